Background: an optimization exercise with open tools, aiming at small area, a short achievable clock period and few clock cycles per item. Do not read the settings as production practice.
At most, simulation tests tie the RTL to the original design; equivalence was not proved.
The runs stand in the order in which they began. Some may have run side by side, so a run need not build on the results above it, and the first need not be the original design.
Not every run is shown, and edits may drop behaviour that the tests do not exercise.
No functional check of the RTL was part of runs 2 to 7, 10, 11, 14 to 20, 24, 26, 34, 40 to 45, 49 to 56 and 58.
Power and IR drop assume default switching activity.

[flow/run.sh]
#!/bin/bash
# synth_recipe.tcl (not shown) runs the flow's synth.tcl, then flattens the netlist and writes it again
# the make line also repeats each setting of config.mk as NAME=value (left out here)
make -C /OpenROAD-flow-scripts/flow DESIGN_CONFIG=/design/flow/config.mk WORK_HOME=/design/flow/orfs CLKGATE_MAP_FILE= SYNTH_SCRIPT=/design/flow/synth_recipe.tcl finish
[flow/config.mk]
export PLATFORM = sky130hd
export DESIGN_NAME = booth_multiplier
export DESIGN_NICKNAME = booth_multiplier
export VERILOG_FILES = /design/flow/design.v
export SDC_FILE = /design/flow/constraint.sdc
export NUM_CORES = 4
export LEC_CHECK = 0
export CAP_MARGIN = 20
export CORE_MARGIN = 2
export CORE_UTILIZATION = 40
export PLACE_DENSITY = 0.6
export SLEW_MARGIN = 20
[flow/constraint.sdc]
create_clock -name core_clock -period 5.0 [get_ports {clk}]
set_input_delay 1.0000 -clock core_clock [delete_from_list [all_inputs] [get_ports {clk}]]
set_output_delay 1.0000 -clock core_clock [all_outputs]
set_load 0.01 [all_outputs]
[flow/design.v]
module booth_multiplier(
    input        clk,
    input        reset_n,
    input        op_start,
    input        op_clear,
    input  [31:0] multiplier,
    input  [31:0] multiplicand,
    output reg    op_done,
    output reg [63:0] result
);
    localparam IDLE  = 2'b00;	 
    localparam CALC  = 2'b01;  
    localparam SHIFT = 2'b10;  
    localparam DONE  = 2'b11;	 
    reg [1:0] state;
    reg [64:0] p_reg;  
    reg [31:0] m_reg;  
    reg        q_0;    
    reg [5:0]  count;  
    wire [64:0] add_val;
    wire [64:0] sub_val;
    assign add_val = {m_reg[31], m_reg, 32'b0};
    assign sub_val = {(~{m_reg[31], m_reg} + 33'd1), 32'b0};  
    always @(posedge clk or negedge reset_n) begin
        if (!reset_n) begin
            state   <= IDLE;
            p_reg   <= 0;
            m_reg   <= 0;
            q_0     <= 0;
            count   <= 0;
            op_done <= 0;
            result  <= 0;
        end
        else if (op_clear) begin
            state   <= IDLE;
            p_reg   <= 0;
            m_reg   <= 0;
            q_0     <= 0;
            count   <= 0;
            op_done <= 0;
            result  <= 0;
        end
        else begin
            case (state)
                IDLE: begin
                    op_done <= 0;
                    if (op_start) begin
                        m_reg <= multiplicand;
                        p_reg <= {33'b0, multiplier};  
                        q_0   <= 0;
                        count <= 0;
                        state <= CALC;  
                    end
                end
                CALC: begin
                    case ({p_reg[0], q_0})
                        2'b01: p_reg <= p_reg + add_val;  
                        2'b10: p_reg <= p_reg + sub_val;  
                        default: p_reg <= p_reg;          
                    endcase
                    state <= SHIFT;  
                end
                SHIFT: begin
                    {p_reg, q_0} <= {p_reg[64], p_reg[64:1], p_reg[0]};
                    if (count == 31) begin
                        state <= DONE;
                    end else begin
                        count <= count + 1;
                        state <= CALC;  
                    end
                end
                DONE: begin
                    result  <= p_reg[63:0];
                    op_done <= 1;
                end
            endcase
        end
    end
endmodule
==> impl_results.md, run 1 <==
* Outcome: no timing/DRC/antenna violations
* Ys flop type: dfrtp_1
* DR pass1 iterations at 5
* Sequential area share after synthesis at 43.14%
* Crit-path max cell delay at 0.59 ns
* Max frequency at 0.2307 GHz
* Vias at 8,208
* Crit path arrival time at 4.68 ns
* Period utilization at 86.69%
* # port buffers at 132
* WL final at 25,900 um
* Worst-margin pin slew at 1.002 ns
* Clock latency (worst-skew pair) at 0.45 ns
* LEAKAGE at 5.261 nW
* Worst vdd ir at 0.2370 mV
* Post-CTS Setup Bufs at 0
* H-tree levels at 4
* RePlAce Congestion at 0.8714
* Max Cap Violations at 0
* Worst hold margin at 0.4532 ns
* WP buf/inv at 0
* Unrepaired setup endpoints after global routing: false
* Syn-to-layout area delta at 23.10%
* Max reg flops at 65
* Setup TNS at 0 ns
* Async set or reset register ratio after synthesis at 100.0%
* Crit-path slowest cell: or4_4
* Crit path launch type: register
* Vias per cell at 5.396
* Non-filler cells, final at 1,521
* CTS resizes at 0
* Clock Sinks at 171
* Clock-pin slew on the worst setup and hold paths at 0.08 ns
* Core Footprint at 24,320 um^2
* Area contributors post-synth: dfrtp_1 (43%), mux2i_1 (6.7%), o21ai_0 (6.1%)
* Share of cells above drive strength 1 at 5.263%
* Final instance area at 12,210 um^2
* Most area-hungry cell type in the Yosys netlist: dfrtp_1
* Nets@finish at 1,297
* Die Area at 26,070 um^2
* Top-count cell post-synth: dfrtp_1
* Wl on met1 at 11,960 um
* Post-DP Area at 11,540 um^2
* TritonCTS Buffers at 17
* First-pass GRT wire length at 43,120 um
* Std cell rows at 57
* Total grt overflow at 0
* Min-delay worst type: in -> async
* Avg Synthesized Cell Area at 9.168 um^2
* WP data required at 5.35 ns
* Cells after DPL at 1,488
* Vias in the first global route at 8,312
* Starting Density at 40.79%
* Pins Over Slew Limit at 0
* YS warnings at 1
* Top Layer Used: met5
* Total power draw at 0.004700 W
* WL met3 at 1480 um
* Final Hold Fails at 0
* Relative slew slack at 33.22%
* DR iter-0 viols at 520
* DRC at 0
* PD cells at 384.9 nW/um^2
* Final setup vio count at 0
* DR WL met2 at 12,010 um
* GRT Total Usage at 20.64%
* Synth Instances at 1,082
* Clock buffer depth at 2
* Yosys reg bits at 171
* Commonest cells post-synth: dfrtp_1 (171), nand2_1 (122), o21ai_0 (120), nor2_1 (93), mux2i_1 (66)
* Yosys top cell area share at 43.14%
* Die Width at 161.5 um
* Initial antenna violation count at 1
* Worst-path cell chain: or4_4, nor4_4, or3b_1, nor2_2, a21o_4, o21a_4, o21ai_0, xor2_1, ha_1, a21o_1, a211oi_1, nor3_1, a211oi_1, a21boi_0, o21a_1, o41ai_2
* Clock skew at 0.01412 ns
* Pin count of the biggest net entering global routing at 106
* Post-synth EDFFs at 0
* Kind of critical path: reg -> reg
* Largest fanout on the critical path at 6
* CP Capture Type: register
* CTS tree: yes
* Final worst path period need at 4.334 ns
* Antenna cell count at 0
* Post-CTS Hold Buffers at 0
* Count of cell types in the netlist at 58
* Fill cells at 2,313
* Final ANT Viol Nets at 0
* CP delay by family, top: compound AO/OA/AOI/OAI gates
* DR WL/cell at 17.03 um
* Detail Placement HPWL at 17,910 um
* # IOs at 133
* Root Buffer: clkbuf_16
* Post-Syn Area at 9920 um^2
* Die H at 161.5 um
* CP dominant cell by count: a211oi_1
path summary, 6_finish.rpt:
| kind | start | end | slack, ns | depth (start not counted) |
|---|---|---|---|---|
| min in group core_clock | result[46] | result[46] | 0.52 | 2 |
| max | m_reg[3] | p_reg[64] | 0.67 | 16 |
| max reg2reg | m_reg[3] | p_reg[64] | 0.67 | 16 |
| max in group asynchronous | reset_n | result[0] | 3.86 | 2 |
| min | reset_n | result[38] | 0.45 | 1 |
| min reg2reg | result[46] | result[46] | 0.52 | 2 |
final cells by class:
class                      instances  area [um^2]  area share, %
clock buffer                      17        425.4          3.484
multi-input combinational        831         5375          44.02
clock inverter                    15        211.5          1.732
inverter                          19        71.32         0.5841
sequential                       171         4279          35.04
timing repair buffer             144         1443          11.81
tap                              324        405.4          3.320
logic make-up after synthesis:
kind of cell | count (synthesis) | synth area share (%)
AOI/OAI and AO/OA | 301 | 18.72
muxes | 66 | 6.660
and+or+nand+nor | 362 | 17.66
adders and majority gates | 45 | 5.752
buffers and inverters | 80 | 3.040
xor gates and xnor gates | 57 | 5.033
DFF | 171 | 43.14
report_power, final:
group	internal, W	switching (W)	total, W
sequential	0.00153	0.000164	0.00169
clock	0.000697	0.000718	0.00142
combinational	0.000600	0.000994	0.00159
total	0.00282	0.00188	0.00470
per-stage QoR:
step	setup slack (ns)	utilization [%]
floorplan	1.098	-
global placement	0.8343	47.47
detailed placement	0.6806	47.47
CTS	0.6564	50.09
global route	0.2835	50.21
finish	0.6656	50.21
cell usage in the layout, fill, tap and decap left out, drive strengths merged, types with 10 or more instances in the layout:
cell type / instances
a21o: 14
a21oi: 47
a22oi: 29
a31oi: 36
buf: 14
clkbuf: 17
clkdlybuf4s50: 130
dfrtp: 171
ha: 44
inv: 26
mux2i: 66
nand2: 122
nand2b: 43
nand3: 10
nor2: 94
nor2b: 36
nor3: 12
o21ai: 121
o31ai: 11
xnor2: 25
xor2: 32
metal layers:
| metal | vias up | global-route usage (%) |
|---|---|---|
| li1 | 4015 | - |
| met3 | 36 | 5.187 |
| met1 | 3954 | 27.06 |
| met5 | - | 0 |
| met4 | 2 | 5.438 |
| met2 | 201 | 34.13 |
Testbench counts, summed over its fixed seeds: cycles 107,192, items 1,600.
==> run 2: too many edits to list; what changed since run 1 <==
flow/design.v: 79 -> 465 lines; modules unchanged: 0
  booth_multiplier: edited, 79 -> 465 lines, shown in part
==> module booth_multiplier, changes in run 2, first 42 of 539 lines <==
@@ -1,79 +1,465 @@
 module booth_multiplier(
-    input        clk,
-    input        reset_n,
-    input        op_start,
-    input        op_clear,
+    input         clk,
+    input         reset_n,
+    input         op_start,
+    input         op_clear,
     input  [31:0] multiplier,
     input  [31:0] multiplicand,
-    output reg    op_done,
-    output reg [63:0] result
+    output        op_done,
+    output [63:0] result
 );
-    localparam IDLE  = 2'b00;	 
-    localparam CALC  = 2'b01;  
-    localparam SHIFT = 2'b10;  
-    localparam DONE  = 2'b11;	 
-    reg [1:0] state;
-    reg [64:0] p_reg;  
-    reg [31:0] m_reg;  
-    reg        q_0;    
-    reg [5:0]  count;  
-    wire [64:0] add_val;
-    wire [64:0] sub_val;
-    assign add_val = {m_reg[31], m_reg, 32'b0};
-    assign sub_val = {(~{m_reg[31], m_reg} + 33'd1), 32'b0};  
-    always @(posedge clk or negedge reset_n) begin
-        if (!reset_n) begin
-            state   <= IDLE;
-            p_reg   <= 0;
-            m_reg   <= 0;
-            q_0     <= 0;
-            count   <= 0;
-            op_done <= 0;
-            result  <= 0;
-        end
-        else if (op_clear) begin
-            state   <= IDLE;
==> run 2 against run 1 <==
The layout now fails its checks (negative setup slack). Final area grew 1.2%. Clock power shrank 49%. Die area shrank 3.3%. Synthesized area shrank 3.4%. Setup slack lost 9.1 ns. Routed wire length grew 9.7%. Sequential share of layout area shrank 13 points.
==> impl_results.md, run 2 <==
* Outcome: finished with violations (was no timing/DRC/antenna violations)
* Violated checks: negative setup slack
* H-tree levels at 3 (was 4)
* Die Width at 158.8 um (was 161.5 um)
* Clock buffer depth at 2 (unchanged)
* Most frequent cells in the layout: buf_4 (148), clkdlybuf4s50_1 (132), a21oi_1 (114), nor2_1 (88), nand2_1 (77) (was dfrtp_1 (171), clkdlybuf4s50_1 (130), nand2_1 (122), o21ai_0 (120), nor2_1 (92))
* DR WL/cell at 17.86 um (was 17.03 um)
* Top cell category: multi-input gates (unchanged)
* Die Area at 25,200 um^2 (was 26,070 um^2)
* Yosys reg bits at 104 (was 171)
* Worst R2R Path Depth at 43 (was 16)
* Place WS at -8.371 ns (was 0.6806 ns)
* Crit-path slowest cell: edfxtp_1 (was or4_4)
* Final Hold Fails at 0 (unchanged)
* PD cells at 463.0 nW/um^2 (was 384.9 nW/um^2)
* WP data required at 5.25 ns (was 5.35 ns)
* Avg Synthesized Cell Area at 8.732 um^2 (was 9.168 um^2)
* CP dominant cell by count: fa_2 (was a211oi_1)
* YS warnings at 1 (unchanged)
* Relative slew slack at 31.05% (was 33.22%)
* Initial antenna violation count at 0 (was 1)
* # IOs at 133 (unchanged)
* Unrepaired setup endpoints after global routing: true (was false)
* CP Capture Type: register (unchanged)
* Sequential area share after synthesis at 28.53% (was 43.14%)
* Vias per cell at 5.554 (was 5.396)
* Buffering overhead at 19.96% (was 11.81%)
* Antenna cell count at 0 (unchanged)
* Die H at 158.8 um (was 161.5 um)
* Starting Density at 40.81% (was 40.79%)
* FF-to-FF End: s_q[29] (was p_reg[64])
* Hold endpoint: cnt[0]
* Final ANT Viol Nets at 0 (unchanged)
* Max frequency at 0.07468 GHz (was 0.2307 GHz)
* RePlAce Congestion at 0.8842 (was 0.8714)
* Crit path arrival time at 13.64 ns (was 4.68 ns)
* GRT Total Usage at 22.32% (was 20.64%)
* DR iter-0 viols at 761 (was 520)
* Nets@finish at 1,433 (was 1,297)
* Async set or reset register ratio after synthesis at 1.923% (was 100.0%)
* Post-CTS Hold Buffers at 0 (unchanged)
* Final setup vio count at 26 (was 0)
* Bufs w/o clock at 283 (was 144)
* Most area-hungry cell type in the Yosys netlist: edfxtp_1 (was dfrtp_1)
* TritonCTS Buffers at 9 (was 17)
* Fraction of area in multi-input gates at 49.95% (was 44.02%)
* Vias in the first global route at 8,125 (was 8,312)
* # port buffers at 132 (unchanged)
* Sequential share of cell area at 22.12% (was 35.04%)
* Clock Sinks at 104 (was 171)
* Pins Over Slew Limit at 0 (unchanged)
* LEAKAGE at 4.890 nW (was 5.261 nW)
* Storage cell area at 2734 um^2 (was 4279 um^2)
* Flop-to-flop setup slack at -8.39 ns (was 0.67 ns)
* Final worst setup slack at -8.391 ns (was 0.6656 ns)
* DRC at 0 (unchanged)
* Multi-input gates at 790 (was 831)
* Post-synth EDFFs at 64 (was 0)
* Root Buffer: clkbuf_16 (unchanged)
* Clock-pin slew on the worst setup and hold paths at 0.08 ns (about the same)
* Worst-margin pin slew at 1.032 ns (was 1.002 ns)
* Final worst path period need at 13.39 ns (was 4.334 ns)
* Commonest cells post-synth: a21oi_1 (114), clkbuf_1 (97), nor2_1 (91), nand2_1 (82), inv_1 (77) (was dfrtp_1 (171), nand2_1 (122), o21ai_0 (120), nor2_1 (93), mux2i_1 (66))
* Cells after DPL at 1,572 (was 1,488)
* Largest fanout on the critical path at 7 (was 6)
* Synth Instances at 1,097 (was 1,082)
* Area contributors post-synth: edfxtp_1 (20%), fa_1 (13%), dfxtp_1 (7.9%) (was dfrtp_1 (43%), mux2i_1 (6.7%), o21ai_0 (6.1%))
* Reg2Reg Launch Point: lo_q[0] (was m_reg[3])
* Share of cells above drive strength 1 at 20.99% (was 5.263%)
* Std cell rows at 56 (was 57)
* Yosys top cell area share at 20.06% (was 43.14%)
run 2: changes by cell type in the layout (fill, tap and decap cells not counted), sizes merged, moves of 40 or more:
cell	previous run	this run
dfrtp	171	2
buf	14	151
o21ai	121	49
a21oi	47	114
edfxtp	0	64
fa	1	64
mux2i	66	3
o22ai	0	62
inv	26	84
nand2	122	82
run 2: critical path: cells and delay by family, from the launching register on:
kind	cells	cell delay, ns
AOI/OAI and AO/OA	4	0.65
adders and majority gates	34	11.87
buffers and inverters	5	0.25
DFF	1	0.54
run 2: what timing repair did:
action	4_1_cts	5_1_grt
pin swaps	3	10
resized for setup	4	12
buffers inserted	2	1
setup endpoints to repair	26	26
run 2: cells by family (layout without fill, tap and decap cells):
logic type                 Yosys count  in the layout  share of synthesized area (%)
buffers and inverters              203            378                          8.242
DFF                                104            104                          28.53
and+or+nand+nor                    263            263                          12.96
adders and majority gates          129            129                          21.06
AOI/OAI and AO/OA                  357            357                          24.65
xor gates and xnor gates             8              8                         0.7315
muxes                               33             33                          3.840
run 2: worst max path at each step:
stage,to,cells after the start,startpoint
after floorplan,s_q[29],45,lo_q[0]
final,s_q[29],43,lo_q[0]
after detailed placement,s_q[29],45,lo_q[0]
after global placement,s_q[29],43,lo_q[0]
after CTS,s_q[29],43,lo_q[0]
after global routing,s_q[29],43,lo_q[0]
run 2: report_power, final:
group / internal (W) / switching (W)
Clock: 0.000353 / 0.000373
Sequential: 0.00108 / 0.000137
Combinational: 0.00178 / 0.00199
run 2: per-layer routing:
layer	part of all wire [%]	vias up	GRT usage [%]
met5	0	-	0
met4	0.86	0	4.337
met3	6.2	15	3.239
met2	43	276	31.56
met1	50	4285	35.71
li1	-	4260	-
run 2: through the flow:
step	total power (W)	instance area, um^2	hold WS [ns]	setup TNS, ns
floorplan	0.003655	9704	0.4368	-110.25
global placement	0.004871	12000	0.4549	-111.19
detailed placement	0.004908	12000	0.4645	-112.64
CTS	0.005688	12320	0.4876	-112.04
global route	0.006265	12360	0.4972	-118.97
finish	0.005721	12360	0.4794	-113.39
--- run 3: outline of the changes from run 2 ---
flow/design.v: 465 -> 727 lines; modules unchanged: 0
  booth_multiplier: edited, 465 -> 727 lines, not shown
==> run 3 against run 2 <==
Still fails the layout checks on negative setup slack. Register-to-register slack better by 0.25 ns. Cell count rose by 49%. Via count rose by 51%. Total power grew 110%. Largest cell class unchanged. Largest power group unchanged. Highest routed layer unchanged.
==> impl_results.md, run 3 <==
* Final Util at 50.61% (was 52.64%)
* Std cell rows at 67 (was 56)
* TritonCTS Buffers at 9 (unchanged)
* LEAKAGE at 7.057 nW (was 4.890 nW)
* Most area-hungry cell type in the Yosys netlist: fa_1 (was edfxtp_1)
* Final worst setup slack at -8.141 ns (was -8.391 ns)
* Ys flop type: edfxtp_1 (unchanged)
* Crit-path slowest cell: fa_1 (was edfxtp_1)
* Cells after DPL at 2,345 (was 1,572)
* Final Hold Fails at 0 (unchanged)
* Largest fanout on the critical path at 5 (was 7)
* Area contributors post-synth: fa_1 (19%), edfxtp_1 (14%), a21oi_1 (6.8%) (was edfxtp_1 (20%), fa_1 (13%), dfxtp_1 (7.9%))
* Post-synth EDFFs at 64 (unchanged)
* Non-filler cells, final at 2,365 (was 1,591)
* Post-CTS Setup Bufs at 3 (was 2)
* Share of cells above drive strength 1 at 17.11% (was 20.99%)
* Max Cap Violations at 0 (unchanged)
* Unrepaired setup endpoints after global routing: true (unchanged)
* Commonest non-fill, non-tap cell in the layout: buf_4 (unchanged)
* WP buf/inv at 7 (was 5)
* DR WL/cell at 18.50 um (was 17.86 um)
* # port buffers at 132 (unchanged)
* Most frequent cells in the layout: buf_4 (201), a21oi_1 (178), nand2_1 (170), inv_1 (166), nor2_1 (147) (was buf_4 (148), clkdlybuf4s50_1 (132), a21oi_1 (114), nor2_1 (88), nand2_1 (77))
* Clock latency (worst-skew pair) at 0.39 ns (was 0.37 ns)
* Pin count of the biggest net entering global routing at 62 (was 126)
* Top Layer Used: met4 (unchanged)
* Outcome: finished with violations (unchanged)
* Starting Density at 40.67% (was 40.81%)
* WP data required at 5.26 ns (was 5.25 ns)
* CTS resizes at 42 (was 4)
* Commonest cells post-synth: a21oi_1 (185), nand2_1 (178), inv_1 (175), clkbuf_1 (154), nor2_1 (151) (was a21oi_1 (114), clkbuf_1 (97), nor2_1 (91), nand2_1 (82), inv_1 (77))
* Vias at 13,310 (was 8,836)
* CP delay by family, top: adder cells (unchanged)
* Logic gate share of total power at 82.7% (was 66.1%)
* Internal power at 0.006157 W (was 0.003216 W)
* Post-Syn Area at 13,670 um^2 (was 9579 um^2)
* Pins Over Slew Limit at 0 (unchanged)
* Core Footprint at 33,620 um^2 (was 23,470 um^2)
* Final worst path period need at 13.14 ns (was 13.39 ns)
* Vias in the first global route at 12,360 (was 8,125)
* Crit-path max cell delay at 0.55 ns (was 0.54 ns)
* Clk network pwr share at 6.5% (was 12.7%)
* Total power draw at 0.01192 W (was 0.005721 W)
* CP Capture Type: register (unchanged)
* Count of cell types in the netlist at 62 (was 71)
* Nets@finish at 2,171 (was 1,433)
* WL final at 43,740 um (was 28,420 um)
* Vias per cell at 5.629 (was 5.554)
* Yosys top cell area share at 18.89% (was 20.06%)
* Clock-pin slew on the worst setup and hold paths at 0.09 ns (was 0.08 ns)
* Final setup vio count at 25 (was 26)
* Net Sw Frac at 48.34% (was 43.78%)
* Root Buffer: clkbuf_16 (unchanged)
* Top-count cell post-synth: a21oi_1 (unchanged)
* Initial antenna violation count at 0 (unchanged)
* H-tree levels at 3 (unchanged)
* PD cells at 700.6 nW/um^2 (was 463.0 nW/um^2)
* Sequential area share after synthesis at 20.13% (was 28.53%)
* Critical Path Start: lo_q[1] (was lo_q[0])
* Final ANT Viol Nets at 0 (unchanged)
* Crit path launch type: register (unchanged)
* # IOs at 133 (unchanged)
* Antenna cell count at 0 (unchanged)
* YS warnings at 1 (unchanged)
* Worst vdd ir at 0.5337 mV (was 0.1648 mV)
* HP Start: cnt[0] (unchanged)
* Async set or reset register ratio after synthesis at 1.905% (was 1.923%)
* Min-delay worst type: reg -> reg (unchanged)
* Violated checks: negative setup slack (unchanged)
* GRT Total Usage at 24.59% (was 22.32%)
* Setup TNS at -107.69 ns (was -113.39 ns)
-- run 3: cell count changes after synthesis, sizes merged, moves of 28 or more --
cell    before  now
a21oi      114  185
a22oi        5   72
clkbuf      98  154
fa          64  129
ha          34   62
inv         78  175
nand2       82  178
nor2        91  152
o21ai       49  102
o22ai       62  117
-- run 3: path summary, 6_finish.rpt --
path / end / slack (ns) / cells after the start
worst max-delay path: s_q[26] / -8.14 / 45
worst min-delay path: cnt[0] / 0.47 / 1
worst max register to register: s_q[26] / -8.14 / 45
worst min register to register: cnt[0] / 0.47 / 1
max in group asynchronous: done / 4.12 / 1
min in group asynchronous: busy / 0.76 / 1
-- run 3: stage by stage --
| step | hold slack, ns | setup slack [ns] |
|---|---|---|
| 2_1_floorplan | 0.4202 | -8.044 |
| 3_3_place_gp | 0.4353 | -8.252 |
| 3_5_place_dp | 0.4461 | -8.408 |
| 4_1_cts | 0.4637 | -8.160 |
| 5_1_grt | 0.4996 | -8.482 |
| 6_report | 0.4657 | -8.141 |
-- run 3: power by group through the flow --
stage / Clock [W] / Combinational, W / Sequential, W
floorplan: 0 / 0.00602 / 0.00134
global placement: 0 / 0.00917 / 0.00130
detailed placement: 0 / 0.00931 / 0.00130
CTS: 0.000795 / 0.00962 / 0.00128
global route: 0.000823 / 0.0110 / 0.00130
finish: 0.000777 / 0.00986 / 0.00128
-- run 3: kinds of logic after synthesis --
family	count (synthesis)	share of synthesized area [%]
compound gates	604	27.46
simple gates	428	13.57
buf+inv	371	10.25
fa+ha+maj	222	26.83
flops	105	20.13
xor+xnor	20	1.281
mux	6	0.4667
-- run 3: metal layers --
metal	track usage, %	vias up
met1	37.86	6395
met3	3.336	34
met4	5.589	0
li1	-	6418
met5	0	-
met2	36.37	465
-- run 3: area by class of cell --
class | instances | area [um^2] | area share, %
multi-input combinational | 1280 | 9812 | 57.67
sequential | 105 | 2754 | 16.19
timing repair buffer | 340 | 2909 | 17.10
tap | 448 | 560.5 | 3.295
clock inverter | 6 | 62.56 | 0.3677
clock buffer | 10 | 250.2 | 1.471
inverter | 176 | 664.4 | 3.905
## Run 4: large edit since run 3, in outline
flow/design.v: 727 -> 727 lines; modules unchanged: 0
  booth_multiplier: edited, 727 -> 727 lines, shown in part
==> module booth_multiplier, changes in run 4, first 85 of 619 lines <==
@@ -50,22 +50,22 @@
   wire fs1;
   wire fc2;
-  wire fs3;
-  wire fc4;
+  wire hs3;
+  wire hc4;
   wire fs5;
   wire fc6;
-  wire fs7;
-  wire fc8;
+  wire hs7;
+  wire hc8;
   wire fs9;
   wire fc10;
   wire fs11;
   wire fc12;
-  wire fs13;
-  wire fc14;
+  wire hs13;
+  wire hc14;
   wire fs15;
   wire fc16;
   wire fs17;
   wire fc18;
-  wire fs19;
-  wire fc20;
+  wire hs19;
+  wire hc20;
   wire fs21;
   wire fc22;
@@ -74,6 +74,6 @@
   wire fs25;
   wire fc26;
-  wire fs27;
-  wire fc28;
+  wire hs27;
+  wire hc28;
   wire fs29;
   wire fc30;
@@ -82,6 +82,6 @@
   wire fs33;
   wire fc34;
-  wire fs35;
-  wire fc36;
+  wire hs35;
+  wire hc36;
   wire fs37;
   wire fc38;
@@ -92,6 +92,6 @@
   wire fs43;
   wire fc44;
-  wire fs45;
-  wire fc46;
+  wire hs45;
+  wire hc46;
   wire fs47;
   wire fc48;
@@ -102,6 +102,6 @@
   wire fs53;
   wire fc54;
-  wire fs55;
-  wire fc56;
+  wire hs55;
+  wire hc56;
   wire fs57;
   wire fc58;
@@ -112,6 +112,6 @@
   wire fs63;
   wire fc64;
-  wire fs65;
-  wire fc66;
+  wire hs65;
+  wire hc66;
   wire fs67;
   wire fc68;
@@ -122,6 +122,6 @@
   wire fs73;
   wire fc74;
-  wire fs75;
-  wire fc76;
+  wire hs75;
+  wire hc76;
   wire fs77;
   wire fc78;
==> run 4 against run 3 <==
The run now finishes clean. Total power down 6.3%. Sequential power is 39% higher. Clock power increased by 71%. Flip-flop and latch count is 28 higher. Non-clock buffer count is 169 lower. Setup slack better by 8.7 ns.
==> impl_results.md, run 4 <==
* Fraction of area in multi-input gates at 59.98% (was 57.67%)
* LEAKAGE at 7.210 nW (was 7.057 nW)
* Multi-input gates at 1,389 (was 1,280)
* Count of cell types in the netlist at 63 (was 62)
* Top cell category: multi-input gates (unchanged)
* Buffering overhead at 9.502% (was 17.10%)
* Clock buffer depth at 2 (unchanged)
* Final Hold Fails at 0 (unchanged)
* DR pass1 iterations at 6 (was 5)
* Async set or reset register ratio after synthesis at 1.504% (was 1.905%)
* CP Capture Type: register (unchanged)
* Starting Density at 40.66% (was 40.67%)
* CTS resizes at 0 (was 42)
* Clock latency (worst-skew pair) at 0.46 ns (was 0.39 ns)
* CTS tree: yes (unchanged)
* Core Footprint at 37,760 um^2 (was 33,620 um^2)
* Seq_cells at 133 (was 105)
* Relative slew slack at 37.08% (was 36.87%)
* Largest fanout on the critical path at 87 (was 5)
* Clock buffers at 23 (was 10)
* Area of the multi-input gates at 10,500 um^2 (was 9812 um^2)
* Antenna cell count at 0 (unchanged)
* Area contributors post-synth: fa_1 (16%), edfxtp_1 (13%), ha_1 (8.8%) (was fa_1 (19%), edfxtp_1 (14%), a21oi_1 (6.8%))
* Synth Instances at 1,936 (was 1,756)
* Grt met3 use at 4.301% (was 3.336%)
* Unrepaired setup endpoints after global routing: false (was true)
* Total grt overflow at 0 (unchanged)
* Post-CTS Hold Buffers at 0 (unchanged)
* Max frequency at 0.2268 GHz (was 0.07610 GHz)
* Max Cap Violations at 0 (unchanged)
* Non-CTS inverters at 209 (was 176)
* Pins Over Slew Limit at 0 (unchanged)
* H-tree levels at 4 (was 3)
* Commonest non-fill, non-tap cell in the layout: inv_1 (was buf_4)
* Clock skew at 0.008258 ns (was 0.02177 ns)
* PD cells at 637.8 nW/um^2 (was 700.6 nW/um^2)
* YS warnings at 1 (unchanged)
* Root Buffer: clkbuf_16 (unchanged)
* Syn-to-layout area delta at 14.09% (was 24.44%)
* Clk cell area share at 3.458% (was 1.839%)
* Setup TNS at 0 ns (was -107.69 ns)
* Post-synth EDFFs at 64 (unchanged)
* Min-delay worst type: reg -> reg (unchanged)
* Crit path launch type: register (unchanged)
* Vias at 13,970 (was 13,310)
* Final ANT Viol Nets at 0 (unchanged)
* Vias in the first global route at 13,670 (was 12,360)
* Clock Sinks at 133 (was 105)
* Clock-pin slew on the worst setup and hold paths at 0.06 ns (was 0.09 ns)
* Vias per cell at 5.712 (was 5.629)
* Worst-margin pin slew at 0.9437 ns (was 0.9435 ns)
* TritonCTS Buffers at 17 (was 9)
* Pin count of the biggest net entering global routing at 88 (was 62)
* Global route hottest layer: met2 (was met1)
* Total power draw at 0.01117 W (was 0.01192 W)
* Die Area at 39,960 um^2 (was 35,670 um^2)
* Most area-hungry cell type in the Yosys netlist: fa_1 (unchanged)
* WP data required at 5.18 ns (was 5.26 ns)
* DR iter-0 viols at 1,222 (was 1,455)
* Top-count cell post-synth: inv_1 (was a21oi_1)
* First-pass GRT wire length at 79,380 um (was 69,480 um)
* Detail Placement HPWL at 36,980 um (was 33,500 um)
* Cells after DPL at 2,413 (was 2,345)
* Ys flop type: dfxtp_1 (was edfxtp_1)
* Avg Synthesized Cell Area at 7.929 um^2 (was 7.786 um^2)
* DRC at 0 (unchanged)
* DR WL/cell at 20.37 um (was 18.50 um)
* Kind of critical path: reg -> reg (unchanged)
* Yosys reg bits at 133 (was 105)
* Final worst path period need at 4.410 ns (was 13.14 ns)
* Outcome: no timing/DRC/antenna violations (was finished with violations)
-- run 4: changes by cell type after synthesis, sizes merged, moves of 27 or more --
cell   change
ha        +46
o21ai     +39
inv       +34
a22oi     +28
dfxtp     +28
nand2     +27
-- run 4: critical path: stages (launching register included) --
cell and delay (ns):
edfxtp_1 0.61, buf_12 0.35, nor2b_1 0.46, nand2_1 0.09
o21ai_0 0.09, nand2_1 0.07, o221ai_1 0.11, fa_1 0.50
fa_1 0.53, inv_1 0.05, ha_1 0.19, ha_1 0.29
ha_1 0.34, a21oi_1 0.18, xor2_1 0.18, o21ai_1 0.07
-- run 4: through the flow --
step / util [%] / worst slack [ns] / instance area, um^2 / hold slack [ns]
floorplan: - / 0.8202 / 15350 / 0.4202
global placement: 44.75 / 0.5080 / 16900 / 0.4318
detailed placement: 44.75 / 0.4100 / 16900 / 0.4463
CTS: 46.36 / 0.4327 / 17500 / 0.4604
global route: 46.39 / 0.2210 / 17510 / 0.4779
finish: 46.39 / 0.5901 / 17510 / 0.4561
-- run 4: worst paths after layout --
check	slack, ns	start	end	cells past startpoint
setup reg to reg	0.59	lo_q[1]	lo_q[31]	15
setup / recovery	0.59	lo_q[1]	lo_q[31]	15
max in group asynchronous	4.19	reset_n	busy	1
min in group asynchronous	0.70	reset_n	done	1
hold / removal	0.46	cnt[0]	cnt[0]	1
hold reg to reg	0.46	cnt[0]	cnt[0]	1
-- run 4: cells by family after synthesis --
| family | count (synthesis) | synth area share [%] |
|---|---|---|
| compound gates | 660 | 27.11 |
| xor+xnor | 42 | 2.397 |
| fa+ha+maj | 262 | 26.93 |
| buf+inv | 414 | 10.13 |
| flops | 133 | 21.58 |
| mux | 2 | 0.1467 |
| simple gates | 423 | 11.70 |
-- run 4: metal layers --
| layer | wire (um) | up-vias |
|---|---|---|
| met5 | 0 | - |
| met4 | 1574 | 0 |
| met3 | 2406 | 68 |
| met2 | 24570 | 433 |
| met1 | 21250 | 6743 |
| li1 | - | 6721 |
-- run 4: power breakdown --
group	internal (W)	leakage, nW	total, W	switching, W
combinational	0.00339	5.68	0.00806	0.00467
sequential	0.00144	1.23	0.00178	0.000342
clock	0.000798	0.300	0.00133	0.000532
==> run 5, diff against run 4 <==
==> flow/design.v (replaced) <==
module booth_multiplier(
    input         clk,
    input         reset_n,
    input         op_start,
    input         op_clear,
    input  [31:0] multiplier,
    input  [31:0] multiplicand,
    output        op_done,
    output [63:0] result
);
  reg busy, done;
  reg [3:0] cnt;
  wire last = (cnt == 8);
  reg  [31:0] m_q;             
  reg  [31:0] lo_q;            
  reg  [31:0] s_q, c_q;       
  reg         bq;              
  reg         cy_q;            
  assign op_done = done;
  assign result  = {s_q[31:0], lo_q};
  wire [1:0] ng;
  wire [32:0] e0;
  wire one0 = lo_q[0] ^ bq;
  wire two0 = (lo_q[1] & ~lo_q[0] & ~bq) | (~lo_q[1] & lo_q[0] & bq);
  assign ng[0] = lo_q[1];
  wire [32:0] mg0 = ({33{one0}} & {m_q[31], m_q}) | ({33{two0}} & {m_q, 1'b0});
  wire [32:0] pp0 = mg0 ^ {33{ng[0]}};
  assign e0 = {~pp0[32], pp0[31:0]};
  wire [32:0] e1;
  wire one1 = lo_q[2] ^ lo_q[1];
  wire two1 = (lo_q[3] & ~lo_q[2] & ~lo_q[1]) | (~lo_q[3] & lo_q[2] & lo_q[1]);
  assign ng[1] = lo_q[3];
  wire [32:0] mg1 = ({33{one1}} & {m_q[31], m_q}) | ({33{two1}} & {m_q, 1'b0});
  wire [32:0] pp1 = mg1 ^ {33{ng[1]}};
  assign e1 = {~pp1[32], pp1[31:0]};
  wire fs1;
  wire fc2;
  wire hs3;
  wire hc4;
  wire fs5;
  wire fc6;
  wire hs7;
  wire hc8;
  wire fs9;
  wire fc10;
  wire fs11;
  wire fc12;
  wire hs13;
  wire hc14;
  wire fs15;
  wire fc16;
  wire fs17;
  wire fc18;
  wire hs19;
  wire hc20;
  wire fs21;
  wire fc22;
  wire fs23;
  wire fc24;
  wire hs25;
  wire hc26;
  wire fs27;
  wire fc28;
  wire fs29;
  wire fc30;
  wire hs31;
  wire hc32;
  wire fs33;
  wire fc34;
  wire fs35;
  wire fc36;
  wire hs37;
  wire hc38;
  wire fs39;
  wire fc40;
  wire fs41;
  wire fc42;
  wire hs43;
  wire hc44;
  wire fs45;
  wire fc46;
  wire fs47;
  wire fc48;
  wire hs49;
  wire hc50;
  wire fs51;
  wire fc52;
  wire fs53;
  wire fc54;
  wire hs55;
  wire hc56;
  wire fs57;
  wire fc58;
  wire fs59;
  wire fc60;
  wire hs61;
  wire hc62;
  wire fs63;
  wire fc64;
  wire fs65;
  wire fc66;
  wire hs67;
  wire hc68;
  wire fs69;
  wire fc70;
  wire fs71;
  wire fc72;
  wire hs73;
  wire hc74;
  wire fs75;
  wire fc76;
  wire fs77;
  wire fc78;
  wire hs79;
  wire hc80;
  wire fs81;
  wire fc82;
  wire fs83;
  wire fc84;
  wire hs85;
  wire hc86;
  wire fs87;
  wire fc88;
  wire fs89;
  wire fc90;
  wire hs91;
  wire hc92;
  wire fs93;
  wire fc94;
  wire fs95;
  wire fc96;
  wire hs97;
  wire hc98;
  wire fs99;
  wire fc100;
  wire fs101;
  wire fc102;
  wire hs103;
  wire hc104;
  wire fs105;
  wire fc106;
  wire fs107;
  wire fc108;
  wire hs109;
  wire hc110;
  wire fs111;
  wire fc112;
  wire fs113;
  wire fc114;
  wire hs115;
  wire hc116;
  wire fs117;
  wire fc118;
  wire fs119;
  wire fc120;
  wire hs121;
  wire hc122;
  wire fs123;
  wire fc124;
  wire fs125;
  wire fc126;
  wire hs127;
  wire hc128;
  wire fs129;
  wire fc130;
  wire fs131;
  wire fc132;
  wire hs133;
  wire hc134;
  wire fs135;
  wire fc136;
  wire fs137;
  wire fc138;
  wire hs139;
  wire hc140;
  wire fs141;
  wire fc142;
  wire fs143;
  wire fc144;
  wire hs145;
  wire hc146;
  wire fs147;
  wire fc148;
  wire fs149;
  wire fc150;
  wire hs151;
  wire hc152;
  wire fs153;
  wire fc154;
  wire fs155;
  wire fc156;
  wire hs157;
  wire hc158;
  wire fs159;
  wire fc160;
  wire fs161;
  wire fc162;
  wire hs163;
  wire hc164;
  wire fs165;
  wire fc166;
  wire fs167;
  wire fc168;
  wire hs169;
  wire hc170;
  wire fs171;
  wire fc172;
  wire fs173;
  wire fc174;
  wire hs175;
  wire hc176;
  wire fs177;
  wire fc178;
  wire fs179;
  wire fc180;
  wire hs181;
  wire hc182;
  wire fs183;
  wire fc184;
  wire fs185;
  wire fc186;
  wire hs187;
  wire hc188;
  wire fs189;
  wire fc190;
  wire hs191;
  wire hc192;
  wire hs193;
  wire hc194;
  assign fs1 = c_q[0] ^ cy_q ^ s_q[0];
  assign fc2 = (c_q[0] & cy_q) | (s_q[0] & (c_q[0] ^ cy_q));
  assign hs3 = ng[0] ^ fs1;
  assign hc4 = ng[0] & fs1;
  assign fs5 = c_q[1] ^ s_q[1] ^ fc2;
  assign fc6 = (c_q[1] & s_q[1]) | (fc2 & (c_q[1] ^ s_q[1]));
  assign hs7 = e0[1] ^ hc4;
  assign hc8 = e0[1] & hc4;
  assign fs9 = c_q[2] ^ s_q[2] ^ ng[1];
  assign fc10 = (c_q[2] & s_q[2]) | (ng[1] & (c_q[2] ^ s_q[2]));
  assign fs11 = e0[2] ^ e1[0] ^ fs9;
  assign fc12 = (e0[2] & e1[0]) | (fs9 & (e0[2] ^ e1[0]));
  assign hs13 = fc6 ^ hc8;
  assign hc14 = fc6 & hc8;
  assign fs15 = c_q[3] ^ s_q[3] ^ e0[3];
  assign fc16 = (c_q[3] & s_q[3]) | (e0[3] & (c_q[3] ^ s_q[3]));
  assign fs17 = e1[1] ^ fc10 ^ fs15;
  assign fc18 = (e1[1] & fc10) | (fs15 & (e1[1] ^ fc10));
  assign hs19 = fc12 ^ hc14;
  assign hc20 = fc12 & hc14;
  assign fs21 = c_q[4] ^ s_q[4] ^ e0[4];
  assign fc22 = (c_q[4] & s_q[4]) | (e0[4] & (c_q[4] ^ s_q[4]));
  assign fs23 = e1[2] ^ fc16 ^ fs21;
  assign fc24 = (e1[2] & fc16) | (fs21 & (e1[2] ^ fc16));
  assign hs25 = fc18 ^ hc20;
  assign hc26 = fc18 & hc20;
  assign fs27 = c_q[5] ^ s_q[5] ^ e0[5];
  assign fc28 = (c_q[5] & s_q[5]) | (e0[5] & (c_q[5] ^ s_q[5]));
  assign fs29 = e1[3] ^ fc22 ^ fs27;
  assign fc30 = (e1[3] & fc22) | (fs27 & (e1[3] ^ fc22));
  assign hs31 = fc24 ^ fs29;
  assign hc32 = fc24 & fs29;
  assign fs33 = c_q[6] ^ s_q[6] ^ e0[6];
  assign fc34 = (c_q[6] & s_q[6]) | (e0[6] & (c_q[6] ^ s_q[6]));
  assign fs35 = e1[4] ^ fc28 ^ fs33;
  assign fc36 = (e1[4] & fc28) | (fs33 & (e1[4] ^ fc28));
  assign hs37 = fc30 ^ fs35;
  assign hc38 = fc30 & fs35;
  assign fs39 = c_q[7] ^ s_q[7] ^ e0[7];
  assign fc40 = (c_q[7] & s_q[7]) | (e0[7] & (c_q[7] ^ s_q[7]));
  assign fs41 = e1[5] ^ fc34 ^ fs39;
  assign fc42 = (e1[5] & fc34) | (fs39 & (e1[5] ^ fc34));
  assign hs43 = fc36 ^ fs41;
  assign hc44 = fc36 & fs41;
  assign fs45 = c_q[8] ^ s_q[8] ^ e0[8];
  assign fc46 = (c_q[8] & s_q[8]) | (e0[8] & (c_q[8] ^ s_q[8]));
  assign fs47 = e1[6] ^ fc40 ^ fs45;
  assign fc48 = (e1[6] & fc40) | (fs45 & (e1[6] ^ fc40));
  assign hs49 = fc42 ^ fs47;
  assign hc50 = fc42 & fs47;
  assign fs51 = c_q[9] ^ s_q[9] ^ e0[9];
  assign fc52 = (c_q[9] & s_q[9]) | (e0[9] & (c_q[9] ^ s_q[9]));
  assign fs53 = e1[7] ^ fc46 ^ fs51;
  assign fc54 = (e1[7] & fc46) | (fs51 & (e1[7] ^ fc46));
  assign hs55 = fc48 ^ fs53;
  assign hc56 = fc48 & fs53;
  assign fs57 = c_q[10] ^ s_q[10] ^ e0[10];
  assign fc58 = (c_q[10] & s_q[10]) | (e0[10] & (c_q[10] ^ s_q[10]));
  assign fs59 = e1[8] ^ fc52 ^ fs57;
  assign fc60 = (e1[8] & fc52) | (fs57 & (e1[8] ^ fc52));
  assign hs61 = fc54 ^ fs59;
  assign hc62 = fc54 & fs59;
  assign fs63 = c_q[11] ^ s_q[11] ^ e0[11];
  assign fc64 = (c_q[11] & s_q[11]) | (e0[11] & (c_q[11] ^ s_q[11]));
  assign fs65 = e1[9] ^ fc58 ^ fs63;
  assign fc66 = (e1[9] & fc58) | (fs63 & (e1[9] ^ fc58));
  assign hs67 = fc60 ^ fs65;
  assign hc68 = fc60 & fs65;
  assign fs69 = c_q[12] ^ s_q[12] ^ e0[12];
  assign fc70 = (c_q[12] & s_q[12]) | (e0[12] & (c_q[12] ^ s_q[12]));
  assign fs71 = e1[10] ^ fc64 ^ fs69;
  assign fc72 = (e1[10] & fc64) | (fs69 & (e1[10] ^ fc64));
  assign hs73 = fc66 ^ fs71;
  assign hc74 = fc66 & fs71;
  assign fs75 = c_q[13] ^ s_q[13] ^ e0[13];
  assign fc76 = (c_q[13] & s_q[13]) | (e0[13] & (c_q[13] ^ s_q[13]));
  assign fs77 = e1[11] ^ fc70 ^ fs75;
  assign fc78 = (e1[11] & fc70) | (fs75 & (e1[11] ^ fc70));
  assign hs79 = fc72 ^ fs77;
  assign hc80 = fc72 & fs77;
  assign fs81 = c_q[14] ^ s_q[14] ^ e0[14];
  assign fc82 = (c_q[14] & s_q[14]) | (e0[14] & (c_q[14] ^ s_q[14]));
  assign fs83 = e1[12] ^ fc76 ^ fs81;
  assign fc84 = (e1[12] & fc76) | (fs81 & (e1[12] ^ fc76));
  assign hs85 = fc78 ^ fs83;
  assign hc86 = fc78 & fs83;
  assign fs87 = c_q[15] ^ s_q[15] ^ e0[15];
  assign fc88 = (c_q[15] & s_q[15]) | (e0[15] & (c_q[15] ^ s_q[15]));
  assign fs89 = e1[13] ^ fc82 ^ fs87;
  assign fc90 = (e1[13] & fc82) | (fs87 & (e1[13] ^ fc82));
  assign hs91 = fc84 ^ fs89;
  assign hc92 = fc84 & fs89;
  assign fs93 = c_q[16] ^ s_q[16] ^ e0[16];
  assign fc94 = (c_q[16] & s_q[16]) | (e0[16] & (c_q[16] ^ s_q[16]));
  assign fs95 = e1[14] ^ fc88 ^ fs93;
  assign fc96 = (e1[14] & fc88) | (fs93 & (e1[14] ^ fc88));
  assign hs97 = fc90 ^ fs95;
  assign hc98 = fc90 & fs95;
  assign fs99 = c_q[17] ^ s_q[17] ^ e0[17];
  assign fc100 = (c_q[17] & s_q[17]) | (e0[17] & (c_q[17] ^ s_q[17]));
  assign fs101 = e1[15] ^ fc94 ^ fs99;
  assign fc102 = (e1[15] & fc94) | (fs99 & (e1[15] ^ fc94));
  assign hs103 = fc96 ^ fs101;
  assign hc104 = fc96 & fs101;
  assign fs105 = c_q[18] ^ s_q[18] ^ e0[18];
  assign fc106 = (c_q[18] & s_q[18]) | (e0[18] & (c_q[18] ^ s_q[18]));
  assign fs107 = e1[16] ^ fc100 ^ fs105;
  assign fc108 = (e1[16] & fc100) | (fs105 & (e1[16] ^ fc100));
  assign hs109 = fc102 ^ fs107;
  assign hc110 = fc102 & fs107;
  assign fs111 = c_q[19] ^ s_q[19] ^ e0[19];
  assign fc112 = (c_q[19] & s_q[19]) | (e0[19] & (c_q[19] ^ s_q[19]));
  assign fs113 = e1[17] ^ fc106 ^ fs111;
  assign fc114 = (e1[17] & fc106) | (fs111 & (e1[17] ^ fc106));
  assign hs115 = fc108 ^ fs113;
  assign hc116 = fc108 & fs113;
  assign fs117 = c_q[20] ^ s_q[20] ^ e0[20];
  assign fc118 = (c_q[20] & s_q[20]) | (e0[20] & (c_q[20] ^ s_q[20]));
  assign fs119 = e1[18] ^ fc112 ^ fs117;
  assign fc120 = (e1[18] & fc112) | (fs117 & (e1[18] ^ fc112));
  assign hs121 = fc114 ^ fs119;
  assign hc122 = fc114 & fs119;
  assign fs123 = c_q[21] ^ s_q[21] ^ e0[21];
  assign fc124 = (c_q[21] & s_q[21]) | (e0[21] & (c_q[21] ^ s_q[21]));
  assign fs125 = e1[19] ^ fc118 ^ fs123;
  assign fc126 = (e1[19] & fc118) | (fs123 & (e1[19] ^ fc118));
  assign hs127 = fc120 ^ fs125;
  assign hc128 = fc120 & fs125;
  assign fs129 = c_q[22] ^ s_q[22] ^ e0[22];
  assign fc130 = (c_q[22] & s_q[22]) | (e0[22] & (c_q[22] ^ s_q[22]));
  assign fs131 = e1[20] ^ fc124 ^ fs129;
  assign fc132 = (e1[20] & fc124) | (fs129 & (e1[20] ^ fc124));
  assign hs133 = fc126 ^ fs131;
  assign hc134 = fc126 & fs131;
  assign fs135 = c_q[23] ^ s_q[23] ^ e0[23];
  assign fc136 = (c_q[23] & s_q[23]) | (e0[23] & (c_q[23] ^ s_q[23]));
  assign fs137 = e1[21] ^ fc130 ^ fs135;
  assign fc138 = (e1[21] & fc130) | (fs135 & (e1[21] ^ fc130));
  assign hs139 = fc132 ^ fs137;
  assign hc140 = fc132 & fs137;
  assign fs141 = c_q[24] ^ s_q[24] ^ e0[24];
  assign fc142 = (c_q[24] & s_q[24]) | (e0[24] & (c_q[24] ^ s_q[24]));
  assign fs143 = e1[22] ^ fc136 ^ fs141;
  assign fc144 = (e1[22] & fc136) | (fs141 & (e1[22] ^ fc136));
  assign hs145 = fc138 ^ fs143;
  assign hc146 = fc138 & fs143;
  assign fs147 = c_q[25] ^ s_q[25] ^ e0[25];
  assign fc148 = (c_q[25] & s_q[25]) | (e0[25] & (c_q[25] ^ s_q[25]));
  assign fs149 = e1[23] ^ fc142 ^ fs147;
  assign fc150 = (e1[23] & fc142) | (fs147 & (e1[23] ^ fc142));
  assign hs151 = fc144 ^ fs149;
  assign hc152 = fc144 & fs149;
  assign fs153 = c_q[26] ^ s_q[26] ^ e0[26];
  assign fc154 = (c_q[26] & s_q[26]) | (e0[26] & (c_q[26] ^ s_q[26]));
  assign fs155 = e1[24] ^ fc148 ^ fs153;
  assign fc156 = (e1[24] & fc148) | (fs153 & (e1[24] ^ fc148));
  assign hs157 = fc150 ^ fs155;
  assign hc158 = fc150 & fs155;
  assign fs159 = c_q[27] ^ s_q[27] ^ e0[27];
  assign fc160 = (c_q[27] & s_q[27]) | (e0[27] & (c_q[27] ^ s_q[27]));
  assign fs161 = e1[25] ^ fc154 ^ fs159;
  assign fc162 = (e1[25] & fc154) | (fs159 & (e1[25] ^ fc154));
  assign hs163 = fc156 ^ fs161;
  assign hc164 = fc156 & fs161;
  assign fs165 = c_q[28] ^ s_q[28] ^ e0[28];
  assign fc166 = (c_q[28] & s_q[28]) | (e0[28] & (c_q[28] ^ s_q[28]));
  assign fs167 = e1[26] ^ fc160 ^ fs165;
  assign fc168 = (e1[26] & fc160) | (fs165 & (e1[26] ^ fc160));
  assign hs169 = fc162 ^ fs167;
  assign hc170 = fc162 & fs167;
  assign fs171 = c_q[29] ^ s_q[29] ^ e0[29];
  assign fc172 = (c_q[29] & s_q[29]) | (e0[29] & (c_q[29] ^ s_q[29]));
  assign fs173 = e1[27] ^ fc166 ^ fs171;
  assign fc174 = (e1[27] & fc166) | (fs171 & (e1[27] ^ fc166));
  assign hs175 = fc168 ^ fs173;
  assign hc176 = fc168 & fs173;
  assign fs177 = c_q[30] ^ s_q[30] ^ e0[30];
  assign fc178 = (c_q[30] & s_q[30]) | (e0[30] & (c_q[30] ^ s_q[30]));
  assign fs179 = e1[28] ^ fc172 ^ fs177;
  assign fc180 = (e1[28] & fc172) | (fs177 & (e1[28] ^ fc172));
  assign hs181 = fc174 ^ fs179;
  assign hc182 = fc174 & fs179;
  assign fs183 = c_q[31] ^ s_q[31] ^ e0[31];
  assign fc184 = (c_q[31] & s_q[31]) | (e0[31] & (c_q[31] ^ s_q[31]));
  assign fs185 = e1[29] ^ fc178 ^ fs183;
  assign fc186 = (e1[29] & fc178) | (fs183 & (e1[29] ^ fc178));
  assign hs187 = fc180 ^ fs185;
  assign hc188 = fc180 & fs185;
  assign fs189 = e0[32] ^ e1[30] ^ fc184;
  assign fc190 = (e0[32] & e1[30]) | (fc184 & (e0[32] ^ e1[30]));
  assign hs191 = fs189 ^ fc186;
  assign hc192 = fs189 & fc186;
  assign hs193 = e1[31] ^ fc190;
  assign hc194 = e1[31] & fc190;
  wire [35:0] sn = {1'b0, e1[32], hc192, hc188, hc182, hc176, hc170, hc164, hc158, hc152, hc146, hc140, hc134, hc128, hc122, hc116, hc110, hc104, hc98, hc92, hc86, hc80, hc74, hc68, hc62, hc56, hc50, hc44, hc38, hc32, hc26, fs23, fs17, fs11, fs5, e0[0]};
  wire [35:0] cn = {1'b0, hc194, hs193, hs191, hs187, hs181, hs175, hs169, hs163, hs157, hs151, hs145, hs139, hs133, hs127, hs121, hs115, hs109, hs103, hs97, hs91, hs85, hs79, hs73, hs67, hs61, hs55, hs49, hs43, hs37, hs31, hs25, hs19, hs13, hs7, hs3};
  wire [4:0] lowsum = sn[3:0] + cn[3:0];
  wire [31:0] hi = s_q[31:0] + c_q[31:0] + 32'hAAAAAAAB + {31'b0, cy_q};
  always @(posedge clk or negedge reset_n) begin
    if (!reset_n) begin
      busy <= 1'b0;
      done <= 1'b0;
    end else if (op_clear) begin
      busy <= 1'b0;
      done <= 1'b0;
    end else if (!busy && !done) begin
      busy <= op_start;
    end else if (busy && last) begin
      busy <= 1'b0;
      done <= 1'b1;
    end
  end
  always @(posedge clk) begin
    if (!busy) begin
      cnt <= 0;
    end else begin
      cnt <= cnt + 1'b1;
    end
    if (!busy && !done) begin
      m_q  <= multiplicand;
      lo_q <= multiplier;
      s_q  <= 0;
      c_q  <= 0;
      bq   <= 1'b0;
      cy_q <= 1'b0;
    end else if (busy && !last) begin
      lo_q <= {lowsum[3:0], lo_q[31:4]};
      bq   <= lo_q[3];
      cy_q <= lowsum[4];
      s_q  <= sn[35:4];
      c_q  <= cn[35:4];
    end else if (busy) begin
      s_q  <= hi;
    end
  end
endmodule
==> run 5 against run 4 <==
Setup slack gained 0.69 ns. Cell count shrank 20%. Utilization grew 1.6 points. Routed wire length shrank 30%. Critical path type unchanged. Largest cell class unchanged.
==> impl_results.md, run 5 <==
* Outcome: no timing/DRC/antenna violations (unchanged)
* LEAKAGE at 6.207 nW (was 7.210 nW)
* Post-CTS Hold Buffers at 0 (unchanged)
* XOR/XNOR share of the synthesized area at 2.585% (was 2.396%)
* Critical Path Start: lo_q[1] (unchanged)
* GRT Total Usage at 22.67% (was 26.02%)
* Min-delay worst type: reg -> reg (unchanged)
* DRC at 0 (unchanged)
* Core Footprint at 29,800 um^2 (was 37,760 um^2)
* Starting Density at 40.94% (was 40.66%)
* Post-synth EDFFs at 64 (unchanged)
* Commonest cells post-synth: nand2_1 (223), inv_1 (202), a21oi_1 (126), clkbuf_1 (108), ha_1 (100) (was inv_1 (208), nand2_1 (205), clkbuf_1 (176), a21oi_1 (167), nor2_1 (125))
* Setup TNS at 0 ns (unchanged)
* RePlAce Congestion at 0.8567 (was 0.8858)
* Max frequency at 0.2690 GHz (was 0.2268 GHz)
* Yosys reg bits at 135 (was 133)
* Detail Placement HPWL at 26,010 um (was 36,980 um)
* Share of cells above drive strength 1 at 4.528% (was 4.705%)
* DR pass1 iterations at 5 (was 6)
* Vias at 10,720 (was 13,970)
* Initial antenna violation count at 1 (was 0)
* Largest family of logic cells by synthesized area: adder cells (was compound AO/OA/AOI/OAI gates)
* Internal power at 0.003732 W (was 0.005626 W)
* Sequential area share after synthesis at 27.49% (was 21.58%)
* Final Hold Fails at 0 (unchanged)
* Clock Sinks at 135 (was 133)
* Commonest non-fill, non-tap cell in the layout: nand2_1 (was inv_1)
* FF-to-FF End: s_q[26] (was lo_q[31])
* H-tree levels at 4 (unchanged)
* Adder-Cell Fraction of Synth Area at 23.55% (was 26.93%)
* CP Capture Type: register (unchanged)
* Yosys top cell area share at 15.76% (was 16.17%)
* Async set or reset register ratio after synthesis at 1.481% (was 1.504%)
* Pin count of the biggest net entering global routing at 150 (was 88)
* TritonCTS Buffers at 17 (unchanged)
* Final worst path period need at 3.717 ns (was 4.410 ns)
* Period utilization at 74.35% (was 88.20%)
* WP data required at 5.29 ns (was 5.18 ns)
* Clk network pwr share at 19.3% (was 11.9%)
* Worst R2R Path Depth at 12 (was 15)
* Final ANT Viol Nets at 0 (unchanged)
* Vias in the first global route at 10,650 (was 13,670)
* Post-synthesis simple-gate area fraction at 13.48% (was 11.70%)
* WL final at 34,860 um (was 49,810 um)
* Pins Over Slew Limit at 0 (unchanged)
* Sw power at 0.003024 W (was 0.005543 W)
* DR iter-0 viols at 810 (was 1,222)
* # port buffers at 132 (unchanged)
* Die Width at 178.6 um (was 199.9 um)
* Total power draw at 0.006756 W (was 0.01117 W)
* # IOs at 133 (unchanged)
* Most frequent cells in the layout: nand2_1 (223), inv_1 (202), clkdlybuf4s50_1 (132), a21oi_1 (126), ha_1 (100) (was inv_1 (208), nand2_1 (205), a21oi_1 (167), clkdlybuf4s50_1 (132), fa_1 (124))
* Sequential power share at 24.4% (was 15.9%)
* Clock-pin slew on the worst setup and hold paths at 0.06 ns (about the same)
* Root Buffer: clkbuf_16 (unchanged)
* Clock buffer depth at 2 (unchanged)
* Post-Syn Area at 12,200 um^2 (was 15,350 um^2)
* Area contributors post-synth: edfxtp_1 (16%), dfxtp_1 (11%), fa_1 (11%) (was fa_1 (16%), edfxtp_1 (13%), ha_1 (8.8%))
* Syn-to-layout area delta at 17.29% (was 14.09%)
* Post-synthesis compound-gate area fraction at 22.47% (was 27.11%)
* Mux share of post-synthesis cell area at 0.3282% (was 0.1467%)
* Unrepaired setup endpoints after global routing: false (unchanged)
* Worst-margin pin slew at 1.078 ns (was 0.9437 ns)
* Post-DP Area at 13,710 um^2 (was 16,900 um^2)
* Logic gate share of total power at 56.3% (was 72.2%)
* Antenna cell count at 0 (unchanged)
* Top-count cell post-synth: nand2_1 (was inv_1)
* Kind of critical path: reg -> reg (unchanged)
* YS warnings at 1 (unchanged)
* Flop-to-flop setup slack at 1.28 ns (was 0.59 ns)
* PD cells at 472.2 nW/um^2 (was 637.8 nW/um^2)
[run 5: how the worst min path moves through the flow]
stage,end,slack [ns],depth (start not counted)
after detailed placement,cnt[0],0.46,1
final,cnt[0],0.47,1
after global placement,cnt[0],0.45,1
after global routing,cnt[0],0.50,1
after CTS,cnt[0],0.48,1
after floorplan,cnt[0],0.44,1
[run 5: worst max-delay path: stages, from the launching register on]
cell and delay [ns]:
edfxtp_1 0.68, and2_0 0.54, buf_4 0.39, a21oi_1 0.11, o22ai_1 0.14, a21oi_1 0.09
fa_1 0.52, inv_1 0.06, fa_1 0.47, inv_1 0.05, ha_1 0.17, a22oi_1 0.20
o21ai_0 0.13
[run 5: stage by stage]
stage | setup WS (ns) | std cells
global placement | 1.370 | 1926
floorplan | 1.707 | 1510
CTS | 1.323 | 1958
global route | 1.027 | 1958
detailed placement | 1.342 | 1926
finish | 1.283 | 1958
[run 5: cells by family after synthesis]
group / Yosys count
XOR/XNOR: 36
AND/OR/NAND/NOR: 377
adder cells (fa/ha/maj): 198
multiplexers: 4
AO/OA/AOI/OAI: 432
flip-flops: 135
buffers and inverters: 328
[run 5: cell type report]
type	count	area [um^2]	share of cell area, %
Inverter	203	763.2	5.334
Tap cell	390	488.0	3.411
Timing Repair Buffer	151	1489	10.41
Clock inverter	15	168.9	1.181
Clock buffer	17	425.4	2.973
Multi-Input combinational cell	1047	7619	53.25
Sequential cell	135	3354	23.45
[run 5: per-layer routing]
layer | global-route usage (%) | part of all wire, % | wire (um) | up-vias
met2 | 40.65 | 51 | 17740 | 261
met3 | 4.177 | 4.4 | 1517 | 52
li1 | - | - | - | 5261
met5 | 0 | 0 | 0 | -
met4 | 7.825 | 2.7 | 936 | 0
met1 | 27.06 | 42 | 14670 | 5145
[run 5: power groups by stage]
stage | Clock (W) | Combinational [W] | Sequential [W]
final | 0.00130 | 0.00381 | 0.00165
after global routing | 0.00137 | 0.00440 | 0.00168
after CTS | 0.00133 | 0.00384 | 0.00165
after detailed placement | 0 | 0.00380 | 0.00167
after global placement | 0 | 0.00375 | 0.00167
after floorplan | 0 | 0.00273 | 0.00158
==> run 6, diff against run 5 <==
==> flow/design.v: back to that of run 4 <==
--- a/flow/config.mk
+++ b/flow/config.mk
@@ -10,3 +10,4 @@
 export CORE_UTILIZATION = 40
 export PLACE_DENSITY = 0.6
+export SETUP_SLACK_MARGIN = 1.5
 export SLEW_MARGIN = 20
==> run 6 against run 5 <==
Fmax down 2.5%. Die area up 25%. Via count up 41%. Highest routed layer unchanged.
==> impl_results.md, run 6 <==
* Avg Synthesized Cell Area at 7.929 um^2 (was 8.078 um^2)
* # IOs at 133 (unchanged)
* Top-count cell post-synth: inv_1 (was nand2_1)
* Area contributors post-synth: fa_1 (16%), edfxtp_1 (13%), ha_1 (8.8%) (was edfxtp_1 (16%), dfxtp_1 (11%), fa_1 (11%))
* H-tree levels at 4 (unchanged)
* Yosys top cell area share at 16.17% (was 15.76%)
* Starting Density at 40.66% (was 40.94%)
* Count of cell types in the netlist at 63 (was 62)
* Crit path launch type: register (unchanged)
* WP data required at 5.32 ns (was 5.29 ns)
* Detail Placement HPWL at 36,710 um (was 26,010 um)
* YS warnings at 1 (unchanged)
* Worst hold margin at 0.4513 ns (was 0.4731 ns)
* GRT Total Usage at 27.82% (was 22.67%)
* Post-Syn Area at 15,350 um^2 (was 12,200 um^2)
* HP Start: cnt[0] (unchanged)
* Initial antenna violation count at 0 (was 1)
* Vias per cell at 5.896 (was 5.474)
* Pin count of the biggest net entering global routing at 74 (was 150)
* Ys flop type: dfxtp_1 (unchanged)
* Pins Over Slew Limit at 0 (unchanged)
* Unrepaired setup endpoints after global routing: true (was false)
* Vias in the first global route at 14,250 (was 10,650)
* Crit path arrival time at 4.13 ns (was 4.01 ns)
* Yosys reg bits at 133 (was 135)
* Clock-pin slew on the worst setup and hold paths at 0.06 ns (about the same)
* Post-synth EDFFs at 64 (unchanged)
* Worst-path cell chain: buf_6, buf_12, buf_16, nor2b_4, nand2_1, o31ai_2, a21oi_2, fa_1, inv_2, fa_1, fa_1, inv_2, ha_4, ha_4, buf_4, buf_6, a21oi_2, a21oi_1 (was and2_0, buf_4, a21oi_1, o22ai_1, a21oi_1, fa_1, inv_1, fa_1, inv_1, ha_1, a22oi_1, o21ai_0)
* Outcome: no timing/DRC/antenna violations (unchanged)
* Commonest cells post-synth: inv_1 (208), nand2_1 (205), clkbuf_1 (176), a21oi_1 (167), nor2_1 (125) (was nand2_1 (223), inv_1 (202), a21oi_1 (126), clkbuf_1 (108), ha_1 (100))
* Most frequent cells in the layout: nand2_1 (195), inv_1 (193), a21oi_1 (150), clkdlybuf4s50_1 (132), nor2_1 (122) (was nand2_1 (223), inv_1 (202), clkdlybuf4s50_1 (132), a21oi_1 (126), ha_1 (100))
* CTS tree: yes (unchanged)
* Non-filler cells, final at 2,563 (was 1,958)
* Flop-to-flop setup slack at 1.19 ns (was 1.28 ns)
* Clock skew at 0.009350 ns (was 0.007915 ns)
* Die Width at 199.9 um (was 178.6 um)
* Total power draw at 0.01329 W (was 0.006756 W)
* Vias at 15,110 (was 10,720)
* Max frequency at 0.2624 GHz (was 0.2690 GHz)
* # port buffers at 132 (unchanged)
* Crit-path slowest cell: fa_1 (was edfxtp_1)
* Cells after DPL at 2,412 (was 1,926)
* Syn-to-layout area delta at 32.23% (was 17.29%)
* Std cell rows at 71 (was 63)
* Post-CTS Hold Buffers at 0 (unchanged)
* Crit-path max cell delay at 0.54 ns (was 0.68 ns)
* Clock buffer depth at 2 (unchanged)
* Clock Sinks at 133 (was 135)
* DR WL/cell at 22.10 um (was 17.80 um)
* Die Area at 39,960 um^2 (was 31,910 um^2)
* Final ANT Viol Nets at 0 (unchanged)
* Sequential area share after synthesis at 21.58% (was 27.49%)
* Critical Path Start: lo_q[0] (was lo_q[1])
* Kind of critical path: reg -> reg (unchanged)
* Commonest non-fill, non-tap cell in the layout: nand2_1 (unchanged)
* RePlAce Congestion at 0.8942 (was 0.8567)
* WL final at 56,630 um (was 34,860 um)
* Final Hold Fails at 0 (unchanged)
* LEAKAGE at 8.284 nW (was 6.207 nW)
* PD cells at 654.9 nW/um^2 (was 472.2 nW/um^2)
* DR pass1 iterations at 6 (was 5)
* Total grt overflow at 0 (unchanged)
* TritonCTS Buffers at 17 (unchanged)
* Relative slew slack at 30.38% (was 28.16%)
* First-pass GRT wire length at 84,040 um (was 56,100 um)
* Core Footprint at 37,760 um^2 (was 29,800 um^2)
* Antenna cell count at 0 (unchanged)
* CP dominant cell by count: fa_1
* Min-delay worst type: reg -> reg (unchanged)
* Largest fanout on the critical path at 6 (was 23)
* Most area-hungry cell type in the Yosys netlist: fa_1 (was edfxtp_1)
run 6: cell types whose count changed after synthesis, sizes merged, moves of 10 or more:
cell    before  now
nor2        56  126
o22ai       62  114
a21oi      126  167
o31ai       50   35
a211oi       6   16
nand2      223  205
clkbuf     108  176
a22oi       43  100
a221oi       4   19
o21ai       83  141
o311a        1   13
buf         17   29
fa          64  124
run 6: repair_timing:
action,4_1_cts,5_1_grt
endpoints found under the setup margin,61,59
pin swaps,59,89
gates cloned,13,7
resized for setup,192,194
setup buffers,28,71
run 6: logic make-up after synthesis:
| family | share of synthesized area (%) |
|---|---|
| buffers and inverters | 10.13 |
| muxes | 0.1467 |
| xor gates and xnor gates | 2.397 |
| AOI/OAI and AO/OA | 27.11 |
| DFF | 21.58 |
| and+or+nand+nor | 11.70 |
| adders and majority gates | 26.93 |
run 6: layout make-up:
type / count / area (um^2)
fillers: 3443 / 17460
well taps: 511 / 639.4
clock buffers: 18 / 429.2
multi-input cells: 1389 / 11660
clock inverters: 14 / 127.6
inverters: 209 / 785.8
flip-flops and latches: 133 / 3317
repair buffers: 289 / 3334
run 6: final timing paths:
check                          to  cells past startpoint
hold reg to reg            cnt[0]                      1
setup reg to reg             cy_q                     18
max in group asynchronous    busy                      1
setup / recovery             cy_q                     18
min in group asynchronous    done                      1
hold / removal             cnt[0]                      1
run 6: routing by layer:
metal  vias to the layer above  GRT usage [%]  routed length, um
met1                      7254          35.46              22670
met4                         0          14.02               3327
met3                       166          4.536               4170
met5                         -              0                  0
li1                       6981              -                  -
met2                       711          45.78              26460
run 6: through the flow:
step	setup WS [ns]	utilization (%)	instance area [um^2]
after floorplan	1.255	-	15530
after global placement	0.8885	44.92	16960
after detailed placement	0.7918	44.94	16970
after CTS	1.178	49.92	18850
after global routing	1.014	53.76	20300
final	1.189	53.76	20300
run 6: power by group:
part,internal (W),switching (W),total [W]
registers,0.00144,0.000305,0.00174
logic,0.00480,0.00551,0.0103
clock network,0.000687,0.000557,0.00124
==> run 7, diff against run 6 <==
--- a/flow/config.mk
+++ b/flow/config.mk
@@ -10,4 +10,4 @@
 export CORE_UTILIZATION = 40
 export PLACE_DENSITY = 0.6
-export SETUP_SLACK_MARGIN = 1.5
+export SETUP_SLACK_MARGIN = 2.5
 export SLEW_MARGIN = 20
==> run 7 against run 6 <==
Critical path depth fell by 5. Routed wire length rose by 2.5%. Register-to-register slack got worse by 0.07 ns. Count of clock-buffer cells in the layout fell by 1. Clock power rose by 5%. Setup slack got worse by 0.067 ns. Combinational power rose by 17%. Critical endpoint is now lo_q[31]. Largest cell class unchanged. Largest power group unchanged.
==> impl_results.md, run 7 <==
* Nets@finish at 2,349 (was 2,339)
* # port buffers at 132 (unchanged)
* Worst-path cell chain: buf_6, xor2_2, and2_4, a221oi_2, fa_2, inv_1, fa_1, fa_1, inv_2, ha_4, ha_4, xor2_2, o21ai_1 (was buf_6, buf_12, buf_16, nor2b_4, nand2_1, o31ai_2, a21oi_2, fa_1, inv_2, fa_1, fa_1, inv_2, ha_4, ha_4, buf_4, buf_6, a21oi_2, a21oi_1)
* Vias at 15,380 (was 15,110)
* Vias per cell at 5.977 (was 5.896)
* Max frequency at 0.2579 GHz (was 0.2624 GHz)
* Vias in the first global route at 14,780 (was 14,250)
* WP buf/inv at 3 (was 7)
* Critical Path Start: lo_q[3] (was lo_q[0])
* Worst vdd ir at 0.7296 mV (was 0.5507 mV)
* Final instance area at 21,270 um^2 (was 20,300 um^2)
* Worst R2R Path Depth at 13 (was 18)
* CP delay by family, top: adder cells (unchanged)
* Clock buffer depth at 2 (unchanged)
* Crit path launch type: register (unchanged)
* CTS tree: yes (unchanged)
* Final worst setup slack at 1.122 ns (was 1.189 ns)
* Clock Sinks at 133 (unchanged)
* PD cells at 711.1 nW/um^2 (was 654.9 nW/um^2)
* Clock-pin slew on the worst setup and hold paths at 0.06 ns (about the same)
* RePlAce Congestion at 0.9436 (was 0.8942)
* Std cell rows at 71 (unchanged)
* Most area-hungry cell type in the Yosys netlist: fa_1 (unchanged)
* Area of the multi-input gates at 12,530 um^2 (was 11,660 um^2)
* H-tree levels at 4 (unchanged)
* Crit path arrival time at 4.04 ns (was 4.13 ns)
* Non-filler cells, final at 2,573 (was 2,563)
* Die H at 199.9 um (unchanged)
* Outcome: no timing/DRC/antenna violations (unchanged)
* Post-synth EDFFs at 64 (unchanged)
* Yosys reg bits at 133 (unchanged)
* Synth Instances at 1,936 (unchanged)
* Sequential area share after synthesis at 21.58% (unchanged)
* DR pass1 iterations at 7 (was 6)
* Kind of critical path: reg -> reg (unchanged)
* Clock skew at 0.01383 ns (was 0.009350 ns)
* Levels on crit path at 13 (was 18)
* Initial antenna violation count at 0 (unchanged)
* Max Cap Violations at 0 (unchanged)
* Period utilization at 77.55% (was 76.22%)
* Storage cell area at 3378 um^2 (was 3317 um^2)
* Post-Syn Area at 15,350 um^2 (unchanged)
* Share of cells above drive strength 1 at 30.60% (was 21.78%)
* Clock latency (worst-skew pair) at 0.46 ns (was 0.45 ns)
* Place WS at 0.6994 ns (was 0.7918 ns)
* Core Footprint at 37,760 um^2 (unchanged)
* Fill cells at 3,222 (was 3,443)
* Pin count of the biggest net entering global routing at 73 (was 74)
* Die Area at 39,960 um^2 (unchanged)
* Ys flop type: dfxtp_1 (unchanged)
* Avg Synthesized Cell Area at 7.929 um^2 (unchanged)
* FF-to-FF End: lo_q[31] (was cy_q)
* Cells after DPL at 2,420 (was 2,412)
* WL final at 58,030 um (was 56,630 um)
* Relative slew slack at 23.99% (was 30.38%)
* Crit-path max cell delay at 0.55 ns (was 0.54 ns)
* Worst Setup EP: lo_q[31] (was cy_q)
* Starting Density at 40.66% (unchanged)
* CP Capture Type: register (unchanged)
* Commonest non-fill, non-tap cell in the layout: nand2_1 (unchanged)
* TritonCTS Buffers at 17 (unchanged)
* Antenna cell count at 0 (unchanged)
* Syn-to-layout area delta at 38.56% (was 32.23%)
* Count of cell types in the netlist at 63 (unchanged)
* Async set or reset register ratio after synthesis at 1.504% (unchanged)
* Post-DP Area at 17,340 um^2 (was 16,970 um^2)
* LEAKAGE at 8.408 nW (was 8.284 nW)
* Unrepaired setup endpoints after global routing: true (unchanged)
* Final Hold Fails at 0 (unchanged)
* DR iter-0 viols at 1,753 (was 1,571)
* Pins Over Slew Limit at 0 (unchanged)
-- run 7: cell types whose count changed in the layout (fill, tap and decap cells not counted), sizes merged, moves of 2 or more --
| cell | delta |
|---|---|
| clkinv | -2 |
| clkdlybuf4s50 | -12 |
| dlygate4sd2 | +5 |
| buf | +15 |
| bufbuf | -4 |
| dlymetal6s2s | +3 |
| clkinvlp | +3 |
-- run 7: power by group --
| part | leakage (nW) | internal [W] | switching, W | total (W) |
|---|---|---|---|---|
| registers | 1.25 | 0.00146 | 0.000316 | 0.00178 |
| logic | 6.89 | 0.00584 | 0.00621 | 0.0120 |
| clock network | 0.266 | 0.000734 | 0.000568 | 0.00130 |
| total | 8.41 | 0.00803 | 0.00709 | 0.0151 |
-- run 7: logic make-up (layout without fill, tap and decap cells) --
logic type / after synthesis / in the layout / share of synthesized area (%)
compound gates: 660 / 660 / 27.11
simple gates: 423 / 424 / 11.70
buf+inv: 414 / 539 / 10.13
fa+ha+maj: 262 / 262 / 26.93
flops: 133 / 133 / 21.58
xor+xnor: 42 / 42 / 2.397
mux: 2 / 2 / 0.1467
-- run 7: worst min-delay path by stage --
stage,start,endpoint,slack [ns]
2_1_floorplan,cnt[0],cnt[0],0.42
3_3_place_gp,cnt[0],cnt[0],0.43
3_5_place_dp,cnt[0],cnt[0],0.45
4_1_cts,cnt[0],cnt[0],0.46
5_1_grt,cnt[0],cnt[0],0.50
6_report,cnt[0],cnt[0],0.46
-- run 7: layout make-up --
cell class                      instances  area share, %
Timing Repair Buffer                  298          15.73
Inverter                              209          3.736
Sequential cell                       133          15.88
Clock buffer                           17          2.000
Tap cell                              511          3.006
Multi-Input combinational cell       1390          58.93
Clock inverter                         15         0.7177
-- run 7: per-layer routing --
metal | vias up | track usage, % | share of wire [%]
met1 | 7424 | 36.69 | 41
met4 | 0 | 12.81 | 5.0
li1 | 6986 | - | -
met3 | 173 | 4.704 | 8.0
met5 | - | 0 | 0
met2 | 796 | 46.01 | 46
-- run 7: repair_timing --
item / CTS / global route
pin swaps: 92 / 127
resized for setup: 301 / 204
buffers inserted: 49 / 48
setup endpoints to repair: 89 / 110
gates cloned: 17 / 7
--- run 8: outline of the changes from run 7 ---
flow/design.v: 727 -> 718 lines; modules unchanged: 0
  booth_multiplier: edited, 727 -> 476 lines, shown in part
  mul_fa: new, 4 lines
  mul_ha: new, 4 lines
  mul_add8: new, 37 lines, not shown
  mul_add32: new, 197 lines, not shown
==> module booth_multiplier, changes in run 8, first 24 of 895 lines <==
@@ -9,63 +9,63 @@
     output [63:0] result
 );
-  reg busy, done;
+  reg       busy, done;
   reg [2:0] cnt;
-  wire last = (cnt == 4);
-  reg  [31:0] m_q;             
-  reg  [31:0] lo_q;            
-  reg  [31:0] s_q, c_q;       
-  reg         bq;              
-  reg         cy_q;            
+  wire      idle = !busy && !done;
+  wire      last = cnt[2];           
+  reg  [31:0] m_q;           
+  reg  [31:0] lo_q;          
+  reg  [31:0] s_q, c_q;      
+  reg  [7:0]  rs_q, rc_q;    
+  reg         cy_q;          
+  reg  [3:0]  one_q, two_q, ng_q;   
   assign op_done = done;
   assign result  = {s_q[31:0], lo_q};
-  wire [3:0] ng;
-  wire [32:0] e0;
==> module mul_fa as of run 8 <==
module mul_fa(input a, input b, input ci, output s, output co);
  assign s  = a ^ b ^ ci;
  assign co = (a & b) | (ci & (a ^ b));
endmodule
==> module mul_ha as of run 8 <==
module mul_ha(input a, input b, output s, output c);
  assign s = a ^ b;
  assign c = a & b;
endmodule
--- a/flow/config.mk
+++ b/flow/config.mk
@@ -10,4 +10,3 @@
 export CORE_UTILIZATION = 40
 export PLACE_DENSITY = 0.6
-export SETUP_SLACK_MARGIN = 2.5
 export SLEW_MARGIN = 20
==> run 8 against run 7 <==
Still clean on timing, DRC and antenna. Global-route usage shrank 5.7 points. Sequential power up 9%. Synthesized area fell by 9.6%. Setup slack worse by 0.017 ns. Non-clock buffer count down 142. Clock skew up 0.0038 ns. Hold slack got worse by 0.037 ns. Die area fell by 9.4%. First-iteration DRC count shrank 51%. Routed wire length down 32%. Clock power up 6%. Largest power group unchanged.
==> impl_results.md, run 8 <==
* Vias in the first global route at 10,750 (was 14,780)
* Core Footprint at 34,370 um^2 (was 37,760 um^2)
* Final setup vio count at 0 (unchanged)
* Period utilization at 77.89% (was 77.55%)
* Ys flop type: dfxtp_1 (unchanged)
* Clock buffer depth at 2 (unchanged)
* Commonest cells post-synth: inv_1 (234), xnor2_1 (147), a22oi_1 (130), fa_1 (122), nand2_1 (91) (was inv_1 (208), nand2_1 (205), clkbuf_1 (176), a21oi_1 (167), nor2_1 (125))
* First-pass GRT wire length at 61,760 um (was 86,150 um)
* Largest fanout on the critical path at 4 (unchanged)
* Die Width at 190.2 um (was 199.9 um)
* Async set or reset register ratio after synthesis at 1.250% (was 1.504%)
* Initial antenna violation count at 1 (was 0)
* GRT Total Usage at 22.52% (was 28.19%)
* Post-CTS Setup Bufs at 0 (was 49)
* Nets@finish at 1,762 (was 2,349)
* # IOs at 133 (unchanged)
* Final worst setup slack at 1.105 ns (was 1.122 ns)
* DR WL/cell at 19.96 um (was 22.55 um)
* Root Buffer: clkbuf_16 (unchanged)
* Std cell rows at 68 (was 71)
* Final instance area at 15,930 um^2 (was 21,270 um^2)
* Crit path launch type: register (unchanged)
* Clock Sinks at 160 (was 133)
* Worst-margin pin slew at 1.057 ns (was 1.140 ns)
* Logic gate share of total power at 62.3% (was 79.6%)
* Sw power at 0.003964 W (was 0.007092 W)
* TritonCTS Buffers at 17 (unchanged)
* Final ANT Viol Nets at 0 (unchanged)
* Max Cap Violations at 0 (unchanged)
* GR Layer Usage met1 at 30.68% (was 36.69%)
* Post-synth EDFFs at 76 (was 64)
* WP data required at 5.32 ns (was 5.17 ns)
* LEAKAGE at 6.482 nW (was 8.408 nW)
* Clock skew at 0.01761 ns (was 0.01383 ns)
* GR Util met2 at 36.22% (was 46.01%)
* Outcome: no timing/DRC/antenna violations (unchanged)
* Yosys reg bits at 160 (was 133)
* Count of cell types in the netlist at 63 (unchanged)
* Setup TNS at 0 ns (unchanged)
* Kind of critical path: reg -> reg (unchanged)
* Total grt overflow at 0 (unchanged)
* Die H at 190.2 um (was 199.9 um)
* CTS resizes at 0 (was 301)
* Final Hold Fails at 0 (unchanged)
* Internal power at 0.004835 W (was 0.008031 W)
* Global route hottest layer: met2 (unchanged)
* Non-filler cells, final at 1,973 (was 2,573)
* Detail Placement HPWL at 29,150 um (was 35,910 um)
* Worst hold margin at 0.4205 ns (was 0.4577 ns)
* Share of cells above drive strength 1 at 6.126% (was 30.60%)
* Clock latency (worst-skew pair) at 0.46 ns (about the same)
* CP Capture Type: register (unchanged)
* Avg Synthesized Cell Area at 9.444 um^2 (was 7.929 um^2)
* Grt met3 use at 5.024% (was 4.704%)
* Cells after DPL at 1,941 (was 2,420)
* Sequential area share after synthesis at 28.64% (was 21.58%)
* YS warnings at 1 (unchanged)
* DRC at 0 (unchanged)
* Commonest non-fill, non-tap cell in the layout: inv_1 (was nand2_1)
* Min-delay worst type: reg -> reg (unchanged)
* Starting Density at 40.36% (was 40.66%)
* Crit path arrival time at 4.22 ns (was 4.04 ns)
* # port buffers at 132 (unchanged)
* Top-count cell post-synth: inv_1 (unchanged)
* Most frequent cells in the layout: inv_1 (233), xnor2_1 (147), clkdlybuf4s50_1 (132), a22oi_1 (130), fa_1 (122) (was nand2_1 (183), inv_1 (160), a21oi_1 (138), clkdlybuf4s50_1 (120), nor2_1 (119))
* WL final at 39,370 um (was 58,030 um)
* Sequential power share at 22.1% (was 11.8%)
* DR pass1 iterations at 6 (was 7)
* Net Sw Frac at 45.05% (was 46.89%)
* RePlAce Congestion at 0.8786 (was 0.9436)
* Crit-path max cell delay at 0.66 ns (was 0.55 ns)
[run 8: area by class of cell]
class                           instances  area (um^2)
Fill cell                            3260        18440
Multi-Input combinational cell        933         8361
Sequential cell                       160         3974
Timing Repair Buffer                  156         1541
Inverter                              237        889.6
Tap cell                              455        569.3
Clock buffer                           21        440.4
Clock inverter                         11        155.1
[run 8: stage by stage]
stage	utilization (%)	power (W)
finish	46.35	0.008799
global route	46.35	0.009645
CTS	46.35	0.008879
detailed placement	44.61	0.007436
global placement	44.49	0.007370
floorplan	-	0.005639
[run 8: final timing paths]
path / depth (start not counted) / end / from / slack [ns]
min reg2reg: 1 / cnt[0] / cnt[0] / 0.42
min in group asynchronous: 1 / done / reset_n / 0.70
max reg2reg: 13 / s_q[30] / s_q[1] / 1.11
min: 1 / cnt[0] / cnt[0] / 0.42
max: 13 / s_q[30] / s_q[1] / 1.11
max in group asynchronous: 1 / busy / reset_n / 4.18
[run 8: worst max-delay path, delay by kind of cell (launching register included)]
family                     cells  cell delay [ns]
adders and majority gates      2             0.57
AOI/OAI and AO/OA              7             2.31
and+or+nand+nor                2             0.41
DFF                            1             0.35
buffers and inverters          2             0.12
[run 8: logic make-up after synthesis]
logic type      Yosys count  synth area share, %
xor+xnor                175                11.05
simple gates            225                7.269
mux                      28                2.237
fa+ha+maj               193                23.95
buf+inv                 376                11.27
compound gates          312                15.58
flops                   160                28.64
[run 8: power by group through the flow]
| stage | clock (W) | combinational [W] | sequential (W) |
|---|---|---|---|
| 6_report | 0.00138 | 0.00548 | 0.00194 |
| 5_1_grt | 0.00145 | 0.00621 | 0.00198 |
| 4_1_cts | 0.00141 | 0.00553 | 0.00194 |
| 3_5_place_dp | 0 | 0.00547 | 0.00197 |
| 3_3_place_gp | 0 | 0.00540 | 0.00197 |
| 2_1_floorplan | 0 | 0.00384 | 0.00180 |
[run 8: layer usage]
layer | vias up | routed length [um]
met5 | - | 0
met4 | 0 | 591
met3 | 39 | 2463
met2 | 342 | 18320
met1 | 5118 | 18000
li1 | 4889 | -
Testbench counts for the RTL of run 8, summed over its fixed seeds: cycles 11,192, items 1,600.
==> run 9, diff against run 8 <==
--- a/flow/config.mk
+++ b/flow/config.mk
@@ -11,2 +11,4 @@
 export PLACE_DENSITY = 0.6
 export SLEW_MARGIN = 20
+export SYNTH_HIERARCHICAL = 1
+export SYNTH_MINIMUM_KEEP_SIZE = 0
==> run 9 against run 8 <==
Still clean. Flip-flop and latch count unchanged. Critical path depth increased by 1. Utilization increased by 0.49 points. Register-to-register slack improved by 0.28 ns. Routed wire length decreased by 6.9%. Hold slack improved by 0.0040 ns. Global-route usage decreased by 1.1 points. Clock power about the same. Final area decreased by 1.9%. Synthesized cell count decreased by 11%. Largest power group unchanged. Highest routed layer unchanged.
==> impl_results.md, run 9 <==
* Unrepaired setup endpoints after global routing: false (unchanged)
* Largest fanout on the critical path at 4 (unchanged)
* Clock Sinks at 160 (unchanged)
* Max Cap Violations at 0 (unchanged)
* Final Hold Fails at 0 (unchanged)
* Most frequent cells in the layout: xnor2_1 (151), clkdlybuf4s50_1 (132), a22oi_1 (125), fa_1 (125), nand2_1 (112) (was inv_1 (233), xnor2_1 (147), clkdlybuf4s50_1 (132), a22oi_1 (130), fa_1 (122))
* CTS tree: yes (unchanged)
* Final ANT Viol Nets at 0 (unchanged)
* Die H at 187.5 um (was 190.2 um)
* Worst-margin pin slew at 1.217 ns (was 1.057 ns)
* Std cell rows at 67 (was 68)
* Post-CTS Hold Buffers at 0 (unchanged)
* CP Capture Type: register (unchanged)
* PD cells at 572.9 nW/um^2 (was 552.3 nW/um^2)
* Clock buffer depth at 2 (unchanged)
* Die Width at 187.5 um (was 190.2 um)
* Cells after DPL at 1,800 (was 1,941)
* DR iter-0 viols at 917 (was 855)
* YS warnings at 7 (was 1)
* Total grt overflow at 0 (unchanged)
* Core Footprint at 33,360 um^2 (was 34,370 um^2)
* Logic gate share of total power at 62.2% (was 62.3%)
* Min-delay worst type: reg -> reg (unchanged)
* RePlAce Congestion at 0.8597 (was 0.8786)
* Syn-to-layout area delta at 16.04% (was 14.83%)
* Sequential power share at 22.7% (was 22.1%)
* Pins Over Slew Limit at 0 (unchanged)
* Period utilization at 72.29% (was 77.89%)
* Root Buffer: clkbuf_16 (unchanged)
* Avg Synthesized Cell Area at 10.33 um^2 (was 9.444 um^2)
* Clock-pin slew on the worst setup and hold paths at 0.07 ns (about the same)
* Kind of critical path: reg -> reg (unchanged)
* First-pass GRT wire length at 57,890 um (was 61,760 um)
* Vias in the first global route at 10,180 (was 10,750)
* Post-Syn Area at 13,470 um^2 (was 13,870 um^2)
* Net Sw Frac at 43.98% (was 45.05%)
* Nets@finish at 1,641 (was 1,762)
* Starting Density at 40.36% (about the same)
* DR WL/cell at 19.96 um (about the same)
* Outcome: no timing/DRC/antenna violations (unchanged)
* DRC at 0 (unchanged)
* WL final at 36,650 um (was 39,370 um)
* Internal power at 0.005015 W (was 0.004835 W)
* Post-CTS Setup Bufs at 0 (unchanged)
* Final setup vio count at 0 (unchanged)
* Clk network pwr share at 15.1% (was 15.7%)
* Vias per cell at 5.394 (was 5.265)
* Setup TNS at 0 ns (unchanged)
* Commonest non-fill, non-tap cell in the layout: xnor2_1 (was inv_1)
* Initial antenna violation count at 0 (was 1)
* Pin count of the biggest net entering global routing at 50 (was 86)
* # port buffers at 132 (unchanged)
* Share of cells above drive strength 1 at 7.709% (was 6.126%)
* H-tree levels at 4 (unchanged)
* GRT Total Usage at 21.38% (was 22.52%)
* CTS resizes at 0 (unchanged)
* Vias at 9,903 (was 10,390)
* # IOs at 133 (unchanged)
* Fill cells at 3,185 (was 3,260)
* Relative slew slack at 18.83% (was 29.55%)
* Crit path launch type: register (unchanged)
* Die Area at 35,150 um^2 (was 36,190 um^2)
* Clock skew at 0.02094 ns (was 0.01761 ns)
* Detail Placement HPWL at 26,830 um (was 29,150 um)
* Worst Hold Path Cells at 1 (unchanged)
* WP data required at 5.38 ns (was 5.32 ns)
* Non-filler cells, final at 1,836 (was 1,973)
* Synth Instances at 1,304 (was 1,469)
* Final worst setup slack at 1.385 ns (was 1.105 ns)
* Worst vdd ir at 0.2790 mV (was 0.2927 mV)
* Crit path arrival time at 3.99 ns (was 4.22 ns)
* Sw power at 0.003937 W (was 0.003964 W)
* Worst R2R Path Depth at 14 (was 13)
* Clock latency (worst-skew pair) at 0.46 ns (about the same)
* Final worst path period need at 3.615 ns (was 3.895 ns)
* DR pass1 iterations at 5 (was 6)
* Max frequency at 0.2766 GHz (was 0.2568 GHz)
* Worst hold margin at 0.4245 ns (was 0.4205 ns)
* Place WS at 1.429 ns (was 1.205 ns)
* Antenna cell count at 0 (unchanged)
* LEAKAGE at 5.938 nW (was 6.482 nW)
* TritonCTS Buffers at 17 (unchanged)
run 9: layout make-up:
type / instances / area (um^2) / share of cell area (%)
Clock buffer: 21 / 480.5 / 3.075
Clock inverter: 11 / 117.6 / 0.7527
Inverter: 84 / 315.3 / 2.018
Multi-Input combinational cell: 952 / 8608 / 55.09
Sequential cell: 160 / 3975 / 25.44
Tap cell: 448 / 560.5 / 3.587
Timing Repair Buffer: 160 / 1569 / 10.04
run 9: metrics by stage:
stage / power, W / cell area, um^2 / utilization [%]
finish: 0.008952 / 15630 / 46.83
global route: 0.009790 / 15630 / 46.83
CTS: 0.008993 / 15570 / 46.65
detailed placement: 0.007597 / 14970 / 44.86
global placement: 0.007513 / 14950 / 44.82
floorplan: 0.005797 / 13480 / -
run 9: critical path: stages (launching register included):
cell and delay [ns]:
dfxtp_1 0.33, ha_1 0.31, a21oi_2 0.19, o2111ai_2 0.19
a221o_1 0.39, a21o_1 0.22, a21oi_1 0.17, nand4b_4 0.21
a2111oi_4 0.10, o31ai_1 0.49, or3b_4 0.48, a21oi_2 0.16
xnor2_1 0.12, nand3_1 0.07, o21ai_0 0.09
run 9: path summary, 6_finish.rpt:
check                           slack (ns)       to     from
worst max-delay path                  1.39  s_q[31]  rs_q[0]
worst min-delay path                  0.42   cnt[0]   cnt[0]
worst max register to register        1.39  s_q[31]  rs_q[0]
worst min register to register        0.42   cnt[0]   cnt[0]
max in group asynchronous             4.16     done  reset_n
min in group asynchronous             0.71     busy  reset_n
run 9: power by group through the flow:
stage	sequential (W)	combinational (W)	clock, W
after floorplan	0.00194	0.00386	0
after global placement	0.00209	0.00542	0
after detailed placement	0.00209	0.00551	0
after CTS	0.00206	0.00554	0.00139
after global routing	0.00208	0.00627	0.00144
final	0.00203	0.00556	0.00135
run 9: per-layer routing:
| metal | routed length [um] | share of wire [%] | global-route usage, % | vias to the layer above |
|---|---|---|---|---|
| met2 | 17140 | 47 | 34.27 | 338 |
| met1 | 16650 | 45 | 29.40 | 4901 |
| met5 | 0 | 0 | 0 | - |
| li1 | - | - | - | 4623 |
| met3 | 2170 | 5.9 | 4.165 | 41 |
| met4 | 693 | 1.9 | 6.269 | 0 |
## Run 10: large edit since run 9, in outline
flow/design.v: 718 -> 719 lines; modules unchanged: 2
  booth_multiplier: edited, 476 -> 556 lines, shown in part
  mul_add8: edited, 37 -> 35 lines, not shown
  mul_pg32: new, 120 lines, not shown
  removed: mul_add32
==> module booth_multiplier, changes in run 10, first 63 of 461 lines <==
@@ -10,7 +10,7 @@
 );
   reg       busy, done;
-  reg [2:0] cnt;
+  reg [1:0] cnt;
   wire      idle = !busy && !done;
-  wire      last = cnt[2];           
+  wire      last = (cnt == 2'd3);
   reg  [31:0] m_q;           
   reg  [31:0] lo_q;          
@@ -19,6 +19,4 @@
   reg         cy_q;          
   reg  [3:0]  one_q, two_q, ng_q;   
-  assign op_done = done;
-  assign result  = {s_q[31:0], lo_q};
   function [11:0] enc;
     input [7:0] b;
@@ -96,6 +94,6 @@
   wire fs47;
   wire fc48;
-  wire fs49;
-  wire fc50;
+  wire hs49;
+  wire hc50;
   wire fs51;
   wire fc52;
@@ -116,6 +114,6 @@
   wire fs67;
   wire fc68;
-  wire fs69;
-  wire fc70;
+  wire hs69;
+  wire hc70;
   wire fs71;
   wire fc72;
@@ -136,6 +134,6 @@
   wire fs87;
   wire fc88;
-  wire fs89;
-  wire fc90;
+  wire hs89;
+  wire hc90;
   wire fs91;
   wire fc92;
@@ -156,6 +154,6 @@
   wire fs107;
   wire fc108;
-  wire fs109;
-  wire fc110;
+  wire hs109;
+  wire hc110;
   wire fs111;
   wire fc112;
@@ -176,6 +174,6 @@
   wire fs127;
   wire fc128;
-  wire fs129;
-  wire fc130;
+  wire hs129;
+  wire hc130;
   wire fs131;
   wire fc132;
@@ -196,6 +194,6 @@
==> run 10 against run 9 <==
Critical path type is now reg -> out. First-iteration DRC count shrank 23%. Register-to-register slack is essentially flat. Flip-flop and latch count shrank 8. Setup slack lost 1.2 ns. Non-clock buffer count shrank 5. Hold slack lost 0.00085 ns. Largest cell class unchanged. Sequential share of layout area shrank 0.77 points. Cell count shrank 4.1%. Count of clock-buffer cells in the layout shrank 1. Clock skew shrank 0.0090 ns. Still clean on timing, DRC and antenna. Largest power group unchanged.
==> impl_results.md, run 10 <==
* Worst-margin pin slew at 1.103 ns (was 1.217 ns)
* Global route hottest layer: met2 (unchanged)
* Crit path arrival time at 3.81 ns (was 3.99 ns)
* Post-DP Area at 14,490 um^2 (was 14,970 um^2)
* Final worst path period need at 4.808 ns (was 3.615 ns)
* Largest fanout on the critical path at 5 (was 4)
* Crit path launch type: register (unchanged)
* Root Buffer: clkbuf_16 (unchanged)
* CTS tree: yes (unchanged)
* Final ANT Viol Nets at 0 (unchanged)
* Syn-to-layout area delta at 11.76% (was 16.04%)
* Unrepaired setup endpoints after global routing: false (unchanged)
* Commonest non-fill, non-tap cell in the layout: xnor2_1 (unchanged)
* Detail Placement HPWL at 24,580 um (was 26,830 um)
* Min-delay worst type: reg -> reg (unchanged)
* DR pass1 iterations at 6 (was 5)
* Reg2Reg Launch Point: ng_q[1] (was rs_q[0])
* Post-Syn Area at 13,560 um^2 (was 13,470 um^2)
* GRT Total Usage at 19.78% (was 21.38%)
* Avg Synthesized Cell Area at 10.29 um^2 (was 10.33 um^2)
* Total grt overflow at 0 (unchanged)
* Setup TNS at 0 ns (unchanged)
* Die Width at 188.1 um (was 187.5 um)
* HP Start: cnt[0] (unchanged)
* Die H at 188.1 um (was 187.5 um)
* Pin count of the biggest net entering global routing at 86 (was 50)
* Die Area at 35,390 um^2 (was 35,150 um^2)
* Relative slew slack at 26.49% (was 18.83%)
* Std cell rows at 67 (unchanged)
* Period utilization at 96.17% (was 72.29%)
* Nets@finish at 1,562 (was 1,641)
* LEAKAGE at 5.835 nW (was 5.938 nW)
* Grt met3 use at 4.005% (was 4.165%)
* First-pass GRT wire length at 54,400 um (was 57,890 um)
* Kind of critical path: reg -> out (was reg -> reg)
* Worst Hold Path Cells at 1 (unchanged)
* Clock-pin slew on the worst setup and hold paths at 0.06 ns (was 0.07 ns)
* Clock skew at 0.01190 ns (was 0.02094 ns)
* DR iter-0 viols at 707 (was 917)
* DR WL/cell at 19.35 um (was 19.96 um)
* Total power draw at 0.008714 W (was 0.008952 W)
* Final instance area at 15,160 um^2 (was 15,630 um^2)
* PD cells at 574.9 nW/um^2 (was 572.9 nW/um^2)
* Worst R2R Path Depth at 8 (was 14)
* FF-to-FF End: c_q[17] (was s_q[31])
* Core Footprint at 33,450 um^2 (was 33,360 um^2)
* Max Cap Violations at 0 (unchanged)
* TritonCTS Buffers at 17 (unchanged)
* WL final at 34,050 um (was 36,650 um)
* CP Capture Type: output port (was register)
* YS warnings at 7 (unchanged)
* Vias at 9,424 (was 9,903)
* WP data required at 4.00 ns (was 5.38 ns)
* Vias per cell at 5.355 (was 5.394)
* Clock buffer depth at 2 (unchanged)
* Vias in the first global route at 9,669 (was 10,180)
* GR Util met2 at 31.59% (was 34.27%)
* Share of cells above drive strength 1 at 7.393% (was 7.709%)
* Pins Over Slew Limit at 0 (unchanged)
* Final setup vio count at 0 (unchanged)
* Outcome: no timing/DRC/antenna violations (unchanged)
* Fill cells at 3,136 (was 3,185)
* H-tree levels at 4 (unchanged)
* GR Layer Usage met1 at 27.09% (was 29.40%)
* Most frequent cells in the layout: xnor2_1 (167), nand2_1 (160), fa_1 (139), clkdlybuf4s50_1 (132), a22oi_1 (124) (was xnor2_1 (151), clkdlybuf4s50_1 (132), a22oi_1 (125), fa_1 (125), nand2_1 (112))
* Final Hold Fails at 0 (unchanged)
* Hold endpoint: cnt[0] (unchanged)
* Clock latency (worst-skew pair) at 0.45 ns (was 0.46 ns)
* Antenna cell count at 0 (unchanged)
* Flop-to-flop setup slack at 1.40 ns (was 1.39 ns)
* DRC at 0 (unchanged)
## run 10: layer usage
metal,routed length [um],share of wire [%],up-vias
met4,556,1.6,2
met5,11,0.032,-
met1,15630,46,4735
met2,16170,47,247
li1,-,-,4408
met3,1681,4.9,32
## run 10: critical path: stages, from the launching register on
cell	delay, ns
dfxtp_1	0.34
ha_1	0.38
and4_1	0.25
a2bb2oi_4	0.20
a32oi_4	0.18
a2111o_1	0.53
buf_4	0.21
a31oi_1	0.20
inv_1	0.07
a21o_1	0.17
a21oi_1	0.14
xnor2_1	0.14
clkdlybuf4s50_1	0.55
## run 10: per-stage QoR
step	hold WS, ns	instances	util (%)
after CTS	0.4242	1760	45.21
after global placement	0.4005	1727	43.31
final	0.4236	1760	45.31
after global routing	0.4460	1760	45.31
after floorplan	0.3896	1319	-
after detailed placement	0.4139	1727	43.31
## run 10: how the worst max path moves through the flow
| stage | startpoint | end | slack (ns) | cells past startpoint |
|---|---|---|---|---|
| after floorplan | s_q[5] | result[54] | 1.46 | 11 |
| after global placement | s_q[5] | result[63] | 0.48 | 10 |
| after detailed placement | s_q[5] | result[63] | 0.46 | 10 |
| after CTS | s_q[5] | result[54] | 0.05 | 12 |
| after global routing | s_q[3] | result[54] | 0.005 | 12 |
| final | s_q[3] | result[54] | 0.19 | 12 |
## run 10: timing repair
action | in CTS | in global routing
endpoints found under the setup margin | 1 | 4
pin swaps | 1 | 2
gates resized for setup | 1 | 4
hold buffers | 0 | 0
setup buffers | 1 | 0
## run 10: power by group
group	internal [W]	switching [W]	leakage [nW]	total, W
Sequential	0.00159	0.000332	1.41	0.00192
Clock	0.000845	0.000568	0.298	0.00141
Combinational	0.00262	0.00276	4.13	0.00538
Total	0.00505	0.00366	5.83	0.00871
## run 10: cell type report
| cell class | instances | area (um^2) | share of cell area (%) |
|---|---|---|---|
| clock buffer | 20 | 436.7 | 2.881 |
| multi-input combinational | 958 | 8642 | 57.02 |
| clock inverter | 12 | 190.2 | 1.255 |
| inverter | 15 | 56.30 | 0.3715 |
| sequential | 152 | 3739 | 24.67 |
| timing repair buffer | 155 | 1531 | 10.10 |
| tap | 448 | 560.5 | 3.699 |
## Run 11: large edit since run 10, in outline
flow/design.v: 719 -> 718 lines; modules unchanged: 4
  booth_multiplier: edited, 556 -> 555 lines, shown in part
==> module booth_multiplier, changes in run 11, first 14 of 269 lines <==
@@ -12,5 +12,6 @@
   reg [1:0] cnt;
   wire      idle = !busy && !done;
-  wire      last = (cnt == 2'd3);
+  wire      fin  = (cnt == 2'd0);             
+  wire      last = busy && (cnt == 2'd3);   
   reg  [31:0] m_q;           
   reg  [31:0] lo_q;          
@@ -33,16 +34,23 @@
     end
   endfunction
-  wire [11:0] enc_next = idle ? enc(multiplier[7:0], 1'b0) : enc(lo_q[15:8], lo_q[7]);
-  wire [32:0] mg0 = ({33{one_q[0]}} & {m_q[31], m_q}) | ({33{two_q[0]}} & {m_q, 1'b0});
-  wire [32:0] pp0 = mg0 ^ {33{ng_q[0]}};
removed: flow/run.sh
==> flow/flow/run.sh (new file) <==
#!/bin/bash
# Standard layout, except: plain buf_1 cells as the port buffers, and a
# clock tree of clkbuf_4 cells without dummy loads.
export BUFFER_PORTS_ARGS="-buffer_cell sky130_fd_sc_hd__buf_1"
export CTS_ARGS="-sink_clustering_enable -repair_clock_nets -dont_use_dummy_load -root_buf sky130_fd_sc_hd__clkbuf_16 -buf_list \"sky130_fd_sc_hd__clkbuf_4 sky130_fd_sc_hd__clkbuf_8\""
bash standard.sh > standard.log 2>&1
==> flow/standard.sh (new file) <==
#!/bin/bash
# synth_recipe.tcl (not shown) runs the flow's synth.tcl, then flattens the netlist and writes it again
# the make line also repeats each setting of config.mk as NAME=value (left out here)
make -C /OpenROAD-flow-scripts/flow DESIGN_CONFIG=/design/flow/config.mk WORK_HOME=/design/flow/orfs CLKGATE_MAP_FILE= SYNTH_SCRIPT=/design/flow/synth_recipe.tcl "${@:-finish}"
==> run 11 against run 10 <==
Still clean on timing, DRC and antenna. Utilization down 2.5 points. Flip-flop and latch count up 8. Synthesized area up 3.2%. Hold slack worse by 0.052 ns. First-iteration DRC count up 0.99%. Clock power down 46%. Critical path type is now reg -> reg. Largest cell class unchanged.
==> impl_results.md, run 11 <==
* Outcome: no timing/DRC/antenna violations (unchanged)
* Clock Sinks at 160 (was 152)
* Sw power at 0.004792 W (was 0.003659 W)
* Max Cap Violations at 0 (unchanged)
* Crit path launch type: register (unchanged)
* Final Util at 42.81% (was 45.31%)
* Vias per cell at 5.302 (was 5.355)
* Final ANT Viol Nets at 0 (unchanged)
* Vias at 9,745 (was 9,424)
* Worst-path cell chain: or2_4, buf_4, mux2i_2, o22ai_1, xnor2_1, fa_1, fa_1, fa_1, fa_1, nand2_1, o21ai_0 (was ha_1, and4_1, a2bb2oi_4, a32oi_4, a2111o_1, buf_4, a31oi_1, inv_1, a21o_1, a21oi_1, xnor2_1, clkdlybuf4s50_1)
* Core Footprint at 34,460 um^2 (was 33,450 um^2)
* Worst vdd ir at 0.2466 mV (was 0.2814 mV)
* Final setup vio count at 0 (unchanged)
* Min-delay worst type: in -> async (was reg -> reg)
* GRT Total Usage at 20.15% (was 19.78%)
* Setup TNS at 0 ns (unchanged)
* Root Buffer: clkbuf_16 (unchanged)
* # port buffers at 132 (unchanged)
* Die Width at 191.1 um (was 188.1 um)
* CP dominant cell by count: fa_1
* Total grt overflow at 0 (unchanged)
* LEAKAGE at 5.856 nW (was 5.835 nW)
* TritonCTS Buffers at 17 (unchanged)
* First-pass GRT wire length at 56,340 um (was 54,400 um)
* Worst hold margin at 0.3711 ns (was 0.4236 ns)
* Final Hold Fails at 0 (unchanged)
* Avg Synthesized Cell Area at 10.51 um^2 (was 10.29 um^2)
* DRC at 0 (unchanged)
* WL final at 35,840 um (was 34,050 um)
* Synth Instances at 1,332 (was 1,318)
* Final worst setup slack at 0.5712 ns (was 0.1916 ns)
* WP buf/inv at 1 (was 3)
* CTS tree: yes (unchanged)
* Clock skew at 0.03169 ns (was 0.01190 ns)
* Clock buffer depth at 2 (unchanged)
* Pin count of the biggest net entering global routing at 78 (was 86)
* Die H at 191.1 um (was 188.1 um)
* # IOs at 133 (unchanged)
* Detail Placement HPWL at 26,860 um (was 24,580 um)
* Starting Density at 40.62% (was 40.54%)
* Sequential power share at 23.7% (was 22.0%)
* Die Area at 36,500 um^2 (was 35,390 um^2)
* YS warnings at 7 (unchanged)
* Crit-path slowest cell: or2_4 (was clkdlybuf4s50_1)
* Clk network pwr share at 7.3% (was 16.2%)
* Internal power at 0.005530 W (was 0.005055 W)
* Post-CTS Setup Bufs at 0 (was 1)
* Clock-pin slew on the worst setup and hold paths at 0.08 ns (was 0.06 ns)
* Std cell rows at 68 (was 67)
* Place WS at 0.4783 ns (was 0.4638 ns)
* Most frequent cells in the layout: xnor2_1 (144), fa_1 (139), buf_1 (132), nand2_1 (131), o22ai_1 (125) (was xnor2_1 (167), nand2_1 (160), fa_1 (139), clkdlybuf4s50_1 (132), a22oi_1 (124))
* Period utilization at 88.58% (was 96.17%)
* Nets@finish at 1,649 (was 1,562)
* Antenna cell count at 0 (unchanged)
* Clock latency (worst-skew pair) at 0.40 ns (was 0.45 ns)
* Commonest non-fill, non-tap cell in the layout: xnor2_1 (unchanged)
* Total power draw at 0.01032 W (was 0.008714 W)
* Initial antenna violation count at 0 (was 1)
* Post-CTS Hold Buffers at 0 (unchanged)
* Relative slew slack at 51.00% (was 26.49%)
* Pins Over Slew Limit at 0 (unchanged)
* Logic gate share of total power at 68.9% (was 61.8%)
* Net Sw Frac at 46.43% (was 41.99%)
* DR WL/cell at 19.50 um (was 19.35 um)
* PD cells at 699.6 nW/um^2 (was 574.9 nW/um^2)
* Unrepaired setup endpoints after global routing: false (unchanged)
* CP delay by family, top: adder cells (was compound AO/OA/AOI/OAI gates)
* Crit path arrival time at 4.52 ns (was 3.81 ns)
* DR iter-0 viols at 714 (was 707)
* Vias in the first global route at 10,050 (was 9,669)
* H-tree levels at 4 (unchanged)
* CP Capture Type: register (was output port)
* Syn-to-layout area delta at 5.409% (was 11.76%)
* Post-Syn Area at 14,000 um^2 (was 13,560 um^2)
* RePlAce Congestion at 0.8237 (was 0.8488)
* Kind of critical path: reg -> reg (was reg -> out)
* CTS resizes at 0 (was 1)
* WP data required at 5.09 ns (was 4.00 ns)
* Crit-path max cell delay at 0.56 ns (was 0.55 ns)
* Max frequency at 0.2258 GHz (was 0.2080 GHz)
* DR pass1 iterations at 6 (unchanged)
* Share of cells above drive strength 1 at 8.171% (was 7.393%)
* Worst-margin pin slew at 0.7350 ns (was 1.103 ns)
* Largest fanout on the critical path at 25 (was 5)
* Final worst path period need at 4.429 ns (was 4.808 ns)
-- run 11: routing by layer --
metal,part of all wire (%),global-route usage [%],routed length [um]
met5,0,0,0
met4,1.3,5.296,461
met3,5.0,3.286,1778
met2,48,33.24,17290
met1,45,27.53,16310
-- run 11: cell type report --
cell class	instances	area [um^2]
inverter	52	195.2
multi-input combinational	989	9095
timing repair buffer	165	793.3
tap	455	569.3
fill	3321	19710
sequential	160	3855
clock buffer	17	245.2
-- run 11: worst paths after layout --
check	from	end	slack, ns	cells after the start
worst max-delay path	busy	s_q[4]	0.57	11
worst min register to register	cnt[0]	cnt[0]	0.41	1
min in group core_clock	cnt[0]	cnt[0]	0.41	1
worst max register to register	busy	s_q[4]	0.57	11
worst min-delay path	reset_n	busy	0.37	1
max in group asynchronous	reset_n	busy	4.49	1
-- run 11: power groups by stage --
stage	Clock, W	Sequential [W]	Combinational [W]
after floorplan	0	0.00242	0.00538
after global placement	0	0.00247	0.00699
after detailed placement	0	0.00248	0.00709
after CTS	0.000787	0.00245	0.00718
after global routing	0.000829	0.00250	0.00803
final	0.000757	0.00245	0.00712
-- run 11: stage by stage --
step / cells / cell area [um^2]
after floorplan: 1333 / 14000
after global placement: 1821 / 14500
after detailed placement: 1821 / 14500
after CTS: 1838 / 14750
after global routing: 1838 / 14750
final: 1838 / 14750
==> run 12, diff against run 11 <==
==> flow/design.v: back to that of run 8 <==
==> run 12 against run 11 <==
Still clean on timing, DRC and antenna. Register-to-register slack better by 0.67 ns. Flip-flop and latch count unchanged. Clock power up 2.8%. Sequential share of layout area up 1.4 points. First-iteration DRC count up 22%. Setup slack better by 0.67 ns. Count of clock-buffer cells in the layout unchanged. Cell count down 1.1%. Final area down 2.2%. Global-route usage up 1.0 points. Critical path type unchanged. Highest routed layer unchanged.
==> impl_results.md, run 12 <==
* Commonest non-fill, non-tap cell in the layout: xnor2_1 (unchanged)
* Clock buffer depth at 2 (unchanged)
* Setup TNS at 0 ns (unchanged)
* Vias in the first global route at 10,180 (was 10,050)
* CTS resizes at 0 (unchanged)
* Syn-to-layout area delta at 7.117% (was 5.409%)
* Die Width at 187.5 um (was 191.1 um)
* Non-filler cells, final at 1,817 (was 1,838)
* Clock latency (worst-skew pair) at 0.41 ns (was 0.40 ns)
* Pin count of the biggest net entering global routing at 49 (was 78)
* Max Cap Violations at 0 (unchanged)
* Crit path arrival time at 4.07 ns (was 4.52 ns)
* Share of cells above drive strength 1 at 6.501% (was 8.171%)
* Core Footprint at 33,360 um^2 (was 34,460 um^2)
* DR pass1 iterations at 5 (was 6)
* Clock Sinks at 160 (unchanged)
* WP data required at 5.31 ns (was 5.09 ns)
* Cells after DPL at 1,798 (was 1,821)
* Post-CTS Hold Buffers at 0 (unchanged)
* Final ANT Viol Nets at 0 (unchanged)
* Worst vdd ir at 0.2643 mV (was 0.2466 mV)
* CP Capture Type: register (unchanged)
* PD cells at 566.0 nW/um^2 (was 699.6 nW/um^2)
* H-tree levels at 4 (unchanged)
* YS warnings at 7 (unchanged)
* Final worst path period need at 3.762 ns (was 4.429 ns)
* Clock-pin slew on the worst setup and hold paths at 0.08 ns (about the same)
* CP dominant cell by count: a21oi_1 (was fa_1)
* Largest fanout on the critical path at 4 (was 25)
* Avg Synthesized Cell Area at 10.33 um^2 (was 10.51 um^2)
* Starting Density at 40.36% (was 40.62%)
* # IOs at 133 (unchanged)
* Unrepaired setup endpoints after global routing: false (unchanged)
* Vias at 9,959 (was 9,745)
* Die H at 187.5 um (was 191.1 um)
* Outcome: no timing/DRC/antenna violations (unchanged)
* Reg2Reg Launch Point: rs_q[0] (was busy)
* Post-Syn Area at 13,470 um^2 (was 14,000 um^2)
* Die Area at 35,150 um^2 (was 36,500 um^2)
* Flop-to-flop setup slack at 1.24 ns (was 0.57 ns)
* DR WL/cell at 20.01 um (was 19.50 um)
* Post-CTS Setup Bufs at 0 (unchanged)
* Root Buffer: clkbuf_16 (unchanged)
* First-pass GRT wire length at 57,140 um (was 56,340 um)
* WL final at 36,360 um (was 35,840 um)
* Relative slew slack at 25.15% (was 51.00%)
* Final Util at 43.23% (was 42.81%)
* Worst R2R Path Depth at 14 (was 11)
* Crit-path max cell delay at 0.68 ns (was 0.56 ns)
* GRT Total Usage at 21.16% (was 20.15%)
* Initial antenna violation count at 0 (unchanged)
* Kind of critical path: reg -> reg (unchanged)
* Crit-path slowest cell: nor3_1 (was or2_4)
* RePlAce Congestion at 0.8417 (was 0.8237)
* Std cell rows at 67 (was 68)
* TritonCTS Buffers at 17 (unchanged)
* DR iter-0 viols at 870 (was 714)
* Synth Instances at 1,304 (was 1,332)
* Vias per cell at 5.481 (was 5.302)
* Nets@finish at 1,637 (was 1,649)
* Worst-path cell chain: ha_1, a21oi_2, o2111ai_2, a221o_1, a21o_1, a21oi_1, nand4b_4, a2111oi_4, nor3_1, o31ai_1, a21oi_1, xnor2_1, mux2i_1, o21ai_0 (was or2_4, buf_4, mux2i_2, o22ai_1, xnor2_1, fa_1, fa_1, fa_1, fa_1, nand2_1, o21ai_0)
* CTS tree: yes (unchanged)
* Min-delay worst type: in -> async (unchanged)
* Max frequency at 0.2658 GHz (was 0.2258 GHz)
* # port buffers at 132 (unchanged)
* FF-to-FF End: s_q[25] (was s_q[4])
* Period utilization at 75.24% (was 88.58%)
* Total grt overflow at 0 (unchanged)
* Final Hold Fails at 0 (unchanged)
* Crit path launch type: register (unchanged)
* Most frequent cells in the layout: xnor2_1 (151), buf_1 (132), a22oi_1 (125), fa_1 (125), nand2_1 (112) (was xnor2_1 (144), fa_1 (139), buf_1 (132), nand2_1 (131), o22ai_1 (125))
* LEAKAGE at 5.414 nW (was 5.856 nW)
* Pins Over Slew Limit at 0 (unchanged)
* DRC at 0 (unchanged)
* Detail Placement HPWL at 26,960 um (was 26,860 um)
* Worst-margin pin slew at 1.123 ns (was 0.7350 ns)
* Final setup vio count at 0 (unchanged)
* Antenna cell count at 0 (unchanged)
* Clock skew at 0.04366 ns (was 0.03169 ns)
-- run 12: final cells by class --
cell class | instances | area [um^2]
fillers | 3291 | 18940
well taps | 448 | 560.5
flip-flops and latches | 160 | 3975
clock buffers | 17 | 245.2
multi-input cells | 952 | 8616
repair buffers | 156 | 713.2
inverters | 84 | 315.3
-- run 12: how the worst max path moves through the flow --
| stage | from | endpoint | slack, ns |
|---|---|---|---|
| finish | rs_q[0] | s_q[25] | 1.24 |
| global placement | rs_q[0] | s_q[25] | 1.48 |
| global route | rs_q[0] | s_q[25] | 1.0 |
| floorplan | rs_q[0] | s_q[29] | 1.80 |
| CTS | rs_q[0] | s_q[25] | 1.30 |
| detailed placement | rs_q[0] | s_q[25] | 1.37 |
-- run 12: critical path: cells and delay by family (launching register included) --
| kind | cells | cell delay (ns) |
|---|---|---|
| xor+xnor | 1 | 0.14 |
| simple gates | 2 | 0.89 |
| compound gates | 9 | 1.90 |
| flops | 1 | 0.33 |
| mux | 1 | 0.08 |
| fa+ha+maj | 1 | 0.31 |
-- run 12: where the power goes --
| part | total, W | switching [W] | internal, W |
|---|---|---|---|
| logic | 0.00532 | 0.00289 | 0.00242 |
| clock network | 0.000778 | 0.000457 | 0.000322 |
| registers | 0.00207 | 0.000423 | 0.00165 |
-- run 12: metrics by stage --
stage	setup slack (ns)	hold WS, ns	instance area (um^2)	total power (W)
after floorplan	1.804	0.3896	13480	0.005797
after global placement	1.483	0.4000	14100	0.007339
after detailed placement	1.367	0.4214	14140	0.007405
after CTS	1.301	0.3558	14390	0.008217
after global routing	0.9980	0.3521	14430	0.008965
final	1.238	0.3746	14430	0.008164
-- run 12: layer usage --
| layer | GRT usage [%] | vias to the layer above | wire [um] |
|---|---|---|---|
| li1 | - | 4600 | - |
| met2 | 34.29 | 341 | 17170 |
| met5 | 0 | - | 0 |
| met3 | 3.977 | 40 | 2228 |
| met4 | 6.723 | 0 | 759 |
| met1 | 28.70 | 4978 | 16200 |
Testbench counts for the RTL of run 12, summed over its fixed seeds: cycles 11,192, items 1,600.
--- run 13: outline of the changes from run 12 ---
flow/design.v: 718 -> 749 lines; modules unchanged: 2
  booth_multiplier: edited, 476 -> 586 lines, shown in part
  mul_add8: edited, 37 -> 35 lines, not shown
  mul_pg32: new, 120 lines, not shown
  removed: mul_add32
==> module booth_multiplier, changes in run 13, first 31 of 636 lines <==
@@ -10,7 +10,9 @@
 );
   reg       busy, done;
-  reg [2:0] cnt;
-  wire      idle = !busy && !done;
-  wire      last = cnt[2];           
+  reg       act;                         
+  reg [1:0] cnt;
+  wire      idle = !act;
+  wire      fin  = (cnt == 2'd0);             
+  wire      last = busy && (cnt == 2'd3);   
   reg  [31:0] m_q;           
   reg  [31:0] lo_q;          
@@ -19,6 +21,4 @@
   reg         cy_q;          
   reg  [3:0]  one_q, two_q, ng_q;   
-  assign op_done = done;
-  assign result  = {s_q[31:0], lo_q};
   function [11:0] enc;
     input [7:0] b;
@@ -35,31 +35,38 @@
     end
   endfunction
-  wire [11:0] enc_next = idle ? enc(multiplier[7:0], 1'b0) : enc(lo_q[15:8], lo_q[7]);
-  wire [32:0] mg0 = ({33{one_q[0]}} & {m_q[31], m_q}) | ({33{two_q[0]}} & {m_q, 1'b0});
-  wire [32:0] pp0 = mg0 ^ {33{ng_q[0]}};
+  wire [11:0] enc_next = busy ? enc(lo_q[15:8], lo_q[7]) : enc(multiplier[15:8], multiplier[7]);
+  wire [11:0] enc_in   = enc(multiplier[7:0], 1'b0);
+  wire [3:0]  one_c = busy ? one_q : enc_in[3:0];
+  wire [3:0]  two_c = busy ? two_q : enc_in[7:4];
+  wire [3:0]  ng_c  = busy ? ng_q  : enc_in[11:8];
==> run 13 against run 12 <==
Register-to-register slack worse by 0.30 ns. Fmax is 7.4% lower. Clock skew hardly changed. Critical path type unchanged.
==> impl_results.md, run 13 <==
* TritonCTS Buffers at 17 (unchanged)
* Vias in the first global route at 9,763 (was 10,180)
* Relative slew slack at 40.07% (was 25.15%)
* Synth Instances at 1,311 (was 1,304)
* WP data required at 5.12 ns (was 5.31 ns)
* Internal power at 0.004618 W (was 0.004392 W)
* Unrepaired setup endpoints after global routing: false (unchanged)
* Final worst path period need at 4.062 ns (was 3.762 ns)
* CTS resizes at 0 (unchanged)
* Share of cells above drive strength 1 at 10.22% (was 6.501%)
* Starting Density at 40.60% (was 40.36%)
* Fill cells at 3,377 (was 3,291)
* Final ANT Viol Nets at 0 (unchanged)
* WL final at 34,950 um (was 36,360 um)
* Post-CTS Hold Buffers at 0 (unchanged)
* Clock skew at 0.04346 ns (was 0.04366 ns)
* Min-delay worst type: in -> async (unchanged)
* Worst Setup EP: s_q[17] (was s_q[25])
* DR WL/cell at 19.25 um (was 20.01 um)
* CP Capture Type: register (unchanged)
* Die Width at 191.3 um (was 187.5 um)
* Pins Over Slew Limit at 0 (unchanged)
* First-pass GRT wire length at 54,390 um (was 57,140 um)
* Std cell rows at 68 (was 67)
* DR pass1 iterations at 4 (was 5)
* Largest fanout on the critical path at 17 (was 4)
* Crit path launch type: register (unchanged)
* Total grt overflow at 0 (unchanged)
* Clock buffer depth at 2 (unchanged)
* Sequential power share at 27.4% (was 25.3%)
* Logic gate share of total power at 63.5% (was 65.1%)
* Most frequent cells in the layout: xnor2_1 (145), fa_1 (139), buf_1 (132), o22ai_1 (125), dfxtp_1 (94) (was xnor2_1 (151), buf_1 (132), a22oi_1 (125), fa_1 (125), nand2_1 (112))
* YS warnings at 7 (unchanged)
* Worst vdd ir at 0.2568 mV (was 0.2643 mV)
* Clock latency (worst-skew pair) at 0.40 ns (was 0.41 ns)
* Die Area at 36,580 um^2 (was 35,150 um^2)
* Max Cap Violations at 0 (unchanged)
* Clock-pin slew on the worst setup and hold paths at 0.09 ns (was 0.08 ns)
* Post-Syn Area at 14,030 um^2 (was 13,470 um^2)
* Storage cell area at 3886 um^2 (was 3975 um^2)
* Post-CTS Setup Bufs at 0 (unchanged)
* Vias at 9,628 (was 9,959)
* Avg Synthesized Cell Area at 10.70 um^2 (was 10.33 um^2)
* Pin count of the biggest net entering global routing at 63 (was 49)
* DR iter-0 viols at 553 (was 870)
* Root Buffer: clkbuf_16 (unchanged)
* Sw power at 0.003808 W (was 0.003773 W)
* Total power draw at 0.008426 W (was 0.008164 W)
* Antenna cell count at 0 (unchanged)
* Setup TNS at 0 ns (unchanged)
* Syn-to-layout area delta at 5.228% (was 7.117%)
* DRC at 0 (unchanged)
* Reg2Reg Launch Point: act (was rs_q[0])
* PD cells at 570.9 nW/um^2 (was 566.0 nW/um^2)
* LEAKAGE at 5.860 nW (was 5.414 nW)
* Clk network pwr share at 9.1% (was 9.5%)
* Initial antenna violation count at 1 (was 0)
* H-tree levels at 4 (unchanged)
* Max frequency at 0.2462 GHz (was 0.2658 GHz)
* Commonest non-fill, non-tap cell in the layout: xnor2_1 (unchanged)
* Worst R2R Path Depth at 9 (was 14)
* GRT Total Usage at 19.47% (was 21.16%)
* Worst hold margin at 0.3906 ns (was 0.3746 ns)
* Nets@finish at 1,635 (was 1,637)
* Final Hold Fails at 0 (unchanged)
* Kind of critical path: reg -> reg (unchanged)
* Flop-to-flop setup slack at 0.94 ns (was 1.24 ns)
* Final setup vio count at 0 (unchanged)
* Detail Placement HPWL at 26,770 um (was 26,960 um)
* RePlAce Congestion at 0.8205 (was 0.8417)
* Worst-margin pin slew at 0.8801 ns (was 1.123 ns)
* Core Footprint at 34,540 um^2 (was 33,360 um^2)
* FF-to-FF End: s_q[17] (was s_q[25])
* Period utilization at 81.23% (was 75.24%)
* Crit path arrival time at 4.19 ns (was 4.07 ns)
* # IOs at 133 (unchanged)
* Net Sw Frac at 45.20% (was 46.21%)
* Area of the multi-input gates at 9107 um^2 (was 8616 um^2)
* Die H at 191.3 um (was 187.5 um)
* Vias per cell at 5.305 (was 5.481)
* Outcome: no timing/DRC/antenna violations (unchanged)
* Critical Path Start: act (was rs_q[0])
* CTS tree: yes (unchanged)
* # port buffers at 132 (unchanged)
* Clock Sinks at 161 (was 160)
==> run 13: cell type report <==
cell class                      count  area share (%)
Tap cell                          455           3.857
Inverter                           52           1.322
Timing Repair Buffer              165           5.120
Sequential cell                   161           26.33
Clock buffer                       17           1.662
Multi-Input combinational cell    965           61.71
==> run 13: per-layer routing <==
layer	routed length (um)	vias up	GRT usage, %
li1	-	4545	-
met1	15700	4771	26.27
met2	16880	286	32.06
met3	1848	26	3.855
met4	520	0	4.822
met5	0	-	0
==> run 13: critical path, cell delays in order (launching register included) <==
cell     delay [ns]
dfrtp_4        0.74
buf_4          0.35
mux2i_2        0.60
o22ai_1        0.21
xnor2_1        0.34
fa_1           0.50
fa_1           0.49
fa_1           0.39
nand2_1        0.06
o21ai_0        0.08
==> run 13: metrics by stage <==
stage	instances	util [%]	cell area, um^2	setup slack [ns]
2_1_floorplan	1312	-	14030	1.060
6_report	1815	42.73	14760	0.9385
3_3_place_gp	1798	42.02	14510	0.6358
3_5_place_dp	1798	42.02	14510	0.6005
5_1_grt	1815	42.73	14760	0.7499
4_1_cts	1815	42.73	14760	0.8840
==> run 13: how the worst min path moves through the flow <==
stage	start	to	cells after the start	slack (ns)
finish	reset_n	done	1	0.39
global route	reset_n	done	1	0.38
CTS	reset_n	done	1	0.38
detailed placement	cnt[0]	cnt[0]	1	0.40
global placement	cnt[0]	cnt[0]	1	0.39
floorplan	cnt[0]	cnt[0]	1	0.38
==> run 13: power groups by stage <==
stage | registers (W) | logic [W] | clock network (W)
3_3_place_gp | 0.00234 | 0.00530 | 0
6_report | 0.00231 | 0.00535 | 0.000763
2_1_floorplan | 0.00229 | 0.00426 | 0
4_1_cts | 0.00232 | 0.00541 | 0.000795
5_1_grt | 0.00237 | 0.00607 | 0.000835
3_5_place_dp | 0.00235 | 0.00536 | 0
Testbench counts for the RTL of run 13, summed over its fixed seeds: cycles 9,592, items 1,600.
==> run 14, diff against run 13 <==
--- a/flow/design.v
+++ b/flow/design.v
@@ -11,4 +11,5 @@
   reg       busy, done;
   reg       act;                         
+  reg       esel, msel_a, msel_b, gsel;
   reg [1:0] cnt;
   wire      idle = !act;
@@ -37,10 +38,10 @@
   wire [11:0] enc_next = busy ? enc(lo_q[15:8], lo_q[7]) : enc(multiplier[15:8], multiplier[7]);
   wire [11:0] enc_in   = enc(multiplier[7:0], 1'b0);
-  wire [3:0]  one_c = busy ? one_q : enc_in[3:0];
-  wire [3:0]  two_c = busy ? two_q : enc_in[7:4];
-  wire [3:0]  ng_c  = busy ? ng_q  : enc_in[11:8];
-  wire [31:0]     m_c   = act  ? m_q   : multiplicand;
-  wire [31:0] s_g = s_q & {32{busy}};
-  wire [31:0] c_g = c_q & {32{busy}};
+  wire [3:0]  one_c = esel ? one_q : enc_in[3:0];
+  wire [3:0]  two_c = esel ? two_q : enc_in[7:4];
+  wire [3:0]  ng_c  = esel ? ng_q  : enc_in[11:8];
+  wire [31:0]     m_c   = {msel_b ? m_q[31:16] : multiplicand[31:16], msel_a ? m_q[15:0] : multiplicand[15:0]};
+  wire [31:0] s_g = s_q & {32{gsel}};
+  wire [31:0] c_g = c_q & {32{gsel}};
   wire [32:0] mg0 = ({33{one_c[0]}} & {m_c[31], m_c}) | ({33{two_c[0]}} & {m_c, 1'b0});
   wire [32:0] pp0 = mg0 ^ {33{ng_c[0]}};
@@ -553,4 +554,17 @@
   always @(posedge clk or negedge reset_n) begin
     if (!reset_n) begin
+      esel   <= 1'b0;
+      msel_a <= 1'b0;
+      msel_b <= 1'b0;
+      gsel   <= 1'b0;
+    end else begin
+      esel   <= !op_clear && (busy || (!act && op_start));
+      msel_a <= !op_clear && (msel_a || done || op_start);
+      msel_b <= !op_clear && (busy ? !fin : (!done && op_start));
+      gsel   <= !op_clear && (busy || done || (!act && op_start));
+    end
+  end
+  always @(posedge clk or negedge reset_n) begin
+    if (!reset_n) begin
       busy <= 1'b0;
       done <= 1'b0;
@@ -570,6 +584,5 @@
   always @(posedge clk) begin
     cnt <= busy ? cnt + 2'd1 : 2'd1;
-    if (idle)
-      m_q <= multiplicand;
+    m_q <= m_c;                            
     if (idle)
       lo_q <= {lw_sum[7:0], multiplier[31:8]};
==> run 14 against run 13 <==
Combinational power is 4.9% higher. Fmax is 0.33% lower. Largest cell class unchanged. Non-clock buffer count is 1 lower. Total power is 3.8% higher. Utilization is 0.20 points lower. Die area is 1.6% higher. Synthesized cell count is 0.84% higher. Routed wire length is 1.4% higher. Global-route usage is 0.27 points higher. Still clean on timing, DRC and antenna. Synthesized area is 1.7% higher. Clock power is 2% higher. Setup slack worse by 0.013 ns.
==> impl_results.md, run 14 <==
* Outcome: no timing/DRC/antenna violations (unchanged)
* Initial antenna violation count at 0 (was 1)
* Setup TNS at 0 ns (unchanged)
* Final worst path period need at 4.075 ns (was 4.062 ns)
* DR iter-0 viols at 557 (was 553)
* Pin count of the biggest net entering global routing at 63 (unchanged)
* GR Layer Usage met1 at 26.76% (was 26.27%)
* Worst R2R Path Depth at 9 (unchanged)
* Core Footprint at 35,310 um^2 (was 34,540 um^2)
* Die Area at 37,170 um^2 (was 36,580 um^2)
* Worst-path cell chain: buf_1, and3b_1, o31ai_4, buf_4, o22ai_1, xnor2_1, fa_1, fa_1, fa_1, nand2_1, o21ai_0 (was buf_4, mux2i_2, o22ai_1, xnor2_1, fa_1, fa_1, fa_1, nand2_1, o21ai_0)
* CTS resizes at 0 (unchanged)
* Root Buffer: clkbuf_16 (unchanged)
* Final ANT Viol Nets at 0 (unchanged)
* DRC at 0 (unchanged)
* YS warnings at 7 (unchanged)
* H-tree levels at 4 (unchanged)
* Global route hottest layer: met2 (unchanged)
* Net Sw Frac at 45.31% (was 45.20%)
* Die Width at 192.8 um (was 191.3 um)
* Flop-to-flop setup slack at 1.09 ns (was 0.94 ns)
* Total grt overflow at 0 (unchanged)
* WP data required at 5.10 ns (was 5.12 ns)
* Fill cells at 3,363 (was 3,377)
* Sequential power share at 26.9% (was 27.4%)
* PD cells at 582.3 nW/um^2 (was 570.9 nW/um^2)
* Place WS at 0.5199 ns (was 0.6005 ns)
* CP Capture Type: register (unchanged)
* Syn-to-layout area delta at 5.318% (was 5.228%)
* Antenna cell count at 0 (unchanged)
* Vias per cell at 5.366 (was 5.305)
* Final Hold Fails at 0 (unchanged)
* Clock buffer depth at 2 (unchanged)
* Grt met3 use at 3.673% (was 3.855%)
* CP dominant cell by count: fa_1 (unchanged)
* Pins Over Slew Limit at 0 (unchanged)
* Post-CTS Hold Buffers at 0 (unchanged)
* Relative slew slack at 29.56% (was 40.07%)
* Clock-pin slew on the worst setup and hold paths at 0.07 ns (was 0.09 ns)
* Worst vdd ir at 0.2999 mV (was 0.2568 mV)
* GR Util met2 at 31.98% (was 32.06%)
* Final worst setup slack at 0.9250 ns (was 0.9385 ns)
* Vias at 9,836 (was 9,628)
* # port buffers at 132 (unchanged)
* Std cell rows at 69 (was 68)
* Detail Placement HPWL at 26,960 um (was 26,770 um)
* Clock skew at 0.04048 ns (was 0.04346 ns)
* Die H at 192.8 um (was 191.3 um)
* Post-Syn Area at 14,260 um^2 (was 14,030 um^2)
* CP delay by family, top: adder cells (unchanged)
* Commonest non-fill, non-tap cell in the layout: xnor2_1 (unchanged)
* Clock Sinks at 165 (was 161)
* Min-delay worst type: reg -> reg (was in -> async)
* First-pass GRT wire length at 55,650 um (was 54,390 um)
* Starting Density at 40.38% (was 40.60%)
* WP buf/inv at 2 (was 1)
* Most frequent cells in the layout: xnor2_1 (145), fa_1 (139), buf_1 (132), o22ai_1 (116), dfxtp_1 (94) (was xnor2_1 (145), fa_1 (139), buf_1 (132), o22ai_1 (125), dfxtp_1 (94))
* TritonCTS Buffers at 17 (unchanged)
* Logic gate share of total power at 64.2% (was 63.5%)
* HP Start: cnt[0]
* Final setup vio count at 0 (unchanged)
* Crit path arrival time at 4.17 ns (was 4.19 ns)
* GRT Total Usage at 19.74% (was 19.47%)
* Sw power at 0.003962 W (was 0.003808 W)
* DR WL/cell at 19.33 um (was 19.25 um)
* Worst-margin pin slew at 1.027 ns (was 0.8801 ns)
* Period utilization at 81.50% (was 81.23%)
* LEAKAGE at 5.967 nW (was 5.860 nW)
* DR pass1 iterations at 5 (was 4)
* RePlAce Congestion at 0.8881 (was 0.8205)
* Avg Synthesized Cell Area at 10.78 um^2 (was 10.70 um^2)
run 14: power by group through the flow:
stage,Sequential [W],Combinational [W],Clock [W]
floorplan,0.00234,0.00442,0
detailed placement,0.00239,0.00558,0
global route,0.00241,0.00635,0.000851
global placement,0.00239,0.00551,0
CTS,0.00236,0.00564,0.000811
finish,0.00235,0.00561,0.000782
run 14: stage by stage:
step | cell area (um^2) | hold slack [ns] | power, W | util (%) | instances
finish | 15020 | 0.4085 | 0.008744 | 42.53 | 1833
global route | 15020 | 0.4414 | 0.009605 | 42.53 | 1833
CTS | 15010 | 0.4143 | 0.008816 | 42.51 | 1833
detailed placement | 14760 | 0.3972 | 0.007971 | 41.81 | 1816
global placement | 14760 | 0.3856 | 0.007901 | 41.81 | 1816
floorplan | 14260 | 0.3753 | 0.006753 | - | 1323
run 14: how the worst max path moves through the flow:
| stage | startpoint | cells past startpoint | slack (ns) | to |
|---|---|---|---|---|
| final | multiplier[3] | 11 | 0.93 | s_q[13] |
| after global routing | multiplier[3] | 11 | 0.78 | s_q[13] |
| after CTS | multiplier[3] | 11 | 0.92 | s_q[13] |
| after detailed placement | multiplier[3] | 11 | 0.52 | s_q[13] |
| after global placement | multiplier[3] | 11 | 0.59 | s_q[13] |
| after floorplan | multiplier[7] | 10 | 1.19 | s_q[0] |
run 14: layout make-up:
| cell class | instances | area (um^2) | area share [%] |
|---|---|---|---|
| Multi-Input combinational cell | 972 | 9261 | 61.68 |
| Sequential cell | 165 | 3981 | 26.51 |
| Timing Repair Buffer | 164 | 748.2 | 4.983 |
| Tap cell | 461 | 576.8 | 3.841 |
| Clock buffer | 17 | 245.2 | 1.633 |
| Inverter | 54 | 202.7 | 1.350 |
run 14: metal layers:
layer / routed length [um] / vias up
met1: 15880 / 4891
met3: 1923 / 42
li1: - / 4591
met5: 0 / -
met2: 16910 / 312
met4: 714 / 0
==> run 15, diff against run 14 <==
--- a/flow/design.v
+++ b/flow/design.v
@@ -544,10 +544,7 @@
   wire [39:0] sn = {last, e3[32], hc322, fc318, hc314, fc308, fc302, fc294, fc284, fc274, fc264, fc254, fc244, fc234, fc224, fc214, fc204, fc194, fc184, fc174, fc164, fc154, fc144, fc134, fc124, fc114, fc104, fc94, fc84, fc74, fc64, fc54, hc44, fc34, fc26, fc18, fs15, fs9, e0[1], e0[0]};
   wire [39:0] cn = {1'b0, fc324, fs323, hs321, fs317, hs313, fs307, fs301, fs293, fs283, fs273, fs263, fs253, fs243, fs233, fs223, fs213, fs203, fs193, fs183, fs173, fs163, fs153, fs143, fs133, fs123, fs113, fs103, fs93, fs83, fs73, fs63, fs53, hs43, fs33, fs25, fs17, hs11, hs5, fs1};
-  wire [8:0] lw_sum;
-  mul_add8 u_lw (.a(rs_q), .b(rc_q), .ci(cy_q), .s(lw_sum));
-  wire [31:0] hp, hg, hpp;
-  mul_pg32 u_hf (.a(s_q[31:0]), .b(c_q[31:0]), .p(hp), .g(hg), .pp(hpp));
-  wire [31:0] hc = hg | (hpp & {32{lw_sum[8]}});
-  wire [31:0] hi = hp ^ {hc[30:0], lw_sum[8]};
+  wire [39:0] ad_sum;
+  wire        ad_cy;                     
+  mul_add40 u_ad (.a({s_q, rs_q}), .b({c_q, rc_q}), .ci(cy_q), .s(ad_sum), .ct(ad_cy));
   assign op_done = done;
   assign result  = {s_q[31:0], lo_q};
@@ -586,13 +583,13 @@
     m_q <= m_c;                            
     if (idle)
-      lo_q <= {lw_sum[7:0], multiplier[31:8]};
+      lo_q <= {ad_sum[7:0], multiplier[31:8]};
     else if (busy)
-      lo_q <= {lw_sum[7:0], lo_q[31:8]};
+      lo_q <= {ad_sum[7:0], lo_q[31:8]};
     if (!done)
-      s_q <= (busy && fin) ? hi : sn[39:8];
+      s_q <= (busy && fin) ? ad_sum[39:8] : sn[39:8];
     c_q  <= cn[39:8];
     rs_q <= sn[7:0];
     rc_q <= cn[7:0];
-    cy_q <= busy & lw_sum[8];
+    cy_q <= busy & ad_cy;
     {ng_q, two_q, one_q} <= enc_next;
   end
@@ -606,7 +603,8 @@
   assign c = a & b;
 endmodule
-module mul_add8(input [7:0] a, input [7:0] b, input ci, output [8:0] s);
-  wire [7:0] p = a ^ b;
-  wire [7:0] g = a & b;
+module mul_add40(input [39:0] a, input [39:0] b, input ci, output [39:0] s, output ct);
+  wire [39:0] p = a ^ b;
+  wire [39:0] g0 = a & b;
+  wire [39:0] g = {g0[39:1], g0[0] | (p[0] & ci)};
   wire gg1 = g[1] | (p[1] & g[0]);
   wire pq2 = p[1] & p[0];
@@ -617,146 +615,141 @@
   wire gg7 = g[7] | (p[7] & g[6]);
   wire pq8 = p[7] & p[6];
-  wire gg9 = gg3 | (pq4 & gg1);
-  wire pq10 = pq4 & pq2;
-  wire gg11 = gg7 | (pq8 & gg5);
-  wire pq12 = pq8 & pq6;
-  wire gg13 = gg11 | (pq12 & gg9);
-  wire pq14 = pq12 & pq10;
-  wire gg15 = gg5 | (pq6 & gg9);
-  wire pq16 = pq6 & pq10;
-  wire gg17 = g[2] | (p[2] & gg1);
-  wire pq18 = p[2] & pq2;
-  wire gg19 = g[4] | (p[4] & gg9);
-  wire pq20 = p[4] & pq10;
-  wire gg21 = g[6] | (p[6] & gg15);
-  wire pq22 = p[6] & pq16;
-  wire c0 = g[0] | (p[0] & ci);
-  wire c1 = gg1 | (pq2 & ci);
-  wire c2 = gg17 | (pq18 & ci);
-  wire c3 = gg9 | (pq10 & ci);
-  wire c4 = gg19 | (pq20 & ci);
-  wire c5 = gg15 | (pq16 & ci);
-  wire c6 = gg21 | (pq22 & ci);
-  wire c7 = gg13 | (pq14 & ci);
-  assign s = {c7, p ^ {c6, c5, c4, c3, c2, c1, c0, ci}};
-endmodule
-module mul_pg32(input [31:0] a, input [31:0] b, output [31:0] p, output [31:0] g, output [31:0] pp);
-  wire [31:0] gb = a & b;
-  assign p = a ^ b;
-  wire gg1 = gb[1] | (p[1] & gb[0]);
-  wire pq2 = p[1] & p[0];
-  wire gg3 = gb[3] | (p[3] & gb[2]);
-  wire pq4 = p[3] & p[2];
-  wire gg5 = gb[5] | (p[5] & gb[4]);
-  wire pq6 = p[5] & p[4];
-  wire gg7 = gb[7] | (p[7] & gb[6]);
-  wire pq8 = p[7] & p[6];
-  wire gg9 = gb[9] | (p[9] & gb[8]);
+  wire gg9 = g[9] | (p[9] & g[8]);
   wire pq10 = p[9] & p[8];
-  wire gg11 = gb[11] | (p[11] & gb[10]);
+  wire gg11 = g[11] | (p[11] & g[10]);
   wire pq12 = p[11] & p[10];
-  wire gg13 = gb[13] | (p[13] & gb[12]);
+  wire gg13 = g[13] | (p[13] & g[12]);
   wire pq14 = p[13] & p[12];
-  wire gg15 = gb[15] | (p[15] & gb[14]);
+  wire gg15 = g[15] | (p[15] & g[14]);
   wire pq16 = p[15] & p[14];
-  wire gg17 = gb[17] | (p[17] & gb[16]);
+  wire gg17 = g[17] | (p[17] & g[16]);
   wire pq18 = p[17] & p[16];
-  wire gg19 = gb[19] | (p[19] & gb[18]);
+  wire gg19 = g[19] | (p[19] & g[18]);
   wire pq20 = p[19] & p[18];
-  wire gg21 = gb[21] | (p[21] & gb[20]);
+  wire gg21 = g[21] | (p[21] & g[20]);
   wire pq22 = p[21] & p[20];
-  wire gg23 = gb[23] | (p[23] & gb[22]);
+  wire gg23 = g[23] | (p[23] & g[22]);
   wire pq24 = p[23] & p[22];
-  wire gg25 = gb[25] | (p[25] & gb[24]);
+  wire gg25 = g[25] | (p[25] & g[24]);
   wire pq26 = p[25] & p[24];
-  wire gg27 = gb[27] | (p[27] & gb[26]);
+  wire gg27 = g[27] | (p[27] & g[26]);
   wire pq28 = p[27] & p[26];
-  wire gg29 = gb[29] | (p[29] & gb[28]);
+  wire gg29 = g[29] | (p[29] & g[28]);
   wire pq30 = p[29] & p[28];
-  wire gg31 = gb[31] | (p[31] & gb[30]);
+  wire gg31 = g[31] | (p[31] & g[30]);
   wire pq32 = p[31] & p[30];
-  wire gg33 = gg3 | (pq4 & gg1);
-  wire pq34 = pq4 & pq2;
-  wire gg35 = gg7 | (pq8 & gg5);
-  wire pq36 = pq8 & pq6;
-  wire gg37 = gg11 | (pq12 & gg9);
-  wire pq38 = pq12 & pq10;
-  wire gg39 = gg15 | (pq16 & gg13);
-  wire pq40 = pq16 & pq14;
-  wire gg41 = gg19 | (pq20 & gg17);
-  wire pq42 = pq20 & pq18;
-  wire gg43 = gg23 | (pq24 & gg21);
-  wire pq44 = pq24 & pq22;
-  wire gg45 = gg27 | (pq28 & gg25);
-  wire pq46 = pq28 & pq26;
-  wire gg47 = gg31 | (pq32 & gg29);
-  wire pq48 = pq32 & pq30;
-  wire gg49 = gg35 | (pq36 & gg33);
-  wire pq50 = pq36 & pq34;
-  wire gg51 = gg39 | (pq40 & gg37);
-  wire pq52 = pq40 & pq38;
-  wire gg53 = gg43 | (pq44 & gg41);
-  wire pq54 = pq44 & pq42;
-  wire gg55 = gg47 | (pq48 & gg45);
-  wire pq56 = pq48 & pq46;
-  wire gg57 = gg51 | (pq52 & gg49);
-  wire pq58 = pq52 & pq50;
-  wire gg59 = gg55 | (pq56 & gg53);
-  wire pq60 = pq56 & pq54;
-  wire gg61 = gg59 | (pq60 & gg57);
-  wire pq62 = pq60 & pq58;
-  wire gg63 = gg53 | (pq54 & gg57);
-  wire pq64 = pq54 & pq58;
-  wire gg65 = gg37 | (pq38 & gg49);
-  wire pq66 = pq38 & pq50;
-  wire gg67 = gg41 | (pq42 & gg57);
-  wire pq68 = pq42 & pq58;
-  wire gg69 = gg45 | (pq46 & gg63);
-  wire pq70 = pq46 & pq64;
-  wire gg71 = gg5 | (pq6 & gg33);
-  wire pq72 = pq6 & pq34;
-  wire gg73 = gg9 | (pq10 & gg49);
-  wire pq74 = pq10 & pq50;
-  wire gg75 = gg13 | (pq14 & gg65);
-  wire pq76 = pq14 & pq66;
-  wire gg77 = gg17 | (pq18 & gg57);
-  wire pq78 = pq18 & pq58;
-  wire gg79 = gg21 | (pq22 & gg67);
-  wire pq80 = pq22 & pq68;
-  wire gg81 = gg25 | (pq26 & gg63);
-  wire pq82 = pq26 & pq64;
-  wire gg83 = gg29 | (pq30 & gg69);
-  wire pq84 = pq30 & pq70;
-  wire gg85 = gb[2] | (p[2] & gg1);
-  wire pq86 = p[2] & pq2;
-  wire gg87 = gb[4] | (p[4] & gg33);
-  wire pq88 = p[4] & pq34;
-  wire gg89 = gb[6] | (p[6] & gg71);
-  wire pq90 = p[6] & pq72;
-  wire gg91 = gb[8] | (p[8] & gg49);
-  wire pq92 = p[8] & pq50;
-  wire gg93 = gb[10] | (p[10] & gg73);
-  wire pq94 = p[10] & pq74;
-  wire gg95 = gb[12] | (p[12] & gg65);
-  wire pq96 = p[12] & pq66;
-  wire gg97 = gb[14] | (p[14] & gg75);
-  wire pq98 = p[14] & pq76;
-  wire gg99 = gb[16] | (p[16] & gg57);
-  wire pq100 = p[16] & pq58;
-  wire gg101 = gb[18] | (p[18] & gg77);
-  wire pq102 = p[18] & pq78;
-  wire gg103 = gb[20] | (p[20] & gg67);
-  wire pq104 = p[20] & pq68;
-  wire gg105 = gb[22] | (p[22] & gg79);
-  wire pq106 = p[22] & pq80;
-  wire gg107 = gb[24] | (p[24] & gg63);
-  wire pq108 = p[24] & pq64;
-  wire gg109 = gb[26] | (p[26] & gg81);
-  wire pq110 = p[26] & pq82;
-  wire gg111 = gb[28] | (p[28] & gg69);
-  wire pq112 = p[28] & pq70;
-  wire gg113 = gb[30] | (p[30] & gg83);
-  wire pq114 = p[30] & pq84;
-  assign g = {gg61, gg113, gg83, gg111, gg69, gg109, gg81, gg107, gg63, gg105, gg79, gg103, gg67, gg101, gg77, gg99, gg57, gg97, gg75, gg95, gg65, gg93, gg73, gg91, gg49, gg89, gg71, gg87, gg33, gg85, gg1, gb[0]};
-  assign pp = {pq62, pq114, pq84, pq112, pq70, pq110, pq82, pq108, pq64, pq106, pq80, pq104, pq68, pq102, pq78, pq100, pq58, pq98, pq76, pq96, pq66, pq94, pq74, pq92, pq50, pq90, pq72, pq88, pq34, pq86, pq2, p[0]};
+  wire gg33 = g[33] | (p[33] & g[32]);
+  wire pq34 = p[33] & p[32];
+  wire gg35 = g[35] | (p[35] & g[34]);
+  wire pq36 = p[35] & p[34];
+  wire gg37 = g[37] | (p[37] & g[36]);
+  wire pq38 = p[37] & p[36];
+  wire gg39 = g[39] | (p[39] & g[38]);
+  wire pq40 = p[39] & p[38];
+  wire gg41 = gg3 | (pq4 & gg1);
+  wire pq42 = pq4 & pq2;
+  wire gg43 = gg7 | (pq8 & gg5);
+  wire pq44 = pq8 & pq6;
+  wire gg45 = gg11 | (pq12 & gg9);
+  wire pq46 = pq12 & pq10;
+  wire gg47 = gg15 | (pq16 & gg13);
+  wire pq48 = pq16 & pq14;
+  wire gg49 = gg19 | (pq20 & gg17);
+  wire pq50 = pq20 & pq18;
+  wire gg51 = gg23 | (pq24 & gg21);
+  wire pq52 = pq24 & pq22;
+  wire gg53 = gg27 | (pq28 & gg25);
+  wire pq54 = pq28 & pq26;
+  wire gg55 = gg31 | (pq32 & gg29);
+  wire pq56 = pq32 & pq30;
+  wire gg57 = gg35 | (pq36 & gg33);
+  wire pq58 = pq36 & pq34;
+  wire gg59 = gg39 | (pq40 & gg37);
+  wire pq60 = pq40 & pq38;
+  wire gg61 = gg43 | (pq44 & gg41);
+  wire pq62 = pq44 & pq42;
+  wire gg63 = gg47 | (pq48 & gg45);
+  wire pq64 = pq48 & pq46;
+  wire gg65 = gg51 | (pq52 & gg49);
+  wire pq66 = pq52 & pq50;
+  wire gg67 = gg55 | (pq56 & gg53);
+  wire pq68 = pq56 & pq54;
+  wire gg69 = gg59 | (pq60 & gg57);
+  wire pq70 = pq60 & pq58;
+  wire gg71 = gg63 | (pq64 & gg61);
+  wire pq72 = pq64 & pq62;
+  wire gg73 = gg67 | (pq68 & gg65);
+  wire pq74 = pq68 & pq66;
+  wire gg75 = gg73 | (pq74 & gg71);
+  wire pq76 = pq74 & pq72;
+  wire gg77 = gg65 | (pq66 & gg71);
+  wire pq78 = pq66 & pq72;
+  wire gg79 = gg69 | (pq70 & gg75);
+  wire pq80 = pq70 & pq76;
+  wire gg81 = gg45 | (pq46 & gg61);
+  wire pq82 = pq46 & pq62;
+  wire gg83 = gg49 | (pq50 & gg71);
+  wire pq84 = pq50 & pq72;
+  wire gg85 = gg53 | (pq54 & gg77);
+  wire pq86 = pq54 & pq78;
+  wire gg87 = gg57 | (pq58 & gg75);
+  wire pq88 = pq58 & pq76;
+  wire gg89 = gg5 | (pq6 & gg41);
+  wire pq90 = pq6 & pq42;
+  wire gg91 = gg9 | (pq10 & gg61);
+  wire pq92 = pq10 & pq62;
+  wire gg93 = gg13 | (pq14 & gg81);
+  wire pq94 = pq14 & pq82;
+  wire gg95 = gg17 | (pq18 & gg71);
+  wire pq96 = pq18 & pq72;
+  wire gg97 = gg21 | (pq22 & gg83);
+  wire pq98 = pq22 & pq84;
+  wire gg99 = gg25 | (pq26 & gg77);
+  wire pq100 = pq26 & pq78;
+  wire gg101 = gg29 | (pq30 & gg85);
+  wire pq102 = pq30 & pq86;
+  wire gg103 = gg33 | (pq34 & gg75);
+  wire pq104 = pq34 & pq76;
+  wire gg105 = gg37 | (pq38 & gg87);
+  wire pq106 = pq38 & pq88;
+  wire gg107 = g[2] | (p[2] & gg1);
+  wire pq108 = p[2] & pq2;
+  wire gg109 = g[4] | (p[4] & gg41);
+  wire pq110 = p[4] & pq42;
+  wire gg111 = g[6] | (p[6] & gg89);
+  wire pq112 = p[6] & pq90;
+  wire gg113 = g[8] | (p[8] & gg61);
+  wire pq114 = p[8] & pq62;
+  wire gg115 = g[10] | (p[10] & gg91);
+  wire pq116 = p[10] & pq92;
+  wire gg117 = g[12] | (p[12] & gg81);
+  wire pq118 = p[12] & pq82;
+  wire gg119 = g[14] | (p[14] & gg93);
+  wire pq120 = p[14] & pq94;
+  wire gg121 = g[16] | (p[16] & gg71);
+  wire pq122 = p[16] & pq72;
+  wire gg123 = g[18] | (p[18] & gg95);
+  wire pq124 = p[18] & pq96;
+  wire gg125 = g[20] | (p[20] & gg83);
+  wire pq126 = p[20] & pq84;
+  wire gg127 = g[22] | (p[22] & gg97);
+  wire pq128 = p[22] & pq98;
+  wire gg129 = g[24] | (p[24] & gg77);
+  wire pq130 = p[24] & pq78;
+  wire gg131 = g[26] | (p[26] & gg99);
+  wire pq132 = p[26] & pq100;
+  wire gg133 = g[28] | (p[28] & gg85);
+  wire pq134 = p[28] & pq86;
+  wire gg135 = g[30] | (p[30] & gg101);
+  wire pq136 = p[30] & pq102;
+  wire gg137 = g[32] | (p[32] & gg75);
+  wire pq138 = p[32] & pq76;
+  wire gg139 = g[34] | (p[34] & gg103);
+  wire pq140 = p[34] & pq104;
+  wire gg141 = g[36] | (p[36] & gg87);
+  wire pq142 = p[36] & pq88;
+  wire gg143 = g[38] | (p[38] & gg105);
+  wire pq144 = p[38] & pq106;
+  assign s = p ^ {gg143, gg105, gg141, gg87, gg139, gg103, gg137, gg75, gg135, gg101, gg133, gg85, gg131, gg99, gg129, gg77, gg127, gg97, gg125, gg83, gg123, gg95, gg121, gg71, gg119, gg93, gg117, gg81, gg115, gg91, gg113, gg61, gg111, gg89, gg109, gg41, gg107, gg1, g[0], ci};
+  assign ct = gg61;
 endmodule
==> run 15 against run 14 <==
Still clean. Combinational power decreased by 7.8%. Global-route usage up 0.47 points. First-iteration DRC count up 5.0%. Via count down 6.4%. Non-clock buffer count grew 3. Register-to-register slack worse by 0.33 ns. Routed wire length down 1.1%. Synthesized area fell by 3.7%. Cell count fell by 5.1%.
==> impl_results.md, run 15 <==
* Crit path arrival time at 4.38 ns (was 4.17 ns)
* Worst hold margin at 0.4024 ns (was 0.4085 ns)
* Yosys reg bits at 165
* LEAKAGE at 5.941 nW (was 5.967 nW)
* Avg Synthesized Cell Area at 11.73 um^2 (was 10.78 um^2)
* Commonest non-fill, non-tap cell in the layout: fa_1 (was xnor2_1)
* Crit-path max cell delay at 1.05 ns (was 0.49 ns)
* Clock Sinks at 165 (unchanged)
* CP Capture Type: register (unchanged)
* DR pass1 iterations at 5 (unchanged)
* Unrepaired setup endpoints after global routing: false (unchanged)
* Total power draw at 0.008377 W (was 0.008744 W)
* Relative slew slack at 28.94% (was 29.56%)
* Net Sw Frac at 43.37% (was 45.31%)
* Cells after DPL at 1,723 (was 1,816)
* Initial antenna violation count at 0 (unchanged)
* Sequential area share after synthesis at 28.99%
* Setup TNS at 0 ns (unchanged)
* Final instance area at 14,950 um^2 (was 15,020 um^2)
* Die Width at 189.2 um (was 192.8 um)
* Crit path launch type: register (was input pin)
* Die Area at 35,810 um^2 (was 37,170 um^2)
* Outcome: no timing/DRC/antenna violations (unchanged)
* Final Hold Fails at 0 (unchanged)
* PD cells at 560.2 nW/um^2 (was 582.3 nW/um^2)
* First-pass GRT wire length at 55,060 um (was 55,650 um)
* WL met3 at 2250 um (was 1923 um)
* Kind of critical path: reg -> reg (was in -> reg)
* Storage cell area at 3980 um^2 (was 3981 um^2)
* Final ANT Viol Nets at 0 (unchanged)
* Largest fanout on the critical path at 32 (was 31)
* Max Cap Violations at 0 (unchanged)
* Ys flop type: dfxtp_1
* Top-count cell post-synth: fa_1
* # IOs at 133 (unchanged)
* Clock buffer depth at 2 (unchanged)
* CTS tree: yes (unchanged)
* WP data required at 5.14 ns (was 5.10 ns)
* Max frequency at 0.2359 GHz (was 0.2454 GHz)
* GRT Total Usage at 20.21% (was 19.74%)
* DR iter-0 viols at 585 (was 557)
* Pins Over Slew Limit at 0 (unchanged)
* Std cell rows at 67 (was 69)
* Starting Density at 40.73% (was 40.38%)
* DR WL/cell at 20.14 um (was 19.33 um)
* Post-DP Area at 14,710 um^2 (was 14,760 um^2)
* Clock skew at 0.03236 ns (was 0.04048 ns)
* Most area-hungry cell type in the Yosys netlist: fa_1
* Area of the multi-input gates at 9100 um^2 (was 9261 um^2)
* Die H at 189.2 um (was 192.8 um)
* CTS resizes at 0 (unchanged)
* Internal power at 0.004743 W (was 0.004782 W)
* # port buffers at 132 (unchanged)
* Clock-pin slew on the worst setup and hold paths at 0.07 ns (about the same)
* Synth Instances at 1,170 (was 1,322)
* CP dominant cell by count: fa_1 (unchanged)
* Share of cells above drive strength 1 at 12.93% (was 10.13%)
* Count of cell types in the netlist at 61
* DR WL met2 at 16,670 um (was 16,910 um)
* TritonCTS Buffers at 17 (unchanged)
* Final Util at 44.37% (was 42.53%)
* Clk network pwr share at 9.4% (was 8.9%)
* DRC at 0 (unchanged)
* Top Layer Used: met4 (unchanged)
* Post-synth EDFFs at 64
* Area contributors post-synth: fa_1 (23%), edfxtp_1 (14%), dfxtp_1 (14%)
* Non-filler cells, final at 1,740 (was 1,833)
* Worst-margin pin slew at 1.066 ns (was 1.027 ns)
* Vias per cell at 5.289 (was 5.366)
* Worst vdd ir at 0.2464 mV (was 0.2999 mV)
* Root Buffer: clkbuf_16 (unchanged)
-- run 15: kinds of logic after synthesis --
kind of cell / share of synthesized area [%]
AOI/OAI and AO/OA: 10.92
and+or+nand+nor: 6.865
adders and majority gates: 28.84
muxes: 8.861
other: 0.02732
xor gates and xnor gates: 10.40
DFF: 28.99
buffers and inverters: 5.087
-- run 15: per-module statistics from Yosys (local to each module, per instance) --
module,cell area (um^2),times used,flip-flops and latches,cells
mul_ha,12.51,24,0,1
mul_fa,20.02,138,0,1
mul_add40,1782,1,0,205
booth_multiplier,8880,1,165,803
-- run 15: layer usage --
| metal | vias to the layer above | global-route usage [%] |
|---|---|---|
| met1 | 4588 | 27.06 |
| met2 | 321 | 32.60 |
| met5 | - | 0 |
| met4 | 0 | 6.440 |
| met3 | 41 | 4.560 |
| li1 | 4253 | - |
-- run 15: layout make-up --
class,instances,area share (%)
multi-input cells,861,60.86
flip-flops and latches,165,26.62
repair buffers,167,5.071
well taps,448,3.749
inverters,82,2.059
clock buffers,17,1.640
-- run 15: final timing paths --
check,from,endpoint,slack (ns),cells after the start
max,esel,s_q[24],0.76,9
min,cnt[0],cnt[0],0.40,1
max reg2reg,esel,s_q[24],0.76,9
min reg2reg,cnt[0],cnt[0],0.40,1
max in group asynchronous,reset_n,msel_b,4.23,1
min in group asynchronous,reset_n,done,0.48,1
-- run 15: power groups by stage --
stage / Sequential (W) / Combinational (W) / Clock (W)
after floorplan: 0.00239 / 0.00372 / 0
after global placement: 0.00245 / 0.00510 / 0
after detailed placement: 0.00245 / 0.00521 / 0
after CTS: 0.00243 / 0.00526 / 0.000814
after global routing: 0.00248 / 0.00593 / 0.000862
final: 0.00242 / 0.00517 / 0.000788
-- run 15: worst max-delay path, delay by kind of cell (launching register included) --
family / cells / cell delay, ns
adders and majority gates: 3 / 1.38
muxes: 1 / 0.28
AOI/OAI and AO/OA: 2 / 0.28
buffers and inverters: 1 / 0.39
xor gates and xnor gates: 1 / 0.34
and+or+nand+nor: 1 / 0.25
DFF: 1 / 1.05
==> run 16, diff against run 15 <==
--- a/flow/config.mk
+++ b/flow/config.mk
@@ -10,4 +10,5 @@
 export CORE_UTILIZATION = 40
 export PLACE_DENSITY = 0.6
+export SETUP_SLACK_MARGIN = 1.0
 export SLEW_MARGIN = 20
 export SYNTH_HIERARCHICAL = 1
==> run 16 against run 15 <==
Synthesized area unchanged. Still clean. Register-to-register slack improved by 0.40 ns. Count of clock-buffer cells in the layout unchanged. Highest routed layer unchanged. Routed wire length increased by 0.29%. First-iteration DRC count decreased by 11%. Critical path type is now in -> reg. Final area increased by 0.27%.
==> impl_results.md, run 16 <==
* Detail Placement HPWL at 26,480 um (unchanged)
* Vias in the first global route at 9,663 (unchanged)
* Core Footprint at 33,700 um^2 (unchanged)
* Synth Instances at 1,170 (unchanged)
* Flop-to-flop setup slack at 1.16 ns (was 0.76 ns)
* Grt met3 use at 4.560% (unchanged)
* DRC at 0 (unchanged)
* DR pass1 iterations at 4 (was 5)
* WL final at 35,150 um (was 35,050 um)
* Post-synthesis compound-gate area fraction at 10.92% (unchanged)
* Post-Syn Area at 13,720 um^2 (unchanged)
* Initial antenna violation count at 0 (unchanged)
* Kind of critical path: in -> reg (was reg -> reg)
* Final setup vio count at 0 (unchanged)
* Syn-to-layout area delta at 9.235% (was 8.943%)
* Relative slew slack at 36.07% (was 28.94%)
* CTS tree: yes (unchanged)
* HP Start: cnt[0] (unchanged)
* GR Layer Usage met1 at 27.06% (unchanged)
* Levels on crit path at 10 (was 9)
* CP dominant cell by count: fa_1 (unchanged)
* Clock-pin slew on the worst setup and hold paths at 0.07 ns (about the same)
* Crit path arrival time at 4.03 ns (was 4.38 ns)
* LEAKAGE at 5.952 nW (was 5.941 nW)
* Share of cells above drive strength 1 at 13.31% (was 12.93%)
* Max frequency at 0.2574 GHz (was 0.2359 GHz)
* Root Buffer: clkbuf_16 (unchanged)
* Most frequent cells in the layout: fa_1 (159), xnor2_1 (147), buf_1 (130), o22ai_1 (115), dfxtp_1 (94) (was fa_1 (159), xnor2_1 (147), buf_1 (132), o22ai_1 (115), dfxtp_1 (94))
* Total grt overflow at 0 (unchanged)
* Worst vdd ir at 0.2452 mV (was 0.2464 mV)
* PD cells at 561.3 nW/um^2 (was 560.2 nW/um^2)
* Commonest non-fill, non-tap cell in the layout: fa_1 (unchanged)
* Setup TNS at 0 ns (unchanged)
* Max Cap Violations at 0 (unchanged)
* Crit-path max cell delay at 0.49 ns (was 1.05 ns)
* Unrepaired setup endpoints after global routing: false (unchanged)
* Die H at 189.2 um (unchanged)
* Pin count of the biggest net entering global routing at 64 (unchanged)
* RePlAce Congestion at 0.8278 (unchanged)
* GRT Total Usage at 20.21% (unchanged)
* Crit path launch type: input pin (was register)
* Avg Synthesized Cell Area at 11.73 um^2 (unchanged)
* Largest family of logic cells by synthesized area: adder cells (unchanged)
* Largest fanout on the critical path at 31 (was 32)
* Die Area at 35,810 um^2 (unchanged)
* Clock latency (worst-skew pair) at 0.41 ns (about the same)
* Std cell rows at 67 (unchanged)
* Min-delay worst type: reg -> reg (unchanged)
* Die Width at 189.2 um (unchanged)
* TritonCTS Buffers at 17 (unchanged)
* Final Hold Fails at 0 (unchanged)
* Reg2Reg Launch Point: msel_b (was esel)
* # IOs at 133 (unchanged)
* Vias per cell at 5.321 (was 5.289)
* Sequential area share after synthesis at 28.99% (unchanged)
* Outcome: no timing/DRC/antenna violations (unchanged)
* Final Util at 44.49% (was 44.37%)
* Period utilization at 77.71% (was 84.77%)
* Post-CTS Setup Bufs at 0 (unchanged)
* XOR/XNOR share of the synthesized area at 10.40% (unchanged)
* CP Capture Type: register (unchanged)
* Final worst setup slack at 1.114 ns (was 0.7613 ns)
* Most area-hungry cell type in the Yosys netlist: fa_1 (unchanged)
* # port buffers at 132 (unchanged)
* Final worst path period need at 3.886 ns (was 4.239 ns)
* First-pass GRT wire length at 55,060 um (unchanged)
* WP buf/inv at 2 (was 1)
* Vias at 9,259 (was 9,203)
* DR WL/cell at 20.20 um (was 20.14 um)
* DR iter-0 viols at 523 (was 585)
* H-tree levels at 4 (unchanged)
-- run 16: cell counts after synthesis --
Identical to the previous run, type by type.
-- run 16: kinds of logic after synthesis --
family / after synthesis
fa+ha+maj: 221
compound gates: 210
simple gates: 169
flops: 165
xor+xnor: 163
buf+inv: 145
mux: 96
other cells: 1
-- run 16: power by group --
group          total [W]  switching [W]  internal (W)
Sequential       0.00242       0.000387       0.00203
Combinational    0.00521        0.00280       0.00241
Clock           0.000789       0.000468      0.000322
Total            0.00842        0.00366       0.00476
-- run 16: routing by layer --
metal,vias up,part of all wire [%]
li1,4256,-
met2,331,48
met5,-,0
met1,4628,44
met3,44,6.2
met4,0,2.3
-- run 16: cell type report --
type,count,area (um^2)
clock buffers,17,245.2
fillers,3173,18710
inverters,82,307.8
multi-input cells,861,9126
flip-flops and latches,165,3984
well taps,448,560.5
repair buffers,167,768.2
-- run 16: repair_timing --
action	in CTS	in global routing
endpoints found under the setup margin	26	26
gates resized for setup	2	9
hold buffers	0	0
endpoints found under the hold margin	0	0
pin swaps	0	2
-- run 16: Yosys stat by module (local to each module, per instance) --
| module | area, um^2 | flops+latches | copies in the design | cells |
|---|---|---|---|---|
| mul_fa | 20.02 | 0 | 138 | 1 |
| mul_add40 | 1782 | 0 | 1 | 205 |
| mul_ha | 12.51 | 0 | 24 | 1 |
| booth_multiplier | 8880 | 165 | 1 | 803 |
-- run 16: worst max-delay path by stage --
stage | from | end | slack, ns
2_1_floorplan | multiplier[7] | s_q[0] | 1.06
3_3_place_gp | multiplier[3] | s_q[17] | 0.53
3_5_place_dp | multiplier[3] | s_q[3] | 0.48
4_1_cts | multiplier[5] | s_q[16] | 1.02
5_1_grt | rs_q[0] | s_q[19] | 0.98
6_report | multiplier[3] | s_q[22] | 1.11
-- run 16: per-stage QoR --
stage,cell area (um^2),std cells
2_1_floorplan,13730,1171
3_3_place_gp,14710,1723
3_5_place_dp,14710,1723
4_1_cts,14950,1740
5_1_grt,14990,1740
6_report,14990,1740
==> run 17, diff against run 16 <==
--- a/flow/config.mk
+++ b/flow/config.mk
@@ -10,5 +10,5 @@
 export CORE_UTILIZATION = 40
 export PLACE_DENSITY = 0.6
-export SETUP_SLACK_MARGIN = 1.0
+export SETUP_SLACK_MARGIN = 1.5
 export SLEW_MARGIN = 20
 export SYNTH_HIERARCHICAL = 1
==> run 17 against run 16 <==
Total power grew 9.5%. Setup slack gained 0.17 ns. Critical path depth grew 2. Utilization grew 5.7 points. Die area is the same. Critical path type unchanged. Largest cell class unchanged. Highest routed layer unchanged.
==> impl_results.md, run 17 <==
* Clock buffer depth at 2 (unchanged)
* Net Sw Frac at 43.11% (was 43.47%)
* Reg2Reg Launch Point: cnt[0] (was msel_b)
* Die Area at 35,810 um^2 (unchanged)
* Detail Placement HPWL at 26,760 um (was 26,480 um)
* Crit-path slowest cell: fa_2 (was fa_1)
* DR pass1 iterations at 6 (was 4)
* Crit path arrival time at 3.84 ns (was 4.03 ns)
* CP Capture Type: register (unchanged)
* Post-CTS Hold Buffers at 0 (unchanged)
* Storage cell area at 3990 um^2 (was 3984 um^2)
* Post-synthesis simple-gate area fraction at 6.865% (unchanged)
* Adder-Cell Fraction of Synth Area at 28.84% (unchanged)
* Root Buffer: clkbuf_16 (unchanged)
* Post-synthesis compound-gate area fraction at 10.92% (unchanged)
* Largest fanout on the critical path at 6 (was 31)
* Crit path launch type: input pin (unchanged)
* RePlAce Congestion at 0.8182 (was 0.8278)
* Yosys reg bits at 165 (unchanged)
* Syn-to-layout area delta at 23.15% (was 9.235%)
* Final worst path period need at 3.712 ns (was 3.886 ns)
* Clk network pwr share at 8.6% (was 9.4%)
* Min-delay worst type: reg -> reg (unchanged)
* Final Hold Fails at 0 (unchanged)
* Worst-path cell chain: buf_8, and3b_2, o31ai_4, buf_6, buf_12, buf_16, o22ai_4, xnor2_2, fa_2, fa_2, fa_2, mux2_4 (was buf_2, and3b_1, o31ai_4, buf_6, o22ai_1, xnor2_1, fa_1, fa_1, fa_1, mux2_2)
* Clock-pin slew on the worst setup and hold paths at 0.09 ns (was 0.07 ns)
* CTS resizes at 81 (was 2)
* XOR/XNOR share of the synthesized area at 10.40% (unchanged)
* CP dominant cell by count: fa_2 (was fa_1)
* Largest family of logic cells by synthesized area: adder cells (unchanged)
* Share of cells above drive strength 1 at 27.81% (was 13.31%)
* Std cell rows at 67 (unchanged)
* Pin count of the biggest net entering global routing at 35 (was 64)
* Worst Setup EP: s_q[18] (was s_q[22])
* GRT Total Usage at 21.35% (was 20.21%)
* Antenna cell count at 0 (unchanged)
* Final setup vio count at 0 (unchanged)
* Pins Over Slew Limit at 0 (unchanged)
* YS warnings at 7 (unchanged)
* WL final at 39,380 um (was 35,150 um)
* Starting Density at 40.73% (unchanged)
* Clock skew at 0.03283 ns (was 0.03323 ns)
* Max Cap Violations at 0 (unchanged)
* Outcome: no timing/DRC/antenna violations (unchanged)
* Worst R2R Path Depth at 7 (unchanged)
* Critical Path Start: multiplier[4] (was multiplier[3])
* Kind of critical path: in -> reg (unchanged)
* DRC at 0 (unchanged)
* Sw power at 0.003971 W (was 0.003658 W)
* Worst-margin pin slew at 0.8681 ns (was 0.9324 ns)
* TritonCTS Buffers at 17 (unchanged)
* WP data required at 5.13 ns (was 5.14 ns)
* Area contributors post-synth: fa_1 (23%), edfxtp_1 (14%), dfxtp_1 (14%) (unchanged)
* FF-to-FF End: s_q[3] (was s_q[12])
* DR iter-0 viols at 744 (was 523)
* Setup TNS at 0 ns (unchanged)
* Relative slew slack at 42.12% (was 36.07%)
* Initial antenna violation count at 1 (was 0)
* # port buffers at 132 (unchanged)
* Total grt overflow at 0 (unchanged)
* # IOs at 133 (unchanged)
* Vias in the first global route at 9,716 (was 9,663)
* Die H at 189.2 um (unchanged)
* CTS tree: yes (unchanged)
* Ys flop type: dfxtp_1 (unchanged)
* Clock latency (worst-skew pair) at 0.40 ns (was 0.41 ns)
* Clock Sinks at 165 (unchanged)
* Post-synth EDFFs at 64 (unchanged)
* Area of the multi-input gates at 9945 um^2 (was 9126 um^2)
* Internal power at 0.005241 W (was 0.004757 W)
* LEAKAGE at 6.713 nW (was 5.952 nW)
[run 17: cell type report]
| cell class | count | area share, % |
|---|---|---|
| timing repair buffer | 244 | 10.96 |
| tap | 448 | 3.317 |
| multi-input combinational | 862 | 58.84 |
| clock buffer | 17 | 1.451 |
| inverter | 82 | 1.821 |
| sequential | 165 | 23.61 |
[run 17: worst reg2reg max path, cell delays in order (launching register included)]
cell and delay, ns:
dfxtp_1 0.37, ha_1 0.18, and2_1 0.70, fa_1 0.57, fa_1 0.41, fa_1 0.49
fa_2 0.36, mux2_2 0.27
[run 17: how the worst min path moves through the flow]
stage                start      to  slack [ns]  depth (start not counted)
finish              cnt[0]  cnt[0]        0.42                          1
detailed placement  cnt[0]  cnt[0]        0.40                          1
global placement    cnt[0]  cnt[0]        0.38                          1
CTS                 cnt[0]  cnt[0]        0.42                          1
floorplan           cnt[0]  cnt[0]        0.38                          1
global route        cnt[0]  cnt[0]        0.43                          1
[run 17: per-stage QoR]
step / utilization, % / total power, W / std cells / setup WS, ns
6_report: 50.15 / 0.009212 / 1818 / 1.288
3_5_place_dp: 44.40 / 0.007840 / 1725 / 0.6582
2_1_floorplan: - / 0.006200 / 1171 / 1.190
4_1_cts: 46.85 / 0.008910 / 1764 / 1.311
5_1_grt: 50.15 / 0.01006 / 1818 / 1.225
3_3_place_gp: 44.40 / 0.007794 / 1725 / 0.6970
[run 17: Yosys stat by module, one instance, submodules excluded]
module,copies in the design,cell area [um^2],cells,flip-flops and latches
mul_add40,1,1782,205,0
booth_multiplier,1,8880,803,165
mul_fa,138,20.02,1,0
mul_ha,24,12.51,1,0
[run 17: power groups by stage]
stage,sequential [W],clock (W),combinational [W]
4_1_cts,0.00242,0.000823,0.00567
2_1_floorplan,0.00239,0,0.00381
3_3_place_gp,0.00244,0,0.00535
3_5_place_dp,0.00245,0,0.00539
5_1_grt,0.00248,0.000862,0.00671
6_report,0.00243,0.000794,0.00599
[run 17: routing by layer]
metal | vias to the layer above | track usage [%] | routed length [um]
li1 | 4441 | - | -
met1 | 4879 | 29.24 | 17210
met2 | 362 | 34.67 | 19150
met3 | 44 | 3.763 | 2454
met4 | 0 | 6.380 | 565
met5 | - | 0 | 0
==> run 18, diff against run 17 <==
--- a/flow/config.mk
+++ b/flow/config.mk
@@ -10,5 +10,5 @@
 export CORE_UTILIZATION = 40
 export PLACE_DENSITY = 0.6
-export SETUP_SLACK_MARGIN = 1.5
+export SETUP_SLACK_MARGIN = 2.0
 export SLEW_MARGIN = 20
 export SYNTH_HIERARCHICAL = 1
==> run 18 against run 17 <==
Still clean on timing, DRC and antenna. Fmax is 1.7% higher. Cell count up 1.7%. Global-route usage up 0.60 points. Synthesized cell count did not move. Sequential share of layout area decreased by 0.91 points. Critical path depth is the same. Final area grew 4.0%. Register-to-register slack better by 0.05 ns. Via count is 1.1% higher. Largest power group unchanged.
==> impl_results.md, run 18 <==
* TritonCTS Buffers at 17 (unchanged)
* Final ANT Viol Nets at 0 (unchanged)
* Async set or reset register ratio after synthesis at 4.242% (unchanged)
* Setup TNS at 0 ns (unchanged)
* Unrepaired setup endpoints after global routing: true (unchanged)
* Clock skew at 0.05522 ns (was 0.03283 ns)
* First-pass GRT wire length at 59,270 um (was 57,580 um)
* Vias per cell at 5.321 (was 5.350)
* Place WS at 0.5899 ns (was 0.6582 ns)
* Max frequency at 0.2740 GHz (was 0.2694 GHz)
* Initial antenna violation count at 0 (was 1)
* Outcome: no timing/DRC/antenna violations (unchanged)
* Worst-path cell chain: buf_6, and3b_1, o31ai_4, buf_6, buf_16, buf_4, o22ai_4, xnor2_2, fa_2, fa_2, fa_2, mux2_4 (was buf_8, and3b_2, o31ai_4, buf_6, buf_12, buf_16, o22ai_4, xnor2_2, fa_2, fa_2, fa_2, mux2_4)
* Total grt overflow at 0 (unchanged)
* Die H at 189.2 um (unchanged)
* Area contributors post-synth: fa_1 (23%), edfxtp_1 (14%), dfxtp_1 (14%) (unchanged)
* Relative slew slack at 41.15% (was 42.12%)
* PD cells at 537.9 nW/um^2 (was 545.1 nW/um^2)
* Storage cell area at 3991 um^2 (was 3990 um^2)
* Syn-to-layout area delta at 28.10% (was 23.15%)
* Commonest cells post-synth: fa_1 (159), xnor2_1 (147), o22ai_1 (115), dfxtp_1 (94), inv_1 (82) (unchanged)
* Pin count of the biggest net entering global routing at 35 (unchanged)
* Clock latency (worst-skew pair) at 0.43 ns (was 0.40 ns)
* Pins Over Slew Limit at 0 (unchanged)
* # port buffers at 132 (unchanged)
* CP delay by family, top: adder cells (unchanged)
* Worst hold margin at 0.4115 ns (was 0.4182 ns)
* Starting Density at 40.73% (unchanged)
* Vias at 9,834 (was 9,726)
* Final worst path period need at 3.649 ns (was 3.712 ns)
* Clock buffer depth at 2 (unchanged)
* Top-count cell post-synth: fa_1 (unchanged)
* Final worst setup slack at 1.351 ns (was 1.288 ns)
* Synth Instances at 1,170 (unchanged)
* Fill cells at 2,962 (was 3,006)
* Max Cap Violations at 0 (unchanged)
* Sequential area share after synthesis at 28.99% (unchanged)
* Die Width at 189.2 um (unchanged)
* Largest fanout on the critical path at 8 (was 6)
* Die Area at 35,810 um^2 (unchanged)
* Min-delay worst type: reg -> reg (unchanged)
* Worst vdd ir at 0.2519 mV (was 0.2367 mV)
* Yosys top cell area share at 23.19% (unchanged)
* DR iter-0 viols at 730 (was 744)
* Count of cell types in the netlist at 61 (unchanged)
* DRC at 0 (unchanged)
* GRT Total Usage at 21.95% (was 21.35%)
* Clock-pin slew on the worst setup and hold paths at 0.10 ns (was 0.09 ns)
* Nets@finish at 1,691 (was 1,661)
* Share of cells above drive strength 1 at 31.93% (was 27.81%)
* RePlAce Congestion at 0.8073 (was 0.8182)
* DR pass1 iterations at 5 (was 6)
* Post-CTS Hold Buffers at 0 (unchanged)
* Post-Syn Area at 13,720 um^2 (unchanged)
* Area of the multi-input gates at 10,280 um^2 (was 9945 um^2)
* # IOs at 133 (unchanged)
* Detail Placement HPWL at 26,660 um (was 26,760 um)
* WP buf/inv at 4 (unchanged)
* Final Hold Fails at 0 (unchanged)
* Clock Sinks at 165 (unchanged)
* DR WL/cell at 21.12 um (was 21.66 um)
* Post-synth EDFFs at 64 (unchanged)
* Std cell rows at 67 (unchanged)
* Total power draw at 0.009456 W (was 0.009212 W)
* Root Buffer: clkbuf_16 (unchanged)
* Period utilization at 72.98% (was 74.24%)
* Yosys reg bits at 165 (unchanged)
* YS warnings at 7 (unchanged)
* Avg Synthesized Cell Area at 11.73 um^2 (unchanged)
* Vias in the first global route at 10,000 (was 9,716)
* LEAKAGE at 6.963 nW (was 6.713 nW)
-- run 18: cells by family (layout without fill, tap and decap cells) --
logic type	Yosys count	after routing	synth area share, %
AOI/OAI and AO/OA	210	210	10.92
xor gates and xnor gates	163	163	10.40
adders and majority gates	221	221	28.84
buffers and inverters	145	374	5.087
DFF	165	165	28.99
muxes	96	96	8.861
other	1	2	0.02732
and+or+nand+nor	169	169	6.865
-- run 18: power breakdown --
group	internal, W	switching (W)
registers	0.00203	0.000384
logic	0.00303	0.00321
clock network	0.000322	0.000481
-- run 18: Yosys stat by module (local to each module, per instance) --
module            flip-flops and latches  cells
mul_add40                              0    205
mul_ha                                 0      1
booth_multiplier                     165    803
mul_fa                                 0      1
-- run 18: repair_timing --
action / in CTS / in global routing
endpoints found under the setup margin: 69 / 65
resized for setup: 176 / 83
pin swaps: 84 / 79
gates cloned: 8 / 3
buffers inserted: 42 / 52
-- run 18: metal layers --
layer,track usage (%),part of all wire (%),wire length (um),vias up
met1,30.10,44,17170,5019
met2,35.98,49,19180,275
met3,3.818,5.1,1986,45
li1,-,-,-,4495
met5,0,0,0,-
met4,5.844,1.8,698,0
-- run 18: area by class of cell --
cell class              count  area share (%)
clock buffers              17           1.395
flip-flops and latches    165           22.70
repair buffers            275           12.48
well taps                 448           3.188
inverters                  82           1.751
multi-input cells         861           58.49
-- run 18: path summary, 6_finish.rpt --
check,startpoint,end,slack [ns],cells past startpoint
hold / removal,cnt[0],cnt[0],0.41,1
setup / recovery,multiplier[1],s_q[2],1.35,12
hold reg to reg,cnt[0],cnt[0],0.41,1
max in group asynchronous,reset_n,msel_b,4.24,1
setup reg to reg,esel,s_q[2],1.44,12
min in group asynchronous,reset_n,done,0.45,1
-- run 18: metrics by stage --
stage	util (%)	area (um^2)	instances
4_1_cts	49.21	16580	1793
6_report	52.17	17580	1848
3_3_place_gp	44.40	14960	1726
5_1_grt	52.17	17580	1848
2_1_floorplan	-	13970	1171
3_5_place_dp	44.40	14960	1726
==> run 19: too many edits to list; what changed since run 18 <==
flow/design.v: 755 -> 737 lines; modules unchanged: 3
  booth_multiplier: edited, 596 -> 578 lines, shown in part
==> module booth_multiplier, changes in run 19, first 26 of 287 lines <==
@@ -10,10 +10,8 @@
 );
   reg       busy, done;
-  reg       act;                         
-  reg       esel, msel_a, msel_b, gsel;
-  reg [1:0] cnt;
-  wire      idle = !act;
-  wire      fin  = (cnt == 2'd0);             
-  wire      last = busy && (cnt == 2'd3);   
+  reg [2:0] cnt;
+  wire      idle = !busy && !done;
+  wire      fin  = cnt[2];                        
+  wire      last = (cnt == 3'd3);         
   reg  [31:0] m_q;           
   reg  [31:0] lo_q;          
@@ -36,23 +34,16 @@
     end
   endfunction
-  wire [11:0] enc_next = busy ? enc(lo_q[15:8], lo_q[7]) : enc(multiplier[15:8], multiplier[7]);
-  wire [11:0] enc_in   = enc(multiplier[7:0], 1'b0);
-  wire [3:0]  one_c = esel ? one_q : enc_in[3:0];
-  wire [3:0]  two_c = esel ? two_q : enc_in[7:4];
-  wire [3:0]  ng_c  = esel ? ng_q  : enc_in[11:8];
-  wire [31:0]     m_c   = {msel_b ? m_q[31:16] : multiplicand[31:16], msel_a ? m_q[15:0] : multiplicand[15:0]};
-  wire [31:0] s_g = s_q & {32{gsel}};
-  wire [31:0] c_g = c_q & {32{gsel}};
--- a/flow/config.mk
+++ b/flow/config.mk
@@ -10,5 +10,4 @@
 export CORE_UTILIZATION = 40
 export PLACE_DENSITY = 0.6
-export SETUP_SLACK_MARGIN = 2.0
 export SLEW_MARGIN = 20
 export SYNTH_HIERARCHICAL = 1
==> run 19 against run 18 <==
Critical endpoint is now s_q[31]. Synthesized area down 2.3%. Still clean on timing, DRC and antenna. Sequential power shrank 9.5%. Utilization is 9.2 points lower. Routed wire length fell by 8.5%.
==> impl_results.md, run 19 <==
* Vias in the first global route at 9,939 (was 10,000)
* Cells after DPL at 1,704 (was 1,726)
* Root Buffer: clkbuf_16 (unchanged)
* DR WL/cell at 20.76 um (was 21.12 um)
* DR iter-0 viols at 789 (was 730)
* Post-synth EDFFs at 64 (unchanged)
* Storage cell area at 3890 um^2 (was 3991 um^2)
* Period utilization at 69.10% (was 72.98%)
* H-tree levels at 4 (unchanged)
* Syn-to-layout area delta at 6.605% (was 28.10%)
* Clock buffer depth at 2 (unchanged)
* Flop-to-flop setup slack at 1.55 ns (was 1.44 ns)
* Final ANT Viol Nets at 0 (unchanged)
* Count of cell types in the netlist at 57 (was 61)
* Outcome: no timing/DRC/antenna violations (unchanged)
* TritonCTS Buffers at 17 (unchanged)
* Worst hold margin at 0.3678 ns (was 0.4115 ns)
* Vias per cell at 5.494 (was 5.321)
* Nets@finish at 1,564 (was 1,691)
* First-pass GRT wire length at 57,470 um (was 59,270 um)
* Final setup vio count at 0 (unchanged)
* Relative slew slack at 21.90% (was 41.15%)
* RePlAce Congestion at 0.8793 (was 0.8073)
* FF-to-FF End: s_q[31] (was s_q[2])
* DRC at 0 (unchanged)
* Final worst setup slack at 1.545 ns (was 1.351 ns)
* Clock Sinks at 161 (was 165)
* Synth Instances at 1,217 (was 1,170)
* Crit path arrival time at 3.76 ns (was 3.82 ns)
* Commonest cells post-synth: fa_1 (159), xnor2_1 (142), a22oi_1 (124), nand2_1 (108), dfxtp_1 (95) (was fa_1 (159), xnor2_1 (147), o22ai_1 (115), dfxtp_1 (94), inv_1 (82))
* Ys flop type: dfxtp_1 (unchanged)
* Clock latency (worst-skew pair) at 0.41 ns (was 0.43 ns)
* Final Hold Fails at 0 (unchanged)
* PD cells at 534.9 nW/um^2 (was 537.9 nW/um^2)
* Min-delay worst type: in -> async (was reg -> reg)
* Post-Syn Area at 13,410 um^2 (was 13,720 um^2)
* Clk network pwr share at 10.2% (was 8.5%)
* Detail Placement HPWL at 25,650 um (was 26,660 um)
* Kind of critical path: reg -> reg (was in -> reg)
* Max frequency at 0.2894 GHz (was 0.2740 GHz)
* Largest fanout on the critical path at 3 (was 8)
* Crit path launch type: register (was input pin)
* Clock-pin slew on the worst setup and hold paths at 0.08 ns (was 0.10 ns)
* Yosys reg bits at 161 (was 165)
* Critical Path Start: rs_q[0] (was multiplier[1])
* Reg2Reg Launch Point: rs_q[0] (was esel)
* Initial antenna violation count at 0 (unchanged)
* GRT Total Usage at 21.06% (was 21.95%)
* Die Area at 35,010 um^2 (was 35,810 um^2)
* Die H at 187.1 um (was 189.2 um)
* Core Footprint at 33,280 um^2 (was 33,700 um^2)
* Antenna cell count at 0 (unchanged)
* WP data required at 5.31 ns (was 5.18 ns)
* Non-filler cells, final at 1,721 (was 1,848)
* Area contributors post-synth: fa_1 (24%), edfxtp_1 (14%), dfxtp_1 (14%) (was fa_1 (23%), edfxtp_1 (14%), dfxtp_1 (14%))
* Worst R2R Path Depth at 15 (was 12)
* DR pass1 iterations at 6 (was 5)
* # port buffers at 132 (unchanged)
* Avg Synthesized Cell Area at 11.02 um^2 (was 11.73 um^2)
* Unrepaired setup endpoints after global routing: false (was true)
* Total grt overflow at 0 (unchanged)
* Most frequent cells in the layout: fa_1 (159), xnor2_1 (142), buf_1 (132), a22oi_1 (124), nand2_1 (108) (was buf_1 (124), xnor2_1 (113), dfxtp_1 (94), buf_4 (89), fa_1 (88))
* LEAKAGE at 5.571 nW (was 6.963 nW)
* CTS resizes at 0 (was 176)
* Final worst path period need at 3.455 ns (was 3.649 ns)
* Internal power at 0.004208 W (was 0.005380 W)
* Fill cells at 3,228 (was 2,962)
* Post-CTS Hold Buffers at 0 (unchanged)
* CP Capture Type: register (unchanged)
* Vias at 9,455 (was 9,834)
* Area of the multi-input gates at 8838 um^2 (was 10,280 um^2)
==> run 19: how the worst min path moves through the flow <==
stage	endpoint	slack, ns	cells past startpoint
2_1_floorplan	cnt[0]	0.39	1
3_3_place_gp	cnt[0]	0.40	1
3_5_place_dp	cnt[0]	0.41	1
4_1_cts	busy	0.35	1
5_1_grt	busy	0.35	1
6_report	busy	0.37	1
==> run 19: cells by family after synthesis <==
logic type	Yosys count	synth area share, %
simple gates	191	6.596
flops	161	28.88
mux	66	6.064
compound gates	268	13.28
other cells	1	0.02796
buf+inv	150	5.243
fa+ha+maj	221	29.52
xor+xnor	159	10.38
==> run 19: final cells by class <==
cell class | instances | area share, %
clock buffers | 17 | 1.715
inverters | 41 | 1.085
multi-input cells | 907 | 61.82
flip-flops and latches | 161 | 27.21
well taps | 448 | 3.921
repair buffers | 147 | 4.253
==> run 19: power by group through the flow <==
stage	logic, W	clock network, W	registers (W)
3_5_place_dp	0.00466	0	0.00221
3_3_place_gp	0.00457	0	0.00221
6_report	0.00468	0.000782	0.00219
5_1_grt	0.00533	0.000855	0.00224
2_1_floorplan	0.00343	0	0.00199
4_1_cts	0.00469	0.000806	0.00219
==> run 19: per-layer routing <==
metal,vias up,track usage [%],part of all wire [%],wire length [um]
met5,-,0,0,0
met1,4723,28.81,45,15920
li1,4315,-,-,-
met4,0,5.495,1.8,638
met3,42,4.221,6.9,2467
met2,375,34.22,47,16700
==> run 19: modules after synthesis, one instance, submodules excluded <==
module	cells	flip-flops and latches	cell area (um^2)
booth_multiplier	854	161	8616
mul_add40	201	0	1733
mul_fa	1	0	20.02
mul_ha	1	0	12.51
==> run 19: worst max-delay path, stage by stage (launching register included) <==
cell	delay (ns)
dfxtp_1	0.32
inv_1	0.08
fa_1	0.16
inv_1	0.05
fa_1	0.40
a211oi_1	0.28
o211ai_1	0.22
nand4_1	0.13
o221a_2	0.22
o211a_1	0.26
a21oi_1	0.12
a211o_1	0.29
fa_1	0.38
xnor2_1	0.17
mux2i_1	0.09
o21ai_0	0.18
==> run 19: stage by stage <==
step                utilization [%]  area, um^2
global placement              42.22       14050
finish                        42.96       14300
floorplan                         -       13420
global route                  42.96       14300
detailed placement            42.22       14050
CTS                           42.96       14300
==> run 20, diff against run 19 <==
--- a/flow/config.mk
+++ b/flow/config.mk
@@ -10,4 +10,5 @@
 export CORE_UTILIZATION = 40
 export PLACE_DENSITY = 0.6
+export SETUP_SLACK_MARGIN = 1.5
 export SLEW_MARGIN = 20
 export SYNTH_HIERARCHICAL = 1
==> run 20 against run 19 <==
Combinational power about the same. Via count increased by 0.12%. Total power about the same. Clock power about the same. Setup slack improved by 0.16 ns. Count of clock-buffer cells in the layout unchanged. Final area increased by 0.32%. Utilization increased by 0.14 points.
==> impl_results.md, run 20 <==
* WP data required at 5.31 ns (about the same)
* Clock skew at 0.03821 ns (was 0.03777 ns)
* Die Width at 187.1 um (unchanged)
* Initial antenna violation count at 0 (unchanged)
* Synth Instances at 1,217 (unchanged)
* Crit path launch type: register (unchanged)
* LEAKAGE at 5.578 nW (was 5.571 nW)
* Final ANT Viol Nets at 0 (unchanged)
* DR iter-0 viols at 804 (was 789)
* Core Footprint at 33,280 um^2 (unchanged)
* Crit-path slowest cell: fa_1 (unchanged)
* Top-count cell post-synth: fa_1 (unchanged)
* # port buffers at 132 (unchanged)
* Total grt overflow at 0 (unchanged)
* Area contributors post-synth: fa_1 (24%), edfxtp_1 (14%), dfxtp_1 (14%) (unchanged)
* Share of cells above drive strength 1 at 7.300% (was 6.834%)
* Post-CTS Hold Buffers at 0 (unchanged)
* Max frequency at 0.3035 GHz (was 0.2894 GHz)
* Vias per cell at 5.497 (was 5.494)
* Reg2Reg Launch Point: rs_q[0] (unchanged)
* DRC at 0 (unchanged)
* Die H at 187.1 um (unchanged)
* Worst-path cell chain: inv_1, fa_1, inv_1, fa_2, a211oi_2, o211ai_1, nand4_1, o221a_4, o211a_4, a21oi_4, a211o_1, fa_1, xnor2_1, mux2i_1, o21ai_0 (was inv_1, fa_1, inv_1, fa_1, a211oi_1, o211ai_1, nand4_1, o221a_2, o211a_1, a21oi_1, a211o_1, fa_1, xnor2_1, mux2i_1, o21ai_0)
* RePlAce Congestion at 0.8793 (unchanged)
* H-tree levels at 4 (unchanged)
* Clk network pwr share at 10.2% (about the same)
* Critical Path Start: rs_q[0] (unchanged)
* Avg Synthesized Cell Area at 11.02 um^2 (unchanged)
* Final setup vio count at 0 (unchanged)
* DR pass1 iterations at 5 (was 6)
* Final instance area at 14,340 um^2 (was 14,300 um^2)
* Logic gate share of total power at 61.2% (about the same)
* Max Cap Violations at 0 (unchanged)
* Commonest cells post-synth: fa_1 (159), xnor2_1 (142), a22oi_1 (124), nand2_1 (108), dfxtp_1 (95) (unchanged)
* Final Util at 43.10% (was 42.96%)
* PD cells at 533.5 nW/um^2 (was 534.9 nW/um^2)
* CTS tree: yes (unchanged)
* Yosys reg bits at 161 (unchanged)
* Unrepaired setup endpoints after global routing: false (unchanged)
* Cells after DPL at 1,704 (unchanged)
* Ys flop type: dfxtp_1 (unchanged)
* GRT Total Usage at 21.06% (unchanged)
* Outcome: no timing/DRC/antenna violations (unchanged)
* First-pass GRT wire length at 57,470 um (unchanged)
* Place WS at 1.640 ns (unchanged)
* Async set or reset register ratio after synthesis at 1.242% (unchanged)
* Detail Placement HPWL at 25,650 um (unchanged)
* Std cell rows at 67 (unchanged)
* Worst vdd ir at 0.2518 mV (was 0.2528 mV)
* Final worst setup slack at 1.705 ns (was 1.545 ns)
* Crit-path max cell delay at 0.38 ns (was 0.40 ns)
* Sequential power share at 28.6% (about the same)
* Post-DP Area at 14,050 um^2 (unchanged)
* Relative slew slack at 22.56% (was 21.90%)
* DR WL/cell at 20.80 um (was 20.76 um)
* Net Sw Frac at 44.98% (was 44.97%)
* Root Buffer: clkbuf_16 (unchanged)
* Most area-hungry cell type in the Yosys netlist: fa_1 (unchanged)
* WL final at 35,820 um (was 35,720 um)
* Pin count of the biggest net entering global routing at 70 (unchanged)
* Vias at 9,466 (was 9,455)
* Die Area at 35,010 um^2 (unchanged)
* CP delay by family, top: compound AO/OA/AOI/OAI gates (unchanged)
* Sequential area share after synthesis at 28.88% (unchanged)
* WP buf/inv at 2 (unchanged)
* Count of cell types in the netlist at 57 (unchanged)
* Pins Over Slew Limit at 0 (unchanged)
* Internal power at 0.004210 W (was 0.004208 W)
* Setup TNS at 0 ns (unchanged)
* Period utilization at 65.89% (was 69.10%)
* Post-Syn Area at 13,410 um^2 (unchanged)
==> run 20: repair_timing <==
item / in CTS / in global routing
setup buffers: 0 / 1
resized for setup: 0 / 7
endpoints found under the setup margin: 0 / 11
==> run 20: cells by family after synthesis <==
family	Yosys count	share of synthesized area [%]
XOR/XNOR	159	10.38
AND/OR/NAND/NOR	191	6.596
AO/OA/AOI/OAI	268	13.28
multiplexers	66	6.064
flip-flops	161	28.88
other	1	0.02796
adder cells (fa/ha/maj)	221	29.52
buffers and inverters	150	5.243
==> run 20: metrics by stage <==
stage / hold WS (ns) / total power (W)
2_1_floorplan: 0.3896 / 0.005425
3_3_place_gp: 0.4007 / 0.006779
3_5_place_dp: 0.4097 / 0.006875
4_1_cts: 0.3521 / 0.007679
5_1_grt: 0.3521 / 0.008433
6_report: 0.3665 / 0.007652
==> run 20: worst paths after layout <==
path,to,slack (ns),cells past startpoint
max,s_q[31],1.71,15
min,busy,0.37,1
max reg2reg,s_q[31],1.71,15
min reg2reg,cnt[0],0.42,1
max in group asynchronous,busy,4.49,1
min in group core_clock,cnt[0],0.42,1
==> run 20: routing by layer <==
| metal | vias up | track usage, % | wire (um) |
|---|---|---|---|
| li1 | 4315 | - | - |
| met5 | - | 0 | 0 |
| met2 | 337 | 34.22 | 16850 |
| met3 | 42 | 4.221 | 2241 |
| met4 | 0 | 5.495 | 615 |
| met1 | 4772 | 28.81 | 16110 |
==> run 20: power groups by stage <==
stage	Combinational [W]	Clock, W	Sequential (W)
final	0.00468	0.000781	0.00219
after global routing	0.00533	0.000855	0.00224
after CTS	0.00469	0.000806	0.00219
after detailed placement	0.00466	0	0.00221
after global placement	0.00457	0	0.00221
after floorplan	0.00343	0	0.00199
==> run 20: per-module statistics from Yosys (local to each module, per instance) <==
module	cells	area, um^2	copies in the design	flip-flops and latches
mul_ha	1	12.51	24	0
mul_add40	201	1733	1	0
mul_fa	1	20.02	138	0
booth_multiplier	854	8616	1	161
==> run 20: layout make-up <==
class | instances | area, um^2
Fill cell | 3221 | 18940
Multi-Input combinational cell | 907 | 8877
Sequential cell | 161 | 3890
Timing Repair Buffer | 148 | 615.6
Tap cell | 448 | 560.5
Clock buffer | 17 | 245.2
Inverter | 41 | 155.1
==> run 21, diff against run 20 <==
--- a/flow/design.v
+++ b/flow/design.v
@@ -562,15 +562,11 @@
     else if (busy)
       lo_q <= {ad_sum[7:0], lo_q[31:8]};
-    if (idle) begin
+    if (idle)
       s_q  <= 0;
-      c_q  <= 0;
-      rs_q <= 0;
-      rc_q <= 0;
-    end else if (busy) begin
+    else if (busy)
       s_q  <= fin ? ad_sum[39:8] : sn[39:8];
-      c_q  <= cn[39:8];
-      rs_q <= sn[7:0];
-      rc_q <= cn[7:0];
-    end
+    c_q  <= busy ? cn[39:8] : 32'd0;
+    rs_q <= busy ? sn[7:0] : 8'd0;
+    rc_q <= busy ? cn[7:0] : 8'd0;
     cy_q <= busy & ad_cy;
     {ng_q, two_q, one_q} <= enc_next;
==> run 21 against run 20 <==
Total power is 1.7% lower. Final area is 1.8% lower. Via count is 6.1% lower. Register-to-register slack worse by 0.03 ns. First-iteration DRC count is 0.50% lower. Setup slack worse by 0.027 ns. Combinational power is 2% lower. Critical path depth is 9 lower. Largest cell class unchanged. Largest power group unchanged.
==> impl_results.md, run 21 <==
* Outcome: no timing/DRC/antenna violations (unchanged)
* Vias at 8,888 (was 9,466)
* Crit path arrival time at 3.59 ns (was 3.60 ns)
* CTS tree: yes (unchanged)
* # IOs at 133 (unchanged)
* Seq group at 0.00218 W (was 0.00219 W)
* Starting Density at 40.80% (was 40.30%)
* Top-count cell post-synth: fa_1 (unchanged)
* Initial antenna violation count at 0 (unchanged)
* Most frequent cells in the layout: fa_1 (158), xnor2_1 (142), buf_1 (132), a22oi_1 (111), dfxtp_1 (84) (was fa_1 (158), xnor2_1 (142), buf_1 (132), a22oi_1 (124), nand2_1 (108))
* Flop-to-flop setup slack at 1.68 ns (was 1.71 ns)
* Final instance area at 14,090 um^2 (was 14,340 um^2)
* # port buffers at 132 (unchanged)
* Pin count of the biggest net entering global routing at 71 (was 70)
* PD cells at 533.8 nW/um^2 (was 533.5 nW/um^2)
* Yosys top cell area share at 23.92% (was 23.73%)
* Yosys reg bits at 161 (unchanged)
* Final Util at 43.19% (was 43.10%)
* Ys flop type: dfxtp_1 (unchanged)
* Die Width at 186.4 um (was 187.1 um)
* RePlAce Congestion at 0.8324 (was 0.8793)
* CTS resizes at 0 (unchanged)
* Period utilization at 66.44% (was 65.89%)
* Logic gate share of total power at 61.0% (was 61.2%)
* Worst-path cell chain: a22oi_1, xnor2_1, fa_1, fa_1, fa_1, and2_1 (was inv_1, fa_1, inv_1, fa_2, a211oi_2, o211ai_1, nand4_1, o221a_4, o211a_4, a21oi_4, a211o_1, fa_1, xnor2_1, mux2i_1, o21ai_0)
* Pins Over Slew Limit at 0 (unchanged)
* Final setup vio count at 0 (unchanged)
* Count of cell types in the netlist at 61 (was 57)
* Largest fanout on the critical path at 33 (was 3)
* Crit path launch type: register (unchanged)
* Max frequency at 0.3010 GHz (was 0.3035 GHz)
* Post-DP Area at 13,830 um^2 (was 14,050 um^2)
* Post-Syn Area at 13,310 um^2 (was 13,410 um^2)
* Clock-pin slew on the worst setup and hold paths at 0.11 ns (was 0.08 ns)
* Area contributors post-synth: fa_1 (24%), edfxtp_1 (14%), dfxtp_1 (14%) (unchanged)
* Std cell rows at 66 (was 67)
* WP buf/inv at 0 (was 2)
* Clock Sinks at 161 (unchanged)
* First-pass GRT wire length at 54,180 um (was 57,470 um)
* H-tree levels at 4 (unchanged)
* Clock latency (worst-skew pair) at 0.40 ns (was 0.41 ns)
* Post-CTS Hold Buffers at 0 (unchanged)
* Nets@finish at 1,480 (was 1,565)
* Most area-hungry cell type in the Yosys netlist: fa_1 (unchanged)
* CP dominant cell by count: fa_1
* Post-CTS Setup Bufs at 0 (unchanged)
* Min-delay worst type: in -> async (unchanged)
* Vias per cell at 5.449 (was 5.497)
* FF-to-FF End: c_q[22] (was s_q[31])
* Clock-net power at 0.000761 W (was 0.000781 W)
* Final worst path period need at 3.322 ns (was 3.295 ns)
* Crit-path max cell delay at 0.93 ns (was 0.38 ns)
* DR iter-0 viols at 800 (was 804)
* Top pwr grp: combinational logic (unchanged)
* GRT Total Usage at 20.13% (was 21.06%)
* YS warnings at 7 (unchanged)
* Final Hold Fails at 0 (unchanged)
* WP data required at 5.26 ns (was 5.31 ns)
* Worst vdd ir at 0.2089 mV (was 0.2518 mV)
* Setup TNS at 0 ns (unchanged)
* Internal power at 0.004207 W (was 0.004210 W)
* CP delay by family, top: adder cells (was compound AO/OA/AOI/OAI gates)
* Clock skew at 0.04169 ns (was 0.03821 ns)
* Share of cells above drive strength 1 at 8.663% (was 7.300%)
* Sw power at 0.003313 W (was 0.003442 W)
* Relative slew slack at 23.50% (was 22.56%)
* Commonest cells post-synth: fa_1 (159), xnor2_1 (142), a22oi_1 (111), dfxtp_1 (95), edfxtp_1 (64) (was fa_1 (159), xnor2_1 (142), a22oi_1 (124), nand2_1 (108), dfxtp_1 (95))
* Async set or reset register ratio after synthesis at 1.242% (unchanged)
* Unrepaired setup endpoints after global routing: false (unchanged)
* Total grt overflow at 0 (unchanged)
* Worst-margin pin slew at 1.147 ns (was 1.162 ns)
==> run 21: cell count changes after synthesis, sizes merged <==
cell | previous run | this run
a22o | 4 | 0
and2 | 4 | 49
buf | 50 | 90
clkbuf | 59 | 11
clkinv | 1 | 0
inv | 40 | 41
nand2 | 108 | 27
nand3 | 37 | 34
nor2 | 12 | 14
o21ai | 86 | 43
==> run 21: routing by layer <==
layer	track usage [%]	routed length, um	share of wire, %
met1	26.72	14570	43
met5	0	0	0
met3	4.608	2335	6.8
met4	5.262	601	1.8
met2	33.21	16680	49
==> run 21: stage by stage <==
| stage | cells | hold WS (ns) | setup slack [ns] | total power, W |
|---|---|---|---|---|
| final | 1631 | 0.4067 | 1.678 | 0.007520 |
| after global routing | 1631 | 0.3873 | 1.523 | 0.008312 |
| after CTS | 1631 | 0.3911 | 1.551 | 0.007582 |
| after floorplan | 1126 | 0.3896 | 1.558 | 0.005295 |
| after global placement | 1614 | 0.4015 | 1.578 | 0.006738 |
| after detailed placement | 1614 | 0.4127 | 1.563 | 0.006800 |
==> run 21: how the worst max path moves through the flow <==
stage | startpoint | to | slack [ns] | cells after the start
CTS | one_q[0] | s_q[2] | 1.55 | 8
finish | one_q[2] | c_q[22] | 1.68 | 6
floorplan | cnt[2] | c_q[2] | 1.56 | 8
detailed placement | two_q[0] | s_q[2] | 1.56 | 8
global placement | one_q[0] | s_q[3] | 1.58 | 8
global route | cnt[0] | s_q[3] | 1.52 | 9
==> run 21: cell type report <==
type	count	area (um^2)
inverters	41	155.1
multi-input cells	823	8637
clock buffers	17	245.2
fillers	3131	18530
well taps	442	553.0
flip-flops and latches	161	3889
repair buffers	147	608.1
==> run 21: modules after synthesis, one instance, submodules excluded <==
module            copies in the design  cells inside
booth_multiplier                     1           762
mul_add40                            1           201
mul_fa                             138             1
mul_ha                              24             1
==> run 21: logic make-up after synthesis <==
logic type / after synthesis / share of synthesized area [%]
xor gates and xnor gates: 159 / 10.46
DFF: 161 / 29.11
and+or+nand+nor: 154 / 6.440
AOI/OAI and AO/OA: 221 / 12.00
adders and majority gates: 221 / 29.75
other: 1 / 0.02818
muxes: 66 / 6.111
buffers and inverters: 142 / 6.102
Testbench counts for the RTL of run 21, summed over its fixed seeds: cycles 11,192, items 1,600.
==> run 22, diff against run 21 <==
--- a/flow/config.mk
+++ b/flow/config.mk
@@ -10,5 +10,5 @@
 export CORE_UTILIZATION = 40
 export PLACE_DENSITY = 0.6
-export SETUP_SLACK_MARGIN = 1.5
+export SETUP_SLACK_MARGIN = 1.8
 export SLEW_MARGIN = 20
 export SYNTH_HIERARCHICAL = 1
==> run 22 against run 21 <==
Sequential share of layout area decreased by 0.22 points. Clock skew decreased by 0.00085 ns. Largest cell class unchanged. Global-route usage increased by 0.29 points. Final area increased by 1.3%. Fmax increased by 2.9%. Cell count increased by 0.43%. Critical path depth increased by 8. Synthesized cell count unchanged. Clock power increased by 2%. Largest power group unchanged. Highest routed layer unchanged. Sequential power about the same.
==> impl_results.md, run 22 <==
* Count of cell types in the netlist at 61 (unchanged)
* Post-CTS Hold Buffers at 0 (unchanged)
* Adder-Cell Fraction of Synth Area at 29.75% (unchanged)
* Post-synthesis simple-gate area fraction at 6.440% (unchanged)
* CTS tree: yes (unchanged)
* Clock buffer depth at 2 (unchanged)
* DR WL/cell at 21.24 um (was 20.97 um)
* Avg Synthesized Cell Area at 11.83 um^2 (unchanged)
* Max frequency at 0.3099 GHz (was 0.3010 GHz)
* Final instance area at 14,270 um^2 (was 14,090 um^2)
* Die H at 186.4 um (unchanged)
* Place WS at 1.569 ns (was 1.563 ns)
* RePlAce Congestion at 0.8332 (was 0.8324)
* Commonest non-fill, non-tap cell in the layout: fa_1 (unchanged)
* Pin count of the biggest net entering global routing at 100 (was 71)
* Worst-margin pin slew at 0.7756 ns (was 1.147 ns)
* Std cell rows at 66 (unchanged)
* Kind of critical path: reg -> reg (unchanged)
* TritonCTS Buffers at 17 (unchanged)
* Detail Placement HPWL at 24,360 um (was 24,600 um)
* H-tree levels at 4 (unchanged)
* Share of cells above drive strength 1 at 11.20% (was 8.663%)
* Final setup vio count at 0 (unchanged)
* Largest family of logic cells by synthesized area: adder cells (unchanged)
* Total grt overflow at 0 (unchanged)
* Area contributors post-synth: fa_1 (24%), edfxtp_1 (14%), dfxtp_1 (14%) (unchanged)
* Min-delay worst type: in -> async (unchanged)
* Syn-to-layout area delta at 7.240% (was 5.858%)
* Post-synth EDFFs at 64 (unchanged)
* PD cells at 524.9 nW/um^2 (was 533.8 nW/um^2)
* Final worst path period need at 3.227 ns (was 3.322 ns)
* DR pass1 iterations at 5 (was 8)
* Yosys reg bits at 161 (unchanged)
* Core Footprint at 32,620 um^2 (unchanged)
* Post-Syn Area at 13,310 um^2 (unchanged)
* Most frequent cells in the layout: fa_1 (148), xnor2_1 (141), buf_1 (132), a22oi_1 (111), dfxtp_1 (83) (was fa_1 (158), xnor2_1 (142), buf_1 (132), a22oi_1 (111), dfxtp_1 (84))
* XOR/XNOR share of the synthesized area at 10.46% (unchanged)
* Clock skew at 0.04084 ns (was 0.04169 ns)
* CP Capture Type: register (unchanged)
* Setup TNS at 0 ns (unchanged)
* Nets@finish at 1,487 (was 1,480)
* Unrepaired setup endpoints after global routing: true (was false)
* Die Area at 34,750 um^2 (unchanged)
* Ys flop type: dfxtp_1 (unchanged)
* Worst vdd ir at 0.2146 mV (was 0.2089 mV)
* Antenna cell count at 0 (unchanged)
* Sequential area share after synthesis at 29.11% (unchanged)
* Final ANT Viol Nets at 0 (unchanged)
* Crit path launch type: register (unchanged)
* First-pass GRT wire length at 54,550 um (was 54,180 um)
* Largest fanout on the critical path at 3 (was 33)
* YS warnings at 7 (unchanged)
* Commonest cells post-synth: fa_1 (159), xnor2_1 (142), a22oi_1 (111), dfxtp_1 (95), edfxtp_1 (64) (unchanged)
* Period utilization at 64.54% (was 66.44%)
* # port buffers at 132 (unchanged)
* WL final at 34,790 um (was 34,200 um)
* Crit path arrival time at 3.50 ns (was 3.59 ns)
* Top-count cell post-synth: fa_1 (unchanged)
* Outcome: no timing/DRC/antenna violations (unchanged)
* Yosys top cell area share at 23.92% (unchanged)
* Starting Density at 40.80% (unchanged)
* Pins Over Slew Limit at 0 (unchanged)
* Async set or reset register ratio after synthesis at 1.242% (unchanged)
* Max Cap Violations at 0 (unchanged)
* Reg2Reg Launch Point: rs_q[0] (was one_q[2])
* Fill cells at 3,050 (was 3,131)
* Clock Sinks at 161 (unchanged)
* Synth Instances at 1,125 (unchanged)
* GRT Total Usage at 20.42% (was 20.13%)
* Vias in the first global route at 9,260 (was 9,481)
* LEAKAGE at 5.618 nW (was 5.560 nW)
[run 22: metal layers]
metal	up-vias	global-route usage, %	wire [um]
met5	-	0	0
met4	0	5.631	505
met3	39	3.461	2034
met2	325	33.65	16810
met1	4532	27.80	15450
li1	4015	-	-
[run 22: layout make-up]
type	count	area (um^2)	area share, %
Clock buffer	17	245.2	1.718
Inverter	41	155.1	1.087
Multi-Input combinational cell	823	8726	61.14
Sequential cell	161	3908	27.38
Tap cell	442	553.0	3.875
Timing Repair Buffer	154	684.4	4.796
[run 22: cell families (layout without fill, tap and decap cells)]
family,count (synthesis),count (layout)
AO/OA/AOI/OAI,221,221
XOR/XNOR,159,159
buffers and inverters,142,212
other,1,2
adder cells (fa/ha/maj),221,221
AND/OR/NAND/NOR,154,154
flip-flops,161,161
multiplexers,66,66
[run 22: power breakdown]
part	switching, W	total (W)	leakage, nW	internal (W)
clock network	0.000452	0.000774	0.127	0.000322
logic	0.00235	0.00455	4.01	0.00219
registers	0.000494	0.00217	1.48	0.00168
[run 22: path summary, 6_finish.rpt]
kind,endpoint,slack [ns],depth (start not counted)
worst min register to register,cnt[0],0.42,1
min in group core_clock,cnt[0],0.42,1
worst max-delay path,s_q[30],1.77,14
worst max register to register,s_q[30],1.77,14
max in group asynchronous,busy,4.45,1
worst min-delay path,done,0.40,1
[run 22: what timing repair did]
item | in CTS | in global routing
endpoints found under the setup margin | 47 | 26
pin swaps | 15 | 24
gates resized for setup | 22 | 27
setup buffers | 1 | 6
[run 22: stage by stage]
stage	cells	utilization (%)	total power, W	hold WS, ns
after floorplan	1126	-	0.005295	0.3896
after global placement	1613	42.38	0.006636	0.3988
after CTS	1631	43.30	0.007516	0.3832
final	1638	43.75	0.007491	0.3991
after global routing	1638	43.75	0.008301	0.3796
after detailed placement	1613	42.38	0.006707	0.4106
[run 22: critical path: stages (launching register included)]
cell	delay [ns]
dfxtp_2	0.33
inv_2	0.04
fa_2	0.37
inv_2	0.06
fa_2	0.25
a211oi_4	0.08
o211ai_1	0.36
nand4_1	0.18
o221a_4	0.18
o211a_4	0.25
a21oi_4	0.17
a211o_1	0.18
fa_2	0.43
a32oi_1	0.18
o21ai_1	0.08
==> run 23, diff against run 22 <==
--- a/flow/config.mk
+++ b/flow/config.mk
@@ -10,5 +10,5 @@
 export CORE_UTILIZATION = 40
 export PLACE_DENSITY = 0.6
-export SETUP_SLACK_MARGIN = 1.8
+export SETUP_SLACK_MARGIN = 2.1
 export SLEW_MARGIN = 20
 export SYNTH_HIERARCHICAL = 1
==> run 23 against run 22 <==
Combinational power rose by 5.1%. Sequential power is 4% lower. Synthesized cell count unchanged. First-iteration DRC count fell by 5.9%. Utilization is 1.2 points higher. Register-to-register slack got worse by 0.10 ns. Still clean. Non-clock buffer count is 28 higher.
==> impl_results.md, run 23 <==
* DR iter-0 viols at 739 (was 785)
* Avg Synthesized Cell Area at 11.83 um^2 (unchanged)
* Commonest non-fill, non-tap cell in the layout: xnor2_1 (was fa_1)
* Final worst path period need at 3.329 ns (was 3.227 ns)
* Clock-pin slew on the worst setup and hold paths at 0.07 ns (about the same)
* Die Area at 34,750 um^2 (unchanged)
* RePlAce Congestion at 0.8595 (was 0.8332)
* Die H at 186.4 um (unchanged)
* Antenna cell count at 0 (unchanged)
* Nets@finish at 1,515 (was 1,487)
* Max Cap Violations at 0 (unchanged)
* Final Util at 44.94% (was 43.75%)
* CTS tree: yes (unchanged)
* Sw power at 0.003342 W (was 0.003300 W)
* WL final at 35,650 um (was 34,790 um)
* Kind of critical path: reg -> reg (unchanged)
* Max frequency at 0.3004 GHz (was 0.3099 GHz)
* Core Footprint at 32,620 um^2 (unchanged)
* Initial antenna violation count at 0 (unchanged)
* Most area-hungry cell type in the Yosys netlist: fa_1 (unchanged)
* DRC at 0 (unchanged)
* Place WS at 1.610 ns (was 1.569 ns)
* Clock latency (worst-skew pair) at 0.41 ns (was 0.40 ns)
* Outcome: no timing/DRC/antenna violations (unchanged)
* Period utilization at 66.57% (was 64.54%)
* PD cells at 521.2 nW/um^2 (was 524.9 nW/um^2)
* Min-delay worst type: in -> async (unchanged)
* Vias in the first global route at 9,427 (was 9,260)
* Async set or reset register ratio after synthesis at 1.242% (unchanged)
* Final ANT Viol Nets at 0 (unchanged)
* DR WL/cell at 21.40 um (was 21.24 um)
* Total power draw at 0.007640 W (was 0.007491 W)
* Relative slew slack at 47.95% (was 48.29%)
* Final worst setup slack at 1.671 ns (was 1.773 ns)
* Worst R2R Path Depth at 11 (was 14)
* Crit path arrival time at 3.59 ns (was 3.50 ns)
* Commonest cells post-synth: fa_1 (159), xnor2_1 (142), a22oi_1 (111), dfxtp_1 (95), edfxtp_1 (64) (unchanged)
* Starting Density at 40.80% (unchanged)
* First-pass GRT wire length at 54,990 um (was 54,550 um)
* Worst-margin pin slew at 0.7808 ns (was 0.7756 ns)
* YS warnings at 7 (unchanged)
* Logic gate share of total power at 62.6% (was 60.7%)
* Clock buffer depth at 2 (unchanged)
* Clock skew at 0.04369 ns (was 0.04084 ns)
* Unrepaired setup endpoints after global routing: true (unchanged)
* Final setup vio count at 0 (unchanged)
* Internal power at 0.004298 W (was 0.004191 W)
* Clock Sinks at 161 (unchanged)
* Syn-to-layout area delta at 10.14% (was 7.240%)
* Most frequent cells in the layout: xnor2_1 (142), fa_1 (141), buf_1 (132), a22oi_1 (110), dfxtp_1 (82) (was fa_1 (148), xnor2_1 (141), buf_1 (132), a22oi_1 (111), dfxtp_1 (83))
* Ys flop type: dfxtp_1 (unchanged)
* Post-Syn Area at 13,310 um^2 (unchanged)
* Area contributors post-synth: fa_1 (24%), edfxtp_1 (14%), dfxtp_1 (14%) (unchanged)
* Post-synth EDFFs at 64 (unchanged)
* Setup TNS at 0 ns (unchanged)
* Post-CTS Hold Buffers at 0 (unchanged)
* Clock-net power at 0.000765 W (was 0.000774 W)
* Top-count cell post-synth: fa_1 (unchanged)
* CP Capture Type: register (unchanged)
* # port buffers at 132 (unchanged)
* CTS resizes at 50 (was 22)
* Pins Over Slew Limit at 0 (unchanged)
* Vias at 9,012 (was 8,911)
* Post-CTS Setup Bufs at 12 (was 1)
* Net Sw Frac at 43.74% (was 44.05%)
* Die Width at 186.4 um (unchanged)
* Post-DP Area at 13,820 um^2 (unchanged)
* Share of cells above drive strength 1 at 13.89% (was 11.20%)
* WP data required at 5.26 ns (was 5.27 ns)
* Seq group at 0.00209 W (was 0.00217 W)
* Std cell rows at 66 (unchanged)
-- run 23: logic make-up (layout without fill, tap and decap cells) --
| kind of cell | Yosys count | count (layout) | synth area share [%] |
|---|---|---|---|
| xor+xnor | 159 | 159 | 10.46 |
| flops | 161 | 161 | 29.11 |
| mux | 66 | 66 | 6.111 |
| simple gates | 154 | 154 | 6.440 |
| other cells | 1 | 2 | 0.02818 |
| buf+inv | 142 | 240 | 6.102 |
| compound gates | 221 | 221 | 12.00 |
| fa+ha+maj | 221 | 221 | 29.75 |
-- run 23: per-stage QoR --
| step | hold slack, ns | std cells |
|---|---|---|
| final | 0.4005 | 1666 |
| after CTS | 0.3811 | 1640 |
| after floorplan | 0.3896 | 1126 |
| after global placement | 0.4015 | 1611 |
| after detailed placement | 0.4042 | 1611 |
| after global routing | 0.3929 | 1666 |
-- run 23: Yosys stat by module, one instance, submodules excluded --
module	area (um^2)	flip-flops and latches	cells inside
mul_fa	20.02	0	1
mul_add40	1733	0	201
mul_ha	12.51	0	1
booth_multiplier	8512	161	762
-- run 23: metal layers --
metal,track usage [%],part of all wire [%],vias to the layer above
met3,3.329,5.3,24
li1,-,-,4074
met4,5.385,0.91,0
met2,34.89,50,312
met1,27.29,44,4602
met5,0,0,-
-- run 23: final timing paths --
path,start,end,slack [ns]
worst min-delay path,reset_n,done,0.40
max in group asynchronous,reset_n,busy,4.45
worst min register to register,cnt[0],cnt[0],0.42
worst max register to register,s_q[9],s_q[30],1.67
min in group core_clock,cnt[0],cnt[0],0.42
worst max-delay path,s_q[9],s_q[30],1.67
-- run 23: critical path, stage by stage (launching register included) --
cell and delay, ns:
dfxtp_1 0.36, ha_1 0.37, a21oi_1 0.08, o21ai_0 0.50
nand2_1 0.21, o221a_2 0.35, o211a_1 0.26, a21oi_2 0.21
a211o_1 0.19, fa_2 0.44, a32oi_1 0.18, o21ai_1 0.08
-- run 23: final cells by class --
| type | count | area (um^2) |
|---|---|---|
| Timing Repair Buffer | 182 | 1044 |
| Tap cell | 442 | 553.0 |
| Multi-Input combinational cell | 823 | 8741 |
| Sequential cell | 161 | 3920 |
| Inverter | 41 | 155.1 |
| Fill cell | 3047 | 17960 |
| Clock buffer | 17 | 245.2 |
--- run 24: outline of the changes from run 23 ---
flow/design.v: 733 -> 797 lines; modules unchanged: 2
  booth_multiplier: edited, 574 -> 582 lines, not shown
  mul_add40: edited, 151 -> 207 lines, not shown
--- a/flow/config.mk
+++ b/flow/config.mk
@@ -10,5 +10,5 @@
 export CORE_UTILIZATION = 40
 export PLACE_DENSITY = 0.6
-export SETUP_SLACK_MARGIN = 2.1
+export SETUP_SLACK_MARGIN = 1.8
 export SLEW_MARGIN = 20
 export SYNTH_HIERARCHICAL = 1
==> run 24 against run 23 <==
Critical endpoint is now s_q[2]. Highest routed layer unchanged. Fmax up 6.1%. Non-clock buffer count is 26 lower. Critical path depth down 2. Die area down 1.4%. Critical path type unchanged. Largest power group unchanged.
==> impl_results.md, run 24 <==
* Die H at 185.1 um (was 186.4 um)
* Std cell rows at 66 (unchanged)
* Async set or reset register ratio after synthesis at 1.852% (was 1.242%)
* Top Layer Used: met4 (unchanged)
* # port buffers at 132 (unchanged)
* Ys flop type: dfxtp_1 (unchanged)
* Period utilization at 62.72% (was 66.57%)
* Detail Placement HPWL at 24,160 um (was 24,780 um)
* Outcome: no timing/DRC/antenna violations (unchanged)
* Logic gate share of total power at 64.5% (was 62.6%)
* Core Footprint at 32,450 um^2 (was 32,620 um^2)
* CTS tree: yes (unchanged)
* Syn-to-layout area delta at 8.680% (was 10.14%)
* Worst vdd ir at 0.2070 mV (was 0.2203 mV)
* Worst-margin pin slew at 0.9157 ns (was 0.7808 ns)
* CP Capture Type: register (unchanged)
* Root Buffer: clkbuf_16 (unchanged)
* WP data required at 5.26 ns (about the same)
* WL met3 at 1702 um (was 1879 um)
* Pins Over Slew Limit at 0 (unchanged)
* Max Cap Violations at 0 (unchanged)
* Avg Synthesized Cell Area at 11.26 um^2 (was 11.83 um^2)
* Synth Instances at 1,165 (was 1,125)
* Area contributors post-synth: fa_1 (22%), edfxtp_1 (15%), dfxtp_1 (14%) (was fa_1 (24%), edfxtp_1 (14%), dfxtp_1 (14%))
* Yosys top cell area share at 22.13% (was 23.92%)
* TritonCTS Buffers at 17 (unchanged)
* Final setup vio count at 0 (unchanged)
* Kind of critical path: reg -> reg (unchanged)
* First-pass GRT wire length at 53,030 um (was 54,990 um)
* Flop-to-flop setup slack at 1.86 ns (was 1.67 ns)
* Final worst path period need at 3.136 ns (was 3.329 ns)
* Antenna cell count at 0 (unchanged)
* Clock-pin slew on the worst setup and hold paths at 0.11 ns (was 0.07 ns)
* Total grt overflow at 0 (unchanged)
* Sequential power share at 26.2% (was 27.4%)
* Most area-hungry cell type in the Yosys netlist: fa_1 (unchanged)
* Final ANT Viol Nets at 0 (unchanged)
* Share of cells above drive strength 1 at 10.53% (was 13.89%)
* Commonest non-fill, non-tap cell in the layout: xnor2_1 (unchanged)
* Internal power at 0.004717 W (was 0.004298 W)
* FF-to-FF End: s_q[2] (was s_q[30])
* Starting Density at 40.42% (was 40.80%)
* Pin count of the biggest net entering global routing at 63 (was 100)
* Nets@finish at 1,513 (was 1,515)
* LEAKAGE at 5.421 nW (was 5.783 nW)
* Initial antenna violation count at 0 (unchanged)
* Sequential area share after synthesis at 29.72% (was 29.11%)
* DR WL/cell at 19.93 um (was 21.40 um)
* RePlAce Congestion at 0.8429 (was 0.8595)
* DR iter-0 viols at 615 (was 739)
* DRC at 0 (unchanged)
* Die Area at 34,260 um^2 (was 34,750 um^2)
* Clock buffer depth at 2 (unchanged)
* Post-synth EDFFs at 64 (unchanged)
* Relative slew slack at 38.81% (was 47.95%)
* # IOs at 133 (unchanged)
* Seq group at 0.00221 W (was 0.00209 W)
* Vias at 8,995 (was 9,012)
* Sw power at 0.003694 W (was 0.003342 W)
* Post-Syn Area at 13,120 um^2 (was 13,310 um^2)
* Clock-net power at 0.000782 W (was 0.000765 W)
* GRT Total Usage at 20.35% (was 20.54%)
* DR pass1 iterations at 5 (was 6)
* Fill cells at 3,038 (was 3,047)
* Clock Sinks at 162 (was 161)
* Final Util at 43.93% (was 44.94%)
* Net Sw Frac at 43.92% (was 43.74%)
* Worst R2R Path Depth at 9 (was 11)
* Clock latency (worst-skew pair) at 0.41 ns (about the same)
* Min-delay worst type: in -> async (unchanged)
* Setup TNS at 0 ns (unchanged)
run 24: cell types whose count changed in the layout (fill, tap and decap cells not counted), sizes merged, moves of 13 or more:
cell   previous run  this run
and2             49        19
buf             182       156
nor2b             3        65
fa              159       145
a21oi            16        29
inv              40        20
run 24: cell type report:
type                       instances  area [um^2]  area share [%]
sequential                       162         3921           27.51
multi-input combinational        879         8740           61.30
timing repair buffer             156        716.9           5.029
tap                              442        553.0           3.879
inverter                          21        80.08          0.5617
clock buffer                      17        245.2           1.720
run 24: worst min-delay path by stage:
stage                       start  endpoint  slack [ns]  cells after the start
after floorplan            cnt[0]    cnt[0]        0.39                      1
after global placement     cnt[0]    cnt[0]        0.40                      1
after detailed placement   cnt[0]    cnt[0]        0.41                      1
after CTS                 reset_n     first        0.36                      1
after global routing      reset_n     first        0.36                      1
final                     reset_n     first        0.37                      1
run 24: stage by stage:
step | hold slack (ns) | setup WS, ns
4_1_cts | 0.3575 | 1.802
6_report | 0.3731 | 1.864
2_1_floorplan | 0.3896 | 1.948
3_3_place_gp | 0.3998 | 1.404
5_1_grt | 0.3632 | 1.756
3_5_place_dp | 0.4096 | 1.359
run 24: modules after synthesis, one instance, submodules excluded:
| module | copies in the design | area, um^2 | cells inside |
|---|---|---|---|
| mul_fa | 138 | 20.02 | 1 |
| mul_add40 | 1 | 1628 | 203 |
| mul_ha | 24 | 12.51 | 1 |
| booth_multiplier | 1 | 8427 | 800 |
run 24: what timing repair did:
item | in CTS | in global routing
pin swaps | 1 | 7
setup buffers | 6 | 1
endpoints found under the setup margin | 61 | 30
gates resized for setup | 5 | 37
run 24: layer usage:
metal,GRT usage (%),vias to the layer above
met5,0,-
met4,6.032,0
met3,3.382,37
met2,33.02,284
met1,28.00,4503
li1,-,4171
run 24: critical path: stages (launching register included):
cell     delay, ns
dfrtp_4       0.54
buf_12        0.17
nor2b_1       0.12
ha_1          0.17
fa_2          0.48
fa_2          0.36
fa_1          0.48
fa_1          0.41
mux2i_1       0.14
o21ai_0       0.08
run 24: kinds of logic after synthesis:
kind of cell	share of synthesized area, %
mux	5.370
simple gates	7.907
other cells	0.02859
flops	29.72
fa+ha+maj	28.14
compound gates	12.82
xor+xnor	11.42
buf+inv	4.597
==> run 25: too many edits to list; what changed since run 24 <==
flow/design.v: 797 -> 789 lines; modules unchanged: 3
  booth_multiplier: edited, 582 -> 574 lines, not shown
==> run 25 against run 24 <==
Critical path type unchanged. Synthesized cell count fell by 3.3%. Via count down 1.7%. Still clean on timing, DRC and antenna. Cell count fell by 2.1%.
==> impl_results.md, run 25 <==
* PD cells at 523.7 nW/um^2 (was 590.0 nW/um^2)
* Vias per cell at 5.386 (was 5.364)
* Worst R2R Path Depth at 7 (was 9)
* DRC at 0 (unchanged)
* Die Area at 34,480 um^2 (was 34,260 um^2)
* Syn-to-layout area delta at 6.520% (was 8.680%)
* CP delay by family, top: adder cells (unchanged)
* Count of cell types in the netlist at 64 (was 59)
* # IOs at 133 (unchanged)
* Crit path launch type: register (unchanged)
* Clock buffer depth at 2 (unchanged)
* Kind of critical path: reg -> reg (unchanged)
* Die H at 185.7 um (was 185.1 um)
* Die Width at 185.7 um (was 185.1 um)
* TritonCTS Buffers at 17 (unchanged)
* Commonest cells post-synth: xnor2_1 (147), fa_1 (145), a22oi_1 (111), dfxtp_1 (95), edfxtp_1 (64) (was xnor2_1 (147), fa_1 (145), a22oi_1 (124), dfxtp_1 (95), nor2b_1 (65))
* Period utilization at 60.50% (was 62.72%)
* CP dominant cell by count: fa_1
* Avg Synthesized Cell Area at 11.71 um^2 (was 11.26 um^2)
* LEAKAGE at 5.576 nW (was 5.421 nW)
* Vias in the first global route at 9,167 (was 9,445)
* Area of the multi-input gates at 8620 um^2 (was 8740 um^2)
* Area contributors post-synth: fa_1 (22%), edfxtp_1 (15%), dfxtp_1 (14%) (unchanged)
* Initial antenna violation count at 0 (unchanged)
* Final ANT Viol Nets at 0 (unchanged)
* Clock Sinks at 161 (was 162)
* Clock skew at 0.04015 ns (was 0.04689 ns)
* Sequential area share after synthesis at 29.34% (was 29.72%)
* Max Cap Violations at 0 (unchanged)
* Final worst setup slack at 1.975 ns (was 1.864 ns)
* Max frequency at 0.3306 GHz (was 0.3189 GHz)
* Final setup vio count at 0 (unchanged)
* GRT Total Usage at 19.83% (was 20.35%)
* CTS tree: yes (unchanged)
* Yosys reg bits at 161 (was 162)
* DR WL/cell at 19.87 um (was 19.93 um)
* Worst-path cell chain: a22oi_1, xnor2_1, fa_1, fa_1, fa_1, mux2i_1, o21ai_0 (was buf_12, nor2b_1, ha_1, fa_2, fa_2, fa_1, fa_1, mux2i_1, o21ai_0)
* Place WS at 1.490 ns (was 1.359 ns)
* Flop-to-flop setup slack at 1.97 ns (was 1.86 ns)
* Pin count of the biggest net entering global routing at 71 (was 63)
* Crit path arrival time at 3.26 ns (was 3.39 ns)
* Worst-margin pin slew at 0.7590 ns (was 0.9157 ns)
* Pins Over Slew Limit at 0 (unchanged)
* Relative slew slack at 49.40% (was 38.81%)
* Async set or reset register ratio after synthesis at 1.242% (was 1.852%)
* Root Buffer: clkbuf_16 (unchanged)
* Core Footprint at 32,540 um^2 (was 32,450 um^2)
* Storage cell area at 3894 um^2 (was 3921 um^2)
* Post-synth EDFFs at 64 (unchanged)
* Fill cells at 3,149 (was 3,038)
* Min-delay worst type: in -> async (unchanged)
* Synth Instances at 1,127 (was 1,165)
* Yosys top cell area share at 21.99% (was 22.13%)
* WP data required at 5.23 ns (was 5.26 ns)
* CP Capture Type: register (unchanged)
* Post-Syn Area at 13,200 um^2 (was 13,120 um^2)
* Largest fanout on the critical path at 30 (was 12)
* Std cell rows at 66 (unchanged)
* Final worst path period need at 3.025 ns (was 3.136 ns)
* Starting Density at 40.58% (was 40.42%)
* Ys flop type: dfxtp_1 (unchanged)
* Most area-hungry cell type in the Yosys netlist: fa_1 (unchanged)
* YS warnings at 7 (unchanged)
* Post-CTS Hold Buffers at 0 (unchanged)
* Detail Placement HPWL at 23,950 um (was 24,160 um)
* # port buffers at 132 (unchanged)
* Outcome: no timing/DRC/antenna violations (unchanged)
* WL final at 32,610 um (was 33,430 um)
* Worst vdd ir at 0.2392 mV (was 0.2070 mV)
* Crit-path slowest cell: dfxtp_2 (was dfrtp_4)
* Clock latency (worst-skew pair) at 0.40 ns (was 0.41 ns)
## run 25: area by class of cell
cell class                      instances  share of cell area [%]
Tap cell                              442                   3.932
Sequential cell                       161                   27.69
Multi-Input combinational cell        844                   61.29
Clock buffer                           17                   1.744
Inverter                               22                  0.5961
Timing Repair Buffer                  155                   4.751
## run 25: layer usage
metal / vias to the layer above / track usage (%) / share of wire, %
met2: 254 / 32.66 / 49
met3: 38 / 3.307 / 4.6
li1: 4063 / - / -
met4: 0 / 5.795 / 1.7
met5: - / 0 / 0
met1: 4484 / 26.92 / 45
## run 25: final timing paths
kind / end / from
worst min-delay path: done / reset_n
max in group asynchronous: busy / reset_n
worst max register to register: s_q[22] / one_q[1]
worst min register to register: cnt[0] / cnt[0]
min in group core_clock: cnt[0] / cnt[0]
worst max-delay path: s_q[22] / one_q[1]
## run 25: cells by family after synthesis
family,synth area share (%)
other cells,0.02840
fa+ha+maj,27.96
compound gates,13.21
xor+xnor,11.34
flops,29.34
buf+inv,5.610
mux,6.160
simple gates,6.350
## run 25: power breakdown
group          switching (W)  leakage [nW]  internal [W]
sequential          0.000401          1.48       0.00167
clock               0.000439         0.127      0.000322
combinational        0.00235          3.97       0.00218
## run 25: repair_timing
action / 4_1_cts / 5_1_grt
gates resized for setup: 4 / 5
setup endpoints to repair: 59 / 21
pin swaps: 1 / 0
buffers inserted: 3 / 0
## run 25: worst reg2reg max path, delay by kind of cell, from the launching register on
family                   cells  cell delay, ns
XOR/XNOR                     1            0.29
multiplexers                 1            0.14
adder cells (fa/ha/maj)      3            1.36
AO/OA/AOI/OAI                2            0.32
flip-flops                   1            0.76
## run 25: through the flow
step	hold slack, ns	instances	area, um^2	util (%)	total power (W)
6_report	0.4055	1641	14060	43.22	0.007366
5_1_grt	0.4001	1641	14060	43.22	0.008185
4_1_cts	0.3934	1641	14040	43.14	0.007473
3_5_place_dp	0.4133	1621	13760	42.29	0.006690
3_3_place_gp	0.4013	1621	13760	42.29	0.006631
2_1_floorplan	0.3896	1128	13210	-	0.005340
Testbench counts for the RTL of run 25, summed over its fixed seeds: cycles 11,192, items 1,600.
--- run 26: outline of the changes from run 25 ---
flow/design.v: 789 -> 803 lines; modules unchanged: 3
  booth_multiplier: edited, 574 -> 588 lines, shown in part
==> module booth_multiplier, changes in run 26, first 27 of 260 lines <==
@@ -10,4 +10,5 @@
 );
   reg       busy, done;
+  reg       first;                        
   reg [2:0] cnt;
   wire      idle = !busy && !done;
@@ -20,4 +21,5 @@
   reg         cy_q;          
   reg  [3:0]  one_q, two_q, ng_q;   
+  reg  [3:0]  one_n, two_n, ng_n;   
   function [11:0] enc;
     input [7:0] b;
@@ -34,16 +36,22 @@
     end
   endfunction
+  wire [31:0] s_g = s_q & {32{~first}};
+  wire [31:0] c_g = c_q & {32{~first}};
   wire [11:0] enc_next = busy ? enc(lo_q[15:8], lo_q[7]) : enc(multiplier[7:0], 1'b0);
-  wire [32:0] mg0 = ({33{one_q[0]}} & {m_q[31], m_q}) | ({33{two_q[0]}} & {m_q, 1'b0});
-  wire [32:0] pp0 = mg0 ^ {33{ng_q[0]}};
+  wire [32:0] mg0 = {({17{~one_n[0]}} & {m_q[31], m_q[31:16]}) | ({17{~two_n[0]}} & m_q[31:15]),
+                      ({16{one_q[0]}} & m_q[15:0]) | ({16{two_q[0]}} & {m_q[14:0], 1'b0})};
+  wire [32:0] pp0 = mg0 ^ {{17{~ng_n[0]}}, {16{ng_q[0]}}};
   wire [32:0] e0 = {~pp0[32], pp0[31:0]};
-  wire [32:0] mg1 = ({33{one_q[1]}} & {m_q[31], m_q}) | ({33{two_q[1]}} & {m_q, 1'b0});
-  wire [32:0] pp1 = mg1 ^ {33{ng_q[1]}};
+  wire [32:0] mg1 = {({17{~one_n[1]}} & {m_q[31], m_q[31:16]}) | ({17{~two_n[1]}} & m_q[31:15]),
==> run 26 against run 25 <==
Still clean on timing, DRC and antenna. Critical path depth increased by 8. Clock power is 2.6% higher. Final area grew 3.7%. Highest routed layer unchanged.
==> impl_results.md, run 26 <==
* Final instance area at 14,580 um^2 (was 14,060 um^2)
* Largest fanout on the critical path at 7 (was 30)
* CP Capture Type: register (unchanged)
* Final Hold Fails at 0 (unchanged)
* Top-count cell post-synth: xnor2_1 (unchanged)
* Die Width at 188.0 um (was 185.7 um)
* Root Buffer: clkbuf_16 (unchanged)
* Flop-to-flop setup slack at 1.93 ns (was 1.97 ns)
* Async set or reset register ratio after synthesis at 1.724% (was 1.242%)
* Ys flop type: dfxtp_1 (unchanged)
* Post-synth EDFFs at 64 (unchanged)
* Unrepaired setup endpoints after global routing: true (unchanged)
* Area contributors post-synth: fa_1 (21%), dfxtp_1 (16%), edfxtp_1 (14%) (was fa_1 (22%), edfxtp_1 (15%), dfxtp_1 (14%))
* Avg Synthesized Cell Area at 11.36 um^2 (was 11.71 um^2)
* Max Cap Violations at 0 (unchanged)
* Outcome: no timing/DRC/antenna violations (unchanged)
* WP data required at 5.24 ns (was 5.23 ns)
* Logic gate share of total power at 63.3% (was 61.5%)
* Nets@finish at 1,546 (was 1,477)
* Pin count of the biggest net entering global routing at 60 (was 71)
* Sequential power share at 27.5% (was 28.2%)
* Worst-margin pin slew at 1.074 ns (was 0.7590 ns)
* Die H at 188.0 um (was 185.7 um)
* Vias in the first global route at 9,391 (was 9,167)
* Worst Setup EP: s_q[22] (unchanged)
* Critical Path Start: rs_q[0] (was one_q[1])
* Initial antenna violation count at 0 (unchanged)
* Commonest cells post-synth: xnor2_1 (150), fa_1 (145), dfxtp_1 (107) (was xnor2_1 (147), fa_1 (145), a22oi_1 (111), dfxtp_1 (95), edfxtp_1 (64))
* Setup TNS at 0 ns (unchanged)
* FF-to-FF End: s_q[22] (unchanged)
* Most area-hungry cell type in the Yosys netlist: fa_1 (unchanged)
* Place WS at 1.413 ns (was 1.490 ns)
* Total grt overflow at 0 (unchanged)
* Syn-to-layout area delta at 7.678% (was 6.520%)
* Worst R2R Path Depth at 15 (was 7)
* WP buf/inv at 3 (was 0)
* Share of cells above drive strength 1 at 8.123% (was 9.842%)
* Clk network pwr share at 9.3% (was 10.3%)
* Reg2Reg Launch Point: rs_q[0] (was one_q[1])
* Clock Sinks at 174 (was 161)
* Min-delay worst type: in -> async (unchanged)
* Final worst setup slack at 1.929 ns (was 1.975 ns)
* Clock-pin slew on the worst setup and hold paths at 0.08 ns (about the same)
* Synth Instances at 1,192 (was 1,127)
* Sequential area share after synthesis at 30.56% (was 29.34%)
* Vias at 9,057 (was 8,839)
* Yosys reg bits at 174 (was 161)
* Detail Placement HPWL at 24,980 um (was 23,950 um)
* LEAKAGE at 5.697 nW (was 5.576 nW)
* Worst-path cell chain: inv_1, fa_1, inv_1, fa_2, a21o_1, o21ai_2, a32o_2, o41ai_4, buf_12, a21oi_4, o21bai_4, o21a_1, o311ai_2, mux2i_1, o21ai_0 (was a22oi_1, xnor2_1, fa_1, fa_1, fa_1, mux2i_1, o21ai_0)
* Crit path arrival time at 3.31 ns (was 3.26 ns)
* Clock buffer depth at 2 (unchanged)
* Net Sw Frac at 43.28% (was 43.33%)
* H-tree levels at 4 (unchanged)
* Crit-path max cell delay at 0.42 ns (was 0.76 ns)
* DRC at 0 (unchanged)
* Final setup vio count at 0 (unchanged)
* Post-DP Area at 14,170 um^2 (was 13,760 um^2)
* Final Util at 43.59% (was 43.22%)
* Fill cells at 3,163 (was 3,149)
* YS warnings at 7 (unchanged)
* Count of cell types in the netlist at 61 (was 64)
* Crit-path slowest cell: fa_1 (was dfxtp_2)
* Final ANT Viol Nets at 0 (unchanged)
* Clock skew at 0.01919 ns (was 0.04015 ns)
* Std cell rows at 67 (was 66)
* # port buffers at 132 (unchanged)
* Pins Over Slew Limit at 0 (unchanged)
* Worst vdd ir at 0.2422 mV (was 0.2392 mV)
* WL final at 33,050 um (was 32,610 um)
* Die Area at 35,340 um^2 (was 34,480 um^2)
## run 26: modules after synthesis, one instance, submodules excluded
module,cells,flip-flops and latches,times used,area (um^2)
booth_multiplier,827,174,1,8851
mul_ha,1,0,24,12.51
mul_add40,203,0,1,1628
mul_fa,1,0,138,20.02
## run 26: area by class of cell
type | count | area, um^2 | area share [%]
Multi-Input combinational cell | 888 | 8815 | 60.45
Clock buffer | 17 | 245.2 | 1.682
Timing Repair Buffer | 147 | 653.1 | 4.479
Inverter | 42 | 158.9 | 1.090
Tap cell | 448 | 560.5 | 3.844
Sequential cell | 174 | 4149 | 28.45
## run 26: worst min path at each step
stage	from	end	slack [ns]	cells after the start
final	reset_n	done	0.41	1
after global routing	reset_n	done	0.39	1
after CTS	reset_n	done	0.38	1
after detailed placement	cnt[0]	cnt[0]	0.41	1
after global placement	cnt[0]	cnt[0]	0.40	1
after floorplan	cnt[0]	cnt[0]	0.39	1
## run 26: per-layer routing
metal  GRT usage [%]  up-vias  part of all wire, %
li1                -     4286                    -
met1           26.15     4517                   45
met2           31.88      218                   49
met3           4.323       36                  4.8
met4           4.694        0                  1.5
met5               0        -                    0
## run 26: repair_timing
item | 4_1_cts | 5_1_grt
setup endpoints to repair | 60 | 24
pin swaps | 1 | 4
buffers inserted | 4 | 2
resized for setup | 1 | 22
## run 26: worst reg2reg max path, delay by kind of cell, from the launching register on
kind	cells	cell delay (ns)
compound gates	9	1.54
buf+inv	3	0.32
fa+ha+maj	2	0.62
flops	1	0.31
mux	1	0.15
## run 26: logic make-up after synthesis
logic type / Yosys count / synth area share, %
AO/OA/AOI/OAI: 248 / 12.33
multiplexers: 66 / 5.996
other: 1 / 0.02769
flip-flops: 174 / 30.56
XOR/XNOR: 171 / 11.06
AND/OR/NAND/NOR: 193 / 7.872
buffers and inverters: 131 / 4.897
adder cells (fa/ha/maj): 208 / 27.26
## run 26: power groups by stage
stage	sequential (W)	combinational [W]	clock (W)
after floorplan	0.00214	0.00393	0
after global placement	0.00236	0.00524	0
after detailed placement	0.00235	0.00530	0
after CTS	0.00232	0.00535	0.000814
after global routing	0.00237	0.00608	0.000870
final	0.00232	0.00533	0.000781
==> run 27, diff against run 26 <==
==> flow/design.v: back to that of run 25 <==
--- a/flow/config.mk
+++ b/flow/config.mk
@@ -8,6 +8,6 @@
 export CAP_MARGIN = 20
 export CORE_MARGIN = 2
-export CORE_UTILIZATION = 40
-export PLACE_DENSITY = 0.6
+export CORE_UTILIZATION = 50
+export PLACE_DENSITY = 0.7
 export SETUP_SLACK_MARGIN = 1.8
 export SLEW_MARGIN = 20
==> run 27 against run 26 <==
Clock power decreased by 3.2%. Global-route usage grew 4.0 points. Die area is 22% lower. Largest cell class unchanged. Combinational power fell by 14%. Critical path depth shrank 5. Flip-flop and latch count shrank 13. Largest power group unchanged. Final area down 3.9%.
==> impl_results.md, run 27 <==
* Outcome: no timing/DRC/antenna violations (unchanged)
* Setup TNS at 0 ns (unchanged)
* Most frequent cells in the layout: xnor2_1 (147), fa_1 (145), buf_1 (132), a22oi_1 (111), dfxtp_1 (84) (was xnor2_1 (150), fa_1 (136), buf_1 (132), dfxtp_1 (102))
* Clock Sinks at 161 (was 174)
* Yosys reg bits at 161 (was 174)
* Kind of critical path: reg -> reg (unchanged)
* Post-DP Area at 13,600 um^2 (was 14,170 um^2)
* Async set or reset register ratio after synthesis at 1.242% (was 1.724%)
* GR Util met2 at 37.80% (was 31.88%)
* Clock latency (worst-skew pair) at 0.40 ns (about the same)
* Largest fanout on the critical path at 4 (was 7)
* Commonest cells post-synth: xnor2_1 (147), fa_1 (145), a22oi_1 (111), dfxtp_1 (95), edfxtp_1 (64) (was xnor2_1 (150), fa_1 (145), dfxtp_1 (107))
* Critical Path Start: s_q[9] (was rs_q[0])
* Logic gate share of total power at 61.8% (was 63.3%)
* # IOs at 133 (unchanged)
* Total grt overflow at 0 (unchanged)
* LEAKAGE at 5.614 nW (was 5.697 nW)
* Sequential power share at 28.1% (was 27.5%)
* Final setup vio count at 0 (unchanged)
* Relative slew slack at 49.58% (was 28.28%)
* Internal power at 0.004204 W (was 0.004782 W)
* Clock buffer depth at 2 (unchanged)
* Final Hold Fails at 0 (unchanged)
* Vias in the first global route at 9,250 (was 9,391)
* Max frequency at 0.3245 GHz (was 0.3256 GHz)
* YS warnings at 7 (unchanged)
* Reg2Reg Launch Point: s_q[9] (was rs_q[0])
* Sequential area share after synthesis at 29.34% (was 30.56%)
* Worst-margin pin slew at 0.7563 ns (was 1.074 ns)
* CP Capture Type: register (unchanged)
* Total power draw at 0.007438 W (was 0.008431 W)
* Top Layer Used: met4 (unchanged)
* Area contributors post-synth: fa_1 (22%), edfxtp_1 (15%), dfxtp_1 (14%) (was fa_1 (21%), dfxtp_1 (16%), edfxtp_1 (14%))
* Count of cell types in the netlist at 64 (was 61)
* Worst vdd ir at 0.2297 mV (was 0.2422 mV)
* Initial antenna violation count at 0 (unchanged)
* PD cells at 530.9 nW/um^2 (was 578.2 nW/um^2)
* Die H at 166.5 um (was 188.0 um)
* Worst hold margin at 0.3942 ns (was 0.4081 ns)
* Post-synth EDFFs at 64 (unchanged)
* Cells after DPL at 1,511 (was 1,693)
* Period utilization at 61.63% (was 61.42%)
* Clock skew at 0.04890 ns (was 0.01919 ns)
* Starting Density at 50.81% (was 40.49%)
* Sw power at 0.003234 W (was 0.003649 W)
* CTS tree: yes (unchanged)
* Most area-hungry cell type in the Yosys netlist: fa_1 (unchanged)
* Clk network pwr share at 10.2% (was 9.3%)
* Synth Instances at 1,127 (was 1,192)
* Core Footprint at 25,980 um^2 (was 33,450 um^2)
* Share of cells above drive strength 1 at 10.47% (was 8.123%)
* First-pass GRT wire length at 51,180 um (was 53,100 um)
* DR pass1 iterations at 7 (was 5)
* Detail Placement HPWL at 23,440 um (was 24,980 um)
* Pins Over Slew Limit at 0 (unchanged)
* Wl on met1 at 13,690 um (was 14,760 um)
* # port buffers at 132 (unchanged)
* Avg Synthesized Cell Area at 11.71 um^2 (was 11.36 um^2)
* GR Layer Usage met1 at 32.46% (was 26.15%)
* Die Area at 27,720 um^2 (was 35,340 um^2)
* Fill cells at 2,290 (was 3,163)
* Nets@finish at 1,482 (was 1,546)
* Yosys top cell area share at 21.99% (was 21.44%)
* DR WL/cell at 20.75 um (was 19.26 um)
* Root Buffer: clkbuf_16 (unchanged)
* RePlAce Congestion at 0.8542 (was 0.8680)
* Net Sw Frac at 43.48% (was 43.28%)
* Clock-pin slew on the worst setup and hold paths at 0.09 ns (was 0.08 ns)
* Max Cap Violations at 0 (unchanged)
* Final Util at 53.91% (was 43.59%)
* GRT Total Usage at 23.43% (was 19.43%)
==> run 27: changes by cell type after synthesis, sizes merged, moves of 12 or more <==
cell	before	now
a22oi	60	124
and2	20	50
buf	55	90
clkbuf	34	11
dfxtp	107	95
inv	41	22
nor2b	64	3
o22ai	64	1
==> run 27: kinds of logic (layout without fill, tap and decap cells) <==
family / count (synthesis) / count (layout) / share of synthesized area, %
XOR/XNOR: 171 / 171 / 11.34
other: 1 / 2 / 0.02840
multiplexers: 66 / 66 / 6.160
AND/OR/NAND/NOR: 156 / 156 / 6.350
buffers and inverters: 123 / 199 / 5.610
flip-flops: 161 / 161 / 29.34
AO/OA/AOI/OAI: 241 / 241 / 13.21
adder cells (fa/ha/maj): 208 / 208 / 27.96
==> run 27: final timing paths <==
kind	to	cells past startpoint
hold / removal	busy	1
max in group asynchronous	busy	1
setup / recovery	s_q[25]	10
setup reg to reg	s_q[25]	10
hold reg to reg	cnt[0]	1
min in group core_clock	cnt[0]	1
==> run 27: critical path: stages, from the launching register on <==
cell and delay (ns):
dfxtp_1 0.47, ha_1 0.32, a21oi_1 0.13, o21ai_0 0.16, a21oi_1 0.44, o21ai_0 0.36, a21o_2 0.32, fa_1 0.37
xor2_1 0.17, mux2i_1 0.13, o21ai_0 0.09
==> run 27: power by group through the flow <==
stage          clock (W)  sequential [W]  combinational [W]
5_1_grt         0.000817         0.00214            0.00523
2_1_floorplan          0         0.00195            0.00339
4_1_cts         0.000769         0.00208            0.00461
3_5_place_dp           0         0.00211            0.00459
3_3_place_gp           0         0.00210            0.00446
6_report        0.000756         0.00209            0.00459
==> run 27: cell type report <==
class	count	area, um^2	share of cell area [%]
Timing Repair Buffer	160	718.2	5.126
Inverter	22	83.83	0.5984
Tap cell	335	419.2	2.992
Sequential cell	161	3901	27.85
Multi-Input combinational cell	844	8642	61.69
Clock buffer	17	245.2	1.750
==> run 27: repair_timing <==
| item | in CTS | in global routing |
|---|---|---|
| setup endpoints to repair | 59 | 20 |
| pin swaps | 1 | 5 |
| hold buffers | 0 | 0 |
| resized for setup | 6 | 11 |
| setup buffers | 2 | 9 |
Testbench counts for the RTL of run 27, summed over its fixed seeds: cycles 11,192, items 1,600.
==> run 28, diff against run 27 <==
--- a/flow/config.mk
+++ b/flow/config.mk
@@ -8,7 +8,7 @@
 export CAP_MARGIN = 20
 export CORE_MARGIN = 2
-export CORE_UTILIZATION = 50
-export PLACE_DENSITY = 0.7
-export SETUP_SLACK_MARGIN = 1.8
+export CORE_UTILIZATION = 40
+export PLACE_DENSITY = 0.6
+export SETUP_SLACK_MARGIN = 2.0
 export SLEW_MARGIN = 20
 export SYNTH_HIERARCHICAL = 1
==> run 28 against run 27 <==
Still clean on timing, DRC and antenna. Global-route usage decreased by 3.1 points. Cell count increased by 6.9%. Die area increased by 24%. Register-to-register slack improved by 0.09 ns. Largest power group unchanged. First-iteration DRC count increased by 7.1%. Setup slack improved by 0.089 ns. Critical endpoint is now s_q[7]. Highest routed layer unchanged. Sequential share of layout area decreased by 0.33 points. Synthesized area unchanged.
==> impl_results.md, run 28 <==
* Final ANT Viol Nets at 0 (unchanged)
* Area contributors post-synth: fa_1 (22%), edfxtp_1 (15%), dfxtp_1 (14%) (unchanged)
* Worst-path cell chain: inv_1, fa_2, inv_2, fa_2, a21o_1, o21ai_2, a32o_2, o21bai_1, a21o_1, a211o_1, o41ai_2, xnor2_1, mux2i_1, o21ai_1 (was ha_1, a21oi_1, o21ai_0, a21oi_1, o21ai_0, a21o_2, fa_1, xor2_1, mux2i_1, o21ai_0)
* Final worst setup slack at 2.007 ns (was 1.919 ns)
* Most frequent cells in the layout: xnor2_1 (147), fa_1 (142), buf_1 (132), a22oi_1 (111), dfxtp_1 (83) (was xnor2_1 (147), fa_1 (145), buf_1 (132), a22oi_1 (111), dfxtp_1 (84))
* Initial antenna violation count at 0 (unchanged)
* Syn-to-layout area delta at 7.543% (was 6.113%)
* DR WL/cell at 20.42 um (was 20.75 um)
* Vias in the first global route at 9,182 (was 9,250)
* Antenna cell count at 0 (unchanged)
* Relative slew slack at 32.14% (was 49.58%)
* Crit path launch type: register (unchanged)
* Worst vdd ir at 0.2265 mV (was 0.2297 mV)
* Detail Placement HPWL at 23,940 um (was 23,440 um)
* RePlAce Congestion at 0.8577 (was 0.8542)
* Clock-pin slew on the worst setup and hold paths at 0.10 ns (was 0.09 ns)
* Crit path arrival time at 3.25 ns (was 3.33 ns)
* Final Hold Fails at 0 (unchanged)
* Min-delay worst type: in -> async (unchanged)
* Kind of critical path: reg -> reg (unchanged)
* Global route hottest layer: met2 (unchanged)
* Clock latency (worst-skew pair) at 0.40 ns (about the same)
* LEAKAGE at 5.614 nW (about the same)
* WL met3 at 1842 um (was 1895 um)
* Period utilization at 59.85% (was 61.63%)
* Starting Density at 40.58% (was 50.81%)
* Avg Synthesized Cell Area at 11.71 um^2 (unchanged)
* Core Footprint at 32,540 um^2 (was 25,980 um^2)
* WP data required at 5.26 ns (was 5.25 ns)
* Top Layer Used: met4 (unchanged)
* PD cells at 525.2 nW/um^2 (was 530.9 nW/um^2)
* Die H at 185.7 um (was 166.5 um)
* Commonest cells post-synth: xnor2_1 (147), fa_1 (145), a22oi_1 (111), dfxtp_1 (95), edfxtp_1 (64) (unchanged)
* Max Cap Violations at 0 (unchanged)
* Top pwr grp: combinational logic (unchanged)
* Final worst path period need at 2.993 ns (was 3.081 ns)
* Final Util at 43.64% (was 53.91%)
* Post-CTS Hold Buffers at 0 (unchanged)
* Most area-hungry cell type in the Yosys netlist: fa_1 (unchanged)
* Net Sw Frac at 43.59% (was 43.48%)
* Total grt overflow at 0 (unchanged)
* Share of cells above drive strength 1 at 11.22% (was 10.47%)
* Setup TNS at 0 ns (unchanged)
* Outcome: no timing/DRC/antenna violations (unchanged)
* Wl on met1 at 15,010 um (was 13,690 um)
* Sequential power share at 28.2% (was 28.1%)
* Nets@finish at 1,481 (was 1,482)
* Top-count cell post-synth: xnor2_1 (unchanged)
* H-tree levels at 4 (unchanged)
* Internal power at 0.004206 W (was 0.004204 W)
* Place WS at 1.467 ns (was 1.462 ns)
* Crit-path max cell delay at 0.34 ns (was 0.47 ns)
* Crit-path slowest cell: o41ai_2 (was dfxtp_1)
* Post-CTS Setup Bufs at 7 (was 2)
* Commonest non-fill, non-tap cell in the layout: xnor2_1 (unchanged)
* First-pass GRT wire length at 53,010 um (was 51,180 um)
* Die Area at 34,480 um^2 (was 27,720 um^2)
* Count of cell types in the netlist at 64 (unchanged)
* DR pass1 iterations at 5 (was 7)
* Non-filler cells, final at 1,645 (was 1,539)
* Sequential area share after synthesis at 29.34% (unchanged)
* Clock buffer depth at 2 (unchanged)
* Root Buffer: clkbuf_16 (unchanged)
* GR Layer Usage met1 at 28.34% (was 32.46%)
* Synth Instances at 1,127 (unchanged)
* Grt met3 use at 3.111% (was 4.206%)
* Clk network pwr share at 10.5% (was 10.2%)
* Cells after DPL at 1,616 (was 1,511)
* DR iter-0 viols at 803 (was 750)
* Logic gate share of total power at 61.3% (was 61.8%)
* Final setup vio count at 0 (unchanged)
-- run 28: cell counts after synthesis --
Identical to the previous run, type by type.
-- run 28: modules after synthesis, one instance, submodules excluded --
module | flops+latches | cell area [um^2] | copies in the design | cells inside
mul_ha | 0 | 12.51 | 24 | 1
mul_fa | 0 | 20.02 | 138 | 1
mul_add40 | 0 | 1628 | 1 | 203
booth_multiplier | 161 | 8512 | 1 | 762
-- run 28: worst paths after layout --
kind / endpoint / cells past startpoint / from
min in group core_clock: cnt[0] / 1 / cnt[0]
setup / recovery: s_q[7] / 14 / cy_q
hold reg to reg: cnt[0] / 1 / cnt[0]
setup reg to reg: s_q[7] / 14 / cy_q
hold / removal: done / 1 / reset_n
max in group asynchronous: busy / 1 / reset_n
-- run 28: logic make-up (layout without fill, tap and decap cells) --
logic type	Yosys count	in the layout	share of synthesized area, %
AO/OA/AOI/OAI	241	241	13.21
XOR/XNOR	171	171	11.34
adder cells (fa/ha/maj)	208	208	27.96
buffers and inverters	123	198	5.610
flip-flops	161	161	29.34
multiplexers	66	66	6.160
other	1	2	0.02840
AND/OR/NAND/NOR	156	156	6.350
-- run 28: through the flow --
| step | area [um^2] | hold WS (ns) |
|---|---|---|
| 6_report | 14200 | 0.4112 |
| 5_1_grt | 14200 | 0.3941 |
| 4_1_cts | 14070 | 0.3922 |
| 3_5_place_dp | 13740 | 0.4062 |
| 3_3_place_gp | 13730 | 0.4008 |
| 2_1_floorplan | 13220 | 0.3896 |
-- run 28: final cells by class --
| class | count | area, um^2 |
|---|---|---|
| Timing Repair Buffer | 159 | 738.2 |
| Inverter | 22 | 83.83 |
| Multi-Input combinational cell | 844 | 8671 |
| Sequential cell | 161 | 3908 |
| Fill cell | 3126 | 18340 |
| Clock buffer | 17 | 245.2 |
| Tap cell | 442 | 553.0 |
-- run 28: critical path: cells and delay by family, from the launching register on --
| family | cells | cell delay [ns] |
|---|---|---|
| AOI/OAI and AO/OA | 8 | 1.62 |
| xor gates and xnor gates | 1 | 0.14 |
| adders and majority gates | 2 | 0.52 |
| buffers and inverters | 2 | 0.10 |
| DFF | 1 | 0.31 |
| muxes | 1 | 0.16 |
==> run 29, diff against run 28 <==
--- a/flow/config.mk
+++ b/flow/config.mk
@@ -14,2 +14,3 @@
 export SYNTH_HIERARCHICAL = 1
 export SYNTH_MINIMUM_KEEP_SIZE = 0
+export TNS_END_PERCENT = 20
==> run 29 against run 28 <==
Sequential power about the same. Setup slack improved by 0.0024 ns. Final area down 0.19%. Clock skew grew 0.0012 ns.
==> impl_results.md, run 29 <==
* WP data required at 5.25 ns (was 5.26 ns)
* Count of cell types in the netlist at 64 (unchanged)
* Pins Over Slew Limit at 0 (unchanged)
* Final ANT Viol Nets at 0 (unchanged)
* Area of the multi-input gates at 8671 um^2 (unchanged)
* Die Width at 185.7 um (unchanged)
* PD cells at 525.2 nW/um^2 (about the same)
* # IOs at 133 (unchanged)
* CP Capture Type: register (unchanged)
* Clock buffer depth at 2 (unchanged)
* Place WS at 1.467 ns (unchanged)
* Final setup vio count at 0 (unchanged)
* # port buffers at 132 (unchanged)
* DRC at 0 (unchanged)
* Core Footprint at 32,540 um^2 (unchanged)
* CTS tree: yes (unchanged)
* Post-Syn Area at 13,200 um^2 (unchanged)
* RePlAce Congestion at 0.8577 (unchanged)
* Commonest cells post-synth: xnor2_1 (147), fa_1 (145), a22oi_1 (111), dfxtp_1 (95), edfxtp_1 (64) (unchanged)
* Pin count of the biggest net entering global routing at 100 (unchanged)
* Synth Instances at 1,127 (unchanged)
* Async set or reset register ratio after synthesis at 1.242% (unchanged)
* YS warnings at 7 (unchanged)
* DR iter-0 viols at 823 (was 803)
* Relative slew slack at 31.06% (was 32.14%)
* Outcome: no timing/DRC/antenna violations (unchanged)
* Nets@finish at 1,480 (was 1,481)
* Worst vdd ir at 0.2271 mV (was 0.2265 mV)
* GRT Total Usage at 20.37% (about the same)
* Most frequent cells in the layout: xnor2_1 (147), fa_1 (143), buf_1 (132), a22oi_1 (111), dfxtp_1 (85) (was xnor2_1 (147), fa_1 (142), buf_1 (132), a22oi_1 (111), dfxtp_1 (83))
* Clock Sinks at 161 (unchanged)
* GR Layer Usage met1 at 28.35% (was 28.34%)
* Non-filler cells, final at 1,644 (was 1,645)
* Vias per cell at 5.428 (was 5.391)
* Die H at 185.7 um (unchanged)
* Largest fanout on the critical path at 4 (was 3)
* Avg Synthesized Cell Area at 11.71 um^2 (unchanged)
* Clock-pin slew on the worst setup and hold paths at 0.10 ns (about the same)
* Vias in the first global route at 9,187 (was 9,182)
* Total grt overflow at 0 (unchanged)
* Total power draw at 0.007443 W (was 0.007457 W)
* Final Hold Fails at 0 (unchanged)
* Clock latency (worst-skew pair) at 0.40 ns (about the same)
* Worst R2R Path Depth at 14 (unchanged)
* Max Cap Violations at 0 (unchanged)
* Unrepaired setup endpoints after global routing: true (unchanged)
* Final Util at 43.55% (was 43.64%)
* Worst hold margin at 0.4133 ns (was 0.4112 ns)
* Final worst path period need at 2.990 ns (was 2.993 ns)
* Area contributors post-synth: fa_1 (22%), edfxtp_1 (15%), dfxtp_1 (14%) (unchanged)
* H-tree levels at 4 (unchanged)
* Root Buffer: clkbuf_16 (unchanged)
* WL final at 33,490 um (was 33,590 um)
* Min-delay worst type: in -> async (unchanged)
* Fill cells at 3,129 (was 3,126)
* Crit path arrival time at 3.24 ns (was 3.25 ns)
* Antenna cell count at 0 (unchanged)
* Starting Density at 40.58% (unchanged)
* Crit path launch type: register (unchanged)
* Commonest non-fill, non-tap cell in the layout: xnor2_1 (unchanged)
* Period utilization at 59.80% (was 59.85%)
* LEAKAGE at 5.605 nW (was 5.614 nW)
* Max frequency at 0.3344 GHz (was 0.3342 GHz)
* Setup TNS at 0 ns (unchanged)
* Yosys reg bits at 161 (unchanged)
* Clock skew at 0.03614 ns (was 0.03497 ns)
* Yosys top cell area share at 21.99% (unchanged)
* Detail Placement HPWL at 23,940 um (unchanged)
* Die Area at 34,480 um^2 (unchanged)
* Storage cell area at 3905 um^2 (was 3908 um^2)
* Post-synth EDFFs at 64 (unchanged)
[run 29: cell counts after synthesis]
Identical to the previous run, type by type.
[run 29: Yosys stat by module (local to each module, per instance)]
module / times used / cells
booth_multiplier: 1 / 762
mul_ha: 24 / 1
mul_add40: 1 / 203
mul_fa: 138 / 1
[run 29: cells by family (layout without fill, tap and decap cells)]
kind of cell | after synthesis | in the layout | synth area share, %
AOI/OAI and AO/OA | 241 | 241 | 13.21
xor gates and xnor gates | 171 | 171 | 11.34
adders and majority gates | 208 | 208 | 27.96
buffers and inverters | 123 | 197 | 5.610
DFF | 161 | 161 | 29.34
muxes | 66 | 66 | 6.160
other | 1 | 2 | 0.02840
and+or+nand+nor | 156 | 156 | 6.350
[run 29: timing repair]
item,CTS,global route
resized for setup,12,24
endpoints found under the setup margin,59,46
hold buffers,0,0
pin swaps,6,8
buffers inserted,7,4
cloned,0,0
[run 29: path summary, 6_finish.rpt]
check / slack, ns / from / to
worst min-delay path: 0.41 / reset_n / done
max in group asynchronous: 4.44 / reset_n / busy
worst max-delay path: 2.01 / cy_q / s_q[25]
min in group core_clock: 0.41 / cnt[0] / cnt[0]
worst min register to register: 0.41 / cnt[0] / cnt[0]
worst max register to register: 2.01 / cy_q / s_q[25]
[run 29: where the power goes]
part	switching, W	internal [W]
Clock	0.000454	0.000322
Combinational	0.00236	0.00220
Sequential	0.000433	0.00168
[run 29: critical path, stage by stage, from the launching register on]
cell,delay (ns)
dfxtp_1,0.31
inv_1,0.06
fa_2,0.19
inv_2,0.04
fa_2,0.33
a21o_1,0.21
o21ai_2,0.15
a32o_2,0.25
o41ai_4,0.08
buf_6,0.17
a21o_2,0.22
fa_1,0.37
xor2_1,0.17
mux2i_1,0.21
o21ai_1,0.08
[run 29: layout make-up]
type / instances / share of cell area, %
flip-flops and latches: 161 / 27.56
multi-input cells: 844 / 61.19
repair buffers: 158 / 5.033
inverters: 22 / 0.5916
well taps: 442 / 3.903
clock buffers: 17 / 1.731
[run 29: metal layers]
metal  routed length (um)  share of wire [%]  vias up
met1                15270                 46     4554
met4                  393                1.2        0
met3                 1652                4.9       34
met2                16180                 48      268
li1                     -                  -     4067
met5                    0                  0        -
==> run 30, diff against run 29 <==
--- a/flow/config.mk
+++ b/flow/config.mk
@@ -10,7 +10,6 @@
 export CORE_UTILIZATION = 40
 export PLACE_DENSITY = 0.6
-export SETUP_SLACK_MARGIN = 2.0
+export SETUP_SLACK_MARGIN = 2.3
 export SLEW_MARGIN = 20
 export SYNTH_HIERARCHICAL = 1
 export SYNTH_MINIMUM_KEEP_SIZE = 0
-export TNS_END_PERCENT = 20
==> run 30 against run 29 <==
Flip-flop and latch count is the same. Sequential power decreased by 5%. Register-to-register slack improved by 0.06 ns. Via count rose by 3.9%. Die area unchanged. Utilization grew 4.4 points. Combinational power rose by 13%.
==> impl_results.md, run 30 <==
* Outcome: no timing/DRC/antenna violations (unchanged)
* Antenna cell count at 1 (was 0)
* DR pass1 iterations at 6 (was 7)
* Top pwr grp: combinational logic (unchanged)
* CTS tree: yes (unchanged)
* Internal power at 0.004497 W (was 0.004200 W)
* Clk network pwr share at 9.7% (was 10.4%)
* Clock buffers at 17 (unchanged)
* Commonest non-fill, non-tap cell in the layout: buf_1 (was xnor2_1)
* Non-CTS inverters at 22 (unchanged)
* Sw power at 0.003438 W (was 0.003243 W)
* Pins Over Slew Limit at 0 (unchanged)
* Max frequency at 0.3415 GHz (was 0.3344 GHz)
* Count of cell types in the netlist at 64 (unchanged)
* FF-to-FF End: s_q[7] (was s_q[25])
* Initial antenna violation count at 1 (was 0)
* Total power draw at 0.007934 W (was 0.007443 W)
* Vias at 9,275 (was 8,923)
* Die Width at 185.7 um (unchanged)
* Worst-margin pin slew at 1.122 ns (was 1.033 ns)
* Logic gate share of total power at 64.9% (was 61.3%)
* Adder-Cell Fraction of Synth Area at 27.96% (unchanged)
* Worst vdd ir at 0.2202 mV (was 0.2271 mV)
* Post-synth EDFFs at 64 (unchanged)
* Post-CTS Hold Buffers at 0 (unchanged)
* Min-delay worst type: in -> async (unchanged)
* Commonest cells post-synth: xnor2_1 (147), fa_1 (145), a22oi_1 (111), dfxtp_1 (95), edfxtp_1 (64) (unchanged)
* Detail Placement HPWL at 23,700 um (was 23,940 um)
* Nets@finish at 1,550 (was 1,480)
* Mux share of post-synthesis cell area at 6.160% (unchanged)
* Core Footprint at 32,540 um^2 (unchanged)
* Sequential area share after synthesis at 29.34% (unchanged)
* WP data required at 5.31 ns (was 5.25 ns)
* Avg Synthesized Cell Area at 11.71 um^2 (unchanged)
* TritonCTS Buffers at 17 (unchanged)
* Clock buffer depth at 2 (unchanged)
* Final Util at 47.97% (was 43.55%)
* Multi-input gates at 844 (unchanged)
* Storage cell area at 3934 um^2 (was 3905 um^2)
* Vias per cell at 5.408 (was 5.428)
* Crit path launch type: register (unchanged)
* Vias in the first global route at 9,582 (was 9,187)
* DR iter-0 viols at 683 (was 823)
* Root Buffer: clkbuf_16 (unchanged)
* RePlAce Congestion at 0.8323 (was 0.8577)
* Clk cell area share at 1.571% (was 1.731%)
* Pin count of the biggest net entering global routing at 100 (unchanged)
* Most frequent cells in the layout: buf_1 (132), xnor2_1 (127), fa_1 (111), dfxtp_1 (68), edfxtp_1 (64) (was xnor2_1 (147), fa_1 (143), buf_1 (132), a22oi_1 (111), dfxtp_1 (85))
* # IOs at 133 (unchanged)
* Worst R2R Path Depth at 14 (unchanged)
* Final Hold Fails at 0 (unchanged)
* Sequential power share at 25.4% (was 28.3%)
* Bufs w/o clock at 228 (was 158)
* Most area-hungry cell type in the Yosys netlist: fa_1 (unchanged)
* Logic power comb at 0.00515 W (was 0.00456 W)
* Top cell category: multi-input gates (unchanged)
* Yosys top cell area share at 21.99% (unchanged)
* Clock skew at 0.03496 ns (was 0.03614 ns)
* CP Capture Type: register (unchanged)
* Kind of critical path: reg -> reg (unchanged)
* Syn-to-layout area delta at 18.20% (was 7.335%)
* Area of the multi-input gates at 9240 um^2 (was 8671 um^2)
* # port buffers at 132 (unchanged)
* Die H at 185.7 um (unchanged)
* XOR/XNOR share of the synthesized area at 11.34% (unchanged)
* Largest family of logic cells by synthesized area: adder cells (unchanged)
* Starting Density at 40.58% (unchanged)
* Place WS at 1.578 ns (was 1.467 ns)
* Max Cap Violations at 0 (unchanged)
* Period utilization at 58.56% (was 59.80%)
* Clock-net power at 0.000772 W (was 0.000776 W)
run 30: cell counts after synthesis:
Identical to the previous run, type by type.
run 30: kinds of logic after synthesis:
logic type                 count (synthesis)
xor gates and xnor gates                 171
adders and majority gates                208
muxes                                     66
buffers and inverters                    123
and+or+nand+nor                          156
other                                      1
DFF                                      161
AOI/OAI and AO/OA                        241
run 30: modules after synthesis (local to each module, per instance):
module / cells / times used / flops+latches
mul_add40: 203 / 1 / 0
mul_ha: 1 / 24 / 0
mul_fa: 1 / 138 / 0
booth_multiplier: 762 / 1 / 161
run 30: routing by layer:
layer	wire length, um	track usage [%]	vias to the layer above
met1	16180	29.14	4740
met5	0	0	-
met3	2008	3.639	41
li1	-	-	4211
met2	17550	34.63	283
met4	733	6.236	0
run 30: critical path, cell delays in order, from the launching register on:
cell,delay [ns]
dfxtp_2,0.33
inv_2,0.05
fa_2,0.18
inv_2,0.03
fa_2,0.34
a21o_1,0.20
o21ai_2,0.14
a32o_2,0.26
o21bai_1,0.10
a21o_1,0.24
a211o_1,0.32
o41ai_4,0.27
xnor2_1,0.17
mux2i_1,0.10
o21ai_1,0.14
run 30: what timing repair did:
action                                  in CTS  in global routing
resized for setup                           79                130
pin swaps                                   28                 70
setup buffers                               41                 36
cloned                                       0                  3
hold endpoints to repair                     0                  0
endpoints found under the setup margin      69                 58
run 30: worst max path at each step:
stage / from / end / slack [ns]
after floorplan: cnt[2] / c_q[2] / 2.19
after global placement: one_q[1] / s_q[22] / 1.52
after CTS: rs_q[0] / s_q[24] / 2.05
final: rc_q[0] / s_q[7] / 2.07
after global routing: rc_q[0] / s_q[7] / 1.91
after detailed placement: rs_q[0] / s_q[15] / 1.58
run 30: through the flow:
step / hold WS (ns) / area (um^2) / std cells
4_1_cts: 0.3881 / 14710 / 1674
5_1_grt: 0.3954 / 15610 / 1715
6_report: 0.4048 / 15610 / 1715
3_5_place_dp: 0.4114 / 13760 / 1616
3_3_place_gp: 0.4071 / 13760 / 1616
2_1_floorplan: 0.4007 / 13250 / 1128
==> run 31, diff against run 30 <==
==> flow/flow/run.sh (replaced) <==
#!/bin/bash
# Standard layout, except: plain buf_1 cells as the port buffers, and a
# clock tree of clkbuf_4/8 cells under a clkbuf_16 root, without dummy loads.
export BUFFER_PORTS_ARGS="-buffer_cell sky130_fd_sc_hd__buf_1"
export CTS_ARGS="-sink_clustering_enable -repair_clock_nets -dont_use_dummy_load -root_buf sky130_fd_sc_hd__clkbuf_16 -buf_list \"sky130_fd_sc_hd__clkbuf_4 sky130_fd_sc_hd__clkbuf_8\""
export SKIP_GATE_CLONING=1
bash standard.sh > standard.log 2>&1
--- a/flow/config.mk
+++ b/flow/config.mk
@@ -10,5 +10,5 @@
 export CORE_UTILIZATION = 40
 export PLACE_DENSITY = 0.6
-export SETUP_SLACK_MARGIN = 2.3
+export SETUP_SLACK_MARGIN = 2.0
 export SLEW_MARGIN = 20
 export SYNTH_HIERARCHICAL = 1
==> run 31 against run 30 <==
Global-route usage shrank 0.90 points. Setup slack worse by 0.064 ns. Register-to-register slack worse by 0.06 ns. Total power is 6.0% lower. First-iteration DRC count grew 18%. Die area stayed put. Synthesized area is the same. Hold slack better by 0.0064 ns. Fmax fell by 2.2%. Flip-flop and latch count stayed put. Sequential share of layout area grew 2.3 points. Count of clock-buffer cells in the layout stayed put. Largest cell class unchanged.
==> impl_results.md, run 31 <==
* Core Footprint at 32,540 um^2 (unchanged)
* LEAKAGE at 5.614 nW (was 6.163 nW)
* Min-delay worst type: in -> async (unchanged)
* CP delay by family, top: compound AO/OA/AOI/OAI gates (unchanged)
* Starting Density at 40.58% (unchanged)
* Max frequency at 0.3342 GHz (was 0.3415 GHz)
* Worst vdd ir at 0.2265 mV (was 0.2202 mV)
* CTS tree: yes (unchanged)
* Crit-path slowest cell: o41ai_2 (was fa_2)
* TritonCTS Buffers at 17 (unchanged)
* Fill cells at 3,126 (was 2,960)
* Sw power at 0.003251 W (was 0.003438 W)
* Async set or reset register ratio after synthesis at 1.242% (unchanged)
* Ys flop type: dfxtp_1 (unchanged)
* First-pass GRT wire length at 53,010 um (was 55,060 um)
* Kind of critical path: reg -> reg (unchanged)
* PD cells at 525.2 nW/um^2 (was 508.4 nW/um^2)
* # IOs at 133 (unchanged)
* Top-count cell post-synth: xnor2_1 (unchanged)
* WP data required at 5.26 ns (was 5.31 ns)
* Pin count of the biggest net entering global routing at 100 (unchanged)
* Adder-Cell Fraction of Synth Area at 27.96% (unchanged)
* Vias per cell at 5.391 (was 5.408)
* Max Cap Violations at 0 (unchanged)
* Vias at 8,868 (was 9,275)
* Yosys top cell area share at 21.99% (unchanged)
* Final setup vio count at 0 (unchanged)
* Post-synthesis simple-gate area fraction at 6.350% (unchanged)
* Setup TNS at 0 ns (unchanged)
* Internal power at 0.004206 W (was 0.004497 W)
* Clock Sinks at 161 (unchanged)
* Pins Over Slew Limit at 0 (unchanged)
* Sequential area share after synthesis at 29.34% (unchanged)
* Most area-hungry cell type in the Yosys netlist: fa_1 (unchanged)
* Yosys reg bits at 161 (unchanged)
* Die H at 185.7 um (unchanged)
* Worst-path cell chain: inv_1, fa_2, inv_2, fa_2, a21o_1, o21ai_2, a32o_2, o21bai_1, a21o_1, a211o_1, o41ai_2, xnor2_1, mux2i_1, o21ai_1 (was inv_2, fa_2, inv_2, fa_2, a21o_1, o21ai_2, a32o_2, o21bai_1, a21o_1, a211o_1, o41ai_4, xnor2_1, mux2i_1, o21ai_1)
* # port buffers at 132 (unchanged)
* Commonest non-fill, non-tap cell in the layout: xnor2_1 (was buf_1)
* Share of cells above drive strength 1 at 11.22% (was 26.10%)
* Vias in the first global route at 9,182 (was 9,582)
* DR WL/cell at 20.42 um (was 21.27 um)
* Largest family of logic cells by synthesized area: adder cells (unchanged)
* YS warnings at 7 (unchanged)
* Root Buffer: clkbuf_16 (unchanged)
* H-tree levels at 4 (unchanged)
* Post-Syn Area at 13,200 um^2 (unchanged)
* Place WS at 1.467 ns (was 1.578 ns)
* Die Width at 185.7 um (unchanged)
* Initial antenna violation count at 0 (was 1)
* Clock skew at 0.03497 ns (was 0.03496 ns)
* Crit-path max cell delay at 0.34 ns (about the same)
* Area contributors post-synth: fa_1 (22%), edfxtp_1 (15%), dfxtp_1 (14%) (unchanged)
* Most frequent cells in the layout: xnor2_1 (147), fa_1 (142), buf_1 (132), a22oi_1 (111), dfxtp_1 (83) (was buf_1 (132), xnor2_1 (127), fa_1 (111), dfxtp_1 (68), edfxtp_1 (64))
* XOR/XNOR share of the synthesized area at 11.34% (unchanged)
* Relative slew slack at 32.14% (was 25.20%)
* Std cell rows at 66 (unchanged)
* Crit path arrival time at 3.25 ns (was 3.24 ns)
* Clock buffer depth at 2 (unchanged)
* DRC at 0 (unchanged)
* Net Sw Frac at 43.59% (was 43.33%)
* Post-CTS Hold Buffers at 0 (unchanged)
* Largest fanout on the critical path at 3 (was 4)
* Final Hold Fails at 0 (unchanged)
* Count of cell types in the netlist at 64 (unchanged)
* Total grt overflow at 0 (unchanged)
* DR iter-0 viols at 803 (was 683)
* Outcome: no timing/DRC/antenna violations (unchanged)
* Sequential power share at 28.2% (was 25.4%)
* Die Area at 34,480 um^2 (unchanged)
* Final worst path period need at 2.993 ns (was 2.928 ns)
## run 31: path summary, 6_finish.rpt
check                         from     end  slack, ns  cells after the start
max                           cy_q  s_q[7]       2.01                     14
min                        reset_n    done       0.41                      1
max reg2reg                   cy_q  s_q[7]       2.01                     14
min reg2reg                 cnt[0]  cnt[0]       0.41                      1
max in group asynchronous  reset_n    busy       4.44                      1
min in group core_clock     cnt[0]  cnt[0]       0.41                      1
## run 31: area by class of cell
| type | count | area share [%] |
|---|---|---|
| multi-input cells | 844 | 61.07 |
| repair buffers | 159 | 5.199 |
| flip-flops and latches | 161 | 27.52 |
| inverters | 22 | 0.5904 |
| clock buffers | 17 | 1.727 |
| well taps | 442 | 3.895 |
## run 31: timing repair
item	in CTS	in global routing
gates resized for setup	13	28
pin swaps	6	9
setup endpoints to repair	59	46
setup buffers	7	5
## run 31: cells by family after synthesis
kind of cell	count (synthesis)
compound gates	241
xor+xnor	171
fa+ha+maj	208
buf+inv	123
flops	161
mux	66
other cells	1
simple gates	156
## run 31: Yosys stat by module, one instance, submodules excluded
module | cells | copies in the design | area, um^2 | flops+latches
booth_multiplier | 762 | 1 | 8512 | 161
mul_add40 | 203 | 1 | 1628 | 0
mul_ha | 1 | 24 | 12.51 | 0
mul_fa | 1 | 138 | 20.02 | 0
## run 31: power groups by stage
stage               Sequential, W  Combinational, W  Clock, W
finish                    0.00211           0.00457  0.000780
global route              0.00215           0.00525  0.000846
CTS                       0.00211           0.00459  0.000805
detailed placement        0.00214           0.00455         0
global placement          0.00213           0.00449         0
floorplan                 0.00195           0.00339         0
## run 31: per-stage QoR
step | instances | instance area [um^2] | utilization [%] | total power (W)
floorplan | 1128 | 13220 | - | 0.005340
global placement | 1616 | 13730 | 42.21 | 0.006621
detailed placement | 1616 | 13740 | 42.22 | 0.006689
CTS | 1640 | 14070 | 43.25 | 0.007503
global route | 1645 | 14200 | 43.64 | 0.008244
finish | 1645 | 14200 | 43.64 | 0.007457
## run 31: routing by layer
layer	vias to the layer above	GRT usage, %	part of all wire [%]
met5	-	0	0
met1	4489	28.34	45
met4	0	5.638	1.4
met2	275	33.07	48
met3	34	3.111	5.5
li1	4070	-	-
==> run 32, diff against run 31 <==
--- a/flow/flow/run.sh
+++ b/flow/flow/run.sh
@@ -4,4 +4,4 @@
 export BUFFER_PORTS_ARGS="-buffer_cell sky130_fd_sc_hd__buf_1"
 export CTS_ARGS="-sink_clustering_enable -repair_clock_nets -dont_use_dummy_load -root_buf sky130_fd_sc_hd__clkbuf_16 -buf_list \"sky130_fd_sc_hd__clkbuf_4 sky130_fd_sc_hd__clkbuf_8\""
-export SKIP_GATE_CLONING=1
+export SETUP_REPAIR_SEQUENCE="unbuffer,sizedown,sizeup,swap"
 bash standard.sh > standard.log 2>&1
==> run 32 against run 31 <==
Cell count did not move. Sequential power barely moved. Synthesized cell count stayed put. Critical endpoint unchanged. Register-to-register slack hardly changed.
==> impl_results.md, run 32 <==
* Yosys top cell area share at 21.99% (unchanged)
* LEAKAGE at 5.614 nW (unchanged)
* Root Buffer: clkbuf_16 (unchanged)
* Mux share of post-synthesis cell area at 6.160% (unchanged)
* Net Sw Frac at 43.59% (unchanged)
* Final ANT Viol Nets at 0 (unchanged)
* Clock-pin slew on the worst setup and hold paths at 0.10 ns (about the same)
* Worst vdd ir at 0.2265 mV (unchanged)
* Final Util at 43.64% (unchanged)
* Share of cells above drive strength 1 at 11.22% (unchanged)
* Std cell rows at 66 (unchanged)
* Detail Placement HPWL at 23,940 um (unchanged)
* Clock Sinks at 161 (unchanged)
* Crit path arrival time at 3.25 ns (about the same)
* Crit-path max cell delay at 0.34 ns (about the same)
* Sequential power share at 28.2% (about the same)
* Period utilization at 59.85% (unchanged)
* Starting Density at 40.58% (unchanged)
* DR pass1 iterations at 5 (unchanged)
* Initial antenna violation count at 0 (unchanged)
* Sequential area share after synthesis at 29.34% (unchanged)
* Logic gate share of total power at 61.3% (about the same)
* Most frequent cells in the layout: xnor2_1 (147), fa_1 (142), buf_1 (132), a22oi_1 (111), dfxtp_1 (83) (unchanged)
* Relative slew slack at 32.14% (unchanged)
* WP data required at 5.26 ns (about the same)
* Final worst setup slack at 2.007 ns (unchanged)
* Vias in the first global route at 9,182 (unchanged)
* Clk network pwr share at 10.5% (about the same)
* Vias at 8,868 (unchanged)
* CTS tree: yes (unchanged)
* # port buffers at 132 (unchanged)
* Crit-path slowest cell: o41ai_2 (unchanged)
* Syn-to-layout area delta at 7.543% (unchanged)
* Outcome: no timing/DRC/antenna violations (unchanged)
* Clock skew at 0.03497 ns (unchanged)
* Commonest cells post-synth: xnor2_1 (147), fa_1 (145), a22oi_1 (111), dfxtp_1 (95), edfxtp_1 (64) (unchanged)
* Area contributors post-synth: fa_1 (22%), edfxtp_1 (15%), dfxtp_1 (14%) (unchanged)
* YS warnings at 7 (unchanged)
* Most area-hungry cell type in the Yosys netlist: fa_1 (unchanged)
* Internal power at 0.004206 W (unchanged)
* Setup TNS at 0 ns (unchanged)
* Sw power at 0.003251 W (unchanged)
* Count of cell types in the netlist at 64 (unchanged)
* DRC at 0 (unchanged)
* Post-CTS Hold Buffers at 0 (unchanged)
* CP Capture Type: register (unchanged)
* Yosys reg bits at 161 (unchanged)
* Core Footprint at 32,540 um^2 (unchanged)
* Adder-Cell Fraction of Synth Area at 27.96% (unchanged)
* Cells after DPL at 1,616 (unchanged)
* Commonest non-fill, non-tap cell in the layout: xnor2_1 (unchanged)
* XOR/XNOR share of the synthesized area at 11.34% (unchanged)
* Worst-path cell chain: inv_1, fa_2, inv_2, fa_2, a21o_1, o21ai_2, a32o_2, o21bai_1, a21o_1, a211o_1, o41ai_2, xnor2_1, mux2i_1, o21ai_1 (unchanged)
* Total grt overflow at 0 (unchanged)
* Final Hold Fails at 0 (unchanged)
* First-pass GRT wire length at 53,010 um (unchanged)
* DR iter-0 viols at 803 (unchanged)
* Antenna cell count at 0 (unchanged)
* PD cells at 525.2 nW/um^2 (unchanged)
* Async set or reset register ratio after synthesis at 1.242% (unchanged)
* GRT Total Usage at 20.37% (unchanged)
* Die Width at 185.7 um (unchanged)
* Max frequency at 0.3342 GHz (unchanged)
* WL final at 33,590 um (unchanged)
* Ys flop type: dfxtp_1 (unchanged)
* Flop-to-flop setup slack at 2.01 ns (about the same)
* # IOs at 133 (unchanged)
* Crit path launch type: register (unchanged)
* Post-Syn Area at 13,200 um^2 (unchanged)
* Kind of critical path: reg -> reg (unchanged)
* TritonCTS Buffers at 17 (unchanged)
## run 32: area by class of cell
cell class | instances | area [um^2]
multi-input cells | 844 | 8671
clock buffers | 17 | 245.2
well taps | 442 | 553.0
repair buffers | 159 | 738.2
flip-flops and latches | 161 | 3908
fillers | 3126 | 18340
inverters | 22 | 83.83
## run 32: layer usage
metal / up-vias / part of all wire, % / track usage [%]
li1: 4070 / - / -
met1: 4489 / 45 / 28.34
met2: 275 / 48 / 33.07
met3: 34 / 5.5 / 3.111
met4: 0 / 1.4 / 5.638
met5: - / 0 / 0
## run 32: what timing repair did
action,4_1_cts,5_1_grt
setup buffers,7,5
pin swaps,6,9
endpoints found under the setup margin,59,46
gates resized for setup,13,28
gates cloned,0,0
## run 32: stage by stage
stage,hold slack (ns),total power (W),cell area (um^2)
4_1_cts,0.3922,0.007503,14070
5_1_grt,0.3941,0.008244,14200
3_3_place_gp,0.4008,0.006621,13730
2_1_floorplan,0.3896,0.005340,13220
6_report,0.4112,0.007457,14200
3_5_place_dp,0.4062,0.006689,13740
## run 32: power groups by stage
stage | clock [W] | sequential, W | combinational (W)
after global routing | 0.000846 | 0.00215 | 0.00525
final | 0.000780 | 0.00211 | 0.00457
after detailed placement | 0 | 0.00214 | 0.00455
after CTS | 0.000805 | 0.00211 | 0.00459
after global placement | 0 | 0.00213 | 0.00449
after floorplan | 0 | 0.00195 | 0.00339
## run 32: Yosys stat by module (local to each module, per instance)
module	area, um^2	cells	flops+latches
mul_fa	20.02	1	0
mul_ha	12.51	1	0
mul_add40	1628	203	0
booth_multiplier	8512	762	161
## run 32: final timing paths
| kind | from | to | cells past startpoint |
|---|---|---|---|
| worst min-delay path | reset_n | done | 1 |
| worst max-delay path | cy_q | s_q[7] | 14 |
| max in group asynchronous | reset_n | busy | 1 |
| worst min register to register | cnt[0] | cnt[0] | 1 |
| worst max register to register | cy_q | s_q[7] | 14 |
| min in group core_clock | cnt[0] | cnt[0] | 1 |
## run 32: critical path, delay by kind of cell (launching register included)
family / cells / cell delay [ns]
xor gates and xnor gates: 1 / 0.14
AOI/OAI and AO/OA: 8 / 1.62
DFF: 1 / 0.31
buffers and inverters: 2 / 0.10
muxes: 1 / 0.16
adders and majority gates: 2 / 0.52
==> run 33, diff against run 32 <==
==> flow/flow/run.sh (replaced) <==
#!/bin/bash
# Standard layout, except: plain buf_1 cells as the port buffers, and a
# clock tree of clkbuf_4 cells without dummy loads.
export BUFFER_PORTS_ARGS="-buffer_cell sky130_fd_sc_hd__buf_1"
export CTS_ARGS="-sink_clustering_enable -repair_clock_nets -dont_use_dummy_load -root_buf sky130_fd_sc_hd__clkbuf_16 -buf_list \"sky130_fd_sc_hd__clkbuf_4 sky130_fd_sc_hd__clkbuf_8\""
bash standard.sh > standard.log 2>&1
--- a/flow/config.mk
+++ b/flow/config.mk
@@ -6,4 +6,5 @@
 export NUM_CORES = 4
 export LEC_CHECK = 0
+export ABC_AREA = 1
 export CAP_MARGIN = 20
 export CORE_MARGIN = 2
==> run 33 against run 32 <==
Hold slack worse by 0.043 ns. Synthesized cell count is 34% higher. Flip-flop and latch count is the same. Sequential share of layout area fell by 1.1 points. Final area rose by 4.2%. Sequential power decreased by 2%. Critical path type unchanged. Critical endpoint is now s_q[20]. Largest cell class unchanged.
==> impl_results.md, run 33 <==
* Final Hold Fails at 0 (unchanged)
* PD cells at 478.4 nW/um^2 (was 525.2 nW/um^2)
* Sequential area share after synthesis at 28.48% (was 29.34%)
* Top pwr grp: combinational logic (unchanged)
* DR iter-0 viols at 699 (was 803)
* Std cell rows at 67 (was 66)
* DR WL/cell at 16.99 um (was 20.42 um)
* Commonest non-fill, non-tap cell in the layout: nand2_1 (was xnor2_1)
* Yosys top cell area share at 21.35% (was 21.99%)
* Final instance area at 14,800 um^2 (was 14,200 um^2)
* Reg2Reg Launch Point: one_q[1] (was cy_q)
* Pins Over Slew Limit at 0 (unchanged)
* Initial antenna violation count at 1 (was 0)
* Flop-to-flop setup slack at 2.09 ns (was 2.01 ns)
* Vias per cell at 4.953 (was 5.391)
* Most frequent cells in the layout: nand2_1 (350), o21ai_0 (168), inv_1 (153), fa_1 (145), xor2_1 (144) (was xnor2_1 (147), fa_1 (142), buf_1 (132), a22oi_1 (111), dfxtp_1 (83))
* Clock-net power at 0.000751 W (was 0.000780 W)
* Logic power comb at 0.00427 W (was 0.00457 W)
* LEAKAGE at 7.159 nW (was 5.614 nW)
* First-pass GRT wire length at 56,700 um (was 53,010 um)
* Clock buffer depth at 2 (unchanged)
* GRT Total Usage at 20.68% (was 20.37%)
* Final setup vio count at 0 (unchanged)
* # IOs at 133 (unchanged)
* Nets@finish at 1,892 (was 1,481)
* Clock latency (worst-skew pair) at 0.41 ns (was 0.40 ns)
* Clock-pin slew on the worst setup and hold paths at 0.10 ns (about the same)
* Largest fanout on the critical path at 15 (was 3)
* H-tree levels at 4 (unchanged)
* Clock skew at 0.04056 ns (was 0.03497 ns)
* Vias in the first global route at 10,390 (was 9,182)
* Share of cells above drive strength 1 at 8.984% (was 11.22%)
* Post-DP Area at 14,370 um^2 (was 13,740 um^2)
* Starting Density at 40.56% (was 40.58%)
* Synth Instances at 1,505 (was 1,127)
* Commonest cells post-synth: nand2_1 (350), o21ai_0 (179), inv_1 (157), fa_1 (145), xor2_1 (144) (was xnor2_1 (147), fa_1 (145), a22oi_1 (111), dfxtp_1 (95), edfxtp_1 (64))
* Die Area at 35,490 um^2 (was 34,480 um^2)
* Fill cells at 3,352 (was 3,126)
* Antenna cell count at 0 (unchanged)
* Ys flop type: dfxtp_1 (unchanged)
* Worst-margin pin slew at 0.9779 ns (was 1.017 ns)
* Die H at 188.4 um (was 185.7 um)
* Die Width at 188.4 um (was 185.7 um)
* Final ANT Viol Nets at 0 (unchanged)
* Post-CTS Hold Buffers at 0 (unchanged)
* Outcome: no timing/DRC/antenna violations (unchanged)
* WL final at 35,030 um (was 33,590 um)
* Max Cap Violations at 0 (unchanged)
* Setup TNS at 0 ns (unchanged)
* Area of the multi-input gates at 8743 um^2 (was 8671 um^2)
* Post-Syn Area at 13,600 um^2 (was 13,200 um^2)
* XOR/XNOR share of the synthesized area at 9.854% (was 11.34%)
* Worst vdd ir at 0.2330 mV (was 0.2265 mV)
* Max frequency at 0.3439 GHz (was 0.3342 GHz)
* Kind of critical path: reg -> reg (unchanged)
* Count of cell types in the netlist at 44 (was 64)
* Area contributors post-synth: fa_1 (21%), edfxtp_1 (14%), dfxtp_1 (14%) (was fa_1 (22%), edfxtp_1 (15%), dfxtp_1 (14%))
* Clock Sinks at 161 (unchanged)
* Post-synthesis compound-gate area fraction at 10.42% (was 13.21%)
* Unrepaired setup endpoints after global routing: true (unchanged)
* TritonCTS Buffers at 17 (unchanged)
* # port buffers at 132 (unchanged)
* Net Sw Frac at 45.04% (was 43.59%)
* Async set or reset register ratio after synthesis at 1.242% (unchanged)
* DRC at 0 (unchanged)
* Pin count of the biggest net entering global routing at 56 (was 100)
* Internal power at 0.003890 W (was 0.004206 W)
* Detail Placement HPWL at 26,040 um (was 23,940 um)
* FF-to-FF End: s_q[20] (was s_q[7])
* YS warnings at 7 (unchanged)
* Largest family of logic cells by synthesized area: adder cells (unchanged)
[run 33: cell types whose count changed in the layout (fill, tap and decap cells not counted), moves of 14 or more]
cell	delta
xnor2_1	-138
a22oi_1	-111
a21oi_1	+17
xor2_1	+120
nand2_1	+322
inv_1	+135
nor2_1	+43
and2_1	-50
o21ai_2	+14
mux2i_1	-31
o21ai_0	+134
[run 33: layout make-up]
class | instances | share of cell area, %
multi-input combinational | 1114 | 59.09
sequential | 161 | 26.46
timing repair buffer | 155 | 4.600
inverter | 164 | 4.261
tap | 448 | 3.788
clock buffer | 17 | 1.657
timing repair inverter | 3 | 0.1522
[run 33: worst max path at each step]
stage | startpoint | to | slack [ns] | cells after the start
6_report | one_q[1] | s_q[20] | 2.09 | 9
3_3_place_gp | two_q[0] | s_q[22] | 1.61 | 8
5_1_grt | one_q[1] | s_q[11] | 1.95 | 9
4_1_cts | one_q[1] | s_q[22] | 2.00 | 9
2_1_floorplan | cnt[2] | s_q[3] | 2.02 | 9
3_5_place_dp | two_q[0] | s_q[22] | 1.60 | 8
[run 33: repair_timing]
item	CTS	global route
setup endpoints to repair	60	50
cloned	3	0
gates resized for setup	19	17
pin swaps	1	3
setup buffers	11	2
[run 33: routing by layer]
layer,GRT usage [%],vias up,part of all wire [%]
li1,-,4962,-
met1,27.98,4856,45
met2,32.63,338,46
met3,4.954,56,6.6
met4,6.941,2,2.6
met5,0,-,0.037
[run 33: per-stage QoR]
stage	power [W]	utilization [%]	std cells	hold slack (ns)
3_5_place_dp	0.006351	42.85	2029	0.4260
4_1_cts	0.007171	44.04	2060	0.3501
6_report	0.007079	44.13	2062	0.3685
2_1_floorplan	0.005114	-	1506	0.3992
5_1_grt	0.007895	44.13	2062	0.3416
3_3_place_gp	0.006288	42.85	2029	0.4066
[run 33: modules after synthesis, one instance, submodules excluded]
module,copies in the design,cells
mul_ha,24,1
mul_fa,138,1
mul_add40,1,337
booth_multiplier,1,1006
[run 33: worst max-delay path, stage by stage, from the launching register on]
cell and delay, ns:
dfxtp_4 0.42, clkinvlp_4 0.09, buf_4 0.19, o21ai_0 0.20
xor2_1 0.12, fa_1 0.65, fa_1 0.46, fa_1 0.38
o21ai_0 0.18, o21ai_1 0.08
==> run 34, diff against run 33 <==
==> flow/design.v: back to that of run 24 <==
--- a/flow/config.mk
+++ b/flow/config.mk
@@ -6,5 +6,4 @@
 export NUM_CORES = 4
 export LEC_CHECK = 0
-export ABC_AREA = 1
 export CAP_MARGIN = 20
 export CORE_MARGIN = 2
==> run 34 against run 33 <==
Non-clock buffer count up 13. Cell count down 18%. Synthesized cell count down 23%.
==> impl_results.md, run 34 <==
* Outcome: no timing/DRC/antenna violations (unchanged)
* Final worst setup slack at 1.893 ns (was 2.092 ns)
* Logic gate share of total power at 65.6% (was 60.3%)
* Worst vdd ir at 0.2418 mV (was 0.2330 mV)
* Period utilization at 62.15% (was 58.16%)
* # IOs at 133 (unchanged)
* Clk network pwr share at 8.8% (was 10.6%)
* CTS tree: yes (unchanged)
* Largest fanout on the critical path at 8 (was 15)
* Crit path launch type: register (unchanged)
* Storage cell area at 3935 um^2 (was 3915 um^2)
* WL final at 34,450 um (was 35,030 um)
* Ys flop type: dfxtp_1 (unchanged)
* Sequential power share at 25.6% (was 29.1%)
* Post-Syn Area at 13,120 um^2 (was 13,600 um^2)
* Max frequency at 0.3218 GHz (was 0.3439 GHz)
* Min-delay worst type: in -> async (unchanged)
* Post-DP Area at 13,790 um^2 (was 14,370 um^2)
* DR WL/cell at 20.39 um (was 16.99 um)
* Sequential area share after synthesis at 29.72% (was 28.48%)
* Most frequent cells in the layout: xnor2_1 (147), buf_1 (132), a22oi_1 (124), dfxtp_1 (83), fa_1 (78) (was nand2_1 (350), o21ai_0 (168), inv_1 (153), fa_1 (145), xor2_1 (144))
* Syn-to-layout area delta at 12.69% (was 8.814%)
* Final Util at 45.55% (was 44.13%)
* Initial antenna violation count at 0 (was 1)
* DR pass1 iterations at 5 (unchanged)
* YS warnings at 7 (unchanged)
* Std cell rows at 66 (was 67)
* Avg Synthesized Cell Area at 11.26 um^2 (was 9.036 um^2)
* RePlAce Congestion at 0.8460 (was 0.8578)
* Clock skew at 0.03524 ns (was 0.04056 ns)
* Final Hold Fails at 0 (unchanged)
* Vias at 9,118 (was 10,210)
* Internal power at 0.004957 W (was 0.003890 W)
* Vias in the first global route at 9,386 (was 10,390)
* Yosys reg bits at 162 (was 161)
* Async set or reset register ratio after synthesis at 1.852% (was 1.242%)
* Detail Placement HPWL at 23,940 um (was 26,040 um)
* Starting Density at 40.42% (was 40.56%)
* Die Area at 34,260 um^2 (was 35,490 um^2)
* GR Util met2 at 33.56% (was 32.63%)
* WP data required at 5.24 ns (was 5.27 ns)
* Fill cells at 3,024 (was 3,352)
* Area contributors post-synth: fa_1 (22%), edfxtp_1 (15%), dfxtp_1 (14%) (was fa_1 (21%), edfxtp_1 (14%), dfxtp_1 (14%))
* Final instance area at 14,780 um^2 (was 14,800 um^2)
* Die H at 185.1 um (was 188.4 um)
* Crit path arrival time at 3.35 ns (was 3.18 ns)
* Setup TNS at 0 ns (unchanged)
* Total grt overflow at 0 (unchanged)
* Unrepaired setup endpoints after global routing: true (unchanged)
* Pins Over Slew Limit at 0 (unchanged)
* GR Layer Usage met1 at 28.38% (was 27.98%)
* Commonest non-fill, non-tap cell in the layout: xnor2_1 (was nand2_1)
* Mux share of post-synthesis cell area at 5.370% (was 2.622%)
* Relative slew slack at 38.96% (was 34.73%)
* Area of the multi-input gates at 9101 um^2 (was 8743 um^2)
* DR iter-0 viols at 754 (was 699)
* WL met3 at 1571 um (was 2309 um)
* Core Footprint at 32,450 um^2 (was 33,530 um^2)
* Global route hottest layer: met2 (unchanged)
* Wl on met1 at 15,610 um (was 15,690 um)
* Clock Sinks at 162 (was 161)
* TritonCTS Buffers at 17 (unchanged)
* Most area-hungry cell type in the Yosys netlist: fa_1 (unchanged)
* Max Cap Violations at 0 (unchanged)
* Net Sw Frac at 43.40% (was 45.04%)
* CP Capture Type: register (unchanged)
* Post-synth EDFFs at 64 (unchanged)
* Grt met3 use at 3.048% (was 4.954%)
* Clock-pin slew on the worst setup and hold paths at 0.07 ns (was 0.10 ns)
* Post-synthesis compound-gate area fraction at 12.82% (was 10.42%)
* Die Width at 185.1 um (was 188.4 um)
## run 34: cell count changes in the layout (fill, tap and decap cells not counted), sizes merged, moves of 11 or more
cell | previous run | this run
inv | 160 | 20
nor2b | 0 | 65
and2 | 0 | 19
xor2 | 144 | 24
o21ai | 199 | 50
xnor2 | 9 | 147
a21oi | 46 | 29
mux2 | 24 | 35
nor2 | 67 | 21
nand2 | 370 | 29
nand3 | 24 | 35
mux2i | 0 | 31
buf | 155 | 167
a22oi | 0 | 124
## run 34: metrics by stage
stage / hold WS (ns) / std cells
final: 0.4157 / 1689
after global routing: 0.4045 / 1689
after CTS: 0.4015 / 1681
after detailed placement: 0.4124 / 1652
after global placement: 0.4038 / 1652
after floorplan: 0.3896 / 1166
## run 34: power by group through the flow
stage          combinational, W  clock, W  sequential, W
2_1_floorplan           0.00388         0        0.00202
3_3_place_gp            0.00520         0        0.00226
3_5_place_dp            0.00526         0        0.00226
4_1_cts                 0.00554  0.000797        0.00222
5_1_grt                 0.00649  0.000842        0.00228
6_report                0.00575  0.000773        0.00224
## run 34: path summary, 6_finish.rpt
path	start	endpoint	slack [ns]	cells after the start
worst max-delay path	first	s_q[23]	1.89	9
worst min-delay path	reset_n	done	0.42	1
worst max register to register	first	s_q[23]	1.89	9
worst min register to register	cnt[0]	cnt[0]	0.42	1
max in group asynchronous	reset_n	first	4.41	1
min in group core_clock	cnt[0]	cnt[0]	0.42	1
## run 34: area by class of cell
class                           count  share of cell area [%]
Tap cell                          442                   3.741
Clock buffer                       17                   1.659
Multi-Input combinational cell    879                   61.57
Timing Repair Buffer              168                   5.866
Sequential cell                   162                   26.62
Inverter                           21                  0.5417
## run 34: timing repair
item | in CTS | in global routing
pin swaps | 10 | 46
endpoints found under the setup margin | 65 | 45
resized for setup | 68 | 103
cloned | 1 | 2
setup buffers | 11 | 6
## run 34: critical path, cell delays in order (launching register included)
cell and delay (ns):
dfrtp_4 0.60, buf_6 0.17, clkbuf_16 0.18, nor2b_1 0.13
ha_2 0.29, fa_1 0.56, fa_2 0.47, fa_2 0.36
mux2i_1 0.12, o21ai_0 0.08
==> run 35, diff against run 34 <==
==> flow/design.v: back to that of run 25 <==
--- a/flow/config.mk
+++ b/flow/config.mk
@@ -9,5 +9,5 @@
 export CORE_MARGIN = 2
 export CORE_UTILIZATION = 40
-export PLACE_DENSITY = 0.6
+export PLACE_DENSITY = 0.5
 export SETUP_SLACK_MARGIN = 2.0
 export SLEW_MARGIN = 20
==> run 35 against run 34 <==
Fmax is 1.3% higher. Critical endpoint is now s_q[11]. Critical path type unchanged. First-iteration DRC count is 35% lower. Synthesized cell count is 3.3% lower. Highest routed layer unchanged. Largest cell class unchanged. Final area decreased by 3.5%. Sequential power fell by 8%.
==> impl_results.md, run 35 <==
* Cells after DPL at 1,619 (was 1,652)
* Crit-path max cell delay at 0.36 ns (was 0.60 ns)
* Std cell rows at 66 (unchanged)
* Post-DP Area at 13,770 um^2 (was 13,790 um^2)
* Final worst setup slack at 1.931 ns (was 1.893 ns)
* Area of the multi-input gates at 8692 um^2 (was 9101 um^2)
* Async set or reset register ratio after synthesis at 1.242% (was 1.852%)
* Clock latency (worst-skew pair) at 0.41 ns (was 0.40 ns)
* Die Width at 185.7 um (was 185.1 um)
* Yosys top cell area share at 21.99% (was 22.13%)
* Yosys reg bits at 161 (was 162)
* Storage cell area at 3904 um^2 (was 3935 um^2)
* Min-delay worst type: in -> async (unchanged)
* Relative slew slack at 48.83% (was 38.96%)
* Setup TNS at 0 ns (unchanged)
* Most area-hungry cell type in the Yosys netlist: fa_1 (unchanged)
* Clock skew at 0.04331 ns (was 0.03524 ns)
* Share of cells above drive strength 1 at 11.45% (was 18.85%)
* Internal power at 0.004206 W (was 0.004957 W)
* Place WS at 1.685 ns (was 1.323 ns)
* Count of cell types in the netlist at 64 (was 59)
* Sw power at 0.003250 W (was 0.003800 W)
* Antenna cell count at 0 (unchanged)
* Worst vdd ir at 0.2090 mV (was 0.2418 mV)
* WP buf/inv at 4 (was 2)
* DR WL met2 at 16,000 um (was 16,630 um)
* Outcome: no timing/DRC/antenna violations (unchanged)
* Net Sw Frac at 43.59% (was 43.40%)
* Die Area at 34,480 um^2 (was 34,260 um^2)
* Worst-margin pin slew at 0.7676 ns (was 0.9134 ns)
* Post-CTS Hold Buffers at 0 (unchanged)
* Detail Placement HPWL at 25,260 um (was 23,940 um)
* GRT Total Usage at 20.96% (was 20.47%)
* Vias per cell at 5.289 (was 5.398)
* # IOs at 133 (unchanged)
* Crit path launch type: register (unchanged)
* Wl on met1 at 16,340 um (was 15,610 um)
* Reg2Reg Launch Point: rs_q[0] (was first)
* YS warnings at 7 (unchanged)
* Unrepaired setup endpoints after global routing: true (unchanged)
* Levels on crit path at 16 (was 9)
* Pin count of the biggest net entering global routing at 100 (was 59)
* Most frequent cells in the layout: xnor2_1 (147), fa_1 (141), buf_1 (132), a22oi_1 (111), dfxtp_1 (85) (was xnor2_1 (147), buf_1 (132), a22oi_1 (124), dfxtp_1 (83), fa_1 (78))
* DR iter-0 viols at 489 (was 754)
* Crit path arrival time at 3.36 ns (was 3.35 ns)
* Starting Density at 40.58% (was 40.42%)
* Worst R2R Path Depth at 16 (was 9)
* Worst-path cell chain: inv_2, fa_2, inv_2, fa_2, a21o_1, o21ai_2, a32o_2, o41ai_4, buf_6, buf_6, a21o_2, a21o_1, a21oi_2, xnor2_1, mux2i_1, o21ai_1 (was buf_6, clkbuf_16, nor2b_1, ha_2, fa_1, fa_2, fa_2, mux2i_1, o21ai_0)
* Clock Sinks at 161 (was 162)
* PD cells at 522.6 nW/um^2 (was 592.4 nW/um^2)
* Clock buffer depth at 2 (unchanged)
* First-pass GRT wire length at 54,300 um (was 53,220 um)
* Synth Instances at 1,127 (was 1,165)
* WL met3 at 1619 um (was 1571 um)
* Die H at 185.7 um (was 185.1 um)
* Non-filler cells, final at 1,647 (was 1,689)
* TritonCTS Buffers at 17 (unchanged)
* Seq group at 0.00207 W (was 0.00224 W)
* DR pass1 iterations at 5 (unchanged)
* Critical Path Start: rs_q[0] (was first)
* Final instance area at 14,270 um^2 (was 14,780 um^2)
* RePlAce Congestion at 0.7894 (was 0.8460)
* Max Cap Violations at 0 (unchanged)
* Clock-net power at 0.000768 W (was 0.000773 W)
* Clk network pwr share at 10.3% (was 8.8%)
* Area contributors post-synth: fa_1 (22%), edfxtp_1 (15%), dfxtp_1 (14%) (unchanged)
* DR WL/cell at 20.92 um (was 20.39 um)
* H-tree levels at 4 (unchanged)
* DRC at 0 (unchanged)
* Final Util at 43.85% (was 45.55%)
* Top Layer Used: met4 (unchanged)
## run 35: what timing repair did
| action | CTS | global route |
|---|---|---|
| resized for setup | 27 | 18 |
| setup buffers | 7 | 4 |
| endpoints found under the setup margin | 60 | 47 |
| pin swaps | 15 | 9 |
| cloned | 0 | 0 |
## run 35: routing by layer
layer / track usage [%] / vias up
li1: - / 4077
met1: 29.62 / 4404
met2: 32.70 / 199
met3: 4.461 / 31
met4: 5.417 / 0
met5: 0 / -
## run 35: worst paths after layout
| check | slack [ns] | to |
|---|---|---|
| worst min-delay path | 0.39 | busy |
| min in group core_clock | 0.42 | cnt[0] |
| worst min register to register | 0.42 | cnt[0] |
| worst max register to register | 1.93 | s_q[11] |
| max in group asynchronous | 4.48 | done |
| worst max-delay path | 1.93 | s_q[11] |
## run 35: cells by family (layout without fill, tap and decap cells)
| family | count (synthesis) | count (layout) | synth area share, % |
|---|---|---|---|
| buffers and inverters | 123 | 200 | 5.610 |
| adder cells (fa/ha/maj) | 208 | 208 | 27.96 |
| other | 1 | 2 | 0.02840 |
| multiplexers | 66 | 66 | 6.160 |
| XOR/XNOR | 171 | 171 | 11.34 |
| flip-flops | 161 | 161 | 29.34 |
| AND/OR/NAND/NOR | 156 | 156 | 6.350 |
| AO/OA/AOI/OAI | 241 | 241 | 13.21 |
## run 35: area by class of cell
class                      instances  area share [%]
multi-input combinational        844           60.93
sequential                       161           27.36
inverter                          22          0.5876
tap                              442           3.877
timing repair buffer             161           5.525
clock buffer                      17           1.719
## run 35: Yosys stat by module (local to each module, per instance)
module,copies in the design,flops+latches
mul_add40,1,0
booth_multiplier,1,161
mul_ha,24,0
mul_fa,138,0
## run 35: worst register-to-register path, cell delays in order, from the launching register on
cell     delay [ns]
dfxtp_2        0.33
inv_2          0.05
fa_2           0.19
inv_2          0.04
fa_2           0.36
a21o_1         0.21
o21ai_2        0.16
a32o_2         0.29
o41ai_4        0.08
buf_6          0.21
buf_6          0.14
a21o_2         0.17
a21o_1         0.18
a21oi_2        0.14
xnor2_1        0.15
mux2i_1        0.10
o21ai_1        0.14
Testbench counts for the RTL of run 35, summed over its fixed seeds: cycles 11,192, items 1,600.
==> run 36, diff against run 35 <==
--- a/flow/config.mk
+++ b/flow/config.mk
@@ -9,5 +9,5 @@
 export CORE_MARGIN = 2
 export CORE_UTILIZATION = 40
-export PLACE_DENSITY = 0.5
+export PLACE_DENSITY = 0.95
 export SETUP_SLACK_MARGIN = 2.0
 export SLEW_MARGIN = 20
==> run 36 against run 35 <==
Still clean. Die area is the same. Clock skew is 0.0012 ns higher. Combinational power increased by 7.8%. Critical path depth fell by 1. Sequential power grew 4%. First-iteration DRC count increased to 2.7 times the previous value. Critical path type unchanged. Critical endpoint is now s_q[7].
==> impl_results.md, run 36 <==
* Final setup vio count at 0 (unchanged)
* CTS resizes at 24 (was 27)
* PD cells at 552.8 nW/um^2 (was 522.6 nW/um^2)
* Final Hold Fails at 0 (unchanged)
* Non-filler cells, final at 1,651 (was 1,647)
* Setup TNS at 0 ns (unchanged)
* DR WL met2 at 18,280 um (was 16,000 um)
* TritonCTS Buffers at 17 (unchanged)
* Post-DP Area at 13,740 um^2 (was 13,770 um^2)
* Cells after DPL at 1,615 (was 1,619)
* Top-count cell post-synth: xnor2_1 (unchanged)
* Max frequency at 0.3105 GHz (was 0.3259 GHz)
* Share of cells above drive strength 1 at 12.90% (was 11.45%)
* Initial antenna violation count at 0 (unchanged)
* Async set or reset register ratio after synthesis at 1.242% (unchanged)
* Detail Placement HPWL at 25,800 um (was 25,260 um)
* GR Layer Usage met1 at 25.61% (was 29.62%)
* Grt met3 use at 4.774% (was 4.461%)
* Starting Density at 40.58% (unchanged)
* Most area-hungry cell type in the Yosys netlist: fa_1 (unchanged)
* Crit path arrival time at 3.51 ns (was 3.36 ns)
* Final Util at 43.99% (was 43.85%)
* RePlAce Congestion at 0.9227 (was 0.7894)
* Final ANT Viol Nets at 0 (unchanged)
* Crit path launch type: register (unchanged)
* Worst-path cell chain: inv_2, fa_2, inv_2, fa_2, a21o_1, o21ai_2, a32o_2, buf_6, o21bai_1, a21o_1, a211o_1, o41ai_2, xnor2_1, mux2i_1, o21ai_1 (was inv_2, fa_2, inv_2, fa_2, a21o_1, o21ai_2, a32o_2, o41ai_4, buf_6, buf_6, a21o_2, a21o_1, a21oi_2, xnor2_1, mux2i_1, o21ai_1)
* Synth Instances at 1,127 (unchanged)
* Final worst path period need at 3.221 ns (was 3.069 ns)
* Vias at 9,917 (was 8,711)
* Unrepaired setup endpoints after global routing: true (unchanged)
* Syn-to-layout area delta at 8.406% (was 8.055%)
* Crit-path max cell delay at 0.35 ns (was 0.36 ns)
* DR WL/cell at 22.66 um (was 20.92 um)
* Die H at 185.7 um (unchanged)
* YS warnings at 7 (unchanged)
* CP delay by family, top: compound AO/OA/AOI/OAI gates (unchanged)
* DRC at 0 (unchanged)
* WL final at 37,410 um (was 34,450 um)
* GRT Total Usage at 21.32% (was 20.96%)
* Clock Sinks at 161 (unchanged)
* Top Layer Used: met4 (unchanged)
* LEAKAGE at 5.656 nW (was 5.635 nW)
* Kind of critical path: reg -> reg (unchanged)
* Worst-margin pin slew at 0.8639 ns (was 0.7676 ns)
* Post-synth EDFFs at 64 (unchanged)
* WP buf/inv at 3 (was 4)
* # IOs at 133 (unchanged)
* # port buffers at 132 (unchanged)
* First-pass GRT wire length at 55,990 um (was 54,300 um)
* Clock buffer depth at 2 (unchanged)
* Outcome: no timing/DRC/antenna violations (unchanged)
* Vias per cell at 6.007 (was 5.289)
* Clock-pin slew on the worst setup and hold paths at 0.10 ns (about the same)
* Antenna cell count at 0 (unchanged)
* Count of cell types in the netlist at 64 (unchanged)
* Relative slew slack at 42.41% (was 48.83%)
* Pin count of the biggest net entering global routing at 71 (was 100)
* Vias in the first global route at 10,230 (was 9,170)
* Die Area at 34,480 um^2 (unchanged)
* Total power draw at 0.007912 W (was 0.007456 W)
* Crit-path slowest cell: fa_2 (unchanged)
* Post-CTS Setup Bufs at 7 (unchanged)
* Yosys top cell area share at 21.99% (unchanged)
* Die Width at 185.7 um (unchanged)
* GR Util met2 at 35.54% (was 32.70%)
* Flop-to-flop setup slack at 1.78 ns (was 1.93 ns)
* WP data required at 5.29 ns (was 5.30 ns)
* DR pass1 iterations at 6 (was 5)
* DR iter-0 viols at 1,343 (was 489)
* Commonest cells post-synth: xnor2_1 (147), fa_1 (145), a22oi_1 (111), dfxtp_1 (95), edfxtp_1 (64) (unchanged)
* Final worst setup slack at 1.779 ns (was 1.931 ns)
==> run 36: changes by cell type in the layout (fill, tap and decap cells not counted), moves of 3 or more <==
cell     change
o21ai_0     -10
o21ai_1     +10
buf_4        +8
dfxtp_1      -7
dfxtp_4      +5
buf_6        -3
==> run 36: kinds of logic (layout without fill, tap and decap cells) <==
group / count (synthesis) / after routing / synth area share, %
other: 1 / 2 / 0.02840
adders and majority gates: 208 / 208 / 27.96
xor gates and xnor gates: 171 / 171 / 11.34
AOI/OAI and AO/OA: 241 / 241 / 13.21
buffers and inverters: 123 / 204 / 5.610
DFF: 161 / 161 / 29.34
muxes: 66 / 66 / 6.160
and+or+nand+nor: 156 / 156 / 6.350
==> run 36: final timing paths <==
kind | start | to | cells past startpoint
min | reset_n | done | 1
max in group asynchronous | reset_n | busy | 1
min reg2reg | cnt[0] | cnt[0] | 1
max reg2reg | rc_q[0] | s_q[7] | 15
max | rc_q[0] | s_q[7] | 15
min in group core_clock | cnt[0] | cnt[0] | 1
==> run 36: cell type report <==
type | instances | area, um^2
Fill cell | 2827 | 18220
Multi-Input combinational cell | 844 | 8712
Sequential cell | 161 | 3924
Timing Repair Buffer | 165 | 794.5
Tap cell | 442 | 553.0
Clock buffer | 17 | 245.2
Inverter | 22 | 83.83
==> run 36: power by group <==
| part | switching, W | leakage, nW | internal (W) |
|---|---|---|---|
| combinational | 0.00265 | 4.05 | 0.00233 |
| clock | 0.000450 | 0.127 | 0.000322 |
| sequential | 0.000482 | 1.48 | 0.00168 |
==> run 36: worst register-to-register path: stages, from the launching register on <==
cell	delay [ns]
dfxtp_2	0.34
inv_2	0.06
fa_2	0.20
inv_2	0.04
fa_2	0.35
a21o_1	0.19
o21ai_2	0.15
a32o_2	0.29
buf_6	0.12
o21bai_1	0.06
a21o_1	0.23
a211o_1	0.31
o41ai_2	0.33
xnor2_1	0.19
mux2i_1	0.10
o21ai_1	0.14
==> run 36: modules after synthesis (local to each module, per instance) <==
| module | flops+latches | cells inside | times used |
|---|---|---|---|
| booth_multiplier | 161 | 762 | 1 |
| mul_add40 | 0 | 203 | 1 |
| mul_fa | 0 | 1 | 138 |
| mul_ha | 0 | 1 | 24 |
==> run 37, diff against run 36 <==
--- a/flow/config.mk
+++ b/flow/config.mk
@@ -9,5 +9,5 @@
 export CORE_MARGIN = 2
 export CORE_UTILIZATION = 40
-export PLACE_DENSITY = 0.95
+export PLACE_DENSITY = 0.75
 export SETUP_SLACK_MARGIN = 2.0
 export SLEW_MARGIN = 20
==> run 37 against run 36 <==
Count of clock-buffer cells in the layout is the same. Cell count fell by 0.30%. Critical endpoint is now s_q[24]. Total power decreased by 4.8%. Highest routed layer unchanged. Utilization fell by 0.30 points. Final area is 0.68% lower. Clock power is 2% lower. Global-route usage shrank 1.4 points. Still clean on timing, DRC and antenna. Clock skew is 0.0088 ns lower. Non-clock buffer count decreased by 5. Critical path depth fell by 6. Sequential share of layout area grew 0.11 points.
==> impl_results.md, run 37 <==
* Clock-net power at 0.000753 W (was 0.000772 W)
* Setup TNS at 0 ns (unchanged)
* Nets@finish at 1,482 (was 1,487)
* Seq group at 0.00209 W (was 0.00216 W)
* Clock skew at 0.03570 ns (was 0.04449 ns)
* Sequential area share after synthesis at 29.34% (unchanged)
* Post-synthesis compound-gate area fraction at 13.21% (unchanged)
* YS warnings at 7 (unchanged)
* WL final at 33,300 um (was 37,410 um)
* Flop-to-flop setup slack at 2.06 ns (was 1.78 ns)
* Std cell rows at 66 (unchanged)
* Final Hold Fails at 0 (unchanged)
* Commonest cells post-synth: xnor2_1 (147), fa_1 (145), a22oi_1 (111), dfxtp_1 (95), edfxtp_1 (64) (unchanged)
* Async set or reset register ratio after synthesis at 1.242% (unchanged)
* CP dominant cell by count: o21ai_0
* Vias in the first global route at 9,599 (was 10,230)
* Largest family of logic cells by synthesized area: adder cells (unchanged)
* Max frequency at 0.3404 GHz (was 0.3105 GHz)
* Share of cells above drive strength 1 at 11.54% (was 12.90%)
* Die Width at 185.7 um (unchanged)
* Most frequent cells in the layout: xnor2_1 (147), fa_1 (142), buf_1 (132), a22oi_1 (111), dfxtp_1 (81) (was xnor2_1 (147), fa_1 (141), buf_1 (132), a22oi_1 (111), dfxtp_1 (78))
* Crit-path slowest cell: o21ai_0 (was fa_2)
* PD cells at 529.9 nW/um^2 (was 552.8 nW/um^2)
* WP buf/inv at 0 (was 3)
* Top-count cell post-synth: xnor2_1 (unchanged)
* Initial antenna violation count at 0 (unchanged)
* Outcome: no timing/DRC/antenna violations (unchanged)
* Unrepaired setup endpoints after global routing: true (unchanged)
* Internal power at 0.004242 W (was 0.004334 W)
* CP Capture Type: register (unchanged)
* CTS tree: yes (unchanged)
* Detail Placement HPWL at 24,160 um (was 25,800 um)
* Core Footprint at 32,540 um^2 (unchanged)
* FF-to-FF End: s_q[24] (was s_q[7])
* Vias per cell at 5.509 (was 6.007)
* Most area-hungry cell type in the Yosys netlist: fa_1 (unchanged)
* Crit-path max cell delay at 0.58 ns (was 0.35 ns)
* DRC at 0 (unchanged)
* Clk network pwr share at 10.0% (was 9.8%)
* First-pass GRT wire length at 52,050 um (was 55,990 um)
* TritonCTS Buffers at 17 (unchanged)
* DR WL/cell at 20.23 um (was 22.66 um)
* RePlAce Congestion at 0.9009 (was 0.9227)
* Worst R2R Path Depth at 9 (was 15)
* Sequential power share at 27.7% (was 27.3%)
* CP delay by family, top: compound AO/OA/AOI/OAI gates (unchanged)
* Clock latency (worst-skew pair) at 0.40 ns (was 0.41 ns)
* LEAKAGE at 5.620 nW (was 5.656 nW)
* Clock Sinks at 161 (unchanged)
* Storage cell area at 3913 um^2 (was 3924 um^2)
* Reg2Reg Launch Point: s_q[9] (was rc_q[0])
* Kind of critical path: reg -> reg (unchanged)
* Avg Synthesized Cell Area at 11.71 um^2 (unchanged)
* Area contributors post-synth: fa_1 (22%), edfxtp_1 (15%), dfxtp_1 (14%) (unchanged)
* Total grt overflow at 0 (unchanged)
* Logic gate share of total power at 62.3% (was 62.9%)
* Mux share of post-synthesis cell area at 6.160% (unchanged)
* Largest fanout on the critical path at 4 (unchanged)
* Ys flop type: dfxtp_1 (unchanged)
* GRT Total Usage at 19.90% (was 21.32%)
* DR pass1 iterations at 5 (was 6)
* Fill cells at 3,092 (was 2,827)
* Pin count of the biggest net entering global routing at 71 (unchanged)
* Post-synthesis simple-gate area fraction at 6.350% (unchanged)
* Worst vdd ir at 0.2278 mV (was 0.2502 mV)
* Min-delay worst type: in -> async (unchanged)
* Clock-pin slew on the worst setup and hold paths at 0.07 ns (was 0.10 ns)
* Final setup vio count at 0 (unchanged)
* DR iter-0 viols at 787 (was 1,343)
* XOR/XNOR share of the synthesized area at 11.34% (unchanged)
* Root Buffer: clkbuf_16 (unchanged)
[run 37: cell counts after synthesis]
No cell type changed its count.
[run 37: area by class of cell]
| cell class | instances | area share, % |
|---|---|---|
| tap | 442 | 3.890 |
| clock buffer | 17 | 1.725 |
| multi-input combinational | 844 | 61.03 |
| timing repair buffer | 160 | 5.237 |
| inverter | 22 | 0.5897 |
| sequential | 161 | 27.52 |
[run 37: worst reg2reg max path, delay by kind of cell (launching register included)]
kind | cells | cell delay, ns
multiplexers | 1 | 0.14
AO/OA/AOI/OAI | 6 | 1.49
adder cells (fa/ha/maj) | 2 | 0.80
flip-flops | 1 | 0.37
[run 37: through the flow]
| stage | cells | total power (W) | util [%] |
|---|---|---|---|
| 4_1_cts | 1638 | 0.007533 | 43.21 |
| 6_report | 1646 | 0.007533 | 43.69 |
| 2_1_floorplan | 1128 | 0.005340 | - |
| 3_5_place_dp | 1616 | 0.006729 | 42.24 |
| 5_1_grt | 1646 | 0.008280 | 43.69 |
| 3_3_place_gp | 1615 | 0.006536 | 42.18 |
[run 37: worst max-delay path by stage]
| stage | from | to | depth (start not counted) |
|---|---|---|---|
| 5_1_grt | rs_q[0] | s_q[21] | 15 |
| 3_3_place_gp | one_q[1] | s_q[13] | 7 |
| 3_5_place_dp | one_q[0] | s_q[22] | 8 |
| 2_1_floorplan | cnt[2] | c_q[2] | 8 |
| 4_1_cts | one_q[0] | s_q[22] | 8 |
| 6_report | s_q[9] | s_q[24] | 9 |
[run 37: timing repair]
item / 4_1_cts / 5_1_grt
pin swaps: 2 / 8
resized for setup: 13 / 33
hold buffers: 0 / 0
setup buffers: 5 / 8
endpoints found under the setup margin: 62 / 39
[run 37: metal layers]
layer	track usage, %	part of all wire [%]
met1	25.70	42
met2	32.36	48
met3	4.383	6.3
met4	8.283	3.3
met5	0	0
[run 37: logic make-up (layout without fill, tap and decap cells)]
group | Yosys count | count (layout)
flops | 161 | 161
compound gates | 241 | 241
other cells | 1 | 2
xor+xnor | 171 | 171
simple gates | 156 | 156
fa+ha+maj | 208 | 208
buf+inv | 123 | 199
mux | 66 | 66
==> run 38, diff against run 37 <==
--- a/flow/config.mk
+++ b/flow/config.mk
@@ -9,5 +9,5 @@
 export CORE_MARGIN = 2
 export CORE_UTILIZATION = 40
-export PLACE_DENSITY = 0.75
+export PLACE_DENSITY = 0.7
 export SETUP_SLACK_MARGIN = 2.0
 export SLEW_MARGIN = 20
==> run 38 against run 37 <==
Flip-flop and latch count unchanged. Largest cell class unchanged. Clock power rose by 0.8%. First-iteration DRC count increased by 2.5%. Sequential share of layout area down 0.17 points. Still clean. Largest power group unchanged. Total power fell by 0.13%. Synthesized area unchanged. Count of clock-buffer cells in the layout stayed put. Routed wire length shrank 0.59%. Die area unchanged.
==> impl_results.md, run 38 <==
* Vias at 8,987 (was 9,068)
* Yosys top cell area share at 21.99% (unchanged)
* Most frequent cells in the layout: xnor2_1 (147), fa_1 (141), buf_1 (132), a22oi_1 (111), dfxtp_1 (84) (was xnor2_1 (147), fa_1 (142), buf_1 (132), a22oi_1 (111), dfxtp_1 (81))
* Most area-hungry cell type in the Yosys netlist: fa_1 (unchanged)
* FF-to-FF End: s_q[7] (was s_q[24])
* Post-DP Area at 13,780 um^2 (was 13,740 um^2)
* Sequential area share after synthesis at 29.34% (unchanged)
* Max frequency at 0.3264 GHz (was 0.3404 GHz)
* First-pass GRT wire length at 52,250 um (was 52,050 um)
* # port buffers at 132 (unchanged)
* Relative slew slack at 50.06% (was 50.31%)
* Cells after DPL at 1,620 (was 1,616)
* Avg Synthesized Cell Area at 11.71 um^2 (unchanged)
* Commonest cells post-synth: xnor2_1 (147), fa_1 (145), a22oi_1 (111), dfxtp_1 (95), edfxtp_1 (64) (unchanged)
* Worst hold margin at 0.3978 ns (was 0.3933 ns)
* Fill cells at 3,078 (was 3,092)
* Share of cells above drive strength 1 at 11.83% (was 11.54%)
* Max Cap Violations at 0 (unchanged)
* CTS tree: yes (unchanged)
* Largest family of logic cells by synthesized area: adder cells (unchanged)
* Synth Instances at 1,127 (unchanged)
* # IOs at 133 (unchanged)
* DRC at 0 (unchanged)
* Final ANT Viol Nets at 0 (unchanged)
* Async set or reset register ratio after synthesis at 1.242% (unchanged)
* GRT Total Usage at 20.02% (was 19.90%)
* Largest fanout on the critical path at 4 (unchanged)
* Flop-to-flop setup slack at 1.94 ns (was 2.06 ns)
* YS warnings at 7 (unchanged)
* Outcome: no timing/DRC/antenna violations (unchanged)
* Count of cell types in the netlist at 64 (unchanged)
* Net Sw Frac at 43.59% (was 43.69%)
* Post-synthesis compound-gate area fraction at 13.21% (unchanged)
* Final setup vio count at 0 (unchanged)
* Reg2Reg Launch Point: rc_q[0] (was s_q[9])
* Non-filler cells, final at 1,651 (was 1,646)
* Yosys reg bits at 161 (unchanged)
* Area contributors post-synth: fa_1 (22%), edfxtp_1 (15%), dfxtp_1 (14%) (unchanged)
* Post-CTS Hold Buffers at 0 (unchanged)
* RePlAce Congestion at 0.8748 (was 0.9009)
* Storage cell area at 3906 um^2 (was 3913 um^2)
* CP Capture Type: register (unchanged)
* Worst vdd ir at 0.2269 mV (was 0.2278 mV)
* Ys flop type: dfxtp_1 (unchanged)
* Initial antenna violation count at 0 (unchanged)
* Place WS at 1.518 ns (was 1.533 ns)
* Internal power at 0.004243 W (was 0.004242 W)
* PD cells at 526.9 nW/um^2 (was 529.9 nW/um^2)
* Antenna cell count at 0 (unchanged)
* Post-synthesis simple-gate area fraction at 6.350% (unchanged)
* Top-count cell post-synth: xnor2_1 (unchanged)
* DR pass1 iterations at 5 (unchanged)
* Pins Over Slew Limit at 0 (unchanged)
* Clock buffer depth at 2 (unchanged)
* Starting Density at 40.58% (unchanged)
* Clock skew at 0.03810 ns (was 0.03570 ns)
* Clock latency (worst-skew pair) at 0.40 ns (about the same)
* XOR/XNOR share of the synthesized area at 11.34% (unchanged)
* Std cell rows at 66 (unchanged)
* Worst-margin pin slew at 0.7490 ns (was 0.7454 ns)
* Crit path arrival time at 3.40 ns (was 3.19 ns)
* Final instance area at 14,280 um^2 (was 14,210 um^2)
* Clk network pwr share at 10.1% (was 10.0%)
* Min-delay worst type: in -> async (unchanged)
* H-tree levels at 4 (unchanged)
* Crit-path max cell delay at 0.36 ns (was 0.58 ns)
* Die Area at 34,480 um^2 (unchanged)
* Kind of critical path: reg -> reg (unchanged)
* Clock-pin slew on the worst setup and hold paths at 0.09 ns (was 0.07 ns)
* WP data required at 5.33 ns (was 5.25 ns)
* Nets@finish at 1,487 (was 1,482)
==> run 38: cell types whose count changed in the layout (fill, tap and decap cells not counted), sizes merged <==
cell  previous run  this run
buf            160       165
==> run 38: layout make-up <==
type | instances | share of cell area [%]
clock buffers | 17 | 1.717
inverters | 22 | 0.5871
multi-input cells | 844 | 60.85
flip-flops and latches | 161 | 27.36
well taps | 442 | 3.873
repair buffers | 165 | 5.617
==> run 38: routing by layer <==
| metal | GRT usage [%] | vias up | routed length (um) | part of all wire, % |
|---|---|---|---|---|
| met5 | 0 | - | 0 | 0 |
| met4 | 7.339 | 0 | 803 | 2.4 |
| met3 | 3.815 | 65 | 2086 | 6.3 |
| met2 | 33.19 | 334 | 16150 | 49 |
| met1 | 26.09 | 4503 | 14060 | 42 |
| li1 | - | 4085 | - | - |
==> run 38: worst max-delay path: cells and delay by family (launching register included) <==
family          cells  cell delay, ns
mux                 1            0.12
buf+inv             2            0.10
compound gates      8            1.73
fa+ha+maj           2            0.55
xor+xnor            1            0.21
flops               1            0.31
==> run 38: worst max-delay path by stage <==
stage              from      end  depth (start not counted)
4_1_cts         rs_q[0]  s_q[31]                         15
5_1_grt         rc_q[0]   s_q[7]                         14
2_1_floorplan    cnt[2]   c_q[2]                          8
6_report        rc_q[0]   s_q[7]                         14
3_3_place_gp   one_q[1]  s_q[13]                          7
3_5_place_dp    rs_q[0]  s_q[31]                         14
==> run 38: Yosys stat by module (local to each module, per instance) <==
module            cells inside  copies in the design  flops+latches  cell area [um^2]
mul_fa                       1                   138              0             20.02
booth_multiplier           762                     1            161              8512
mul_ha                       1                    24              0             12.51
mul_add40                  203                     1              0              1628
==> run 38: timing repair <==
action / CTS / global route
buffers inserted: 5 / 9
resized for setup: 7 / 41
hold endpoints to repair: 0 / 0
pin swaps: 5 / 22
setup endpoints to repair: 60 / 56
==> run 38: power by group through the flow <==
stage                     combinational (W)  sequential, W  clock, W
after global placement              0.00451        0.00210         0
after CTS                           0.00466        0.00208  0.000782
after global routing                0.00530        0.00213  0.000834
after detailed placement            0.00462        0.00211         0
after floorplan                     0.00339        0.00195         0
final                               0.00468        0.00209  0.000759
==> run 39, diff against run 38 <==
--- a/flow/config.mk
+++ b/flow/config.mk
@@ -9,5 +9,5 @@
 export CORE_MARGIN = 2
 export CORE_UTILIZATION = 40
-export PLACE_DENSITY = 0.7
+export PLACE_DENSITY = 0.8
 export SETUP_SLACK_MARGIN = 2.0
 export SLEW_MARGIN = 20
==> run 39 against run 38 <==
Die area stayed put. Critical path depth fell by 5. Clock skew increased by 0.0084 ns. Setup slack better by 0.054 ns. Final area decreased by 0.44%. Largest cell class unchanged. Via count increased by 2.8%. Still clean. Flip-flop and latch count stayed put. Hold slack improved by 0.0099 ns.
==> impl_results.md, run 39 <==
* Outcome: no timing/DRC/antenna violations (unchanged)
* Largest fanout on the critical path at 4 (unchanged)
* RePlAce Congestion at 0.9158 (was 0.8748)
* Clock-pin slew on the worst setup and hold paths at 0.07 ns (was 0.09 ns)
* Yosys reg bits at 161 (unchanged)
* Sequential power share at 28.5% (was 27.7%)
* TritonCTS Buffers at 17 (unchanged)
* Sw power at 0.003287 W (was 0.003280 W)
* CTS tree: yes (unchanged)
* YS warnings at 7 (unchanged)
* Crit-path max cell delay at 0.57 ns (was 0.36 ns)
* Die H at 185.7 um (unchanged)
* Crit path arrival time at 3.23 ns (was 3.40 ns)
* Max frequency at 0.3323 GHz (was 0.3264 GHz)
* Period utilization at 60.19% (was 61.28%)
* Post-CTS Hold Buffers at 0 (unchanged)
* Crit-path slowest cell: o21ai_0 (was o41ai_2)
* Clock latency (worst-skew pair) at 0.40 ns (about the same)
* Commonest non-fill, non-tap cell in the layout: xnor2_1 (unchanged)
* FF-to-FF End: s_q[24] (was s_q[7])
* Flop-to-flop setup slack at 1.99 ns (was 1.94 ns)
* Post-Syn Area at 13,200 um^2 (unchanged)
* Top pwr grp: combinational logic (unchanged)
* H-tree levels at 4 (unchanged)
* Initial antenna violation count at 1 (was 0)
* Pins Over Slew Limit at 0 (unchanged)
* CP delay by family, top: compound AO/OA/AOI/OAI gates (unchanged)
* Yosys top cell area share at 21.99% (unchanged)
* Post-synth EDFFs at 64 (unchanged)
* Top-count cell post-synth: xnor2_1 (unchanged)
* Logic gate share of total power at 61.2% (was 62.2%)
* Levels on crit path at 9 (was 14)
* DR iter-0 viols at 917 (was 807)
* Async set or reset register ratio after synthesis at 1.242% (unchanged)
* Sequential area share after synthesis at 29.34% (unchanged)
* Share of cells above drive strength 1 at 11.82% (was 11.83%)
* Vias in the first global route at 9,630 (was 9,491)
* Commonest cells post-synth: xnor2_1 (147), fa_1 (145), a22oi_1 (111), dfxtp_1 (95), edfxtp_1 (64) (unchanged)
* Final worst setup slack at 1.991 ns (was 1.936 ns)
* Total power draw at 0.007510 W (was 0.007523 W)
* Clock Sinks at 161 (unchanged)
* Reg2Reg Launch Point: s_q[9] (was rc_q[0])
* Min-delay worst type: in -> async (unchanged)
* Synth Instances at 1,127 (unchanged)
* Internal power at 0.004222 W (was 0.004243 W)
* GRT Total Usage at 19.79% (was 20.02%)
* Area contributors post-synth: fa_1 (22%), edfxtp_1 (15%), dfxtp_1 (14%) (unchanged)
* Unrepaired setup endpoints after global routing: true (unchanged)
* Place WS at 1.496 ns (was 1.518 ns)
* Clock-net power at 0.000769 W (was 0.000759 W)
* Clock skew at 0.04651 ns (was 0.03810 ns)
* Root Buffer: clkbuf_16 (unchanged)
* Final ANT Viol Nets at 0 (unchanged)
* Net Sw Frac at 43.77% (was 43.59%)
* Final worst path period need at 3.009 ns (was 3.064 ns)
* Die Area at 34,480 um^2 (unchanged)
* Core Footprint at 32,540 um^2 (unchanged)
* Kind of critical path: reg -> reg (unchanged)
* DRC at 0 (unchanged)
* Worst vdd ir at 0.2637 mV (was 0.2269 mV)
* Relative slew slack at 50.28% (was 50.06%)
* CP Capture Type: register (unchanged)
* Pin count of the biggest net entering global routing at 71 (unchanged)
* Clock buffer depth at 2 (unchanged)
* Logic power comb at 0.00460 W (was 0.00468 W)
* WP buf/inv at 0 (was 2)
* Setup TNS at 0 ns (unchanged)
* Worst-path cell chain: ha_1, a21oi_1, o21ai_0, a21oi_2, o21ai_0, a21o_4, fa_2, mux2i_1, o21ai_0 (was inv_2, fa_2, inv_2, fa_2, a21o_1, o21ai_2, a32o_2, o21bai_1, a21o_1, a211o_1, o41ai_2, xnor2_1, mux2i_1, o21ai_1)
* Most area-hungry cell type in the Yosys netlist: fa_1 (unchanged)
* Max Cap Violations at 0 (unchanged)
* # IOs at 133 (unchanged)
[run 39: cell type report]
class                      count  area, um^2  share of cell area (%)
timing repair buffer         166       762.0                   5.360
multi-input combinational    844        8648                   60.83
clock buffer                  17       245.2                   1.725
tap                          442       553.0                   3.890
sequential                   161        3921                   27.58
antenna                        1       2.502                 0.01760
inverter                      22       83.83                  0.5897
[run 39: Yosys stat by module (local to each module, per instance)]
module	cells inside	cell area [um^2]	copies in the design
mul_add40	203	1628	1
mul_ha	1	12.51	24
booth_multiplier	762	8512	1
mul_fa	1	20.02	138
[run 39: through the flow]
| stage | instance area [um^2] | util, % | instances | hold slack (ns) |
|---|---|---|---|---|
| 2_1_floorplan | 13220 | - | 1128 | 0.3896 |
| 3_3_place_gp | 13760 | 42.29 | 1620 | 0.3995 |
| 3_5_place_dp | 13770 | 42.32 | 1620 | 0.4084 |
| 4_1_cts | 14120 | 43.39 | 1646 | 0.4008 |
| 5_1_grt | 14220 | 43.69 | 1653 | 0.4047 |
| 6_report | 14220 | 43.69 | 1653 | 0.4077 |
[run 39: how the worst min path moves through the flow]
stage / startpoint / endpoint / cells past startpoint
2_1_floorplan: cnt[0] / cnt[0] / 1
3_5_place_dp: cnt[0] / cnt[0] / 1
6_report: reset_n / done / 1
5_1_grt: reset_n / done / 1
4_1_cts: reset_n / done / 1
3_3_place_gp: cnt[0] / cnt[0] / 1
[run 39: repair_timing]
action	CTS	global route
setup buffers	9	6
setup endpoints to repair	61	52
resized for setup	16	19
pin swaps	9	13
[run 39: kinds of logic (layout without fill, tap and decap cells)]
kind of cell | Yosys count | count (layout) | share of synthesized area [%]
xor gates and xnor gates | 171 | 171 | 11.34
muxes | 66 | 66 | 6.160
and+or+nand+nor | 156 | 156 | 6.350
AOI/OAI and AO/OA | 241 | 241 | 13.21
other | 1 | 3 | 0.02840
DFF | 161 | 161 | 29.34
adders and majority gates | 208 | 208 | 27.96
buffers and inverters | 123 | 205 | 5.610
[run 39: per-layer routing]
metal / GRT usage [%] / routed length, um / up-vias
met2: 32.54 / 16250 / 455
met5: 0 / 0 / -
met4: 7.780 / 970 / 0
met1: 25.10 / 13510 / 4610
li1: - / - / 4098
met3: 4.852 / 2632 / 79
==> run 40: too many edits to list; what changed since run 39 <==
flow/design.v: 789 -> 803 lines; modules unchanged: 3
  booth_multiplier: edited, 574 -> 588 lines, shown in part
==> module booth_multiplier, changes in run 40, first 17 of 253 lines <==
@@ -10,8 +10,10 @@
 );
   reg       busy, done;
+  reg       first;                        
+  reg       step;                         
+  reg       last;                         
   reg [2:0] cnt;
   wire      idle = !busy && !done;
   wire      fin  = cnt[2];                        
-  wire      last = (cnt == 3'd3);         
   reg  [31:0] m_q;           
   reg  [31:0] lo_q;          
@@ -34,4 +36,5 @@
     end
   endfunction
+  wire [31:0] s_g = s_q & {32{~first}};
   wire [11:0] enc_next = busy ? enc(lo_q[15:8], lo_q[7]) : enc(multiplier[7:0], 1'b0);
==> flow/flow/run.sh (replaced) <==
#!/bin/bash
# Standard layout, except: plain buf_1 cells as the port buffers, and a clock
# tree of clkbuf_4/clkbuf_8 cells under a clkbuf_16 root, without dummy loads.
export BUFFER_PORTS_ARGS="-buffer_cell sky130_fd_sc_hd__buf_1"
export CTS_ARGS="-sink_clustering_enable -repair_clock_nets -dont_use_dummy_load -root_buf sky130_fd_sc_hd__clkbuf_16 -buf_list \"sky130_fd_sc_hd__clkbuf_4 sky130_fd_sc_hd__clkbuf_8\""
bash standard.sh > standard.log 2>&1
--- a/flow/config.mk
+++ b/flow/config.mk
@@ -9,5 +9,5 @@
 export CORE_MARGIN = 2
 export CORE_UTILIZATION = 40
-export PLACE_DENSITY = 0.8
+export PLACE_DENSITY = 0.75
 export SETUP_SLACK_MARGIN = 2.0
 export SLEW_MARGIN = 20
==> run 40 against run 39 <==
Routed wire length fell by 5.4%. Count of clock-buffer cells in the layout did not move. Setup slack got worse by 0.028 ns. Synthesized area fell by 1.9%. Sequential share of layout area rose by 0.38 points. Die area fell by 1.8%. Clock power fell by 1%. Still clean. Critical endpoint is now c_q[14]. Final area rose by 0.55%. Register-to-register slack got worse by 0.03 ns. Synthesized cell count fell by 2.5%.
==> impl_results.md, run 40 <==
* Min-delay worst type: in -> async (unchanged)
* Detail Placement HPWL at 23,180 um (was 23,840 um)
* Post-CTS Hold Buffers at 0 (unchanged)
* WP buf/inv at 1 (was 0)
* Clock latency (worst-skew pair) at 0.40 ns (about the same)
* Die H at 184.0 um (was 185.7 um)
* Pin count of the biggest net entering global routing at 45 (was 71)
* Root Buffer: clkbuf_16 (unchanged)
* WP data required at 5.28 ns (was 5.22 ns)
* Largest family of logic cells by synthesized area: adder cells (unchanged)
* Final Hold Fails at 0 (unchanged)
* CP Capture Type: register (unchanged)
* Post-Syn Area at 12,960 um^2 (was 13,200 um^2)
* Clk network pwr share at 9.2% (was 10.2%)
* CP dominant cell by count: fa_2 (was o21ai_0)
* Clock Sinks at 164 (was 161)
* Area contributors post-synth: fa_1 (22%), edfxtp_1 (15%), dfxtp_1 (15%) (was fa_1 (22%), edfxtp_1 (15%), dfxtp_1 (14%))
* Sw power at 0.003564 W (was 0.003287 W)
* Kind of critical path: reg -> reg (unchanged)
* Clock-pin slew on the worst setup and hold paths at 0.09 ns (was 0.07 ns)
* Total power draw at 0.008294 W (was 0.007510 W)
* Net Sw Frac at 42.97% (was 43.77%)
* Share of cells above drive strength 1 at 16.91% (was 11.82%)
* Flop-to-flop setup slack at 1.96 ns (was 1.99 ns)
* CTS tree: yes (unchanged)
* Final ANT Viol Nets at 0 (unchanged)
* Total grt overflow at 0 (unchanged)
* Syn-to-layout area delta at 10.31% (was 7.676%)
* RePlAce Congestion at 0.8501 (was 0.9158)
* Relative slew slack at 47.98% (was 50.28%)
* DR iter-0 viols at 701 (was 917)
* Die Width at 184.0 um (was 185.7 um)
* Final Util at 45.07% (was 43.69%)
* Top-count cell post-synth: xnor2_1 (unchanged)
* Initial antenna violation count at 0 (was 1)
* Worst-margin pin slew at 0.7803 ns (was 0.7458 ns)
* Final setup vio count at 0 (unchanged)
* # IOs at 133 (unchanged)
* Worst R2R Path Depth at 8 (was 9)
* Commonest cells post-synth: xnor2_1 (149), fa_1 (145), a22oi_1 (124), dfxtp_1 (95), edfxtp_1 (64) (was xnor2_1 (147), fa_1 (145), a22oi_1 (111), dfxtp_1 (95), edfxtp_1 (64))
* Nets@finish at 1,461 (was 1,488)
* Period utilization at 60.75% (was 60.19%)
* Post-synthesis compound-gate area fraction at 11.89% (was 13.21%)
* Sequential area share after synthesis at 30.48% (was 29.34%)
* DRC at 0 (unchanged)
* Post-synthesis simple-gate area fraction at 6.750% (was 6.350%)
* Crit-path max cell delay at 0.56 ns (was 0.57 ns)
* Avg Synthesized Cell Area at 11.79 um^2 (was 11.71 um^2)
* LEAKAGE at 5.588 nW (was 5.635 nW)
* Vias per cell at 5.466 (was 5.591)
* Logic gate share of total power at 63.9% (was 61.2%)
* Crit-path slowest cell: fa_2 (was o21ai_0)
* PD cells at 580.3 nW/um^2 (was 528.3 nW/um^2)
* Die Area at 33,850 um^2 (was 34,480 um^2)
* DR WL/cell at 19.92 um (was 20.18 um)
* Mux share of post-synthesis cell area at 6.692% (was 6.160%)
* CP delay by family, top: adder cells (was compound AO/OA/AOI/OAI gates)
* Crit path launch type: register (unchanged)
* Adder-Cell Fraction of Synth Area at 28.49% (was 27.96%)
* Max Cap Violations at 0 (unchanged)
* Starting Density at 40.85% (was 40.58%)
* Vias at 8,664 (was 9,242)
* YS warnings at 7 (unchanged)
* Yosys top cell area share at 22.40% (was 21.99%)
* Outcome: no timing/DRC/antenna violations (unchanged)
* Final worst path period need at 3.037 ns (was 3.009 ns)
* Async set or reset register ratio after synthesis at 3.049% (was 1.242%)
* Worst-path cell chain: buf_12, nor2b_2, ha_2, fa_2, fa_2, fa_2, fa_2, and2_1 (was ha_1, a21oi_1, o21ai_0, a21oi_2, o21ai_0, a21o_4, fa_2, mux2i_1, o21ai_0)
* Ys flop type: dfxtp_1 (unchanged)
* Post-synth EDFFs at 64 (unchanged)
* Pins Over Slew Limit at 0 (unchanged)
run 40: what timing repair did:
action	4_1_cts	5_1_grt
cloned	0	0
endpoints found under the setup margin	67	48
gates resized for setup	36	57
pin swaps	8	17
setup buffers	7	6
run 40: layer usage:
metal | track usage [%] | up-vias | part of all wire, %
li1 | - | 3946 | -
met1 | 25.30 | 4403 | 43
met2 | 31.80 | 265 | 49
met3 | 3.031 | 50 | 5.3
met4 | 7.104 | 0 | 2.3
met5 | 0 | - | 0
run 40: cell families after synthesis:
family | Yosys count
other | 1
buffers and inverters | 115
XOR/XNOR | 172
AO/OA/AOI/OAI | 213
AND/OR/NAND/NOR | 158
flip-flops | 164
multiplexers | 68
adder cells (fa/ha/maj) | 208
run 40: through the flow:
stage / setup slack, ns / hold WS [ns] / std cells / cell area, um^2
2_1_floorplan: 2.093 / 0.4173 / 1100 / 12960
3_3_place_gp: 1.444 / 0.4280 / 1555 / 13630
3_5_place_dp: 1.401 / 0.4649 / 1555 / 13630
4_1_cts: 1.996 / 0.4185 / 1579 / 14060
5_1_grt: 1.880 / 0.4342 / 1585 / 14290
6_report: 1.963 / 0.4352 / 1585 / 14290
run 40: layout make-up:
| type | count | area (um^2) |
|---|---|---|
| fill | 2888 | 17420 |
| inverter | 21 | 78.83 |
| timing repair buffer | 160 | 749.5 |
| clock buffer | 17 | 245.2 |
| tap | 402 | 503.0 |
| multi-input combinational | 821 | 8720 |
| sequential | 164 | 3998 |
run 40: power by group through the flow:
| stage | combinational (W) | clock, W | sequential, W |
|---|---|---|---|
| 2_1_floorplan | 0.00379 | 0 | 0.00202 |
| 3_3_place_gp | 0.00490 | 0 | 0.00225 |
| 3_5_place_dp | 0.00505 | 0 | 0.00225 |
| 4_1_cts | 0.00518 | 0.000789 | 0.00222 |
| 5_1_grt | 0.00603 | 0.000833 | 0.00228 |
| 6_report | 0.00530 | 0.000760 | 0.00224 |
run 40: how the worst max path moves through the flow:
stage | cells past startpoint | end | startpoint
after floorplan | 8 | s_q[11] | first
after global placement | 7 | s_q[23] | first
after detailed placement | 7 | s_q[15] | first
after CTS | 8 | s_q[23] | first
after global routing | 14 | s_q[22] | rs_q[0]
final | 8 | c_q[14] | first
==> run 41, diff against run 40 <==
--- a/flow/config.mk
+++ b/flow/config.mk
@@ -9,5 +9,5 @@
 export CORE_MARGIN = 2
 export CORE_UTILIZATION = 40
-export PLACE_DENSITY = 0.75
+export PLACE_DENSITY = 0.6
 export SETUP_SLACK_MARGIN = 2.0
 export SLEW_MARGIN = 20
==> run 41 against run 40 <==
Still clean on timing, DRC and antenna. Count of clock-buffer cells in the layout unchanged. Sequential share of layout area fell by 0.081 points. Utilization is 0.075 points higher. Global-route usage up 0.86 points. Total power up 1.8%. Fmax decreased by 0.31%. Clock power increased by 3.0%. Cell count rose by 0.13%. Synthesized area unchanged. Combinational power increased by 3%. Critical path depth unchanged. Sequential power shrank 3%. Critical path type unchanged. Largest cell class unchanged.
==> impl_results.md, run 41 <==
* Crit-path slowest cell: dfrtp_2 (was fa_2)
* Period utilization at 60.93% (was 60.75%)
* Final Hold Fails at 0 (unchanged)
* Nets@finish at 1,462 (was 1,461)
* Wl on met1 at 14,300 um (was 13,580 um)
* Most frequent cells in the layout: xnor2_1 (149), buf_1 (132), a22oi_1 (124), fa_1 (105), dfxtp_1 (83) (was xnor2_1 (147), buf_1 (132), a22oi_1 (124), fa_1 (116), dfxtp_1 (83))
* FF-to-FF End: s_q[23] (was c_q[14])
* Max Cap Violations at 0 (unchanged)
* Final instance area at 14,320 um^2 (was 14,290 um^2)
* CP delay by family, top: adder cells (unchanged)
* Post-CTS Hold Buffers at 0 (unchanged)
* Die H at 184.0 um (unchanged)
* Largest fanout on the critical path at 16 (was 9)
* Vias in the first global route at 9,050 (was 9,035)
* # IOs at 133 (unchanged)
* Crit path arrival time at 3.30 ns (was 3.32 ns)
* Top-count cell post-synth: xnor2_1 (unchanged)
* Relative slew slack at 43.03% (was 47.98%)
* Initial antenna violation count at 1 (was 0)
* Std cell rows at 65 (unchanged)
* Clock latency (worst-skew pair) at 0.42 ns (was 0.40 ns)
* Final setup vio count at 0 (unchanged)
* RePlAce Congestion at 0.8523 (was 0.8501)
* Setup TNS at 0 ns (unchanged)
* DR WL met2 at 15,790 um (was 15,580 um)
* DR iter-0 viols at 725 (was 701)
* Levels on crit path at 8 (unchanged)
* Commonest non-fill, non-tap cell in the layout: xnor2_1 (unchanged)
* Final ANT Viol Nets at 0 (unchanged)
* Die Width at 184.0 um (unchanged)
* GRT Total Usage at 20.02% (was 19.16%)
* # port buffers at 132 (unchanged)
* Core Footprint at 31,720 um^2 (unchanged)
* CTS resizes at 55 (was 36)
* TritonCTS Buffers at 17 (unchanged)
* Fill cells at 3,028 (was 2,888)
* Post-DP Area at 13,640 um^2 (was 13,630 um^2)
* WP data required at 5.26 ns (was 5.28 ns)
* Total grt overflow at 0 (unchanged)
* Starting Density at 40.85% (unchanged)
* Vias per cell at 5.382 (was 5.466)
* LEAKAGE at 5.594 nW (was 5.588 nW)
* Post-Syn Area at 12,960 um^2 (unchanged)
* DRC at 0 (unchanged)
* DR pass1 iterations at 6 (unchanged)
* Pins Over Slew Limit at 0 (unchanged)
* Crit path launch type: register (unchanged)
* PD cells at 589.7 nW/um^2 (was 580.3 nW/um^2)
* Min-delay worst type: in -> async (unchanged)
* Max frequency at 0.3282 GHz (was 0.3292 GHz)
* Kind of critical path: reg -> reg (unchanged)
* Avg Synthesized Cell Area at 11.79 um^2 (unchanged)
* Reg2Reg Launch Point: first (unchanged)
* Sequential area share after synthesis at 30.48% (unchanged)
* Pin count of the biggest net entering global routing at 44 (was 45)
* Worst vdd ir at 0.3641 mV (was 0.3101 mV)
* Post-CTS Setup Bufs at 4 (was 7)
* Outcome: no timing/DRC/antenna violations (unchanged)
* Yosys top cell area share at 22.40% (unchanged)
* Worst-margin pin slew at 0.8546 ns (was 0.7803 ns)
* Root Buffer: clkbuf_16 (unchanged)
* Post-synth EDFFs at 64 (unchanged)
* Async set or reset register ratio after synthesis at 3.049% (unchanged)
* Crit-path max cell delay at 0.46 ns (was 0.56 ns)
* Die Area at 33,850 um^2 (unchanged)
* WP buf/inv at 1 (unchanged)
* Synth Instances at 1,099 (unchanged)
* DR WL/cell at 20.30 um (was 19.92 um)
* Detail Placement HPWL at 23,260 um (was 23,180 um)
* CP Capture Type: register (unchanged)
* Area contributors post-synth: fa_1 (22%), edfxtp_1 (15%), dfxtp_1 (15%) (unchanged)
==> run 41: worst max path at each step <==
stage | startpoint | end | slack (ns)
after global placement | rs_q[0] | s_q[31] | 1.46
after global routing | first | c_q[1] | 1.87
final | first | s_q[23] | 1.95
after CTS | first | c_q[6] | 1.96
after floorplan | first | s_q[11] | 2.09
after detailed placement | rs_q[0] | s_q[31] | 1.39
==> run 41: metal layers <==
metal  GRT usage (%)  vias up
met3           3.487       34
li1                -     3957
met2           33.22      240
met5               0        -
met1           26.51     4311
met4           6.720        0
==> run 41: cells by family after synthesis <==
family | count (synthesis) | synth area share, %
buffers and inverters | 115 | 4.056
xor gates and xnor gates | 172 | 11.63
AOI/OAI and AO/OA | 213 | 11.89
other | 1 | 0.02894
muxes | 68 | 6.692
adders and majority gates | 208 | 28.49
and+or+nand+nor | 158 | 6.750
DFF | 164 | 30.48
==> run 41: modules after synthesis (local to each module, per instance) <==
module / area [um^2] / flip-flops and latches / cells inside
booth_multiplier: 8267 / 164 / 734
mul_add40: 1628 / 0 / 203
mul_fa: 20.02 / 0 / 1
mul_ha: 12.51 / 0 / 1
==> run 41: layout make-up <==
class	instances	area, um^2	share of cell area [%]
antenna	1	2.502	0.01748
clock buffer	17	245.2	1.713
inverter	21	78.83	0.5506
multi-input combinational	821	8718	60.89
sequential	164	3993	27.89
tap	402	503.0	3.513
timing repair buffer	161	777.0	5.427
==> run 41: where the power goes <==
part | internal (W) | total [W] | switching (W)
clock network | 0.000322 | 0.000783 | 0.000461
registers | 0.00174 | 0.00218 | 0.000436
logic | 0.00275 | 0.00548 | 0.00273
total | 0.00482 | 0.00844 | 0.00363
==> run 41: per-stage QoR <==
step           std cells  setup WS (ns)  util (%)  hold WS, ns  total power [W]
2_1_floorplan       1100          2.093         -       0.4173         0.005810
3_3_place_gp        1555          1.457     42.98       0.4296         0.007399
3_5_place_dp        1555          1.394     42.99       0.4431         0.007431
4_1_cts             1577          1.963     44.46       0.4099         0.008403
5_1_grt             1587          1.868     45.14       0.4082         0.009377
6_report            1587          1.953     45.14       0.4139         0.008443
==> run 42, diff against run 41 <==
--- a/flow/config.mk
+++ b/flow/config.mk
@@ -9,6 +9,6 @@
 export CORE_MARGIN = 2
 export CORE_UTILIZATION = 40
-export PLACE_DENSITY = 0.6
-export SETUP_SLACK_MARGIN = 2.0
+export PLACE_DENSITY = 0.75
+export SETUP_SLACK_MARGIN = 0
 export SLEW_MARGIN = 20
 export SYNTH_HIERARCHICAL = 1
==> run 42 against run 41 <==
Still clean. Register-to-register slack worse by 0.50 ns. Flip-flop and latch count unchanged. Critical path depth up 5. Utilization down 1.4 points.
==> impl_results.md, run 42 <==
* Period utilization at 71.03% (was 60.93%)
* DRC at 0 (unchanged)
* Sequential area share after synthesis at 30.48% (unchanged)
* GRT Total Usage at 19.03% (was 20.02%)
* Worst vdd ir at 0.2889 mV (was 0.3641 mV)
* Adder-Cell Fraction of Synth Area at 28.49% (unchanged)
* Final Hold Fails at 0 (unchanged)
* Top-count cell post-synth: xnor2_1 (unchanged)
* Share of cells above drive strength 1 at 10.51% (was 17.74%)
* Final ANT Viol Nets at 0 (unchanged)
* Avg Synthesized Cell Area at 11.79 um^2 (unchanged)
* WP data required at 5.26 ns (about the same)
* Post-synthesis compound-gate area fraction at 11.89% (unchanged)
* Net Sw Frac at 43.30% (was 42.97%)
* Clock skew at 0.03576 ns (was 0.05537 ns)
* CTS tree: yes (unchanged)
* Final setup vio count at 0 (unchanged)
* Sequential power share at 27.1% (was 25.8%)
* Root Buffer: clkbuf_16 (unchanged)
* Area of the multi-input gates at 8487 um^2 (was 8718 um^2)
* Detail Placement HPWL at 23,230 um (was 23,260 um)
* CTS resizes at 0 (was 55)
* Final worst setup slack at 1.449 ns (was 1.953 ns)
* Die H at 184.0 um (unchanged)
* PD cells at 582.9 nW/um^2 (was 589.7 nW/um^2)
* TritonCTS Buffers at 17 (unchanged)
* Die Width at 184.0 um (unchanged)
* Std cell rows at 65 (unchanged)
* Commonest cells post-synth: xnor2_1 (149), fa_1 (145), a22oi_1 (124), dfxtp_1 (95), edfxtp_1 (64) (unchanged)
* Pins Over Slew Limit at 0 (unchanged)
* RePlAce Congestion at 0.8408 (was 0.8523)
* Max frequency at 0.2816 GHz (was 0.3282 GHz)
* Pin count of the biggest net entering global routing at 83 (was 44)
* Post-Syn Area at 12,960 um^2 (unchanged)
* Largest fanout on the critical path at 7 (was 16)
* # port buffers at 132 (unchanged)
* Logic gate share of total power at 63.4% (was 64.9%)
* Clock Sinks at 164 (unchanged)
* Post-CTS Setup Bufs at 0 (was 4)
* Core Footprint at 31,720 um^2 (unchanged)
* Total power draw at 0.008093 W (was 0.008443 W)
* Critical Path Start: rs_q[0] (was first)
* Worst hold margin at 0.4388 ns (was 0.4139 ns)
* Synth Instances at 1,099 (unchanged)
* Post-DP Area at 13,630 um^2 (was 13,640 um^2)
* CP Capture Type: register (unchanged)
* Mux share of post-synthesis cell area at 6.692% (unchanged)
* Crit path launch type: register (unchanged)
* Fill cells at 2,916 (was 3,028)
* LEAKAGE at 5.507 nW (was 5.594 nW)
* Non-filler cells, final at 1,572 (was 1,587)
* Vias in the first global route at 8,985 (was 9,050)
* Total grt overflow at 0 (unchanged)
* Vias per cell at 5.464 (was 5.382)
* XOR/XNOR share of the synthesized area at 11.63% (unchanged)
* Commonest non-fill, non-tap cell in the layout: xnor2_1 (unchanged)
* Yosys reg bits at 164 (unchanged)
* # IOs at 133 (unchanged)
* Outcome: no timing/DRC/antenna violations (unchanged)
* Reg2Reg Launch Point: rs_q[0] (was first)
* Ys flop type: dfxtp_1 (unchanged)
* Clk network pwr share at 9.5% (was 9.3%)
* Cells after DPL at 1,555 (unchanged)
* Area contributors post-synth: fa_1 (22%), edfxtp_1 (15%), dfxtp_1 (15%) (unchanged)
* Syn-to-layout area delta at 7.146% (was 10.50%)
* YS warnings at 7 (unchanged)
* Async set or reset register ratio after synthesis at 3.049% (unchanged)
* Post-synth EDFFs at 64 (unchanged)
* Clock-pin slew on the worst setup and hold paths at 0.10 ns (was 0.12 ns)
* Final instance area at 13,880 um^2 (was 14,320 um^2)
* Antenna cell count at 0 (was 1)
-- run 42: cell counts after synthesis --
Identical to the previous run, type by type.
-- run 42: cells by family (layout without fill, tap and decap cells) --
kind of cell | count (synthesis) | after routing
flip-flops | 164 | 164
buffers and inverters | 115 | 185
multiplexers | 68 | 68
AO/OA/AOI/OAI | 213 | 213
XOR/XNOR | 172 | 172
adder cells (fa/ha/maj) | 208 | 208
AND/OR/NAND/NOR | 158 | 158
other | 1 | 2
-- run 42: per-module statistics from Yosys (local to each module, per instance) --
module / cell area (um^2) / flops+latches
mul_fa: 20.02 / 0
mul_add40: 1628 / 0
booth_multiplier: 8267 / 164
mul_ha: 12.51 / 0
-- run 42: power by group through the flow --
stage                     clock network, W  logic, W  registers, W
after floorplan                          0   0.00379       0.00202
after CTS                         0.000788   0.00517       0.00219
after detailed placement                 0   0.00512       0.00222
after global placement                   0   0.00500       0.00222
final                             0.000771   0.00513       0.00219
after global routing              0.000846   0.00585       0.00224
-- run 42: metal layers --
| metal | global-route usage [%] | wire (um) |
|---|---|---|
| met1 | 25.43 | 13350 |
| met2 | 32.66 | 15330 |
| met3 | 2.833 | 1346 |
| met4 | 4.288 | 518 |
| met5 | 0 | 0 |
-- run 42: final timing paths --
| check | to | slack, ns | cells after the start |
|---|---|---|---|
| min in group core_clock | cnt[0] | 0.46 | 1 |
| max in group asynchronous | step | 4.33 | 1 |
| max | s_q[29] | 1.45 | 13 |
| max reg2reg | s_q[29] | 1.45 | 13 |
| min reg2reg | cnt[0] | 0.46 | 1 |
| min | busy | 0.44 | 1 |
-- run 42: cell type report --
cell class              instances  area share [%]
clock buffers                  17           1.766
inverters                      21          0.5678
multi-input cells             821           61.13
flip-flops and latches        164           28.53
well taps                     402           3.623
repair buffers                147           4.380
-- run 42: worst max-delay path: stages, from the launching register on --
cell	delay, ns
dfxtp_1	0.32
inv_1	0.05
fa_1	0.40
inv_1	0.07
fa_1	0.19
a21o_1	0.16
o21ai_2	0.07
a32o_2	0.29
o41ai_4	0.81
a211oi_1	0.23
o21bai_1	0.29
a21oi_1	0.13
xnor2_1	0.13
mux2_2	0.26
==> run 43, diff against run 42 <==
--- a/flow/config.mk
+++ b/flow/config.mk
@@ -10,5 +10,5 @@
 export CORE_UTILIZATION = 40
 export PLACE_DENSITY = 0.75
-export SETUP_SLACK_MARGIN = 0
+export SETUP_SLACK_MARGIN = 1.6
 export SLEW_MARGIN = 20
 export SYNTH_HIERARCHICAL = 1
==> run 43 against run 42 <==
First-iteration DRC count down 3.7%. Largest cell class unchanged. Global-route usage up 0.056 points. Flip-flop and latch count unchanged. Still clean on timing, DRC and antenna. Largest power group unchanged. Cell count up 0.13%. Highest routed layer unchanged. Die area unchanged.
==> impl_results.md, run 43 <==
* Clk network pwr share at 9.5% (about the same)
* CP Capture Type: register (unchanged)
* Fraction of area in multi-input gates at 60.99% (was 61.13%)
* FF-to-FF End: s_q[0] (was s_q[29])
* Relative slew slack at 23.45% (was 23.38%)
* Syn-to-layout area delta at 7.396% (was 7.146%)
* Crit-path slowest cell: dfrtp_4 (was o41ai_4)
* Sequential area share after synthesis at 30.48% (unchanged)
* Bufs w/o clock at 149 (was 147)
* Logic gate share of total power at 63.4% (about the same)
* DR WL/cell at 19.45 um (was 19.44 um)
* Clock Sinks at 164 (unchanged)
* Final Hold Fails at 0 (unchanged)
* Total grt overflow at 0 (unchanged)
* Kind of critical path: reg -> reg (unchanged)
* Buffering overhead at 4.568% (was 4.380%)
* Non-CTS inverters at 21 (unchanged)
* Sw power at 0.003499 W (was 0.003504 W)
* Clk cell area share at 1.762% (was 1.766%)
* Synth Instances at 1,099 (unchanged)
* Die Width at 184.0 um (unchanged)
* Pin count of the biggest net entering global routing at 83 (unchanged)
* Yosys reg bits at 164 (unchanged)
* Root Buffer: clkbuf_16 (unchanged)
* Sequential power share at 27.1% (about the same)
* Period utilization at 66.17% (was 71.03%)
* Core Footprint at 31,720 um^2 (unchanged)
* Critical Path Start: first (was rs_q[0])
* Top Layer Used: met4 (unchanged)
* Flop-to-flop setup slack at 1.69 ns (was 1.45 ns)
* DR pass1 iterations at 5 (unchanged)
* Place WS at 1.436 ns (unchanged)
* Final setup vio count at 0 (unchanged)
* Detail Placement HPWL at 23,230 um (unchanged)
* Pins Over Slew Limit at 0 (unchanged)
* GR Util met2 at 32.54% (was 32.66%)
* Reg2Reg Launch Point: first (was rs_q[0])
* Sequential share of cell area at 28.50% (was 28.53%)
* Final worst path period need at 3.308 ns (was 3.551 ns)
* Wl on met1 at 13,290 um (was 13,350 um)
* WL final at 30,610 um (was 30,550 um)
* Ys flop type: dfxtp_1 (unchanged)
* Clock buffers at 17 (unchanged)
* Max Cap Violations at 0 (unchanged)
* Most frequent cells in the layout: xnor2_1 (149), fa_1 (145), buf_1 (132), a22oi_1 (124), dfxtp_1 (85) (was xnor2_1 (149), fa_1 (145), buf_1 (132), a22oi_1 (124), dfxtp_1 (86))
* Crit-path max cell delay at 0.59 ns (was 0.81 ns)
* PD cells at 581.8 nW/um^2 (was 582.9 nW/um^2)
* GRT Total Usage at 19.08% (was 19.03%)
* CTS tree: yes (unchanged)
* DRC at 0 (unchanged)
* CP dominant cell by count: fa_1
* First-pass GRT wire length at 50,050 um (was 49,930 um)
* TritonCTS Buffers at 17 (unchanged)
* Clock-pin slew on the worst setup and hold paths at 0.10 ns (about the same)
* LEAKAGE at 5.516 nW (was 5.507 nW)
* Final worst setup slack at 1.692 ns (was 1.449 ns)
* Multi-input gates at 821 (unchanged)
* Antenna cell count at 0 (unchanged)
* Clock latency (worst-skew pair) at 0.40 ns (was 0.39 ns)
* Post-CTS Hold Buffers at 0 (unchanged)
* Setup TNS at 0 ns (unchanged)
* WL met3 at 1494 um (was 1346 um)
* Outcome: no timing/DRC/antenna violations (unchanged)
* Grt met3 use at 3.051% (was 2.833%)
* Vias per cell at 5.466 (was 5.464)
* Avg Synthesized Cell Area at 11.79 um^2 (unchanged)
* Share of cells above drive strength 1 at 10.84% (was 10.51%)
* Num tapcells at 402 (unchanged)
* Initial antenna violation count at 0 (unchanged)
* Largest fanout on the critical path at 17 (was 7)
* Internal power at 0.004598 W (was 0.004588 W)
run 43: cell counts after synthesis:
No cell type changed its count.
run 43: worst min-delay path by stage:
stage,cells after the start,end,slack (ns)
detailed placement,1,cnt[0],0.46
finish,1,first,0.43
floorplan,1,cnt[0],0.42
CTS,1,busy,0.43
global placement,1,cnt[0],0.43
global route,1,busy,0.43
run 43: worst max-delay path: cells and delay by family (launching register included):
kind                     cells  cell delay, ns
adder cells (fa/ha/maj)      4            1.84
AND/OR/NAND/NOR              1            0.22
flip-flops                   1            0.59
multiplexers                 1            0.27
buffers and inverters        1            0.25
run 43: what timing repair did:
| item | CTS | global route |
|---|---|---|
| pin swaps | 1 | 0 |
| resized for setup | 3 | 2 |
| buffers inserted | 2 | 0 |
| setup endpoints to repair | 37 | 17 |
run 43: cell families (layout without fill, tap and decap cells):
family	after synthesis	count (layout)	synth area share (%)
AOI/OAI and AO/OA	213	213	11.89
DFF	164	164	30.48
muxes	68	68	6.692
buffers and inverters	115	187	4.056
and+or+nand+nor	158	158	6.750
xor gates and xnor gates	172	172	11.63
other	1	2	0.02894
adders and majority gates	208	208	28.49
run 43: power groups by stage:
stage               Sequential, W  Clock [W]  Combinational, W
floorplan                 0.00202          0           0.00379
global placement          0.00222          0           0.00500
detailed placement        0.00222          0           0.00512
CTS                       0.00219   0.000788           0.00519
global route              0.00224   0.000846           0.00587
finish                    0.00219   0.000772           0.00513
run 43: metrics by stage:
| stage | cell area, um^2 | std cells | hold slack (ns) | util (%) |
|---|---|---|---|---|
| floorplan | 12960 | 1100 | 0.4173 | - |
| global placement | 13630 | 1555 | 0.4291 | 42.98 |
| detailed placement | 13630 | 1555 | 0.4557 | 42.98 |
| CTS | 13910 | 1574 | 0.4272 | 43.85 |
| global route | 13920 | 1574 | 0.4300 | 43.87 |
| finish | 13920 | 1574 | 0.4344 | 43.87 |
run 43: Yosys stat by module (local to each module, per instance):
module,flops+latches,cells inside,times used
mul_fa,0,1,138
booth_multiplier,164,734,1
mul_ha,0,1,24
mul_add40,0,203,1
## Run 44: large edit since run 43, in outline
flow/design.v: 803 -> 842 lines; modules unchanged: 3
  booth_multiplier: edited, 588 -> 627 lines, not shown
--- a/flow/config.mk
+++ b/flow/config.mk
@@ -10,5 +10,5 @@
 export CORE_UTILIZATION = 40
 export PLACE_DENSITY = 0.75
-export SETUP_SLACK_MARGIN = 1.6
+export SETUP_SLACK_MARGIN = 1.8
 export SLEW_MARGIN = 20
 export SYNTH_HIERARCHICAL = 1
==> run 44 against run 43 <==
Still clean. Critical path depth up 1. Routed wire length rose by 4.3%. Sequential share of layout area down 0.98 points. Setup slack better by 0.14 ns. Utilization rose by 0.85 points. Final area rose by 4.3%. Register-to-register slack gained 0.14 ns. Critical endpoint is now s_q[7]. Highest routed layer unchanged.
==> impl_results.md, run 44 <==
* Die Area at 34,280 um^2 (was 33,850 um^2)
* Crit-path slowest cell: edfxtp_1 (was dfrtp_4)
* Final ANT Viol Nets at 0 (unchanged)
* Ys flop type: dfxtp_1 (unchanged)
* Worst-path cell chain: buf_4, a22oi_2, xnor2_1, fa_1, fa_1, fa_1, fa_1, mux2_2 (was buf_4, nor2b_1, fa_1, fa_1, fa_1, fa_1, mux2_2)
* Final Util at 44.72% (was 43.87%)
* Share of cells above drive strength 1 at 13.70% (was 10.84%)
* Initial antenna violation count at 0 (unchanged)
* Syn-to-layout area delta at 10.57% (was 7.396%)
* Worst vdd ir at 0.3397 mV (was 0.2880 mV)
* Worst R2R Path Depth at 8 (was 7)
* Vias in the first global route at 9,183 (was 9,016)
* Total power draw at 0.008606 W (was 0.008097 W)
* CP delay by family, top: adder cells (unchanged)
* CP dominant cell by count: fa_1 (unchanged)
* Max Cap Violations at 0 (unchanged)
* Area contributors post-synth: fa_1 (22%), dfxtp_1 (15%), edfxtp_1 (15%) (was fa_1 (22%), edfxtp_1 (15%), dfxtp_1 (15%))
* # port buffers at 132 (unchanged)
* LEAKAGE at 5.828 nW (was 5.516 nW)
* Most area-hungry cell type in the Yosys netlist: fa_1 (unchanged)
* Clock buffer depth at 2 (unchanged)
* WP buf/inv at 1 (unchanged)
* Worst Setup EP: s_q[7] (was s_q[0])
* Std cell rows at 66 (was 65)
* Count of cell types in the netlist at 54 (was 55)
* Crit-path max cell delay at 0.55 ns (was 0.59 ns)
* Max frequency at 0.3152 GHz (was 0.3023 GHz)
* Final worst path period need at 3.172 ns (was 3.308 ns)
* GRT Total Usage at 19.13% (was 19.08%)
* Synth Instances at 1,113 (was 1,099)
* Outcome: no timing/DRC/antenna violations (unchanged)
* Crit path arrival time at 3.46 ns (was 3.58 ns)
* Reg2Reg Launch Point: m_q[6] (was first)
* Post-Syn Area at 13,130 um^2 (was 12,960 um^2)
* CP Capture Type: register (unchanged)
* Kind of critical path: reg -> reg (unchanged)
* Pin count of the biggest net entering global routing at 83 (unchanged)
* Vias at 8,914 (was 8,603)
* Top-count cell post-synth: xnor2_1 (unchanged)
* Largest fanout on the critical path at 8 (was 17)
* Period utilization at 63.45% (was 66.17%)
* First-pass GRT wire length at 50,000 um (was 50,050 um)
* Vias per cell at 5.367 (was 5.466)
* DRC at 0 (unchanged)
* Critical Path Start: m_q[6] (was first)
* Setup TNS at 0 ns (unchanged)
* Relative slew slack at 25.47% (was 23.45%)
* H-tree levels at 4 (unchanged)
* TritonCTS Buffers at 17 (unchanged)
* Avg Synthesized Cell Area at 11.79 um^2 (about the same)
* YS warnings at 7 (unchanged)
* Worst-margin pin slew at 1.118 ns (was 1.148 ns)
* PD cells at 592.9 nW/um^2 (was 581.8 nW/um^2)
* Die Width at 185.2 um (was 184.0 um)
* Yosys top cell area share at 22.11% (was 22.40%)
* Levels on crit path at 8 (was 7)
* Crit path launch type: register (unchanged)
* DR WL/cell at 19.22 um (was 19.45 um)
* # IOs at 133 (unchanged)
* Detail Placement HPWL at 23,750 um (was 23,230 um)
* Die H at 185.2 um (was 184.0 um)
* Final setup vio count at 0 (unchanged)
* Commonest cells post-synth: xnor2_1 (149), fa_1 (145), a22oi_1 (124), dfxtp_1 (96), ha_1 (77) (was xnor2_1 (149), fa_1 (145), a22oi_1 (124), dfxtp_1 (95), edfxtp_1 (64))
* Most frequent cells in the layout: xnor2_1 (149), fa_1 (145), buf_1 (132), a22oi_1 (122), dfxtp_1 (83) (was xnor2_1 (149), fa_1 (145), buf_1 (132), a22oi_1 (124), dfxtp_1 (85))
* Nets@finish at 1,511 (was 1,450)
* Clock-pin slew on the worst setup and hold paths at 0.10 ns (about the same)
* Async set or reset register ratio after synthesis at 2.439% (was 3.049%)
* DR pass1 iterations at 5 (unchanged)
* Clock skew at 0.03961 ns (was 0.03685 ns)
* Root Buffer: clkbuf_16 (unchanged)
* Starting Density at 40.45% (was 40.85%)
-- run 44: cell count changes after synthesis --
cell,delta
ha_1,+14
buf_2,-1
dfxtp_1,+1
dfrtp_1,-1
buf_1,-1
clkbuf_1,+2
-- run 44: area by class of cell --
class / instances / area (um^2)
fill: 2940 / 17940
multi-input combinational: 835 / 8688
sequential: 164 / 3995
timing repair buffer: 182 / 953.4
tap: 442 / 553.0
clock buffer: 17 / 245.2
inverter: 21 / 78.83
-- run 44: timing repair --
action	CTS	global route
gates cloned	0	0
resized for setup	21	14
hold endpoints to repair	0	0
hold buffers	0	0
setup buffers	3	30
pin swaps	1	3
endpoints found under the setup margin	54	22
-- run 44: power by group --
group          internal [W]  total (W)  switching, W
registers           0.00174    0.00214      0.000397
clock network      0.000321   0.000762      0.000440
logic               0.00279    0.00571       0.00291
-- run 44: cells by family after synthesis --
kind of cell | after synthesis | share of synthesized area (%)
AO/OA/AOI/OAI | 213 | 11.73
buffers and inverters | 115 | 3.994
multiplexers | 68 | 6.606
flip-flops | 164 | 30.04
other | 1 | 0.02857
AND/OR/NAND/NOR | 158 | 6.663
XOR/XNOR | 172 | 11.48
adder cells (fa/ha/maj) | 222 | 29.45
-- run 44: Yosys stat by module (local to each module, per instance) --
module | area [um^2] | cells inside
booth_multiplier | 8260 | 734
mul_fa | 20.02 | 1
mul_ha | 12.51 | 1
mul_add40 | 1628 | 203
-- run 44: metrics by stage --
step                      area (um^2)  cells  setup slack, ns  hold WS [ns]
after floorplan                 13130   1114            1.804        0.4173
after global placement          13870   1611            1.474        0.4286
final                           14510   1661            1.828        0.3974
after global routing            14510   1661            1.732        0.3747
after CTS                       14200   1631            1.767        0.3814
after detailed placement        13870   1611            1.454        0.4590
-- run 44: metal layers --
| metal | vias to the layer above | GRT usage (%) | routed length [um] |
|---|---|---|---|
| li1 | 4065 | - | - |
| met1 | 4447 | 25.49 | 14010 |
| met2 | 354 | 31.16 | 15350 |
| met3 | 48 | 3.854 | 1833 |
| met4 | 0 | 6.413 | 723 |
| met5 | - | 0 | 0 |
==> run 45, diff against run 44 <==
--- a/flow/config.mk
+++ b/flow/config.mk
@@ -10,5 +10,5 @@
 export CORE_UTILIZATION = 40
 export PLACE_DENSITY = 0.75
-export SETUP_SLACK_MARGIN = 1.8
+export SETUP_SLACK_MARGIN = 2.0
 export SLEW_MARGIN = 20
 export SYNTH_HIERARCHICAL = 1
==> run 45 against run 44 <==
Sequential share of layout area shrank 2.0 points. Routed wire length up 9.7%. Still clean on timing, DRC and antenna. Hold slack improved by 0.0092 ns. Clock power rose by 2%. Via count increased by 6.6%. Count of clock-buffer cells in the layout unchanged.
==> impl_results.md, run 45 <==
* TritonCTS Buffers at 17 (unchanged)
* Ys flop type: dfxtp_1 (unchanged)
* Reg2Reg Launch Point: one_q[0] (was m_q[6])
* PD cells at 594.3 nW/um^2 (was 592.9 nW/um^2)
* First-pass GRT wire length at 52,120 um (was 50,000 um)
* Fill cells at 2,753 (was 2,940)
* WP data required at 5.28 ns (was 5.29 ns)
* Most frequent cells in the layout: buf_1 (132), xnor2_1 (130), fa_1 (96), a22oi_1 (85), buf_4 (83) (was xnor2_1 (149), fa_1 (145), buf_1 (132), a22oi_1 (122), dfxtp_1 (83))
* Avg Synthesized Cell Area at 11.79 um^2 (unchanged)
* Pins Over Slew Limit at 0 (unchanged)
* LEAKAGE at 6.245 nW (was 5.828 nW)
* Min-delay worst type: in -> async (unchanged)
* Unrepaired setup endpoints after global routing: true (unchanged)
* Commonest non-fill, non-tap cell in the layout: buf_1 (was xnor2_1)
* CTS resizes at 53 (was 21)
* Clock latency (worst-skew pair) at 0.42 ns (was 0.41 ns)
* Most area-hungry cell type in the Yosys netlist: fa_1 (unchanged)
* RePlAce Congestion at 0.8709 (was 0.8780)
* Post-Syn Area at 13,130 um^2 (unchanged)
* Die Width at 185.2 um (unchanged)
* Pin count of the biggest net entering global routing at 51 (was 83)
* YS warnings at 7 (unchanged)
* Final setup vio count at 0 (unchanged)
* Clock buffer depth at 2 (unchanged)
* Post-CTS Setup Bufs at 41 (was 3)
* FF-to-FF End: s_q[3] (was s_q[7])
* Crit path arrival time at 3.44 ns (was 3.46 ns)
* DRC at 0 (unchanged)
* Root Buffer: clkbuf_16 (unchanged)
* Worst Setup EP: s_q[3] (was s_q[7])
* Final worst path period need at 3.160 ns (was 3.172 ns)
* DR iter-0 viols at 962 (was 777)
* Setup TNS at 0 ns (unchanged)
* Total grt overflow at 0 (unchanged)
* Nets@finish at 1,566 (was 1,511)
* Post-CTS Hold Buffers at 0 (unchanged)
* Period utilization at 63.19% (was 63.45%)
* Worst-margin pin slew at 0.6949 ns (was 1.118 ns)
* DR WL/cell at 20.40 um (was 19.22 um)
* Final ANT Viol Nets at 0 (unchanged)
* CP Capture Type: register (unchanged)
* H-tree levels at 4 (unchanged)
* Async set or reset register ratio after synthesis at 2.439% (unchanged)
* Yosys top cell area share at 22.11% (unchanged)
* Clock-pin slew on the worst setup and hold paths at 0.11 ns (was 0.10 ns)
* Yosys reg bits at 164 (unchanged)
* Crit path launch type: register (unchanged)
* Crit-path max cell delay at 0.52 ns (was 0.55 ns)
* Top-count cell post-synth: xnor2_1 (unchanged)
* Max Cap Violations at 0 (unchanged)
* WL final at 35,010 um (was 31,920 um)
* Die H at 185.2 um (unchanged)
* CP dominant cell by count: fa_1 (unchanged)
* Detail Placement HPWL at 23,700 um (was 23,750 um)
* Synth Instances at 1,113 (unchanged)
* Post-synth EDFFs at 64 (unchanged)
* Crit-path slowest cell: fa_1 (was edfxtp_1)
* Worst R2R Path Depth at 8 (unchanged)
* Area contributors post-synth: fa_1 (22%), dfxtp_1 (15%), edfxtp_1 (15%) (unchanged)
* Vias in the first global route at 9,429 (was 9,183)
* Kind of critical path: reg -> reg (unchanged)
* DR pass1 iterations at 6 (was 5)
* Outcome: no timing/DRC/antenna violations (unchanged)
* Relative slew slack at 53.67% (was 25.47%)
* Max frequency at 0.3165 GHz (was 0.3152 GHz)
* Largest fanout on the critical path at 8 (unchanged)
* Initial antenna violation count at 0 (unchanged)
* Antenna cell count at 0 (unchanged)
* Worst-path cell chain: buf_12, a22oi_2, xnor2_1, fa_1, fa_1, fa_1, fa_1, mux2_2 (was buf_4, a22oi_2, xnor2_1, fa_1, fa_1, fa_1, fa_1, mux2_2)
* Core Footprint at 32,450 um^2 (unchanged)
* # port buffers at 132 (unchanged)
==> run 45: where the power goes <==
group | total [W] | switching, W | internal, W
registers | 0.00211 | 0.000371 | 0.00174
clock network | 0.000776 | 0.000454 | 0.000322
logic | 0.00643 | 0.00321 | 0.00321
==> run 45: logic make-up (layout without fill, tap and decap cells) <==
kind of cell | Yosys count | after routing | share of synthesized area (%)
adders and majority gates | 222 | 222 | 29.45
AOI/OAI and AO/OA | 213 | 213 | 11.73
xor gates and xnor gates | 172 | 172 | 11.48
DFF | 164 | 164 | 30.04
and+or+nand+nor | 158 | 158 | 6.663
buffers and inverters | 115 | 275 | 3.994
muxes | 68 | 68 | 6.606
other | 1 | 2 | 0.02857
==> run 45: modules after synthesis, one instance, submodules excluded <==
module | flip-flops and latches | cells
mul_ha | 0 | 1
booth_multiplier | 164 | 734
mul_add40 | 0 | 203
mul_fa | 0 | 1
==> run 45: worst max-delay path, delay by kind of cell (launching register included) <==
| family | cells | cell delay, ns |
|---|---|---|
| compound gates | 1 | 0.20 |
| xor+xnor | 1 | 0.19 |
| fa+ha+maj | 4 | 1.84 |
| buf+inv | 1 | 0.14 |
| flops | 1 | 0.39 |
| mux | 1 | 0.26 |
==> run 45: area by class of cell <==
class / instances / area (um^2) / share of cell area [%]
Timing Repair Buffer: 237 / 1505 / 9.609
Clock buffer: 17 / 245.2 / 1.565
Sequential cell: 164 / 3994 / 25.50
Multi-Input combinational cell: 835 / 9289 / 59.30
Inverter: 21 / 78.83 / 0.5032
Tap cell: 442 / 553.0 / 3.530
==> run 45: metal layers <==
| metal | up-vias | track usage, % | part of all wire (%) |
|---|---|---|---|
| li1 | 4178 | - | - |
| met1 | 4795 | 26.34 | 41 |
| met2 | 443 | 32.90 | 49 |
| met3 | 85 | 3.775 | 7.3 |
| met4 | 0 | 7.524 | 3.2 |
| met5 | - | 0 | 0 |
==> run 45: stage by stage <==
stage	std cells	instance area (um^2)	power [W]	util [%]	setup slack, ns
floorplan	1114	13170	0.006103	-	1.966
detailed placement	1609	13860	0.007795	42.70	1.451
global placement	1609	13860	0.007591	42.70	1.479
global route	1716	15670	0.01027	48.27	1.771
finish	1716	15670	0.009310	48.27	1.840
CTS	1668	14690	0.008772	45.27	1.902
==> run 46, diff against run 45 <==
==> flow/design.v: back to that of run 25 <==
==> flow/flow/run.sh (replaced) <==
#!/bin/bash
# Standard layout, except: plain buf_1 cells as the port buffers, and a clock
# tree of clkbuf_8 clusters of up to 24 flip-flops under a clkbuf_16 root,
# without dummy loads.
export BUFFER_PORTS_ARGS="-buffer_cell sky130_fd_sc_hd__buf_1"
export CTS_ARGS="-sink_clustering_enable -sink_clustering_size 24 -repair_clock_nets -dont_use_dummy_load -root_buf sky130_fd_sc_hd__clkbuf_16 -buf_list \"sky130_fd_sc_hd__clkbuf_8\""
bash standard.sh > standard.log 2>&1
==> run 46 against run 45 <==
Still clean. Synthesized area grew 0.58%. Combinational power shrank 27%. Count of clock-buffer cells in the layout is the same. Global-route usage shrank 0.14 points. Setup slack gained 0.22 ns. Register-to-register slack gained 0.22 ns. Die area grew 0.57%. Via count shrank 4.6%. Cell count shrank 4.1%. Largest cell class unchanged. Largest power group unchanged. Highest routed layer unchanged.
==> impl_results.md, run 46 <==
* Total grt overflow at 0 (unchanged)
* CP Capture Type: register (unchanged)
* Pin count of the biggest net entering global routing at 71 (was 51)
* Largest fanout on the critical path at 4 (was 8)
* Post-Syn Area at 13,200 um^2 (was 13,130 um^2)
* Place WS at 1.533 ns (was 1.451 ns)
* Die Width at 185.7 um (was 185.2 um)
* Async set or reset register ratio after synthesis at 1.242% (was 2.439%)
* Initial antenna violation count at 0 (unchanged)
* Internal power at 0.004242 W (was 0.005271 W)
* CTS tree: yes (unchanged)
* Sequential area share after synthesis at 29.34% (was 30.04%)
* Clock buffer depth at 2 (unchanged)
* Sequential power share at 27.7% (was 22.7%)
* Final instance area at 14,210 um^2 (was 15,670 um^2)
* Std cell rows at 66 (unchanged)
* Setup TNS at 0 ns (unchanged)
* Clock-pin slew on the worst setup and hold paths at 0.07 ns (was 0.11 ns)
* Share of cells above drive strength 1 at 11.54% (was 27.32%)
* LEAKAGE at 5.620 nW (was 6.245 nW)
* Outcome: no timing/DRC/antenna violations (unchanged)
* DR pass1 iterations at 5 (was 6)
* Clk network pwr share at 10.0% (was 8.3%)
* WL final at 33,300 um (was 35,010 um)
* Yosys reg bits at 161 (was 164)
* DRC at 0 (unchanged)
* Fill cells at 3,092 (was 2,753)
* Unrepaired setup endpoints after global routing: true (unchanged)
* DR iter-0 viols at 787 (was 962)
* Commonest non-fill, non-tap cell in the layout: xnor2_1 (was buf_1)
* Detail Placement HPWL at 24,160 um (was 23,700 um)
* Ys flop type: dfxtp_1 (unchanged)
* Total power draw at 0.007533 W (was 0.009310 W)
* Root Buffer: clkbuf_16 (unchanged)
* GRT Total Usage at 19.90% (was 20.04%)
* Yosys top cell area share at 21.99% (was 22.11%)
* Crit path launch type: register (unchanged)
* Kind of critical path: reg -> reg (unchanged)
* WP data required at 5.25 ns (was 5.28 ns)
* # port buffers at 132 (unchanged)
* YS warnings at 7 (unchanged)
* TritonCTS Buffers at 17 (unchanged)
* Most area-hungry cell type in the Yosys netlist: fa_1 (unchanged)
* Crit path arrival time at 3.19 ns (was 3.44 ns)
* Top-count cell post-synth: xnor2_1 (unchanged)
* Logic power comb at 0.00469 W (was 0.00643 W)
* Post-DP Area at 13,740 um^2 (was 13,860 um^2)
* Commonest cells post-synth: xnor2_1 (147), fa_1 (145), a22oi_1 (111), dfxtp_1 (95), edfxtp_1 (64) (was xnor2_1 (149), fa_1 (145), a22oi_1 (124), dfxtp_1 (96), ha_1 (77))
* Critical Path Start: s_q[9] (was one_q[0])
* Worst-margin pin slew at 0.7454 ns (was 0.6949 ns)
* Die H at 185.7 um (was 185.2 um)
* Final Hold Fails at 0 (unchanged)
* Vias at 9,068 (was 9,501)
* Relative slew slack at 50.31% (was 53.67%)
* # IOs at 133 (unchanged)
* Clock skew at 0.03570 ns (was 0.04350 ns)
* Clock Sinks at 161 (was 164)
* Final worst setup slack at 2.062 ns (was 1.840 ns)
* Logic gate share of total power at 62.3% (was 69.0%)
* Max frequency at 0.3404 GHz (was 0.3165 GHz)
* H-tree levels at 4 (unchanged)
* Syn-to-layout area delta at 7.667% (was 19.34%)
* Vias in the first global route at 9,599 (was 9,429)
* PD cells at 529.9 nW/um^2 (was 594.3 nW/um^2)
* Final setup vio count at 0 (unchanged)
* Reg2Reg Launch Point: s_q[9] (was one_q[0])
* Top pwr grp: combinational logic (unchanged)
* Vias per cell at 5.509 (was 5.537)
* Count of cell types in the netlist at 64 (was 54)
* Synth Instances at 1,127 (was 1,113)
* Non-filler cells, final at 1,646 (was 1,716)
run 46: cell count changes after synthesis, moves of 23 or more:
| cell | before | now |
|---|---|---|
| buf_2 | 15 | 63 |
| clkbuf_1 | 45 | 9 |
| mux2_2 | 41 | 6 |
| nor2b_1 | 36 | 3 |
| mux2i_1 | 0 | 31 |
| nand3_1 | 3 | 33 |
| clkbuf_2 | 29 | 1 |
| o21ai_0 | 17 | 40 |
run 46: final timing paths:
path	cells after the start	slack, ns	to
min in group core_clock	1	0.42	cnt[0]
max	9	2.06	s_q[24]
min	1	0.39	busy
max in group asynchronous	1	4.47	busy
min reg2reg	1	0.42	cnt[0]
max reg2reg	9	2.06	s_q[24]
run 46: cell families after synthesis:
logic type	share of synthesized area (%)
AO/OA/AOI/OAI	13.21
multiplexers	6.160
buffers and inverters	5.610
AND/OR/NAND/NOR	6.350
adder cells (fa/ha/maj)	27.96
XOR/XNOR	11.34
flip-flops	29.34
other	0.02840
run 46: what timing repair did:
action	4_1_cts	5_1_grt
endpoints found under the setup margin	62	39
gates resized for setup	13	33
pin swaps	2	8
buffers inserted	5	8
run 46: per-layer routing:
layer / up-vias / GRT usage [%] / part of all wire [%]
met4: 0 / 8.283 / 3.3
met3: 75 / 4.383 / 6.3
met1: 4563 / 25.70 / 42
met2: 354 / 32.36 / 48
li1: 4076 / - / -
met5: - / 0 / 0
run 46: per-module statistics from Yosys (local to each module, per instance):
module	flip-flops and latches	copies in the design	cells inside	area, um^2
mul_ha	0	24	1	12.51
booth_multiplier	161	1	762	8512
mul_add40	0	1	203	1628
mul_fa	0	138	1	20.02
run 46: area by class of cell:
type	count	area (um^2)	area share, %
Inverter	22	83.83	0.5897
Multi-Input combinational cell	844	8676	61.03
Tap cell	442	553.0	3.890
Timing Repair Buffer	160	744.5	5.237
Clock buffer	17	245.2	1.725
Sequential cell	161	3913	27.52
run 46: critical path: stages, from the launching register on:
cell     delay, ns
dfxtp_1       0.37
ha_1          0.37
a21oi_1       0.08
o21ai_0       0.36
a21oi_2       0.18
o21ai_0       0.58
a21o_2        0.21
fa_2          0.43
mux2i_1       0.14
o21ai_0       0.08
Testbench counts for the RTL of run 46, summed over its fixed seeds: cycles 11,192, items 1,600.
==> run 47, diff against run 46 <==
==> flow/flow/run.sh (replaced) <==
#!/bin/bash
# Standard layout, except: plain buf_1 cells as the port buffers, and a
# clock tree of clkbuf_4 cells without dummy loads.
export BUFFER_PORTS_ARGS="-buffer_cell sky130_fd_sc_hd__buf_1"
export CTS_ARGS="-sink_clustering_enable -repair_clock_nets -dont_use_dummy_load -root_buf sky130_fd_sc_hd__clkbuf_16 -buf_list \"sky130_fd_sc_hd__clkbuf_4 sky130_fd_sc_hd__clkbuf_8\""
bash standard.sh > standard.log 2>&1
--- a/flow/config.mk
+++ b/flow/config.mk
@@ -9,4 +9,5 @@
 export CORE_MARGIN = 2
 export CORE_UTILIZATION = 40
+export GPL_TIMING_DRIVEN = 0
 export PLACE_DENSITY = 0.75
 export SETUP_SLACK_MARGIN = 2.0
==> run 47 against run 46 <==
Utilization grew 1.6 points. First-iteration DRC count shrank 3.8%. Combinational power rose by 5.1%. Synthesized area unchanged. Setup slack worse by 0.019 ns. Routed wire length is 2.1% higher. Cell count up 5.0%. Critical path depth is 6 higher. Critical path type unchanged. Critical endpoint is now s_q[15]. Highest routed layer unchanged.
==> impl_results.md, run 47 <==
* Detail Placement HPWL at 26,480 um (was 24,160 um)
* Yosys top cell area share at 21.99% (unchanged)
* Clock latency (worst-skew pair) at 0.39 ns (was 0.40 ns)
* DR WL met2 at 16,150 um (was 16,060 um)
* Avg Synthesized Cell Area at 11.71 um^2 (unchanged)
* RePlAce Congestion at 0.9345 (was 0.9009)
* Post-synthesis compound-gate area fraction at 13.21% (unchanged)
* Min-delay worst type: in -> async (unchanged)
* Sequential area share after synthesis at 29.34% (unchanged)
* Final Hold Fails at 0 (unchanged)
* Die Width at 185.7 um (unchanged)
* H-tree levels at 4 (unchanged)
* Outcome: no timing/DRC/antenna violations (unchanged)
* Post-Syn Area at 13,200 um^2 (unchanged)
* # IOs at 133 (unchanged)
* Nets@finish at 1,565 (was 1,482)
* Post-synth EDFFs at 64 (unchanged)
* Clock skew at 0.02962 ns (was 0.03570 ns)
* Clock buffer depth at 2 (unchanged)
* Setup TNS at 0 ns (unchanged)
* Final Util at 45.25% (was 43.69%)
* Area contributors post-synth: fa_1 (22%), edfxtp_1 (15%), dfxtp_1 (14%) (unchanged)
* WL met3 at 2546 um (was 2111 um)
* Sw power at 0.003315 W (was 0.003292 W)
* Synth Instances at 1,127 (unchanged)
* WP data required at 5.30 ns (was 5.25 ns)
* Ys flop type: dfxtp_1 (unchanged)
* Total power draw at 0.007623 W (was 0.007533 W)
* Period utilization at 59.14% (was 58.76%)
* CP Capture Type: register (unchanged)
* Crit path launch type: register (unchanged)
* Die H at 185.7 um (unchanged)
* Mux share of post-synthesis cell area at 6.160% (unchanged)
* Count of cell types in the netlist at 64 (unchanged)
* Largest fanout on the critical path at 7 (was 4)
* Top-count cell post-synth: xnor2_1 (unchanged)
* Std cell rows at 66 (unchanged)
* Core Footprint at 32,540 um^2 (unchanged)
* Worst hold margin at 0.3959 ns (was 0.3933 ns)
* Pin count of the biggest net entering global routing at 42 (was 71)
* Commonest cells post-synth: xnor2_1 (147), fa_1 (145), a22oi_1 (111), dfxtp_1 (95), edfxtp_1 (64) (unchanged)
* Largest family of logic cells by synthesized area: adder cells (unchanged)
* Die Area at 34,480 um^2 (unchanged)
* DRC at 0 (unchanged)
* Final worst path period need at 2.957 ns (was 2.938 ns)
* Internal power at 0.004308 W (was 0.004242 W)
* Wl on met1 at 14,370 um (was 14,030 um)
* Clk network pwr share at 9.9% (was 10.0%)
* Max Cap Violations at 0 (unchanged)
* Relative slew slack at 30.23% (was 50.31%)
* Crit-path slowest cell: fa_2 (was o21ai_0)
* Worst-margin pin slew at 1.047 ns (was 0.7454 ns)
* Adder-Cell Fraction of Synth Area at 27.96% (unchanged)
* DR iter-0 viols at 757 (was 787)
* Syn-to-layout area delta at 11.50% (was 7.667%)
* Clock Sinks at 161 (unchanged)
* Clock-pin slew on the worst setup and hold paths at 0.08 ns (was 0.07 ns)
* XOR/XNOR share of the synthesized area at 11.34% (unchanged)
* First-pass GRT wire length at 53,320 um (was 52,050 um)
* WL final at 33,980 um (was 33,300 um)
* Worst-path cell chain: inv_2, fa_2, inv_2, fa_2, a21o_1, o21ai_2, a32o_2, o41ai_4, buf_12, a31oi_2, o21ai_2, a21o_1, xor2_1, mux2i_1, o21ai_0 (was ha_1, a21oi_1, o21ai_0, a21oi_2, o21ai_0, a21o_2, fa_2, mux2i_1, o21ai_0)
* Final setup vio count at 0 (unchanged)
* Top Layer Used: met4 (unchanged)
* Sequential power share at 25.5% (was 27.7%)
* Unrepaired setup endpoints after global routing: true (unchanged)
* Crit path arrival time at 3.26 ns (was 3.19 ns)
* WP buf/inv at 3 (was 0)
* Most area-hungry cell type in the Yosys netlist: fa_1 (unchanged)
* Vias per cell at 5.439 (was 5.509)
* Total grt overflow at 0 (unchanged)
* Starting Density at 40.58% (unchanged)
[run 47: cell counts after synthesis]
No cell type changed its count.
[run 47: metrics by stage]
stage / instances / area, um^2 / setup WS, ns
2_1_floorplan: 1128 / 13220 / 2.089
3_3_place_gp: 1702 / 14270 / 1.538
3_5_place_dp: 1702 / 14270 / 1.464
4_1_cts: 1722 / 14570 / 1.988
5_1_grt: 1729 / 14720 / 1.886
6_report: 1729 / 14720 / 2.043
[run 47: repair_timing]
action / 4_1_cts / 5_1_grt
gates resized for setup: 4 / 37
gates cloned: 0 / 0
hold buffers: 0 / 0
endpoints found under the setup margin: 30 / 27
pin swaps: 1 / 9
setup buffers: 3 / 7
[run 47: final cells by class]
cell class	count	area (um^2)
Buffer	101	686.9
Inverter	22	82.58
Timing Repair Buffer	142	586.8
Multi-Input combinational cell	844	8690
Fill cell	2998	17810
Clock buffer	17	245.2
Tap cell	442	553.0
Sequential cell	161	3877
[run 47: path summary, 6_finish.rpt]
path,start,to,slack (ns),cells after the start
min reg2reg,cnt[0],cnt[0],0.42,1
max reg2reg,rs_q[0],s_q[15],2.04,15
min,reset_n,busy,0.40,1
min in group core_clock,cnt[0],cnt[0],0.42,1
max in group asynchronous,reset_n,done,4.48,1
max,rs_q[0],s_q[15],2.04,15
[run 47: metal layers]
| layer | vias to the layer above | track usage [%] |
|---|---|---|
| li1 | 4252 | - |
| met1 | 4715 | 27.31 |
| met2 | 378 | 32.70 |
| met3 | 59 | 4.089 |
| met4 | 0 | 7.780 |
| met5 | - | 0 |
[run 47: power groups by stage]
stage	registers (W)	clock network, W	logic (W)
after floorplan	0.00195	0	0.00339
after global placement	0.00196	0	0.00472
after detailed placement	0.00197	0	0.00481
after CTS	0.00194	0.000780	0.00488
after global routing	0.00198	0.000818	0.00555
final	0.00194	0.000751	0.00493
[run 47: logic make-up (layout without fill, tap and decap cells)]
group,count (synthesis),in the layout
AO/OA/AOI/OAI,241,241
adder cells (fa/ha/maj),208,208
XOR/XNOR,171,171
flip-flops,161,161
AND/OR/NAND/NOR,156,156
buffers and inverters,123,282
multiplexers,66,66
other,1,2
==> run 48, diff against run 47 <==
--- a/flow/config.mk
+++ b/flow/config.mk
@@ -9,5 +9,5 @@
 export CORE_MARGIN = 2
 export CORE_UTILIZATION = 40
-export GPL_TIMING_DRIVEN = 0
+export GPL_ROUTABILITY_DRIVEN = 0
 export PLACE_DENSITY = 0.75
 export SETUP_SLACK_MARGIN = 2.0
==> run 48 against run 47 <==
Still clean. Utilization fell by 1.6 points. Non-clock buffer count shrank 83. Global-route usage shrank 0.51 points. Largest power group unchanged. Highest routed layer unchanged.
==> impl_results.md, run 48 <==
* Outcome: no timing/DRC/antenna violations (unchanged)
* Antenna cell count at 0 (unchanged)
* Final worst path period need at 2.938 ns (was 2.957 ns)
* Count of cell types in the netlist at 64 (unchanged)
* Levels on crit path at 9 (was 15)
* Vias at 9,068 (was 9,404)
* # port buffers at 132 (unchanged)
* Worst-path cell chain: ha_1, a21oi_1, o21ai_0, a21oi_2, o21ai_0, a21o_2, fa_2, mux2i_1, o21ai_0 (was inv_2, fa_2, inv_2, fa_2, a21o_1, o21ai_2, a32o_2, o41ai_4, buf_12, a31oi_2, o21ai_2, a21o_1, xor2_1, mux2i_1, o21ai_0)
* Pin count of the biggest net entering global routing at 71 (was 42)
* Post-synth EDFFs at 64 (unchanged)
* Clock buffer depth at 2 (unchanged)
* Clock skew at 0.03570 ns (was 0.02962 ns)
* Die Area at 34,480 um^2 (unchanged)
* Pins Over Slew Limit at 0 (unchanged)
* Share of cells above drive strength 1 at 11.54% (was 15.46%)
* CP dominant cell by count: o21ai_0
* WP data required at 5.25 ns (was 5.30 ns)
* Final ANT Viol Nets at 0 (unchanged)
* Setup TNS at 0 ns (unchanged)
* # IOs at 133 (unchanged)
* Nets@finish at 1,482 (was 1,565)
* Most area-hungry cell type in the Yosys netlist: fa_1 (unchanged)
* Clock latency (worst-skew pair) at 0.40 ns (was 0.39 ns)
* Cells after DPL at 1,616 (was 1,702)
* Final Hold Fails at 0 (unchanged)
* FF-to-FF End: s_q[24] (was s_q[15])
* DR pass1 iterations at 5 (was 6)
* Commonest cells post-synth: xnor2_1 (147), fa_1 (145), a22oi_1 (111), dfxtp_1 (95), edfxtp_1 (64) (unchanged)
* Top-count cell post-synth: xnor2_1 (unchanged)
* Most frequent cells in the layout: xnor2_1 (147), fa_1 (142), buf_1 (132), a22oi_1 (111), dfxtp_1 (81) (was xnor2_1 (147), fa_1 (142), buf_1 (134), a22oi_1 (111), dfxtp_1 (92))
* Flop-to-flop setup slack at 2.06 ns (was 2.04 ns)
* Non-filler cells, final at 1,646 (was 1,729)
* Unrepaired setup endpoints after global routing: true (unchanged)
* Final setup vio count at 0 (unchanged)
* Critical Path Start: s_q[9] (was rs_q[0])
* Async set or reset register ratio after synthesis at 1.242% (unchanged)
* Clock-pin slew on the worst setup and hold paths at 0.07 ns (was 0.08 ns)
* Final Util at 43.69% (was 45.25%)
* Place WS at 1.533 ns (was 1.464 ns)
* Commonest non-fill, non-tap cell in the layout: xnor2_1 (unchanged)
* Max Cap Violations at 0 (unchanged)
* Root Buffer: clkbuf_16 (unchanged)
* Sequential area share after synthesis at 29.34% (unchanged)
* Crit-path slowest cell: o21ai_0 (was fa_2)
* Vias per cell at 5.509 (was 5.439)
* Fill cells at 3,092 (was 2,998)
* Max frequency at 0.3404 GHz (was 0.3382 GHz)
* LEAKAGE at 5.620 nW (was 5.974 nW)
* Std cell rows at 66 (unchanged)
* Ys flop type: dfxtp_1 (unchanged)
* Core Footprint at 32,540 um^2 (unchanged)
* Crit path arrival time at 3.19 ns (was 3.26 ns)
* Final worst setup slack at 2.062 ns (was 2.043 ns)
* GRT Total Usage at 19.90% (was 20.41%)
* First-pass GRT wire length at 52,050 um (was 53,320 um)
* WP buf/inv at 0 (was 3)
* PD cells at 529.9 nW/um^2 (was 517.8 nW/um^2)
* DR WL/cell at 20.23 um (was 19.66 um)
* Worst Setup EP: s_q[24] (was s_q[15])
* Die Width at 185.7 um (unchanged)
* Worst hold margin at 0.3933 ns (was 0.3959 ns)
* Die H at 185.7 um (unchanged)
* CP delay by family, top: compound AO/OA/AOI/OAI gates (unchanged)
* Crit-path max cell delay at 0.58 ns (was 0.37 ns)
* WL final at 33,300 um (was 33,980 um)
* Total power draw at 0.007533 W (was 0.007623 W)
* Avg Synthesized Cell Area at 11.71 um^2 (unchanged)
* Initial antenna violation count at 0 (unchanged)
* Area contributors post-synth: fa_1 (22%), edfxtp_1 (15%), dfxtp_1 (14%) (unchanged)
* DR iter-0 viols at 787 (was 757)
* Reg2Reg Launch Point: s_q[9] (was rs_q[0])
[run 48: cell types whose count changed in the layout (fill, tap and decap cells not counted), moves of 7 or more]
cell      previous run  this run
buf_2               53         0
buf_6               19         5
dfxtp_1             92        81
clkbuf_1             9         0
clkbuf_4             9         0
dfxtp_4              0         8
buf_4               14        21
[run 48: kinds of logic (layout without fill, tap and decap cells)]
kind of cell | count (synthesis) | count (layout) | synth area share [%]
AO/OA/AOI/OAI | 241 | 241 | 13.21
XOR/XNOR | 171 | 171 | 11.34
adder cells (fa/ha/maj) | 208 | 208 | 27.96
other | 1 | 2 | 0.02840
multiplexers | 66 | 66 | 6.160
AND/OR/NAND/NOR | 156 | 156 | 6.350
flip-flops | 161 | 161 | 29.34
buffers and inverters | 123 | 199 | 5.610
[run 48: layer usage]
| metal | vias up | share of wire, % | GRT usage, % |
|---|---|---|---|
| met2 | 354 | 48 | 32.36 |
| met5 | - | 0 | 0 |
| met1 | 4563 | 42 | 25.70 |
| li1 | 4076 | - | - |
| met3 | 75 | 6.3 | 4.383 |
| met4 | 0 | 3.3 | 8.283 |
[run 48: area by class of cell]
class | instances | area, um^2 | area share, %
multi-input combinational | 844 | 8676 | 61.03
sequential | 161 | 3913 | 27.52
timing repair buffer | 160 | 744.5 | 5.237
tap | 442 | 553.0 | 3.890
clock buffer | 17 | 245.2 | 1.725
inverter | 22 | 83.83 | 0.5897
[run 48: modules after synthesis (local to each module, per instance)]
| module | flip-flops and latches | area [um^2] |
|---|---|---|
| mul_ha | 0 | 12.51 |
| mul_add40 | 0 | 1628 |
| booth_multiplier | 161 | 8512 |
| mul_fa | 0 | 20.02 |
[run 48: report_power, final]
group          switching [W]  internal [W]
clock network       0.000432      0.000321
registers           0.000409       0.00168
logic                0.00245       0.00224
total                0.00329       0.00424
[run 48: what timing repair did]
action,in CTS,in global routing
setup endpoints to repair,62,39
setup buffers,5,8
gates resized for setup,13,33
hold endpoints to repair,0,0
pin swaps,2,8
## Run 49: large edit since run 48, in outline
flow/design.v: 789 -> 777 lines; modules unchanged: 3
  booth_multiplier: edited, 574 -> 562 lines, shown in part
==> module booth_multiplier, changes in run 49, first 72 of 608 lines <==
@@ -49,26 +49,26 @@
   wire fs1;
   wire fc2;
-  wire hs3;
-  wire hc4;
-  wire hs5;
-  wire hc6;
+  wire fs3;
+  wire fc4;
+  wire fs5;
+  wire fc6;
   wire fs7;
   wire fc8;
   wire fs9;
   wire fc10;
-  wire hs11;
-  wire hc12;
-  wire hs13;
-  wire hc14;
+  wire fs11;
+  wire fc12;
+  wire fs13;
+  wire fc14;
   wire fs15;
   wire fc16;
-  wire fs17;
-  wire fc18;
-  wire fs19;
-  wire fc20;
+  wire hs17;
+  wire hc18;
+  wire hs19;
+  wire hc20;
   wire fs21;
   wire fc22;
-  wire hs23;
-  wire hc24;
+  wire fs23;
+  wire fc24;
   wire fs25;
   wire fc26;
@@ -83,6 +83,6 @@
   wire fs35;
   wire fc36;
-  wire fs37;
-  wire fc38;
+  wire hs37;
+  wire hc38;
   wire fs39;
   wire fc40;
@@ -91,6 +91,6 @@
   wire hs43;
   wire hc44;
-  wire hs45;
-  wire hc46;
+  wire fs45;
+  wire fc46;
   wire fs47;
   wire fc48;
@@ -115,12 +115,12 @@
   wire fs67;
   wire fc68;
-  wire fs69;
-  wire fc70;
+  wire hs69;
+  wire hc70;
   wire fs71;
   wire fc72;
   wire fs73;
   wire fc74;
-  wire hs75;
-  wire hc76;
--- a/flow/config.mk
+++ b/flow/config.mk
@@ -9,5 +9,4 @@
 export CORE_MARGIN = 2
 export CORE_UTILIZATION = 40
-export GPL_ROUTABILITY_DRIVEN = 0
 export PLACE_DENSITY = 0.75
 export SETUP_SLACK_MARGIN = 2.0
==> run 49 against run 48 <==
Setup slack worse by 0.064 ns. Routed wire length is 4.5% lower. First-iteration DRC count is 27% lower. Critical path depth is 1 lower. Still clean on timing, DRC and antenna. Hold slack worse by 0.015 ns. Count of clock-buffer cells in the layout stayed put. Total power is 2.1% lower.
==> impl_results.md, run 49 <==
* Outcome: no timing/DRC/antenna violations (unchanged)
* Logic gate share of total power at 61.7% (was 62.3%)
* Clock Sinks at 161 (unchanged)
* Crit path arrival time at 3.25 ns (was 3.19 ns)
* Final Hold Fails at 0 (unchanged)
* Die H at 185.2 um (was 185.7 um)
* Net Sw Frac at 43.24% (was 43.69%)
* Final worst path period need at 3.002 ns (was 2.938 ns)
* Yosys top cell area share at 22.11% (was 21.99%)
* Worst hold margin at 0.3779 ns (was 0.3933 ns)
* Grt met3 use at 4.090% (was 4.383%)
* Final instance area at 14,120 um^2 (was 14,210 um^2)
* Vias in the first global route at 9,166 (was 9,599)
* Most area-hungry cell type in the Yosys netlist: fa_1 (unchanged)
* RePlAce Congestion at 0.8552
* Cells after DPL at 1,611 (was 1,616)
* Kind of critical path: reg -> reg (unchanged)
* Internal power at 0.004185 W (was 0.004242 W)
* Final setup vio count at 0 (unchanged)
* Total power draw at 0.007374 W (was 0.007533 W)
* Period utilization at 60.03% (was 58.76%)
* Die Area at 34,290 um^2 (was 34,480 um^2)
* Clock buffer depth at 2 (unchanged)
* Worst-margin pin slew at 0.8185 ns (was 0.7454 ns)
* Post-Syn Area at 13,130 um^2 (was 13,200 um^2)
* Pin count of the biggest net entering global routing at 70 (was 71)
* Setup TNS at 0 ns (unchanged)
* Detail Placement HPWL at 23,340 um (was 24,160 um)
* Top-count cell post-synth: xnor2_1 (unchanged)
* Crit-path slowest cell: fa_1 (was o21ai_0)
* Commonest non-fill, non-tap cell in the layout: xnor2_1 (unchanged)
* Total grt overflow at 0 (unchanged)
* Yosys reg bits at 161 (unchanged)
* Min-delay worst type: in -> async (unchanged)
* CTS tree: yes (unchanged)
* Async set or reset register ratio after synthesis at 1.242% (unchanged)
* GR Util met2 at 31.52% (was 32.36%)
* Final worst setup slack at 1.998 ns (was 2.062 ns)
* Post-CTS Setup Bufs at 8 (was 5)
* Sequential area share after synthesis at 29.51% (was 29.34%)
* GR Layer Usage met1 at 25.21% (was 25.70%)
* Avg Synthesized Cell Area at 11.69 um^2 (was 11.71 um^2)
* Final ANT Viol Nets at 0 (unchanged)
* Syn-to-layout area delta at 7.567% (was 7.667%)
* PD cells at 522.2 nW/um^2 (was 529.9 nW/um^2)
* Area contributors post-synth: fa_1 (22%), edfxtp_1 (15%), dfxtp_1 (14%) (unchanged)
* DR iter-0 viols at 575 (was 787)
* Sequential power share at 28.0% (was 27.7%)
* GRT Total Usage at 19.19% (was 19.90%)
* YS warnings at 7 (unchanged)
* CP dominant cell by count: fa_1 (was o21ai_0)
* DR pass1 iterations at 5 (unchanged)
* Pins Over Slew Limit at 0 (unchanged)
* WP data required at 5.25 ns (about the same)
* WL final at 31,790 um (was 33,300 um)
* Vias at 8,892 (was 9,068)
* TritonCTS Buffers at 17 (unchanged)
* Clock skew at 0.03597 ns (was 0.03570 ns)
* Share of cells above drive strength 1 at 12.70% (was 11.54%)
* # port buffers at 132 (unchanged)
* Final Util at 43.52% (was 43.69%)
* Die Width at 185.2 um (was 185.7 um)
* Largest fanout on the critical path at 3 (was 4)
* LEAKAGE at 5.492 nW (was 5.620 nW)
* Non-filler cells, final at 1,639 (was 1,646)
* DRC at 0 (unchanged)
* First-pass GRT wire length at 50,310 um (was 52,050 um)
* Most frequent cells in the layout: xnor2_1 (146), buf_1 (132), fa_1 (129), a22oi_1 (109), dfxtp_1 (83) (was xnor2_1 (147), fa_1 (142), buf_1 (132), a22oi_1 (111), dfxtp_1 (81))
* # IOs at 133 (unchanged)
* CP Capture Type: register (unchanged)
* Crit path launch type: register (unchanged)
[run 49: cell types whose count changed after synthesis, sizes merged]
cell,before,now
ha,63,59
clkbuf,11,12
xnor2,147,146
nor2,21,22
and2,50,49
xor2,24,25
buf,90,89
[run 49: routing by layer]
layer	vias up	wire, um
li1	4060	-
met1	4502	13460
met2	294	15770
met3	36	1988
met4	0	573
met5	-	0
[run 49: path summary, 6_finish.rpt]
path                       startpoint     end  slack [ns]  depth (start not counted)
max                            cnt[0]  s_q[1]        2.00                          8
min                           reset_n    busy        0.38                          1
max reg2reg                    cnt[0]  s_q[1]        2.00                          8
min reg2reg                    cnt[0]  cnt[0]        0.47                          1
max in group asynchronous     reset_n    done        4.48                          1
min in group core_clock        cnt[0]  cnt[0]        0.47                          1
[run 49: cell type report]
class | instances | area (um^2)
inverters | 22 | 83.83
repair buffers | 157 | 694.4
clock buffers | 17 | 245.2
well taps | 442 | 553.0
fillers | 2979 | 18330
multi-input cells | 840 | 8643
flip-flops and latches | 161 | 3902
[run 49: logic make-up after synthesis]
kind of cell / count (synthesis) / synth area share (%)
AO/OA/AOI/OAI: 241 / 13.36
adder cells (fa/ha/maj): 204 / 27.73
XOR/XNOR: 171 / 11.41
flip-flops: 161 / 29.51
AND/OR/NAND/NOR: 156 / 6.347
buffers and inverters: 123 / 5.680
multiplexers: 66 / 5.937
other: 1 / 0.02856
[run 49: per-module statistics from Yosys (local to each module, per instance)]
module            times used  flops+latches
booth_multiplier           1            161
mul_add40                  1              0
mul_fa                   138              0
mul_ha                    20              0
[run 49: critical path, delay by kind of cell (launching register included)]
kind / cells / cell delay, ns
adder cells (fa/ha/maj): 6 / 2.30
flip-flops: 1 / 0.35
multiplexers: 1 / 0.13
AO/OA/AOI/OAI: 1 / 0.08
[run 49: power groups by stage]
| stage | Sequential [W] | Combinational (W) | Clock (W) |
|---|---|---|---|
| 3_5_place_dp | 0.00209 | 0.00446 | 0 |
| 5_1_grt | 0.00211 | 0.00520 | 0.000821 |
| 2_1_floorplan | 0.00194 | 0.00328 | 0 |
| 6_report | 0.00207 | 0.00455 | 0.000757 |
| 4_1_cts | 0.00206 | 0.00448 | 0.000773 |
| 3_3_place_gp | 0.00208 | 0.00431 | 0 |
--- run 50: outline of the changes from run 49 ---
flow/design.v: 777 -> 885 lines; modules unchanged: 3
  booth_multiplier: edited, 562 -> 670 lines, shown in part
==> module booth_multiplier, changes in run 50, first 87 of 770 lines <==
@@ -49,26 +49,26 @@
   wire fs1;
   wire fc2;
-  wire fs3;
-  wire fc4;
-  wire fs5;
-  wire fc6;
+  wire hs3;
+  wire hc4;
+  wire hs5;
+  wire hc6;
   wire fs7;
   wire fc8;
   wire fs9;
   wire fc10;
-  wire fs11;
-  wire fc12;
-  wire fs13;
-  wire fc14;
+  wire hs11;
+  wire hc12;
+  wire hs13;
+  wire hc14;
   wire fs15;
   wire fc16;
-  wire hs17;
-  wire hc18;
-  wire hs19;
-  wire hc20;
+  wire fs17;
+  wire fc18;
+  wire fs19;
+  wire fc20;
   wire fs21;
   wire fc22;
-  wire fs23;
-  wire fc24;
+  wire hs23;
+  wire hc24;
   wire fs25;
   wire fc26;
@@ -77,22 +77,22 @@
   wire fs29;
   wire fc30;
-  wire fs31;
-  wire fc32;
+  wire hs31;
+  wire hc32;
   wire fs33;
   wire fc34;
-  wire fs35;
-  wire fc36;
-  wire hs37;
-  wire hc38;
+  wire hs35;
+  wire hc36;
+  wire fs37;
+  wire fc38;
   wire fs39;
   wire fc40;
   wire fs41;
   wire fc42;
-  wire hs43;
-  wire hc44;
+  wire fs43;
+  wire fc44;
   wire fs45;
   wire fc46;
-  wire fs47;
-  wire fc48;
+  wire hs47;
+  wire hc48;
   wire fs49;
   wire fc50;
@@ -103,12 +103,12 @@
   wire fs55;
   wire fc56;
-  wire fs57;
-  wire fc58;
+  wire hs57;
+  wire hc58;
   wire fs59;
   wire fc60;
   wire fs61;
   wire fc62;
-  wire fs63;
-  wire fc64;
==> run 50 against run 49 <==
Register-to-register slack about the same. Count of clock-buffer cells in the layout unchanged. Setup slack worse by 0.0093 ns. Routed wire length up 7.0%. Final area up 4.9%. Sequential power about the same. Critical path type unchanged. Total power up 4.1%. Non-clock buffer count up 4. Fmax down 0.31%. Clock power up 0.7%. Die area up 4.2%.
==> impl_results.md, run 50 <==
* Logic power comb at 0.00483 W (was 0.00455 W)
* Outcome: no timing/DRC/antenna violations (unchanged)
* Worst-path cell chain: inv_2, fa_2, inv_2, fa_2, a21o_1, o21ai_2, a32o_2, o41ai_4, buf_12, a21oi_2, o21bai_4, buf_4, o2111ai_1, o311ai_1, mux2i_1, o21ai_0 (was ha_4, ha_4, fa_1, fa_1, fa_1, fa_2, mux2i_1, o21ai_0)
* Most frequent cells in the layout: xnor2_1 (146), buf_1 (132), fa_1 (120), a22oi_1 (98), ha_1 (95) (was xnor2_1 (146), buf_1 (132), fa_1 (129), a22oi_1 (109), dfxtp_1 (83))
* Crit-path slowest cell: fa_2 (was fa_1)
* Worst vdd ir at 0.2041 mV (was 0.1797 mV)
* Clock Sinks at 162 (was 161)
* Setup TNS at 0 ns (unchanged)
* Top-count cell post-synth: xnor2_1 (unchanged)
* Worst-margin pin slew at 0.7297 ns (was 0.8185 ns)
* Synth Instances at 1,157 (was 1,123)
* Detail Placement HPWL at 24,940 um (was 23,340 um)
* Yosys reg bits at 162 (was 161)
* Async set or reset register ratio after synthesis at 1.235% (was 1.242%)
* Clock-pin slew on the worst setup and hold paths at 0.08 ns (was 0.09 ns)
* Cells after DPL at 1,652 (was 1,611)
* Internal power at 0.004330 W (was 0.004185 W)
* Starting Density at 40.72% (was 40.45%)
* Pins Over Slew Limit at 0 (unchanged)
* Min-delay worst type: in -> async (unchanged)
* CP delay by family, top: compound AO/OA/AOI/OAI gates (was adder cells)
* Clock latency (worst-skew pair) at 0.40 ns (about the same)
* Kind of critical path: reg -> reg (unchanged)
* Crit path arrival time at 3.31 ns (was 3.25 ns)
* Seq group at 0.00209 W (was 0.00207 W)
* Max frequency at 0.3321 GHz (was 0.3332 GHz)
* Die Width at 189.0 um (was 185.2 um)
* Nets@finish at 1,544 (was 1,471)
* FF-to-FF End: s_q[22] (was s_q[1])
* Post-synth EDFFs at 64 (unchanged)
* Area contributors post-synth: fa_1 (21%), dfxtp_1 (14%), edfxtp_1 (14%) (was fa_1 (22%), edfxtp_1 (15%), dfxtp_1 (14%))
* DR WL/cell at 20.22 um (was 19.39 um)
* Commonest cells post-synth: xnor2_1 (146), fa_1 (143), a22oi_1 (98), ha_1 (97), dfxtp_1 (96) (was xnor2_1 (146), fa_1 (145), a22oi_1 (109), dfxtp_1 (95), buf_2 (65))
* Die Area at 35,720 um^2 (was 34,290 um^2)
* Relative slew slack at 51.35% (was 45.44%)
* PD cells at 518.3 nW/um^2 (was 522.2 nW/um^2)
* WP data required at 5.30 ns (was 5.25 ns)
* Syn-to-layout area delta at 8.200% (was 7.567%)
* # IOs at 133 (unchanged)
* Final instance area at 14,810 um^2 (was 14,120 um^2)
* Root Buffer: clkbuf_16 (unchanged)
* WL final at 34,010 um (was 31,790 um)
* Count of cell types in the netlist at 61 (was 62)
* Vias in the first global route at 9,867 (was 9,166)
* Vias per cell at 5.524 (was 5.425)
* Sw power at 0.003346 W (was 0.003189 W)
* Clock buffer depth at 2 (unchanged)
* Non-filler cells, final at 1,682 (was 1,639)
* YS warnings at 7 (unchanged)
* Reg2Reg Launch Point: cy_q (was cnt[0])
* Share of cells above drive strength 1 at 14.26% (was 12.70%)
* CP Capture Type: register (unchanged)
* Clk network pwr share at 9.9% (was 10.3%)
* Avg Synthesized Cell Area at 11.83 um^2 (was 11.69 um^2)
* Core Footprint at 33,620 um^2 (was 32,450 um^2)
* DRC at 0 (unchanged)
* RePlAce Congestion at 0.8729 (was 0.8552)
* LEAKAGE at 5.955 nW (was 5.492 nW)
* Final setup vio count at 0 (unchanged)
* Total grt overflow at 0 (unchanged)
* Net Sw Frac at 43.59% (was 43.24%)
* GRT Total Usage at 19.32% (was 19.19%)
* Sequential power share at 27.2% (was 28.0%)
* CTS tree: yes (unchanged)
* Yosys top cell area share at 20.91% (was 22.11%)
* Pin count of the biggest net entering global routing at 72 (was 70)
* Final Hold Fails at 0 (unchanged)
* Std cell rows at 67 (was 66)
* Flop-to-flop setup slack at 1.99 ns (was 2.00 ns)
* Max Cap Violations at 0 (unchanged)
* Commonest non-fill, non-tap cell in the layout: xnor2_1 (unchanged)
run 50: cell families (layout without fill, tap and decap cells):
| group | Yosys count | after routing | synth area share, % |
|---|---|---|---|
| AO/OA/AOI/OAI | 240 | 240 | 13.25 |
| XOR/XNOR | 171 | 171 | 10.94 |
| adder cells (fa/ha/maj) | 240 | 240 | 29.78 |
| buffers and inverters | 123 | 200 | 5.420 |
| flip-flops | 162 | 162 | 28.45 |
| multiplexers | 67 | 67 | 6.015 |
| AND/OR/NAND/NOR | 154 | 154 | 6.143 |
run 50: through the flow:
step / total power [W] / setup WS (ns) / utilization, % / hold slack, ns
2_1_floorplan: 0.005372 / 2.016 / - / 0.3896
3_3_place_gp: 0.006627 / 1.486 / 42.33 / 0.3996
3_5_place_dp: 0.006811 / 1.516 / 42.39 / 0.4069
4_1_cts: 0.007624 / 1.971 / 43.49 / 0.4034
5_1_grt: 0.008403 / 1.847 / 44.06 / 0.4094
6_report: 0.007676 / 1.989 / 44.06 / 0.4107
run 50: routing by layer:
| layer | vias up | GRT usage [%] | routed length (um) |
|---|---|---|---|
| li1 | 4208 | - | - |
| met1 | 4677 | 24.42 | 14010 |
| met2 | 338 | 32.67 | 16900 |
| met3 | 69 | 3.874 | 2082 |
| met4 | 0 | 7.242 | 1015 |
| met5 | - | 0 | 0 |
run 50: repair_timing:
action                     in CTS  in global routing
hold buffers                    0                  0
setup endpoints to repair      63                 47
setup buffers                   5                  8
hold endpoints to repair        0                  0
resized for setup              19                 59
pin swaps                       7                 26
run 50: worst max path at each step:
stage,startpoint,to,depth (start not counted)
after floorplan,cnt[2],c_q[10],9
after global placement,two_q[1],c_q[22],6
after detailed placement,rs_q[0],s_q[21],14
after CTS,rs_q[0],s_q[21],15
after global routing,cy_q,s_q[13],16
final,cy_q,s_q[22],16
run 50: layout make-up:
class / instances / area (um^2) / area share [%]
multi-input combinational: 872 / 9191 / 62.06
timing repair buffer: 161 / 793.3 / 5.356
tap: 448 / 560.5 / 3.785
inverter: 22 / 83.83 / 0.5660
sequential: 162 / 3936 / 26.58
clock buffer: 17 / 245.2 / 1.656
--- run 51: outline of the changes from run 50 ---
flow/design.v: 885 -> 802 lines; modules unchanged: 3
  booth_multiplier: edited, 670 -> 587 lines, shown in part
==> module booth_multiplier, changes in run 51, first 40 of 776 lines <==
@@ -10,11 +10,11 @@
 );
   reg       busy, done;
+  reg       first;                        
   reg [2:0] cnt;
   wire      idle = !busy && !done;
   wire      fin  = cnt[2];                        
-  wire      last = (cnt == 3'd3);         
   reg  [31:0] m_q;           
   reg  [31:0] lo_q;          
-  reg  [31:0] s_q, c_q;      
+  reg  [32:0] s_q, c_q;      
   reg  [7:0]  rs_q, rc_q;    
   reg         cy_q;          
@@ -77,10 +77,10 @@
   wire fs29;
   wire fc30;
-  wire hs31;
-  wire hc32;
+  wire fs31;
+  wire fc32;
   wire fs33;
   wire fc34;
-  wire hs35;
-  wire hc36;
+  wire fs35;
+  wire fc36;
   wire fs37;
   wire fc38;
@@ -89,10 +89,10 @@
   wire fs41;
   wire fc42;
-  wire fs43;
-  wire fc44;
-  wire fs45;
-  wire fc46;
-  wire hs47;
-  wire hc48;
+  wire hs43;
+  wire hc44;
==> flow/flow/run.sh (replaced) <==
#!/bin/bash
# Standard layout, except: plain buf_1 cells as the port buffers, and a clock
# tree of clkbuf_4/clkbuf_8 cells under a clkbuf_16 root, without dummy loads.
export BUFFER_PORTS_ARGS="-buffer_cell sky130_fd_sc_hd__buf_1"
export CTS_ARGS="-sink_clustering_enable -repair_clock_nets -dont_use_dummy_load -root_buf sky130_fd_sc_hd__clkbuf_16 -buf_list \"sky130_fd_sc_hd__clkbuf_4 sky130_fd_sc_hd__clkbuf_8\""
bash standard.sh > standard.log 2>&1
==> run 51 against run 50 <==
Highest routed layer unchanged. Largest power group unchanged. Non-clock buffer count is 1 lower. Still clean on timing, DRC and antenna. Sequential power down 2%. Utilization is 0.091 points lower.
==> impl_results.md, run 51 <==
* Outcome: no timing/DRC/antenna violations (unchanged)
* Async set or reset register ratio after synthesis at 1.227% (was 1.235%)
* Unrepaired setup endpoints after global routing: true (unchanged)
* Clock-pin slew on the worst setup and hold paths at 0.09 ns (was 0.08 ns)
* RePlAce Congestion at 0.8693 (was 0.8729)
* Share of cells above drive strength 1 at 11.41% (was 14.26%)
* Most area-hungry cell type in the Yosys netlist: fa_1 (unchanged)
* Pins Over Slew Limit at 0 (unchanged)
* Pin count of the biggest net entering global routing at 73 (was 72)
* Worst-path cell chain: inv_2, fa_2, inv_2, fa_2, a21o_1, o21ai_2, a32o_2, o41ai_4, buf_6, a21oi_4, o21bai_4, o21a_1, o311ai_1, mux2i_1, o21ai_0 (was inv_2, fa_2, inv_2, fa_2, a21o_1, o21ai_2, a32o_2, o41ai_4, buf_12, a21oi_2, o21bai_4, buf_4, o2111ai_1, o311ai_1, mux2i_1, o21ai_0)
* Vias in the first global route at 9,345 (was 9,867)
* H-tree levels at 4 (unchanged)
* Antenna cell count at 0 (unchanged)
* Final worst setup slack at 2.000 ns (was 1.989 ns)
* Count of cell types in the netlist at 64 (was 61)
* Die Area at 34,580 um^2 (was 35,720 um^2)
* Die Width at 186.0 um (was 189.0 um)
* Area contributors post-synth: fa_1 (20%), dfxtp_1 (15%), edfxtp_1 (15%) (was fa_1 (21%), dfxtp_1 (14%), edfxtp_1 (14%))
* Crit-path max cell delay at 0.38 ns (was 0.37 ns)
* Final setup vio count at 0 (unchanged)
* Post-synth EDFFs at 64 (unchanged)
* Final ANT Viol Nets at 0 (unchanged)
* PD cells at 518.9 nW/um^2 (was 518.3 nW/um^2)
* # IOs at 133 (unchanged)
* Total grt overflow at 0 (unchanged)
* Detail Placement HPWL at 23,350 um (was 24,940 um)
* Period utilization at 60.00% (was 60.22%)
* Final instance area at 14,310 um^2 (was 14,810 um^2)
* WL final at 33,490 um (was 34,010 um)
* Die H at 186.0 um (was 189.0 um)
* Worst hold margin at 0.4003 ns (was 0.4107 ns)
* Total power draw at 0.007423 W (was 0.007676 W)
* Final worst path period need at 3.000 ns (was 3.011 ns)
* Clock skew at 0.03616 ns (was 0.04611 ns)
* CTS tree: yes (unchanged)
* Std cell rows at 66 (was 67)
* Yosys reg bits at 163 (was 162)
* Yosys top cell area share at 20.25% (was 20.91%)
* Commonest cells post-synth: xnor2_1 (144), fa_1 (134), a22oi_1 (103), dfxtp_1 (97), ha_1 (76) (was xnor2_1 (146), fa_1 (143), a22oi_1 (98), ha_1 (97), dfxtp_1 (96))
* Worst-margin pin slew at 0.7891 ns (was 0.7297 ns)
* Worst R2R Path Depth at 15 (was 16)
* Nets@finish at 1,489 (was 1,544)
* Post-Syn Area at 13,250 um^2 (was 13,690 um^2)
* # port buffers at 132 (unchanged)
* Max Cap Violations at 0 (unchanged)
* Cells after DPL at 1,620 (was 1,652)
* Crit path launch type: register (unchanged)
* LEAKAGE at 5.691 nW (was 5.955 nW)
* Clock buffer depth at 2 (unchanged)
* Syn-to-layout area delta at 8.001% (was 8.200%)
* Worst vdd ir at 0.2176 mV (was 0.2041 mV)
* DR WL/cell at 20.28 um (was 20.22 um)
* Relative slew slack at 47.39% (was 51.35%)
* DRC at 0 (unchanged)
* Ys flop type: dfxtp_1 (unchanged)
* Initial antenna violation count at 0 (unchanged)
* Clock Sinks at 163 (was 162)
* Starting Density at 40.71% (was 40.72%)
* GRT Total Usage at 19.09% (was 19.32%)
* Place WS at 1.558 ns (was 1.516 ns)
* Sequential area share after synthesis at 29.55% (was 28.45%)
* Top-count cell post-synth: xnor2_1 (unchanged)
* Final Util at 43.97% (was 44.06%)
* First-pass GRT wire length at 50,570 um (was 53,840 um)
* Commonest non-fill, non-tap cell in the layout: xnor2_1 (unchanged)
* CP Capture Type: register (unchanged)
* YS warnings at 7 (unchanged)
* DR iter-0 viols at 842 (was 756)
* WP data required at 5.22 ns (was 5.30 ns)
* Kind of critical path: reg -> reg (unchanged)
* Clock latency (worst-skew pair) at 0.40 ns (about the same)
## run 51: layer usage
metal	global-route usage (%)	vias up	part of all wire [%]
met2	32.45	333	50
li1	-	4115	-
met4	6.142	0	2.6
met3	2.896	59	6.6
met5	0	-	0
met1	24.97	4564	41
## run 51: critical path: cells and delay by family, from the launching register on
kind	cells	cell delay, ns
compound gates	9	1.47
fa+ha+maj	2	0.56
buf+inv	3	0.31
flops	1	0.33
mux	1	0.14
## run 51: how the worst max path moves through the flow
stage	endpoint	startpoint	depth (start not counted)	slack [ns]
4_1_cts	s_q[15]	rs_q[0]	15	2.00
2_1_floorplan	s_q[24]	rs_q[0]	12	2.18
3_5_place_dp	s_q[14]	two_q[0]	8	1.56
3_3_place_gp	s_q[6]	two_q[0]	8	1.57
6_report	s_q[22]	rs_q[0]	15	2.00
5_1_grt	s_q[15]	rs_q[0]	15	1.84
## run 51: logic make-up (layout without fill, tap and decap cells)
group,Yosys count,after routing,synth area share (%)
compound gates,241,241,13.53
fa+ha+maj,210,210,27.43
xor+xnor,172,172,11.37
flops,163,163,29.55
simple gates,154,154,6.376
buf+inv,125,201,5.573
mux,66,66,6.140
other cells,1,2,0.02831
## run 51: repair_timing
item	4_1_cts	5_1_grt
hold buffers	0	0
buffers inserted	3	11
endpoints found under the setup margin	62	30
pin swaps	3	15
gates resized for setup	11	34
## run 51: area by class of cell
cell class / count / area (um^2) / area share, %
clock buffers: 17 / 245.2 / 1.714
inverters: 24 / 91.34 / 0.6385
multi-input cells: 845 / 8665 / 60.57
flip-flops and latches: 163 / 3941 / 27.55
well taps: 442 / 553.0 / 3.866
repair buffers: 160 / 809.5 / 5.659
## run 51: Yosys stat by module (local to each module, per instance)
module / flops+latches / times used / area [um^2] / cells inside
mul_fa: 0 / 127 / 20.02 / 1
mul_add40: 0 / 1 / 1628 / 203
booth_multiplier: 163 / 1 / 8599 / 764
mul_ha: 0 / 38 / 12.51 / 1
## run 51: power breakdown
group          internal (W)  switching, W  total (W)
Clock              0.000322      0.000442   0.000764
Sequential          0.00168      0.000361    0.00204
Combinational       0.00221       0.00242    0.00462
Total               0.00420       0.00322    0.00742
==> run 52, diff against run 51 <==
--- a/flow/config.mk
+++ b/flow/config.mk
@@ -10,5 +10,5 @@
 export CORE_UTILIZATION = 40
 export PLACE_DENSITY = 0.75
-export SETUP_SLACK_MARGIN = 2.0
+export SETUP_SLACK_MARGIN = 2.3
 export SLEW_MARGIN = 20
 export SYNTH_HIERARCHICAL = 1
==> run 52 against run 51 <==
Synthesized area stayed put. Sequential power is 2% lower. Critical path depth is 6 lower. Combinational power is 15% higher. Die area stayed put. Count of clock-buffer cells in the layout stayed put. Register-to-register slack better by 0.05 ns. Synthesized cell count stayed put. Non-clock buffer count is 95 higher. Critical endpoint is now c_q[1]. Largest power group unchanged. Highest routed layer unchanged.
==> impl_results.md, run 52 <==
* Outcome: no timing/DRC/antenna violations (unchanged)
* Final setup vio count at 0 (unchanged)
* Pin count of the biggest net entering global routing at 53 (was 73)
* Detail Placement HPWL at 23,560 um (was 23,350 um)
* DR WL/cell at 21.85 um (was 20.28 um)
* Pins Over Slew Limit at 0 (unchanged)
* Reg2Reg Launch Point: one_q[1] (was rs_q[0])
* Vias in the first global route at 9,737 (was 9,345)
* Synth Instances at 1,132 (unchanged)
* Flop-to-flop setup slack at 2.05 ns (was 2.00 ns)
* Sequential area share after synthesis at 29.55% (unchanged)
* WL final at 38,150 um (was 33,490 um)
* First-pass GRT wire length at 53,760 um (was 50,570 um)
* Storage cell area at 3961 um^2 (was 3941 um^2)
* Setup TNS at 0 ns (unchanged)
* Fill cells at 2,746 (was 3,011)
* Post-CTS Hold Buffers at 0 (unchanged)
* DRC at 0 (unchanged)
* WP data required at 5.33 ns (was 5.22 ns)
* GRT Total Usage at 20.32% (was 19.09%)
* CTS resizes at 62 (was 11)
* RePlAce Congestion at 0.8958 (was 0.8693)
* Vias per cell at 5.729 (was 5.494)
* Relative slew slack at 50.81% (was 47.39%)
* Die Area at 34,580 um^2 (unchanged)
* DR iter-0 viols at 1,073 (was 842)
* Area contributors post-synth: fa_1 (20%), dfxtp_1 (15%), edfxtp_1 (15%) (unchanged)
* Share of cells above drive strength 1 at 27.22% (was 11.41%)
* Nets@finish at 1,584 (was 1,489)
* Worst-path cell chain: buf_6, clkbuf_16, buf_6, a22oi_2, xnor2_2, fa_2, fa_2, fa_2, and2_1 (was inv_2, fa_2, inv_2, fa_2, a21o_1, o21ai_2, a32o_2, o41ai_4, buf_6, a21oi_4, o21bai_4, o21a_1, o311ai_1, mux2i_1, o21ai_0)
* Max Cap Violations at 0 (unchanged)
* Vias at 10,000 (was 9,071)
* Std cell rows at 66 (unchanged)
* Commonest non-fill, non-tap cell in the layout: buf_1 (was xnor2_1)
* Async set or reset register ratio after synthesis at 1.227% (unchanged)
* Worst-margin pin slew at 0.7379 ns (was 0.7891 ns)
* Crit-path slowest cell: fa_2 (unchanged)
* Count of cell types in the netlist at 64 (unchanged)
* Crit path arrival time at 3.27 ns (was 3.22 ns)
* Core Footprint at 32,540 um^2 (unchanged)
* Max frequency at 0.3392 GHz (was 0.3333 GHz)
* Kind of critical path: reg -> reg (unchanged)
* Ys flop type: dfxtp_1 (unchanged)
* Final ANT Viol Nets at 0 (unchanged)
* Most area-hungry cell type in the Yosys netlist: fa_1 (unchanged)
* Commonest cells post-synth: xnor2_1 (144), fa_1 (134), a22oi_1 (103), dfxtp_1 (97), ha_1 (76) (unchanged)
* CP dominant cell by count: fa_2
* YS warnings at 7 (unchanged)
* Die Width at 186.0 um (unchanged)
* Syn-to-layout area delta at 19.52% (was 8.001%)
* Crit path launch type: register (unchanged)
* Worst vdd ir at 0.2582 mV (was 0.2176 mV)
* LEAKAGE at 6.371 nW (was 5.691 nW)
* CTS tree: yes (unchanged)
* Min-delay worst type: in -> async (unchanged)
* Initial antenna violation count at 0 (unchanged)
* PD cells at 511.5 nW/um^2 (was 518.9 nW/um^2)
* DR pass1 iterations at 7 (was 5)
* Critical Path Start: one_q[1] (was rs_q[0])
* Clock latency (worst-skew pair) at 0.42 ns (was 0.40 ns)
* Total grt overflow at 0 (unchanged)
* Most frequent cells in the layout: buf_1 (132), xnor2_1 (119), fa_1 (96), buf_4 (89), dfxtp_1 (82) (was xnor2_1 (144), fa_1 (132), buf_1 (132), a22oi_1 (103), dfxtp_1 (88))
* Top-count cell post-synth: xnor2_1 (unchanged)
* Largest fanout on the critical path at 8 (was 5)
* H-tree levels at 4 (unchanged)
* TritonCTS Buffers at 17 (unchanged)
* # port buffers at 132 (unchanged)
* CP Capture Type: register (unchanged)
* Clock Sinks at 163 (unchanged)
* Antenna cell count at 0 (unchanged)
* Final Util at 48.65% (was 43.97%)
-- run 52: per-layer routing --
metal  vias up  track usage [%]  part of all wire (%)
li1       4308                -                     -
met1      5001            26.29                    39
met2       548            34.02                    49
met3       145            3.737                   8.2
met4         0            7.307                   3.9
met5         -                0                     0
-- run 52: area by class of cell --
cell class | instances | area share [%]
flip-flops and latches | 163 | 25.02
inverters | 24 | 0.5770
clock buffers | 17 | 1.549
well taps | 442 | 3.494
multi-input cells | 845 | 58.25
repair buffers | 255 | 11.10
-- run 52: metrics by stage --
| stage | area (um^2) | total power [W] | cells | worst slack [ns] | hold WS [ns] |
|---|---|---|---|---|---|
| finish | 15830 | 0.008097 | 1746 | 2.052 | 0.3878 |
| global route | 15830 | 0.008781 | 1746 | 1.893 | 0.3895 |
| CTS | 14680 | 0.007561 | 1681 | 2.012 | 0.3782 |
| detailed placement | 13810 | 0.006604 | 1626 | 1.618 | 0.4091 |
| global placement | 13810 | 0.006469 | 1626 | 1.604 | 0.3994 |
| floorplan | 13250 | 0.005279 | 1133 | 2.285 | 0.3896 |
-- run 52: cell families after synthesis --
kind of cell	after synthesis	share of synthesized area, %
other	1	0.02831
multiplexers	66	6.140
adder cells (fa/ha/maj)	210	27.43
XOR/XNOR	172	11.37
buffers and inverters	125	5.573
AO/OA/AOI/OAI	241	13.53
AND/OR/NAND/NOR	154	6.376
flip-flops	163	29.55
-- run 52: where the power goes --
group	total (W)	internal (W)	leakage (nW)	switching (W)
clock	0.000776	0.000321	0.127	0.000454
sequential	0.00200	0.00168	1.50	0.000321
combinational	0.00532	0.00257	4.75	0.00275
total	0.00810	0.00457	6.37	0.00353
-- run 52: critical path: cells and delay by family (launching register included) --
kind            cells  cell delay [ns]
fa+ha+maj           3             1.44
buf+inv             3             0.44
flops               1             0.39
compound gates      1             0.26
simple gates        1             0.17
xor+xnor            1             0.15
-- run 52: Yosys stat by module, one instance, submodules excluded --
module	cells	flops+latches	area [um^2]	times used
booth_multiplier	764	163	8599	1
mul_add40	203	0	1628	1
mul_fa	1	0	20.02	127
mul_ha	1	0	12.51	38
==> run 53, diff against run 52 <==
--- a/flow/design.v
+++ b/flow/design.v
@@ -547,7 +547,12 @@
   wire [40:0] sn = {1'b0, 1'b1, hc328, fc326, hc322, hc316, fc310, fc304, fc294, fc284, fc274, fc264, fc254, fc244, fc234, fc224, fc214, fc204, fc194, fc184, fc174, fc164, fc154, fc144, fc134, fc124, fc114, fc104, fc94, fc84, fc74, fc64, fc54, hc44, fc34, fc26, fc18, fs15, fs9, e0[1], e0[0]};
   wire [40:0] cn = {1'b0, hc330, hs329, hs327, fs325, hs321, hs315, fs309, fs303, fs293, fs283, fs273, fs263, fs253, fs243, fs233, fs223, fs213, fs203, fs193, fs183, fs173, fs163, fs153, fs143, fs133, fs123, fs113, fs103, fs93, fs83, fs73, fs63, fs53, hs43, fs33, fs25, fs17, hs11, hs5, fs1};
-  wire [39:0] ad_sum;
-  wire        ad_cy;                     
-  mul_add40 u_ad (.a({s_q[31:0], rs_q}), .b({c_q[31:0], rc_q}), .ci(cy_q), .s(ad_sum), .ct(ad_cy));
+  wire [8:0] lw;                       
+  mul_add8 u_lw (.a(rs_q), .b(rc_q), .ci(cy_q), .s(lw));
+  wire [31:0] hp, hg, hpp;
+  mul_pg32 u_hf (.a(s_q[31:0]), .b(c_q[31:0]), .p(hp), .g(hg), .pp(hpp));
+  wire [31:0] hc = hg | (hpp & {32{lw[8]}});
+  wire [31:0] hi = hp ^ {hc[30:0], lw[8]};
+  wire [39:0] ad_sum = {hi, lw[7:0]};
+  wire        ad_cy = lw[8];
   assign op_done = done;
   assign result  = {s_q[31:0], lo_q};
@@ -594,8 +599,7 @@
   assign c = a & b;
 endmodule
-module mul_add40(input [39:0] a, input [39:0] b, input ci, output [39:0] s, output ct);
-  wire [39:0] p = a ^ b;
-  wire [39:0] g0 = a & b;
-  wire [39:0] g = {g0[39:1], g0[0] | (p[0] & ci)};
+module mul_add8(input [7:0] a, input [7:0] b, input ci, output [8:0] s);
+  wire [7:0] p = a ^ b;
+  wire [7:0] g = a & b;
   wire gg1 = g[1] | (p[1] & g[0]);
   wire pq2 = p[1] & p[0];
@@ -606,197 +610,194 @@
   wire gg7 = g[7] | (p[7] & g[6]);
   wire pq8 = p[7] & p[6];
-  wire gg9 = g[9] | (p[9] & g[8]);
+  wire gg9 = g[2] | (p[2] & gg1);
+  wire pq10 = p[2] & pq2;
+  wire gg11 = gg3 | (pq4 & gg1);
+  wire pq12 = pq4 & pq2;
+  wire gg13 = g[6] | (p[6] & gg5);
+  wire pq14 = p[6] & pq6;
+  wire gg15 = gg7 | (pq8 & gg5);
+  wire pq16 = pq8 & pq6;
+  wire gg17 = g[4] | (p[4] & gg11);
+  wire pq18 = p[4] & pq12;
+  wire gg19 = gg5 | (pq6 & gg11);
+  wire pq20 = pq6 & pq12;
+  wire gg21 = gg13 | (pq14 & gg11);
+  wire pq22 = pq14 & pq12;
+  wire gg23 = gg15 | (pq16 & gg11);
+  wire pq24 = pq16 & pq12;
+  wire c0 = g[0] | (p[0] & ci);
+  wire c1 = gg1 | (pq2 & ci);
+  wire c2 = gg9 | (pq10 & ci);
+  wire c3 = gg11 | (pq12 & ci);
+  wire c4 = gg17 | (pq18 & ci);
+  wire c5 = gg19 | (pq20 & ci);
+  wire c6 = gg21 | (pq22 & ci);
+  wire c7 = gg23 | (pq24 & ci);
+  assign s = {c7, p ^ {c6, c5, c4, c3, c2, c1, c0, ci}};
+endmodule
+module mul_pg32(input [31:0] a, input [31:0] b, output [31:0] p, output [31:0] g, output [31:0] pp);
+  wire [31:0] gb = a & b;
+  assign p = a ^ b;
+  wire gg1 = gb[1] | (p[1] & gb[0]);
+  wire pq2 = p[1] & p[0];
+  wire gg3 = gb[3] | (p[3] & gb[2]);
+  wire pq4 = p[3] & p[2];
+  wire gg5 = gb[5] | (p[5] & gb[4]);
+  wire pq6 = p[5] & p[4];
+  wire gg7 = gb[7] | (p[7] & gb[6]);
+  wire pq8 = p[7] & p[6];
+  wire gg9 = gb[9] | (p[9] & gb[8]);
   wire pq10 = p[9] & p[8];
-  wire gg11 = g[11] | (p[11] & g[10]);
+  wire gg11 = gb[11] | (p[11] & gb[10]);
   wire pq12 = p[11] & p[10];
-  wire gg13 = g[13] | (p[13] & g[12]);
+  wire gg13 = gb[13] | (p[13] & gb[12]);
   wire pq14 = p[13] & p[12];
-  wire gg15 = g[15] | (p[15] & g[14]);
+  wire gg15 = gb[15] | (p[15] & gb[14]);
   wire pq16 = p[15] & p[14];
-  wire gg17 = g[17] | (p[17] & g[16]);
+  wire gg17 = gb[17] | (p[17] & gb[16]);
   wire pq18 = p[17] & p[16];
-  wire gg19 = g[19] | (p[19] & g[18]);
+  wire gg19 = gb[19] | (p[19] & gb[18]);
   wire pq20 = p[19] & p[18];
-  wire gg21 = g[21] | (p[21] & g[20]);
+  wire gg21 = gb[21] | (p[21] & gb[20]);
   wire pq22 = p[21] & p[20];
-  wire gg23 = g[23] | (p[23] & g[22]);
+  wire gg23 = gb[23] | (p[23] & gb[22]);
   wire pq24 = p[23] & p[22];
-  wire gg25 = g[25] | (p[25] & g[24]);
+  wire gg25 = gb[25] | (p[25] & gb[24]);
   wire pq26 = p[25] & p[24];
-  wire gg27 = g[27] | (p[27] & g[26]);
+  wire gg27 = gb[27] | (p[27] & gb[26]);
   wire pq28 = p[27] & p[26];
-  wire gg29 = g[29] | (p[29] & g[28]);
+  wire gg29 = gb[29] | (p[29] & gb[28]);
   wire pq30 = p[29] & p[28];
-  wire gg31 = g[31] | (p[31] & g[30]);
+  wire gg31 = gb[31] | (p[31] & gb[30]);
   wire pq32 = p[31] & p[30];
-  wire gg33 = g[33] | (p[33] & g[32]);
-  wire pq34 = p[33] & p[32];
-  wire gg35 = g[35] | (p[35] & g[34]);
-  wire pq36 = p[35] & p[34];
-  wire gg37 = g[37] | (p[37] & g[36]);
-  wire pq38 = p[37] & p[36];
-  wire gg39 = g[39] | (p[39] & g[38]);
-  wire pq40 = p[39] & p[38];
-  wire gg41 = g[2] | (p[2] & gg1);
-  wire pq42 = p[2] & pq2;
-  wire gg43 = gg3 | (pq4 & gg1);
-  wire pq44 = pq4 & pq2;
-  wire gg45 = g[6] | (p[6] & gg5);
-  wire pq46 = p[6] & pq6;
-  wire gg47 = gg7 | (pq8 & gg5);
-  wire pq48 = pq8 & pq6;
-  wire gg49 = g[10] | (p[10] & gg9);
-  wire pq50 = p[10] & pq10;
-  wire gg51 = gg11 | (pq12 & gg9);
-  wire pq52 = pq12 & pq10;
-  wire gg53 = g[14] | (p[14] & gg13);
-  wire pq54 = p[14] & pq14;
-  wire gg55 = gg15 | (pq16 & gg13);
-  wire pq56 = pq16 & pq14;
-  wire gg57 = g[18] | (p[18] & gg17);
-  wire pq58 = p[18] & pq18;
-  wire gg59 = gg19 | (pq20 & gg17);
-  wire pq60 = pq20 & pq18;
-  wire gg61 = g[22] | (p[22] & gg21);
-  wire pq62 = p[22] & pq22;
-  wire gg63 = gg23 | (pq24 & gg21);
-  wire pq64 = pq24 & pq22;
-  wire gg65 = g[26] | (p[26] & gg25);
-  wire pq66 = p[26] & pq26;
-  wire gg67 = gg27 | (pq28 & gg25);
-  wire pq68 = pq28 & pq26;
-  wire gg69 = g[30] | (p[30] & gg29);
-  wire pq70 = p[30] & pq30;
-  wire gg71 = gg31 | (pq32 & gg29);
-  wire pq72 = pq32 & pq30;
-  wire gg73 = g[34] | (p[34] & gg33);
-  wire pq74 = p[34] & pq34;
-  wire gg75 = gg35 | (pq36 & gg33);
-  wire pq76 = pq36 & pq34;
-  wire gg77 = g[38] | (p[38] & gg37);
-  wire pq78 = p[38] & pq38;
-  wire gg79 = gg39 | (pq40 & gg37);
-  wire pq80 = pq40 & pq38;
-  wire gg81 = g[4] | (p[4] & gg43);
-  wire pq82 = p[4] & pq44;
-  wire gg83 = gg5 | (pq6 & gg43);
-  wire pq84 = pq6 & pq44;
-  wire gg85 = gg45 | (pq46 & gg43);
-  wire pq86 = pq46 & pq44;
-  wire gg87 = gg47 | (pq48 & gg43);
-  wire pq88 = pq48 & pq44;
-  wire gg89 = g[12] | (p[12] & gg51);
-  wire pq90 = p[12] & pq52;
-  wire gg91 = gg13 | (pq14 & gg51);
-  wire pq92 = pq14 & pq52;
-  wire gg93 = gg53 | (pq54 & gg51);
-  wire pq94 = pq54 & pq52;
-  wire gg95 = gg55 | (pq56 & gg51);
-  wire pq96 = pq56 & pq52;
-  wire gg97 = g[20] | (p[20] & gg59);
-  wire pq98 = p[20] & pq60;
-  wire gg99 = gg21 | (pq22 & gg59);
-  wire pq100 = pq22 & pq60;
-  wire gg101 = gg61 | (pq62 & gg59);
-  wire pq102 = pq62 & pq60;
-  wire gg103 = gg63 | (pq64 & gg59);
-  wire pq104 = pq64 & pq60;
-  wire gg105 = g[28] | (p[28] & gg67);
-  wire pq106 = p[28] & pq68;
-  wire gg107 = gg29 | (pq30 & gg67);
-  wire pq108 = pq30 & pq68;
-  wire gg109 = gg69 | (pq70 & gg67);
-  wire pq110 = pq70 & pq68;
-  wire gg111 = gg71 | (pq72 & gg67);
-  wire pq112 = pq72 & pq68;
-  wire gg113 = g[36] | (p[36] & gg75);
-  wire pq114 = p[36] & pq76;
-  wire gg115 = gg37 | (pq38 & gg75);
-  wire pq116 = pq38 & pq76;
-  wire gg117 = gg77 | (pq78 & gg75);
-  wire pq118 = pq78 & pq76;
-  wire gg119 = gg79 | (pq80 & gg75);
-  wire pq120 = pq80 & pq76;
-  wire gg121 = g[8] | (p[8] & gg87);
-  wire pq122 = p[8] & pq88;
-  wire gg123 = gg9 | (pq10 & gg87);
-  wire pq124 = pq10 & pq88;
-  wire gg125 = gg49 | (pq50 & gg87);
-  wire pq126 = pq50 & pq88;
-  wire gg127 = gg51 | (pq52 & gg87);
-  wire pq128 = pq52 & pq88;
-  wire gg129 = gg89 | (pq90 & gg87);
-  wire pq130 = pq90 & pq88;
-  wire gg131 = gg91 | (pq92 & gg87);
-  wire pq132 = pq92 & pq88;
-  wire gg133 = gg93 | (pq94 & gg87);
-  wire pq134 = pq94 & pq88;
-  wire gg135 = gg95 | (pq96 & gg87);
-  wire pq136 = pq96 & pq88;
-  wire gg137 = g[24] | (p[24] & gg103);
-  wire pq138 = p[24] & pq104;
-  wire gg139 = gg25 | (pq26 & gg103);
-  wire pq140 = pq26 & pq104;
-  wire gg141 = gg65 | (pq66 & gg103);
-  wire pq142 = pq66 & pq104;
-  wire gg143 = gg67 | (pq68 & gg103);
-  wire pq144 = pq68 & pq104;
-  wire gg145 = gg105 | (pq106 & gg103);
-  wire pq146 = pq106 & pq104;
-  wire gg147 = gg107 | (pq108 & gg103);
-  wire pq148 = pq108 & pq104;
-  wire gg149 = gg109 | (pq110 & gg103);
-  wire pq150 = pq110 & pq104;
-  wire gg151 = gg111 | (pq112 & gg103);
-  wire pq152 = pq112 & pq104;
-  wire gg153 = g[16] | (p[16] & gg135);
-  wire pq154 = p[16] & pq136;
-  wire gg155 = gg17 | (pq18 & gg135);
-  wire pq156 = pq18 & pq136;
-  wire gg157 = gg57 | (pq58 & gg135);
-  wire pq158 = pq58 & pq136;
-  wire gg159 = gg59 | (pq60 & gg135);
-  wire pq160 = pq60 & pq136;
-  wire gg161 = gg97 | (pq98 & gg135);
-  wire pq162 = pq98 & pq136;
-  wire gg163 = gg99 | (pq100 & gg135);
-  wire pq164 = pq100 & pq136;
-  wire gg165 = gg101 | (pq102 & gg135);
-  wire pq166 = pq102 & pq136;
-  wire gg167 = gg103 | (pq104 & gg135);
-  wire pq168 = pq104 & pq136;
-  wire gg169 = gg137 | (pq138 & gg135);
-  wire pq170 = pq138 & pq136;
-  wire gg171 = gg139 | (pq140 & gg135);
-  wire pq172 = pq140 & pq136;
-  wire gg173 = gg141 | (pq142 & gg135);
-  wire pq174 = pq142 & pq136;
-  wire gg175 = gg143 | (pq144 & gg135);
-  wire pq176 = pq144 & pq136;
-  wire gg177 = gg145 | (pq146 & gg135);
-  wire pq178 = pq146 & pq136;
-  wire gg179 = gg147 | (pq148 & gg135);
-  wire pq180 = pq148 & pq136;
-  wire gg181 = gg149 | (pq150 & gg135);
-  wire pq182 = pq150 & pq136;
-  wire gg183 = gg151 | (pq152 & gg135);
-  wire pq184 = pq152 & pq136;
-  wire gg185 = g[32] | (p[32] & gg183);
-  wire pq186 = p[32] & pq184;
-  wire gg187 = gg33 | (pq34 & gg183);
-  wire pq188 = pq34 & pq184;
-  wire gg189 = gg73 | (pq74 & gg183);
-  wire pq190 = pq74 & pq184;
-  wire gg191 = gg75 | (pq76 & gg183);
-  wire pq192 = pq76 & pq184;
-  wire gg193 = gg113 | (pq114 & gg183);
-  wire pq194 = pq114 & pq184;
-  wire gg195 = gg115 | (pq116 & gg183);
-  wire pq196 = pq116 & pq184;
-  wire gg197 = gg117 | (pq118 & gg183);
-  wire pq198 = pq118 & pq184;
-  wire gg199 = gg119 | (pq120 & gg183);
-  wire pq200 = pq120 & pq184;
-  assign s = p ^ {gg197, gg195, gg193, gg191, gg189, gg187, gg185, gg183, gg181, gg179, gg177, gg175, gg173, gg171, gg169, gg167, gg165, gg163, gg161, gg159, gg157, gg155, gg153, gg135, gg133, gg131, gg129, gg127, gg125, gg123, gg121, gg87, gg85, gg83, gg81, gg43, gg41, gg1, g[0], ci};
-  assign ct = gg87;
+  wire gg33 = gb[2] | (p[2] & gg1);
+  wire pq34 = p[2] & pq2;
+  wire gg35 = gg3 | (pq4 & gg1);
+  wire pq36 = pq4 & pq2;
+  wire gg37 = gb[6] | (p[6] & gg5);
+  wire pq38 = p[6] & pq6;
+  wire gg39 = gg7 | (pq8 & gg5);
+  wire pq40 = pq8 & pq6;
+  wire gg41 = gb[10] | (p[10] & gg9);
+  wire pq42 = p[10] & pq10;
+  wire gg43 = gg11 | (pq12 & gg9);
+  wire pq44 = pq12 & pq10;
+  wire gg45 = gb[14] | (p[14] & gg13);
+  wire pq46 = p[14] & pq14;
+  wire gg47 = gg15 | (pq16 & gg13);
+  wire pq48 = pq16 & pq14;
+  wire gg49 = gb[18] | (p[18] & gg17);
+  wire pq50 = p[18] & pq18;
+  wire gg51 = gg19 | (pq20 & gg17);
+  wire pq52 = pq20 & pq18;
+  wire gg53 = gb[22] | (p[22] & gg21);
+  wire pq54 = p[22] & pq22;
+  wire gg55 = gg23 | (pq24 & gg21);
+  wire pq56 = pq24 & pq22;
+  wire gg57 = gb[26] | (p[26] & gg25);
+  wire pq58 = p[26] & pq26;
+  wire gg59 = gg27 | (pq28 & gg25);
+  wire pq60 = pq28 & pq26;
+  wire gg61 = gb[30] | (p[30] & gg29);
+  wire pq62 = p[30] & pq30;
+  wire gg63 = gg31 | (pq32 & gg29);
+  wire pq64 = pq32 & pq30;
+  wire gg65 = gb[4] | (p[4] & gg35);
+  wire pq66 = p[4] & pq36;
+  wire gg67 = gg5 | (pq6 & gg35);
+  wire pq68 = pq6 & pq36;
+  wire gg69 = gg37 | (pq38 & gg35);
+  wire pq70 = pq38 & pq36;
+  wire gg71 = gg39 | (pq40 & gg35);
+  wire pq72 = pq40 & pq36;
+  wire gg73 = gb[12] | (p[12] & gg43);
+  wire pq74 = p[12] & pq44;
+  wire gg75 = gg13 | (pq14 & gg43);
+  wire pq76 = pq14 & pq44;
+  wire gg77 = gg45 | (pq46 & gg43);
+  wire pq78 = pq46 & pq44;
+  wire gg79 = gg47 | (pq48 & gg43);
+  wire pq80 = pq48 & pq44;
+  wire gg81 = gb[20] | (p[20] & gg51);
+  wire pq82 = p[20] & pq52;
+  wire gg83 = gg21 | (pq22 & gg51);
+  wire pq84 = pq22 & pq52;
+  wire gg85 = gg53 | (pq54 & gg51);
+  wire pq86 = pq54 & pq52;
+  wire gg87 = gg55 | (pq56 & gg51);
+  wire pq88 = pq56 & pq52;
+  wire gg89 = gb[28] | (p[28] & gg59);
+  wire pq90 = p[28] & pq60;
+  wire gg91 = gg29 | (pq30 & gg59);
+  wire pq92 = pq30 & pq60;
+  wire gg93 = gg61 | (pq62 & gg59);
+  wire pq94 = pq62 & pq60;
+  wire gg95 = gg63 | (pq64 & gg59);
+  wire pq96 = pq64 & pq60;
+  wire gg97 = gb[8] | (p[8] & gg71);
+  wire pq98 = p[8] & pq72;
+  wire gg99 = gg9 | (pq10 & gg71);
+  wire pq100 = pq10 & pq72;
+  wire gg101 = gg41 | (pq42 & gg71);
+  wire pq102 = pq42 & pq72;
+  wire gg103 = gg43 | (pq44 & gg71);
+  wire pq104 = pq44 & pq72;
+  wire gg105 = gg73 | (pq74 & gg71);
+  wire pq106 = pq74 & pq72;
+  wire gg107 = gg75 | (pq76 & gg71);
+  wire pq108 = pq76 & pq72;
+  wire gg109 = gg77 | (pq78 & gg71);
+  wire pq110 = pq78 & pq72;
+  wire gg111 = gg79 | (pq80 & gg71);
+  wire pq112 = pq80 & pq72;
+  wire gg113 = gb[24] | (p[24] & gg87);
+  wire pq114 = p[24] & pq88;
+  wire gg115 = gg25 | (pq26 & gg87);
+  wire pq116 = pq26 & pq88;
+  wire gg117 = gg57 | (pq58 & gg87);
+  wire pq118 = pq58 & pq88;
+  wire gg119 = gg59 | (pq60 & gg87);
+  wire pq120 = pq60 & pq88;
+  wire gg121 = gg89 | (pq90 & gg87);
+  wire pq122 = pq90 & pq88;
+  wire gg123 = gg91 | (pq92 & gg87);
+  wire pq124 = pq92 & pq88;
+  wire gg125 = gg93 | (pq94 & gg87);
+  wire pq126 = pq94 & pq88;
+  wire gg127 = gg95 | (pq96 & gg87);
+  wire pq128 = pq96 & pq88;
+  wire gg129 = gb[16] | (p[16] & gg111);
+  wire pq130 = p[16] & pq112;
+  wire gg131 = gg17 | (pq18 & gg111);
+  wire pq132 = pq18 & pq112;
+  wire gg133 = gg49 | (pq50 & gg111);
+  wire pq134 = pq50 & pq112;
+  wire gg135 = gg51 | (pq52 & gg111);
+  wire pq136 = pq52 & pq112;
+  wire gg137 = gg81 | (pq82 & gg111);
+  wire pq138 = pq82 & pq112;
+  wire gg139 = gg83 | (pq84 & gg111);
+  wire pq140 = pq84 & pq112;
+  wire gg141 = gg85 | (pq86 & gg111);
+  wire pq142 = pq86 & pq112;
+  wire gg143 = gg87 | (pq88 & gg111);
+  wire pq144 = pq88 & pq112;
+  wire gg145 = gg113 | (pq114 & gg111);
+  wire pq146 = pq114 & pq112;
+  wire gg147 = gg115 | (pq116 & gg111);
+  wire pq148 = pq116 & pq112;
+  wire gg149 = gg117 | (pq118 & gg111);
+  wire pq150 = pq118 & pq112;
+  wire gg151 = gg119 | (pq120 & gg111);
+  wire pq152 = pq120 & pq112;
+  wire gg153 = gg121 | (pq122 & gg111);
+  wire pq154 = pq122 & pq112;
+  wire gg155 = gg123 | (pq124 & gg111);
+  wire pq156 = pq124 & pq112;
+  wire gg157 = gg125 | (pq126 & gg111);
+  wire pq158 = pq126 & pq112;
+  wire gg159 = gg127 | (pq128 & gg111);
+  wire pq160 = pq128 & pq112;
+  assign g = {gg159, gg157, gg155, gg153, gg151, gg149, gg147, gg145, gg143, gg141, gg139, gg137, gg135, gg133, gg131, gg129, gg111, gg109, gg107, gg105, gg103, gg101, gg99, gg97, gg71, gg69, gg67, gg65, gg35, gg33, gg1, gb[0]};
+  assign pp = {pq160, pq158, pq156, pq154, pq152, pq150, pq148, pq146, pq144, pq142, pq140, pq138, pq136, pq134, pq132, pq130, pq112, pq110, pq108, pq106, pq104, pq102, pq100, pq98, pq72, pq70, pq68, pq66, pq36, pq34, pq2, p[0]};
 endmodule
--- a/flow/config.mk
+++ b/flow/config.mk
@@ -10,5 +10,5 @@
 export CORE_UTILIZATION = 40
 export PLACE_DENSITY = 0.75
-export SETUP_SLACK_MARGIN = 2.3
+export SETUP_SLACK_MARGIN = 2.0
 export SLEW_MARGIN = 20
 export SYNTH_HIERARCHICAL = 1
==> run 53 against run 52 <==
Still clean on timing, DRC and antenna. Die area up 1.7%. Clock skew down 0.010 ns. Count of clock-buffer cells in the layout unchanged. Clock power about the same. Via count down 4.8%. Critical path depth up 2. Setup slack better by 0.013 ns. Sequential power up 4%. Routed wire length down 13%. Cell count down 2.1%. Non-clock buffer count down 94. Combinational power down about 20%.
==> impl_results.md, run 53 <==
* DRC at 0 (unchanged)
* CTS resizes at 31 (was 62)
* Total grt overflow at 0 (unchanged)
* Detail Placement HPWL at 24,120 um (was 23,560 um)
* Syn-to-layout area delta at 6.274% (was 19.52%)
* Largest fanout on the critical path at 7 (was 8)
* Post-CTS Hold Buffers at 0 (unchanged)
* PD cells at 495.6 nW/um^2 (was 511.5 nW/um^2)
* DR iter-0 viols at 819 (was 1,073)
* Critical Path Start: c_q[1] (was one_q[1])
* Crit path arrival time at 3.17 ns (was 3.27 ns)
* H-tree levels at 4 (unchanged)
* DR pass1 iterations at 6 (was 7)
* Synth Instances at 1,249 (was 1,132)
* Most frequent cells in the layout: xnor2_1 (133), buf_1 (132), fa_1 (128), a22oi_1 (124), nand2_1 (82) (was buf_1 (132), xnor2_1 (119), fa_1 (96), buf_4 (89), dfxtp_1 (82))
* Die H at 187.6 um (was 186.0 um)
* Clock-pin slew on the worst setup and hold paths at 0.09 ns (was 0.11 ns)
* # port buffers at 132 (unchanged)
* Share of cells above drive strength 1 at 13.16% (was 27.22%)
* Avg Synthesized Cell Area at 10.79 um^2 (was 11.70 um^2)
* Final setup vio count at 0 (unchanged)
* Core Footprint at 33,360 um^2 (was 32,540 um^2)
* Commonest non-fill, non-tap cell in the layout: xnor2_1 (was buf_1)
* Outcome: no timing/DRC/antenna violations (unchanged)
* Die Width at 187.6 um (was 186.0 um)
* Antenna cell count at 0 (unchanged)
* LEAKAGE at 5.637 nW (was 6.371 nW)
* Worst R2R Path Depth at 11 (was 9)
* Max frequency at 0.3406 GHz (was 0.3392 GHz)
* TritonCTS Buffers at 17 (unchanged)
* Vias at 9,518 (was 10,000)
* Vias per cell at 5.569 (was 5.729)
* # IOs at 133 (unchanged)
* Kind of critical path: reg -> reg (unchanged)
* Final Hold Fails at 0 (unchanged)
* Max Cap Violations at 0 (unchanged)
* Die Area at 35,190 um^2 (was 34,580 um^2)
* DR WL/cell at 19.32 um (was 21.85 um)
* WP data required at 5.23 ns (was 5.33 ns)
* Period utilization at 58.72% (was 58.97%)
* Clock buffer depth at 2 (unchanged)
* Clock skew at 0.04334 ns (was 0.05381 ns)
* Post-Syn Area at 13,480 um^2 (was 13,250 um^2)
* Post-DP Area at 13,700 um^2 (was 13,810 um^2)
* CP Capture Type: register (unchanged)
* Pins Over Slew Limit at 0 (unchanged)
* GRT Total Usage at 18.62% (was 20.32%)
* Clock Sinks at 163 (unchanged)
* YS warnings at 7 (unchanged)
* Final worst path period need at 2.936 ns (was 2.948 ns)
* Min-delay worst type: in -> async (unchanged)
* Initial antenna violation count at 0 (unchanged)
* Std cell rows at 67 (was 66)
* Relative slew slack at 41.28% (was 50.81%)
* Vias in the first global route at 9,461 (was 9,737)
* CTS tree: yes (unchanged)
* First-pass GRT wire length at 52,230 um (was 53,760 um)
* Unrepaired setup endpoints after global routing: true (unchanged)
* Nets@finish at 1,538 (was 1,584)
* Root Buffer: clkbuf_16 (unchanged)
* Worst-margin pin slew at 0.8790 ns (was 0.7379 ns)
* Final ANT Viol Nets at 0 (unchanged)
* Final instance area at 14,330 um^2 (was 15,830 um^2)
* Worst vdd ir at 0.2222 mV (was 0.2582 mV)
* Reg2Reg Launch Point: c_q[1] (was one_q[1])
* RePlAce Congestion at 0.8892 (was 0.8958)
* WL final at 33,020 um (was 38,150 um)
* Setup TNS at 0 ns (unchanged)
* Post-CTS Setup Bufs at 3 (was 36)
* Crit path launch type: register (unchanged)
* Clock latency (worst-skew pair) at 0.40 ns (was 0.42 ns)
* Pin count of the biggest net entering global routing at 59 (was 53)
* FF-to-FF End: s_q[21] (was c_q[1])
* Starting Density at 40.40% (was 40.71%)
* Flop-to-flop setup slack at 2.06 ns (was 2.05 ns)
==> run 53: cell types whose count changed in the layout (fill, tap and decap cells not counted), sizes merged, moves of 7 or more <==
cell,previous run,this run
inv,23,16
mux2i,31,0
and2,51,58
o221ai,0,30
xnor2,144,133
nor2,18,27
a21oi,27,44
nand2,25,84
nand3,34,7
buf,251,161
xor2,28,44
a21o,12,29
and3,3,16
o21ai,49,15
==> run 53: worst max-delay path by stage <==
stage,slack [ns],to
4_1_cts,1.99,s_q[31]
6_report,2.06,s_q[21]
3_5_place_dp,1.60,s_q[0]
2_1_floorplan,2.00,s_q[31]
5_1_grt,1.95,s_q[31]
3_3_place_gp,1.51,s_q[0]
==> run 53: cell type report <==
type                       count  area, um^2
fill                        3232       19040
multi-input combinational    904        8740
sequential                   163        3981
timing repair buffer         161       739.5
tap                          448       560.5
clock buffer                  17       245.2
inverter                      16       60.06
==> run 53: stage by stage <==
step | hold slack [ns] | std cells | utilization [%] | power (W) | setup slack [ns]
floorplan | 0.3896 | 1250 | - | 0.005046 | 2.002
global placement | 0.3994 | 1677 | 41.06 | 0.006114 | 1.507
detailed placement | 0.4114 | 1677 | 41.07 | 0.006225 | 1.599
CTS | 0.3804 | 1697 | 42.23 | 0.007051 | 1.993
global route | 0.3847 | 1709 | 42.94 | 0.007827 | 1.945
finish | 0.3883 | 1709 | 42.94 | 0.007101 | 2.064
==> run 53: report_power, final <==
group / switching, W / internal, W / total (W)
clock network: 0.000452 / 0.000322 / 0.000774
registers: 0.000390 / 0.00169 / 0.00208
logic: 0.00222 / 0.00204 / 0.00425
total: 0.00306 / 0.00404 / 0.00710
==> run 53: per-layer routing <==
layer | vias to the layer above | global-route usage [%] | wire length [um]
met4 | 0 | 5.754 | 733
met2 | 395 | 29.19 | 15310
met1 | 4745 | 26.22 | 14820
met3 | 59 | 3.313 | 2153
met5 | - | 0 | 0
li1 | 4319 | - | -
==> run 53: critical path: stages (launching register included) <==
cell      delay (ns)
dfxtp_2         0.35
ha_4            0.26
a21o_4          0.21
a31o_4          0.26
nand2_4         0.07
o21ai_4         0.08
a221o_2         0.53
a221o_2         0.46
a21o_1          0.17
a21oi_2         0.11
xor2_1          0.16
o221ai_1        0.13
==> run 54, diff against run 53 <==
--- a/flow/config.mk
+++ b/flow/config.mk
@@ -10,5 +10,5 @@
 export CORE_UTILIZATION = 40
 export PLACE_DENSITY = 0.75
-export SETUP_SLACK_MARGIN = 2.0
+export SETUP_SLACK_MARGIN = 2.2
 export SLEW_MARGIN = 20
 export SYNTH_HIERARCHICAL = 1
==> run 54 against run 53 <==
Sequential power down 2%. Sequential share of layout area down 1.0 points. Setup slack better by 0.059 ns. Largest cell class unchanged. Count of clock-buffer cells in the layout unchanged. Critical path type unchanged. Highest routed layer unchanged.
==> impl_results.md, run 54 <==
* CP Capture Type: register (unchanged)
* Max frequency at 0.3476 GHz (was 0.3406 GHz)
* Total grt overflow at 0 (unchanged)
* Pin count of the biggest net entering global routing at 103 (was 59)
* First-pass GRT wire length at 53,610 um (was 52,230 um)
* Final ANT Viol Nets at 0 (unchanged)
* Syn-to-layout area delta at 10.40% (was 6.274%)
* Die H at 187.6 um (unchanged)
* Vias at 9,782 (was 9,518)
* LEAKAGE at 5.857 nW (was 5.637 nW)
* YS warnings at 7 (unchanged)
* # port buffers at 132 (unchanged)
* Final worst setup slack at 2.123 ns (was 2.064 ns)
* CTS tree: yes (unchanged)
* Die Area at 35,190 um^2 (unchanged)
* Std cell rows at 67 (unchanged)
* RePlAce Congestion at 0.8801 (was 0.8892)
* Clock-pin slew on the worst setup and hold paths at 0.08 ns (was 0.09 ns)
* Final setup vio count at 0 (unchanged)
* Setup TNS at 0 ns (unchanged)
* Unrepaired setup endpoints after global routing: true (unchanged)
* Clock latency (worst-skew pair) at 0.40 ns (about the same)
* Period utilization at 57.54% (was 58.72%)
* Worst vdd ir at 0.2238 mV (was 0.2222 mV)
* Core Footprint at 33,360 um^2 (unchanged)
* Max Cap Violations at 0 (unchanged)
* DRC at 0 (unchanged)
* Die Width at 187.6 um (unchanged)
* GRT Total Usage at 19.19% (was 18.62%)
* Kind of critical path: reg -> reg (unchanged)
* Worst hold margin at 0.3930 ns (was 0.3883 ns)
* WL final at 35,280 um (was 33,020 um)
* Worst-margin pin slew at 0.9784 ns (was 0.8790 ns)
* Pins Over Slew Limit at 0 (unchanged)
* DR iter-0 viols at 877 (was 819)
* Largest fanout on the critical path at 6 (was 7)
* Detail Placement HPWL at 24,160 um (was 24,120 um)
* Non-filler cells, final at 1,745 (was 1,709)
* PD cells at 487.7 nW/um^2 (was 495.6 nW/um^2)
* Clock Sinks at 163 (unchanged)
* Crit path arrival time at 3.09 ns (was 3.17 ns)
* Antenna cell count at 0 (unchanged)
* Share of cells above drive strength 1 at 18.43% (was 13.16%)
* WP data required at 5.21 ns (was 5.23 ns)
* Initial antenna violation count at 0 (unchanged)
* Min-delay worst type: in -> async (unchanged)
* Clock skew at 0.03345 ns (was 0.04334 ns)
* Relative slew slack at 34.78% (was 41.28%)
* Grt met3 use at 4.080% (was 3.313%)
* TritonCTS Buffers at 17 (unchanged)
* Outcome: no timing/DRC/antenna violations (unchanged)
* Vias in the first global route at 9,873 (was 9,461)
* # IOs at 133 (unchanged)
* Most frequent cells in the layout: xnor2_1 (132), buf_1 (132), fa_1 (119), a22oi_1 (106), nand2_1 (82) (was xnor2_1 (133), buf_1 (132), fa_1 (128), a22oi_1 (124), nand2_1 (82))
* Post-CTS Hold Buffers at 0 (unchanged)
* Synth Instances at 1,249 (unchanged)
* Clock buffer depth at 2 (unchanged)
* Avg Synthesized Cell Area at 10.79 um^2 (unchanged)
* Final worst path period need at 2.877 ns (was 2.936 ns)
* DR WL/cell at 20.22 um (was 19.32 um)
* H-tree levels at 4 (unchanged)
* Crit path launch type: register (unchanged)
* Cells after DPL at 1,674 (was 1,677)
* Starting Density at 40.40% (unchanged)
* Final Hold Fails at 0 (unchanged)
* GR Layer Usage met1 at 25.76% (was 26.22%)
* Vias per cell at 5.606 (was 5.569)
* Post-Syn Area at 13,480 um^2 (unchanged)
* Global route hottest layer: met2 (unchanged)
* GR Util met2 at 31.00% (was 29.19%)
* Place WS at 1.626 ns (was 1.599 ns)
* DR pass1 iterations at 6 (unchanged)
* Root Buffer: clkbuf_16 (unchanged)
* Nets@finish at 1,574 (was 1,538)
==> run 54: layout make-up <==
| type | instances | area [um^2] |
|---|---|---|
| multi-input combinational | 904 | 8905 |
| inverter | 16 | 62.56 |
| clock buffer | 17 | 245.2 |
| tap | 448 | 560.5 |
| timing repair buffer | 197 | 1129 |
| sequential | 163 | 3981 |
| fill | 3170 | 18480 |
==> run 54: through the flow <==
stage | total power (W) | area, um^2 | util, %
2_1_floorplan | 0.005073 | 13560 | -
3_3_place_gp | 0.006145 | 13750 | 41.21
3_5_place_dp | 0.006261 | 13750 | 41.22
4_1_cts | 0.007111 | 14310 | 42.89
5_1_grt | 0.007961 | 14880 | 44.61
6_report | 0.007259 | 14880 | 44.61
==> run 54: per-layer routing <==
layer / vias to the layer above / share of wire, %
met5: - / 0
met4: 0 / 2.8
met3: 84 / 8.2
met2: 453 / 47
met1: 4841 / 42
li1: 4404 / -
==> run 54: worst paths after layout <==
kind | from | end | slack, ns | cells past startpoint
setup / recovery | s_q[1] | s_q[19] | 2.12 | 11
hold / removal | reset_n | busy | 0.39 | 1
setup reg to reg | s_q[1] | s_q[19] | 2.12 | 11
hold reg to reg | cnt[0] | cnt[0] | 0.43 | 1
max in group asynchronous | reset_n | busy | 4.47 | 1
min in group core_clock | cnt[0] | cnt[0] | 0.43 | 1
==> run 54: report_power, final <==
| part | switching, W | leakage [nW] | internal (W) |
|---|---|---|---|
| registers | 0.000341 | 1.50 | 0.00169 |
| logic | 0.00234 | 4.23 | 0.00213 |
| clock network | 0.000448 | 0.127 | 0.000322 |
| total | 0.00312 | 5.86 | 0.00413 |
==> run 54: critical path, stage by stage (launching register included) <==
cell	delay, ns
dfxtp_4	0.36
ha_4	0.24
a21o_4	0.21
a31o_4	0.26
nand2_4	0.08
o21ai_4	0.07
a221o_2	0.46
a21o_2	0.24
a221o_1	0.30
a21oi_2	0.14
xor2_1	0.20
o221ai_1	0.14
==> run 54: what timing repair did <==
| action | in CTS | in global routing |
|---|---|---|
| buffers inserted | 19 | 35 |
| pin swaps | 28 | 24 |
| gates cloned | 0 | 0 |
| setup endpoints to repair | 67 | 48 |
| gates resized for setup | 48 | 55 |
==> run 55, diff against run 54 <==
--- a/flow/config.mk
+++ b/flow/config.mk
@@ -9,6 +9,6 @@
 export CORE_MARGIN = 2
 export CORE_UTILIZATION = 40
-export PLACE_DENSITY = 0.75
-export SETUP_SLACK_MARGIN = 2.2
+export PLACE_DENSITY = 0.65
+export SETUP_SLACK_MARGIN = 2.0
 export SLEW_MARGIN = 20
 export SYNTH_HIERARCHICAL = 1
==> run 55 against run 54 <==
Largest power group unchanged. Still clean on timing, DRC and antenna. Count of clock-buffer cells in the layout unchanged. Utilization decreased by 1.7 points. Hold slack improved by 0.018 ns. Routed wire length decreased by 6.3%. Flip-flop and latch count unchanged. Sequential power increased by 3%. Cell count decreased by 2.1%. Clock power decreased by 1%. Global-route usage decreased by 0.15 points. Sequential share of layout area increased by 1.0 points. Die area unchanged. Combinational power decreased by 4.9%. Critical endpoint is now s_q[21].
==> impl_results.md, run 55 <==
* Outcome: no timing/DRC/antenna violations (unchanged)
* Clk network pwr share at 10.8% (was 10.6%)
* Post-Syn Area at 13,480 um^2 (unchanged)
* H-tree levels at 4 (unchanged)
* Post-DP Area at 13,690 um^2 (was 13,750 um^2)
* Core Footprint at 33,360 um^2 (unchanged)
* CP dominant cell by count: a221o_2
* GRT Total Usage at 19.04% (was 19.19%)
* Kind of critical path: reg -> reg (unchanged)
* Clock latency (worst-skew pair) at 0.39 ns (was 0.40 ns)
* Flop-to-flop setup slack at 2.05 ns (was 2.12 ns)
* RePlAce Congestion at 0.8653 (was 0.8801)
* Avg Synthesized Cell Area at 10.79 um^2 (unchanged)
* Worst Setup EP: s_q[21] (was s_q[19])
* Die Width at 187.6 um (unchanged)
* Initial antenna violation count at 0 (unchanged)
* Total grt overflow at 0 (unchanged)
* Relative slew slack at 35.61% (was 34.78%)
* Nets@finish at 1,537 (was 1,574)
* YS warnings at 7 (unchanged)
* Final worst setup slack at 2.054 ns (was 2.123 ns)
* Commonest non-fill, non-tap cell in the layout: xnor2_1
* Pins Over Slew Limit at 0 (unchanged)
* CP delay by family, top: compound AO/OA/AOI/OAI gates (unchanged)
* Area of the multi-input gates at 8750 um^2 (was 8905 um^2)
* Worst-margin pin slew at 0.9658 ns (was 0.9784 ns)
* Period utilization at 58.92% (was 57.54%)
* Clock-pin slew on the worst setup and hold paths at 0.10 ns (was 0.08 ns)
* Clock buffer depth at 2 (unchanged)
* Largest fanout on the critical path at 7 (was 6)
* CTS tree: yes (unchanged)
* Final Hold Fails at 0 (unchanged)
* Vias at 9,302 (was 9,782)
* Share of cells above drive strength 1 at 12.78% (was 18.43%)
* Std cell rows at 67 (unchanged)
* Crit-path slowest cell: a221o_2 (unchanged)
* Net Sw Frac at 42.98% (was 43.04%)
* Crit path launch type: register (unchanged)
* Starting Density at 40.40% (unchanged)
* First-pass GRT wire length at 52,820 um (was 53,610 um)
* # IOs at 133 (unchanged)
* Syn-to-layout area delta at 6.218% (was 10.40%)
* Reg2Reg Launch Point: s_q[1] (unchanged)
* WL final at 33,060 um (was 35,280 um)
* Max Cap Violations at 0 (unchanged)
* PD cells at 495.0 nW/um^2 (was 487.7 nW/um^2)
* Sw power at 0.003046 W (was 0.003124 W)
* Levels on crit path at 11 (unchanged)
* DR iter-0 viols at 796 (was 877)
* Antenna cell count at 0 (unchanged)
* Pin count of the biggest net entering global routing at 100 (was 103)
* Storage cell area at 3974 um^2 (was 3981 um^2)
* Clock skew at 0.03495 ns (was 0.03345 ns)
* Synth Instances at 1,249 (unchanged)
* FF-to-FF End: s_q[21] (was s_q[19])
* Worst R2R Path Depth at 11 (unchanged)
* Logic gate share of total power at 59.8% (was 61.5%)
* # port buffers at 132 (unchanged)
* Worst-path cell chain: ha_4, a21o_4, a31o_4, nand2_4, o21ai_4, a221o_2, a221o_2, a21o_1, a21oi_2, xor2_1, o221ai_1 (was ha_4, a21o_4, a31o_4, nand2_4, o21ai_4, a221o_2, a21o_2, a221o_1, a21oi_2, xor2_1, o221ai_1)
* Final ANT Viol Nets at 0 (unchanged)
* Setup TNS at 0 ns (unchanged)
* Final setup vio count at 0 (unchanged)
* Place WS at 1.640 ns (was 1.626 ns)
* Internal power at 0.004042 W (was 0.004135 W)
* Fill cells at 3,223 (was 3,170)
* Post-CTS Hold Buffers at 0 (unchanged)
* Worst vdd ir at 0.2008 mV (was 0.2238 mV)
* DR pass1 iterations at 8 (was 6)
* Max frequency at 0.3395 GHz (was 0.3476 GHz)
* Vias per cell at 5.446 (was 5.606)
* LEAKAGE at 5.634 nW (was 5.857 nW)
## run 55: power by group through the flow
stage,Clock (W),Combinational [W],Sequential (W)
finish,0.000762,0.00424,0.00209
detailed placement,0,0.00415,0.00210
floorplan,0,0.00313,0.00192
global route,0.000826,0.00490,0.00214
global placement,0,0.00410,0.00210
CTS,0.000786,0.00421,0.00209
## run 55: layout make-up
type / instances / area share (%)
inverters: 16 / 0.4194
well taps: 448 / 3.915
repair buffers: 160 / 5.094
clock buffers: 17 / 1.713
flip-flops and latches: 163 / 27.75
multi-input cells: 904 / 61.11
## run 55: stage by stage
step	total power, W	hold slack, ns	util [%]	cells
after CTS	0.007087	0.3930	42.21	1694
final	0.007088	0.4114	42.92	1708
after detailed placement	0.006250	0.4122	41.03	1675
after global placement	0.006202	0.4002	41.02	1675
after floorplan	0.005046	0.3896	-	1250
after global routing	0.007864	0.4002	42.92	1708
## run 55: how the worst min path moves through the flow
stage                  from     end  cells past startpoint
floorplan            cnt[0]  cnt[0]                      1
global placement     cnt[0]  cnt[0]                      1
detailed placement   cnt[0]  cnt[0]                      1
CTS                 reset_n    done                      1
global route        reset_n    done                      1
finish              reset_n    done                      1
## run 55: routing by layer
layer,global-route usage [%],vias up,part of all wire (%)
li1,-,4318,-
met1,26.97,4634,46
met2,29.83,312,46
met3,3.537,38,6.2
met4,5.300,0,2.0
met5,0,-,0
## run 55: repair_timing
action	CTS	global route
endpoints found under the setup margin	61	48
setup buffers	2	14
pin swaps	4	14
endpoints found under the hold margin	0	0
gates resized for setup	29	35
==> run 56, diff against run 55 <==
--- a/flow/config.mk
+++ b/flow/config.mk
@@ -9,5 +9,5 @@
 export CORE_MARGIN = 2
 export CORE_UTILIZATION = 40
-export PLACE_DENSITY = 0.65
+export PLACE_DENSITY = 0.85
 export SETUP_SLACK_MARGIN = 2.0
 export SLEW_MARGIN = 20
==> run 56 against run 55 <==
Setup slack worse by 0.028 ns. Global-route usage up 0.21 points. Total power up 1.5%. Routed wire length up 3.6%. First-iteration DRC count up 32%. Clock skew about the same. Final area down 0.12%. Synthesized area unchanged. Die area unchanged. Register-to-register slack worse by 0.03 ns. Synthesized cell count unchanged. Combinational power up 2%.
==> impl_results.md, run 56 <==
* PD cells at 503.0 nW/um^2 (was 495.0 nW/um^2)
* Largest fanout on the critical path at 5 (was 7)
* Setup TNS at 0 ns (unchanged)
* Pins Over Slew Limit at 0 (unchanged)
* Initial antenna violation count at 0 (unchanged)
* Unrepaired setup endpoints after global routing: true (unchanged)
* Clock latency (worst-skew pair) at 0.40 ns (was 0.39 ns)
* # port buffers at 132 (unchanged)
* GRT Total Usage at 19.26% (was 19.04%)
* Crit-path max cell delay at 0.37 ns (was 0.52 ns)
* Net Sw Frac at 43.45% (was 42.98%)
* Kind of critical path: reg -> reg (unchanged)
* Internal power at 0.004068 W (was 0.004042 W)
* Worst vdd ir at 0.2100 mV (was 0.2008 mV)
* WL final at 34,260 um (was 33,060 um)
* Max frequency at 0.3362 GHz (was 0.3395 GHz)
* Antenna cell count at 0 (unchanged)
* Starting Density at 40.40% (unchanged)
* CP dominant cell by count: buf_4 (was a221o_2)
* CP delay by family, top: compound AO/OA/AOI/OAI gates (unchanged)
* RePlAce Congestion at 0.9002 (was 0.8653)
* Period utilization at 59.48% (was 58.92%)
* DR pass1 iterations at 7 (was 8)
* Crit-path slowest cell: dfxtp_4 (was a221o_2)
* YS warnings at 7 (unchanged)
* Total power draw at 0.007193 W (was 0.007088 W)
* Final ANT Viol Nets at 0 (unchanged)
* Outcome: no timing/DRC/antenna violations (unchanged)
* Worst-path cell chain: ha_4, a21o_1, a211oi_2, o31ai_2, o31a_1, a221o_1, a31oi_4, buf_4, buf_4, o21ai_0, a21oi_1, xor2_1, o221ai_1 (was ha_4, a21o_4, a31o_4, nand2_4, o21ai_4, a221o_2, a221o_2, a21o_1, a21oi_2, xor2_1, o221ai_1)
* Max Cap Violations at 0 (unchanged)
* Crit path arrival time at 3.20 ns (was 3.16 ns)
* Die Area at 35,190 um^2 (unchanged)
* Final Hold Fails at 0 (unchanged)
* Syn-to-layout area delta at 6.089% (was 6.218%)
* Reg2Reg Launch Point: s_q[17] (was s_q[1])
* Clock buffer depth at 2 (unchanged)
* Relative slew slack at 40.59% (was 35.61%)
* Post-DP Area at 13,700 um^2 (was 13,690 um^2)
* DR iter-0 viols at 1,050 (was 796)
* Min-delay worst type: in -> async (unchanged)
* # IOs at 133 (unchanged)
* Non-filler cells, final at 1,710 (was 1,708)
* Pin count of the biggest net entering global routing at 56 (was 100)
* Detail Placement HPWL at 24,950 um (was 23,880 um)
* Total grt overflow at 0 (unchanged)
* Place WS at 1.581 ns (was 1.640 ns)
* DR WL/cell at 20.03 um (was 19.36 um)
* Critical Path Start: s_q[17] (was s_q[1])
* Final setup vio count at 0 (unchanged)
* Avg Synthesized Cell Area at 10.79 um^2 (unchanged)
* TritonCTS Buffers at 17 (unchanged)
* LEAKAGE at 5.637 nW (was 5.634 nW)
* Final instance area at 14,300 um^2 (was 14,320 um^2)
* Clk network pwr share at 10.7% (was 10.8%)
* CTS tree: yes (unchanged)
* Final worst path period need at 2.974 ns (was 2.946 ns)
* First-pass GRT wire length at 54,170 um (was 52,820 um)
* Post-Syn Area at 13,480 um^2 (unchanged)
* Clock Sinks at 163 (unchanged)
* Std cell rows at 67 (unchanged)
* Post-CTS Hold Buffers at 0 (unchanged)
* Root Buffer: clkbuf_16 (unchanged)
* Crit path launch type: register (unchanged)
* Vias per cell at 5.688 (was 5.446)
* Die Width at 187.6 um (unchanged)
* Share of cells above drive strength 1 at 12.76% (was 12.78%)
* Clock-pin slew on the worst setup and hold paths at 0.10 ns (about the same)
* DRC at 0 (unchanged)
* Sw power at 0.003125 W (was 0.003046 W)
* Worst-margin pin slew at 0.8890 ns (was 0.9658 ns)
* Final worst setup slack at 2.026 ns (was 2.054 ns)
## run 56: repair_timing
item / 4_1_cts / 5_1_grt
setup endpoints to repair: 63 / 77
gates resized for setup: 28 / 42
pin swaps: 2 / 15
buffers inserted: 1 / 14
## run 56: worst register-to-register path, cell delays in order, from the launching register on
cell and delay [ns]:
dfxtp_4 0.37, ha_4 0.25, a21o_1 0.18, a211oi_2 0.23
o31ai_2 0.10, o31a_1 0.35, a221o_1 0.36, a31oi_4 0.19
buf_4 0.15, buf_4 0.10, o21ai_0 0.06, a21oi_1 0.18
xor2_1 0.18, o221ai_1 0.13
## run 56: path summary, 6_finish.rpt
kind / endpoint / slack (ns) / cells past startpoint
max: s_q[30] / 2.03 / 13
min: busy / 0.37 / 1
max reg2reg: s_q[30] / 2.03 / 13
min reg2reg: cnt[0] / 0.42 / 1
max in group asynchronous: busy / 4.49 / 1
min in group core_clock: cnt[0] / 0.42 / 1
## run 56: layout make-up
class / count / area, um^2 / share of cell area, %
inverters: 16 / 60.06 / 0.4199
repair buffers: 162 / 728.2 / 5.092
well taps: 448 / 560.5 / 3.920
flip-flops and latches: 163 / 3993 / 27.92
clock buffers: 17 / 245.2 / 1.715
multi-input cells: 904 / 8715 / 60.94
## run 56: power groups by stage
stage               registers [W]  logic, W  clock network (W)
finish                    0.00208   0.00434           0.000772
global route              0.00212   0.00488           0.000838
detailed placement        0.00208   0.00420                  0
global placement          0.00207   0.00398                  0
floorplan                 0.00192   0.00313                  0
CTS                       0.00206   0.00425           0.000781
## run 56: per-layer routing
metal / share of wire, % / wire [um] / global-route usage [%] / up-vias
met5: 0 / 0 / 0 / -
met1: 42 / 14380 / 25.63 / 4772
li1: - / - / - / 4320
met3: 8.0 / 2738 / 3.968 / 81
met4: 2.5 / 870 / 6.481 / 0
met2: 47 / 16270 / 31.31 / 553
## run 56: metrics by stage
stage	hold slack (ns)	utilization [%]
floorplan	0.3896	-
global placement	0.3997	41.07
detailed placement	0.4099	41.07
CTS	0.3529	42.13
global route	0.3593	42.86
finish	0.3656	42.86
==> run 57, diff against run 56 <==
==> flow/design.v: back to that of run 25 <==
==> flow/flow/run.sh (replaced) <==
#!/bin/bash
# Standard layout, except: plain buf_1 cells as the port buffers, and a
# clock tree of clkbuf_4 cells without dummy loads.
export BUFFER_PORTS_ARGS="-buffer_cell sky130_fd_sc_hd__buf_1"
export CTS_ARGS="-sink_clustering_enable -repair_clock_nets -dont_use_dummy_load -root_buf sky130_fd_sc_hd__clkbuf_16 -buf_list \"sky130_fd_sc_hd__clkbuf_4 sky130_fd_sc_hd__clkbuf_8\""
bash standard.sh > standard.log 2>&1
--- a/flow/config.mk
+++ b/flow/config.mk
@@ -6,10 +6,10 @@
 export NUM_CORES = 4
 export LEC_CHECK = 0
-export CAP_MARGIN = 20
+export CAP_MARGIN = 5
 export CORE_MARGIN = 2
 export CORE_UTILIZATION = 40
-export PLACE_DENSITY = 0.85
+export PLACE_DENSITY = 0.75
 export SETUP_SLACK_MARGIN = 2.0
-export SLEW_MARGIN = 20
+export SLEW_MARGIN = 5
 export SYNTH_HIERARCHICAL = 1
 export SYNTH_MINIMUM_KEEP_SIZE = 0
==> run 57 against run 56 <==
Sequential share of layout area decreased by 0.40 points. Synthesized area down 2.1%. Flip-flop and latch count fell by 2. Setup slack worse by 0.0015 ns. Synthesized cell count is 9.8% lower. Critical path type unchanged. Largest power group unchanged.
==> impl_results.md, run 57 <==
* Worst hold margin at 0.3929 ns (was 0.3656 ns)
* CTS tree: yes (unchanged)
* Min-delay worst type: in -> async (unchanged)
* Clock latency (worst-skew pair) at 0.40 ns (about the same)
* CP dominant cell by count: fa_2 (was buf_4)
* Post-CTS Hold Buffers at 0 (unchanged)
* Internal power at 0.004238 W (was 0.004068 W)
* Cells after DPL at 1,615 (was 1,678)
* GRT Total Usage at 19.85% (was 19.26%)
* Max Cap Violations at 0 (unchanged)
* Area contributors post-synth: fa_1 (22%), edfxtp_1 (15%), dfxtp_1 (14%)
* Share of cells above drive strength 1 at 11.72% (was 12.76%)
* WL final at 33,360 um (was 34,260 um)
* Count of cell types in the netlist at 64
* Logic gate share of total power at 62.0% (was 60.3%)
* Mux share of post-synthesis cell area at 6.160%
* Period utilization at 59.51% (was 59.48%)
* Avg Synthesized Cell Area at 11.71 um^2 (was 10.79 um^2)
* WP data required at 5.26 ns (was 5.23 ns)
* Outcome: no timing/DRC/antenna violations (unchanged)
* Largest family of logic cells by synthesized area: adder cells
* Total power draw at 0.007539 W (was 0.007193 W)
* DR pass1 iterations at 6 (was 7)
* H-tree levels at 4 (unchanged)
* CP Capture Type: register (unchanged)
* Vias in the first global route at 9,577 (was 9,908)
* Yosys reg bits at 161
* Most frequent cells in the layout: xnor2_1 (147), fa_1 (142), buf_1 (132), a22oi_1 (111), dfxtp_1 (81) (was xnor2_1 (133), buf_1 (132), fa_1 (128), a22oi_1 (124), nand2_1 (82))
* GR Layer Usage met1 at 25.76% (was 25.63%)
* Worst-path cell chain: inv_2, fa_2, inv_2, fa_2, a21o_1, o21ai_2, a32o_2, o41ai_4, buf_6, a21o_4, fa_2, mux2i_1, o21ai_1 (was ha_4, a21o_1, a211oi_2, o31ai_2, o31a_1, a221o_1, a31oi_4, buf_4, buf_4, o21ai_0, a21oi_1, xor2_1, o221ai_1)
* Kind of critical path: reg -> reg (unchanged)
* Std cell rows at 66 (was 67)
* WP buf/inv at 3 (was 2)
* # port buffers at 132 (unchanged)
* Crit path arrival time at 3.24 ns (was 3.20 ns)
* Clock Sinks at 161 (was 163)
* Post-synthesis simple-gate area fraction at 6.350%
* Antenna cell count at 0 (unchanged)
* Async set or reset register ratio after synthesis at 1.242%
* Clock-pin slew on the worst setup and hold paths at 0.08 ns (was 0.10 ns)
* Core Footprint at 32,540 um^2 (was 33,360 um^2)
* Vias at 9,105 (was 9,726)
* Commonest cells post-synth: xnor2_1 (147), fa_1 (145), a22oi_1 (111), dfxtp_1 (95), edfxtp_1 (64)
* Final setup vio count at 0 (unchanged)
* Place WS at 1.476 ns (was 1.581 ns)
* LEAKAGE at 5.617 nW (was 5.637 nW)
* Crit-path slowest cell: fa_2 (was dfxtp_4)
* Adder-Cell Fraction of Synth Area at 27.96%
* Relative slew slack at 17.59% (was 40.59%)
* Die Area at 34,480 um^2 (was 35,190 um^2)
* Final worst setup slack at 2.025 ns (was 2.026 ns)
* Net Sw Frac at 43.79% (was 43.45%)
* Grt met3 use at 4.539% (was 3.968%)
* Die Width at 185.7 um (was 187.6 um)
* Pins Over Slew Limit at 0 (unchanged)
* Yosys top cell area share at 21.99%
* Crit-path max cell delay at 0.43 ns (was 0.37 ns)
* RePlAce Congestion at 0.9009 (was 0.9002)
* Sequential area share after synthesis at 29.34%
* GR Util met2 at 32.55% (was 31.31%)
* Pin count of the biggest net entering global routing at 71 (was 56)
* Post-DP Area at 13,720 um^2 (was 13,700 um^2)
* Initial antenna violation count at 0 (unchanged)
* Synth Instances at 1,127 (was 1,249)
* Final worst path period need at 2.975 ns (was 2.974 ns)
* Starting Density at 40.58% (was 40.40%)
* TritonCTS Buffers at 17 (unchanged)
* Syn-to-layout area delta at 7.676% (was 6.089%)
* Post-synth EDFFs at 64
* Final ANT Viol Nets at 0 (unchanged)
* Commonest non-fill, non-tap cell in the layout: xnor2_1 (unchanged)
==> run 57: cell count changes in the layout (fill, tap and decap cells not counted), sizes merged, moves of 16 or more <==
cell | previous run | this run
a21o | 29 | 12
a21oi | 44 | 28
fa | 128 | 145
ha | 79 | 63
mux2i | 0 | 31
nand2 | 84 | 29
nand3 | 7 | 33
o21ai | 15 | 50
o221ai | 30 | 0
xor2 | 44 | 24
==> run 57: power by group through the flow <==
stage                     sequential, W  clock (W)  combinational, W
after floorplan                 0.00195          0           0.00339
after global placement          0.00211          0           0.00442
after detailed placement        0.00212          0           0.00461
after CTS                       0.00210   0.000781           0.00466
after global routing            0.00214   0.000836           0.00528
final                           0.00210   0.000761           0.00468
==> run 57: cell type report <==
| cell class | count | area (um^2) |
|---|---|---|
| clock buffers | 17 | 245.2 |
| fillers | 3064 | 18320 |
| inverters | 22 | 83.83 |
| multi-input cells | 844 | 8701 |
| flip-flops and latches | 161 | 3913 |
| well taps | 442 | 553.0 |
| repair buffers | 159 | 720.7 |
==> run 57: cells by family (layout without fill, tap and decap cells) <==
logic type                 count (synthesis)  in the layout
adders and majority gates                208            208
AOI/OAI and AO/OA                        241            241
xor gates and xnor gates                 171            171
muxes                                     66             66
DFF                                      161            161
other                                      1              2
buffers and inverters                    123            198
and+or+nand+nor                          156            156
==> run 57: timing repair <==
item	in CTS	in global routing
endpoints found under the setup margin	66	30
cloned	0	0
pin swaps	2	16
gates resized for setup	15	36
setup buffers	5	8
==> run 57: path summary, 6_finish.rpt <==
path                               from      end  slack (ns)  cells after the start
max in group asynchronous       reset_n     busy        4.47                      1
worst max register to register  rs_q[0]  s_q[24]        2.02                     13
worst max-delay path            rs_q[0]  s_q[24]        2.02                     13
worst min register to register   cnt[0]   cnt[0]        0.43                      1
min in group core_clock          cnt[0]   cnt[0]        0.43                      1
worst min-delay path            reset_n     done        0.39                      1
==> run 57: routing by layer <==
metal / part of all wire, % / vias up / wire length, um
li1: - / 4066 / -
met1: 41 / 4579 / 13560
met2: 49 / 391 / 16250
met3: 7.8 / 69 / 2607
met4: 2.8 / 0 / 937
met5: 0 / - / 0
Testbench counts for the RTL of run 57, summed over its fixed seeds: cycles 11,192, items 1,600.
==> run 58, diff against run 57 <==
==> flow/design.v: back to that of run 53 <==
==> flow/flow/run.sh (replaced) <==
#!/bin/bash
# Standard layout, except: plain buf_1 cells as the port buffers, and a clock
# tree of clkbuf_4/clkbuf_8 cells under a clkbuf_16 root, without dummy loads.
export BUFFER_PORTS_ARGS="-buffer_cell sky130_fd_sc_hd__buf_1"
export CTS_ARGS="-sink_clustering_enable -repair_clock_nets -dont_use_dummy_load -root_buf sky130_fd_sc_hd__clkbuf_16 -buf_list \"sky130_fd_sc_hd__clkbuf_4 sky130_fd_sc_hd__clkbuf_8\""
bash standard.sh > standard.log 2>&1
==> run 58 against run 57 <==
Still clean. Global-route usage fell by 1.2 points. Final area increased by 0.92%. Sequential power is essentially flat. Flip-flop and latch count up 2. Setup slack improved by 0.042 ns. Routed wire length fell by 1.8%. Total power down 5.7%.
==> impl_results.md, run 58 <==
* Most frequent cells in the layout: xnor2_1 (133), buf_1 (132), fa_1 (128), a22oi_1 (124), nand2_1 (82) (was xnor2_1 (147), fa_1 (142), buf_1 (132), a22oi_1 (111), dfxtp_1 (81))
* Final setup vio count at 0 (unchanged)
* Root Buffer: clkbuf_16 (unchanged)
* Synth Instances at 1,249 (was 1,127)
* Die Area at 35,190 um^2 (was 34,480 um^2)
* Kind of critical path: reg -> reg (unchanged)
* Antenna cell count at 0 (unchanged)
* Pins Over Slew Limit at 0 (unchanged)
* Initial antenna violation count at 0 (unchanged)
* Crit path arrival time at 3.20 ns (was 3.24 ns)
* Net Sw Frac at 43.02% (was 43.79%)
* Starting Density at 40.40% (was 40.58%)
* Min-delay worst type: in -> async (unchanged)
* Logic gate share of total power at 59.9% (was 62.0%)
* Clock latency (worst-skew pair) at 0.40 ns (about the same)
* Crit-path slowest cell: fa_1 (was fa_2)
* LEAKAGE at 5.652 nW (was 5.617 nW)
* Final Util at 43.00% (was 43.69%)
* Post-Syn Area at 13,480 um^2 (was 13,200 um^2)
* CTS tree: yes (unchanged)
* Clock Sinks at 163 (was 161)
* Crit path launch type: register (unchanged)
* Final instance area at 14,350 um^2 (was 14,220 um^2)
* Share of cells above drive strength 1 at 13.29% (was 11.72%)
* Clock buffer depth at 2 (unchanged)
* Clock skew at 0.03794 ns (was 0.03335 ns)
* Avg Synthesized Cell Area at 10.79 um^2 (was 11.71 um^2)
* Syn-to-layout area delta at 6.423% (was 7.676%)
* CP Capture Type: register (unchanged)
* Final worst path period need at 2.933 ns (was 2.975 ns)
* Vias at 9,455 (was 9,105)
* YS warnings at 7 (unchanged)
* WP data required at 5.27 ns (was 5.26 ns)
* First-pass GRT wire length at 52,390 um (was 52,210 um)
* Worst-margin pin slew at 0.8973 ns (was 1.235 ns)
* Clk network pwr share at 10.9% (was 10.1%)
* Largest fanout on the critical path at 21 (was 4)
* Fill cells at 3,210 (was 3,064)
* Internal power at 0.004052 W (was 0.004238 W)
* Worst vdd ir at 0.2145 mV (was 0.2262 mV)
* Unrepaired setup endpoints after global routing: true (unchanged)
* PD cells at 495.7 nW/um^2 (was 530.3 nW/um^2)
* TritonCTS Buffers at 17 (unchanged)
* Setup TNS at 0 ns (unchanged)
* WP buf/inv at 1 (was 3)
* Cells after DPL at 1,677 (was 1,615)
* Outcome: no timing/DRC/antenna violations (unchanged)
* Die Width at 187.6 um (was 185.7 um)
* CP dominant cell by count: fa_1 (was fa_2)
* Worst R2R Path Depth at 8 (was 13)
* # port buffers at 132 (unchanged)
* Vias in the first global route at 9,537 (was 9,577)
* Levels on crit path at 8 (was 13)
* Sequential power share at 29.2% (was 27.9%)
* Core Footprint at 33,360 um^2 (was 32,540 um^2)
* Post-DP Area at 13,700 um^2 (was 13,720 um^2)
* Non-filler cells, final at 1,712 (was 1,645)
* Vias per cell at 5.523 (was 5.535)
* Nets@finish at 1,541 (was 1,481)
* RePlAce Congestion at 0.8892 (was 0.9009)
* CP delay by family, top: adder cells (was compound AO/OA/AOI/OAI gates)
* Total grt overflow at 0 (unchanged)
* H-tree levels at 4 (unchanged)
* GRT Total Usage at 18.69% (was 19.85%)
* Max frequency at 0.3409 GHz (was 0.3361 GHz)
* Max Cap Violations at 0 (unchanged)
* # IOs at 133 (unchanged)
* Relative slew slack at 40.04% (was 17.59%)
* Detail Placement HPWL at 24,180 um (was 24,010 um)
* Sw power at 0.003059 W (was 0.003301 W)
* Worst-path cell chain: buf_8, fa_1, fa_1, fa_1, fa_1, o21ai_0, a21oi_1, a31o_2 (was inv_2, fa_2, inv_2, fa_2, a21o_1, o21ai_2, a32o_2, o41ai_4, buf_6, a21o_4, fa_2, mux2i_1, o21ai_1)
-- run 58: cell types whose count changed in the layout (fill, tap and decap cells not counted), moves of 14 or more --
cell,change
nand2_1,+55
mux2i_1,-31
o221ai_1,+30
mux2_2,+29
mux2_4,-29
nand3_1,-27
o21ai_0,-21
xor2_1,+21
a21oi_1,+18
fa_1,-14
xnor2_1,-14
-- run 58: worst paths after layout --
| check | from | to | slack, ns |
|---|---|---|---|
| max | ng_q[2] | s_q[0] | 2.07 |
| min | reset_n | done | 0.37 |
| max reg2reg | ng_q[2] | s_q[0] | 2.07 |
| min reg2reg | cnt[0] | cnt[0] | 0.42 |
| max in group asynchronous | reset_n | busy | 4.46 |
| min in group core_clock | cnt[0] | cnt[0] | 0.42 |
-- run 58: stage by stage --
stage                     power, W  setup WS (ns)
after CTS                 0.007053          1.985
final                     0.007111          2.067
after global placement    0.006114          1.507
after global routing      0.007830          1.977
after detailed placement  0.006230          1.513
after floorplan           0.005046          2.002
-- run 58: power by group through the flow --
stage | clock network (W) | logic, W | registers, W
after detailed placement | 0 | 0.00414 | 0.00209
after floorplan | 0 | 0.00313 | 0.00192
after CTS | 0.000785 | 0.00419 | 0.00207
final | 0.000775 | 0.00426 | 0.00207
after global routing | 0.000830 | 0.00489 | 0.00211
after global placement | 0 | 0.00403 | 0.00208
-- run 58: layer usage --
metal / wire, um / share of wire [%] / up-vias / GRT usage, %
met3: 2192 / 6.7 / 48 / 3.743
met1: 14720 / 45 / 4712 / 25.99
met4: 655 / 2.0 / 0 / 5.572
met5: 0 / 0 / - / 0
met2: 15180 / 46 / 360 / 29.49
li1: - / - / 4335 / -
-- run 58: timing repair --
item	CTS	global route
pin swaps	3	23
setup buffers	2	16
resized for setup	30	46
endpoints found under the hold margin	0	0
endpoints found under the setup margin	63	37
-- run 58: area by class of cell --
cell class              count  area [um^2]  share of cell area [%]
multi-input cells         904         8737                   60.90
flip-flops and latches    163         3983                   27.76
repair buffers            164        758.2                   5.285
well taps                 448        560.5                   3.907
clock buffers              17        245.2                   1.709
inverters                  16        62.56                  0.4361

what the ideal ports hide:
The flow's constraints put no driver on any port. The routed layouts listed below were extracted and timed again, unchanged, in two steps. Step 1, drivers: a clkbuf_16 drives clk and a buf_2 each remaining input, both assumed. Step 2 adds t to the input delays and takes it off the output delays; t is the mean of the earliest and latest rising clock arrival at the registers after step 1. Input paths then give back, and output paths get back, about the clock's delay inside the block. a / b / c = ideal ports / drivers / drivers and shift; a / b = the first two.
run	t, ns	setup slack, ns	slew at the worst register clock pin (ns)	worst slew at a driven data input, ns
run 1	0.490	0.666 / 0.666 / 0.666	0.09 / 0.09	0.08
run 2	0.412	-8.391 / -8.391 / -8.391	0.08 / 0.08	0.05
run 3	0.437	-8.141 / -8.141 / -8.141	0.09 / 0.09	0.05
run 4	0.508	0.590 / 0.590 / 0.590	0.07 / 0.07	0.04
run 5	0.485	1.283 / 1.283 / 1.283	0.07 / 0.07	0.05
run 6	0.502	1.189 / 1.189 / 1.189	0.07 / 0.07	0.05
run 7	0.500	1.122 / 1.122 / 1.122	0.07 / 0.07	0.05
run 8	0.503	1.105 / 1.105 / 1.105	0.07 / 0.07	0.06
run 9	0.498	1.385 / 1.385 / 1.385	0.08 / 0.08	0.05
run 10	0.489	0.192 / 0.145 / 0.634	0.07 / 0.07	0.07
run 11	0.433	0.571 / 0.571 / 0.473	0.09 / 0.09	0.04
run 12	0.439	1.238 / 1.238 / 1.238	0.10 / 0.10	0.04
run 13	0.433	0.938 / 0.938 / 0.536	0.09 / 0.09	0.05
run 14	0.447	0.925 / 0.955 / 0.508	0.11 / 0.11	0.08
run 15	0.448	0.761 / 0.761 / 0.384	0.10 / 0.10	0.05
run 16	0.448	1.114 / 1.115 / 0.667	0.10 / 0.10	0.05
run 17	0.441	1.288 / 1.252 / 0.811	0.10 / 0.10	0.12
run 18	0.463	1.351 / 1.352 / 0.889	0.12 / 0.12	0.08
run 19	0.442	1.545 / 1.545 / 1.545	0.10 / 0.10	0.04
run 20	0.444	1.705 / 1.705 / 1.705	0.10 / 0.10	0.04
run 21	0.434	1.678 / 1.678 / 1.678	0.11 / 0.11	0.05
run 22	0.432	1.773 / 1.773 / 1.773	0.11 / 0.11	0.04
run 23	0.439	1.671 / 1.671 / 1.671	0.11 / 0.11	0.04
run 24	0.441	1.864 / 1.864 / 1.864	0.11 / 0.11	0.06
run 25	0.433	1.975 / 1.975 / 1.975	0.10 / 0.10	0.05
run 26	0.436	1.929 / 1.929 / 1.929	0.09 / 0.09	0.07
run 27	0.422	1.919 / 1.919 / 1.919	0.11 / 0.11	0.05
run 28	0.431	2.007 / 2.007 / 2.007	0.10 / 0.10	0.08
run 29	0.427	2.010 / 2.010 / 2.010	0.10 / 0.10	0.08
run 30	0.434	2.072 / 2.072 / 2.072	0.10 / 0.10	0.07
run 31	0.431	2.007 / 2.007 / 2.007	0.10 / 0.10	0.08
run 32	0.431	2.007 / 2.007 / 2.007	0.10 / 0.10	0.08
run 33	0.442	2.092 / 2.092 / 2.092	0.10 / 0.10	0.05
run 34	0.436	1.893 / 1.893 / 1.893	0.10 / 0.10	0.08
run 35	0.433	1.931 / 1.931 / 1.931	0.10 / 0.10	0.04
run 36	0.431	1.779 / 1.779 / 1.779	0.11 / 0.11	0.06
run 37	0.433	2.062 / 2.062 / 2.062	0.10 / 0.10	0.06
run 38	0.433	1.936 / 1.936 / 1.936	0.10 / 0.10	0.06
run 39	0.433	1.991 / 1.991 / 1.991	0.12 / 0.12	0.08
run 40	0.433	1.963 / 1.963 / 1.963	0.09 / 0.09	0.06
run 41	0.444	1.953 / 1.953 / 1.953	0.12 / 0.12	0.07
run 42	0.426	1.449 / 1.449 / 1.449	0.10 / 0.10	0.06
run 43	0.430	1.692 / 1.692 / 1.692	0.10 / 0.10	0.05
run 44	0.440	1.828 / 1.828 / 1.828	0.10 / 0.10	0.04
run 45	0.446	1.840 / 1.840 / 1.840	0.11 / 0.11	0.04
run 46	0.433	2.062 / 2.062 / 2.062	0.10 / 0.10	0.06
run 47	0.423	2.043 / 2.043 / 2.043	0.09 / 0.09	0.07
run 48	0.433	2.062 / 2.062 / 2.062	0.10 / 0.10	0.06
run 49	0.426	1.998 / 1.998 / 1.998	0.10 / 0.10	0.06
run 50	0.426	1.989 / 1.989 / 1.989	0.10 / 0.10	0.07
run 51	0.428	2.000 / 2.000 / 2.000	0.10 / 0.10	0.05
run 52	0.440	2.052 / 2.052 / 2.052	0.11 / 0.11	0.06
run 53	0.428	2.064 / 2.064 / 2.064	0.11 / 0.11	0.05
run 54	0.427	2.123 / 2.123 / 2.123	0.10 / 0.10	0.06
run 55	0.423	2.054 / 2.054 / 2.054	0.10 / 0.10	0.06
run 56	0.429	2.026 / 2.026 / 2.026	0.10 / 0.10	0.05
run 57	0.434	2.025 / 2.025 / 2.025	0.09 / 0.09	0.06
run 58	0.427	2.067 / 2.067 / 2.067	0.11 / 0.11	0.05
For run 17, which loses most, drivers alone change the setup slack by -0.036 ns; drivers and shift together by -0.477 ns.
